Source: an optimization exercise on an open RTL-to-GDS flow (aim: small area). Production flows keep margins and buffers that such runs may drop. RTL that was checked went through simulation tests only; none was proved equivalent to the original. Order is by start time. A run may have started before the one above it ended, and the first run may already hold edits. Some runs may be left out. An edit can pass the tests and still lose a function that they never use. For runs 1, 12 and 13, only the layout was checked, not whether the RTL still works.

==> flow/design.v <==
module BTN_IF (
    input       wire      Fg_CLK,
    input       wire      Ext_RESETn,
    input       wire      iExtBtn,
    output      wire[2:0] oIntBtn
);
    reg [24:0]          rCnt;  
    reg [2:0]           rIntBtn;
    localparam Delay_Time = 25'd2400;
    assign oIntBtn = (rIntBtn[2] & ~rIntBtn[1] & (rCnt == 25'd0)) ? 1'd1 : 1'd0;
    always @(posedge Fg_CLK or negedge Ext_RESETn) begin    : u_rCNT
    if (~Ext_RESETn) begin
        rCnt <= 25'd0;
    end
    else begin   
        if(rCnt == 25'd0) begin
            rCnt <= (oIntBtn == 1'd1) ? 25'd1 : 25'd0;  
        end
        else begin 
            rCnt <= (rCnt != Delay_Time) ? rCnt+25'd1 : 25'd0;
        end
    end
    end
    always @(posedge Fg_CLK or negedge Ext_RESETn) begin  : u_rIntBtn
    if (~Ext_RESETn) begin
        rIntBtn <= 3'b111;
    end
    else    begin
        rIntBtn <=  {rIntBtn[1],rIntBtn[0],iExtBtn};
    end
    end
endmodule
module SamplingCtrl (
    input   wire    Fg_CLK,
    input   wire    [2:0]oIntBtn,
    input   wire    Fg_RESETn,
    output  wire    DDSEnable,  
    output  wire    DDSReady,
    output  wire    [2:0]DDSMode
);
    reg [2:0] rDDSMode;
    reg [13:0]rValue;
    reg [13:0] rCnt;
    reg rDDSEnable;
    reg begin_ready;
    reg rDDSReady;
    reg [6:0] rCnt_Ready;
    reg rPulse_In;
    assign  DDSMode = rDDSMode;
    assign  DDSReady = rDDSReady;
    assign  DDSEnable = rDDSEnable;
    always @(posedge Fg_CLK or negedge  Fg_RESETn) begin  : u_rCnt
        if (~Fg_RESETn) begin
            rCnt <= 13'd0;
        end
        else    begin
        rCnt <= (rCnt < rValue) ? rCnt + 13'd1 : 13'd0;
    end
    end
    always @(posedge Fg_CLK or negedge Fg_RESETn) begin : u_rValue
    if(~Fg_RESETn) begin
            rValue <= 13'd0;
    end
    else begin
            case (rDDSMode)
                0: rValue   <=  0;
                1: rValue   <=  9;
                2: rValue   <=  99;
                3: rValue   <=  999;
                4:rValue    <=  9999;
                default: rValue <= 0;
            endcase
    end
    end
    always @(posedge Fg_CLK or negedge Fg_RESETn) begin : u_rDDSEnable
    if (~Fg_RESETn) begin
        rDDSEnable <= 1'd0;
    end
    else begin
        rDDSEnable <= (rCnt == rValue) ? 1 : 0;
    end
    end
    always @(posedge Fg_CLK or negedge  Fg_RESETn) begin : u_rDDSMode
    if(~Fg_RESETn) begin
        rDDSMode <= 3'd0;
    end
    else begin
    if((oIntBtn && rDDSMode == 0) || (rDDSEnable && rPulse_In)) begin
        rDDSMode <= (rDDSMode < 3'd4) ? rDDSMode + 3'd1 : 3'd0;
    end
    end 
    end
    always @(posedge Fg_CLK or negedge  Fg_RESETn) begin : u_rPulse_In
    if(~Fg_RESETn) begin
        rPulse_In <= 1'd0;
    end
    else begin
        if(oIntBtn) begin
            rPulse_In <= 1'd1;
        end
            else if (rDDSEnable == 1) begin
                rPulse_In <= 1'd0;
            end
            else
                rPulse_In = rPulse_In;
    end
    end
    always @(posedge Fg_CLK or negedge Fg_RESETn) begin : u_rbegin_ready
    if (!Fg_RESETn) begin
        begin_ready <= 1'd1;
    end else begin
        begin_ready <= (rCnt_Ready < 80 &&  begin_ready == 1) ? 1'd1 : 0;
    end
    end
    always @(posedge Fg_CLK or negedge Fg_RESETn) begin : u_rCnt_Ready
    if (~Fg_RESETn) begin
        rCnt_Ready <= 7'd0;
    end
    else begin
        if (begin_ready == 1'd1) begin
            rCnt_Ready <= (rCnt_Ready < 80) ? rCnt_Ready + 7'd1 :  7'd0;
        end
    end
    end
    always @(posedge Fg_CLK or negedge Fg_RESETn) begin : u_rDDSReady
    if (~Fg_RESETn) begin
        rDDSReady <= 1'd0;
    end
    else begin 
        if(rCnt_Ready < 80) begin
            rDDSReady <= 1'd0;
        end 
        else    begin
            rDDSReady <= 1'd1;
        end
    end
    end
endmodule
module Oscillator(
    input   wire        Fg_CLK,
    input   wire        Fg_RESETn,
    input   wire        DDSEnable,
    input   wire        DDSReady,
    input   wire[31:0]  init_1,
    input   wire[31:0]  init_2,
    output  wire[31:0]  out_1, 
    output  wire[31:0]  out_2
); 
reg [31:0] r_out_1;
reg [31:0] r_out_2;
reg [31:0] r_out1_a;
reg [31:0] r_out;
reg [31:0] a;
reg [63:0] c;
assign  out_1 = r_out_1;
assign  out_2 = r_out_2;
always @(posedge Fg_CLK or negedge Fg_RESETn) begin :u_r_out_1
    if (~Fg_RESETn) begin
        r_out_1 <= 0;
    end
    else if(DDSReady) begin
        r_out_1 <= init_1;  
    end
    else if(DDSEnable) begin
        r_out_1 <= r_out;
    end
end
always @(posedge Fg_CLK or negedge  Fg_RESETn) begin : u_r_out_2
    if (~Fg_RESETn) begin
        r_out_2 <= 0;
    end
    else if(DDSReady) begin
        r_out_2 <= 0;
    end
    else if(DDSEnable) begin
        r_out_2 <= r_out_1;
    end
end
always @(posedge Fg_CLK or negedge  Fg_RESETn) begin    
    if (~Fg_RESETn) begin
        a <= 0;
    end
    else if(DDSReady) begin
        a <= init_2; 
    end
end
always @(*) begin 
   c <= $signed(a)*$signed(r_out_1);
    r_out1_a <= c[60:29];
end
always @(*) begin 
    r_out <= r_out1_a - r_out_2;
end
endmodule
module Interpolator (
    input   wire        Fg_CLK,
    input   wire        Fg_RESETn,
    input   wire [31:0] out_1,   
    input   wire [31:0] out_2,  
    input   wire [2:0]  DDSMode,
    input   wire        DDSEnable,
    output  wire [11:0] InterpOut
);
    reg [31:0] N;
    reg [63:0] delta;
    reg [32:0] Out;
    reg [11:0] rInterpOut;
    reg Enable_delay;
    assign  InterpOut = rInterpOut;
    always @(posedge Fg_CLK or negedge Fg_RESETn) begin 
    if (~Fg_RESETn) begin
        N <= 0;
    end
        else    begin
            case (DDSMode)
                0: N <= 32'd1; 
                1: N <= 32'd53687091;    
                2: N <= 32'd5368709;
                3: N <= 32'd536870;
                4: N <= 32'd53687;
                default: N <= 32'd1;
            endcase
        end
    end
    always @(*) begin
         delta <= $signed(out_1-out_2) * $signed(N);
    end
    always @(posedge Fg_CLK or negedge Fg_RESETn) begin 
    if (~Fg_RESETn) begin
        Enable_delay <= 0;
    end
    else
        Enable_delay <= DDSEnable;
    end
    always @(posedge Fg_CLK or negedge Fg_RESETn) begin
    if(~Fg_RESETn) begin
        Out <= 0;
    end
    else begin 
        if (Enable_delay) begin    
            Out <= out_2;
        end
         else begin
            Out <= $signed(Out) + delta[60:29];
        end
    end
    end
    always @(posedge Fg_CLK or negedge Fg_RESETn) begin
    if (~Fg_RESETn) begin
        rInterpOut <= 0;
    end
    else    
        rInterpOut <= Out[29:18]; 
    end
endmodule
module dds_core (
    input   wire        clk,         
    input   wire        rst_n,       
    input   wire        btn,         
    output  wire [11:0] dac_out,     
    output  wire [2:0]  mode         
);
    wire    [2:0]oIntBtn;
    wire    wDDSEnable;
    wire    [2:0]wDDSMode;
    wire    wDDSReady;
    wire    [31:0]wout_1;
    wire    [31:0]wout_2;
    wire    [11:0]wOUT;
    assign dac_out = wOUT;
    assign mode    = wDDSMode;
    BTN_IF m_BtnIf (
        .iExtBtn(btn),
        .Fg_CLK(clk),
        .oIntBtn(oIntBtn),
        .Ext_RESETn(rst_n)
    );
    SamplingCtrl m_samp(
        .Fg_CLK(clk),
        .oIntBtn(oIntBtn),
        .Fg_RESETn(rst_n),
        .DDSEnable(wDDSEnable),
        .DDSReady(wDDSReady),
        .DDSMode(wDDSMode)
    );
    Oscillator m_osc(
        .Fg_CLK(clk),
        .Fg_RESETn(rst_n),
        .DDSEnable(wDDSEnable),
        .DDSReady(wDDSReady),
        .init_1(32'd96878045), 
        .init_2(32'd1054193702), 
        .out_1(wout_1),
        .out_2(wout_2)
    );
    Interpolator m_interp(
        .Fg_CLK(clk),
        .Fg_RESETn(rst_n),
        .out_1(wout_1),
        .out_2(wout_2),
        .DDSMode(wDDSMode),
        .DDSEnable(wDDSEnable),
        .InterpOut(wOUT)
    );
endmodule
==> flow/run.sh <==
#!/bin/bash
# synth_recipe.tcl (not shown) runs the flow's synth.tcl, then flattens the netlist and writes it again
# the make line also repeats each setting of config.mk as NAME=value (left out here)
make -C /OpenROAD-flow-scripts/flow DESIGN_CONFIG=/design/flow/config.mk WORK_HOME=/design/flow/orfs CLKGATE_MAP_FILE= SYNTH_SCRIPT=/design/flow/synth_recipe.tcl finish
==> flow/config.mk <==
export PLATFORM = sky130hd
export DESIGN_NAME = dds_core
export DESIGN_NICKNAME = dds_core
export VERILOG_FILES = /design/flow/design.v
export SDC_FILE = /design/flow/constraint.sdc
export NUM_CORES = 4
export LEC_CHECK = 0
export CAP_MARGIN = 20
export CORE_MARGIN = 2
export CORE_UTILIZATION = 40
export PLACE_DENSITY = 0.6
export SLEW_MARGIN = 20
==> flow/constraint.sdc <==
create_clock -name core_clock -period 15.0 [get_ports {clk}]
set_input_delay 3.0000 -clock core_clock [delete_from_list [all_inputs] [get_ports {clk}]]
set_output_delay 3.0000 -clock core_clock [all_outputs]
set_load 0.01 [all_outputs]
==> flow_summary.ini, run 1 <==
[outcome]
outcome = no timing/DRC/antenna violations

[clocking]
postCtsHoldBufs = 0
cts_setup_buffers = 0
cts_root_buffer = clkbuf_16
cts_resized = 0
path_clk_slew_ps = 90
cts_buffers = 17
cts_max_level = 4
clock_latency_ps = 480
cts_buffer_depth = 2
tritoncts = done
clkSinkCount = 178

[routing]
first_pass_iters = 5
drt-total-wl_microns = 147000
drc = 0
ant_nets = 0
wire_per_inst_microns = 20.3
vias_per_cell = 5.02
num_vias = 36300
dr.first_iter.drc_count = 2203

[grt]
grt_max_degree = 111
grt_pass1_wl_microns = 235000
track_usage_pct = 22.4
grt_overflow_total = 0
first_global_vias = 40000
antenna_found_initial = 1

[critical_path]
cp_data_arrival_time_ps = 12820
end_kind = register
startpoint = m_osc.r_out_2[1]
regToRegSetupSlack_ps = 2510
ff2ff_path_depth = 49
critical_path.max_stage_delay_ps = 600
crit_path_start_kind = register
crit_top_cell = fa_1
required_ps = 15330
critPathKind = register to register
path_max_fanout = 8
r2r-start = m_osc.r_out_2[1]
r2r_end = m_interp.Out[29]
cp_slowest_cell = fa_1

[timing]
tightestPinTransition_ps = 1070
tns_ps = 0
timing_hold_violations_final = 0
skew_ps = 18.5
rsz0062_at_grt = false
finalCritPeriodShare_pct = 83.3
min_period_ps = 12490
setup_viol = 0
clock.fmax_ghz = 0.0801
drv_slew = 0
maxSlewHeadroom_pct = 28.6
fin_ws_ps = 2510

[placed_design]
hpwl_microns = 128000
post-place-ws_ps = 2600
port_buffers = 17
gp_congestion = 0.946

[floorplan]
start_util_pct = 40.3
fp.dieW_microns = 371
core_region_area_sq_um = 133000
std_cell_rows = 134
io-pin-count = 18
die_h_microns = 371
dieArea_sq_um = 137000

[final_layout]
num-nets-final = 7361
synthToLayoutAreaGrowth_pct = 5.55
drive_gt1_share_pct = 2.53

[hold_path]
hp-class = register to register
hold_end = m_BtnIf.rIntBtn[1]
min_from = m_BtnIf.rIntBtn[0]
hold_path_depth = 0

[job]
drv_cap = 0

[logic_synthesis]
syn_inst = 5464
synthFlopType = dfrtp_1
synth_cell_types = 88
synth_area_sq_um = 53800
synth_edf_count = 0
syn_nets = 7379
synthArstFlopShare_pct = 100
syn_avg_cell_area_sq_um = 9.84
yosys_warnings = 4
yosysSeqAreaShare_pct = 8.29
ys_ff_latch = 178
==> cells in the mapped netlist, drive strengths merged, types with 8 or more instances <==
library cell,instances,area [sq um]
a211o,8,70.1
a211oi,20,155
a21boi,10,78.8
a21o,72,541
a21oi,140,712
a31oi,15,100
and2,185,1160
and3,15,93.8
buf,8,47.5
clkbuf,91,342
dfrtp,174,4350
fa,1170,23400
ha,742,9280
inv,1566,5880
mux2,8,90.1
mux2i,49,490
nand2,313,1170
nand2b,48,300
nand3,46,230
nand4,33,206
nor2,163,612
nor2b,41,257
nor3,31,155
nor4,8,50.1
o211ai,8,60.1
o21a,27,203
o21ai,142,714
o21bai,22,165
o31ai,9,72.6
or3,12,75.1
xnor2,135,1200
xor2,61,534
==> critical path, delay by kind of cell, from the launching register on <==
kind | cells | cell delay (ps)
AO/OA/AOI/OAI | 21 | 4400
XOR/XNOR | 4 | 530
adder cells (fa/ha/maj) | 10 | 4600
buffers and inverters | 5 | 540
flip-flops | 1 | 460
multiplexers | 1 | 400
AND/OR/NAND/NOR | 8 | 1390
==> final cells by class <==
class / instances / area (sq um)
fill: 13200 / 76700
timing repair buffer: 62 / 512
clock inverter: 14 / 161
multi-input combinational: 3620 / 43100
tap: 1768 / 2210
antenna: 1 / 2.50
inverter: 1567 / 5880
sequential: 178 / 4470
clock buffer: 17 / 425
==> cells by family after synthesis <==
kind of cell	synth area share (%)
buffers and inverters	11.7
AOI/OAI and AO/OA	6.47
DFF	8.29
xor gates and xnor gates	3.22
muxes	1.08
and+or+nand+nor	8.44
adders and majority gates	60.8
==> cell usage in the layout, fill, tap and decap left out, drive strengths merged, types with 46 or more instances in the layout <==
cell type	count
xnor2	135
xor2	61
nand2	313
a21oi	140
dfrtp	174
nand3	46
nor2	163
ha	742
inv	1574
and2	185
fa	1170
mux2i	49
nand2b	48
a21o	72
o21ai	142
==> flip-flops by register name, indices dropped and copies added (netlist names) <==
name,flops
m_osc.r_out_1,32
m_osc.r_out_2,32
m_interp.Out,30
m_BtnIf.rCnt,25
m_samp.rCnt,14
m_interp.rInterpOut,12
m_interp.N,11
m_samp.rCnt_Ready,7
m_BtnIf.rIntBtn,3
m_samp.rDDSMode,3
m_samp.rValue,3
m_interp.Enable_delay,1
m_osc.a,1
m_samp.begin_ready,1
m_samp.rDDSEnable,1
m_samp.rDDSReady,1
m_samp.rPulse_In,1
==> metrics by stage <==
| step | hold WS, ps | area (sq um) | instances | util (%) |
|---|---|---|---|---|
| 3_3_place_gp | 347 | 56100 | 7195 | 42.1 |
| 2_1_floorplan | 345 | 53800 | 5464 | - |
| 4_1_cts | 360 | 56700 | 7226 | 42.5 |
| 6_report | 358 | 56700 | 7227 | 42.5 |
| 5_1_grt | 364 | 56700 | 7226 | 42.5 |
| 3_5_place_dp | 349 | 56100 | 7195 | 42.1 |
==> layer usage <==
metal	global-route usage, %	vias to the layer above	part of all wire (%)
li1	-	16600	-
met1	30.9	18600	44
met2	37.0	962	47
met3	3.23	181	5.9
met4	6.03	0	3.1
met5	0	-	0
==> worst max path at each step <==
stage | slack, ps | to | cells past startpoint
after floorplan | 4170 | m_interp.Out[29] | 50
after global placement | 2690 | m_interp.Out[29] | 50
after detailed placement | 2600 | m_interp.Out[26] | 49
after CTS | 2490 | m_interp.Out[26] | 49
after global routing | 1710 | m_interp.Out[29] | 50
final | 2510 | m_interp.Out[29] | 49
Power of run 1 is not shown: default switching activity piles up to over one toggle a cycle in this logic, so the estimate is an artifact.
==> run 2: changes to the inputs <==
==> flow/design.v (replaced) <==
module BTN_IF (
    input       wire      Fg_CLK,
    input       wire      Ext_RESETn,
    input       wire      iExtBtn,
    output      wire[2:0] oIntBtn
);
    reg [11:0]          rCnt;
    reg [2:0]           rIntBtn;
    localparam Delay_Time = 12'd2400;
    wire press = rIntBtn[2] & ~rIntBtn[1] & (rCnt == 12'd0);
    assign oIntBtn = {2'b00, press};
    always @(posedge Fg_CLK or negedge Ext_RESETn) begin
        if (~Ext_RESETn)
            rCnt <= 12'd0;
        else if (rCnt == 12'd0)
            rCnt <= {11'd0, press};
        else
            rCnt <= (rCnt != Delay_Time) ? rCnt + 12'd1 : 12'd0;
    end
    always @(posedge Fg_CLK or negedge Ext_RESETn) begin
        if (~Ext_RESETn)
            rIntBtn <= 3'b111;
        else
            rIntBtn <= {rIntBtn[1], rIntBtn[0], iExtBtn};
    end
endmodule
module SamplingCtrl (
    input   wire        Fg_CLK,
    input   wire  [2:0] oIntBtn,
    input   wire        Fg_RESETn,
    output  wire        DDSEnable,
    output  wire        DDSReady,
    output  wire  [2:0] DDSMode,
    output  wire  [2:0] DDSModeD     
);
    reg [2:0]  rDDSMode;
    reg [2:0]  rModeD;       
    reg [13:0] rCnt;
    reg        rDDSEnable;
    reg        rPulse_In;
    reg        begin_ready;
    reg        rDDSReady;
    reg [6:0]  rCnt_Ready;
    wire btn_ev = |oIntBtn;
    reg [13:0] rValue;
    always @(*) begin
        case (rModeD)
            3'd1:    rValue = 14'd9;
            3'd2:    rValue = 14'd99;
            3'd3:    rValue = 14'd999;
            3'd4:    rValue = 14'd9999;
            default: rValue = 14'd0;
        endcase
    end
    assign DDSMode   = rDDSMode;
    assign DDSModeD  = rModeD;
    assign DDSReady  = rDDSReady;
    assign DDSEnable = rDDSEnable;
    always @(posedge Fg_CLK or negedge Fg_RESETn) begin
        if (~Fg_RESETn) begin
            rCnt       <= 14'd0;
            rModeD     <= 3'd0;
            rDDSEnable <= 1'b0;
            rDDSMode   <= 3'd0;
            rPulse_In  <= 1'b0;
        end else begin
            rCnt       <= (rCnt < rValue) ? rCnt + 14'd1 : 14'd0;
            rModeD     <= rDDSMode;
            rDDSEnable <= (rCnt == rValue);
            if ((btn_ev && rDDSMode == 3'd0) || (rDDSEnable && rPulse_In))
                rDDSMode <= (rDDSMode < 3'd4) ? rDDSMode + 3'd1 : 3'd0;
            if (btn_ev)
                rPulse_In <= 1'b1;
            else if (rDDSEnable)
                rPulse_In <= 1'b0;
        end
    end
    always @(posedge Fg_CLK or negedge Fg_RESETn) begin
        if (~Fg_RESETn) begin
            begin_ready <= 1'b1;
            rCnt_Ready  <= 7'd0;
            rDDSReady   <= 1'b0;
        end else begin
            begin_ready <= (rCnt_Ready < 7'd80) && begin_ready;
            if (begin_ready)
                rCnt_Ready <= (rCnt_Ready < 7'd80) ? rCnt_Ready + 7'd1 : 7'd0;
            rDDSReady <= !(rCnt_Ready < 7'd80);
        end
    end
endmodule
module Oscillator (
    input   wire        Fg_CLK,
    input   wire        Fg_RESETn,
    input   wire        DDSEnable,
    input   wire        DDSReady,
    input   wire [31:0] init_1,
    input   wire [31:0] init_2,
    output  wire [31:0] out_1,
    output  wire [31:0] out_2
);
    reg [31:0] r_out_1;
    reg [31:0] r_out_2;
    assign out_1 = r_out_1;
    assign out_2 = r_out_2;
    wire [31:0] yp = r_out_1 ^ 32'h80000000;
    wire [31:0] yn = r_out_1 ^ 32'h7fffffff;
    wire [31:0] zn = r_out_2 ^ 32'h7fffffff;
    wire [60:0] c = ({29'd0,yp} << 30) + ({29'd0,yn} << 24) + ({29'd0,yn} << 21)
                  + ({29'd0,yn} << 19) + ({29'd0,yn} << 17) + ({29'd0,yn} << 14)
                  + ({29'd0,yn} << 11) + ({29'd0,yp} << 5)  + ({29'd0,yp} << 3)
                  + ({29'd0,yn} << 1)  + ({29'd0,zn} << 29) + 61'h0f6adbeb212a4802;
    wire [31:0] r_out = c[60:29];
    always @(posedge Fg_CLK or negedge Fg_RESETn) begin
        if (~Fg_RESETn) begin
            r_out_1 <= 32'd0;
            r_out_2 <= 32'd0;
        end else if (DDSReady) begin
            r_out_1 <= init_1;
            r_out_2 <= 32'd0;
        end else if (DDSEnable) begin
            r_out_1 <= r_out;
            r_out_2 <= r_out_1;
        end
    end
endmodule
module Interpolator (
    input   wire        Fg_CLK,
    input   wire        Fg_RESETn,
    input   wire [31:0] out_1,       
    input   wire [31:0] out_2,       
    input   wire [2:0]  DDSModeD,    
    input   wire        DDSEnable,
    output  wire [11:0] InterpOut
);
    reg [29:0] Out;
    reg [11:0] rInterpOut;
    reg        Enable_delay;
    assign InterpOut = rInterpOut;
    wire signed [31:0] d = out_1 - out_2;
    wire [31:0] xm1 = d;
    wire [33:0] xm3 = ({{2{d[31]}},d} << 0) + ({{2{d[31]}},d} << 1);
    wire [34:0] xm5 = ({{3{d[31]}},d} << 0) + ({{3{d[31]}},d} << 2);
    reg [58:0] row0;
    always @(*) case (DDSModeD)
      3'd1: row0 = ({59'd0, (xm3 ^ {1'b1,33'd0})} << 0);
      3'd2: row0 = ({59'd0, (xm5 ^ {1'b1,34'd0})} << 0);
      3'd3: row0 = ({59'd0, (xm3 ^ {1'b1,33'd0})} << 1);
      3'd4: row0 = ({59'd0, (xm1 ^ {1'b1,31'd0})} << 0);
      default: row0 = ({59'd0, (xm1 ^ {1'b1,31'd0})} << 0);
    endcase
    reg [58:0] row1;
    always @(*) case (DDSModeD)
      3'd1: row1 = ({59'd0, (xm3 ^ {1'b1,33'd0})} << 4);
      3'd2: row1 = ({59'd0, (xm1 ^ {1'b0,{31{1'b1}}})} << 7);
      3'd3: row1 = ({59'd0, (xm1 ^ {1'b1,31'd0})} << 5);
      3'd4: row1 = ({59'd0, (xm5 ^ {1'b0,{34{1'b1}}})} << 1);
      default: row1 = 59'd0;
    endcase
    reg [58:0] row2;
    always @(*) case (DDSModeD)
      3'd1: row2 = ({59'd0, (xm3 ^ {1'b1,33'd0})} << 8);
      3'd2: row2 = ({59'd0, (xm5 ^ {1'b0,{34{1'b1}}})} << 10);
      3'd3: row2 = ({59'd0, (xm1 ^ {1'b1,31'd0})} << 8);
      3'd4: row2 = ({59'd0, (xm1 ^ {1'b0,{31{1'b1}}})} << 6);
      default: row2 = 59'd0;
    endcase
    reg [58:0] row3;
    always @(*) case (DDSModeD)
      3'd1: row3 = ({59'd0, (xm3 ^ {1'b1,33'd0})} << 12);
      3'd2: row3 = ({59'd0, (xm1 ^ {1'b1,31'd0})} << 17);
      3'd3: row3 = ({59'd0, (xm3 ^ {1'b1,33'd0})} << 12);
      3'd4: row3 = ({59'd0, (xm1 ^ {1'b1,31'd0})} << 9);
      default: row3 = 59'd0;
    endcase
    reg [58:0] row4;
    always @(*) case (DDSModeD)
      3'd1: row4 = ({59'd0, (xm3 ^ {1'b1,33'd0})} << 16);
      3'd2: row4 = ({59'd0, (xm5 ^ {1'b1,34'd0})} << 20);
      3'd3: row4 = ({59'd0, (xm1 ^ {1'b1,31'd0})} << 19);
      3'd4: row4 = ({59'd0, (xm5 ^ {1'b1,34'd0})} << 12);
      default: row4 = 59'd0;
    endcase
    reg [58:0] row5;
    always @(*) case (DDSModeD)
      3'd1: row5 = ({59'd0, (xm3 ^ {1'b1,33'd0})} << 20);
      3'd2: row5 = 59'd0;
      3'd3: row5 = 59'd0;
      3'd4: row5 = ({59'd0, (xm1 ^ {1'b1,31'd0})} << 15);
      default: row5 = 59'd0;
    endcase
    reg [58:0] row6;
    always @(*) case (DDSModeD)
      3'd1: row6 = ({59'd0, (xm3 ^ {1'b1,33'd0})} << 24);
      3'd2: row6 = 59'd0;
      3'd3: row6 = 59'd0;
      3'd4: row6 = 59'd0;
      default: row6 = 59'd0;
    endcase
    reg [58:0] kc;
    always @(*) case (DDSModeD)
      3'd1: kc = 59'h5ddddde00000000;
      3'd2: kc = 59'h7beefbc00000480;
      3'd3: kc = 59'h7fbdf6c00000000;
      3'd4: kc = 59'h7ff7ed780000042;
      default: kc = 59'h7ffffff80000000;
    endcase
    wire [58:0] p = row0 + row1 + row2 + row3 + row4 + row5 + row6 + kc;
    wire [29:0] delta = p[58:29];
    always @(posedge Fg_CLK or negedge Fg_RESETn) begin
        if (~Fg_RESETn) begin
            Enable_delay <= 1'b0;
            Out          <= 30'd0;
            rInterpOut   <= 12'd0;
        end else begin
            Enable_delay <= DDSEnable;
            Out          <= Enable_delay ? out_2[29:0] : Out + delta;
            rInterpOut   <= Out[29:18];
        end
    end
endmodule
module dds_core (
    input   wire        clk,         
    input   wire        rst_n,       
    input   wire        btn,         
    output  wire [11:0] dac_out,     
    output  wire [2:0]  mode         
);
    wire    [2:0]  oIntBtn;
    wire           wDDSEnable;
    wire    [2:0]  wDDSMode;
    wire    [2:0]  wDDSModeD;
    wire           wDDSReady;
    wire    [31:0] wout_1;
    wire    [31:0] wout_2;
    assign mode = wDDSMode;
    BTN_IF m_BtnIf (
        .Fg_CLK(clk), .Ext_RESETn(rst_n), .iExtBtn(btn), .oIntBtn(oIntBtn)
    );
    SamplingCtrl m_samp (
        .Fg_CLK(clk), .oIntBtn(oIntBtn), .Fg_RESETn(rst_n),
        .DDSEnable(wDDSEnable), .DDSReady(wDDSReady),
        .DDSMode(wDDSMode), .DDSModeD(wDDSModeD)
    );
    Oscillator m_osc (
        .Fg_CLK(clk), .Fg_RESETn(rst_n),
        .DDSEnable(wDDSEnable), .DDSReady(wDDSReady),
        .init_1(32'd96878045),       
        .init_2(32'd1054193702),     
        .out_1(wout_1), .out_2(wout_2)
    );
    Interpolator m_interp (
        .Fg_CLK(clk), .Fg_RESETn(rst_n),
        .out_1(wout_1), .out_2(wout_2),
        .DDSModeD(wDDSModeD), .DDSEnable(wDDSEnable),
        .InterpOut(dac_out)
    );
endmodule
==> run 2 against run 1 <==
  * Cell area fell by 37%
  * Critical path depth rose by 2
  * Final cell count fell by 33%
  * Maximum frequency fell by 13%
  * Routed wire length fell by 24%
  * Flip-flop and latch count fell by 25
  * Global-route usage rose by 3.9 points
  * Utilization rose by 0.37 points
  * Non-clock buffer count rose by 12
  * Clock skew barely moved
  * Sequential share of layout area rose by 2.9 points
  * Critical endpoint is now m_interp.Out[28]
  * Largest cell class unchanged
==> flow_summary.ini, run 2 <==
[outcome]
outcome = no timing/DRC/antenna violations

[floorplan]
fp.dieW_microns = 294
std_cell_rows = 106
die_h_microns = 294
core_region_area_sq_um = 83400
dieArea_sq_um = 86400
io-pin-count = 18
start_util_pct = 40.3

[logic_synthesis]
synthFlopType = dfrtp_1
synth_edf_count = 0
yosysTopAreaCell = fa_1
synth_cell_types = 109
netlist.area_leader.share_pct = 24.7
yosys-top-cells-area = fa_1 (25%), ha_1 (18%), dfrtp_1 (11%)
yosys_warnings = 4
syn_inst = 3792
synthArstFlopShare_pct = 100
ys_ff_latch = 153
synth.most_common_cell = inv_1
netlist_top_cells_count = inv_1 (515), ha_1 (481), fa_1 (415), nor2_1 (275), nand2_1 (252)
syn_nets = 4691
yosysSeqAreaShare_pct = 11.4
syn_avg_cell_area_sq_um = 8.86
synth_area_sq_um = 33600

[critical_path]
path_max_fanout = 16
regToRegSetupSlack_ps = 640
crit_top_cell = inv_1
crit_path_start_kind = register
cp_slowest_cell = ha_1
critical_path.max_stage_delay_ps = 610
cp_data_arrival_time_ps = 14710
r2r_end = m_interp.Out[28]
r2r-start = m_osc.r_out_1[0]
end_kind = register
required_ps = 15350
ff2ff_path_depth = 51
critPathKind = register to register

[timing]
min_period_ps = 14360
tns_ps = 0
timing_hold_violations_final = 0
finalCritPeriodShare_pct = 95.7
fin_ws_ps = 638
tightestPinTransition_ps = 1140
setup_viol = 0
maxSlewHeadroom_pct = 23.5
drv_slew = 0
clock.fmax_ghz = 0.0696
skew_ps = 18.4
rsz0062_at_grt = false

[placed_design]
port_buffers = 17
gp_congestion = 0.999
post-place-ws_ps = 866
hpwl_microns = 90600

[routing]
drt-total-wl_microns = 112000
first_pass_iters = 7
num_vias = 28700
ant_nets = 0
vias_per_cell = 5.90
drc = 0
wire_per_inst_microns = 23.1
dr.first_iter.drc_count = 2811

[clocking]
path_clk_slew_ps = 80
tritoncts = done
cts_setup_buffers = 0
cts_root_buffer = clkbuf_16
cts_max_level = 4
clock_latency_ps = 470
cts_buffers = 17
postCtsHoldBufs = 0
cts_buffer_depth = 2
clkSinkCount = 153
cts_resized = 0

[grt]
grt_overflow_total = 0
antenna_found_initial = 0
track_usage_pct = 26.3
first_global_vias = 28500
grt_max_degree = 71
grt_pass1_wl_microns = 174000

[final_layout]
reg.largest.list = m_osc.r_out_1 (32), m_osc.r_out_2 (32), m_interp.Out (30)
layout_common_cells = inv_1 (513), ha_1 (481), fa_1 (415), nor2_1 (275), nand2_1 (250)
drive_gt1_share_pct = 5.19
nFillCells = 8263
multiInputGateArea_sq_um = 27300
num-nets-final = 4666
synthToLayoutAreaGrowth_pct = 6.47
final_common_cell = inv_1
final-seq-area_sq_um = 3840

[hold_path]
min_from = m_BtnIf.rIntBtn[0]
hp-class = register to register
hold_path_depth = 0
hold_end = m_BtnIf.rIntBtn[1]

[job]
drv_cap = 0
==> run 2: cell count changes in the layout (fill, tap and decap cells not counted), moves of 34 or more <==
| cell | delta |
|---|---|
| nand2_1 | -63 |
| ha_1 | -261 |
| and2_1 | -151 |
| a21oi_1 | +107 |
| o211ai_1 | +34 |
| inv_1 | -1047 |
| o21ai_0 | +55 |
| nor2_1 | +113 |
| fa_1 | -755 |
| nand3_1 | +44 |
==> run 2: worst max path at each step <==
stage | start | end | slack, ps | cells after the start
detailed placement | m_osc.r_out_1[0] | m_interp.Out[28] | 870 | 51
finish | m_osc.r_out_1[0] | m_interp.Out[28] | 640 | 51
floorplan | m_osc.r_out_1[0] | m_interp.Out[28] | 3350 | 52
CTS | m_osc.r_out_1[0] | m_interp.Out[28] | 840 | 51
global placement | m_osc.r_out_1[0] | m_interp.Out[29] | 1010 | 50
global route | m_osc.r_out_1[0] | m_interp.Out[28] | 70 | 51
==> run 2: logic make-up (layout without fill, tap and decap cells) <==
group | count (synthesis) | in the layout | synth area share [%]
xor+xnor | 195 | 195 | 5.26
compound gates | 936 | 936 | 18.7
fa+ha+maj | 897 | 897 | 42.7
other cells | 0 | 1 | 0
simple gates | 899 | 899 | 12.7
flops | 153 | 153 | 11.4
mux | 60 | 60 | 1.81
buf+inv | 652 | 640 | 7.40
==> run 2: final cells by class <==
class                           count  area share, %
Multi-Input combinational cell   2987           76.4
Sequential cell                   153           10.7
Inverter                          534           5.63
Tap cell                         1080           3.78
Timing Repair Buffer               74           1.73
Clock buffer                       18           1.23
Clock inverter                     14          0.476
Antenna cell                        1        0.00699
==> run 2: critical path, delay by kind of cell, from the launching register on <==
kind / cells / cell delay (ps)
buffers and inverters: 7 / 1010
and+or+nand+nor: 14 / 2710
AOI/OAI and AO/OA: 19 / 5180
adders and majority gates: 9 / 3920
DFF: 1 / 500
xor gates and xnor gates: 2 / 900
==> run 2: layer usage <==
layer	routed length [microns]	GRT usage (%)	share of wire, %
met1	49400	37.3	44
met2	48800	40.2	44
met3	9390	4.32	8.4
met4	4490	9.88	4.0
met5	0	0	0
==> run 2: metrics by stage <==
step	area, sq um	hold slack, ps	util, %	std cells
final	35800	357	42.9	4861
after global routing	35800	360	42.9	4860
after CTS	35700	357	42.8	4859
after detailed placement	35100	347	42.1	4827
after global placement	35100	346	42.1	4827
after floorplan	33600	345	-	3792
Power of run 2 is left out for the same reason.
==> run 3: changes to the inputs <==
--- a/flow/design.v
+++ b/flow/design.v
@@ -95,5 +95,5 @@
     input   wire        DDSReady,
     input   wire [31:0] init_1,
-    input   wire [31:0] init_2,
+    input   wire [31:0] r_out,       
     output  wire [31:0] out_1,
     output  wire [31:0] out_2
@@ -103,12 +103,4 @@
     assign out_1 = r_out_1;
     assign out_2 = r_out_2;
-    wire [31:0] yp = r_out_1 ^ 32'h80000000;
-    wire [31:0] yn = r_out_1 ^ 32'h7fffffff;
-    wire [31:0] zn = r_out_2 ^ 32'h7fffffff;
-    wire [60:0] c = ({29'd0,yp} << 30) + ({29'd0,yn} << 24) + ({29'd0,yn} << 21)
-                  + ({29'd0,yn} << 19) + ({29'd0,yn} << 17) + ({29'd0,yn} << 14)
-                  + ({29'd0,yn} << 11) + ({29'd0,yp} << 5)  + ({29'd0,yp} << 3)
-                  + ({29'd0,yn} << 1)  + ({29'd0,zn} << 29) + 61'h0f6adbeb212a4802;
-    wire [31:0] r_out = c[60:29];
     always @(posedge Fg_CLK or negedge Fg_RESETn) begin
         if (~Fg_RESETn) begin
@@ -124,95 +116,138 @@
     end
 endmodule
+module SharedMul (
+    input   wire [31:0] y1,
+    input   wire [31:0] y2,
+    input   wire        osc,         
+    input   wire [2:0]  mode,
+    output  wire [31:0] r_out,       
+    output  wire [29:0] dprod        
+);
+    wire [31:0] d = y1 - y2;
+    wire [31:0] mx = osc ? y1 : d;
+    wire [2:0] msel = osc ? 3'd5 : mode;
+    wire [60:0] zrow = osc ? {(y2 ^ 32'h7fffffff), 29'd0} : 61'd0;
+    wire [31:0] xm1 = mx;
+    wire [33:0] xm3 = ({{2{mx[31]}},mx} << 0) + ({{2{mx[31]}},mx} << 1);
+    reg [60:0] row0;
+    always @(*) case (msel)
+      3'd5: row0 = ({61'd0, (xm3 ^ {1'b1,33'd0})} << 1);
+      3'd1: row0 = ({61'd0, (xm3 ^ {1'b1,33'd0})} << 0);
+      3'd2: row0 = ({61'd0, (xm1 ^ {1'b1,31'd0})} << 0);
+      3'd3: row0 = ({61'd0, (xm3 ^ {1'b1,33'd0})} << 1);
+      3'd4: row0 = ({61'd0, (xm1 ^ {1'b1,31'd0})} << 0);
+      default: row0 = ({61'd0, (xm1 ^ {1'b1,31'd0})} << 0);
+    endcase
+    reg [60:0] row1;
+    always @(*) case (msel)
+      3'd5: row1 = ({61'd0, (xm1 ^ {1'b1,31'd0})} << 5);
+      3'd1: row1 = ({61'd0, (xm3 ^ {1'b1,33'd0})} << 4);
+      3'd2: row1 = ({61'd0, (xm1 ^ {1'b1,31'd0})} << 2);
+      3'd3: row1 = ({61'd0, (xm1 ^ {1'b1,31'd0})} << 5);
+      3'd4: row1 = ({61'd0, (xm3 ^ {1'b1,33'd0})} << 1);
+      default: row1 = 61'd0;
+    endcase
+    reg [60:0] row2;
+    always @(*) case (msel)
+      3'd5: row2 = ({61'd0, (xm1 ^ {1'b0,{31{1'b1}}})} << 11);
+      3'd1: row2 = ({61'd0, (xm3 ^ {1'b1,33'd0})} << 8);
+      3'd2: row2 = ({61'd0, (xm1 ^ {1'b1,31'd0})} << 7);
+      3'd3: row2 = ({61'd0, (xm1 ^ {1'b1,31'd0})} << 8);
+      3'd4: row2 = ({61'd0, (xm3 ^ {1'b1,33'd0})} << 4);
+      default: row2 = 61'd0;
+    endcase
+    reg [60:0] row3;
+    always @(*) case (msel)
+      3'd5: row3 = ({61'd0, (xm1 ^ {1'b0,{31{1'b1}}})} << 14);
+      3'd1: row3 = ({61'd0, (xm3 ^ {1'b1,33'd0})} << 12);
+      3'd2: row3 = ({61'd0, (xm3 ^ {1'b1,33'd0})} << 8);
+      3'd3: row3 = ({61'd0, (xm3 ^ {1'b1,33'd0})} << 12);
+      3'd4: row3 = ({61'd0, (xm3 ^ {1'b1,33'd0})} << 7);
+      default: row3 = 61'd0;
+    endcase
+    reg [60:0] row4;
+    always @(*) case (msel)
+      3'd5: row4 = ({61'd0, (xm3 ^ {1'b1,33'd0})} << 17);
+      3'd1: row4 = ({61'd0, (xm3 ^ {1'b1,33'd0})} << 16);
+      3'd2: row4 = ({61'd0, (xm3 ^ {1'b0,{33{1'b1}}})} << 11);
+      3'd3: row4 = ({61'd0, (xm1 ^ {1'b1,31'd0})} << 19);
+      3'd4: row4 = ({61'd0, (xm1 ^ {1'b1,31'd0})} << 12);
+      default: row4 = 61'd0;
+    endcase
+    reg [60:0] row5;
+    always @(*) case (msel)
+      3'd5: row5 = ({61'd0, (xm3 ^ {1'b0,{33{1'b1}}})} << 20);
+      3'd1: row5 = ({61'd0, (xm3 ^ {1'b1,33'd0})} << 20);
+      3'd2: row5 = ({61'd0, (xm1 ^ {1'b1,31'd0})} << 17);
+      3'd3: row5 = 61'd0;
+      3'd4: row5 = ({61'd0, (xm3 ^ {1'b1,33'd0})} << 14);
+      default: row5 = 61'd0;
+    endcase
+    reg [60:0] row6;
+    always @(*) case (msel)
+      3'd5: row6 = ({61'd0, (xm1 ^ {1'b0,{31{1'b1}}})} << 24);
+      3'd1: row6 = ({61'd0, (xm3 ^ {1'b1,33'd0})} << 24);
+      3'd2: row6 = ({61'd0, (xm1 ^ {1'b1,31'd0})} << 20);
+      3'd3: row6 = 61'd0;
+      3'd4: row6 = 61'd0;
+      default: row6 = 61'd0;
+    endcase
+    reg [60:0] row7;
+    always @(*) case (msel)
+      3'd5: row7 = ({61'd0, (xm1 ^ {1'b1,31'd0})} << 30);
+      3'd1: row7 = 61'd0;
+      3'd2: row7 = ({61'd0, (xm1 ^ {1'b1,31'd0})} << 22);
+      3'd3: row7 = 61'd0;
+      3'd4: row7 = 61'd0;
+      default: row7 = 61'd0;
+    endcase
+    reg [60:0] kc;
+    always @(*) case (msel)
+      3'd5: kc = 61'hf5bdbec21104800;
+      3'd1: kc = 61'h1dddddde00000000;
+      3'd2: kc = 61'h1fd6edbd80000800;
+      3'd3: kc = 61'h1ffbdf6c00000000;
+      3'd4: kc = 61'h1fff76db80000000;
+      default: kc = 61'h1fffffff80000000;
+    endcase
+    wire [60:0] prod = row0 + row1 + row2 + row3 + row4 + row5 + row6 + row7 + kc + zrow;
+    assign r_out = prod[60:29];
+    assign dprod = prod[58:29];
+endmodule
 module Interpolator (
     input   wire        Fg_CLK,
     input   wire        Fg_RESETn,
-    input   wire [31:0] out_1,       
     input   wire [31:0] out_2,       
-    input   wire [2:0]  DDSModeD,    
+    input   wire [29:0] dprod,       
+    input   wire [2:0]  DDSMode,
     input   wire        DDSEnable,
+    input   wire        DDSReady,
     output  wire [11:0] InterpOut
 );
     reg [29:0] Out;
+    reg [29:0] dreg;
     reg [11:0] rInterpOut;
     reg        Enable_delay;
     assign InterpOut = rInterpOut;
-    wire signed [31:0] d = out_1 - out_2;
-    wire [31:0] xm1 = d;
-    wire [33:0] xm3 = ({{2{d[31]}},d} << 0) + ({{2{d[31]}},d} << 1);
-    wire [34:0] xm5 = ({{3{d[31]}},d} << 0) + ({{3{d[31]}},d} << 2);
-    reg [58:0] row0;
-    always @(*) case (DDSModeD)
-      3'd1: row0 = ({59'd0, (xm3 ^ {1'b1,33'd0})} << 0);
-      3'd2: row0 = ({59'd0, (xm5 ^ {1'b1,34'd0})} << 0);
-      3'd3: row0 = ({59'd0, (xm3 ^ {1'b1,33'd0})} << 1);
-      3'd4: row0 = ({59'd0, (xm1 ^ {1'b1,31'd0})} << 0);
-      default: row0 = ({59'd0, (xm1 ^ {1'b1,31'd0})} << 0);
-    endcase
-    reg [58:0] row1;
-    always @(*) case (DDSModeD)
-      3'd1: row1 = ({59'd0, (xm3 ^ {1'b1,33'd0})} << 4);
-      3'd2: row1 = ({59'd0, (xm1 ^ {1'b0,{31{1'b1}}})} << 7);
-      3'd3: row1 = ({59'd0, (xm1 ^ {1'b1,31'd0})} << 5);
-      3'd4: row1 = ({59'd0, (xm5 ^ {1'b0,{34{1'b1}}})} << 1);
-      default: row1 = 59'd0;
-    endcase
-    reg [58:0] row2;
-    always @(*) case (DDSModeD)
-      3'd1: row2 = ({59'd0, (xm3 ^ {1'b1,33'd0})} << 8);
-      3'd2: row2 = ({59'd0, (xm5 ^ {1'b0,{34{1'b1}}})} << 10);
-      3'd3: row2 = ({59'd0, (xm1 ^ {1'b1,31'd0})} << 8);
-      3'd4: row2 = ({59'd0, (xm1 ^ {1'b0,{31{1'b1}}})} << 6);
-      default: row2 = 59'd0;
-    endcase
-    reg [58:0] row3;
-    always @(*) case (DDSModeD)
-      3'd1: row3 = ({59'd0, (xm3 ^ {1'b1,33'd0})} << 12);
-      3'd2: row3 = ({59'd0, (xm1 ^ {1'b1,31'd0})} << 17);
-      3'd3: row3 = ({59'd0, (xm3 ^ {1'b1,33'd0})} << 12);
-      3'd4: row3 = ({59'd0, (xm1 ^ {1'b1,31'd0})} << 9);
-      default: row3 = 59'd0;
-    endcase
-    reg [58:0] row4;
-    always @(*) case (DDSModeD)
-      3'd1: row4 = ({59'd0, (xm3 ^ {1'b1,33'd0})} << 16);
-      3'd2: row4 = ({59'd0, (xm5 ^ {1'b1,34'd0})} << 20);
-      3'd3: row4 = ({59'd0, (xm1 ^ {1'b1,31'd0})} << 19);
-      3'd4: row4 = ({59'd0, (xm5 ^ {1'b1,34'd0})} << 12);
-      default: row4 = 59'd0;
-    endcase
-    reg [58:0] row5;
-    always @(*) case (DDSModeD)
-      3'd1: row5 = ({59'd0, (xm3 ^ {1'b1,33'd0})} << 20);
-      3'd2: row5 = 59'd0;
-      3'd3: row5 = 59'd0;
-      3'd4: row5 = ({59'd0, (xm1 ^ {1'b1,31'd0})} << 15);
-      default: row5 = 59'd0;
-    endcase
-    reg [58:0] row6;
-    always @(*) case (DDSModeD)
-      3'd1: row6 = ({59'd0, (xm3 ^ {1'b1,33'd0})} << 24);
-      3'd2: row6 = 59'd0;
-      3'd3: row6 = 59'd0;
-      3'd4: row6 = 59'd0;
-      default: row6 = 59'd0;
-    endcase
-    reg [58:0] kc;
-    always @(*) case (DDSModeD)
-      3'd1: kc = 59'h5ddddde00000000;
-      3'd2: kc = 59'h7beefbc00000480;
-      3'd3: kc = 59'h7fbdf6c00000000;
-      3'd4: kc = 59'h7ff7ed780000042;
-      default: kc = 59'h7ffffff80000000;
-    endcase
-    wire [58:0] p = row0 + row1 + row2 + row3 + row4 + row5 + row6 + kc;
-    wire [29:0] delta = p[58:29];
+    reg [29:0] dready;
+    always @(*) begin
+        case (DDSMode)
+            3'd1:    dready = 30'd9687804;
+            3'd2:    dready = 30'd968780;
+            3'd3:    dready = 30'd96877;
+            3'd4:    dready = 30'd9687;
+            default: dready = 30'd0;
+        endcase
+    end
     always @(posedge Fg_CLK or negedge Fg_RESETn) begin
         if (~Fg_RESETn) begin
             Enable_delay <= 1'b0;
+            dreg         <= 30'd0;
             Out          <= 30'd0;
             rInterpOut   <= 12'd0;
         end else begin
             Enable_delay <= DDSEnable;
-            Out          <= Enable_delay ? out_2[29:0] : Out + delta;
+            dreg         <= DDSReady ? dready : dprod;
+            Out          <= Enable_delay ? out_2[29:0] : Out + dreg;
             rInterpOut   <= Out[29:18];
         end
@@ -233,4 +268,6 @@
     wire    [31:0] wout_1;
     wire    [31:0] wout_2;
+    wire    [31:0] wr_out;
+    wire    [29:0] wdprod;
     assign mode = wDDSMode;
     BTN_IF m_BtnIf (
@@ -242,15 +279,19 @@
         .DDSMode(wDDSMode), .DDSModeD(wDDSModeD)
     );
+    SharedMul m_mul (
+        .y1(wout_1), .y2(wout_2), .osc(wDDSEnable), .mode(wDDSMode),
+        .r_out(wr_out), .dprod(wdprod)
+    );
     Oscillator m_osc (
         .Fg_CLK(clk), .Fg_RESETn(rst_n),
         .DDSEnable(wDDSEnable), .DDSReady(wDDSReady),
         .init_1(32'd96878045),       
-        .init_2(32'd1054193702),     
+        .r_out(wr_out),
         .out_1(wout_1), .out_2(wout_2)
     );
     Interpolator m_interp (
         .Fg_CLK(clk), .Fg_RESETn(rst_n),
-        .out_1(wout_1), .out_2(wout_2),
-        .DDSModeD(wDDSModeD), .DDSEnable(wDDSEnable),
+        .out_2(wout_2), .dprod(wdprod),
+        .DDSMode(wDDSMode), .DDSEnable(wDDSEnable), .DDSReady(wDDSReady),
         .InterpOut(dac_out)
     );
==> run 3 against run 2 <==
  * Still clean on timing, DRC and antenna
  * Clock skew shrank 2.3 ps
  * First-iteration DRC count rose by 0.60%
  * Flip-flop and latch count grew 30
  * Critical endpoint is now m_osc.r_out_1[31]
==> flow_summary.ini, run 3 <==
[outcome]
outcome = no timing/DRC/antenna violations

[floorplan]
dieArea_sq_um = 67800
core_region_area_sq_um = 65400
start_util_pct = 40.2
die_h_microns = 260
fp.dieW_microns = 260
io-pin-count = 18
std_cell_rows = 94

[placed_design]
placed_area_sq_um = 27400
port_buffers = 17
gp_congestion = 1.00
hpwl_microns = 67600

[final_layout]
reg.largest.list = m_osc.r_out_1 (32), m_osc.r_out_2 (32)
multiInputGateArea_sq_um = 19900
fin_area_sq_um = 28000
layout_common_cells = nand2_1 (355), inv_1 (331), ha_1 (289), fa_1 (248), nor2_1 (228)
final-seq-area_sq_um = 4590
drive_gt1_share_pct = 5.03
nFillCells = 6606
final_common_cell = nand2_1
num-nets-final = 3586
synthToLayoutAreaGrowth_pct = 6.41

[routing]
wire_per_inst_microns = 22.4
ant_nets = 0
drc = 0
num_vias = 23400
dr.first_iter.drc_count = 2828
drt-total-wl_microns = 87900
first_pass_iters = 7
vias_per_cell = 5.96

[clocking]
clkSinkCount = 183
clock_latency_ps = 460
tritoncts = done
cts_buffers = 17
cts_resized = 0
cts_buffer_depth = 2
cts_root_buffer = clkbuf_16
cts_max_level = 4
path_clk_slew_ps = 80
cts_setup_buffers = 0
postCtsHoldBufs = 0

[hold_path]
hp-class = register to register

[logic_synthesis]
yosys_warnings = 5
synth_area_sq_um = 26300
netlist.area_leader.share_pct = 18.9
syn_avg_cell_area_sq_um = 8.48
synth.most_common_cell = nand2_1
syn_inst = 3102
synthArstFlopShare_pct = 100
syn_nets = 3642
synth_edf_count = 0
netlist_top_cells_count = nand2_1 (355), inv_1 (335), ha_1 (289), fa_1 (248), nor2_1 (229)
yosysSeqAreaShare_pct = 17.4
yosysTopAreaCell = fa_1
synthFlopType = dfrtp_1
synth_cell_types = 103
yosys-top-cells-area = fa_1 (19%), dfrtp_1 (17%), ha_1 (14%)
ys_ff_latch = 183

[critical_path]
end_kind = register
cp_data_arrival_time_ps = 13530
critical_path.max_stage_delay_ps = 860
crit_path_start_kind = register
cp_slowest_cell = a2111oi_0
path_max_fanout = 9
required_ps = 15360
critPathKind = register to register
crit_top_cell = fa_1

[grt]
grt_overflow_total = 0
track_usage_pct = 26.2
grt_use_met3_pct = 4.55
grt_max_degree = 115
grt_pass1_wl_microns = 137000
grt-busiest-layer = met2
first_global_vias = 23100
antenna_found_initial = 2
grt_use_met2_pct = 39.9
use_met1_pct = 36.0

[timing]
finalCritPeriodShare_pct = 87.8
tightestPinTransition_ps = 1100
holdWs_ps = 359
setup_viol = 0
drv_slew = 0
tns_ps = 0
maxSlewHeadroom_pct = 24.8
timing_hold_violations_final = 0
skew_ps = 16.1
min_period_ps = 13160
rsz0062_at_grt = false
clock.fmax_ghz = 0.0760

[job]
drv_cap = 0
==> run 3: layout make-up <==
| class | instances | share of cell area (%) |
|---|---|---|
| well taps | 864 | 3.86 |
| clock buffers | 17 | 1.52 |
| clock inverters | 15 | 0.501 |
| diodes | 2 | 0.0179 |
| repair buffers | 68 | 1.99 |
| inverters | 339 | 4.55 |
| multi-input cells | 2437 | 71.2 |
| flip-flops and latches | 183 | 16.4 |
==> run 3: layer usage <==
metal / wire, microns / share of wire (%)
met1: 37500 / 43
met2: 38400 / 44
met3: 7130 / 8.1
met4: 4950 / 5.6
met5: 0 / 0
==> run 3: final timing paths <==
| kind | from | endpoint | slack [ps] | cells after the start |
|---|---|---|---|---|
| max | m_osc.r_out_1[0] | m_osc.r_out_1[31] | 1840 | 40 |
| min | m_BtnIf.rIntBtn[0] | m_BtnIf.rIntBtn[1] | 360 | 0 |
| max reg2reg | m_osc.r_out_1[0] | m_osc.r_out_1[31] | 1840 | 40 |
| min reg2reg | m_BtnIf.rIntBtn[0] | m_BtnIf.rIntBtn[1] | 360 | 0 |
| max in group asynchronous | rst_n | m_samp.rDDSEnable | 10680 | 2 |
| min in group asynchronous | rst_n | m_samp.rCnt_Ready[6] | 2640 | 1 |
==> run 3: critical path: cells and delay by family (launching register included) <==
| kind | cells | cell delay, ps |
|---|---|---|
| compound gates | 16 | 5870 |
| fa+ha+maj | 9 | 3510 |
| simple gates | 8 | 1550 |
| xor+xnor | 2 | 940 |
| buf+inv | 4 | 560 |
| flops | 1 | 410 |
| mux | 1 | 230 |
==> run 3: cell families (layout without fill, tap and decap cells) <==
group           count (synthesis)  count (layout)  share of synthesized area, %
other cells                     0               2                             0
compound gates                818             818                          21.1
buf+inv                       482             439                          6.96
flops                         183             183                          17.4
simple gates                  920             920                          16.3
mux                            25              25                         0.961
fa+ha+maj                     537             537                          32.6
xor+xnor                      137             137                          4.68
==> run 3: through the flow <==
| stage | cells | setup WS, ps | utilization (%) |
|---|---|---|---|
| finish | 3925 | 1840 | 42.8 |
| global route | 3923 | 1060 | 42.8 |
| CTS | 3923 | 2090 | 42.8 |
| detailed placement | 3891 | 2130 | 41.9 |
| global placement | 3891 | 2280 | 41.9 |
| floorplan | 3102 | 4110 | - |
Power of run 3 is left out for the same reason.
--- run 4: outline of the changes from run 3 ---
flow/design.v: 298 -> 2441 lines; modules unchanged: 4
  SharedMul: edited, 99 -> 2009 lines, shown in part
  Interpolator: edited, 39 -> 272 lines
==> module SharedMul, changes in run 4, first 49 of 2088 lines <==
@@ -7,92 +7,2002 @@
     output  wire [29:0] dprod        
 );
-    wire [31:0] d = y1 - y2;
+    wire dsub_g0 = y1[0] & ~y2[0];
+    wire dsub_p0 = y1[0] ^ ~y2[0];
+    wire dsub_g1 = y1[1] & ~y2[1];
+    wire dsub_p1 = y1[1] ^ ~y2[1];
+    wire dsub_g2 = y1[2] & ~y2[2];
+    wire dsub_p2 = y1[2] ^ ~y2[2];
+    wire dsub_g3 = y1[3] & ~y2[3];
+    wire dsub_p3 = y1[3] ^ ~y2[3];
+    wire dsub_g4 = y1[4] & ~y2[4];
+    wire dsub_p4 = y1[4] ^ ~y2[4];
+    wire dsub_g5 = y1[5] & ~y2[5];
+    wire dsub_p5 = y1[5] ^ ~y2[5];
+    wire dsub_g6 = y1[6] & ~y2[6];
+    wire dsub_p6 = y1[6] ^ ~y2[6];
+    wire dsub_g7 = y1[7] & ~y2[7];
+    wire dsub_p7 = y1[7] ^ ~y2[7];
+    wire dsub_g8 = y1[8] & ~y2[8];
+    wire dsub_p8 = y1[8] ^ ~y2[8];
+    wire dsub_g9 = y1[9] & ~y2[9];
+    wire dsub_p9 = y1[9] ^ ~y2[9];
+    wire dsub_g10 = y1[10] & ~y2[10];
+    wire dsub_p10 = y1[10] ^ ~y2[10];
+    wire dsub_g11 = y1[11] & ~y2[11];
+    wire dsub_p11 = y1[11] ^ ~y2[11];
+    wire dsub_g12 = y1[12] & ~y2[12];
+    wire dsub_p12 = y1[12] ^ ~y2[12];
+    wire dsub_g13 = y1[13] & ~y2[13];
+    wire dsub_p13 = y1[13] ^ ~y2[13];
+    wire dsub_g14 = y1[14] & ~y2[14];
+    wire dsub_p14 = y1[14] ^ ~y2[14];
+    wire dsub_g15 = y1[15] & ~y2[15];
+    wire dsub_p15 = y1[15] ^ ~y2[15];
+    wire dsub_g16 = y1[16] & ~y2[16];
+    wire dsub_p16 = y1[16] ^ ~y2[16];
+    wire dsub_g17 = y1[17] & ~y2[17];
+    wire dsub_p17 = y1[17] ^ ~y2[17];
+    wire dsub_g18 = y1[18] & ~y2[18];
+    wire dsub_p18 = y1[18] ^ ~y2[18];
+    wire dsub_g19 = y1[19] & ~y2[19];
+    wire dsub_p19 = y1[19] ^ ~y2[19];
+    wire dsub_g20 = y1[20] & ~y2[20];
+    wire dsub_p20 = y1[20] ^ ~y2[20];
+    wire dsub_g21 = y1[21] & ~y2[21];
+    wire dsub_p21 = y1[21] ^ ~y2[21];
+    wire dsub_g22 = y1[22] & ~y2[22];
==> module Interpolator as of run 4 <==
module Interpolator (
    input   wire        Fg_CLK,
    input   wire        Fg_RESETn,
    input   wire [31:0] out_2,       
    input   wire [29:0] dprod,       
    input   wire [2:0]  DDSMode,
    input   wire        DDSEnable,
    input   wire        DDSReady,
    output  wire [11:0] InterpOut
);
    reg [29:0] Out;
    reg [29:0] dreg;
    reg [11:0] rInterpOut;
    reg        Enable_delay;
    assign InterpOut = rInterpOut;
    reg [29:0] dready;
    always @(*) begin
        case (DDSMode)
            3'd1:    dready = 30'd9687804;
            3'd2:    dready = 30'd968780;
            3'd3:    dready = 30'd96877;
            3'd4:    dready = 30'd9687;
            default: dready = 30'd0;
        endcase
    end
    wire acc_g0 = Out[0] & dreg[0];
    wire acc_p0 = Out[0] ^ dreg[0];
    wire acc_g1 = Out[1] & dreg[1];
    wire acc_p1 = Out[1] ^ dreg[1];
    wire acc_g2 = Out[2] & dreg[2];
    wire acc_p2 = Out[2] ^ dreg[2];
    wire acc_g3 = Out[3] & dreg[3];
    wire acc_p3 = Out[3] ^ dreg[3];
    wire acc_g4 = Out[4] & dreg[4];
    wire acc_p4 = Out[4] ^ dreg[4];
    wire acc_g5 = Out[5] & dreg[5];
    wire acc_p5 = Out[5] ^ dreg[5];
    wire acc_g6 = Out[6] & dreg[6];
    wire acc_p6 = Out[6] ^ dreg[6];
    wire acc_g7 = Out[7] & dreg[7];
    wire acc_p7 = Out[7] ^ dreg[7];
    wire acc_g8 = Out[8] & dreg[8];
    wire acc_p8 = Out[8] ^ dreg[8];
    wire acc_g9 = Out[9] & dreg[9];
    wire acc_p9 = Out[9] ^ dreg[9];
    wire acc_g10 = Out[10] & dreg[10];
    wire acc_p10 = Out[10] ^ dreg[10];
    wire acc_g11 = Out[11] & dreg[11];
    wire acc_p11 = Out[11] ^ dreg[11];
    wire acc_g12 = Out[12] & dreg[12];
    wire acc_p12 = Out[12] ^ dreg[12];
    wire acc_g13 = Out[13] & dreg[13];
    wire acc_p13 = Out[13] ^ dreg[13];
    wire acc_g14 = Out[14] & dreg[14];
    wire acc_p14 = Out[14] ^ dreg[14];
    wire acc_g15 = Out[15] & dreg[15];
    wire acc_p15 = Out[15] ^ dreg[15];
    wire acc_g16 = Out[16] & dreg[16];
    wire acc_p16 = Out[16] ^ dreg[16];
    wire acc_g17 = Out[17] & dreg[17];
    wire acc_p17 = Out[17] ^ dreg[17];
    wire acc_g18 = Out[18] & dreg[18];
    wire acc_p18 = Out[18] ^ dreg[18];
    wire acc_g19 = Out[19] & dreg[19];
    wire acc_p19 = Out[19] ^ dreg[19];
    wire acc_g20 = Out[20] & dreg[20];
    wire acc_p20 = Out[20] ^ dreg[20];
    wire acc_g21 = Out[21] & dreg[21];
    wire acc_p21 = Out[21] ^ dreg[21];
    wire acc_g22 = Out[22] & dreg[22];
    wire acc_p22 = Out[22] ^ dreg[22];
    wire acc_g23 = Out[23] & dreg[23];
    wire acc_p23 = Out[23] ^ dreg[23];
    wire acc_g24 = Out[24] & dreg[24];
    wire acc_p24 = Out[24] ^ dreg[24];
    wire acc_g25 = Out[25] & dreg[25];
    wire acc_p25 = Out[25] ^ dreg[25];
    wire acc_g26 = Out[26] & dreg[26];
    wire acc_p26 = Out[26] ^ dreg[26];
    wire acc_g27 = Out[27] & dreg[27];
    wire acc_p27 = Out[27] ^ dreg[27];
    wire acc_g28 = Out[28] & dreg[28];
    wire acc_p28 = Out[28] ^ dreg[28];
    wire acc_g29 = Out[29] & dreg[29];
    wire acc_p29 = Out[29] ^ dreg[29];
    wire acc_G1 = acc_g1 | (acc_p1 & acc_g0);
    wire acc_P1 = acc_p1 & acc_p0;
    wire acc_G2 = acc_g3 | (acc_p3 & acc_g2);
    wire acc_P2 = acc_p3 & acc_p2;
    wire acc_G3 = acc_g5 | (acc_p5 & acc_g4);
    wire acc_P3 = acc_p5 & acc_p4;
    wire acc_G4 = acc_g7 | (acc_p7 & acc_g6);
    wire acc_P4 = acc_p7 & acc_p6;
    wire acc_G5 = acc_g9 | (acc_p9 & acc_g8);
    wire acc_P5 = acc_p9 & acc_p8;
    wire acc_G6 = acc_g11 | (acc_p11 & acc_g10);
    wire acc_P6 = acc_p11 & acc_p10;
    wire acc_G7 = acc_g13 | (acc_p13 & acc_g12);
    wire acc_P7 = acc_p13 & acc_p12;
    wire acc_G8 = acc_g15 | (acc_p15 & acc_g14);
    wire acc_P8 = acc_p15 & acc_p14;
    wire acc_G9 = acc_g17 | (acc_p17 & acc_g16);
    wire acc_P9 = acc_p17 & acc_p16;
    wire acc_G10 = acc_g19 | (acc_p19 & acc_g18);
    wire acc_P10 = acc_p19 & acc_p18;
    wire acc_G11 = acc_g21 | (acc_p21 & acc_g20);
    wire acc_P11 = acc_p21 & acc_p20;
    wire acc_G12 = acc_g23 | (acc_p23 & acc_g22);
    wire acc_P12 = acc_p23 & acc_p22;
    wire acc_G13 = acc_g25 | (acc_p25 & acc_g24);
    wire acc_P13 = acc_p25 & acc_p24;
    wire acc_G14 = acc_g27 | (acc_p27 & acc_g26);
    wire acc_P14 = acc_p27 & acc_p26;
    wire acc_G15 = acc_g29 | (acc_p29 & acc_g28);
    wire acc_P15 = acc_p29 & acc_p28;
    wire acc_G16 = acc_g2 | (acc_p2 & acc_G1);
    wire acc_P16 = acc_p2 & acc_P1;
    wire acc_G17 = acc_G2 | (acc_P2 & acc_G1);
    wire acc_P17 = acc_P2 & acc_P1;
    wire acc_G18 = acc_g6 | (acc_p6 & acc_G3);
    wire acc_P18 = acc_p6 & acc_P3;
    wire acc_G19 = acc_G4 | (acc_P4 & acc_G3);
    wire acc_P19 = acc_P4 & acc_P3;
    wire acc_G20 = acc_g10 | (acc_p10 & acc_G5);
    wire acc_P20 = acc_p10 & acc_P5;
    wire acc_G21 = acc_G6 | (acc_P6 & acc_G5);
    wire acc_P21 = acc_P6 & acc_P5;
    wire acc_G22 = acc_g14 | (acc_p14 & acc_G7);
    wire acc_P22 = acc_p14 & acc_P7;
    wire acc_G23 = acc_G8 | (acc_P8 & acc_G7);
    wire acc_P23 = acc_P8 & acc_P7;
    wire acc_G24 = acc_g18 | (acc_p18 & acc_G9);
    wire acc_P24 = acc_p18 & acc_P9;
    wire acc_G25 = acc_G10 | (acc_P10 & acc_G9);
    wire acc_P25 = acc_P10 & acc_P9;
    wire acc_G26 = acc_g22 | (acc_p22 & acc_G11);
    wire acc_P26 = acc_p22 & acc_P11;
    wire acc_G27 = acc_G12 | (acc_P12 & acc_G11);
    wire acc_P27 = acc_P12 & acc_P11;
    wire acc_G28 = acc_g26 | (acc_p26 & acc_G13);
    wire acc_P28 = acc_p26 & acc_P13;
    wire acc_G29 = acc_G14 | (acc_P14 & acc_G13);
    wire acc_P29 = acc_P14 & acc_P13;
    wire acc_G30 = acc_g4 | (acc_p4 & acc_G17);
    wire acc_P30 = acc_p4 & acc_P17;
    wire acc_G31 = acc_G3 | (acc_P3 & acc_G17);
    wire acc_P31 = acc_P3 & acc_P17;
    wire acc_G32 = acc_G18 | (acc_P18 & acc_G17);
    wire acc_P32 = acc_P18 & acc_P17;
    wire acc_G33 = acc_G19 | (acc_P19 & acc_G17);
    wire acc_P33 = acc_P19 & acc_P17;
    wire acc_G34 = acc_g12 | (acc_p12 & acc_G21);
    wire acc_P34 = acc_p12 & acc_P21;
    wire acc_G35 = acc_G7 | (acc_P7 & acc_G21);
    wire acc_P35 = acc_P7 & acc_P21;
    wire acc_G36 = acc_G22 | (acc_P22 & acc_G21);
    wire acc_P36 = acc_P22 & acc_P21;
    wire acc_G37 = acc_G23 | (acc_P23 & acc_G21);
    wire acc_P37 = acc_P23 & acc_P21;
    wire acc_G38 = acc_g20 | (acc_p20 & acc_G25);
    wire acc_P38 = acc_p20 & acc_P25;
    wire acc_G39 = acc_G11 | (acc_P11 & acc_G25);
    wire acc_P39 = acc_P11 & acc_P25;
    wire acc_G40 = acc_G26 | (acc_P26 & acc_G25);
    wire acc_P40 = acc_P26 & acc_P25;
    wire acc_G41 = acc_G27 | (acc_P27 & acc_G25);
    wire acc_P41 = acc_P27 & acc_P25;
    wire acc_G42 = acc_g28 | (acc_p28 & acc_G29);
    wire acc_P42 = acc_p28 & acc_P29;
    wire acc_G43 = acc_G15 | (acc_P15 & acc_G29);
    wire acc_P43 = acc_P15 & acc_P29;
    wire acc_G44 = acc_g8 | (acc_p8 & acc_G33);
    wire acc_P44 = acc_p8 & acc_P33;
    wire acc_G45 = acc_G5 | (acc_P5 & acc_G33);
    wire acc_P45 = acc_P5 & acc_P33;
    wire acc_G46 = acc_G20 | (acc_P20 & acc_G33);
    wire acc_P46 = acc_P20 & acc_P33;
    wire acc_G47 = acc_G21 | (acc_P21 & acc_G33);
    wire acc_P47 = acc_P21 & acc_P33;
    wire acc_G48 = acc_G34 | (acc_P34 & acc_G33);
    wire acc_P48 = acc_P34 & acc_P33;
    wire acc_G49 = acc_G35 | (acc_P35 & acc_G33);
    wire acc_P49 = acc_P35 & acc_P33;
    wire acc_G50 = acc_G36 | (acc_P36 & acc_G33);
    wire acc_P50 = acc_P36 & acc_P33;
    wire acc_G51 = acc_G37 | (acc_P37 & acc_G33);
    wire acc_P51 = acc_P37 & acc_P33;
    wire acc_G52 = acc_g24 | (acc_p24 & acc_G41);
    wire acc_P52 = acc_p24 & acc_P41;
    wire acc_G53 = acc_G13 | (acc_P13 & acc_G41);
    wire acc_P53 = acc_P13 & acc_P41;
    wire acc_G54 = acc_G28 | (acc_P28 & acc_G41);
    wire acc_P54 = acc_P28 & acc_P41;
    wire acc_G55 = acc_G29 | (acc_P29 & acc_G41);
    wire acc_P55 = acc_P29 & acc_P41;
    wire acc_G56 = acc_G42 | (acc_P42 & acc_G41);
    wire acc_P56 = acc_P42 & acc_P41;
    wire acc_G57 = acc_G43 | (acc_P43 & acc_G41);
    wire acc_P57 = acc_P43 & acc_P41;
    wire acc_G58 = acc_g16 | (acc_p16 & acc_G51);
    wire acc_P58 = acc_p16 & acc_P51;
    wire acc_G59 = acc_G9 | (acc_P9 & acc_G51);
    wire acc_P59 = acc_P9 & acc_P51;
    wire acc_G60 = acc_G24 | (acc_P24 & acc_G51);
    wire acc_P60 = acc_P24 & acc_P51;
    wire acc_G61 = acc_G25 | (acc_P25 & acc_G51);
    wire acc_P61 = acc_P25 & acc_P51;
    wire acc_G62 = acc_G38 | (acc_P38 & acc_G51);
    wire acc_P62 = acc_P38 & acc_P51;
    wire acc_G63 = acc_G39 | (acc_P39 & acc_G51);
    wire acc_P63 = acc_P39 & acc_P51;
    wire acc_G64 = acc_G40 | (acc_P40 & acc_G51);
    wire acc_P64 = acc_P40 & acc_P51;
    wire acc_G65 = acc_G41 | (acc_P41 & acc_G51);
    wire acc_P65 = acc_P41 & acc_P51;
    wire acc_G66 = acc_G52 | (acc_P52 & acc_G51);
    wire acc_P66 = acc_P52 & acc_P51;
    wire acc_G67 = acc_G53 | (acc_P53 & acc_G51);
    wire acc_P67 = acc_P53 & acc_P51;
    wire acc_G68 = acc_G54 | (acc_P54 & acc_G51);
    wire acc_P68 = acc_P54 & acc_P51;
    wire acc_G69 = acc_G55 | (acc_P55 & acc_G51);
    wire acc_P69 = acc_P55 & acc_P51;
    wire acc_G70 = acc_G56 | (acc_P56 & acc_G51);
    wire acc_P70 = acc_P56 & acc_P51;
    wire acc_G71 = acc_G57 | (acc_P57 & acc_G51);
    wire acc_P71 = acc_P57 & acc_P51;
    wire acc_s0 = acc_p0;
    wire acc_s1 = acc_p1 ^ acc_g0;
    wire acc_s2 = acc_p2 ^ acc_G1;
    wire acc_s3 = acc_p3 ^ acc_G16;
    wire acc_s4 = acc_p4 ^ acc_G17;
    wire acc_s5 = acc_p5 ^ acc_G30;
    wire acc_s6 = acc_p6 ^ acc_G31;
    wire acc_s7 = acc_p7 ^ acc_G32;
    wire acc_s8 = acc_p8 ^ acc_G33;
    wire acc_s9 = acc_p9 ^ acc_G44;
    wire acc_s10 = acc_p10 ^ acc_G45;
    wire acc_s11 = acc_p11 ^ acc_G46;
    wire acc_s12 = acc_p12 ^ acc_G47;
    wire acc_s13 = acc_p13 ^ acc_G48;
    wire acc_s14 = acc_p14 ^ acc_G49;
    wire acc_s15 = acc_p15 ^ acc_G50;
    wire acc_s16 = acc_p16 ^ acc_G51;
    wire acc_s17 = acc_p17 ^ acc_G58;
    wire acc_s18 = acc_p18 ^ acc_G59;
    wire acc_s19 = acc_p19 ^ acc_G60;
    wire acc_s20 = acc_p20 ^ acc_G61;
    wire acc_s21 = acc_p21 ^ acc_G62;
    wire acc_s22 = acc_p22 ^ acc_G63;
    wire acc_s23 = acc_p23 ^ acc_G64;
    wire acc_s24 = acc_p24 ^ acc_G65;
    wire acc_s25 = acc_p25 ^ acc_G66;
    wire acc_s26 = acc_p26 ^ acc_G67;
    wire acc_s27 = acc_p27 ^ acc_G68;
    wire acc_s28 = acc_p28 ^ acc_G69;
    wire acc_s29 = acc_p29 ^ acc_G70;
    wire [29:0] Out_next = {acc_s29, acc_s28, acc_s27, acc_s26, acc_s25, acc_s24, acc_s23, acc_s22, acc_s21, acc_s20, acc_s19, acc_s18, acc_s17, acc_s16, acc_s15, acc_s14, acc_s13, acc_s12, acc_s11, acc_s10, acc_s9, acc_s8, acc_s7, acc_s6, acc_s5, acc_s4, acc_s3, acc_s2, acc_s1, acc_s0};
    always @(posedge Fg_CLK or negedge Fg_RESETn) begin
        if (~Fg_RESETn) begin
            Enable_delay <= 1'b0;
            dreg         <= 30'd0;
            Out          <= 30'd0;
            rInterpOut   <= 12'd0;
        end else begin
            Enable_delay <= DDSEnable;
            dreg         <= DDSReady ? dready : dprod;
            Out          <= Enable_delay ? out_2[29:0] : Out_next;
            rInterpOut   <= Out[29:18];
        end
    end
endmodule
==> run 4 against run 3 <==
  * Still clean on timing, DRC and antenna
  * Final cell count shrank 13%
  * Count of clock-buffer cells in the layout up 2
  * Hold slack better by 3.2 ps
  * Routed wire length decreased by 1.3%
  * Global-route usage is 2.7 points higher
  * Setup slack improved by 200 ps
  * Via count is 11% lower
  * Highest routed layer unchanged
==> flow_summary.ini, run 4 <==
[outcome]
outcome = no timing/DRC/antenna violations

[routing]
wl_met2_microns = 37900
wirelength_met1_microns = 38300
dr.first_iter.drc_count = 2619
drt-total-wl_microns = 86800
ant_nets = 0
wl_met3_microns = 7900
first_pass_iters = 6
maxUsedRoutingLayer = met4
drc = 0
vias_per_cell = 6.12
num_vias = 20900
wire_per_inst_microns = 25.4

[final_layout]
drive_gt1_share_pct = 6.16
insertedDiodeCount = 0
nFillCells = 5719
layout_common_cells = inv_1 (291), fa_1 (259), nor2_1 (244), nand2_1 (238), ha_1 (200)
final_common_cell = inv_1
num-nets-final = 3097
reg.largest.list = m_osc.r_out_1 (32), m_osc.r_out_2 (32)
synthToLayoutAreaGrowth_pct = 7.88
final_cells = 3413

[floorplan]
dieArea_sq_um = 60600
core_region_area_sq_um = 57800
std_cell_rows = 88
start_util_pct = 40.6
die_h_microns = 246
io-pin-count = 18
fp.dieW_microns = 246

[placed_design]
gp_congestion = 0.987
hpwl_microns = 67200
port_buffers = 17
post-place-ws_ps = 2290
dp_cells = 3381

[grt]
track_usage_pct = 28.9
grt_overflow_total = 0
grt_pass1_wl_microns = 132000
grt_max_degree = 113
first_global_vias = 21000
antenna_found_initial = 1

[clocking]
cts_buffer_depth = 2
postCtsHoldBufs = 0
clock_latency_ps = 460
cts_setup_buffers = 0
cts_root_buffer = clkbuf_16
clkSinkCount = 183
tritoncts = done
cts_resized = 0
cts_buffers = 17
path_clk_slew_ps = 80
cts_max_level = 4

[timing]
clock.fmax_ghz = 0.0771
setup_viol = 0
drv_slew = 0
tns_ps = 0
min_period_ps = 12970
fin_ws_ps = 2030
holdWs_ps = 362
timing_hold_violations_final = 0
skew_ps = 16.9
finalCritPeriodShare_pct = 86.5
rsz0062_at_grt = false
tightestPinTransition_ps = 1100
maxSlewHeadroom_pct = 26.5

[logic_synthesis]
synth-xor-area-share_pct = 4.74
synth.area.mux_share_pct = 1.36
synth_edf_count = 0
syn_avg_cell_area_sq_um = 8.84
synth_area_sq_um = 23400
syn_nets = 3114
ys_ff_latch = 183
synth_top_family_by_area = adder cells
synthAdderAreaFrac_pct = 32.8
netlist_top_cells_count = inv_1 (293), fa_1 (259), nor2_1 (244), nand2_1 (239), ha_1 (200)
yosysTopAreaCell = fa_1
yosys-top-cells-area = fa_1 (22%), dfrtp_1 (19%), ha_1 (11%)
synth-simple-area-share_pct = 14.5
yosys_warnings = 4
synthFlopType = dfrtp_1
synthArstFlopShare_pct = 100
yosysSeqAreaShare_pct = 19.6
synth_cell_types = 86
synth-compound-area-share_pct = 20.2
syn_inst = 2652
netlist.area_leader.share_pct = 22.1
synth.most_common_cell = inv_1

[critical_path]
cp_data_arrival_time_ps = 13300
startpoint = m_osc.r_out_1[0]
critical_path.max_stage_delay_ps = 640
r2r-start = m_osc.r_out_1[0]
crit_top_cell = fa_1
required_ps = 15330
r2r_end = m_osc.r_out_1[25]
ff2ff_path_depth = 40
crit_path_start_kind = register
cp_slowest_cell = a21boi_0
regToRegSetupSlack_ps = 2030
end_kind = register
path_max_fanout = 8
critPathKind = register to register
worstSetupEndpoint = m_osc.r_out_1[25]

[hold_path]
hp-class = register to register

[job]
drv_cap = 0
[run 4: through the flow]
stage                     cell area (sq um)  util (%)
after floorplan                       23400         -
after global placement                24600      42.6
after detailed placement              24700      42.7
after CTS                             25300      43.7
after global routing                  25300      43.8
final                                 25300      43.8
[run 4: kinds of logic after synthesis]
family	count (synthesis)
simple gates	746
compound gates	690
fa+ha+maj	460
buf+inv	415
flops	183
xor+xnor	127
mux	31
[run 4: cell type report]
class	count	area [sq um]	share of cell area, %
multi-input combinational	2054	17300	68.6
sequential	183	4590	18.2
inverter	297	1120	4.43
tap	765	957	3.78
timing repair buffer	82	662	2.62
clock buffer	19	453	1.79
clock inverter	13	163	0.643
[run 4: metal layers]
layer	vias up	track usage [%]
met5	-	0
met4	0	8.06
met3	218	5.37
met2	1133	44.2
met1	10300	41.5
li1	9201	-
[run 4: how the worst min path moves through the flow]
| stage | from | end | slack [ps] | depth (start not counted) |
|---|---|---|---|---|
| after floorplan | m_BtnIf.rIntBtn[0] | m_BtnIf.rIntBtn[1] | 350 | 0 |
| after global placement | m_BtnIf.rIntBtn[0] | m_BtnIf.rIntBtn[1] | 350 | 0 |
| after detailed placement | m_BtnIf.rIntBtn[0] | m_BtnIf.rIntBtn[1] | 350 | 0 |
| after CTS | m_BtnIf.rIntBtn[0] | m_BtnIf.rIntBtn[1] | 360 | 0 |
| after global routing | m_BtnIf.rIntBtn[0] | m_BtnIf.rIntBtn[1] | 360 | 0 |
| final | m_BtnIf.rIntBtn[0] | m_BtnIf.rIntBtn[1] | 360 | 0 |
[run 4: worst max-delay path: cells and delay by family (launching register included)]
kind            cells  cell delay [ps]
simple gates        6              880
compound gates     18             5960
buf+inv             4              540
flops               1              400
fa+ha+maj          11             4870
xor+xnor            1              160
Power of run 4 is left out for the same reason.
==> run 5: changes to the inputs <==
--- a/flow/config.mk
+++ b/flow/config.mk
@@ -8,5 +8,5 @@
 export CAP_MARGIN = 20
 export CORE_MARGIN = 2
-export CORE_UTILIZATION = 40
-export PLACE_DENSITY = 0.6
+export CORE_UTILIZATION = 65
+export PLACE_DENSITY = 0.8
 export SLEW_MARGIN = 20
==> run 5 against run 4 <==
  * Non-clock buffer count decreased by 1
  * Maximum frequency increased by 1.3%
  * Register-to-register slack improved by 170 ps
  * Final cell count decreased by 8.9%
  * Hold slack improved by 1.0 ps
  * First-iteration DRC count increased by 36%
  * Routed wire length decreased by 5.6%
  * Area after synthesis unchanged
  * Global-route usage increased by 15 points
  * Count of clock-buffer cells in the layout increased by 2
  * Flip-flop and latch count unchanged
  * Critical path type unchanged
  * Critical endpoint unchanged
==> flow_summary.ini, run 5 <==
[outcome]
outcome = no timing/DRC/antenna violations

[routing]
drt-total-wl_microns = 82000
wire_per_inst_microns = 26.4
ant_nets = 0
first_pass_iters = 8
num_vias = 21700
vias_per_cell = 6.98
drc = 0
dr.first_iter.drc_count = 3569

[logic_synthesis]
syn_inst = 2652
ys_ff_latch = 183
netlist_top_cells_count = inv_1 (293), fa_1 (259), nor2_1 (244), nand2_1 (239), ha_1 (200)
syn_avg_cell_area_sq_um = 8.84
synthArstFlopShare_pct = 100
synth_cell_types = 86
synthFlopType = dfrtp_1
yosys_warnings = 4
synth_edf_count = 0
synth.most_common_cell = inv_1
yosysTopAreaCell = fa_1
synth_area_sq_um = 23400
syn_nets = 3114
yosys-top-cells-area = fa_1 (22%), dfrtp_1 (19%), ha_1 (11%)
netlist.area_leader.share_pct = 22.1
yosysSeqAreaShare_pct = 19.6

[critical_path]
cpLargestDelayFamily = compound AO/OA/AOI/OAI gates
cp_slowest_cell = fa_1
critical_path.max_stage_delay_ps = 660
crit_path_start_kind = register
path_buf_inv = 4
required_ps = 15330
path_max_fanout = 8
critPathKind = register to register
crit_top_cell = fa_1
end_kind = register
cp_data_arrival_time_ps = 13130

[clocking]
path_clk_slew_ps = 70
clock_latency_ps = 440
cts_resized = 0
cts_setup_buffers = 0
cts_root_buffer = clkbuf_16
tritoncts = done
cts_buffer_depth = 2
postCtsHoldBufs = 0
clkSinkCount = 183
cts_buffers = 17
cts_max_level = 4

[timing]
maxSlewHeadroom_pct = 18.3
setup_viol = 0
drv_slew = 0
finalCritPeriodShare_pct = 85.3
rsz0062_at_grt = false
timing_hold_violations_final = 0
clock.fmax_ghz = 0.0781
skew_ps = 15.4
tightestPinTransition_ps = 1220
tns_ps = 0
min_period_ps = 12800

[final_layout]
num-nets-final = 3096
nFillCells = 2761
reg.largest.list = m_osc.r_out_1 (32), m_osc.r_out_2 (32)
synthToLayoutAreaGrowth_pct = 6.21
drive_gt1_share_pct = 5.82
layout_common_cells = inv_1 (291), fa_1 (259), nor2_1 (244), nand2_1 (238), ha_1 (200)
final_util_pct = 70.0
insertedDiodeCount = 0
final_common_cell = inv_1

[job]
drv_cap = 0

[floorplan]
die_h_microns = 194
fp.dieW_microns = 194
start_util_pct = 65.9
io-pin-count = 18
std_cell_rows = 69
core_region_area_sq_um = 35600
dieArea_sq_um = 37600

[hold_path]
hp-class = register to register

[grt]
grt_overflow_total = 0
antenna_found_initial = 0
track_usage_pct = 43.7
grt_pass1_wl_microns = 126000
first_global_vias = 21600
grt_max_degree = 106

[placed_design]
hpwl_microns = 62600
port_buffers = 17
gp_congestion = 1.06
## run 5: cell count changes in the layout (fill, tap and decap cells not counted), sizes merged
cell	change
buf	-1
bufinv	+1
inv	-1
clkinvlp	-2
clkbuf	+2
## run 5: routing by layer
metal / routed length, microns / GRT usage (%)
met5: 0 / 0
met4: 4410 / 19.2
met3: 10700 / 11.1
met2: 35000 / 65.3
met1: 31900 / 60.6
## run 5: area by class of cell
| cell class | count | area, sq um | share of cell area (%) |
|---|---|---|---|
| multi-input cells | 2054 | 17300 | 69.6 |
| flip-flops and latches | 183 | 4590 | 18.4 |
| inverters | 297 | 1120 | 4.50 |
| repair buffers | 81 | 672 | 2.70 |
| well taps | 461 | 577 | 2.32 |
| clock buffers | 21 | 460 | 1.85 |
| clock inverters | 11 | 159 | 0.638 |
## run 5: worst paths after layout
kind	startpoint	end	slack (ps)	cells after the start
max	m_osc.r_out_1[0]	m_osc.r_out_1[25]	2200	40
min	m_BtnIf.rIntBtn[0]	m_BtnIf.rIntBtn[1]	360	0
max reg2reg	m_osc.r_out_1[0]	m_osc.r_out_1[25]	2200	40
min reg2reg	m_BtnIf.rIntBtn[0]	m_BtnIf.rIntBtn[1]	360	0
max in group asynchronous	rst_n	m_BtnIf.rIntBtn[1]	11030	3
min in group asynchronous	rst_n	m_interp.rInterpOut[11]	2630	1
## run 5: cells by family (layout without fill, tap and decap cells)
logic type / count (synthesis) / in the layout / share of synthesized area (%)
adder cells (fa/ha/maj): 460 / 460 / 32.8
AND/OR/NAND/NOR: 746 / 746 / 14.5
XOR/XNOR: 127 / 127 / 4.74
AO/OA/AOI/OAI: 690 / 690 / 20.2
flip-flops: 183 / 183 / 19.6
multiplexers: 31 / 31 / 1.36
buffers and inverters: 415 / 410 / 6.76
## run 5: per-stage QoR
| stage | hold WS (ps) | cells | worst slack, ps | cell area (sq um) |
|---|---|---|---|---|
| 2_1_floorplan | 345 | 2652 | 4440 | 23400 |
| 3_3_place_gp | 349 | 3074 | 2820 | 24200 |
| 3_5_place_dp | 358 | 3074 | 2470 | 24200 |
| 4_1_cts | 366 | 3106 | 2380 | 24900 |
| 5_1_grt | 370 | 3108 | 1540 | 24900 |
| 6_report | 363 | 3108 | 2200 | 24900 |
Power of run 5 is left out for the same reason.
==> run 6: changes to the inputs <==
--- a/flow/design.v
+++ b/flow/design.v
@@ -221,164 +221,118 @@
     wire dsub_G16 = dsub_g31 | (dsub_p31 & dsub_g30);
     wire dsub_P16 = dsub_p31 & dsub_p30;
-    wire dsub_G17 = dsub_g2 | (dsub_p2 & dsub_G1);
-    wire dsub_P17 = dsub_p2 & dsub_P1;
-    wire dsub_G18 = dsub_G2 | (dsub_P2 & dsub_G1);
-    wire dsub_P18 = dsub_P2 & dsub_P1;
-    wire dsub_G19 = dsub_g6 | (dsub_p6 & dsub_G3);
-    wire dsub_P19 = dsub_p6 & dsub_P3;
-    wire dsub_G20 = dsub_G4 | (dsub_P4 & dsub_G3);
-    wire dsub_P20 = dsub_P4 & dsub_P3;
-    wire dsub_G21 = dsub_g10 | (dsub_p10 & dsub_G5);
-    wire dsub_P21 = dsub_p10 & dsub_P5;
-    wire dsub_G22 = dsub_G6 | (dsub_P6 & dsub_G5);
-    wire dsub_P22 = dsub_P6 & dsub_P5;
-    wire dsub_G23 = dsub_g14 | (dsub_p14 & dsub_G7);
-    wire dsub_P23 = dsub_p14 & dsub_P7;
-    wire dsub_G24 = dsub_G8 | (dsub_P8 & dsub_G7);
-    wire dsub_P24 = dsub_P8 & dsub_P7;
-    wire dsub_G25 = dsub_g18 | (dsub_p18 & dsub_G9);
-    wire dsub_P25 = dsub_p18 & dsub_P9;
-    wire dsub_G26 = dsub_G10 | (dsub_P10 & dsub_G9);
-    wire dsub_P26 = dsub_P10 & dsub_P9;
-    wire dsub_G27 = dsub_g22 | (dsub_p22 & dsub_G11);
-    wire dsub_P27 = dsub_p22 & dsub_P11;
-    wire dsub_G28 = dsub_G12 | (dsub_P12 & dsub_G11);
-    wire dsub_P28 = dsub_P12 & dsub_P11;
-    wire dsub_G29 = dsub_g26 | (dsub_p26 & dsub_G13);
-    wire dsub_P29 = dsub_p26 & dsub_P13;
-    wire dsub_G30 = dsub_G14 | (dsub_P14 & dsub_G13);
-    wire dsub_P30 = dsub_P14 & dsub_P13;
-    wire dsub_G31 = dsub_g30 | (dsub_p30 & dsub_G15);
-    wire dsub_P31 = dsub_p30 & dsub_P15;
-    wire dsub_G32 = dsub_G16 | (dsub_P16 & dsub_G15);
-    wire dsub_P32 = dsub_P16 & dsub_P15;
-    wire dsub_G33 = dsub_g4 | (dsub_p4 & dsub_G18);
-    wire dsub_P33 = dsub_p4 & dsub_P18;
-    wire dsub_G34 = dsub_G3 | (dsub_P3 & dsub_G18);
-    wire dsub_P34 = dsub_P3 & dsub_P18;
-    wire dsub_G35 = dsub_G19 | (dsub_P19 & dsub_G18);
-    wire dsub_P35 = dsub_P19 & dsub_P18;
-    wire dsub_G36 = dsub_G20 | (dsub_P20 & dsub_G18);
-    wire dsub_P36 = dsub_P20 & dsub_P18;
-    wire dsub_G37 = dsub_g12 | (dsub_p12 & dsub_G22);
-    wire dsub_P37 = dsub_p12 & dsub_P22;
-    wire dsub_G38 = dsub_G7 | (dsub_P7 & dsub_G22);
-    wire dsub_P38 = dsub_P7 & dsub_P22;
-    wire dsub_G39 = dsub_G23 | (dsub_P23 & dsub_G22);
-    wire dsub_P39 = dsub_P23 & dsub_P22;
-    wire dsub_G40 = dsub_G24 | (dsub_P24 & dsub_G22);
-    wire dsub_P40 = dsub_P24 & dsub_P22;
-    wire dsub_G41 = dsub_g20 | (dsub_p20 & dsub_G26);
-    wire dsub_P41 = dsub_p20 & dsub_P26;
-    wire dsub_G42 = dsub_G11 | (dsub_P11 & dsub_G26);
-    wire dsub_P42 = dsub_P11 & dsub_P26;
-    wire dsub_G43 = dsub_G27 | (dsub_P27 & dsub_G26);
-    wire dsub_P43 = dsub_P27 & dsub_P26;
-    wire dsub_G44 = dsub_G28 | (dsub_P28 & dsub_G26);
-    wire dsub_P44 = dsub_P28 & dsub_P26;
-    wire dsub_G45 = dsub_g28 | (dsub_p28 & dsub_G30);
-    wire dsub_P45 = dsub_p28 & dsub_P30;
-    wire dsub_G46 = dsub_G15 | (dsub_P15 & dsub_G30);
-    wire dsub_P46 = dsub_P15 & dsub_P30;
-    wire dsub_G47 = dsub_G31 | (dsub_P31 & dsub_G30);
-    wire dsub_P47 = dsub_P31 & dsub_P30;
-    wire dsub_G48 = dsub_G32 | (dsub_P32 & dsub_G30);
-    wire dsub_P48 = dsub_P32 & dsub_P30;
-    wire dsub_G49 = dsub_g8 | (dsub_p8 & dsub_G36);
-    wire dsub_P49 = dsub_p8 & dsub_P36;
-    wire dsub_G50 = dsub_G5 | (dsub_P5 & dsub_G36);
-    wire dsub_P50 = dsub_P5 & dsub_P36;
-    wire dsub_G51 = dsub_G21 | (dsub_P21 & dsub_G36);
-    wire dsub_P51 = dsub_P21 & dsub_P36;
-    wire dsub_G52 = dsub_G22 | (dsub_P22 & dsub_G36);
-    wire dsub_P52 = dsub_P22 & dsub_P36;
-    wire dsub_G53 = dsub_G37 | (dsub_P37 & dsub_G36);
-    wire dsub_P53 = dsub_P37 & dsub_P36;
-    wire dsub_G54 = dsub_G38 | (dsub_P38 & dsub_G36);
-    wire dsub_P54 = dsub_P38 & dsub_P36;
-    wire dsub_G55 = dsub_G39 | (dsub_P39 & dsub_G36);
-    wire dsub_P55 = dsub_P39 & dsub_P36;
-    wire dsub_G56 = dsub_G40 | (dsub_P40 & dsub_G36);
-    wire dsub_P56 = dsub_P40 & dsub_P36;
-    wire dsub_G57 = dsub_g24 | (dsub_p24 & dsub_G44);
-    wire dsub_P57 = dsub_p24 & dsub_P44;
-    wire dsub_G58 = dsub_G13 | (dsub_P13 & dsub_G44);
-    wire dsub_P58 = dsub_P13 & dsub_P44;
-    wire dsub_G59 = dsub_G29 | (dsub_P29 & dsub_G44);
-    wire dsub_P59 = dsub_P29 & dsub_P44;
-    wire dsub_G60 = dsub_G30 | (dsub_P30 & dsub_G44);
-    wire dsub_P60 = dsub_P30 & dsub_P44;
-    wire dsub_G61 = dsub_G45 | (dsub_P45 & dsub_G44);
-    wire dsub_P61 = dsub_P45 & dsub_P44;
-    wire dsub_G62 = dsub_G46 | (dsub_P46 & dsub_G44);
-    wire dsub_P62 = dsub_P46 & dsub_P44;
-    wire dsub_G63 = dsub_G47 | (dsub_P47 & dsub_G44);
-    wire dsub_P63 = dsub_P47 & dsub_P44;
-    wire dsub_G64 = dsub_G48 | (dsub_P48 & dsub_G44);
-    wire dsub_P64 = dsub_P48 & dsub_P44;
-    wire dsub_G65 = dsub_g16 | (dsub_p16 & dsub_G56);
-    wire dsub_P65 = dsub_p16 & dsub_P56;
-    wire dsub_G66 = dsub_G9 | (dsub_P9 & dsub_G56);
-    wire dsub_P66 = dsub_P9 & dsub_P56;
-    wire dsub_G67 = dsub_G25 | (dsub_P25 & dsub_G56);
-    wire dsub_P67 = dsub_P25 & dsub_P56;
-    wire dsub_G68 = dsub_G26 | (dsub_P26 & dsub_G56);
-    wire dsub_P68 = dsub_P26 & dsub_P56;
-    wire dsub_G69 = dsub_G41 | (dsub_P41 & dsub_G56);
-    wire dsub_P69 = dsub_P41 & dsub_P56;
-    wire dsub_G70 = dsub_G42 | (dsub_P42 & dsub_G56);
-    wire dsub_P70 = dsub_P42 & dsub_P56;
-    wire dsub_G71 = dsub_G43 | (dsub_P43 & dsub_G56);
-    wire dsub_P71 = dsub_P43 & dsub_P56;
-    wire dsub_G72 = dsub_G44 | (dsub_P44 & dsub_G56);
-    wire dsub_P72 = dsub_P44 & dsub_P56;
-    wire dsub_G73 = dsub_G57 | (dsub_P57 & dsub_G56);
-    wire dsub_P73 = dsub_P57 & dsub_P56;
-    wire dsub_G74 = dsub_G58 | (dsub_P58 & dsub_G56);
-    wire dsub_P74 = dsub_P58 & dsub_P56;
-    wire dsub_G75 = dsub_G59 | (dsub_P59 & dsub_G56);
-    wire dsub_P75 = dsub_P59 & dsub_P56;
-    wire dsub_G76 = dsub_G60 | (dsub_P60 & dsub_G56);
-    wire dsub_P76 = dsub_P60 & dsub_P56;
-    wire dsub_G77 = dsub_G61 | (dsub_P61 & dsub_G56);
-    wire dsub_P77 = dsub_P61 & dsub_P56;
-    wire dsub_G78 = dsub_G62 | (dsub_P62 & dsub_G56);
-    wire dsub_P78 = dsub_P62 & dsub_P56;
-    wire dsub_G79 = dsub_G63 | (dsub_P63 & dsub_G56);
-    wire dsub_P79 = dsub_P63 & dsub_P56;
-    wire dsub_G80 = dsub_G64 | (dsub_P64 & dsub_G56);
-    wire dsub_P80 = dsub_P64 & dsub_P56;
+    wire dsub_G17 = dsub_G2 | (dsub_P2 & dsub_G1);
+    wire dsub_P17 = dsub_P2 & dsub_P1;
+    wire dsub_G18 = dsub_G4 | (dsub_P4 & dsub_G3);
+    wire dsub_P18 = dsub_P4 & dsub_P3;
+    wire dsub_G19 = dsub_G6 | (dsub_P6 & dsub_G5);
+    wire dsub_P19 = dsub_P6 & dsub_P5;
+    wire dsub_G20 = dsub_G8 | (dsub_P8 & dsub_G7);
+    wire dsub_P20 = dsub_P8 & dsub_P7;
+    wire dsub_G21 = dsub_G10 | (dsub_P10 & dsub_G9);
+    wire dsub_P21 = dsub_P10 & dsub_P9;
+    wire dsub_G22 = dsub_G12 | (dsub_P12 & dsub_G11);
+    wire dsub_P22 = dsub_P12 & dsub_P11;
+    wire dsub_G23 = dsub_G14 | (dsub_P14 & dsub_G13);
+    wire dsub_P23 = dsub_P14 & dsub_P13;
+    wire dsub_G24 = dsub_G16 | (dsub_P16 & dsub_G15);
+    wire dsub_P24 = dsub_P16 & dsub_P15;
+    wire dsub_G25 = dsub_G18 | (dsub_P18 & dsub_G17);
+    wire dsub_P25 = dsub_P18 & dsub_P17;
+    wire dsub_G26 = dsub_G20 | (dsub_P20 & dsub_G19);
+    wire dsub_P26 = dsub_P20 & dsub_P19;
+    wire dsub_G27 = dsub_G22 | (dsub_P22 & dsub_G21);
+    wire dsub_P27 = dsub_P22 & dsub_P21;
+    wire dsub_G28 = dsub_G24 | (dsub_P24 & dsub_G23);
+    wire dsub_P28 = dsub_P24 & dsub_P23;
+    wire dsub_G29 = dsub_G26 | (dsub_P26 & dsub_G25);
+    wire dsub_P29 = dsub_P26 & dsub_P25;
+    wire dsub_G30 = dsub_G28 | (dsub_P28 & dsub_G27);
+    wire dsub_P30 = dsub_P28 & dsub_P27;
+    wire dsub_G31 = dsub_G30 | (dsub_P30 & dsub_G29);
+    wire dsub_P31 = dsub_P30 & dsub_P29;
+    wire dsub_G32 = dsub_G27 | (dsub_P27 & dsub_G29);
+    wire dsub_P32 = dsub_P27 & dsub_P29;
+    wire dsub_G33 = dsub_G19 | (dsub_P19 & dsub_G25);
+    wire dsub_P33 = dsub_P19 & dsub_P25;
+    wire dsub_G34 = dsub_G21 | (dsub_P21 & dsub_G29);
+    wire dsub_P34 = dsub_P21 & dsub_P29;
+    wire dsub_G35 = dsub_G23 | (dsub_P23 & dsub_G32);
+    wire dsub_P35 = dsub_P23 & dsub_P32;
+    wire dsub_G36 = dsub_G3 | (dsub_P3 & dsub_G17);
+    wire dsub_P36 = dsub_P3 & dsub_P17;
+    wire dsub_G37 = dsub_G5 | (dsub_P5 & dsub_G25);
+    wire dsub_P37 = dsub_P5 & dsub_P25;
+    wire dsub_G38 = dsub_G7 | (dsub_P7 & dsub_G33);
+    wire dsub_P38 = dsub_P7 & dsub_P33;
+    wire dsub_G39 = dsub_G9 | (dsub_P9 & dsub_G29);
+    wire dsub_P39 = dsub_P9 & dsub_P29;
+    wire dsub_G40 = dsub_G11 | (dsub_P11 & dsub_G34);
+    wire dsub_P40 = dsub_P11 & dsub_P34;
+    wire dsub_G41 = dsub_G13 | (dsub_P13 & dsub_G32);
+    wire dsub_P41 = dsub_P13 & dsub_P32;
+    wire dsub_G42 = dsub_G15 | (dsub_P15 & dsub_G35);
+    wire dsub_P42 = dsub_P15 & dsub_P35;
+    wire dsub_G43 = dsub_g2 | (dsub_p2 & dsub_G1);
+    wire dsub_P43 = dsub_p2 & dsub_P1;
+    wire dsub_G44 = dsub_g4 | (dsub_p4 & dsub_G17);
+    wire dsub_P44 = dsub_p4 & dsub_P17;
+    wire dsub_G45 = dsub_g6 | (dsub_p6 & dsub_G36);
+    wire dsub_P45 = dsub_p6 & dsub_P36;
+    wire dsub_G46 = dsub_g8 | (dsub_p8 & dsub_G25);
+    wire dsub_P46 = dsub_p8 & dsub_P25;
+    wire dsub_G47 = dsub_g10 | (dsub_p10 & dsub_G37);
+    wire dsub_P47 = dsub_p10 & dsub_P37;
+    wire dsub_G48 = dsub_g12 | (dsub_p12 & dsub_G33);
+    wire dsub_P48 = dsub_p12 & dsub_P33;
+    wire dsub_G49 = dsub_g14 | (dsub_p14 & dsub_G38);
+    wire dsub_P49 = dsub_p14 & dsub_P38;
+    wire dsub_G50 = dsub_g16 | (dsub_p16 & dsub_G29);
+    wire dsub_P50 = dsub_p16 & dsub_P29;
+    wire dsub_G51 = dsub_g18 | (dsub_p18 & dsub_G39);
+    wire dsub_P51 = dsub_p18 & dsub_P39;
+    wire dsub_G52 = dsub_g20 | (dsub_p20 & dsub_G34);
+    wire dsub_P52 = dsub_p20 & dsub_P34;
+    wire dsub_G53 = dsub_g22 | (dsub_p22 & dsub_G40);
+    wire dsub_P53 = dsub_p22 & dsub_P40;
+    wire dsub_G54 = dsub_g24 | (dsub_p24 & dsub_G32);
+    wire dsub_P54 = dsub_p24 & dsub_P32;
+    wire dsub_G55 = dsub_g26 | (dsub_p26 & dsub_G41);
+    wire dsub_P55 = dsub_p26 & dsub_P41;
+    wire dsub_G56 = dsub_g28 | (dsub_p28 & dsub_G35);
+    wire dsub_P56 = dsub_p28 & dsub_P35;
+    wire dsub_G57 = dsub_g30 | (dsub_p30 & dsub_G42);
+    wire dsub_P57 = dsub_p30 & dsub_P42;
     wire dsub_s0 = dsub_p0 ^ 1'b1;
     wire dsub_s1 = dsub_p1 ^ dsub_g0c;
     wire dsub_s2 = dsub_p2 ^ dsub_G1;
-    wire dsub_s3 = dsub_p3 ^ dsub_G17;
-    wire dsub_s4 = dsub_p4 ^ dsub_G18;
-    wire dsub_s5 = dsub_p5 ^ dsub_G33;
-    wire dsub_s6 = dsub_p6 ^ dsub_G34;
-    wire dsub_s7 = dsub_p7 ^ dsub_G35;
-    wire dsub_s8 = dsub_p8 ^ dsub_G36;
-    wire dsub_s9 = dsub_p9 ^ dsub_G49;
-    wire dsub_s10 = dsub_p10 ^ dsub_G50;
-    wire dsub_s11 = dsub_p11 ^ dsub_G51;
-    wire dsub_s12 = dsub_p12 ^ dsub_G52;
-    wire dsub_s13 = dsub_p13 ^ dsub_G53;
-    wire dsub_s14 = dsub_p14 ^ dsub_G54;
-    wire dsub_s15 = dsub_p15 ^ dsub_G55;
-    wire dsub_s16 = dsub_p16 ^ dsub_G56;
-    wire dsub_s17 = dsub_p17 ^ dsub_G65;
-    wire dsub_s18 = dsub_p18 ^ dsub_G66;
-    wire dsub_s19 = dsub_p19 ^ dsub_G67;
-    wire dsub_s20 = dsub_p20 ^ dsub_G68;
-    wire dsub_s21 = dsub_p21 ^ dsub_G69;
-    wire dsub_s22 = dsub_p22 ^ dsub_G70;
-    wire dsub_s23 = dsub_p23 ^ dsub_G71;
-    wire dsub_s24 = dsub_p24 ^ dsub_G72;
-    wire dsub_s25 = dsub_p25 ^ dsub_G73;
-    wire dsub_s26 = dsub_p26 ^ dsub_G74;
-    wire dsub_s27 = dsub_p27 ^ dsub_G75;
-    wire dsub_s28 = dsub_p28 ^ dsub_G76;
-    wire dsub_s29 = dsub_p29 ^ dsub_G77;
-    wire dsub_s30 = dsub_p30 ^ dsub_G78;
-    wire dsub_s31 = dsub_p31 ^ dsub_G79;
+    wire dsub_s3 = dsub_p3 ^ dsub_G43;
+    wire dsub_s4 = dsub_p4 ^ dsub_G17;
+    wire dsub_s5 = dsub_p5 ^ dsub_G44;
+    wire dsub_s6 = dsub_p6 ^ dsub_G36;
+    wire dsub_s7 = dsub_p7 ^ dsub_G45;
+    wire dsub_s8 = dsub_p8 ^ dsub_G25;
+    wire dsub_s9 = dsub_p9 ^ dsub_G46;
+    wire dsub_s10 = dsub_p10 ^ dsub_G37;
+    wire dsub_s11 = dsub_p11 ^ dsub_G47;
+    wire dsub_s12 = dsub_p12 ^ dsub_G33;
+    wire dsub_s13 = dsub_p13 ^ dsub_G48;
+    wire dsub_s14 = dsub_p14 ^ dsub_G38;
+    wire dsub_s15 = dsub_p15 ^ dsub_G49;
+    wire dsub_s16 = dsub_p16 ^ dsub_G29;
+    wire dsub_s17 = dsub_p17 ^ dsub_G50;
+    wire dsub_s18 = dsub_p18 ^ dsub_G39;
+    wire dsub_s19 = dsub_p19 ^ dsub_G51;
+    wire dsub_s20 = dsub_p20 ^ dsub_G34;
+    wire dsub_s21 = dsub_p21 ^ dsub_G52;
+    wire dsub_s22 = dsub_p22 ^ dsub_G40;
+    wire dsub_s23 = dsub_p23 ^ dsub_G53;
+    wire dsub_s24 = dsub_p24 ^ dsub_G32;
+    wire dsub_s25 = dsub_p25 ^ dsub_G54;
+    wire dsub_s26 = dsub_p26 ^ dsub_G41;
+    wire dsub_s27 = dsub_p27 ^ dsub_G55;
+    wire dsub_s28 = dsub_p28 ^ dsub_G35;
+    wire dsub_s29 = dsub_p29 ^ dsub_G56;
+    wire dsub_s30 = dsub_p30 ^ dsub_G42;
+    wire dsub_s31 = dsub_p31 ^ dsub_G57;
     wire [31:0] d = {dsub_s31, dsub_s30, dsub_s29, dsub_s28, dsub_s27, dsub_s26, dsub_s25, dsub_s24, dsub_s23, dsub_s22, dsub_s21, dsub_s20, dsub_s19, dsub_s18, dsub_s17, dsub_s16, dsub_s15, dsub_s14, dsub_s13, dsub_s12, dsub_s11, dsub_s10, dsub_s9, dsub_s8, dsub_s7, dsub_s6, dsub_s5, dsub_s4, dsub_s3, dsub_s2, dsub_s1, dsub_s0};
     wire [31:0] mx = osc ? y1 : d;
@@ -483,167 +437,121 @@
     wire x3_G16 = x3_g31 | (x3_p31 & x3_g30);
     wire x3_P16 = x3_p31 & x3_p30;
-    wire x3_G17 = x3_g2 | (x3_p2 & x3_G1);
-    wire x3_P17 = x3_p2 & x3_P1;
-    wire x3_G18 = x3_G2 | (x3_P2 & x3_G1);
-    wire x3_P18 = x3_P2 & x3_P1;
-    wire x3_G19 = x3_g6 | (x3_p6 & x3_G3);
-    wire x3_P19 = x3_p6 & x3_P3;
-    wire x3_G20 = x3_G4 | (x3_P4 & x3_G3);
-    wire x3_P20 = x3_P4 & x3_P3;
-    wire x3_G21 = x3_g10 | (x3_p10 & x3_G5);
-    wire x3_P21 = x3_p10 & x3_P5;
-    wire x3_G22 = x3_G6 | (x3_P6 & x3_G5);
-    wire x3_P22 = x3_P6 & x3_P5;
-    wire x3_G23 = x3_g14 | (x3_p14 & x3_G7);
-    wire x3_P23 = x3_p14 & x3_P7;
-    wire x3_G24 = x3_G8 | (x3_P8 & x3_G7);
-    wire x3_P24 = x3_P8 & x3_P7;
-    wire x3_G25 = x3_g18 | (x3_p18 & x3_G9);
-    wire x3_P25 = x3_p18 & x3_P9;
-    wire x3_G26 = x3_G10 | (x3_P10 & x3_G9);
-    wire x3_P26 = x3_P10 & x3_P9;
-    wire x3_G27 = x3_g22 | (x3_p22 & x3_G11);
-    wire x3_P27 = x3_p22 & x3_P11;
-    wire x3_G28 = x3_G12 | (x3_P12 & x3_G11);
-    wire x3_P28 = x3_P12 & x3_P11;
-    wire x3_G29 = x3_g26 | (x3_p26 & x3_G13);
-    wire x3_P29 = x3_p26 & x3_P13;
-    wire x3_G30 = x3_G14 | (x3_P14 & x3_G13);
-    wire x3_P30 = x3_P14 & x3_P13;
-    wire x3_G31 = x3_g30 | (x3_p30 & x3_G15);
-    wire x3_P31 = x3_p30 & x3_P15;
-    wire x3_G32 = x3_G16 | (x3_P16 & x3_G15);
-    wire x3_P32 = x3_P16 & x3_P15;
-    wire x3_G33 = x3_g4 | (x3_p4 & x3_G18);
-    wire x3_P33 = x3_p4 & x3_P18;
-    wire x3_G34 = x3_G3 | (x3_P3 & x3_G18);
-    wire x3_P34 = x3_P3 & x3_P18;
-    wire x3_G35 = x3_G19 | (x3_P19 & x3_G18);
-    wire x3_P35 = x3_P19 & x3_P18;
-    wire x3_G36 = x3_G20 | (x3_P20 & x3_G18);
-    wire x3_P36 = x3_P20 & x3_P18;
-    wire x3_G37 = x3_g12 | (x3_p12 & x3_G22);
-    wire x3_P37 = x3_p12 & x3_P22;
-    wire x3_G38 = x3_G7 | (x3_P7 & x3_G22);
-    wire x3_P38 = x3_P7 & x3_P22;
-    wire x3_G39 = x3_G23 | (x3_P23 & x3_G22);
-    wire x3_P39 = x3_P23 & x3_P22;
-    wire x3_G40 = x3_G24 | (x3_P24 & x3_G22);
-    wire x3_P40 = x3_P24 & x3_P22;
-    wire x3_G41 = x3_g20 | (x3_p20 & x3_G26);
-    wire x3_P41 = x3_p20 & x3_P26;
-    wire x3_G42 = x3_G11 | (x3_P11 & x3_G26);
-    wire x3_P42 = x3_P11 & x3_P26;
-    wire x3_G43 = x3_G27 | (x3_P27 & x3_G26);
-    wire x3_P43 = x3_P27 & x3_P26;
-    wire x3_G44 = x3_G28 | (x3_P28 & x3_G26);
-    wire x3_P44 = x3_P28 & x3_P26;
-    wire x3_G45 = x3_g28 | (x3_p28 & x3_G30);
-    wire x3_P45 = x3_p28 & x3_P30;
-    wire x3_G46 = x3_G15 | (x3_P15 & x3_G30);
-    wire x3_P46 = x3_P15 & x3_P30;
-    wire x3_G47 = x3_G31 | (x3_P31 & x3_G30);
-    wire x3_P47 = x3_P31 & x3_P30;
-    wire x3_G48 = x3_G32 | (x3_P32 & x3_G30);
-    wire x3_P48 = x3_P32 & x3_P30;
-    wire x3_G49 = x3_g8 | (x3_p8 & x3_G36);
-    wire x3_P49 = x3_p8 & x3_P36;
-    wire x3_G50 = x3_G5 | (x3_P5 & x3_G36);
-    wire x3_P50 = x3_P5 & x3_P36;
-    wire x3_G51 = x3_G21 | (x3_P21 & x3_G36);
-    wire x3_P51 = x3_P21 & x3_P36;
-    wire x3_G52 = x3_G22 | (x3_P22 & x3_G36);
-    wire x3_P52 = x3_P22 & x3_P36;
-    wire x3_G53 = x3_G37 | (x3_P37 & x3_G36);
-    wire x3_P53 = x3_P37 & x3_P36;
-    wire x3_G54 = x3_G38 | (x3_P38 & x3_G36);
-    wire x3_P54 = x3_P38 & x3_P36;
-    wire x3_G55 = x3_G39 | (x3_P39 & x3_G36);
-    wire x3_P55 = x3_P39 & x3_P36;
-    wire x3_G56 = x3_G40 | (x3_P40 & x3_G36);
-    wire x3_P56 = x3_P40 & x3_P36;
-    wire x3_G57 = x3_g24 | (x3_p24 & x3_G44);
-    wire x3_P57 = x3_p24 & x3_P44;
-    wire x3_G58 = x3_G13 | (x3_P13 & x3_G44);
-    wire x3_P58 = x3_P13 & x3_P44;
-    wire x3_G59 = x3_G29 | (x3_P29 & x3_G44);
-    wire x3_P59 = x3_P29 & x3_P44;
-    wire x3_G60 = x3_G30 | (x3_P30 & x3_G44);
-    wire x3_P60 = x3_P30 & x3_P44;
-    wire x3_G61 = x3_G45 | (x3_P45 & x3_G44);
-    wire x3_P61 = x3_P45 & x3_P44;
-    wire x3_G62 = x3_G46 | (x3_P46 & x3_G44);
-    wire x3_P62 = x3_P46 & x3_P44;
-    wire x3_G63 = x3_G47 | (x3_P47 & x3_G44);
-    wire x3_P63 = x3_P47 & x3_P44;
-    wire x3_G64 = x3_G48 | (x3_P48 & x3_G44);
-    wire x3_P64 = x3_P48 & x3_P44;
-    wire x3_G65 = x3_g16 | (x3_p16 & x3_G56);
-    wire x3_P65 = x3_p16 & x3_P56;
-    wire x3_G66 = x3_G9 | (x3_P9 & x3_G56);
-    wire x3_P66 = x3_P9 & x3_P56;
-    wire x3_G67 = x3_G25 | (x3_P25 & x3_G56);
-    wire x3_P67 = x3_P25 & x3_P56;
-    wire x3_G68 = x3_G26 | (x3_P26 & x3_G56);
-    wire x3_P68 = x3_P26 & x3_P56;
-    wire x3_G69 = x3_G41 | (x3_P41 & x3_G56);
-    wire x3_P69 = x3_P41 & x3_P56;
-    wire x3_G70 = x3_G42 | (x3_P42 & x3_G56);
-    wire x3_P70 = x3_P42 & x3_P56;
-    wire x3_G71 = x3_G43 | (x3_P43 & x3_G56);
-    wire x3_P71 = x3_P43 & x3_P56;
-    wire x3_G72 = x3_G44 | (x3_P44 & x3_G56);
-    wire x3_P72 = x3_P44 & x3_P56;
-    wire x3_G73 = x3_G57 | (x3_P57 & x3_G56);
-    wire x3_P73 = x3_P57 & x3_P56;
-    wire x3_G74 = x3_G58 | (x3_P58 & x3_G56);
-    wire x3_P74 = x3_P58 & x3_P56;
-    wire x3_G75 = x3_G59 | (x3_P59 & x3_G56);
-    wire x3_P75 = x3_P59 & x3_P56;
-    wire x3_G76 = x3_G60 | (x3_P60 & x3_G56);
-    wire x3_P76 = x3_P60 & x3_P56;
-    wire x3_G77 = x3_G61 | (x3_P61 & x3_G56);
-    wire x3_P77 = x3_P61 & x3_P56;
-    wire x3_G78 = x3_G62 | (x3_P62 & x3_G56);
-    wire x3_P78 = x3_P62 & x3_P56;
-    wire x3_G79 = x3_G63 | (x3_P63 & x3_G56);
-    wire x3_P79 = x3_P63 & x3_P56;
-    wire x3_G80 = x3_G64 | (x3_P64 & x3_G56);
-    wire x3_P80 = x3_P64 & x3_P56;
-    wire x3_G81 = x3_g32 | (x3_p32 & x3_G80);
-    wire x3_P81 = x3_p32 & x3_P80;
+    wire x3_G17 = x3_G2 | (x3_P2 & x3_G1);
+    wire x3_P17 = x3_P2 & x3_P1;
+    wire x3_G18 = x3_G4 | (x3_P4 & x3_G3);
+    wire x3_P18 = x3_P4 & x3_P3;
+    wire x3_G19 = x3_G6 | (x3_P6 & x3_G5);
+    wire x3_P19 = x3_P6 & x3_P5;
+    wire x3_G20 = x3_G8 | (x3_P8 & x3_G7);
+    wire x3_P20 = x3_P8 & x3_P7;
+    wire x3_G21 = x3_G10 | (x3_P10 & x3_G9);
+    wire x3_P21 = x3_P10 & x3_P9;
+    wire x3_G22 = x3_G12 | (x3_P12 & x3_G11);
+    wire x3_P22 = x3_P12 & x3_P11;
+    wire x3_G23 = x3_G14 | (x3_P14 & x3_G13);
+    wire x3_P23 = x3_P14 & x3_P13;
+    wire x3_G24 = x3_G16 | (x3_P16 & x3_G15);
+    wire x3_P24 = x3_P16 & x3_P15;
+    wire x3_G25 = x3_G18 | (x3_P18 & x3_G17);
+    wire x3_P25 = x3_P18 & x3_P17;
+    wire x3_G26 = x3_G20 | (x3_P20 & x3_G19);
+    wire x3_P26 = x3_P20 & x3_P19;
+    wire x3_G27 = x3_G22 | (x3_P22 & x3_G21);
+    wire x3_P27 = x3_P22 & x3_P21;
+    wire x3_G28 = x3_G24 | (x3_P24 & x3_G23);
+    wire x3_P28 = x3_P24 & x3_P23;
+    wire x3_G29 = x3_G26 | (x3_P26 & x3_G25);
+    wire x3_P29 = x3_P26 & x3_P25;
+    wire x3_G30 = x3_G28 | (x3_P28 & x3_G27);
+    wire x3_P30 = x3_P28 & x3_P27;
+    wire x3_G31 = x3_G30 | (x3_P30 & x3_G29);
+    wire x3_P31 = x3_P30 & x3_P29;
+    wire x3_G32 = x3_G27 | (x3_P27 & x3_G29);
+    wire x3_P32 = x3_P27 & x3_P29;
+    wire x3_G33 = x3_G19 | (x3_P19 & x3_G25);
+    wire x3_P33 = x3_P19 & x3_P25;
+    wire x3_G34 = x3_G21 | (x3_P21 & x3_G29);
+    wire x3_P34 = x3_P21 & x3_P29;
+    wire x3_G35 = x3_G23 | (x3_P23 & x3_G32);
+    wire x3_P35 = x3_P23 & x3_P32;
+    wire x3_G36 = x3_G3 | (x3_P3 & x3_G17);
+    wire x3_P36 = x3_P3 & x3_P17;
+    wire x3_G37 = x3_G5 | (x3_P5 & x3_G25);
+    wire x3_P37 = x3_P5 & x3_P25;
+    wire x3_G38 = x3_G7 | (x3_P7 & x3_G33);
+    wire x3_P38 = x3_P7 & x3_P33;
+    wire x3_G39 = x3_G9 | (x3_P9 & x3_G29);
+    wire x3_P39 = x3_P9 & x3_P29;
+    wire x3_G40 = x3_G11 | (x3_P11 & x3_G34);
+    wire x3_P40 = x3_P11 & x3_P34;
+    wire x3_G41 = x3_G13 | (x3_P13 & x3_G32);
+    wire x3_P41 = x3_P13 & x3_P32;
+    wire x3_G42 = x3_G15 | (x3_P15 & x3_G35);
+    wire x3_P42 = x3_P15 & x3_P35;
+    wire x3_G43 = x3_g2 | (x3_p2 & x3_G1);
+    wire x3_P43 = x3_p2 & x3_P1;
+    wire x3_G44 = x3_g4 | (x3_p4 & x3_G17);
+    wire x3_P44 = x3_p4 & x3_P17;
+    wire x3_G45 = x3_g6 | (x3_p6 & x3_G36);
+    wire x3_P45 = x3_p6 & x3_P36;
+    wire x3_G46 = x3_g8 | (x3_p8 & x3_G25);
+    wire x3_P46 = x3_p8 & x3_P25;
+    wire x3_G47 = x3_g10 | (x3_p10 & x3_G37);
+    wire x3_P47 = x3_p10 & x3_P37;
+    wire x3_G48 = x3_g12 | (x3_p12 & x3_G33);
+    wire x3_P48 = x3_p12 & x3_P33;
+    wire x3_G49 = x3_g14 | (x3_p14 & x3_G38);
+    wire x3_P49 = x3_p14 & x3_P38;
+    wire x3_G50 = x3_g16 | (x3_p16 & x3_G29);
+    wire x3_P50 = x3_p16 & x3_P29;
+    wire x3_G51 = x3_g18 | (x3_p18 & x3_G39);
+    wire x3_P51 = x3_p18 & x3_P39;
+    wire x3_G52 = x3_g20 | (x3_p20 & x3_G34);
+    wire x3_P52 = x3_p20 & x3_P34;
+    wire x3_G53 = x3_g22 | (x3_p22 & x3_G40);
+    wire x3_P53 = x3_p22 & x3_P40;
+    wire x3_G54 = x3_g24 | (x3_p24 & x3_G32);
+    wire x3_P54 = x3_p24 & x3_P32;
+    wire x3_G55 = x3_g26 | (x3_p26 & x3_G41);
+    wire x3_P55 = x3_p26 & x3_P41;
+    wire x3_G56 = x3_g28 | (x3_p28 & x3_G35);
+    wire x3_P56 = x3_p28 & x3_P35;
+    wire x3_G57 = x3_g30 | (x3_p30 & x3_G42);
+    wire x3_P57 = x3_p30 & x3_P42;
+    wire x3_G58 = x3_g32 | (x3_p32 & x3_G31);
+    wire x3_P58 = x3_p32 & x3_P31;
     wire x3_s0 = x3_p0;
     wire x3_s1 = x3_p1 ^ x3_g0;
     wire x3_s2 = x3_p2 ^ x3_G1;
-    wire x3_s3 = x3_p3 ^ x3_G17;
-    wire x3_s4 = x3_p4 ^ x3_G18;
-    wire x3_s5 = x3_p5 ^ x3_G33;
-    wire x3_s6 = x3_p6 ^ x3_G34;
-    wire x3_s7 = x3_p7 ^ x3_G35;
-    wire x3_s8 = x3_p8 ^ x3_G36;
-    wire x3_s9 = x3_p9 ^ x3_G49;
-    wire x3_s10 = x3_p10 ^ x3_G50;
-    wire x3_s11 = x3_p11 ^ x3_G51;
-    wire x3_s12 = x3_p12 ^ x3_G52;
-    wire x3_s13 = x3_p13 ^ x3_G53;
-    wire x3_s14 = x3_p14 ^ x3_G54;
-    wire x3_s15 = x3_p15 ^ x3_G55;
-    wire x3_s16 = x3_p16 ^ x3_G56;
-    wire x3_s17 = x3_p17 ^ x3_G65;
-    wire x3_s18 = x3_p18 ^ x3_G66;
-    wire x3_s19 = x3_p19 ^ x3_G67;
-    wire x3_s20 = x3_p20 ^ x3_G68;
-    wire x3_s21 = x3_p21 ^ x3_G69;
-    wire x3_s22 = x3_p22 ^ x3_G70;
-    wire x3_s23 = x3_p23 ^ x3_G71;
-    wire x3_s24 = x3_p24 ^ x3_G72;
-    wire x3_s25 = x3_p25 ^ x3_G73;
-    wire x3_s26 = x3_p26 ^ x3_G74;
-    wire x3_s27 = x3_p27 ^ x3_G75;
-    wire x3_s28 = x3_p28 ^ x3_G76;
-    wire x3_s29 = x3_p29 ^ x3_G77;
-    wire x3_s30 = x3_p30 ^ x3_G78;
-    wire x3_s31 = x3_p31 ^ x3_G79;
-    wire x3_s32 = x3_p32 ^ x3_G80;
+    wire x3_s3 = x3_p3 ^ x3_G43;
+    wire x3_s4 = x3_p4 ^ x3_G17;
+    wire x3_s5 = x3_p5 ^ x3_G44;
+    wire x3_s6 = x3_p6 ^ x3_G36;
+    wire x3_s7 = x3_p7 ^ x3_G45;
+    wire x3_s8 = x3_p8 ^ x3_G25;
+    wire x3_s9 = x3_p9 ^ x3_G46;
+    wire x3_s10 = x3_p10 ^ x3_G37;
+    wire x3_s11 = x3_p11 ^ x3_G47;
+    wire x3_s12 = x3_p12 ^ x3_G33;
+    wire x3_s13 = x3_p13 ^ x3_G48;
+    wire x3_s14 = x3_p14 ^ x3_G38;
+    wire x3_s15 = x3_p15 ^ x3_G49;
+    wire x3_s16 = x3_p16 ^ x3_G29;
+    wire x3_s17 = x3_p17 ^ x3_G50;
+    wire x3_s18 = x3_p18 ^ x3_G39;
+    wire x3_s19 = x3_p19 ^ x3_G51;
+    wire x3_s20 = x3_p20 ^ x3_G34;
+    wire x3_s21 = x3_p21 ^ x3_G52;
+    wire x3_s22 = x3_p22 ^ x3_G40;
+    wire x3_s23 = x3_p23 ^ x3_G53;
+    wire x3_s24 = x3_p24 ^ x3_G32;
+    wire x3_s25 = x3_p25 ^ x3_G54;
+    wire x3_s26 = x3_p26 ^ x3_G41;
+    wire x3_s27 = x3_p27 ^ x3_G55;
+    wire x3_s28 = x3_p28 ^ x3_G35;
+    wire x3_s29 = x3_p29 ^ x3_G56;
+    wire x3_s30 = x3_p30 ^ x3_G42;
+    wire x3_s31 = x3_p31 ^ x3_G57;
+    wire x3_s32 = x3_p32 ^ x3_G31;
     wire [33:0] xm3 = {x3_s32, x3_s31, x3_s30, x3_s29, x3_s28, x3_s27, x3_s26, x3_s25, x3_s24, x3_s23, x3_s22, x3_s21, x3_s20, x3_s19, x3_s18, x3_s17, x3_s16, x3_s15, x3_s14, x3_s13, x3_s12, x3_s11, x3_s10, x3_s9, x3_s8, x3_s7, x3_s6, x3_s5, x3_s4, x3_s3, x3_s2, x3_s1, x3_s0, mx[0]};
     wire s0 = (msel == 3'd0) | (msel == 3'd6) | (msel == 3'd7);
@@ -2240,156 +2148,116 @@
     wire acc_G15 = acc_g29 | (acc_p29 & acc_g28);
     wire acc_P15 = acc_p29 & acc_p28;
-    wire acc_G16 = acc_g2 | (acc_p2 & acc_G1);
-    wire acc_P16 = acc_p2 & acc_P1;
-    wire acc_G17 = acc_G2 | (acc_P2 & acc_G1);
-    wire acc_P17 = acc_P2 & acc_P1;
-    wire acc_G18 = acc_g6 | (acc_p6 & acc_G3);
-    wire acc_P18 = acc_p6 & acc_P3;
-    wire acc_G19 = acc_G4 | (acc_P4 & acc_G3);
-    wire acc_P19 = acc_P4 & acc_P3;
-    wire acc_G20 = acc_g10 | (acc_p10 & acc_G5);
-    wire acc_P20 = acc_p10 & acc_P5;
-    wire acc_G21 = acc_G6 | (acc_P6 & acc_G5);
-    wire acc_P21 = acc_P6 & acc_P5;
-    wire acc_G22 = acc_g14 | (acc_p14 & acc_G7);
-    wire acc_P22 = acc_p14 & acc_P7;
-    wire acc_G23 = acc_G8 | (acc_P8 & acc_G7);
-    wire acc_P23 = acc_P8 & acc_P7;
-    wire acc_G24 = acc_g18 | (acc_p18 & acc_G9);
-    wire acc_P24 = acc_p18 & acc_P9;
-    wire acc_G25 = acc_G10 | (acc_P10 & acc_G9);
-    wire acc_P25 = acc_P10 & acc_P9;
-    wire acc_G26 = acc_g22 | (acc_p22 & acc_G11);
-    wire acc_P26 = acc_p22 & acc_P11;
-    wire acc_G27 = acc_G12 | (acc_P12 & acc_G11);
-    wire acc_P27 = acc_P12 & acc_P11;
-    wire acc_G28 = acc_g26 | (acc_p26 & acc_G13);
-    wire acc_P28 = acc_p26 & acc_P13;
-    wire acc_G29 = acc_G14 | (acc_P14 & acc_G13);
-    wire acc_P29 = acc_P14 & acc_P13;
-    wire acc_G30 = acc_g4 | (acc_p4 & acc_G17);
-    wire acc_P30 = acc_p4 & acc_P17;
-    wire acc_G31 = acc_G3 | (acc_P3 & acc_G17);
-    wire acc_P31 = acc_P3 & acc_P17;
-    wire acc_G32 = acc_G18 | (acc_P18 & acc_G17);
-    wire acc_P32 = acc_P18 & acc_P17;
-    wire acc_G33 = acc_G19 | (acc_P19 & acc_G17);
-    wire acc_P33 = acc_P19 & acc_P17;
-    wire acc_G34 = acc_g12 | (acc_p12 & acc_G21);
-    wire acc_P34 = acc_p12 & acc_P21;
-    wire acc_G35 = acc_G7 | (acc_P7 & acc_G21);
-    wire acc_P35 = acc_P7 & acc_P21;
-    wire acc_G36 = acc_G22 | (acc_P22 & acc_G21);
-    wire acc_P36 = acc_P22 & acc_P21;
-    wire acc_G37 = acc_G23 | (acc_P23 & acc_G21);
-    wire acc_P37 = acc_P23 & acc_P21;
-    wire acc_G38 = acc_g20 | (acc_p20 & acc_G25);
-    wire acc_P38 = acc_p20 & acc_P25;
-    wire acc_G39 = acc_G11 | (acc_P11 & acc_G25);
-    wire acc_P39 = acc_P11 & acc_P25;
-    wire acc_G40 = acc_G26 | (acc_P26 & acc_G25);
-    wire acc_P40 = acc_P26 & acc_P25;
-    wire acc_G41 = acc_G27 | (acc_P27 & acc_G25);
-    wire acc_P41 = acc_P27 & acc_P25;
-    wire acc_G42 = acc_g28 | (acc_p28 & acc_G29);
-    wire acc_P42 = acc_p28 & acc_P29;
-    wire acc_G43 = acc_G15 | (acc_P15 & acc_G29);
-    wire acc_P43 = acc_P15 & acc_P29;
-    wire acc_G44 = acc_g8 | (acc_p8 & acc_G33);
-    wire acc_P44 = acc_p8 & acc_P33;
-    wire acc_G45 = acc_G5 | (acc_P5 & acc_G33);
-    wire acc_P45 = acc_P5 & acc_P33;
-    wire acc_G46 = acc_G20 | (acc_P20 & acc_G33);
-    wire acc_P46 = acc_P20 & acc_P33;
-    wire acc_G47 = acc_G21 | (acc_P21 & acc_G33);
-    wire acc_P47 = acc_P21 & acc_P33;
-    wire acc_G48 = acc_G34 | (acc_P34 & acc_G33);
-    wire acc_P48 = acc_P34 & acc_P33;
-    wire acc_G49 = acc_G35 | (acc_P35 & acc_G33);
-    wire acc_P49 = acc_P35 & acc_P33;
-    wire acc_G50 = acc_G36 | (acc_P36 & acc_G33);
-    wire acc_P50 = acc_P36 & acc_P33;
-    wire acc_G51 = acc_G37 | (acc_P37 & acc_G33);
-    wire acc_P51 = acc_P37 & acc_P33;
-    wire acc_G52 = acc_g24 | (acc_p24 & acc_G41);
-    wire acc_P52 = acc_p24 & acc_P41;
-    wire acc_G53 = acc_G13 | (acc_P13 & acc_G41);
-    wire acc_P53 = acc_P13 & acc_P41;
-    wire acc_G54 = acc_G28 | (acc_P28 & acc_G41);
-    wire acc_P54 = acc_P28 & acc_P41;
-    wire acc_G55 = acc_G29 | (acc_P29 & acc_G41);
-    wire acc_P55 = acc_P29 & acc_P41;
-    wire acc_G56 = acc_G42 | (acc_P42 & acc_G41);
-    wire acc_P56 = acc_P42 & acc_P41;
-    wire acc_G57 = acc_G43 | (acc_P43 & acc_G41);
-    wire acc_P57 = acc_P43 & acc_P41;
-    wire acc_G58 = acc_g16 | (acc_p16 & acc_G51);
-    wire acc_P58 = acc_p16 & acc_P51;
-    wire acc_G59 = acc_G9 | (acc_P9 & acc_G51);
-    wire acc_P59 = acc_P9 & acc_P51;
-    wire acc_G60 = acc_G24 | (acc_P24 & acc_G51);
-    wire acc_P60 = acc_P24 & acc_P51;
-    wire acc_G61 = acc_G25 | (acc_P25 & acc_G51);
-    wire acc_P61 = acc_P25 & acc_P51;
-    wire acc_G62 = acc_G38 | (acc_P38 & acc_G51);
-    wire acc_P62 = acc_P38 & acc_P51;
-    wire acc_G63 = acc_G39 | (acc_P39 & acc_G51);
-    wire acc_P63 = acc_P39 & acc_P51;
-    wire acc_G64 = acc_G40 | (acc_P40 & acc_G51);
-    wire acc_P64 = acc_P40 & acc_P51;
-    wire acc_G65 = acc_G41 | (acc_P41 & acc_G51);
-    wire acc_P65 = acc_P41 & acc_P51;
-    wire acc_G66 = acc_G52 | (acc_P52 & acc_G51);
-    wire acc_P66 = acc_P52 & acc_P51;
-    wire acc_G67 = acc_G53 | (acc_P53 & acc_G51);
-    wire acc_P67 = acc_P53 & acc_P51;
-    wire acc_G68 = acc_G54 | (acc_P54 & acc_G51);
-    wire acc_P68 = acc_P54 & acc_P51;
-    wire acc_G69 = acc_G55 | (acc_P55 & acc_G51);
-    wire acc_P69 = acc_P55 & acc_P51;
-    wire acc_G70 = acc_G56 | (acc_P56 & acc_G51);
-    wire acc_P70 = acc_P56 & acc_P51;
-    wire acc_G71 = acc_G57 | (acc_P57 & acc_G51);
-    wire acc_P71 = acc_P57 & acc_P51;
+    wire acc_G16 = acc_G2 | (acc_P2 & acc_G1);
+    wire acc_P16 = acc_P2 & acc_P1;
+    wire acc_G17 = acc_G4 | (acc_P4 & acc_G3);
+    wire acc_P17 = acc_P4 & acc_P3;
+    wire acc_G18 = acc_G6 | (acc_P6 & acc_G5);
+    wire acc_P18 = acc_P6 & acc_P5;
+    wire acc_G19 = acc_G8 | (acc_P8 & acc_G7);
+    wire acc_P19 = acc_P8 & acc_P7;
+    wire acc_G20 = acc_G10 | (acc_P10 & acc_G9);
+    wire acc_P20 = acc_P10 & acc_P9;
+    wire acc_G21 = acc_G12 | (acc_P12 & acc_G11);
+    wire acc_P21 = acc_P12 & acc_P11;
+    wire acc_G22 = acc_G14 | (acc_P14 & acc_G13);
+    wire acc_P22 = acc_P14 & acc_P13;
+    wire acc_G23 = acc_G17 | (acc_P17 & acc_G16);
+    wire acc_P23 = acc_P17 & acc_P16;
+    wire acc_G24 = acc_G19 | (acc_P19 & acc_G18);
+    wire acc_P24 = acc_P19 & acc_P18;
+    wire acc_G25 = acc_G21 | (acc_P21 & acc_G20);
+    wire acc_P25 = acc_P21 & acc_P20;
+    wire acc_G26 = acc_G24 | (acc_P24 & acc_G23);
+    wire acc_P26 = acc_P24 & acc_P23;
+    wire acc_G27 = acc_G25 | (acc_P25 & acc_G26);
+    wire acc_P27 = acc_P25 & acc_P26;
+    wire acc_G28 = acc_G18 | (acc_P18 & acc_G23);
+    wire acc_P28 = acc_P18 & acc_P23;
+    wire acc_G29 = acc_G20 | (acc_P20 & acc_G26);
+    wire acc_P29 = acc_P20 & acc_P26;
+    wire acc_G30 = acc_G22 | (acc_P22 & acc_G27);
+    wire acc_P30 = acc_P22 & acc_P27;
+    wire acc_G31 = acc_G3 | (acc_P3 & acc_G16);
+    wire acc_P31 = acc_P3 & acc_P16;
+    wire acc_G32 = acc_G5 | (acc_P5 & acc_G23);
+    wire acc_P32 = acc_P5 & acc_P23;
+    wire acc_G33 = acc_G7 | (acc_P7 & acc_G28);
+    wire acc_P33 = acc_P7 & acc_P28;
+    wire acc_G34 = acc_G9 | (acc_P9 & acc_G26);
+    wire acc_P34 = acc_P9 & acc_P26;
+    wire acc_G35 = acc_G11 | (acc_P11 & acc_G29);
+    wire acc_P35 = acc_P11 & acc_P29;
+    wire acc_G36 = acc_G13 | (acc_P13 & acc_G27);
+    wire acc_P36 = acc_P13 & acc_P27;
+    wire acc_G37 = acc_G15 | (acc_P15 & acc_G30);
+    wire acc_P37 = acc_P15 & acc_P30;
+    wire acc_G38 = acc_g2 | (acc_p2 & acc_G1);
+    wire acc_P38 = acc_p2 & acc_P1;
+    wire acc_G39 = acc_g4 | (acc_p4 & acc_G16);
+    wire acc_P39 = acc_p4 & acc_P16;
+    wire acc_G40 = acc_g6 | (acc_p6 & acc_G31);
+    wire acc_P40 = acc_p6 & acc_P31;
+    wire acc_G41 = acc_g8 | (acc_p8 & acc_G23);
+    wire acc_P41 = acc_p8 & acc_P23;
+    wire acc_G42 = acc_g10 | (acc_p10 & acc_G32);
+    wire acc_P42 = acc_p10 & acc_P32;
+    wire acc_G43 = acc_g12 | (acc_p12 & acc_G28);
+    wire acc_P43 = acc_p12 & acc_P28;
+    wire acc_G44 = acc_g14 | (acc_p14 & acc_G33);
+    wire acc_P44 = acc_p14 & acc_P33;
+    wire acc_G45 = acc_g16 | (acc_p16 & acc_G26);
+    wire acc_P45 = acc_p16 & acc_P26;
+    wire acc_G46 = acc_g18 | (acc_p18 & acc_G34);
+    wire acc_P46 = acc_p18 & acc_P34;
+    wire acc_G47 = acc_g20 | (acc_p20 & acc_G29);
+    wire acc_P47 = acc_p20 & acc_P29;
+    wire acc_G48 = acc_g22 | (acc_p22 & acc_G35);
+    wire acc_P48 = acc_p22 & acc_P35;
+    wire acc_G49 = acc_g24 | (acc_p24 & acc_G27);
+    wire acc_P49 = acc_p24 & acc_P27;
+    wire acc_G50 = acc_g26 | (acc_p26 & acc_G36);
+    wire acc_P50 = acc_p26 & acc_P36;
+    wire acc_G51 = acc_g28 | (acc_p28 & acc_G30);
+    wire acc_P51 = acc_p28 & acc_P30;
     wire acc_s0 = acc_p0;
     wire acc_s1 = acc_p1 ^ acc_g0;
     wire acc_s2 = acc_p2 ^ acc_G1;
-    wire acc_s3 = acc_p3 ^ acc_G16;
-    wire acc_s4 = acc_p4 ^ acc_G17;
-    wire acc_s5 = acc_p5 ^ acc_G30;
+    wire acc_s3 = acc_p3 ^ acc_G38;
+    wire acc_s4 = acc_p4 ^ acc_G16;
+    wire acc_s5 = acc_p5 ^ acc_G39;
     wire acc_s6 = acc_p6 ^ acc_G31;
-    wire acc_s7 = acc_p7 ^ acc_G32;
-    wire acc_s8 = acc_p8 ^ acc_G33;
-    wire acc_s9 = acc_p9 ^ acc_G44;
-    wire acc_s10 = acc_p10 ^ acc_G45;
-    wire acc_s11 = acc_p11 ^ acc_G46;
-    wire acc_s12 = acc_p12 ^ acc_G47;
-    wire acc_s13 = acc_p13 ^ acc_G48;
-    wire acc_s14 = acc_p14 ^ acc_G49;
-    wire acc_s15 = acc_p15 ^ acc_G50;
-    wire acc_s16 = acc_p16 ^ acc_G51;
-    wire acc_s17 = acc_p17 ^ acc_G58;
-    wire acc_s18 = acc_p18 ^ acc_G59;
-    wire acc_s19 = acc_p19 ^ acc_G60;
-    wire acc_s20 = acc_p20 ^ acc_G61;
-    wire acc_s21 = acc_p21 ^ acc_G62;
-    wire acc_s22 = acc_p22 ^ acc_G63;
-    wire acc_s23 = acc_p23 ^ acc_G64;
-    wire acc_s24 = acc_p24 ^ acc_G65;
-    wire acc_s25 = acc_p25 ^ acc_G66;
-    wire acc_s26 = acc_p26 ^ acc_G67;
-    wire acc_s27 = acc_p27 ^ acc_G68;
-    wire acc_s28 = acc_p28 ^ acc_G69;
-    wire acc_s29 = acc_p29 ^ acc_G70;
+    wire acc_s7 = acc_p7 ^ acc_G40;
+    wire acc_s8 = acc_p8 ^ acc_G23;
+    wire acc_s9 = acc_p9 ^ acc_G41;
+    wire acc_s10 = acc_p10 ^ acc_G32;
+    wire acc_s11 = acc_p11 ^ acc_G42;
+    wire acc_s12 = acc_p12 ^ acc_G28;
+    wire acc_s13 = acc_p13 ^ acc_G43;
+    wire acc_s14 = acc_p14 ^ acc_G33;
+    wire acc_s15 = acc_p15 ^ acc_G44;
+    wire acc_s16 = acc_p16 ^ acc_G26;
+    wire acc_s17 = acc_p17 ^ acc_G45;
+    wire acc_s18 = acc_p18 ^ acc_G34;
+    wire acc_s19 = acc_p19 ^ acc_G46;
+    wire acc_s20 = acc_p20 ^ acc_G29;
+    wire acc_s21 = acc_p21 ^ acc_G47;
+    wire acc_s22 = acc_p22 ^ acc_G35;
+    wire acc_s23 = acc_p23 ^ acc_G48;
+    wire acc_s24 = acc_p24 ^ acc_G27;
+    wire acc_s25 = acc_p25 ^ acc_G49;
+    wire acc_s26 = acc_p26 ^ acc_G36;
+    wire acc_s27 = acc_p27 ^ acc_G50;
+    wire acc_s28 = acc_p28 ^ acc_G30;
+    wire acc_s29 = acc_p29 ^ acc_G51;
     wire [29:0] Out_next = {acc_s29, acc_s28, acc_s27, acc_s26, acc_s25, acc_s24, acc_s23, acc_s22, acc_s21, acc_s20, acc_s19, acc_s18, acc_s17, acc_s16, acc_s15, acc_s14, acc_s13, acc_s12, acc_s11, acc_s10, acc_s9, acc_s8, acc_s7, acc_s6, acc_s5, acc_s4, acc_s3, acc_s2, acc_s1, acc_s0};
+    always @(posedge Fg_CLK)
+        dreg <= dprod | ({30{DDSReady}} & dready);
     always @(posedge Fg_CLK or negedge Fg_RESETn) begin
         if (~Fg_RESETn) begin
-            Enable_delay <= 1'b0;
-            dreg         <= 30'd0;
+            Enable_delay <= 1'b1;
             Out          <= 30'd0;
             rInterpOut   <= 12'd0;
         end else begin
             Enable_delay <= DDSEnable;
-            dreg         <= DDSReady ? dready : dprod;
             Out          <= Enable_delay ? out_2[29:0] : Out_next;
             rInterpOut   <= Out[29:18];
--- a/flow/config.mk
+++ b/flow/config.mk
@@ -8,5 +8,5 @@
 export CAP_MARGIN = 20
 export CORE_MARGIN = 2
-export CORE_UTILIZATION = 65
-export PLACE_DENSITY = 0.8
+export CORE_UTILIZATION = 40
+export PLACE_DENSITY = 0.6
 export SLEW_MARGIN = 20
==> run 6 against run 5 <==
  * Flip-flop and latch count unchanged
  * Setup slack got worse by 1400 ps
  * Global-route usage decreased by 15 points
  * Die area increased by 57%
  * Via count decreased by 6.0%
  * Routed wire length increased by 3.5%
  * Hold slack got worse by 4.1 ps
  * Sequential share of layout area decreased by 0.44 points
  * Final cell count increased by 7.3%
  * Highest routed layer unchanged
==> flow_summary.ini, run 6 <==
[final_layout]
num-nets-final = 3056
reg.largest.list = m_osc.r_out_1 (32), m_osc.r_out_2 (32)
final_cells = 3336
final_util_pct = 43.7
insertedDiodeCount = 0
final_common_cell = fa_1
synthToLayoutAreaGrowth_pct = 7.69
drive_gt1_share_pct = 5.43
layout_common_cells = fa_1 (288), inv_1 (287), nor2_1 (275), nand2_1 (240), ha_1 (198)

[critical_path]
crit_top_cell = fa_1
r2r-start = m_osc.r_out_1[0]
cp_data_arrival_time_ps = 14500
critical_path.max_stage_delay_ps = 790
crit_path_start_kind = register
end_kind = register
required_ps = 15300
startpoint = m_osc.r_out_1[0]
path_max_fanout = 9
cp_slowest_cell = a21boi_1
ff2ff_path_depth = 48
critPathKind = register to register

[timing]
skew_ps = 16.7
drv_slew = 0
min_period_ps = 14200
tightestPinTransition_ps = 1200
rsz0062_at_grt = false
clock.fmax_ghz = 0.0704
timing_hold_violations_final = 0
maxSlewHeadroom_pct = 17.6
tns_ps = 0
setup_viol = 0
finalCritPeriodShare_pct = 94.6

[clocking]
postCtsHoldBufs = 0
cts_max_level = 4
cts_buffers = 17
cts_buffer_depth = 2
tritoncts = done
clkSinkCount = 183
clock_latency_ps = 450
cts_root_buffer = clkbuf_16
cts_setup_buffers = 0
path_clk_slew_ps = 70
cts_resized = 0

[logic_synthesis]
synth-xor-area-share_pct = 4.24
syn_inst = 2589
yosys-top-cells-area = fa_1 (25%), dfrtp_1 (16%), ha_1 (11%)
synth_area_sq_um = 22900
yosysTopAreaCell = fa_1
synth-compound-area-share_pct = 17.3
synth.area.mux_share_pct = 1.48
netlist.area_leader.share_pct = 25.2
syn_nets = 3078
ys_ff_latch = 183
synthAdderAreaFrac_pct = 36.0
synthArstFlopShare_pct = 83.6
synth-simple-area-share_pct = 14.8
yosysSeqAreaShare_pct = 19.4
synthFlopType = dfrtp_1
synth_edf_count = 0
netlist_top_cells_count = fa_1 (288), inv_1 (288), nor2_1 (276), nand2_1 (242), ha_1 (198)
syn_avg_cell_area_sq_um = 8.85
synth_top_family_by_area = adder cells
yosys_warnings = 4
synth_cell_types = 80

[grt]
grt_pass1_wl_microns = 131000
first_global_vias = 21100
use_met1_pct = 38.6
grt-busiest-layer = met2
grt_use_met3_pct = 5.86
grt_overflow_total = 0
track_usage_pct = 29.1
grt_use_met2_pct = 45.6
antenna_found_initial = 0
grt_max_degree = 95

[placed_design]
gp_congestion = 1.02
hpwl_microns = 66200
dp_cells = 3303
port_buffers = 17

[outcome]
outcome = no timing/DRC/antenna violations

[routing]
wire_per_inst_microns = 25.4
drc = 0
first_pass_iters = 8
ant_nets = 0
drt-total-wl_microns = 84800
vias_per_cell = 6.11
num_vias = 20400
dr.first_iter.drc_count = 2344

[hold_path]
min_from = m_BtnIf.rIntBtn[0]
hp-class = register to register
hold_path_depth = 0

[floorplan]
start_util_pct = 40.5
dieArea_sq_um = 59200
die_h_microns = 243
std_cell_rows = 87
core_region_area_sq_um = 56500
io-pin-count = 18
fp.dieW_microns = 243

[job]
drv_cap = 0
[run 6: cell types whose count changed after synthesis, moves of 8 or more]
cell	before	now
mux2_2	6	15
dfrtp_1	179	148
nor2_1	244	276
xnor2_1	80	70
a211o_1	19	4
nor3_1	51	67
a21o_1	61	36
a221oi_1	42	27
fa_1	259	288
o21ai_1	16	24
dfxtp_1	0	30
o22ai_1	33	41
o21bai_1	20	4
o21ai_0	128	110
[run 6: per-stage QoR]
step / setup WS (ps) / hold slack (ps) / instance area [sq um]
floorplan: 3850 / 345 / 22900
global placement: 1540 / 350 / 24000
detailed placement: 1220 / 348 / 24000
CTS: 1160 / 359 / 24600
global route: 64.2 / 365 / 24700
finish: 804 / 359 / 24700
[run 6: metal layers]
layer / up-vias / share of wire [%]
met4: 0 / 5.5
met3: 273 / 8.8
met1: 10200 / 41
met5: - / 0
met2: 1069 / 45
li1: 8849 / -
[run 6: worst paths after layout]
path | to | slack (ps)
worst min register to register | m_BtnIf.rIntBtn[1] | 360
worst max-delay path | m_osc.r_out_1[17] | 800
worst max register to register | m_osc.r_out_1[17] | 800
max in group asynchronous | m_interp.Out[9] | 10950
worst min-delay path | m_BtnIf.rIntBtn[1] | 360
min in group asynchronous | m_samp.rCnt[7] | 2650
[run 6: kinds of logic after synthesis]
| family | count (synthesis) |
|---|---|
| muxes | 32 |
| AOI/OAI and AO/OA | 604 |
| xor gates and xnor gates | 111 |
| buffers and inverters | 410 |
| DFF | 183 |
| adders and majority gates | 487 |
| and+or+nand+nor | 762 |
[run 6: cell type report]
cell class              count  area [sq um]
fillers                  5560         31800
multi-input cells        1996         17000
flip-flops and latches    183          4440
inverters                 295          1110
well taps                 756           946
repair buffers             74           604
clock buffers              21           470
clock inverters            11           135
[run 6: worst max-delay path: cells and delay by family, from the launching register on]
kind,cells,cell delay (ps)
AND/OR/NAND/NOR,6,1500
buffers and inverters,5,530
AO/OA/AOI/OAI,24,6300
XOR/XNOR,2,880
adder cells (fa/ha/maj),11,4450
flip-flops,1,390
Power of run 6 is left out for the same reason.
## Run 7: large edit since run 6, in outline
flow/design.v: 2309 -> 2445 lines; modules unchanged: 3
  SharedMul: edited, 1917 -> 2010 lines, shown in part
  Interpolator: edited, 232 -> 274 lines
  dds_core: edited, 43 -> 44 lines
==> module SharedMul, changes in run 7, first 41 of 690 lines <==
@@ -5,5 +5,6 @@
     input   wire [2:0]  mode,
     output  wire [31:0] r_out,       
-    output  wire [29:0] dprod        
+    output  wire [29:0] dprod,       
+    output  wire [2:0]  dtop         
 );
     wire dsub_g0 = y1[0] & ~y2[0];
@@ -104,119 +105,166 @@
     wire dsub_G16 = dsub_g31 | (dsub_p31 & dsub_g30);
     wire dsub_P16 = dsub_p31 & dsub_p30;
-    wire dsub_G17 = dsub_G2 | (dsub_P2 & dsub_G1);
-    wire dsub_P17 = dsub_P2 & dsub_P1;
-    wire dsub_G18 = dsub_G4 | (dsub_P4 & dsub_G3);
-    wire dsub_P18 = dsub_P4 & dsub_P3;
-    wire dsub_G19 = dsub_G6 | (dsub_P6 & dsub_G5);
-    wire dsub_P19 = dsub_P6 & dsub_P5;
-    wire dsub_G20 = dsub_G8 | (dsub_P8 & dsub_G7);
-    wire dsub_P20 = dsub_P8 & dsub_P7;
-    wire dsub_G21 = dsub_G10 | (dsub_P10 & dsub_G9);
-    wire dsub_P21 = dsub_P10 & dsub_P9;
-    wire dsub_G22 = dsub_G12 | (dsub_P12 & dsub_G11);
-    wire dsub_P22 = dsub_P12 & dsub_P11;
-    wire dsub_G23 = dsub_G14 | (dsub_P14 & dsub_G13);
-    wire dsub_P23 = dsub_P14 & dsub_P13;
-    wire dsub_G24 = dsub_G16 | (dsub_P16 & dsub_G15);
-    wire dsub_P24 = dsub_P16 & dsub_P15;
-    wire dsub_G25 = dsub_G18 | (dsub_P18 & dsub_G17);
-    wire dsub_P25 = dsub_P18 & dsub_P17;
-    wire dsub_G26 = dsub_G20 | (dsub_P20 & dsub_G19);
-    wire dsub_P26 = dsub_P20 & dsub_P19;
-    wire dsub_G27 = dsub_G22 | (dsub_P22 & dsub_G21);
-    wire dsub_P27 = dsub_P22 & dsub_P21;
-    wire dsub_G28 = dsub_G24 | (dsub_P24 & dsub_G23);
-    wire dsub_P28 = dsub_P24 & dsub_P23;
-    wire dsub_G29 = dsub_G26 | (dsub_P26 & dsub_G25);
-    wire dsub_P29 = dsub_P26 & dsub_P25;
-    wire dsub_G30 = dsub_G28 | (dsub_P28 & dsub_G27);
-    wire dsub_P30 = dsub_P28 & dsub_P27;
-    wire dsub_G31 = dsub_G30 | (dsub_P30 & dsub_G29);
-    wire dsub_P31 = dsub_P30 & dsub_P29;
==> module Interpolator as of run 7 <==
module Interpolator (
    input   wire        Fg_CLK,
    input   wire        Fg_RESETn,
    input   wire [31:0] out_2,       
    input   wire [29:0] dprod,       
    input   wire [2:0]  dtop,        
    input   wire [2:0]  DDSMode,
    input   wire        DDSEnable,
    input   wire        DDSReady,
    output  wire [11:0] InterpOut
);
    reg [29:0] Out;
    reg [29:0] dreg;
    reg [11:0] rInterpOut;
    reg        Enable_delay;
    assign InterpOut = rInterpOut;
    reg [29:0] dready;
    always @(*) begin
        case (DDSMode)
            3'd1:    dready = 30'd9687804;
            3'd2:    dready = 30'd968780;
            3'd3:    dready = 30'd96877;
            3'd4:    dready = 30'd9687;
            default: dready = 30'd0;
        endcase
    end
    wire acc_g0 = Out[0] & dreg[0];
    wire acc_p0 = Out[0] ^ dreg[0];
    wire acc_g1 = Out[1] & dreg[1];
    wire acc_p1 = Out[1] ^ dreg[1];
    wire acc_g2 = Out[2] & dreg[2];
    wire acc_p2 = Out[2] ^ dreg[2];
    wire acc_g3 = Out[3] & dreg[3];
    wire acc_p3 = Out[3] ^ dreg[3];
    wire acc_g4 = Out[4] & dreg[4];
    wire acc_p4 = Out[4] ^ dreg[4];
    wire acc_g5 = Out[5] & dreg[5];
    wire acc_p5 = Out[5] ^ dreg[5];
    wire acc_g6 = Out[6] & dreg[6];
    wire acc_p6 = Out[6] ^ dreg[6];
    wire acc_g7 = Out[7] & dreg[7];
    wire acc_p7 = Out[7] ^ dreg[7];
    wire acc_g8 = Out[8] & dreg[8];
    wire acc_p8 = Out[8] ^ dreg[8];
    wire acc_g9 = Out[9] & dreg[9];
    wire acc_p9 = Out[9] ^ dreg[9];
    wire acc_g10 = Out[10] & dreg[10];
    wire acc_p10 = Out[10] ^ dreg[10];
    wire acc_g11 = Out[11] & dreg[11];
    wire acc_p11 = Out[11] ^ dreg[11];
    wire acc_g12 = Out[12] & dreg[12];
    wire acc_p12 = Out[12] ^ dreg[12];
    wire acc_g13 = Out[13] & dreg[13];
    wire acc_p13 = Out[13] ^ dreg[13];
    wire acc_g14 = Out[14] & dreg[14];
    wire acc_p14 = Out[14] ^ dreg[14];
    wire acc_g15 = Out[15] & dreg[15];
    wire acc_p15 = Out[15] ^ dreg[15];
    wire acc_g16 = Out[16] & dreg[16];
    wire acc_p16 = Out[16] ^ dreg[16];
    wire acc_g17 = Out[17] & dreg[17];
    wire acc_p17 = Out[17] ^ dreg[17];
    wire acc_g18 = Out[18] & dreg[18];
    wire acc_p18 = Out[18] ^ dreg[18];
    wire acc_g19 = Out[19] & dreg[19];
    wire acc_p19 = Out[19] ^ dreg[19];
    wire acc_g20 = Out[20] & dreg[20];
    wire acc_p20 = Out[20] ^ dreg[20];
    wire acc_g21 = Out[21] & dreg[21];
    wire acc_p21 = Out[21] ^ dreg[21];
    wire acc_g22 = Out[22] & dreg[22];
    wire acc_p22 = Out[22] ^ dreg[22];
    wire acc_g23 = Out[23] & dreg[23];
    wire acc_p23 = Out[23] ^ dreg[23];
    wire acc_g24 = Out[24] & dreg[24];
    wire acc_p24 = Out[24] ^ dreg[24];
    wire acc_g25 = Out[25] & dreg[25];
    wire acc_p25 = Out[25] ^ dreg[25];
    wire acc_g26 = Out[26] & dreg[26];
    wire acc_p26 = Out[26] ^ dreg[26];
    wire acc_g27 = Out[27] & dreg[27];
    wire acc_p27 = Out[27] ^ dreg[27];
    wire acc_g28 = Out[28] & dreg[28];
    wire acc_p28 = Out[28] ^ dreg[28];
    wire acc_g29 = Out[29] & dreg[29];
    wire acc_p29 = Out[29] ^ dreg[29];
    wire acc_G1 = acc_g1 | (acc_p1 & acc_g0);
    wire acc_P1 = acc_p1 & acc_p0;
    wire acc_G2 = acc_g3 | (acc_p3 & acc_g2);
    wire acc_P2 = acc_p3 & acc_p2;
    wire acc_G3 = acc_g5 | (acc_p5 & acc_g4);
    wire acc_P3 = acc_p5 & acc_p4;
    wire acc_G4 = acc_g7 | (acc_p7 & acc_g6);
    wire acc_P4 = acc_p7 & acc_p6;
    wire acc_G5 = acc_g9 | (acc_p9 & acc_g8);
    wire acc_P5 = acc_p9 & acc_p8;
    wire acc_G6 = acc_g11 | (acc_p11 & acc_g10);
    wire acc_P6 = acc_p11 & acc_p10;
    wire acc_G7 = acc_g13 | (acc_p13 & acc_g12);
    wire acc_P7 = acc_p13 & acc_p12;
    wire acc_G8 = acc_g15 | (acc_p15 & acc_g14);
    wire acc_P8 = acc_p15 & acc_p14;
    wire acc_G9 = acc_g17 | (acc_p17 & acc_g16);
    wire acc_P9 = acc_p17 & acc_p16;
    wire acc_G10 = acc_g19 | (acc_p19 & acc_g18);
    wire acc_P10 = acc_p19 & acc_p18;
    wire acc_G11 = acc_g21 | (acc_p21 & acc_g20);
    wire acc_P11 = acc_p21 & acc_p20;
    wire acc_G12 = acc_g23 | (acc_p23 & acc_g22);
    wire acc_P12 = acc_p23 & acc_p22;
    wire acc_G13 = acc_g25 | (acc_p25 & acc_g24);
    wire acc_P13 = acc_p25 & acc_p24;
    wire acc_G14 = acc_g27 | (acc_p27 & acc_g26);
    wire acc_P14 = acc_p27 & acc_p26;
    wire acc_G15 = acc_g29 | (acc_p29 & acc_g28);
    wire acc_P15 = acc_p29 & acc_p28;
    wire acc_G16 = acc_g2 | (acc_p2 & acc_G1);
    wire acc_P16 = acc_p2 & acc_P1;
    wire acc_G17 = acc_G2 | (acc_P2 & acc_G1);
    wire acc_P17 = acc_P2 & acc_P1;
    wire acc_G18 = acc_g6 | (acc_p6 & acc_G3);
    wire acc_P18 = acc_p6 & acc_P3;
    wire acc_G19 = acc_G4 | (acc_P4 & acc_G3);
    wire acc_P19 = acc_P4 & acc_P3;
    wire acc_G20 = acc_g10 | (acc_p10 & acc_G5);
    wire acc_P20 = acc_p10 & acc_P5;
    wire acc_G21 = acc_G6 | (acc_P6 & acc_G5);
    wire acc_P21 = acc_P6 & acc_P5;
    wire acc_G22 = acc_g14 | (acc_p14 & acc_G7);
    wire acc_P22 = acc_p14 & acc_P7;
    wire acc_G23 = acc_G8 | (acc_P8 & acc_G7);
    wire acc_P23 = acc_P8 & acc_P7;
    wire acc_G24 = acc_g18 | (acc_p18 & acc_G9);
    wire acc_P24 = acc_p18 & acc_P9;
    wire acc_G25 = acc_G10 | (acc_P10 & acc_G9);
    wire acc_P25 = acc_P10 & acc_P9;
    wire acc_G26 = acc_g22 | (acc_p22 & acc_G11);
    wire acc_P26 = acc_p22 & acc_P11;
    wire acc_G27 = acc_G12 | (acc_P12 & acc_G11);
    wire acc_P27 = acc_P12 & acc_P11;
    wire acc_G28 = acc_g26 | (acc_p26 & acc_G13);
    wire acc_P28 = acc_p26 & acc_P13;
    wire acc_G29 = acc_G14 | (acc_P14 & acc_G13);
    wire acc_P29 = acc_P14 & acc_P13;
    wire acc_G30 = acc_g4 | (acc_p4 & acc_G17);
    wire acc_P30 = acc_p4 & acc_P17;
    wire acc_G31 = acc_G3 | (acc_P3 & acc_G17);
    wire acc_P31 = acc_P3 & acc_P17;
    wire acc_G32 = acc_G18 | (acc_P18 & acc_G17);
    wire acc_P32 = acc_P18 & acc_P17;
    wire acc_G33 = acc_G19 | (acc_P19 & acc_G17);
    wire acc_P33 = acc_P19 & acc_P17;
    wire acc_G34 = acc_g12 | (acc_p12 & acc_G21);
    wire acc_P34 = acc_p12 & acc_P21;
    wire acc_G35 = acc_G7 | (acc_P7 & acc_G21);
    wire acc_P35 = acc_P7 & acc_P21;
    wire acc_G36 = acc_G22 | (acc_P22 & acc_G21);
    wire acc_P36 = acc_P22 & acc_P21;
    wire acc_G37 = acc_G23 | (acc_P23 & acc_G21);
    wire acc_P37 = acc_P23 & acc_P21;
    wire acc_G38 = acc_g20 | (acc_p20 & acc_G25);
    wire acc_P38 = acc_p20 & acc_P25;
    wire acc_G39 = acc_G11 | (acc_P11 & acc_G25);
    wire acc_P39 = acc_P11 & acc_P25;
    wire acc_G40 = acc_G26 | (acc_P26 & acc_G25);
    wire acc_P40 = acc_P26 & acc_P25;
    wire acc_G41 = acc_G27 | (acc_P27 & acc_G25);
    wire acc_P41 = acc_P27 & acc_P25;
    wire acc_G42 = acc_g28 | (acc_p28 & acc_G29);
    wire acc_P42 = acc_p28 & acc_P29;
    wire acc_G43 = acc_G15 | (acc_P15 & acc_G29);
    wire acc_P43 = acc_P15 & acc_P29;
    wire acc_G44 = acc_g8 | (acc_p8 & acc_G33);
    wire acc_P44 = acc_p8 & acc_P33;
    wire acc_G45 = acc_G5 | (acc_P5 & acc_G33);
    wire acc_P45 = acc_P5 & acc_P33;
    wire acc_G46 = acc_G20 | (acc_P20 & acc_G33);
    wire acc_P46 = acc_P20 & acc_P33;
    wire acc_G47 = acc_G21 | (acc_P21 & acc_G33);
    wire acc_P47 = acc_P21 & acc_P33;
    wire acc_G48 = acc_G34 | (acc_P34 & acc_G33);
    wire acc_P48 = acc_P34 & acc_P33;
    wire acc_G49 = acc_G35 | (acc_P35 & acc_G33);
    wire acc_P49 = acc_P35 & acc_P33;
    wire acc_G50 = acc_G36 | (acc_P36 & acc_G33);
    wire acc_P50 = acc_P36 & acc_P33;
    wire acc_G51 = acc_G37 | (acc_P37 & acc_G33);
    wire acc_P51 = acc_P37 & acc_P33;
    wire acc_G52 = acc_g24 | (acc_p24 & acc_G41);
    wire acc_P52 = acc_p24 & acc_P41;
    wire acc_G53 = acc_G13 | (acc_P13 & acc_G41);
    wire acc_P53 = acc_P13 & acc_P41;
    wire acc_G54 = acc_G28 | (acc_P28 & acc_G41);
    wire acc_P54 = acc_P28 & acc_P41;
    wire acc_G55 = acc_G29 | (acc_P29 & acc_G41);
    wire acc_P55 = acc_P29 & acc_P41;
    wire acc_G56 = acc_G42 | (acc_P42 & acc_G41);
    wire acc_P56 = acc_P42 & acc_P41;
    wire acc_G57 = acc_G43 | (acc_P43 & acc_G41);
    wire acc_P57 = acc_P43 & acc_P41;
    wire acc_G58 = acc_g16 | (acc_p16 & acc_G51);
    wire acc_P58 = acc_p16 & acc_P51;
    wire acc_G59 = acc_G9 | (acc_P9 & acc_G51);
    wire acc_P59 = acc_P9 & acc_P51;
    wire acc_G60 = acc_G24 | (acc_P24 & acc_G51);
    wire acc_P60 = acc_P24 & acc_P51;
    wire acc_G61 = acc_G25 | (acc_P25 & acc_G51);
    wire acc_P61 = acc_P25 & acc_P51;
    wire acc_G62 = acc_G38 | (acc_P38 & acc_G51);
    wire acc_P62 = acc_P38 & acc_P51;
    wire acc_G63 = acc_G39 | (acc_P39 & acc_G51);
    wire acc_P63 = acc_P39 & acc_P51;
    wire acc_G64 = acc_G40 | (acc_P40 & acc_G51);
    wire acc_P64 = acc_P40 & acc_P51;
    wire acc_G65 = acc_G41 | (acc_P41 & acc_G51);
    wire acc_P65 = acc_P41 & acc_P51;
    wire acc_G66 = acc_G52 | (acc_P52 & acc_G51);
    wire acc_P66 = acc_P52 & acc_P51;
    wire acc_G67 = acc_G53 | (acc_P53 & acc_G51);
    wire acc_P67 = acc_P53 & acc_P51;
    wire acc_G68 = acc_G54 | (acc_P54 & acc_G51);
    wire acc_P68 = acc_P54 & acc_P51;
    wire acc_G69 = acc_G55 | (acc_P55 & acc_G51);
    wire acc_P69 = acc_P55 & acc_P51;
    wire acc_G70 = acc_G56 | (acc_P56 & acc_G51);
    wire acc_P70 = acc_P56 & acc_P51;
    wire acc_G71 = acc_G57 | (acc_P57 & acc_G51);
    wire acc_P71 = acc_P57 & acc_P51;
    wire acc_s0 = acc_p0;
    wire acc_s1 = acc_p1 ^ acc_g0;
    wire acc_s2 = acc_p2 ^ acc_G1;
    wire acc_s3 = acc_p3 ^ acc_G16;
    wire acc_s4 = acc_p4 ^ acc_G17;
    wire acc_s5 = acc_p5 ^ acc_G30;
    wire acc_s6 = acc_p6 ^ acc_G31;
    wire acc_s7 = acc_p7 ^ acc_G32;
    wire acc_s8 = acc_p8 ^ acc_G33;
    wire acc_s9 = acc_p9 ^ acc_G44;
    wire acc_s10 = acc_p10 ^ acc_G45;
    wire acc_s11 = acc_p11 ^ acc_G46;
    wire acc_s12 = acc_p12 ^ acc_G47;
    wire acc_s13 = acc_p13 ^ acc_G48;
    wire acc_s14 = acc_p14 ^ acc_G49;
    wire acc_s15 = acc_p15 ^ acc_G50;
    wire acc_s16 = acc_p16 ^ acc_G51;
    wire acc_s17 = acc_p17 ^ acc_G58;
    wire acc_s18 = acc_p18 ^ acc_G59;
    wire acc_s19 = acc_p19 ^ acc_G60;
    wire acc_s20 = acc_p20 ^ acc_G61;
    wire acc_s21 = acc_p21 ^ acc_G62;
    wire acc_s22 = acc_p22 ^ acc_G63;
    wire acc_s23 = acc_p23 ^ acc_G64;
    wire acc_s24 = acc_p24 ^ acc_G65;
    wire acc_s25 = acc_p25 ^ acc_G66;
    wire acc_s26 = acc_p26 ^ acc_G67;
    wire acc_s27 = acc_p27 ^ acc_G68;
    wire acc_s28 = acc_p28 ^ acc_G69;
    wire acc_s29 = acc_p29 ^ acc_G70;
    wire [29:0] Out_next = {acc_s29, acc_s28, acc_s27, acc_s26, acc_s25, acc_s24, acc_s23, acc_s22, acc_s21, acc_s20, acc_s19, acc_s18, acc_s17, acc_s16, acc_s15, acc_s14, acc_s13, acc_s12, acc_s11, acc_s10, acc_s9, acc_s8, acc_s7, acc_s6, acc_s5, acc_s4, acc_s3, acc_s2, acc_s1, acc_s0};
    always @(posedge Fg_CLK)
        dreg <= (DDSMode == 3'd0 || DDSMode > 3'd4) ? {{27{dtop[2]}}, dtop}    
                                                    : (dprod | ({30{DDSReady}} & dready));
    always @(posedge Fg_CLK or negedge Fg_RESETn) begin
        if (~Fg_RESETn) begin
            Enable_delay <= 1'b1;
            Out          <= 30'd0;
            rInterpOut   <= 12'd0;
        end else begin
            Enable_delay <= DDSEnable;
            Out          <= Enable_delay ? out_2[29:0] : Out_next;
            rInterpOut   <= Out[29:18];
        end
    end
endmodule
==> module dds_core, changes in run 7 <==
@@ -15,4 +15,5 @@
     wire    [31:0] wr_out;
     wire    [29:0] wdprod;
+    wire    [2:0]  wdtop;
     assign mode = wDDSMode;
     BTN_IF m_BtnIf (
@@ -26,5 +27,5 @@
     SharedMul m_mul (
         .y1(wout_1), .y2(wout_2), .osc(wDDSEnable), .mode(wDDSMode),
-        .r_out(wr_out), .dprod(wdprod)
+        .r_out(wr_out), .dprod(wdprod), .dtop(wdtop)
     );
     Oscillator m_osc (
@@ -37,5 +38,5 @@
     Interpolator m_interp (
         .Fg_CLK(clk), .Fg_RESETn(rst_n),
-        .out_2(wout_2), .dprod(wdprod),
+        .out_2(wout_2), .dprod(wdprod), .dtop(wdtop),
         .DDSMode(wDDSMode), .DDSEnable(wDDSEnable), .DDSReady(wDDSReady),
         .InterpOut(dac_out)
==> run 7 against run 6 <==
  * Still clean
  * Register-to-register slack better by 1000 ps
  * First-iteration DRC count up 4.4%
  * Maximum frequency up 7.9%
  * Final cell count up 3.9%
  * Area after synthesis up 2.2%
  * Count of clock-buffer cells in the layout down 4
  * Critical path depth down 2
  * Utilization up 0.058 points
  * Clock skew down 3.3 ps
  * Critical path type unchanged
  * Critical endpoint is now m_osc.r_out_1[23]
  * Largest cell class unchanged
==> flow_summary.ini, run 7 <==
[grt]
grt_pass1_wl_microns = 134000
grt_overflow_total = 0
antenna_found_initial = 0
first_global_vias = 21500
grt_max_degree = 86
track_usage_pct = 29.1

[routing]
wirelength_met1_microns = 37900
wire_per_inst_microns = 25.2
vias_per_cell = 6.19
drc = 0
num_vias = 21500
ant_nets = 0
first_pass_iters = 7
dr.first_iter.drc_count = 2448
maxUsedRoutingLayer = met4
wl_met2_microns = 37600
drt-total-wl_microns = 87300
wl_met3_microns = 8180

[clocking]
clock_latency_ps = 450
path_clk_slew_ps = 80
cts_resized = 0
cts_max_level = 4
postCtsHoldBufs = 0
cts_buffer_depth = 2
tritoncts = done
cts_buffers = 17
cts_setup_buffers = 0
cts_root_buffer = clkbuf_16
clkSinkCount = 183

[critical_path]
crit_top_cell = inv_1
path_max_fanout = 14
critical_path.max_stage_delay_ps = 890
required_ps = 15340
cp_data_arrival_time_ps = 13500
end_kind = register
crit_path_start_kind = register
critPathKind = register to register
cp_slowest_cell = a2111oi_0

[placed_design]
gp_congestion = 1.02
port_buffers = 17
hpwl_microns = 67700

[timing]
timing_hold_violations_final = 0
clock.fmax_ghz = 0.0760
tns_ps = 0
min_period_ps = 13160
maxSlewHeadroom_pct = 22.1
rsz0062_at_grt = false
skew_ps = 13.4
finalCritPeriodShare_pct = 87.7
setup_viol = 0
tightestPinTransition_ps = 1140
drv_slew = 0

[floorplan]
dieArea_sq_um = 60500
io-pin-count = 18
fp.dieW_microns = 246
core_region_area_sq_um = 57800
std_cell_rows = 88
start_util_pct = 40.5
die_h_microns = 246

[logic_synthesis]
synthArstFlopShare_pct = 83.6
synth_cell_types = 87
yosys-top-cells-area = fa_1 (22%), dfrtp_1 (16%), ha_1 (11%)
yosysSeqAreaShare_pct = 19.0
syn_avg_cell_area_sq_um = 8.66
synth_area_sq_um = 23400
yosysTopAreaCell = fa_1
synth.most_common_cell = inv_1
ys_ff_latch = 183
netlist.area_leader.share_pct = 22.2
netlist_top_cells_count = inv_1 (303), fa_1 (259), nor2_1 (251), nand2_1 (238), ha_1 (202)
synth_edf_count = 0
yosys_warnings = 4
syn_inst = 2702
synthFlopType = dfrtp_1
syn_nets = 3166

[final_layout]
multiInputGateArea_sq_um = 17400
insertedDiodeCount = 0
nFillCells = 5696
final-seq-area_sq_um = 4440
layout_common_cells = inv_1 (302), fa_1 (259), nor2_1 (249), nand2_1 (238), ha_1 (202)
reg.largest.list = m_osc.r_out_1 (32), m_osc.r_out_2 (32)
num-nets-final = 3153
drive_gt1_share_pct = 6.00
synthToLayoutAreaGrowth_pct = 8.00
final_common_cell = inv_1

[job]
drv_cap = 0

[hold_path]
hp-class = register to register

[outcome]
outcome = no timing/DRC/antenna violations
run 7: layer usage:
metal  vias to the layer above  GRT usage, %
met1                     10600          41.2
li1                       9441             -
met2                      1171          43.8
met3                       238          5.70
met5                         -             0
met4                         0          11.1
run 7: logic make-up after synthesis:
| group | synth area share (%) |
|---|---|
| flip-flops | 19.0 |
| AO/OA/AOI/OAI | 21.0 |
| AND/OR/NAND/NOR | 14.8 |
| buffers and inverters | 6.91 |
| adder cells (fa/ha/maj) | 33.0 |
| multiplexers | 1.06 |
| XOR/XNOR | 4.29 |
run 7: stage by stage:
stage               setup WS (ps)  instances  hold slack (ps)  util, %  instance area (sq um)
floorplan                    4390       2702              345        -                  23400
global placement             2530       3435              358     42.6                  24700
detailed placement           2090       3435              360     42.7                  24700
CTS                          2060       3467              368     43.7                  25300
global route                 1260       3467              369     43.7                  25300
finish                       1840       3467              363     43.7                  25300
run 7: final cells by class:
| class | count | area share [%] |
|---|---|---|
| Clock buffer | 17 | 1.68 |
| Clock inverter | 15 | 0.658 |
| Inverter | 307 | 4.56 |
| Multi-Input combinational cell | 2091 | 68.9 |
| Sequential cell | 183 | 17.6 |
| Tap cell | 765 | 3.79 |
| Timing Repair Buffer | 89 | 2.82 |
run 7: critical path: cells and delay by family, from the launching register on:
kind            cells  cell delay (ps)
simple gates        5             1530
compound gates     24             6540
xor+xnor            1              330
buf+inv             7              750
fa+ha+maj           9             3490
flops               1              390
run 7: path summary, 6_finish.rpt:
check | startpoint | to | slack, ps | cells past startpoint
worst max-delay path | m_osc.r_out_1[0] | m_osc.r_out_1[23] | 1840 | 46
worst min-delay path | m_BtnIf.rIntBtn[0] | m_BtnIf.rIntBtn[1] | 360 | 0
worst max register to register | m_osc.r_out_1[0] | m_osc.r_out_1[23] | 1840 | 46
worst min register to register | m_BtnIf.rIntBtn[0] | m_BtnIf.rIntBtn[1] | 360 | 0
max in group asynchronous | rst_n | m_samp.rDDSReady | 10880 | 2
min in group asynchronous | rst_n | m_samp.rCnt[11] | 2630 | 1
Power of run 7 is left out for the same reason.
==> run 8: changes to the inputs <==
--- a/flow/design.v
+++ b/flow/design.v
@@ -222,164 +222,118 @@
     wire dsub_G16 = dsub_g31 | (dsub_p31 & dsub_g30);
     wire dsub_P16 = dsub_p31 & dsub_p30;
-    wire dsub_G17 = dsub_g2 | (dsub_p2 & dsub_G1);
-    wire dsub_P17 = dsub_p2 & dsub_P1;
-    wire dsub_G18 = dsub_G2 | (dsub_P2 & dsub_G1);
-    wire dsub_P18 = dsub_P2 & dsub_P1;
-    wire dsub_G19 = dsub_g6 | (dsub_p6 & dsub_G3);
-    wire dsub_P19 = dsub_p6 & dsub_P3;
-    wire dsub_G20 = dsub_G4 | (dsub_P4 & dsub_G3);
-    wire dsub_P20 = dsub_P4 & dsub_P3;
-    wire dsub_G21 = dsub_g10 | (dsub_p10 & dsub_G5);
-    wire dsub_P21 = dsub_p10 & dsub_P5;
-    wire dsub_G22 = dsub_G6 | (dsub_P6 & dsub_G5);
-    wire dsub_P22 = dsub_P6 & dsub_P5;
-    wire dsub_G23 = dsub_g14 | (dsub_p14 & dsub_G7);
-    wire dsub_P23 = dsub_p14 & dsub_P7;
-    wire dsub_G24 = dsub_G8 | (dsub_P8 & dsub_G7);
-    wire dsub_P24 = dsub_P8 & dsub_P7;
-    wire dsub_G25 = dsub_g18 | (dsub_p18 & dsub_G9);
-    wire dsub_P25 = dsub_p18 & dsub_P9;
-    wire dsub_G26 = dsub_G10 | (dsub_P10 & dsub_G9);
-    wire dsub_P26 = dsub_P10 & dsub_P9;
-    wire dsub_G27 = dsub_g22 | (dsub_p22 & dsub_G11);
-    wire dsub_P27 = dsub_p22 & dsub_P11;
-    wire dsub_G28 = dsub_G12 | (dsub_P12 & dsub_G11);
-    wire dsub_P28 = dsub_P12 & dsub_P11;
-    wire dsub_G29 = dsub_g26 | (dsub_p26 & dsub_G13);
-    wire dsub_P29 = dsub_p26 & dsub_P13;
-    wire dsub_G30 = dsub_G14 | (dsub_P14 & dsub_G13);
-    wire dsub_P30 = dsub_P14 & dsub_P13;
-    wire dsub_G31 = dsub_g30 | (dsub_p30 & dsub_G15);
-    wire dsub_P31 = dsub_p30 & dsub_P15;
-    wire dsub_G32 = dsub_G16 | (dsub_P16 & dsub_G15);
-    wire dsub_P32 = dsub_P16 & dsub_P15;
-    wire dsub_G33 = dsub_g4 | (dsub_p4 & dsub_G18);
-    wire dsub_P33 = dsub_p4 & dsub_P18;
-    wire dsub_G34 = dsub_G3 | (dsub_P3 & dsub_G18);
-    wire dsub_P34 = dsub_P3 & dsub_P18;
-    wire dsub_G35 = dsub_G19 | (dsub_P19 & dsub_G18);
-    wire dsub_P35 = dsub_P19 & dsub_P18;
-    wire dsub_G36 = dsub_G20 | (dsub_P20 & dsub_G18);
-    wire dsub_P36 = dsub_P20 & dsub_P18;
-    wire dsub_G37 = dsub_g12 | (dsub_p12 & dsub_G22);
-    wire dsub_P37 = dsub_p12 & dsub_P22;
-    wire dsub_G38 = dsub_G7 | (dsub_P7 & dsub_G22);
-    wire dsub_P38 = dsub_P7 & dsub_P22;
-    wire dsub_G39 = dsub_G23 | (dsub_P23 & dsub_G22);
-    wire dsub_P39 = dsub_P23 & dsub_P22;
-    wire dsub_G40 = dsub_G24 | (dsub_P24 & dsub_G22);
-    wire dsub_P40 = dsub_P24 & dsub_P22;
-    wire dsub_G41 = dsub_g20 | (dsub_p20 & dsub_G26);
-    wire dsub_P41 = dsub_p20 & dsub_P26;
-    wire dsub_G42 = dsub_G11 | (dsub_P11 & dsub_G26);
-    wire dsub_P42 = dsub_P11 & dsub_P26;
-    wire dsub_G43 = dsub_G27 | (dsub_P27 & dsub_G26);
-    wire dsub_P43 = dsub_P27 & dsub_P26;
-    wire dsub_G44 = dsub_G28 | (dsub_P28 & dsub_G26);
-    wire dsub_P44 = dsub_P28 & dsub_P26;
-    wire dsub_G45 = dsub_g28 | (dsub_p28 & dsub_G30);
-    wire dsub_P45 = dsub_p28 & dsub_P30;
-    wire dsub_G46 = dsub_G15 | (dsub_P15 & dsub_G30);
-    wire dsub_P46 = dsub_P15 & dsub_P30;
-    wire dsub_G47 = dsub_G31 | (dsub_P31 & dsub_G30);
-    wire dsub_P47 = dsub_P31 & dsub_P30;
-    wire dsub_G48 = dsub_G32 | (dsub_P32 & dsub_G30);
-    wire dsub_P48 = dsub_P32 & dsub_P30;
-    wire dsub_G49 = dsub_g8 | (dsub_p8 & dsub_G36);
-    wire dsub_P49 = dsub_p8 & dsub_P36;
-    wire dsub_G50 = dsub_G5 | (dsub_P5 & dsub_G36);
-    wire dsub_P50 = dsub_P5 & dsub_P36;
-    wire dsub_G51 = dsub_G21 | (dsub_P21 & dsub_G36);
-    wire dsub_P51 = dsub_P21 & dsub_P36;
-    wire dsub_G52 = dsub_G22 | (dsub_P22 & dsub_G36);
-    wire dsub_P52 = dsub_P22 & dsub_P36;
-    wire dsub_G53 = dsub_G37 | (dsub_P37 & dsub_G36);
-    wire dsub_P53 = dsub_P37 & dsub_P36;
-    wire dsub_G54 = dsub_G38 | (dsub_P38 & dsub_G36);
-    wire dsub_P54 = dsub_P38 & dsub_P36;
-    wire dsub_G55 = dsub_G39 | (dsub_P39 & dsub_G36);
-    wire dsub_P55 = dsub_P39 & dsub_P36;
-    wire dsub_G56 = dsub_G40 | (dsub_P40 & dsub_G36);
-    wire dsub_P56 = dsub_P40 & dsub_P36;
-    wire dsub_G57 = dsub_g24 | (dsub_p24 & dsub_G44);
-    wire dsub_P57 = dsub_p24 & dsub_P44;
-    wire dsub_G58 = dsub_G13 | (dsub_P13 & dsub_G44);
-    wire dsub_P58 = dsub_P13 & dsub_P44;
-    wire dsub_G59 = dsub_G29 | (dsub_P29 & dsub_G44);
-    wire dsub_P59 = dsub_P29 & dsub_P44;
-    wire dsub_G60 = dsub_G30 | (dsub_P30 & dsub_G44);
-    wire dsub_P60 = dsub_P30 & dsub_P44;
-    wire dsub_G61 = dsub_G45 | (dsub_P45 & dsub_G44);
-    wire dsub_P61 = dsub_P45 & dsub_P44;
-    wire dsub_G62 = dsub_G46 | (dsub_P46 & dsub_G44);
-    wire dsub_P62 = dsub_P46 & dsub_P44;
-    wire dsub_G63 = dsub_G47 | (dsub_P47 & dsub_G44);
-    wire dsub_P63 = dsub_P47 & dsub_P44;
-    wire dsub_G64 = dsub_G48 | (dsub_P48 & dsub_G44);
-    wire dsub_P64 = dsub_P48 & dsub_P44;
-    wire dsub_G65 = dsub_g16 | (dsub_p16 & dsub_G56);
-    wire dsub_P65 = dsub_p16 & dsub_P56;
-    wire dsub_G66 = dsub_G9 | (dsub_P9 & dsub_G56);
-    wire dsub_P66 = dsub_P9 & dsub_P56;
-    wire dsub_G67 = dsub_G25 | (dsub_P25 & dsub_G56);
-    wire dsub_P67 = dsub_P25 & dsub_P56;
-    wire dsub_G68 = dsub_G26 | (dsub_P26 & dsub_G56);
-    wire dsub_P68 = dsub_P26 & dsub_P56;
-    wire dsub_G69 = dsub_G41 | (dsub_P41 & dsub_G56);
-    wire dsub_P69 = dsub_P41 & dsub_P56;
-    wire dsub_G70 = dsub_G42 | (dsub_P42 & dsub_G56);
-    wire dsub_P70 = dsub_P42 & dsub_P56;
-    wire dsub_G71 = dsub_G43 | (dsub_P43 & dsub_G56);
-    wire dsub_P71 = dsub_P43 & dsub_P56;
-    wire dsub_G72 = dsub_G44 | (dsub_P44 & dsub_G56);
-    wire dsub_P72 = dsub_P44 & dsub_P56;
-    wire dsub_G73 = dsub_G57 | (dsub_P57 & dsub_G56);
-    wire dsub_P73 = dsub_P57 & dsub_P56;
-    wire dsub_G74 = dsub_G58 | (dsub_P58 & dsub_G56);
-    wire dsub_P74 = dsub_P58 & dsub_P56;
-    wire dsub_G75 = dsub_G59 | (dsub_P59 & dsub_G56);
-    wire dsub_P75 = dsub_P59 & dsub_P56;
-    wire dsub_G76 = dsub_G60 | (dsub_P60 & dsub_G56);
-    wire dsub_P76 = dsub_P60 & dsub_P56;
-    wire dsub_G77 = dsub_G61 | (dsub_P61 & dsub_G56);
-    wire dsub_P77 = dsub_P61 & dsub_P56;
-    wire dsub_G78 = dsub_G62 | (dsub_P62 & dsub_G56);
-    wire dsub_P78 = dsub_P62 & dsub_P56;
-    wire dsub_G79 = dsub_G63 | (dsub_P63 & dsub_G56);
-    wire dsub_P79 = dsub_P63 & dsub_P56;
-    wire dsub_G80 = dsub_G64 | (dsub_P64 & dsub_G56);
-    wire dsub_P80 = dsub_P64 & dsub_P56;
+    wire dsub_G17 = dsub_G2 | (dsub_P2 & dsub_G1);
+    wire dsub_P17 = dsub_P2 & dsub_P1;
+    wire dsub_G18 = dsub_G4 | (dsub_P4 & dsub_G3);
+    wire dsub_P18 = dsub_P4 & dsub_P3;
+    wire dsub_G19 = dsub_G6 | (dsub_P6 & dsub_G5);
+    wire dsub_P19 = dsub_P6 & dsub_P5;
+    wire dsub_G20 = dsub_G8 | (dsub_P8 & dsub_G7);
+    wire dsub_P20 = dsub_P8 & dsub_P7;
+    wire dsub_G21 = dsub_G10 | (dsub_P10 & dsub_G9);
+    wire dsub_P21 = dsub_P10 & dsub_P9;
+    wire dsub_G22 = dsub_G12 | (dsub_P12 & dsub_G11);
+    wire dsub_P22 = dsub_P12 & dsub_P11;
+    wire dsub_G23 = dsub_G14 | (dsub_P14 & dsub_G13);
+    wire dsub_P23 = dsub_P14 & dsub_P13;
+    wire dsub_G24 = dsub_G16 | (dsub_P16 & dsub_G15);
+    wire dsub_P24 = dsub_P16 & dsub_P15;
+    wire dsub_G25 = dsub_G18 | (dsub_P18 & dsub_G17);
+    wire dsub_P25 = dsub_P18 & dsub_P17;
+    wire dsub_G26 = dsub_G20 | (dsub_P20 & dsub_G19);
+    wire dsub_P26 = dsub_P20 & dsub_P19;
+    wire dsub_G27 = dsub_G22 | (dsub_P22 & dsub_G21);
+    wire dsub_P27 = dsub_P22 & dsub_P21;
+    wire dsub_G28 = dsub_G24 | (dsub_P24 & dsub_G23);
+    wire dsub_P28 = dsub_P24 & dsub_P23;
+    wire dsub_G29 = dsub_G26 | (dsub_P26 & dsub_G25);
+    wire dsub_P29 = dsub_P26 & dsub_P25;
+    wire dsub_G30 = dsub_G28 | (dsub_P28 & dsub_G27);
+    wire dsub_P30 = dsub_P28 & dsub_P27;
+    wire dsub_G31 = dsub_G30 | (dsub_P30 & dsub_G29);
+    wire dsub_P31 = dsub_P30 & dsub_P29;
+    wire dsub_G32 = dsub_G27 | (dsub_P27 & dsub_G29);
+    wire dsub_P32 = dsub_P27 & dsub_P29;
+    wire dsub_G33 = dsub_G19 | (dsub_P19 & dsub_G25);
+    wire dsub_P33 = dsub_P19 & dsub_P25;
+    wire dsub_G34 = dsub_G21 | (dsub_P21 & dsub_G29);
+    wire dsub_P34 = dsub_P21 & dsub_P29;
+    wire dsub_G35 = dsub_G23 | (dsub_P23 & dsub_G32);
+    wire dsub_P35 = dsub_P23 & dsub_P32;
+    wire dsub_G36 = dsub_G3 | (dsub_P3 & dsub_G17);
+    wire dsub_P36 = dsub_P3 & dsub_P17;
+    wire dsub_G37 = dsub_G5 | (dsub_P5 & dsub_G25);
+    wire dsub_P37 = dsub_P5 & dsub_P25;
+    wire dsub_G38 = dsub_G7 | (dsub_P7 & dsub_G33);
+    wire dsub_P38 = dsub_P7 & dsub_P33;
+    wire dsub_G39 = dsub_G9 | (dsub_P9 & dsub_G29);
+    wire dsub_P39 = dsub_P9 & dsub_P29;
+    wire dsub_G40 = dsub_G11 | (dsub_P11 & dsub_G34);
+    wire dsub_P40 = dsub_P11 & dsub_P34;
+    wire dsub_G41 = dsub_G13 | (dsub_P13 & dsub_G32);
+    wire dsub_P41 = dsub_P13 & dsub_P32;
+    wire dsub_G42 = dsub_G15 | (dsub_P15 & dsub_G35);
+    wire dsub_P42 = dsub_P15 & dsub_P35;
+    wire dsub_G43 = dsub_g2 | (dsub_p2 & dsub_G1);
+    wire dsub_P43 = dsub_p2 & dsub_P1;
+    wire dsub_G44 = dsub_g4 | (dsub_p4 & dsub_G17);
+    wire dsub_P44 = dsub_p4 & dsub_P17;
+    wire dsub_G45 = dsub_g6 | (dsub_p6 & dsub_G36);
+    wire dsub_P45 = dsub_p6 & dsub_P36;
+    wire dsub_G46 = dsub_g8 | (dsub_p8 & dsub_G25);
+    wire dsub_P46 = dsub_p8 & dsub_P25;
+    wire dsub_G47 = dsub_g10 | (dsub_p10 & dsub_G37);
+    wire dsub_P47 = dsub_p10 & dsub_P37;
+    wire dsub_G48 = dsub_g12 | (dsub_p12 & dsub_G33);
+    wire dsub_P48 = dsub_p12 & dsub_P33;
+    wire dsub_G49 = dsub_g14 | (dsub_p14 & dsub_G38);
+    wire dsub_P49 = dsub_p14 & dsub_P38;
+    wire dsub_G50 = dsub_g16 | (dsub_p16 & dsub_G29);
+    wire dsub_P50 = dsub_p16 & dsub_P29;
+    wire dsub_G51 = dsub_g18 | (dsub_p18 & dsub_G39);
+    wire dsub_P51 = dsub_p18 & dsub_P39;
+    wire dsub_G52 = dsub_g20 | (dsub_p20 & dsub_G34);
+    wire dsub_P52 = dsub_p20 & dsub_P34;
+    wire dsub_G53 = dsub_g22 | (dsub_p22 & dsub_G40);
+    wire dsub_P53 = dsub_p22 & dsub_P40;
+    wire dsub_G54 = dsub_g24 | (dsub_p24 & dsub_G32);
+    wire dsub_P54 = dsub_p24 & dsub_P32;
+    wire dsub_G55 = dsub_g26 | (dsub_p26 & dsub_G41);
+    wire dsub_P55 = dsub_p26 & dsub_P41;
+    wire dsub_G56 = dsub_g28 | (dsub_p28 & dsub_G35);
+    wire dsub_P56 = dsub_p28 & dsub_P35;
+    wire dsub_G57 = dsub_g30 | (dsub_p30 & dsub_G42);
+    wire dsub_P57 = dsub_p30 & dsub_P42;
     wire dsub_s0 = dsub_p0 ^ 1'b1;
     wire dsub_s1 = dsub_p1 ^ dsub_g0c;
     wire dsub_s2 = dsub_p2 ^ dsub_G1;
-    wire dsub_s3 = dsub_p3 ^ dsub_G17;
-    wire dsub_s4 = dsub_p4 ^ dsub_G18;
-    wire dsub_s5 = dsub_p5 ^ dsub_G33;
-    wire dsub_s6 = dsub_p6 ^ dsub_G34;
-    wire dsub_s7 = dsub_p7 ^ dsub_G35;
-    wire dsub_s8 = dsub_p8 ^ dsub_G36;
-    wire dsub_s9 = dsub_p9 ^ dsub_G49;
-    wire dsub_s10 = dsub_p10 ^ dsub_G50;
-    wire dsub_s11 = dsub_p11 ^ dsub_G51;
-    wire dsub_s12 = dsub_p12 ^ dsub_G52;
-    wire dsub_s13 = dsub_p13 ^ dsub_G53;
-    wire dsub_s14 = dsub_p14 ^ dsub_G54;
-    wire dsub_s15 = dsub_p15 ^ dsub_G55;
-    wire dsub_s16 = dsub_p16 ^ dsub_G56;
-    wire dsub_s17 = dsub_p17 ^ dsub_G65;
-    wire dsub_s18 = dsub_p18 ^ dsub_G66;
-    wire dsub_s19 = dsub_p19 ^ dsub_G67;
-    wire dsub_s20 = dsub_p20 ^ dsub_G68;
-    wire dsub_s21 = dsub_p21 ^ dsub_G69;
-    wire dsub_s22 = dsub_p22 ^ dsub_G70;
-    wire dsub_s23 = dsub_p23 ^ dsub_G71;
-    wire dsub_s24 = dsub_p24 ^ dsub_G72;
-    wire dsub_s25 = dsub_p25 ^ dsub_G73;
-    wire dsub_s26 = dsub_p26 ^ dsub_G74;
-    wire dsub_s27 = dsub_p27 ^ dsub_G75;
-    wire dsub_s28 = dsub_p28 ^ dsub_G76;
-    wire dsub_s29 = dsub_p29 ^ dsub_G77;
-    wire dsub_s30 = dsub_p30 ^ dsub_G78;
-    wire dsub_s31 = dsub_p31 ^ dsub_G79;
+    wire dsub_s3 = dsub_p3 ^ dsub_G43;
+    wire dsub_s4 = dsub_p4 ^ dsub_G17;
+    wire dsub_s5 = dsub_p5 ^ dsub_G44;
+    wire dsub_s6 = dsub_p6 ^ dsub_G36;
+    wire dsub_s7 = dsub_p7 ^ dsub_G45;
+    wire dsub_s8 = dsub_p8 ^ dsub_G25;
+    wire dsub_s9 = dsub_p9 ^ dsub_G46;
+    wire dsub_s10 = dsub_p10 ^ dsub_G37;
+    wire dsub_s11 = dsub_p11 ^ dsub_G47;
+    wire dsub_s12 = dsub_p12 ^ dsub_G33;
+    wire dsub_s13 = dsub_p13 ^ dsub_G48;
+    wire dsub_s14 = dsub_p14 ^ dsub_G38;
+    wire dsub_s15 = dsub_p15 ^ dsub_G49;
+    wire dsub_s16 = dsub_p16 ^ dsub_G29;
+    wire dsub_s17 = dsub_p17 ^ dsub_G50;
+    wire dsub_s18 = dsub_p18 ^ dsub_G39;
+    wire dsub_s19 = dsub_p19 ^ dsub_G51;
+    wire dsub_s20 = dsub_p20 ^ dsub_G34;
+    wire dsub_s21 = dsub_p21 ^ dsub_G52;
+    wire dsub_s22 = dsub_p22 ^ dsub_G40;
+    wire dsub_s23 = dsub_p23 ^ dsub_G53;
+    wire dsub_s24 = dsub_p24 ^ dsub_G32;
+    wire dsub_s25 = dsub_p25 ^ dsub_G54;
+    wire dsub_s26 = dsub_p26 ^ dsub_G41;
+    wire dsub_s27 = dsub_p27 ^ dsub_G55;
+    wire dsub_s28 = dsub_p28 ^ dsub_G35;
+    wire dsub_s29 = dsub_p29 ^ dsub_G56;
+    wire dsub_s30 = dsub_p30 ^ dsub_G42;
+    wire dsub_s31 = dsub_p31 ^ dsub_G57;
     wire [31:0] d = {dsub_s31, dsub_s30, dsub_s29, dsub_s28, dsub_s27, dsub_s26, dsub_s25, dsub_s24, dsub_s23, dsub_s22, dsub_s21, dsub_s20, dsub_s19, dsub_s18, dsub_s17, dsub_s16, dsub_s15, dsub_s14, dsub_s13, dsub_s12, dsub_s11, dsub_s10, dsub_s9, dsub_s8, dsub_s7, dsub_s6, dsub_s5, dsub_s4, dsub_s3, dsub_s2, dsub_s1, dsub_s0};
     assign dtop = d[31:29];
@@ -485,167 +439,121 @@
     wire x3_G16 = x3_g31 | (x3_p31 & x3_g30);
     wire x3_P16 = x3_p31 & x3_p30;
-    wire x3_G17 = x3_g2 | (x3_p2 & x3_G1);
-    wire x3_P17 = x3_p2 & x3_P1;
-    wire x3_G18 = x3_G2 | (x3_P2 & x3_G1);
-    wire x3_P18 = x3_P2 & x3_P1;
-    wire x3_G19 = x3_g6 | (x3_p6 & x3_G3);
-    wire x3_P19 = x3_p6 & x3_P3;
-    wire x3_G20 = x3_G4 | (x3_P4 & x3_G3);
-    wire x3_P20 = x3_P4 & x3_P3;
-    wire x3_G21 = x3_g10 | (x3_p10 & x3_G5);
-    wire x3_P21 = x3_p10 & x3_P5;
-    wire x3_G22 = x3_G6 | (x3_P6 & x3_G5);
-    wire x3_P22 = x3_P6 & x3_P5;
-    wire x3_G23 = x3_g14 | (x3_p14 & x3_G7);
-    wire x3_P23 = x3_p14 & x3_P7;
-    wire x3_G24 = x3_G8 | (x3_P8 & x3_G7);
-    wire x3_P24 = x3_P8 & x3_P7;
-    wire x3_G25 = x3_g18 | (x3_p18 & x3_G9);
-    wire x3_P25 = x3_p18 & x3_P9;
-    wire x3_G26 = x3_G10 | (x3_P10 & x3_G9);
-    wire x3_P26 = x3_P10 & x3_P9;
-    wire x3_G27 = x3_g22 | (x3_p22 & x3_G11);
-    wire x3_P27 = x3_p22 & x3_P11;
-    wire x3_G28 = x3_G12 | (x3_P12 & x3_G11);
-    wire x3_P28 = x3_P12 & x3_P11;
-    wire x3_G29 = x3_g26 | (x3_p26 & x3_G13);
-    wire x3_P29 = x3_p26 & x3_P13;
-    wire x3_G30 = x3_G14 | (x3_P14 & x3_G13);
-    wire x3_P30 = x3_P14 & x3_P13;
-    wire x3_G31 = x3_g30 | (x3_p30 & x3_G15);
-    wire x3_P31 = x3_p30 & x3_P15;
-    wire x3_G32 = x3_G16 | (x3_P16 & x3_G15);
-    wire x3_P32 = x3_P16 & x3_P15;
-    wire x3_G33 = x3_g4 | (x3_p4 & x3_G18);
-    wire x3_P33 = x3_p4 & x3_P18;
-    wire x3_G34 = x3_G3 | (x3_P3 & x3_G18);
-    wire x3_P34 = x3_P3 & x3_P18;
-    wire x3_G35 = x3_G19 | (x3_P19 & x3_G18);
-    wire x3_P35 = x3_P19 & x3_P18;
-    wire x3_G36 = x3_G20 | (x3_P20 & x3_G18);
-    wire x3_P36 = x3_P20 & x3_P18;
-    wire x3_G37 = x3_g12 | (x3_p12 & x3_G22);
-    wire x3_P37 = x3_p12 & x3_P22;
-    wire x3_G38 = x3_G7 | (x3_P7 & x3_G22);
-    wire x3_P38 = x3_P7 & x3_P22;
-    wire x3_G39 = x3_G23 | (x3_P23 & x3_G22);
-    wire x3_P39 = x3_P23 & x3_P22;
-    wire x3_G40 = x3_G24 | (x3_P24 & x3_G22);
-    wire x3_P40 = x3_P24 & x3_P22;
-    wire x3_G41 = x3_g20 | (x3_p20 & x3_G26);
-    wire x3_P41 = x3_p20 & x3_P26;
-    wire x3_G42 = x3_G11 | (x3_P11 & x3_G26);
-    wire x3_P42 = x3_P11 & x3_P26;
-    wire x3_G43 = x3_G27 | (x3_P27 & x3_G26);
-    wire x3_P43 = x3_P27 & x3_P26;
-    wire x3_G44 = x3_G28 | (x3_P28 & x3_G26);
-    wire x3_P44 = x3_P28 & x3_P26;
-    wire x3_G45 = x3_g28 | (x3_p28 & x3_G30);
-    wire x3_P45 = x3_p28 & x3_P30;
-    wire x3_G46 = x3_G15 | (x3_P15 & x3_G30);
-    wire x3_P46 = x3_P15 & x3_P30;
-    wire x3_G47 = x3_G31 | (x3_P31 & x3_G30);
-    wire x3_P47 = x3_P31 & x3_P30;
-    wire x3_G48 = x3_G32 | (x3_P32 & x3_G30);
-    wire x3_P48 = x3_P32 & x3_P30;
-    wire x3_G49 = x3_g8 | (x3_p8 & x3_G36);
-    wire x3_P49 = x3_p8 & x3_P36;
-    wire x3_G50 = x3_G5 | (x3_P5 & x3_G36);
-    wire x3_P50 = x3_P5 & x3_P36;
-    wire x3_G51 = x3_G21 | (x3_P21 & x3_G36);
-    wire x3_P51 = x3_P21 & x3_P36;
-    wire x3_G52 = x3_G22 | (x3_P22 & x3_G36);
-    wire x3_P52 = x3_P22 & x3_P36;
-    wire x3_G53 = x3_G37 | (x3_P37 & x3_G36);
-    wire x3_P53 = x3_P37 & x3_P36;
-    wire x3_G54 = x3_G38 | (x3_P38 & x3_G36);
-    wire x3_P54 = x3_P38 & x3_P36;
-    wire x3_G55 = x3_G39 | (x3_P39 & x3_G36);
-    wire x3_P55 = x3_P39 & x3_P36;
-    wire x3_G56 = x3_G40 | (x3_P40 & x3_G36);
-    wire x3_P56 = x3_P40 & x3_P36;
-    wire x3_G57 = x3_g24 | (x3_p24 & x3_G44);
-    wire x3_P57 = x3_p24 & x3_P44;
-    wire x3_G58 = x3_G13 | (x3_P13 & x3_G44);
-    wire x3_P58 = x3_P13 & x3_P44;
-    wire x3_G59 = x3_G29 | (x3_P29 & x3_G44);
-    wire x3_P59 = x3_P29 & x3_P44;
-    wire x3_G60 = x3_G30 | (x3_P30 & x3_G44);
-    wire x3_P60 = x3_P30 & x3_P44;
-    wire x3_G61 = x3_G45 | (x3_P45 & x3_G44);
-    wire x3_P61 = x3_P45 & x3_P44;
-    wire x3_G62 = x3_G46 | (x3_P46 & x3_G44);
-    wire x3_P62 = x3_P46 & x3_P44;
-    wire x3_G63 = x3_G47 | (x3_P47 & x3_G44);
-    wire x3_P63 = x3_P47 & x3_P44;
-    wire x3_G64 = x3_G48 | (x3_P48 & x3_G44);
-    wire x3_P64 = x3_P48 & x3_P44;
-    wire x3_G65 = x3_g16 | (x3_p16 & x3_G56);
-    wire x3_P65 = x3_p16 & x3_P56;
-    wire x3_G66 = x3_G9 | (x3_P9 & x3_G56);
-    wire x3_P66 = x3_P9 & x3_P56;
-    wire x3_G67 = x3_G25 | (x3_P25 & x3_G56);
-    wire x3_P67 = x3_P25 & x3_P56;
-    wire x3_G68 = x3_G26 | (x3_P26 & x3_G56);
-    wire x3_P68 = x3_P26 & x3_P56;
-    wire x3_G69 = x3_G41 | (x3_P41 & x3_G56);
-    wire x3_P69 = x3_P41 & x3_P56;
-    wire x3_G70 = x3_G42 | (x3_P42 & x3_G56);
-    wire x3_P70 = x3_P42 & x3_P56;
-    wire x3_G71 = x3_G43 | (x3_P43 & x3_G56);
-    wire x3_P71 = x3_P43 & x3_P56;
-    wire x3_G72 = x3_G44 | (x3_P44 & x3_G56);
-    wire x3_P72 = x3_P44 & x3_P56;
-    wire x3_G73 = x3_G57 | (x3_P57 & x3_G56);
-    wire x3_P73 = x3_P57 & x3_P56;
-    wire x3_G74 = x3_G58 | (x3_P58 & x3_G56);
-    wire x3_P74 = x3_P58 & x3_P56;
-    wire x3_G75 = x3_G59 | (x3_P59 & x3_G56);
-    wire x3_P75 = x3_P59 & x3_P56;
-    wire x3_G76 = x3_G60 | (x3_P60 & x3_G56);
-    wire x3_P76 = x3_P60 & x3_P56;
-    wire x3_G77 = x3_G61 | (x3_P61 & x3_G56);
-    wire x3_P77 = x3_P61 & x3_P56;
-    wire x3_G78 = x3_G62 | (x3_P62 & x3_G56);
-    wire x3_P78 = x3_P62 & x3_P56;
-    wire x3_G79 = x3_G63 | (x3_P63 & x3_G56);
-    wire x3_P79 = x3_P63 & x3_P56;
-    wire x3_G80 = x3_G64 | (x3_P64 & x3_G56);
-    wire x3_P80 = x3_P64 & x3_P56;
-    wire x3_G81 = x3_g32 | (x3_p32 & x3_G80);
-    wire x3_P81 = x3_p32 & x3_P80;
+    wire x3_G17 = x3_G2 | (x3_P2 & x3_G1);
+    wire x3_P17 = x3_P2 & x3_P1;
+    wire x3_G18 = x3_G4 | (x3_P4 & x3_G3);
+    wire x3_P18 = x3_P4 & x3_P3;
+    wire x3_G19 = x3_G6 | (x3_P6 & x3_G5);
+    wire x3_P19 = x3_P6 & x3_P5;
+    wire x3_G20 = x3_G8 | (x3_P8 & x3_G7);
+    wire x3_P20 = x3_P8 & x3_P7;
+    wire x3_G21 = x3_G10 | (x3_P10 & x3_G9);
+    wire x3_P21 = x3_P10 & x3_P9;
+    wire x3_G22 = x3_G12 | (x3_P12 & x3_G11);
+    wire x3_P22 = x3_P12 & x3_P11;
+    wire x3_G23 = x3_G14 | (x3_P14 & x3_G13);
+    wire x3_P23 = x3_P14 & x3_P13;
+    wire x3_G24 = x3_G16 | (x3_P16 & x3_G15);
+    wire x3_P24 = x3_P16 & x3_P15;
+    wire x3_G25 = x3_G18 | (x3_P18 & x3_G17);
+    wire x3_P25 = x3_P18 & x3_P17;
+    wire x3_G26 = x3_G20 | (x3_P20 & x3_G19);
+    wire x3_P26 = x3_P20 & x3_P19;
+    wire x3_G27 = x3_G22 | (x3_P22 & x3_G21);
+    wire x3_P27 = x3_P22 & x3_P21;
+    wire x3_G28 = x3_G24 | (x3_P24 & x3_G23);
+    wire x3_P28 = x3_P24 & x3_P23;
+    wire x3_G29 = x3_G26 | (x3_P26 & x3_G25);
+    wire x3_P29 = x3_P26 & x3_P25;
+    wire x3_G30 = x3_G28 | (x3_P28 & x3_G27);
+    wire x3_P30 = x3_P28 & x3_P27;
+    wire x3_G31 = x3_G30 | (x3_P30 & x3_G29);
+    wire x3_P31 = x3_P30 & x3_P29;
+    wire x3_G32 = x3_G27 | (x3_P27 & x3_G29);
+    wire x3_P32 = x3_P27 & x3_P29;
+    wire x3_G33 = x3_G19 | (x3_P19 & x3_G25);
+    wire x3_P33 = x3_P19 & x3_P25;
+    wire x3_G34 = x3_G21 | (x3_P21 & x3_G29);
+    wire x3_P34 = x3_P21 & x3_P29;
+    wire x3_G35 = x3_G23 | (x3_P23 & x3_G32);
+    wire x3_P35 = x3_P23 & x3_P32;
+    wire x3_G36 = x3_G3 | (x3_P3 & x3_G17);
+    wire x3_P36 = x3_P3 & x3_P17;
+    wire x3_G37 = x3_G5 | (x3_P5 & x3_G25);
+    wire x3_P37 = x3_P5 & x3_P25;
+    wire x3_G38 = x3_G7 | (x3_P7 & x3_G33);
+    wire x3_P38 = x3_P7 & x3_P33;
+    wire x3_G39 = x3_G9 | (x3_P9 & x3_G29);
+    wire x3_P39 = x3_P9 & x3_P29;
+    wire x3_G40 = x3_G11 | (x3_P11 & x3_G34);
+    wire x3_P40 = x3_P11 & x3_P34;
+    wire x3_G41 = x3_G13 | (x3_P13 & x3_G32);
+    wire x3_P41 = x3_P13 & x3_P32;
+    wire x3_G42 = x3_G15 | (x3_P15 & x3_G35);
+    wire x3_P42 = x3_P15 & x3_P35;
+    wire x3_G43 = x3_g2 | (x3_p2 & x3_G1);
+    wire x3_P43 = x3_p2 & x3_P1;
+    wire x3_G44 = x3_g4 | (x3_p4 & x3_G17);
+    wire x3_P44 = x3_p4 & x3_P17;
+    wire x3_G45 = x3_g6 | (x3_p6 & x3_G36);
+    wire x3_P45 = x3_p6 & x3_P36;
+    wire x3_G46 = x3_g8 | (x3_p8 & x3_G25);
+    wire x3_P46 = x3_p8 & x3_P25;
+    wire x3_G47 = x3_g10 | (x3_p10 & x3_G37);
+    wire x3_P47 = x3_p10 & x3_P37;
+    wire x3_G48 = x3_g12 | (x3_p12 & x3_G33);
+    wire x3_P48 = x3_p12 & x3_P33;
+    wire x3_G49 = x3_g14 | (x3_p14 & x3_G38);
+    wire x3_P49 = x3_p14 & x3_P38;
+    wire x3_G50 = x3_g16 | (x3_p16 & x3_G29);
+    wire x3_P50 = x3_p16 & x3_P29;
+    wire x3_G51 = x3_g18 | (x3_p18 & x3_G39);
+    wire x3_P51 = x3_p18 & x3_P39;
+    wire x3_G52 = x3_g20 | (x3_p20 & x3_G34);
+    wire x3_P52 = x3_p20 & x3_P34;
+    wire x3_G53 = x3_g22 | (x3_p22 & x3_G40);
+    wire x3_P53 = x3_p22 & x3_P40;
+    wire x3_G54 = x3_g24 | (x3_p24 & x3_G32);
+    wire x3_P54 = x3_p24 & x3_P32;
+    wire x3_G55 = x3_g26 | (x3_p26 & x3_G41);
+    wire x3_P55 = x3_p26 & x3_P41;
+    wire x3_G56 = x3_g28 | (x3_p28 & x3_G35);
+    wire x3_P56 = x3_p28 & x3_P35;
+    wire x3_G57 = x3_g30 | (x3_p30 & x3_G42);
+    wire x3_P57 = x3_p30 & x3_P42;
+    wire x3_G58 = x3_g32 | (x3_p32 & x3_G31);
+    wire x3_P58 = x3_p32 & x3_P31;
     wire x3_s0 = x3_p0;
     wire x3_s1 = x3_p1 ^ x3_g0;
     wire x3_s2 = x3_p2 ^ x3_G1;
-    wire x3_s3 = x3_p3 ^ x3_G17;
-    wire x3_s4 = x3_p4 ^ x3_G18;
-    wire x3_s5 = x3_p5 ^ x3_G33;
-    wire x3_s6 = x3_p6 ^ x3_G34;
-    wire x3_s7 = x3_p7 ^ x3_G35;
-    wire x3_s8 = x3_p8 ^ x3_G36;
-    wire x3_s9 = x3_p9 ^ x3_G49;
-    wire x3_s10 = x3_p10 ^ x3_G50;
-    wire x3_s11 = x3_p11 ^ x3_G51;
-    wire x3_s12 = x3_p12 ^ x3_G52;
-    wire x3_s13 = x3_p13 ^ x3_G53;
-    wire x3_s14 = x3_p14 ^ x3_G54;
-    wire x3_s15 = x3_p15 ^ x3_G55;
-    wire x3_s16 = x3_p16 ^ x3_G56;
-    wire x3_s17 = x3_p17 ^ x3_G65;
-    wire x3_s18 = x3_p18 ^ x3_G66;
-    wire x3_s19 = x3_p19 ^ x3_G67;
-    wire x3_s20 = x3_p20 ^ x3_G68;
-    wire x3_s21 = x3_p21 ^ x3_G69;
-    wire x3_s22 = x3_p22 ^ x3_G70;
-    wire x3_s23 = x3_p23 ^ x3_G71;
-    wire x3_s24 = x3_p24 ^ x3_G72;
-    wire x3_s25 = x3_p25 ^ x3_G73;
-    wire x3_s26 = x3_p26 ^ x3_G74;
-    wire x3_s27 = x3_p27 ^ x3_G75;
-    wire x3_s28 = x3_p28 ^ x3_G76;
-    wire x3_s29 = x3_p29 ^ x3_G77;
-    wire x3_s30 = x3_p30 ^ x3_G78;
-    wire x3_s31 = x3_p31 ^ x3_G79;
-    wire x3_s32 = x3_p32 ^ x3_G80;
+    wire x3_s3 = x3_p3 ^ x3_G43;
+    wire x3_s4 = x3_p4 ^ x3_G17;
+    wire x3_s5 = x3_p5 ^ x3_G44;
+    wire x3_s6 = x3_p6 ^ x3_G36;
+    wire x3_s7 = x3_p7 ^ x3_G45;
+    wire x3_s8 = x3_p8 ^ x3_G25;
+    wire x3_s9 = x3_p9 ^ x3_G46;
+    wire x3_s10 = x3_p10 ^ x3_G37;
+    wire x3_s11 = x3_p11 ^ x3_G47;
+    wire x3_s12 = x3_p12 ^ x3_G33;
+    wire x3_s13 = x3_p13 ^ x3_G48;
+    wire x3_s14 = x3_p14 ^ x3_G38;
+    wire x3_s15 = x3_p15 ^ x3_G49;
+    wire x3_s16 = x3_p16 ^ x3_G29;
+    wire x3_s17 = x3_p17 ^ x3_G50;
+    wire x3_s18 = x3_p18 ^ x3_G39;
+    wire x3_s19 = x3_p19 ^ x3_G51;
+    wire x3_s20 = x3_p20 ^ x3_G34;
+    wire x3_s21 = x3_p21 ^ x3_G52;
+    wire x3_s22 = x3_p22 ^ x3_G40;
+    wire x3_s23 = x3_p23 ^ x3_G53;
+    wire x3_s24 = x3_p24 ^ x3_G32;
+    wire x3_s25 = x3_p25 ^ x3_G54;
+    wire x3_s26 = x3_p26 ^ x3_G41;
+    wire x3_s27 = x3_p27 ^ x3_G55;
+    wire x3_s28 = x3_p28 ^ x3_G35;
+    wire x3_s29 = x3_p29 ^ x3_G56;
+    wire x3_s30 = x3_p30 ^ x3_G42;
+    wire x3_s31 = x3_p31 ^ x3_G57;
+    wire x3_s32 = x3_p32 ^ x3_G31;
     wire [33:0] xm3 = {x3_s32, x3_s31, x3_s30, x3_s29, x3_s28, x3_s27, x3_s26, x3_s25, x3_s24, x3_s23, x3_s22, x3_s21, x3_s20, x3_s19, x3_s18, x3_s17, x3_s16, x3_s15, x3_s14, x3_s13, x3_s12, x3_s11, x3_s10, x3_s9, x3_s8, x3_s7, x3_s6, x3_s5, x3_s4, x3_s3, x3_s2, x3_s1, x3_s0, mx[0]};
     wire s1 = (msel == 3'd1);
@@ -2242,146 +2150,106 @@
     wire acc_G15 = acc_g29 | (acc_p29 & acc_g28);
     wire acc_P15 = acc_p29 & acc_p28;
-    wire acc_G16 = acc_g2 | (acc_p2 & acc_G1);
-    wire acc_P16 = acc_p2 & acc_P1;
-    wire acc_G17 = acc_G2 | (acc_P2 & acc_G1);
-    wire acc_P17 = acc_P2 & acc_P1;
-    wire acc_G18 = acc_g6 | (acc_p6 & acc_G3);
-    wire acc_P18 = acc_p6 & acc_P3;
-    wire acc_G19 = acc_G4 | (acc_P4 & acc_G3);
-    wire acc_P19 = acc_P4 & acc_P3;
-    wire acc_G20 = acc_g10 | (acc_p10 & acc_G5);
-    wire acc_P20 = acc_p10 & acc_P5;
-    wire acc_G21 = acc_G6 | (acc_P6 & acc_G5);
-    wire acc_P21 = acc_P6 & acc_P5;
-    wire acc_G22 = acc_g14 | (acc_p14 & acc_G7);
-    wire acc_P22 = acc_p14 & acc_P7;
-    wire acc_G23 = acc_G8 | (acc_P8 & acc_G7);
-    wire acc_P23 = acc_P8 & acc_P7;
-    wire acc_G24 = acc_g18 | (acc_p18 & acc_G9);
-    wire acc_P24 = acc_p18 & acc_P9;
-    wire acc_G25 = acc_G10 | (acc_P10 & acc_G9);
-    wire acc_P25 = acc_P10 & acc_P9;
-    wire acc_G26 = acc_g22 | (acc_p22 & acc_G11);
-    wire acc_P26 = acc_p22 & acc_P11;
-    wire acc_G27 = acc_G12 | (acc_P12 & acc_G11);
-    wire acc_P27 = acc_P12 & acc_P11;
-    wire acc_G28 = acc_g26 | (acc_p26 & acc_G13);
-    wire acc_P28 = acc_p26 & acc_P13;
-    wire acc_G29 = acc_G14 | (acc_P14 & acc_G13);
-    wire acc_P29 = acc_P14 & acc_P13;
-    wire acc_G30 = acc_g4 | (acc_p4 & acc_G17);
-    wire acc_P30 = acc_p4 & acc_P17;
-    wire acc_G31 = acc_G3 | (acc_P3 & acc_G17);
-    wire acc_P31 = acc_P3 & acc_P17;
-    wire acc_G32 = acc_G18 | (acc_P18 & acc_G17);
-    wire acc_P32 = acc_P18 & acc_P17;
-    wire acc_G33 = acc_G19 | (acc_P19 & acc_G17);
-    wire acc_P33 = acc_P19 & acc_P17;
-    wire acc_G34 = acc_g12 | (acc_p12 & acc_G21);
-    wire acc_P34 = acc_p12 & acc_P21;
-    wire acc_G35 = acc_G7 | (acc_P7 & acc_G21);
-    wire acc_P35 = acc_P7 & acc_P21;
-    wire acc_G36 = acc_G22 | (acc_P22 & acc_G21);
-    wire acc_P36 = acc_P22 & acc_P21;
-    wire acc_G37 = acc_G23 | (acc_P23 & acc_G21);
-    wire acc_P37 = acc_P23 & acc_P21;
-    wire acc_G38 = acc_g20 | (acc_p20 & acc_G25);
-    wire acc_P38 = acc_p20 & acc_P25;
-    wire acc_G39 = acc_G11 | (acc_P11 & acc_G25);
-    wire acc_P39 = acc_P11 & acc_P25;
-    wire acc_G40 = acc_G26 | (acc_P26 & acc_G25);
-    wire acc_P40 = acc_P26 & acc_P25;
-    wire acc_G41 = acc_G27 | (acc_P27 & acc_G25);
-    wire acc_P41 = acc_P27 & acc_P25;
-    wire acc_G42 = acc_g28 | (acc_p28 & acc_G29);
-    wire acc_P42 = acc_p28 & acc_P29;
-    wire acc_G43 = acc_G15 | (acc_P15 & acc_G29);
-    wire acc_P43 = acc_P15 & acc_P29;
-    wire acc_G44 = acc_g8 | (acc_p8 & acc_G33);
-    wire acc_P44 = acc_p8 & acc_P33;
-    wire acc_G45 = acc_G5 | (acc_P5 & acc_G33);
-    wire acc_P45 = acc_P5 & acc_P33;
-    wire acc_G46 = acc_G20 | (acc_P20 & acc_G33);
-    wire acc_P46 = acc_P20 & acc_P33;
-    wire acc_G47 = acc_G21 | (acc_P21 & acc_G33);
-    wire acc_P47 = acc_P21 & acc_P33;
-    wire acc_G48 = acc_G34 | (acc_P34 & acc_G33);
-    wire acc_P48 = acc_P34 & acc_P33;
-    wire acc_G49 = acc_G35 | (acc_P35 & acc_G33);
-    wire acc_P49 = acc_P35 & acc_P33;
-    wire acc_G50 = acc_G36 | (acc_P36 & acc_G33);
-    wire acc_P50 = acc_P36 & acc_P33;
-    wire acc_G51 = acc_G37 | (acc_P37 & acc_G33);
-    wire acc_P51 = acc_P37 & acc_P33;
-    wire acc_G52 = acc_g24 | (acc_p24 & acc_G41);
-    wire acc_P52 = acc_p24 & acc_P41;
-    wire acc_G53 = acc_G13 | (acc_P13 & acc_G41);
-    wire acc_P53 = acc_P13 & acc_P41;
-    wire acc_G54 = acc_G28 | (acc_P28 & acc_G41);
-    wire acc_P54 = acc_P28 & acc_P41;
-    wire acc_G55 = acc_G29 | (acc_P29 & acc_G41);
-    wire acc_P55 = acc_P29 & acc_P41;
-    wire acc_G56 = acc_G42 | (acc_P42 & acc_G41);
-    wire acc_P56 = acc_P42 & acc_P41;
-    wire acc_G57 = acc_G43 | (acc_P43 & acc_G41);
-    wire acc_P57 = acc_P43 & acc_P41;
-    wire acc_G58 = acc_g16 | (acc_p16 & acc_G51);
-    wire acc_P58 = acc_p16 & acc_P51;
-    wire acc_G59 = acc_G9 | (acc_P9 & acc_G51);
-    wire acc_P59 = acc_P9 & acc_P51;
-    wire acc_G60 = acc_G24 | (acc_P24 & acc_G51);
-    wire acc_P60 = acc_P24 & acc_P51;
-    wire acc_G61 = acc_G25 | (acc_P25 & acc_G51);
-    wire acc_P61 = acc_P25 & acc_P51;
-    wire acc_G62 = acc_G38 | (acc_P38 & acc_G51);
-    wire acc_P62 = acc_P38 & acc_P51;
-    wire acc_G63 = acc_G39 | (acc_P39 & acc_G51);
-    wire acc_P63 = acc_P39 & acc_P51;
-    wire acc_G64 = acc_G40 | (acc_P40 & acc_G51);
-    wire acc_P64 = acc_P40 & acc_P51;
-    wire acc_G65 = acc_G41 | (acc_P41 & acc_G51);
-    wire acc_P65 = acc_P41 & acc_P51;
-    wire acc_G66 = acc_G52 | (acc_P52 & acc_G51);
-    wire acc_P66 = acc_P52 & acc_P51;
-    wire acc_G67 = acc_G53 | (acc_P53 & acc_G51);
-    wire acc_P67 = acc_P53 & acc_P51;
-    wire acc_G68 = acc_G54 | (acc_P54 & acc_G51);
-    wire acc_P68 = acc_P54 & acc_P51;
-    wire acc_G69 = acc_G55 | (acc_P55 & acc_G51);
-    wire acc_P69 = acc_P55 & acc_P51;
-    wire acc_G70 = acc_G56 | (acc_P56 & acc_G51);
-    wire acc_P70 = acc_P56 & acc_P51;
-    wire acc_G71 = acc_G57 | (acc_P57 & acc_G51);
-    wire acc_P71 = acc_P57 & acc_P51;
+    wire acc_G16 = acc_G2 | (acc_P2 & acc_G1);
+    wire acc_P16 = acc_P2 & acc_P1;
+    wire acc_G17 = acc_G4 | (acc_P4 & acc_G3);
+    wire acc_P17 = acc_P4 & acc_P3;
+    wire acc_G18 = acc_G6 | (acc_P6 & acc_G5);
+    wire acc_P18 = acc_P6 & acc_P5;
+    wire acc_G19 = acc_G8 | (acc_P8 & acc_G7);
+    wire acc_P19 = acc_P8 & acc_P7;
+    wire acc_G20 = acc_G10 | (acc_P10 & acc_G9);
+    wire acc_P20 = acc_P10 & acc_P9;
+    wire acc_G21 = acc_G12 | (acc_P12 & acc_G11);
+    wire acc_P21 = acc_P12 & acc_P11;
+    wire acc_G22 = acc_G14 | (acc_P14 & acc_G13);
+    wire acc_P22 = acc_P14 & acc_P13;
+    wire acc_G23 = acc_G17 | (acc_P17 & acc_G16);
+    wire acc_P23 = acc_P17 & acc_P16;
+    wire acc_G24 = acc_G19 | (acc_P19 & acc_G18);
+    wire acc_P24 = acc_P19 & acc_P18;
+    wire acc_G25 = acc_G21 | (acc_P21 & acc_G20);
+    wire acc_P25 = acc_P21 & acc_P20;
+    wire acc_G26 = acc_G24 | (acc_P24 & acc_G23);
+    wire acc_P26 = acc_P24 & acc_P23;
+    wire acc_G27 = acc_G25 | (acc_P25 & acc_G26);
+    wire acc_P27 = acc_P25 & acc_P26;
+    wire acc_G28 = acc_G18 | (acc_P18 & acc_G23);
+    wire acc_P28 = acc_P18 & acc_P23;
+    wire acc_G29 = acc_G20 | (acc_P20 & acc_G26);
+    wire acc_P29 = acc_P20 & acc_P26;
+    wire acc_G30 = acc_G22 | (acc_P22 & acc_G27);
+    wire acc_P30 = acc_P22 & acc_P27;
+    wire acc_G31 = acc_G3 | (acc_P3 & acc_G16);
+    wire acc_P31 = acc_P3 & acc_P16;
+    wire acc_G32 = acc_G5 | (acc_P5 & acc_G23);
+    wire acc_P32 = acc_P5 & acc_P23;
+    wire acc_G33 = acc_G7 | (acc_P7 & acc_G28);
+    wire acc_P33 = acc_P7 & acc_P28;
+    wire acc_G34 = acc_G9 | (acc_P9 & acc_G26);
+    wire acc_P34 = acc_P9 & acc_P26;
+    wire acc_G35 = acc_G11 | (acc_P11 & acc_G29);
+    wire acc_P35 = acc_P11 & acc_P29;
+    wire acc_G36 = acc_G13 | (acc_P13 & acc_G27);
+    wire acc_P36 = acc_P13 & acc_P27;
+    wire acc_G37 = acc_G15 | (acc_P15 & acc_G30);
+    wire acc_P37 = acc_P15 & acc_P30;
+    wire acc_G38 = acc_g2 | (acc_p2 & acc_G1);
+    wire acc_P38 = acc_p2 & acc_P1;
+    wire acc_G39 = acc_g4 | (acc_p4 & acc_G16);
+    wire acc_P39 = acc_p4 & acc_P16;
+    wire acc_G40 = acc_g6 | (acc_p6 & acc_G31);
+    wire acc_P40 = acc_p6 & acc_P31;
+    wire acc_G41 = acc_g8 | (acc_p8 & acc_G23);
+    wire acc_P41 = acc_p8 & acc_P23;
+    wire acc_G42 = acc_g10 | (acc_p10 & acc_G32);
+    wire acc_P42 = acc_p10 & acc_P32;
+    wire acc_G43 = acc_g12 | (acc_p12 & acc_G28);
+    wire acc_P43 = acc_p12 & acc_P28;
+    wire acc_G44 = acc_g14 | (acc_p14 & acc_G33);
+    wire acc_P44 = acc_p14 & acc_P33;
+    wire acc_G45 = acc_g16 | (acc_p16 & acc_G26);
+    wire acc_P45 = acc_p16 & acc_P26;
+    wire acc_G46 = acc_g18 | (acc_p18 & acc_G34);
+    wire acc_P46 = acc_p18 & acc_P34;
+    wire acc_G47 = acc_g20 | (acc_p20 & acc_G29);
+    wire acc_P47 = acc_p20 & acc_P29;
+    wire acc_G48 = acc_g22 | (acc_p22 & acc_G35);
+    wire acc_P48 = acc_p22 & acc_P35;
+    wire acc_G49 = acc_g24 | (acc_p24 & acc_G27);
+    wire acc_P49 = acc_p24 & acc_P27;
+    wire acc_G50 = acc_g26 | (acc_p26 & acc_G36);
+    wire acc_P50 = acc_p26 & acc_P36;
+    wire acc_G51 = acc_g28 | (acc_p28 & acc_G30);
+    wire acc_P51 = acc_p28 & acc_P30;
     wire acc_s0 = acc_p0;
     wire acc_s1 = acc_p1 ^ acc_g0;
     wire acc_s2 = acc_p2 ^ acc_G1;
-    wire acc_s3 = acc_p3 ^ acc_G16;
-    wire acc_s4 = acc_p4 ^ acc_G17;
-    wire acc_s5 = acc_p5 ^ acc_G30;
+    wire acc_s3 = acc_p3 ^ acc_G38;
+    wire acc_s4 = acc_p4 ^ acc_G16;
+    wire acc_s5 = acc_p5 ^ acc_G39;
     wire acc_s6 = acc_p6 ^ acc_G31;
-    wire acc_s7 = acc_p7 ^ acc_G32;
-    wire acc_s8 = acc_p8 ^ acc_G33;
-    wire acc_s9 = acc_p9 ^ acc_G44;
-    wire acc_s10 = acc_p10 ^ acc_G45;
-    wire acc_s11 = acc_p11 ^ acc_G46;
-    wire acc_s12 = acc_p12 ^ acc_G47;
-    wire acc_s13 = acc_p13 ^ acc_G48;
-    wire acc_s14 = acc_p14 ^ acc_G49;
-    wire acc_s15 = acc_p15 ^ acc_G50;
-    wire acc_s16 = acc_p16 ^ acc_G51;
-    wire acc_s17 = acc_p17 ^ acc_G58;
-    wire acc_s18 = acc_p18 ^ acc_G59;
-    wire acc_s19 = acc_p19 ^ acc_G60;
-    wire acc_s20 = acc_p20 ^ acc_G61;
-    wire acc_s21 = acc_p21 ^ acc_G62;
-    wire acc_s22 = acc_p22 ^ acc_G63;
-    wire acc_s23 = acc_p23 ^ acc_G64;
-    wire acc_s24 = acc_p24 ^ acc_G65;
-    wire acc_s25 = acc_p25 ^ acc_G66;
-    wire acc_s26 = acc_p26 ^ acc_G67;
-    wire acc_s27 = acc_p27 ^ acc_G68;
-    wire acc_s28 = acc_p28 ^ acc_G69;
-    wire acc_s29 = acc_p29 ^ acc_G70;
+    wire acc_s7 = acc_p7 ^ acc_G40;
+    wire acc_s8 = acc_p8 ^ acc_G23;
+    wire acc_s9 = acc_p9 ^ acc_G41;
+    wire acc_s10 = acc_p10 ^ acc_G32;
+    wire acc_s11 = acc_p11 ^ acc_G42;
+    wire acc_s12 = acc_p12 ^ acc_G28;
+    wire acc_s13 = acc_p13 ^ acc_G43;
+    wire acc_s14 = acc_p14 ^ acc_G33;
+    wire acc_s15 = acc_p15 ^ acc_G44;
+    wire acc_s16 = acc_p16 ^ acc_G26;
+    wire acc_s17 = acc_p17 ^ acc_G45;
+    wire acc_s18 = acc_p18 ^ acc_G34;
+    wire acc_s19 = acc_p19 ^ acc_G46;
+    wire acc_s20 = acc_p20 ^ acc_G29;
+    wire acc_s21 = acc_p21 ^ acc_G47;
+    wire acc_s22 = acc_p22 ^ acc_G35;
+    wire acc_s23 = acc_p23 ^ acc_G48;
+    wire acc_s24 = acc_p24 ^ acc_G27;
+    wire acc_s25 = acc_p25 ^ acc_G49;
+    wire acc_s26 = acc_p26 ^ acc_G36;
+    wire acc_s27 = acc_p27 ^ acc_G50;
+    wire acc_s28 = acc_p28 ^ acc_G30;
+    wire acc_s29 = acc_p29 ^ acc_G51;
     wire [29:0] Out_next = {acc_s29, acc_s28, acc_s27, acc_s26, acc_s25, acc_s24, acc_s23, acc_s22, acc_s21, acc_s20, acc_s19, acc_s18, acc_s17, acc_s16, acc_s15, acc_s14, acc_s13, acc_s12, acc_s11, acc_s10, acc_s9, acc_s8, acc_s7, acc_s6, acc_s5, acc_s4, acc_s3, acc_s2, acc_s1, acc_s0};
     always @(posedge Fg_CLK)
==> run 8 against run 7 <==
  * Still clean
  * Hold slack worse by 5.9 ps
  * Synthesized cell count is 2.7% lower
  * Setup slack worse by 1200 ps
  * Sequential share of layout area is 0.27 points higher
  * Flip-flop and latch count stayed put
  * Final cell count is 2.9% lower
  * Routed wire length is 1.9% lower
  * Non-clock buffer count is 21 lower
  * Clock skew is 4.6 ps lower
==> flow_summary.ini, run 8 <==
[hold_path]
min_from = m_BtnIf.rIntBtn[0]
hold_path_depth = 0
hp-class = register to register
hold_end = m_BtnIf.rIntBtn[1]

[timing]
tightestPinTransition_ps = 1180
fin_ws_ps = 604
setup_viol = 0
finalCritPeriodShare_pct = 96.0
min_period_ps = 14400
skew_ps = 8.74
clock.fmax_ghz = 0.0695
drv_slew = 0
timing_hold_violations_final = 0
maxSlewHeadroom_pct = 19.6
rsz0062_at_grt = false
tns_ps = 0

[grt]
grt_max_degree = 92
first_global_vias = 21200
track_usage_pct = 29.1
grt_pass1_wl_microns = 132000
antenna_found_initial = 0
grt_overflow_total = 0

[logic_synthesis]
synth.most_common_cell = inv_1
syn_inst = 2630
synth_area_sq_um = 23300
synthFlopType = dfrtp_1
yosys_warnings = 4
yosysTopAreaCell = fa_1
synth_edf_count = 0
syn_nets = 3120
ys_ff_latch = 183
netlist_top_cells_count = inv_1 (300), fa_1 (287), nor2_1 (265), nand2_1 (229), ha_1 (200)
yosys-top-cells-area = fa_1 (25%), dfrtp_1 (16%), ha_1 (11%)
netlist.area_leader.share_pct = 24.7
yosysSeqAreaShare_pct = 19.1
synthArstFlopShare_pct = 83.6
syn_avg_cell_area_sq_um = 8.85
synth_cell_types = 85

[critical_path]
cp_slowest_cell = a2111oi_0
cp_data_arrival_time_ps = 14750
required_ps = 15350
end_kind = register
crit_top_cell = fa_1
r2r_end = m_osc.r_out_1[30]
r2r-start = m_osc.r_out_1[0]
ff2ff_path_depth = 44
critPathKind = register to register
crit_path_start_kind = register
regToRegSetupSlack_ps = 600
critical_path.max_stage_delay_ps = 800
path_max_fanout = 9

[final_layout]
insertedDiodeCount = 0
num-nets-final = 3077
synthToLayoutAreaGrowth_pct = 7.00
drive_gt1_share_pct = 5.92
layout_common_cells = inv_1 (298), fa_1 (287), nor2_1 (263), nand2_1 (227), ha_1 (200)
final_common_cell = inv_1
reg.largest.list = m_osc.r_out_1 (32), m_osc.r_out_2 (32)

[clocking]
clock_latency_ps = 460
tritoncts = done
cts_max_level = 4
cts_root_buffer = clkbuf_16
cts_resized = 0
cts_buffers = 17
path_clk_slew_ps = 70
clkSinkCount = 183
cts_buffer_depth = 2
postCtsHoldBufs = 0
cts_setup_buffers = 0

[floorplan]
die_h_microns = 245
std_cell_rows = 88
start_util_pct = 40.4
dieArea_sq_um = 60100
core_region_area_sq_um = 57600
io-pin-count = 18
fp.dieW_microns = 245

[routing]
drc = 0
vias_per_cell = 6.14
num_vias = 20700
drt-total-wl_microns = 85700
ant_nets = 0
dr.first_iter.drc_count = 2384
wire_per_inst_microns = 25.5
first_pass_iters = 6

[outcome]
outcome = no timing/DRC/antenna violations

[placed_design]
port_buffers = 17
post-place-ws_ps = 974
gp_congestion = 1.01
hpwl_microns = 67700

[job]
drv_cap = 0
## run 8: cell count changes after synthesis, moves of 13 or more
cell / previous run / this run
a2111oi_0: 60 / 46
a21oi_1: 188 / 167
fa_1: 259 / 287
nand3_1: 44 / 27
nor2_1: 251 / 265
o21ai_0: 121 / 108
or3_1: 21 / 8
## run 8: worst max-delay path by stage
stage	from	to	slack, ps
floorplan	m_osc.r_out_1[0]	m_osc.r_out_1[30]	2890
global placement	m_osc.r_out_1[0]	m_osc.r_out_1[30]	1450
detailed placement	m_osc.r_out_1[0]	m_osc.r_out_1[30]	970
CTS	m_osc.r_out_1[0]	m_osc.r_out_1[30]	930
global route	m_osc.r_out_1[0]	m_osc.r_out_1[30]	150
finish	m_osc.r_out_1[0]	m_osc.r_out_1[30]	600
## run 8: per-layer routing
layer  global-route usage [%]  share of wire, %
met1                     38.5                40
met2                     47.0                46
met3                     5.29               8.4
met4                     12.1               4.9
met5                        0                 0
## run 8: cells by family (layout without fill, tap and decap cells)
| family | after synthesis | after routing | synth area share (%) |
|---|---|---|---|
| AO/OA/AOI/OAI | 646 | 646 | 18.6 |
| multiplexers | 31 | 31 | 1.41 |
| adder cells (fa/ha/maj) | 489 | 489 | 35.5 |
| XOR/XNOR | 103 | 103 | 3.88 |
| flip-flops | 183 | 183 | 19.1 |
| buffers and inverters | 433 | 403 | 7.04 |
| AND/OR/NAND/NOR | 745 | 745 | 14.5 |
## run 8: area by class of cell
cell class / instances / area (sq um)
timing repair buffer: 68 / 554
fill: 5668 / 32700
sequential: 183 / 4440
clock inverter: 15 / 141
multi-input combinational: 2014 / 17200
clock buffer: 17 / 425
inverter: 303 / 1140
tap: 765 / 957
## run 8: critical path: cells and delay by family (launching register included)
family,cells,cell delay (ps)
AOI/OAI and AO/OA,23,6380
and+or+nand+nor,4,730
adders and majority gates,11,4810
buffers and inverters,4,690
muxes,1,570
DFF,1,400
xor gates and xnor gates,1,690
## run 8: through the flow
stage / hold slack (ps) / instance area (sq um) / util (%) / cells
finish: 357 / 24900 / 43.2 / 3365
global route: 366 / 24900 / 43.2 / 3365
CTS: 359 / 24900 / 43.2 / 3365
detailed placement: 349 / 24300 / 42.2 / 3333
global placement: 345 / 24300 / 42.2 / 3333
floorplan: 345 / 23300 / - / 2630
Power of run 8 is left out for the same reason.
==> run 9: changes to the inputs <==
--- a/flow/design.v
+++ b/flow/design.v
@@ -65,5 +65,5 @@
             rPulse_In  <= 1'b0;
         end else begin
-            rCnt       <= (rCnt < rValue) ? rCnt + 14'd1 : 14'd0;
+            rCnt       <= (rValue == 14'd0 || rCnt == rValue) ? 14'd0 : rCnt + 14'd1;
             rModeD     <= rDDSMode;
             rDDSEnable <= (rCnt == rValue);
@@ -121,7 +121,7 @@
     input   wire        osc,         
     input   wire [2:0]  mode,
+    input   wire [29:0] acc,         
     output  wire [31:0] r_out,       
-    output  wire [29:0] dprod,       
-    output  wire [2:0]  dtop         
+    output  wire [29:0] dprod        
 );
     wire dsub_g0 = y1[0] & ~y2[0];
@@ -337,5 +337,4 @@
     wire dsub_s31 = dsub_p31 ^ dsub_G57;
     wire [31:0] d = {dsub_s31, dsub_s30, dsub_s29, dsub_s28, dsub_s27, dsub_s26, dsub_s25, dsub_s24, dsub_s23, dsub_s22, dsub_s21, dsub_s20, dsub_s19, dsub_s18, dsub_s17, dsub_s16, dsub_s15, dsub_s14, dsub_s13, dsub_s12, dsub_s11, dsub_s10, dsub_s9, dsub_s8, dsub_s7, dsub_s6, dsub_s5, dsub_s4, dsub_s3, dsub_s2, dsub_s1, dsub_s0};
-    assign dtop = d[31:29];
     wire [31:0] mx = osc ? y1 : d;
     wire [2:0] msel = osc ? 3'd5 : mode;
@@ -557,4 +556,5 @@
     wire x3_s32 = x3_p32 ^ x3_G31;
     wire [33:0] xm3 = {x3_s32, x3_s31, x3_s30, x3_s29, x3_s28, x3_s27, x3_s26, x3_s25, x3_s24, x3_s23, x3_s22, x3_s21, x3_s20, x3_s19, x3_s18, x3_s17, x3_s16, x3_s15, x3_s14, x3_s13, x3_s12, x3_s11, x3_s10, x3_s9, x3_s8, x3_s7, x3_s6, x3_s5, x3_s4, x3_s3, x3_s2, x3_s1, x3_s0, mx[0]};
+    wire s0 = (msel == 3'd0) | (msel == 3'd6) | (msel == 3'd7);
     wire s1 = (msel == 3'd1);
     wire s2 = (msel == 3'd2);
@@ -562,36 +562,36 @@
     wire s4 = (msel == 3'd4);
     wire s5 = (msel == 3'd5);
-    wire r0_0 = (s1 & xm3[0]) | (s2 & xm1[0]) | (s4 & xm1[0]);
-    wire r0_1 = (s1 & xm3[1]) | (s2 & xm1[1]) | (s3 & xm3[0]) | (s4 & xm1[1]) | (s5 & xm3[0]);
-    wire r0_2 = (s1 & xm3[2]) | (s2 & xm1[2]) | (s3 & xm3[1]) | (s4 & xm1[2]) | (s5 & xm3[1]);
-    wire r0_3 = (s1 & xm3[3]) | (s2 & xm1[3]) | (s3 & xm3[2]) | (s4 & xm1[3]) | (s5 & xm3[2]);
-    wire r0_4 = (s1 & xm3[4]) | (s2 & xm1[4]) | (s3 & xm3[3]) | (s4 & xm1[4]) | (s5 & xm3[3]);
-    wire r0_5 = (s1 & xm3[5]) | (s2 & xm1[5]) | (s3 & xm3[4]) | (s4 & xm1[5]) | (s5 & xm3[4]);
-    wire r0_6 = (s1 & xm3[6]) | (s2 & xm1[6]) | (s3 & xm3[5]) | (s4 & xm1[6]) | (s5 & xm3[5]);
-    wire r0_7 = (s1 & xm3[7]) | (s2 & xm1[7]) | (s3 & xm3[6]) | (s4 & xm1[7]) | (s5 & xm3[6]);
-    wire r0_8 = (s1 & xm3[8]) | (s2 & xm1[8]) | (s3 & xm3[7]) | (s4 & xm1[8]) | (s5 & xm3[7]);
-    wire r0_9 = (s1 & xm3[9]) | (s2 & xm1[9]) | (s3 & xm3[8]) | (s4 & xm1[9]) | (s5 & xm3[8]);
-    wire r0_10 = (s1 & xm3[10]) | (s2 & xm1[10]) | (s3 & xm3[9]) | (s4 & xm1[10]) | (s5 & xm3[9]);
-    wire r0_11 = (s1 & xm3[11]) | (s2 & xm1[11]) | (s3 & xm3[10]) | (s4 & xm1[11]) | (s5 & xm3[10]);
-    wire r0_12 = (s1 & xm3[12]) | (s2 & xm1[12]) | (s3 & xm3[11]) | (s4 & xm1[12]) | (s5 & xm3[11]);
-    wire r0_13 = (s1 & xm3[13]) | (s2 & xm1[13]) | (s3 & xm3[12]) | (s4 & xm1[13]) | (s5 & xm3[12]);
-    wire r0_14 = (s1 & xm3[14]) | (s2 & xm1[14]) | (s3 & xm3[13]) | (s4 & xm1[14]) | (s5 & xm3[13]);
-    wire r0_15 = (s1 & xm3[15]) | (s2 & xm1[15]) | (s3 & xm3[14]) | (s4 & xm1[15]) | (s5 & xm3[14]);
-    wire r0_16 = (s1 & xm3[16]) | (s2 & xm1[16]) | (s3 & xm3[15]) | (s4 & xm1[16]) | (s5 & xm3[15]);
-    wire r0_17 = (s1 & xm3[17]) | (s2 & xm1[17]) | (s3 & xm3[16]) | (s4 & xm1[17]) | (s5 & xm3[16]);
-    wire r0_18 = (s1 & xm3[18]) | (s2 & xm1[18]) | (s3 & xm3[17]) | (s4 & xm1[18]) | (s5 & xm3[17]);
-    wire r0_19 = (s1 & xm3[19]) | (s2 & xm1[19]) | (s3 & xm3[18]) | (s4 & xm1[19]) | (s5 & xm3[18]);
-    wire r0_20 = (s1 & xm3[20]) | (s2 & xm1[20]) | (s3 & xm3[19]) | (s4 & xm1[20]) | (s5 & xm3[19]);
-    wire r0_21 = (s1 & xm3[21]) | (s2 & xm1[21]) | (s3 & xm3[20]) | (s4 & xm1[21]) | (s5 & xm3[20]);
-    wire r0_22 = (s1 & xm3[22]) | (s2 & xm1[22]) | (s3 & xm3[21]) | (s4 & xm1[22]) | (s5 & xm3[21]);
-    wire r0_23 = (s1 & xm3[23]) | (s2 & xm1[23]) | (s3 & xm3[22]) | (s4 & xm1[23]) | (s5 & xm3[22]);
-    wire r0_24 = (s1 & xm3[24]) | (s2 & xm1[24]) | (s3 & xm3[23]) | (s4 & xm1[24]) | (s5 & xm3[23]);
-    wire r0_25 = (s1 & xm3[25]) | (s2 & xm1[25]) | (s3 & xm3[24]) | (s4 & xm1[25]) | (s5 & xm3[24]);
-    wire r0_26 = (s1 & xm3[26]) | (s2 & xm1[26]) | (s3 & xm3[25]) | (s4 & xm1[26]) | (s5 & xm3[25]);
-    wire r0_27 = (s1 & xm3[27]) | (s2 & xm1[27]) | (s3 & xm3[26]) | (s4 & xm1[27]) | (s5 & xm3[26]);
-    wire r0_28 = (s1 & xm3[28]) | (s2 & xm1[28]) | (s3 & xm3[27]) | (s4 & xm1[28]) | (s5 & xm3[27]);
-    wire r0_29 = (s1 & xm3[29]) | (s2 & xm1[29]) | (s3 & xm3[28]) | (s4 & xm1[29]) | (s5 & xm3[28]);
-    wire r0_30 = (s1 & xm3[30]) | (s2 & xm1[30]) | (s3 & xm3[29]) | (s4 & xm1[30]) | (s5 & xm3[29]);
-    wire r0_31 = (s1 & xm3[31]) | (s2 & ~xm1[31]) | (s3 & xm3[30]) | (s4 & ~xm1[31]) | (s5 & xm3[30]);
+    wire r0_0 = (s0 & xm1[0]) | (s1 & xm3[0]) | (s2 & xm1[0]) | (s4 & xm1[0]);
+    wire r0_1 = (s0 & xm1[1]) | (s1 & xm3[1]) | (s2 & xm1[1]) | (s3 & xm3[0]) | (s4 & xm1[1]) | (s5 & xm3[0]);
+    wire r0_2 = (s0 & xm1[2]) | (s1 & xm3[2]) | (s2 & xm1[2]) | (s3 & xm3[1]) | (s4 & xm1[2]) | (s5 & xm3[1]);
+    wire r0_3 = (s0 & xm1[3]) | (s1 & xm3[3]) | (s2 & xm1[3]) | (s3 & xm3[2]) | (s4 & xm1[3]) | (s5 & xm3[2]);
+    wire r0_4 = (s0 & xm1[4]) | (s1 & xm3[4]) | (s2 & xm1[4]) | (s3 & xm3[3]) | (s4 & xm1[4]) | (s5 & xm3[3]);
+    wire r0_5 = (s0 & xm1[5]) | (s1 & xm3[5]) | (s2 & xm1[5]) | (s3 & xm3[4]) | (s4 & xm1[5]) | (s5 & xm3[4]);
+    wire r0_6 = (s0 & xm1[6]) | (s1 & xm3[6]) | (s2 & xm1[6]) | (s3 & xm3[5]) | (s4 & xm1[6]) | (s5 & xm3[5]);
+    wire r0_7 = (s0 & xm1[7]) | (s1 & xm3[7]) | (s2 & xm1[7]) | (s3 & xm3[6]) | (s4 & xm1[7]) | (s5 & xm3[6]);
+    wire r0_8 = (s0 & xm1[8]) | (s1 & xm3[8]) | (s2 & xm1[8]) | (s3 & xm3[7]) | (s4 & xm1[8]) | (s5 & xm3[7]);
+    wire r0_9 = (s0 & xm1[9]) | (s1 & xm3[9]) | (s2 & xm1[9]) | (s3 & xm3[8]) | (s4 & xm1[9]) | (s5 & xm3[8]);
+    wire r0_10 = (s0 & xm1[10]) | (s1 & xm3[10]) | (s2 & xm1[10]) | (s3 & xm3[9]) | (s4 & xm1[10]) | (s5 & xm3[9]);
+    wire r0_11 = (s0 & xm1[11]) | (s1 & xm3[11]) | (s2 & xm1[11]) | (s3 & xm3[10]) | (s4 & xm1[11]) | (s5 & xm3[10]);
+    wire r0_12 = (s0 & xm1[12]) | (s1 & xm3[12]) | (s2 & xm1[12]) | (s3 & xm3[11]) | (s4 & xm1[12]) | (s5 & xm3[11]);
+    wire r0_13 = (s0 & xm1[13]) | (s1 & xm3[13]) | (s2 & xm1[13]) | (s3 & xm3[12]) | (s4 & xm1[13]) | (s5 & xm3[12]);
+    wire r0_14 = (s0 & xm1[14]) | (s1 & xm3[14]) | (s2 & xm1[14]) | (s3 & xm3[13]) | (s4 & xm1[14]) | (s5 & xm3[13]);
+    wire r0_15 = (s0 & xm1[15]) | (s1 & xm3[15]) | (s2 & xm1[15]) | (s3 & xm3[14]) | (s4 & xm1[15]) | (s5 & xm3[14]);
+    wire r0_16 = (s0 & xm1[16]) | (s1 & xm3[16]) | (s2 & xm1[16]) | (s3 & xm3[15]) | (s4 & xm1[16]) | (s5 & xm3[15]);
+    wire r0_17 = (s0 & xm1[17]) | (s1 & xm3[17]) | (s2 & xm1[17]) | (s3 & xm3[16]) | (s4 & xm1[17]) | (s5 & xm3[16]);
+    wire r0_18 = (s0 & xm1[18]) | (s1 & xm3[18]) | (s2 & xm1[18]) | (s3 & xm3[17]) | (s4 & xm1[18]) | (s5 & xm3[17]);
+    wire r0_19 = (s0 & xm1[19]) | (s1 & xm3[19]) | (s2 & xm1[19]) | (s3 & xm3[18]) | (s4 & xm1[19]) | (s5 & xm3[18]);
+    wire r0_20 = (s0 & xm1[20]) | (s1 & xm3[20]) | (s2 & xm1[20]) | (s3 & xm3[19]) | (s4 & xm1[20]) | (s5 & xm3[19]);
+    wire r0_21 = (s0 & xm1[21]) | (s1 & xm3[21]) | (s2 & xm1[21]) | (s3 & xm3[20]) | (s4 & xm1[21]) | (s5 & xm3[20]);
+    wire r0_22 = (s0 & xm1[22]) | (s1 & xm3[22]) | (s2 & xm1[22]) | (s3 & xm3[21]) | (s4 & xm1[22]) | (s5 & xm3[21]);
+    wire r0_23 = (s0 & xm1[23]) | (s1 & xm3[23]) | (s2 & xm1[23]) | (s3 & xm3[22]) | (s4 & xm1[23]) | (s5 & xm3[22]);
+    wire r0_24 = (s0 & xm1[24]) | (s1 & xm3[24]) | (s2 & xm1[24]) | (s3 & xm3[23]) | (s4 & xm1[24]) | (s5 & xm3[23]);
+    wire r0_25 = (s0 & xm1[25]) | (s1 & xm3[25]) | (s2 & xm1[25]) | (s3 & xm3[24]) | (s4 & xm1[25]) | (s5 & xm3[24]);
+    wire r0_26 = (s0 & xm1[26]) | (s1 & xm3[26]) | (s2 & xm1[26]) | (s3 & xm3[25]) | (s4 & xm1[26]) | (s5 & xm3[25]);
+    wire r0_27 = (s0 & xm1[27]) | (s1 & xm3[27]) | (s2 & xm1[27]) | (s3 & xm3[26]) | (s4 & xm1[27]) | (s5 & xm3[26]);
+    wire r0_28 = (s0 & xm1[28]) | (s1 & xm3[28]) | (s2 & xm1[28]) | (s3 & xm3[27]) | (s4 & xm1[28]) | (s5 & xm3[27]);
+    wire r0_29 = (s0 & xm1[29]) | (s1 & xm3[29]) | (s2 & xm1[29]) | (s3 & xm3[28]) | (s4 & xm1[29]) | (s5 & xm3[28]);
+    wire r0_30 = (s0 & xm1[30]) | (s1 & xm3[30]) | (s2 & xm1[30]) | (s3 & xm3[29]) | (s4 & xm1[30]) | (s5 & xm3[29]);
+    wire r0_31 = (s0 & ~xm1[31]) | (s1 & xm3[31]) | (s2 & ~xm1[31]) | (s3 & xm3[30]) | (s4 & ~xm1[31]) | (s5 & xm3[30]);
     wire r0_32 = (s1 & xm3[32]) | (s3 & xm3[31]) | (s5 & xm3[31]);
     wire r0_33 = (s1 & ~xm3[33]) | (s3 & xm3[32]) | (s5 & xm3[32]);
@@ -869,34 +869,34 @@
     wire r7_59 = (s5 & xm1[29]);
     wire r7_60 = (s5 & xm1[30]);
-    wire z_29 = s5 & ~y2[0];
-    wire z_30 = s5 & ~y2[1];
-    wire z_31 = s5 & ~y2[2];
-    wire z_32 = s5 & ~y2[3];
-    wire z_33 = s5 & ~y2[4];
-    wire z_34 = s5 & ~y2[5];
-    wire z_35 = s5 & ~y2[6];
-    wire z_36 = s5 & ~y2[7];
-    wire z_37 = s5 & ~y2[8];
-    wire z_38 = s5 & ~y2[9];
-    wire z_39 = s5 & ~y2[10];
-    wire z_40 = s5 & ~y2[11];
-    wire z_41 = s5 & ~y2[12];
-    wire z_42 = s5 & ~y2[13];
-    wire z_43 = s5 & ~y2[14];
-    wire z_44 = s5 & ~y2[15];
-    wire z_45 = s5 & ~y2[16];
-    wire z_46 = s5 & ~y2[17];
-    wire z_47 = s5 & ~y2[18];
-    wire z_48 = s5 & ~y2[19];
-    wire z_49 = s5 & ~y2[20];
-    wire z_50 = s5 & ~y2[21];
-    wire z_51 = s5 & ~y2[22];
-    wire z_52 = s5 & ~y2[23];
-    wire z_53 = s5 & ~y2[24];
-    wire z_54 = s5 & ~y2[25];
-    wire z_55 = s5 & ~y2[26];
-    wire z_56 = s5 & ~y2[27];
-    wire z_57 = s5 & ~y2[28];
-    wire z_58 = s5 & ~y2[29];
+    wire z_29 = osc ? ~y2[0] : acc[0];
+    wire z_30 = osc ? ~y2[1] : acc[1];
+    wire z_31 = osc ? ~y2[2] : acc[2];
+    wire z_32 = osc ? ~y2[3] : acc[3];
+    wire z_33 = osc ? ~y2[4] : acc[4];
+    wire z_34 = osc ? ~y2[5] : acc[5];
+    wire z_35 = osc ? ~y2[6] : acc[6];
+    wire z_36 = osc ? ~y2[7] : acc[7];
+    wire z_37 = osc ? ~y2[8] : acc[8];
+    wire z_38 = osc ? ~y2[9] : acc[9];
+    wire z_39 = osc ? ~y2[10] : acc[10];
+    wire z_40 = osc ? ~y2[11] : acc[11];
+    wire z_41 = osc ? ~y2[12] : acc[12];
+    wire z_42 = osc ? ~y2[13] : acc[13];
+    wire z_43 = osc ? ~y2[14] : acc[14];
+    wire z_44 = osc ? ~y2[15] : acc[15];
+    wire z_45 = osc ? ~y2[16] : acc[16];
+    wire z_46 = osc ? ~y2[17] : acc[17];
+    wire z_47 = osc ? ~y2[18] : acc[18];
+    wire z_48 = osc ? ~y2[19] : acc[19];
+    wire z_49 = osc ? ~y2[20] : acc[20];
+    wire z_50 = osc ? ~y2[21] : acc[21];
+    wire z_51 = osc ? ~y2[22] : acc[22];
+    wire z_52 = osc ? ~y2[23] : acc[23];
+    wire z_53 = osc ? ~y2[24] : acc[24];
+    wire z_54 = osc ? ~y2[25] : acc[25];
+    wire z_55 = osc ? ~y2[26] : acc[26];
+    wire z_56 = osc ? ~y2[27] : acc[27];
+    wire z_57 = osc ? ~y2[28] : acc[28];
+    wire z_58 = osc ? ~y2[29] : acc[29];
     wire z_59 = s5 & ~y2[30];
     wire z_60 = s5 & y2[31];
@@ -906,27 +906,27 @@
     wire kc_24 = s5;
     wire kc_29 = s5;
-    wire kc_31 = s2 | s4;
-    wire kc_32 = s2 | s4;
-    wire kc_33 = s1 | s4;
-    wire kc_34 = s1 | s2 | s3 | s5;
-    wire kc_36 = s1 | s2 | s4;
-    wire kc_37 = s2 | s3 | s5;
-    wire kc_38 = s1 | s3 | s4 | s5;
-    wire kc_39 = s1 | s2 | s4 | s5;
-    wire kc_40 = s1 | s2 | s3 | s5;
-    wire kc_41 = s3 | s4 | s5;
-    wire kc_42 = s1 | s2 | s3 | s4;
-    wire kc_43 = s1 | s2 | s3 | s5;
-    wire kc_44 = s1 | s3 | s4 | s5;
-    wire kc_45 = s2 | s4;
-    wire kc_47 = s1 | s2 | s3 | s5;
-    wire kc_48 = s1 | s3 | s4 | s5;
-    wire kc_49 = s2 | s3 | s4 | s5;
-    wire kc_50 = s1 | s2 | s4;
-    wire kc_51 = s1 | s3 | s4 | s5;
-    wire kc_53 = s3 | s4;
-    wire kc_55 = s1 | s2 | s3 | s4;
-    wire kc_57 = s2 | s3 | s4 | s5;
-    wire kc_60 = s1 | s2 | s3 | s4;
+    wire kc_31 = s0 | s2 | s4;
+    wire kc_32 = s0 | s2 | s4;
+    wire kc_33 = s0 | s1 | s4;
+    wire kc_34 = s0 | s1 | s2 | s3 | s5;
+    wire kc_36 = s0 | s1 | s2 | s4;
+    wire kc_37 = s0 | s2 | s3 | s5;
+    wire kc_38 = s0 | s1 | s3 | s4 | s5;
+    wire kc_39 = s0 | s1 | s2 | s4 | s5;
+    wire kc_40 = s0 | s1 | s2 | s3 | s5;
+    wire kc_41 = s0 | s3 | s4 | s5;
+    wire kc_42 = s0 | s1 | s2 | s3 | s4;
+    wire kc_43 = s0 | s1 | s2 | s3 | s5;
+    wire kc_44 = s0 | s1 | s3 | s4 | s5;
+    wire kc_45 = s0 | s2 | s4;
+    wire kc_47 = s0 | s1 | s2 | s3 | s5;
+    wire kc_48 = s0 | s1 | s3 | s4 | s5;
+    wire kc_49 = s0 | s2 | s3 | s4 | s5;
+    wire kc_50 = s0 | s1 | s2 | s4;
+    wire kc_51 = s0 | s1 | s3 | s4 | s5;
+    wire kc_53 = s0 | s3 | s4;
+    wire kc_55 = s0 | s1 | s2 | s3 | s4;
+    wire kc_57 = s0 | s2 | s3 | s4 | s5;
+    wire kc_60 = s0 | s1 | s2 | s3 | s4;
     wire t1, t2;
     assign {t2, t1} = {1'b0,r0_4} + {1'b0,r1_4};
@@ -2037,16 +2037,16 @@
     input   wire        Fg_CLK,
     input   wire        Fg_RESETn,
-    input   wire [31:0] out_2,       
+    input   wire [31:0] out_1,       
     input   wire [29:0] dprod,       
-    input   wire [2:0]  dtop,        
     input   wire [2:0]  DDSMode,
     input   wire        DDSEnable,
     input   wire        DDSReady,
+    output  wire [29:0] acc,
     output  wire [11:0] InterpOut
 );
-    reg [29:0] Out;
-    reg [29:0] dreg;
+    reg [29:0] racc;         
+    reg [11:0] out_hi;       
     reg [11:0] rInterpOut;
-    reg        Enable_delay;
+    assign acc = racc;
     assign InterpOut = rInterpOut;
     reg [29:0] dready;
@@ -2060,209 +2060,13 @@
         endcase
     end
-    wire acc_g0 = Out[0] & dreg[0];
-    wire acc_p0 = Out[0] ^ dreg[0];
-    wire acc_g1 = Out[1] & dreg[1];
-    wire acc_p1 = Out[1] ^ dreg[1];
-    wire acc_g2 = Out[2] & dreg[2];
-    wire acc_p2 = Out[2] ^ dreg[2];
-    wire acc_g3 = Out[3] & dreg[3];
-    wire acc_p3 = Out[3] ^ dreg[3];
-    wire acc_g4 = Out[4] & dreg[4];
-    wire acc_p4 = Out[4] ^ dreg[4];
-    wire acc_g5 = Out[5] & dreg[5];
-    wire acc_p5 = Out[5] ^ dreg[5];
-    wire acc_g6 = Out[6] & dreg[6];
-    wire acc_p6 = Out[6] ^ dreg[6];
-    wire acc_g7 = Out[7] & dreg[7];
-    wire acc_p7 = Out[7] ^ dreg[7];
-    wire acc_g8 = Out[8] & dreg[8];
-    wire acc_p8 = Out[8] ^ dreg[8];
-    wire acc_g9 = Out[9] & dreg[9];
-    wire acc_p9 = Out[9] ^ dreg[9];
-    wire acc_g10 = Out[10] & dreg[10];
-    wire acc_p10 = Out[10] ^ dreg[10];
-    wire acc_g11 = Out[11] & dreg[11];
-    wire acc_p11 = Out[11] ^ dreg[11];
-    wire acc_g12 = Out[12] & dreg[12];
-    wire acc_p12 = Out[12] ^ dreg[12];
-    wire acc_g13 = Out[13] & dreg[13];
-    wire acc_p13 = Out[13] ^ dreg[13];
-    wire acc_g14 = Out[14] & dreg[14];
-    wire acc_p14 = Out[14] ^ dreg[14];
-    wire acc_g15 = Out[15] & dreg[15];
-    wire acc_p15 = Out[15] ^ dreg[15];
-    wire acc_g16 = Out[16] & dreg[16];
-    wire acc_p16 = Out[16] ^ dreg[16];
-    wire acc_g17 = Out[17] & dreg[17];
-    wire acc_p17 = Out[17] ^ dreg[17];
-    wire acc_g18 = Out[18] & dreg[18];
-    wire acc_p18 = Out[18] ^ dreg[18];
-    wire acc_g19 = Out[19] & dreg[19];
-    wire acc_p19 = Out[19] ^ dreg[19];
-    wire acc_g20 = Out[20] & dreg[20];
-    wire acc_p20 = Out[20] ^ dreg[20];
-    wire acc_g21 = Out[21] & dreg[21];
-    wire acc_p21 = Out[21] ^ dreg[21];
-    wire acc_g22 = Out[22] & dreg[22];
-    wire acc_p22 = Out[22] ^ dreg[22];
-    wire acc_g23 = Out[23] & dreg[23];
-    wire acc_p23 = Out[23] ^ dreg[23];
-    wire acc_g24 = Out[24] & dreg[24];
-    wire acc_p24 = Out[24] ^ dreg[24];
-    wire acc_g25 = Out[25] & dreg[25];
-    wire acc_p25 = Out[25] ^ dreg[25];
-    wire acc_g26 = Out[26] & dreg[26];
-    wire acc_p26 = Out[26] ^ dreg[26];
-    wire acc_g27 = Out[27] & dreg[27];
-    wire acc_p27 = Out[27] ^ dreg[27];
-    wire acc_g28 = Out[28] & dreg[28];
-    wire acc_p28 = Out[28] ^ dreg[28];
-    wire acc_g29 = Out[29] & dreg[29];
-    wire acc_p29 = Out[29] ^ dreg[29];
-    wire acc_G1 = acc_g1 | (acc_p1 & acc_g0);
-    wire acc_P1 = acc_p1 & acc_p0;
-    wire acc_G2 = acc_g3 | (acc_p3 & acc_g2);
-    wire acc_P2 = acc_p3 & acc_p2;
-    wire acc_G3 = acc_g5 | (acc_p5 & acc_g4);
-    wire acc_P3 = acc_p5 & acc_p4;
-    wire acc_G4 = acc_g7 | (acc_p7 & acc_g6);
-    wire acc_P4 = acc_p7 & acc_p6;
-    wire acc_G5 = acc_g9 | (acc_p9 & acc_g8);
-    wire acc_P5 = acc_p9 & acc_p8;
-    wire acc_G6 = acc_g11 | (acc_p11 & acc_g10);
-    wire acc_P6 = acc_p11 & acc_p10;
-    wire acc_G7 = acc_g13 | (acc_p13 & acc_g12);
-    wire acc_P7 = acc_p13 & acc_p12;
-    wire acc_G8 = acc_g15 | (acc_p15 & acc_g14);
-    wire acc_P8 = acc_p15 & acc_p14;
-    wire acc_G9 = acc_g17 | (acc_p17 & acc_g16);
-    wire acc_P9 = acc_p17 & acc_p16;
-    wire acc_G10 = acc_g19 | (acc_p19 & acc_g18);
-    wire acc_P10 = acc_p19 & acc_p18;
-    wire acc_G11 = acc_g21 | (acc_p21 & acc_g20);
-    wire acc_P11 = acc_p21 & acc_p20;
-    wire acc_G12 = acc_g23 | (acc_p23 & acc_g22);
-    wire acc_P12 = acc_p23 & acc_p22;
-    wire acc_G13 = acc_g25 | (acc_p25 & acc_g24);
-    wire acc_P13 = acc_p25 & acc_p24;
-    wire acc_G14 = acc_g27 | (acc_p27 & acc_g26);
-    wire acc_P14 = acc_p27 & acc_p26;
-    wire acc_G15 = acc_g29 | (acc_p29 & acc_g28);
-    wire acc_P15 = acc_p29 & acc_p28;
-    wire acc_G16 = acc_G2 | (acc_P2 & acc_G1);
-    wire acc_P16 = acc_P2 & acc_P1;
-    wire acc_G17 = acc_G4 | (acc_P4 & acc_G3);
-    wire acc_P17 = acc_P4 & acc_P3;
-    wire acc_G18 = acc_G6 | (acc_P6 & acc_G5);
-    wire acc_P18 = acc_P6 & acc_P5;
-    wire acc_G19 = acc_G8 | (acc_P8 & acc_G7);
-    wire acc_P19 = acc_P8 & acc_P7;
-    wire acc_G20 = acc_G10 | (acc_P10 & acc_G9);
-    wire acc_P20 = acc_P10 & acc_P9;
-    wire acc_G21 = acc_G12 | (acc_P12 & acc_G11);
-    wire acc_P21 = acc_P12 & acc_P11;
-    wire acc_G22 = acc_G14 | (acc_P14 & acc_G13);
-    wire acc_P22 = acc_P14 & acc_P13;
-    wire acc_G23 = acc_G17 | (acc_P17 & acc_G16);
-    wire acc_P23 = acc_P17 & acc_P16;
-    wire acc_G24 = acc_G19 | (acc_P19 & acc_G18);
-    wire acc_P24 = acc_P19 & acc_P18;
-    wire acc_G25 = acc_G21 | (acc_P21 & acc_G20);
-    wire acc_P25 = acc_P21 & acc_P20;
-    wire acc_G26 = acc_G24 | (acc_P24 & acc_G23);
-    wire acc_P26 = acc_P24 & acc_P23;
-    wire acc_G27 = acc_G25 | (acc_P25 & acc_G26);
-    wire acc_P27 = acc_P25 & acc_P26;
-    wire acc_G28 = acc_G18 | (acc_P18 & acc_G23);
-    wire acc_P28 = acc_P18 & acc_P23;
-    wire acc_G29 = acc_G20 | (acc_P20 & acc_G26);
-    wire acc_P29 = acc_P20 & acc_P26;
-    wire acc_G30 = acc_G22 | (acc_P22 & acc_G27);
-    wire acc_P30 = acc_P22 & acc_P27;
-    wire acc_G31 = acc_G3 | (acc_P3 & acc_G16);
-    wire acc_P31 = acc_P3 & acc_P16;
-    wire acc_G32 = acc_G5 | (acc_P5 & acc_G23);
-    wire acc_P32 = acc_P5 & acc_P23;
-    wire acc_G33 = acc_G7 | (acc_P7 & acc_G28);
-    wire acc_P33 = acc_P7 & acc_P28;
-    wire acc_G34 = acc_G9 | (acc_P9 & acc_G26);
-    wire acc_P34 = acc_P9 & acc_P26;
-    wire acc_G35 = acc_G11 | (acc_P11 & acc_G29);
-    wire acc_P35 = acc_P11 & acc_P29;
-    wire acc_G36 = acc_G13 | (acc_P13 & acc_G27);
-    wire acc_P36 = acc_P13 & acc_P27;
-    wire acc_G37 = acc_G15 | (acc_P15 & acc_G30);
-    wire acc_P37 = acc_P15 & acc_P30;
-    wire acc_G38 = acc_g2 | (acc_p2 & acc_G1);
-    wire acc_P38 = acc_p2 & acc_P1;
-    wire acc_G39 = acc_g4 | (acc_p4 & acc_G16);
-    wire acc_P39 = acc_p4 & acc_P16;
-    wire acc_G40 = acc_g6 | (acc_p6 & acc_G31);
-    wire acc_P40 = acc_p6 & acc_P31;
-    wire acc_G41 = acc_g8 | (acc_p8 & acc_G23);
-    wire acc_P41 = acc_p8 & acc_P23;
-    wire acc_G42 = acc_g10 | (acc_p10 & acc_G32);
-    wire acc_P42 = acc_p10 & acc_P32;
-    wire acc_G43 = acc_g12 | (acc_p12 & acc_G28);
-    wire acc_P43 = acc_p12 & acc_P28;
-    wire acc_G44 = acc_g14 | (acc_p14 & acc_G33);
-    wire acc_P44 = acc_p14 & acc_P33;
-    wire acc_G45 = acc_g16 | (acc_p16 & acc_G26);
-    wire acc_P45 = acc_p16 & acc_P26;
-    wire acc_G46 = acc_g18 | (acc_p18 & acc_G34);
-    wire acc_P46 = acc_p18 & acc_P34;
-    wire acc_G47 = acc_g20 | (acc_p20 & acc_G29);
-    wire acc_P47 = acc_p20 & acc_P29;
-    wire acc_G48 = acc_g22 | (acc_p22 & acc_G35);
-    wire acc_P48 = acc_p22 & acc_P35;
-    wire acc_G49 = acc_g24 | (acc_p24 & acc_G27);
-    wire acc_P49 = acc_p24 & acc_P27;
-    wire acc_G50 = acc_g26 | (acc_p26 & acc_G36);
-    wire acc_P50 = acc_p26 & acc_P36;
-    wire acc_G51 = acc_g28 | (acc_p28 & acc_G30);
-    wire acc_P51 = acc_p28 & acc_P30;
-    wire acc_s0 = acc_p0;
-    wire acc_s1 = acc_p1 ^ acc_g0;
-    wire acc_s2 = acc_p2 ^ acc_G1;
-    wire acc_s3 = acc_p3 ^ acc_G38;
-    wire acc_s4 = acc_p4 ^ acc_G16;
-    wire acc_s5 = acc_p5 ^ acc_G39;
-    wire acc_s6 = acc_p6 ^ acc_G31;
-    wire acc_s7 = acc_p7 ^ acc_G40;
-    wire acc_s8 = acc_p8 ^ acc_G23;
-    wire acc_s9 = acc_p9 ^ acc_G41;
-    wire acc_s10 = acc_p10 ^ acc_G32;
-    wire acc_s11 = acc_p11 ^ acc_G42;
-    wire acc_s12 = acc_p12 ^ acc_G28;
-    wire acc_s13 = acc_p13 ^ acc_G43;
-    wire acc_s14 = acc_p14 ^ acc_G33;
-    wire acc_s15 = acc_p15 ^ acc_G44;
-    wire acc_s16 = acc_p16 ^ acc_G26;
-    wire acc_s17 = acc_p17 ^ acc_G45;
-    wire acc_s18 = acc_p18 ^ acc_G34;
-    wire acc_s19 = acc_p19 ^ acc_G46;
-    wire acc_s20 = acc_p20 ^ acc_G29;
-    wire acc_s21 = acc_p21 ^ acc_G47;
-    wire acc_s22 = acc_p22 ^ acc_G35;
-    wire acc_s23 = acc_p23 ^ acc_G48;
-    wire acc_s24 = acc_p24 ^ acc_G27;
-    wire acc_s25 = acc_p25 ^ acc_G49;
-    wire acc_s26 = acc_p26 ^ acc_G36;
-    wire acc_s27 = acc_p27 ^ acc_G50;
-    wire acc_s28 = acc_p28 ^ acc_G30;
-    wire acc_s29 = acc_p29 ^ acc_G51;
-    wire [29:0] Out_next = {acc_s29, acc_s28, acc_s27, acc_s26, acc_s25, acc_s24, acc_s23, acc_s22, acc_s21, acc_s20, acc_s19, acc_s18, acc_s17, acc_s16, acc_s15, acc_s14, acc_s13, acc_s12, acc_s11, acc_s10, acc_s9, acc_s8, acc_s7, acc_s6, acc_s5, acc_s4, acc_s3, acc_s2, acc_s1, acc_s0};
-    always @(posedge Fg_CLK)
-        dreg <= (DDSMode == 3'd0 || DDSMode > 3'd4) ? {{27{dtop[2]}}, dtop}    
-                                                    : (dprod | ({30{DDSReady}} & dready));
     always @(posedge Fg_CLK or negedge Fg_RESETn) begin
         if (~Fg_RESETn) begin
-            Enable_delay <= 1'b1;
-            Out          <= 30'd0;
-            rInterpOut   <= 12'd0;
+            racc       <= 30'd0;
+            out_hi     <= 12'd0;
+            rInterpOut <= 12'd0;
         end else begin
-            Enable_delay <= DDSEnable;
-            Out          <= Enable_delay ? out_2[29:0] : Out_next;
-            rInterpOut   <= Out[29:18];
+            racc       <= DDSEnable ? out_1[29:0] : (dprod | ({30{DDSReady}} & dready));
+            out_hi     <= racc[29:18];
+            rInterpOut <= out_hi;
         end
     end
@@ -2284,5 +2088,5 @@
     wire    [31:0] wr_out;
     wire    [29:0] wdprod;
-    wire    [2:0]  wdtop;
+    wire    [29:0] wacc;
     assign mode = wDDSMode;
     BTN_IF m_BtnIf (
@@ -2295,6 +2099,6 @@
     );
     SharedMul m_mul (
-        .y1(wout_1), .y2(wout_2), .osc(wDDSEnable), .mode(wDDSMode),
-        .r_out(wr_out), .dprod(wdprod), .dtop(wdtop)
+        .y1(wout_1), .y2(wout_2), .osc(wDDSEnable), .mode(wDDSMode), .acc(wacc),
+        .r_out(wr_out), .dprod(wdprod)
     );
     Oscillator m_osc (
@@ -2307,5 +2111,5 @@
     Interpolator m_interp (
         .Fg_CLK(clk), .Fg_RESETn(rst_n),
-        .out_2(wout_2), .dprod(wdprod), .dtop(wdtop),
+        .out_1(wout_1), .dprod(wdprod), .acc(wacc),
         .DDSMode(wDDSMode), .DDSEnable(wDDSEnable), .DDSReady(wDDSReady),
         .InterpOut(dac_out)
==> run 9 against run 8 <==
  * Still clean on timing, DRC and antenna
  * Hold slack lost 13 ps
  * Area after synthesis shrank 7.9%
  * Die area shrank 7.8%
  * Global-route usage grew 0.76 points
  * Maximum frequency grew 7.7%
  * Setup slack gained 1000 ps
  * Clock skew grew 1.3 ps
  * Utilization grew 0.27 points
  * Cell area shrank 7.8%
==> flow_summary.ini, run 9 <==
[outcome]
outcome = no timing/DRC/antenna violations

[timing]
clock.fmax_ghz = 0.0748
setup_viol = 0
skew_ps = 10.0
maxSlewHeadroom_pct = 18.6
drv_slew = 0
finalCritPeriodShare_pct = 89.1
timing_hold_violations_final = 0
tns_ps = 0
tightestPinTransition_ps = 1210
rsz0062_at_grt = false
min_period_ps = 13370

[final_layout]
layout_common_cells = nor2_1 (300), fa_1 (272), inv_1 (268), nand2_1 (177), a21oi_1 (165)
multiInputGateArea_sq_um = 15800
final_util_pct = 43.5
reg.largest.list = m_osc.r_out_1 (32), m_osc.r_out_2 (32), m_interp.racc (30)
synthToLayoutAreaGrowth_pct = 7.13
insertedDiodeCount = 0
final_common_cell = nor2_1
num-nets-final = 2850
final-seq-area_sq_um = 4120
drive_gt1_share_pct = 5.27
nFillCells = 5325

[placed_design]
hpwl_microns = 63200
port_buffers = 17
gp_congestion = 1.01

[floorplan]
fp.dieW_microns = 235
dieArea_sq_um = 55400
core_region_area_sq_um = 52800
io-pin-count = 18
std_cell_rows = 84
start_util_pct = 40.6
die_h_microns = 235

[critical_path]
crit_top_cell = fa_1
path_max_fanout = 8
r2r_end = m_osc.r_out_1[31]
end_kind = register
required_ps = 15310
cp_slowest_cell = a2111oi_0
critical_path.max_stage_delay_ps = 870
r2r-start = m_osc.r_out_1[0]
ff2ff_path_depth = 43
regToRegSetupSlack_ps = 1630
startpoint = m_osc.r_out_1[0]
crit_path_start_kind = register
critPathKind = register to register
cp_data_arrival_time_ps = 13680
worstSetupEndpoint = m_osc.r_out_1[31]

[grt]
grt_pass1_wl_microns = 125000
grt_overflow_total = 0
track_usage_pct = 29.9
antenna_found_initial = 0
first_global_vias = 19300
grt_use_met2_pct = 44.4
grt_use_met3_pct = 5.08
grt-busiest-layer = met2
grt_max_degree = 73
use_met1_pct = 43.7

[logic_synthesis]
synth.most_common_cell = nor2_1
netlist_top_cells_count = nor2_1 (300), fa_1 (272), inv_1 (269), nand2_1 (179), a21oi_1 (167)
yosysSeqAreaShare_pct = 19.2
synthArstFlopShare_pct = 100
ys_ff_latch = 164
synth_edf_count = 0
synth_area_sq_um = 21400
syn_inst = 2456
yosysTopAreaCell = fa_1
netlist.area_leader.share_pct = 25.4
yosys-top-cells-area = fa_1 (25%), dfrtp_1 (19%), ha_1 (9.3%)
synth_cell_types = 82
syn_avg_cell_area_sq_um = 8.72
yosys_warnings = 4
synthFlopType = dfrtp_1
syn_nets = 2891

[clocking]
cts_root_buffer = clkbuf_16
clkSinkCount = 164
tritoncts = done
cts_buffer_depth = 2
cts_buffers = 17
postCtsHoldBufs = 0
cts_max_level = 4
cts_resized = 0
clock_latency_ps = 450
path_clk_slew_ps = 60
cts_setup_buffers = 0

[routing]
ant_nets = 0
num_vias = 19300
drc = 0
dr.first_iter.drc_count = 2419
drt-total-wl_microns = 82000
first_pass_iters = 6
vias_per_cell = 6.19
wire_per_inst_microns = 26.3

[job]
drv_cap = 0

[hold_path]
hp-class = register to register
[run 9: cell count changes after synthesis, moves of 13 or more]
cell,change
nand2_1,-50
ha_1,-40
nor2_1,+35
inv_1,-31
a21o_1,-30
dfxtp_1,-30
o22ai_1,+28
o21ai_0,+23
xnor2_1,-16
fa_1,-15
a2111oi_0,-13
[run 9: worst max-delay path, delay by kind of cell, from the launching register on]
kind	cells	cell delay, ps
buffers and inverters	4	360
DFF	1	400
xor gates and xnor gates	2	640
AOI/OAI and AO/OA	17	5040
adders and majority gates	13	5250
muxes	1	460
and+or+nand+nor	6	1080
[run 9: final cells by class]
type	instances	share of cell area [%]
Multi-Input combinational cell	1886	68.8
Sequential cell	164	17.9
Inverter	279	4.57
Tap cell	688	3.75
Timing Repair Buffer	67	2.38
Clock buffer	20	1.99
Clock inverter	12	0.556
[run 9: kinds of logic (layout without fill, tap and decap cells)]
logic type,after synthesis,after routing,share of synthesized area (%)
muxes,27,27,1.40
xor gates and xnor gates,95,95,3.88
and+or+nand+nor,717,717,15.0
AOI/OAI and AO/OA,612,612,18.4
buffers and inverters,406,378,7.21
adders and majority gates,435,435,34.9
DFF,164,164,19.2
[run 9: worst min-delay path by stage]
| stage | cells past startpoint | startpoint | slack (ps) | end |
|---|---|---|---|---|
| after global routing | 0 | m_interp.out_hi[6] | 360 | m_interp.rInterpOut[6] |
| final | 0 | m_interp.out_hi[6] | 340 | m_interp.rInterpOut[6] |
| after CTS | 0 | m_interp.out_hi[6] | 350 | m_interp.rInterpOut[6] |
| after global placement | 0 | m_interp.out_hi[8] | 330 | m_interp.rInterpOut[8] |
| after floorplan | 0 | m_interp.out_hi[0] | 330 | m_interp.rInterpOut[0] |
| after detailed placement | 0 | m_interp.out_hi[10] | 330 | m_interp.rInterpOut[10] |
[run 9: routing by layer]
| metal | wire [microns] | up-vias |
|---|---|---|
| met5 | 70 | - |
| met4 | 3030 | 2 |
| met3 | 7850 | 195 |
| met2 | 35300 | 1131 |
| met1 | 35800 | 9591 |
| li1 | - | 8362 |
[run 9: stage by stage]
step / setup WS [ps] / cells / cell area [sq um] / hold slack, ps
after detailed placement: 1860 / 3084 / 22400 / 335
after global routing: 974 / 3116 / 23000 / 358
after global placement: 1920 / 3084 / 22400 / 332
after CTS: 1810 / 3116 / 22900 / 349
final: 1630 / 3116 / 23000 / 344
after floorplan: 3650 / 2456 / 21400 / 331
Power of run 9 is left out for the same reason.
==> run 10: changes to the inputs <==
--- a/flow/design.v
+++ b/flow/design.v
@@ -35,12 +35,12 @@
 );
     reg [2:0]  rDDSMode;
-    reg [2:0]  rModeD;       
+    reg        rModeChg;     
     reg [13:0] rCnt;
     reg        rDDSEnable;
     reg        rPulse_In;
-    reg        begin_ready;
-    reg        rDDSReady;
     reg [6:0]  rCnt_Ready;
     wire btn_ev = |oIntBtn;
+    wire mode_step = (btn_ev && rDDSMode == 3'd0) || (rDDSEnable && rPulse_In);
+    wire [2:0] rModeD = !rModeChg ? rDDSMode : (rDDSMode == 3'd0) ? 3'd4 : rDDSMode - 3'd1;
     reg [13:0] rValue;
     always @(*) begin
@@ -55,10 +55,9 @@
     assign DDSMode   = rDDSMode;
     assign DDSModeD  = rModeD;
-    assign DDSReady  = rDDSReady;
     assign DDSEnable = rDDSEnable;
     always @(posedge Fg_CLK or negedge Fg_RESETn) begin
         if (~Fg_RESETn) begin
             rCnt       <= 14'd0;
-            rModeD     <= 3'd0;
+            rModeChg   <= 1'b0;
             rDDSEnable <= 1'b0;
             rDDSMode   <= 3'd0;
@@ -66,7 +65,7 @@
         end else begin
             rCnt       <= (rValue == 14'd0 || rCnt == rValue) ? 14'd0 : rCnt + 14'd1;
-            rModeD     <= rDDSMode;
+            rModeChg   <= mode_step;
             rDDSEnable <= (rCnt == rValue);
-            if ((btn_ev && rDDSMode == 3'd0) || (rDDSEnable && rPulse_In))
+            if (mode_step)
                 rDDSMode <= (rDDSMode < 3'd4) ? rDDSMode + 3'd1 : 3'd0;
             if (btn_ev)
@@ -76,15 +75,10 @@
         end
     end
+    assign DDSReady = (rCnt_Ready == 7'd81);
     always @(posedge Fg_CLK or negedge Fg_RESETn) begin
-        if (~Fg_RESETn) begin
-            begin_ready <= 1'b1;
-            rCnt_Ready  <= 7'd0;
-            rDDSReady   <= 1'b0;
-        end else begin
-            begin_ready <= (rCnt_Ready < 7'd80) && begin_ready;
-            if (begin_ready)
-                rCnt_Ready <= (rCnt_Ready < 7'd80) ? rCnt_Ready + 7'd1 : 7'd0;
-            rDDSReady <= !(rCnt_Ready < 7'd80);
-        end
+        if (~Fg_RESETn)
+            rCnt_Ready <= 7'd0;
+        else if (rCnt_Ready != 7'd82)
+            rCnt_Ready <= rCnt_Ready + 7'd1;
     end
 endmodule
@@ -107,10 +101,11 @@
             r_out_1 <= 32'd0;
             r_out_2 <= 32'd0;
-        end else if (DDSReady) begin
-            r_out_1 <= init_1;
-            r_out_2 <= 32'd0;
-        end else if (DDSEnable) begin
-            r_out_1 <= r_out;
-            r_out_2 <= r_out_1;
+        end else begin
+            if (DDSReady)
+                r_out_1 <= init_1;
+            else if (DDSEnable)
+                r_out_1 <= r_out;
+            if (DDSReady | DDSEnable)
+                r_out_2 <= r_out_1;
         end
     end
==> run 10 against run 9 <==
  * Utilization down 0.18 points
  * First-iteration DRC count up 4.4%
  * Routed wire length down 5.3%
  * Maximum frequency down 5.0%
  * Non-clock buffer count down 6
  * Critical path depth up 3
  * Via count down 4.5%
  * Final cell count down 2.6%
  * Clock skew down 1.1 ps
  * Flip-flop and latch count down 4
  * Hold slack better by 1.7 ps
  * Die area down 1.4%
  * Still clean
==> flow_summary.ini, run 10 <==
[floorplan]
dieArea_sq_um = 54700
die_h_microns = 234
std_cell_rows = 84
start_util_pct = 40.4
io-pin-count = 18
fp.dieW_microns = 234
core_region_area_sq_um = 52300

[clocking]
clock_latency_ps = 440
tritoncts = done
cts_setup_buffers = 0
cts_buffers = 17
path_clk_slew_ps = 60
cts_buffer_depth = 2
postCtsHoldBufs = 0
cts_resized = 0
cts_root_buffer = clkbuf_16
clkSinkCount = 160
cts_max_level = 4

[critical_path]
cp_data_arrival_time_ps = 14350
ff2ff_path_depth = 46
regToRegSetupSlack_ps = 930
r2r-start = m_osc.r_out_1[0]
cp_slowest_cell = a2111oi_0
r2r_end = m_interp.racc[21]
worstSetupEndpoint = m_interp.racc[21]
startpoint = m_osc.r_out_1[0]
crit_top_cell = fa_1
critical_path.max_stage_delay_ps = 1000
critPathKind = register to register
required_ps = 15280
end_kind = register
crit_path_start_kind = register
path_max_fanout = 7

[logic_synthesis]
yosys_warnings = 4
yosysTopAreaCell = fa_1
synth_edf_count = 0
synth_area_sq_um = 21100
synthFlopType = dfrtp_1
syn_nets = 2804
netlist.area_leader.share_pct = 25.8
synthArstFlopShare_pct = 100
syn_avg_cell_area_sq_um = 8.93
yosys-top-cells-area = fa_1 (26%), dfrtp_1 (19%), ha_1 (9.7%)
synth_cell_types = 81
yosysSeqAreaShare_pct = 19.0
netlist_top_cells_count = nor2_1 (315), fa_1 (272), inv_1 (262), ha_1 (164), dfrtp_1 (157)
ys_ff_latch = 160
synth.most_common_cell = nor2_1
syn_inst = 2365

[routing]
drc = 0
vias_per_cell = 6.07
num_vias = 18400
first_pass_iters = 8
dr.first_iter.drc_count = 2526
drt-total-wl_microns = 77700
wire_per_inst_microns = 25.6
ant_nets = 0

[timing]
maxSlewHeadroom_pct = 22.2
finalCritPeriodShare_pct = 93.8
tightestPinTransition_ps = 1160
drv_slew = 0
timing_hold_violations_final = 0
rsz0062_at_grt = false
setup_viol = 0
skew_ps = 8.87
clock.fmax_ghz = 0.0711
min_period_ps = 14070
tns_ps = 0
holdWs_ps = 346

[grt]
track_usage_pct = 29.3
grt_pass1_wl_microns = 120000
grt-busiest-layer = met2
antenna_found_initial = 0
grt_use_met2_pct = 43.8
grt_overflow_total = 0
grt_use_met3_pct = 4.94
grt_max_degree = 89
first_global_vias = 18800
use_met1_pct = 42.6

[outcome]
outcome = no timing/DRC/antenna violations

[final_layout]
multiInputGateArea_sq_um = 15700
final-seq-area_sq_um = 4010
final_common_cell = nor2_1
layout_common_cells = nor2_1 (313), fa_1 (272), inv_1 (262), ha_1 (164), dfrtp_1 (156)
drive_gt1_share_pct = 6.39
num-nets-final = 2775
synthToLayoutAreaGrowth_pct = 7.34
nFillCells = 5196
insertedDiodeCount = 0
reg.largest.list = m_osc.r_out_1 (32), m_osc.r_out_2 (32), m_interp.racc (30)
final_util_pct = 43.3
fin_area_sq_um = 22700

[hold_path]
hp-class = register to register

[placed_design]
hpwl_microns = 60700
gp_congestion = 1.03
placed_area_sq_um = 22100
port_buffers = 17

[job]
drv_cap = 0
[run 10: critical path, delay by kind of cell, from the launching register on]
| family | cells | cell delay [ps] |
|---|---|---|
| mux | 1 | 550 |
| buf+inv | 4 | 410 |
| compound gates | 19 | 5590 |
| flops | 1 | 410 |
| fa+ha+maj | 12 | 4690 |
| simple gates | 8 | 1450 |
| xor+xnor | 2 | 800 |
[run 10: layer usage]
metal  vias to the layer above  routed length [microns]  part of all wire (%)
met5                         -                        0                     0
met1                      9043                    34100                    44
met3                       230                     7170                   9.2
li1                       8084                        -                     -
met4                         0                     3370                   4.3
met2                      1060                    33100                    43
[run 10: how the worst min path moves through the flow]
stage | end | from | depth (start not counted)
floorplan | m_interp.rInterpOut[0] | m_interp.out_hi[0] | 0
global placement | m_interp.rInterpOut[9] | m_interp.out_hi[9] | 0
global route | m_interp.rInterpOut[11] | m_interp.out_hi[11] | 0
detailed placement | m_interp.rInterpOut[4] | m_interp.out_hi[4] | 0
CTS | m_interp.rInterpOut[11] | m_interp.out_hi[11] | 0
finish | m_interp.rInterpOut[11] | m_interp.out_hi[11] | 0
[run 10: layout make-up]
type | count | share of cell area (%)
flip-flops and latches | 160 | 17.7
repair buffers | 61 | 2.21
clock buffers | 21 | 2.03
inverters | 268 | 4.44
multi-input cells | 1828 | 69.3
clock inverters | 9 | 0.491
well taps | 688 | 3.80
[run 10: kinds of logic after synthesis]
| group | after synthesis | synth area share (%) |
|---|---|---|
| AO/OA/AOI/OAI | 538 | 17.0 |
| XOR/XNOR | 96 | 3.98 |
| adder cells (fa/ha/maj) | 437 | 35.5 |
| buffers and inverters | 377 | 6.73 |
| flip-flops | 160 | 19.0 |
| multiplexers | 46 | 2.39 |
| AND/OR/NAND/NOR | 711 | 15.3 |
[run 10: through the flow]
step                worst slack [ps]  cells
floorplan                       3370   2365
global placement                1420   3005
detailed placement              1130   3005
CTS                             1090   3035
global route                     286   3035
finish                           929   3035
Power of run 10 is left out for the same reason.
==> run 11: changes to the inputs <==
--- a/flow/design.v
+++ b/flow/design.v
@@ -102,8 +102,6 @@
             r_out_2 <= 32'd0;
         end else begin
-            if (DDSReady)
-                r_out_1 <= init_1;
-            else if (DDSEnable)
-                r_out_1 <= r_out;
+            if (DDSReady | DDSEnable)
+                r_out_1 <= r_out | ({32{DDSReady}} & init_1);
             if (DDSReady | DDSEnable)
                 r_out_2 <= r_out_1;
--- a/flow/config.mk
+++ b/flow/config.mk
@@ -9,4 +9,5 @@
 export CORE_MARGIN = 2
 export CORE_UTILIZATION = 40
+export CTS_BUF_LIST = sky130_fd_sc_hd__clkbuf_4 sky130_fd_sc_hd__clkbuf_8
 export PLACE_DENSITY = 0.6
 export SLEW_MARGIN = 20
==> run 11 against run 10 <==
  * Still clean on timing, DRC and antenna
  * Sequential share of layout area grew 0.29 points
  * Register-to-register slack worse by 140 ps
  * Clock skew is 10 ps higher
  * Via count increased by 1.0%
  * Routed wire length rose by 0.60%
  * Global-route usage increased by 0.053 points
  * Maximum frequency decreased by 0.98%
  * Cell area down 1.6%
  * Hold slack improved by 5.2 ps
  * Critical path type unchanged
==> flow_summary.ini, run 11 <==
[critical_path]
cp_data_arrival_time_ps = 14550
path_max_fanout = 9
required_ps = 15330
cp_slowest_cell = xor2_1
critPathKind = register to register
end_kind = register
crit_path_start_kind = register
crit_top_cell = fa_1
critical_path.max_stage_delay_ps = 870

[timing]
skew_ps = 19.1
tightestPinTransition_ps = 1180
tns_ps = 0
timing_hold_violations_final = 0
clock.fmax_ghz = 0.0704
finalCritPeriodShare_pct = 94.7
drv_slew = 0
min_period_ps = 14210
rsz0062_at_grt = false
setup_viol = 0
maxSlewHeadroom_pct = 19.5

[logic_synthesis]
yosys-top-cells-area = fa_1 (26%), dfrtp_1 (19%), ha_1 (9.8%)
netlist_top_cells_count = nor2_1 (289), fa_1 (272), inv_1 (253), ha_1 (164), dfrtp_1 (157)
yosysSeqAreaShare_pct = 19.1
yosysTopAreaCell = fa_1
synth_edf_count = 0
ys_ff_latch = 160
syn_avg_cell_area_sq_um = 9.00
syn_inst = 2335
synth_area_sq_um = 21000
yosys_warnings = 4
syn_nets = 2774
netlist.area_leader.share_pct = 25.9
synth.most_common_cell = nor2_1
synth_cell_types = 76
synthArstFlopShare_pct = 100
synthFlopType = dfrtp_1

[floorplan]
fp.dieW_microns = 233
std_cell_rows = 84
core_region_area_sq_um = 52200
dieArea_sq_um = 54400
start_util_pct = 40.2
die_h_microns = 233
io-pin-count = 18

[job]
drv_cap = 0

[clocking]
tritoncts = done
cts_buffer_depth = 2
cts_buffers = 17
clock_latency_ps = 490
path_clk_slew_ps = 100
cts_max_level = 4
postCtsHoldBufs = 0
clkSinkCount = 160
cts_resized = 0
cts_setup_buffers = 0
cts_root_buffer = clkbuf_8

[grt]
grt_max_degree = 90
track_usage_pct = 29.4
antenna_found_initial = 0
first_global_vias = 18700
grt_overflow_total = 0
grt_pass1_wl_microns = 120000

[routing]
dr.first_iter.drc_count = 2299
ant_nets = 0
wire_per_inst_microns = 26.0
drt-total-wl_microns = 78200
vias_per_cell = 6.19
first_pass_iters = 8
drc = 0
num_vias = 18600

[final_layout]
num-nets-final = 2742
final_common_cell = nor2_1
nFillCells = 5079
insertedDiodeCount = 0
layout_common_cells = nor2_1 (287), fa_1 (272), inv_1 (252), ha_1 (164), dfrtp_1 (156)
reg.largest.list = m_osc.r_out_1 (32), m_osc.r_out_2 (32), m_interp.racc (30)
synthToLayoutAreaGrowth_pct = 6.18
drive_gt1_share_pct = 6.56

[placed_design]
hpwl_microns = 61400
gp_congestion = 1.00
port_buffers = 17

[hold_path]
hp-class = register to register

[outcome]
outcome = no timing/DRC/antenna violations
-- run 11: area by class of cell --
cell class,count,area (sq um),area share (%)
timing repair buffer,57,468,2.10
sequential,160,4010,18.0
clock buffer,19,255,1.14
tap,688,861,3.86
inverter,265,995,4.46
clock inverter,13,105,0.471
multi-input combinational,1802,15600,70.0
-- run 11: cells by family after synthesis --
logic type	after synthesis	synth area share (%)
AND/OR/NAND/NOR	650	13.9
AO/OA/AOI/OAI	551	17.1
adder cells (fa/ha/maj)	437	35.7
buffers and inverters	373	6.76
flip-flops	160	19.1
XOR/XNOR	107	4.46
multiplexers	57	2.98
-- run 11: worst max-delay path, delay by kind of cell, from the launching register on --
family / cells / cell delay [ps]
flip-flops: 1 / 390
buffers and inverters: 6 / 860
AO/OA/AOI/OAI: 21 / 5650
multiplexers: 1 / 280
XOR/XNOR: 2 / 1080
AND/OR/NAND/NOR: 6 / 1190
adder cells (fa/ha/maj): 11 / 4610
-- run 11: per-stage QoR --
step	hold slack [ps]	area, sq um	instances	utilization (%)	worst slack [ps]
finish	351	22300	3004	42.7	790
global route	343	22300	3004	42.7	176
CTS	351	22300	3004	42.7	1160
detailed placement	336	22000	2972	42.0	1220
global placement	333	21900	2971	42.0	1380
floorplan	331	21000	2335	-	3700
-- run 11: layer usage --
metal	routed length (microns)	GRT usage, %	vias to the layer above
li1	-	-	8010
met1	33100	41.1	9251
met2	34200	44.5	1103
met3	7510	6.59	244
met4	3350	10.8	0
met5	0	0	-
-- run 11: worst paths after layout --
| path | cells after the start | start | endpoint | slack (ps) |
|---|---|---|---|---|
| min in group asynchronous | 1 | rst_n | m_interp.out_hi[10] | 2550 |
| hold reg to reg | 0 | m_BtnIf.rIntBtn[0] | m_BtnIf.rIntBtn[1] | 350 |
| setup reg to reg | 47 | m_osc.r_out_1[0] | m_osc.r_out_1[25] | 790 |
| setup / recovery | 47 | m_osc.r_out_1[0] | m_osc.r_out_1[25] | 790 |
| max in group asynchronous | 2 | rst_n | m_samp.rDDSEnable | 10890 |
| hold / removal | 0 | m_BtnIf.rIntBtn[0] | m_BtnIf.rIntBtn[1] | 350 |
Power of run 11 is left out for the same reason.
==> run 12: changes to the inputs <==
--- a/flow/design.v
+++ b/flow/design.v
@@ -215,118 +215,164 @@
     wire dsub_G16 = dsub_g31 | (dsub_p31 & dsub_g30);
     wire dsub_P16 = dsub_p31 & dsub_p30;
-    wire dsub_G17 = dsub_G2 | (dsub_P2 & dsub_G1);
-    wire dsub_P17 = dsub_P2 & dsub_P1;
-    wire dsub_G18 = dsub_G4 | (dsub_P4 & dsub_G3);
-    wire dsub_P18 = dsub_P4 & dsub_P3;
-    wire dsub_G19 = dsub_G6 | (dsub_P6 & dsub_G5);
-    wire dsub_P19 = dsub_P6 & dsub_P5;
-    wire dsub_G20 = dsub_G8 | (dsub_P8 & dsub_G7);
-    wire dsub_P20 = dsub_P8 & dsub_P7;
-    wire dsub_G21 = dsub_G10 | (dsub_P10 & dsub_G9);
-    wire dsub_P21 = dsub_P10 & dsub_P9;
-    wire dsub_G22 = dsub_G12 | (dsub_P12 & dsub_G11);
-    wire dsub_P22 = dsub_P12 & dsub_P11;
-    wire dsub_G23 = dsub_G14 | (dsub_P14 & dsub_G13);
-    wire dsub_P23 = dsub_P14 & dsub_P13;
-    wire dsub_G24 = dsub_G16 | (dsub_P16 & dsub_G15);
-    wire dsub_P24 = dsub_P16 & dsub_P15;
-    wire dsub_G25 = dsub_G18 | (dsub_P18 & dsub_G17);
-    wire dsub_P25 = dsub_P18 & dsub_P17;
-    wire dsub_G26 = dsub_G20 | (dsub_P20 & dsub_G19);
-    wire dsub_P26 = dsub_P20 & dsub_P19;
-    wire dsub_G27 = dsub_G22 | (dsub_P22 & dsub_G21);
-    wire dsub_P27 = dsub_P22 & dsub_P21;
-    wire dsub_G28 = dsub_G24 | (dsub_P24 & dsub_G23);
-    wire dsub_P28 = dsub_P24 & dsub_P23;
-    wire dsub_G29 = dsub_G26 | (dsub_P26 & dsub_G25);
-    wire dsub_P29 = dsub_P26 & dsub_P25;
-    wire dsub_G30 = dsub_G28 | (dsub_P28 & dsub_G27);
-    wire dsub_P30 = dsub_P28 & dsub_P27;
-    wire dsub_G31 = dsub_G30 | (dsub_P30 & dsub_G29);
-    wire dsub_P31 = dsub_P30 & dsub_P29;
-    wire dsub_G32 = dsub_G27 | (dsub_P27 & dsub_G29);
-    wire dsub_P32 = dsub_P27 & dsub_P29;
-    wire dsub_G33 = dsub_G19 | (dsub_P19 & dsub_G25);
-    wire dsub_P33 = dsub_P19 & dsub_P25;
-    wire dsub_G34 = dsub_G21 | (dsub_P21 & dsub_G29);
-    wire dsub_P34 = dsub_P21 & dsub_P29;
-    wire dsub_G35 = dsub_G23 | (dsub_P23 & dsub_G32);
-    wire dsub_P35 = dsub_P23 & dsub_P32;
-    wire dsub_G36 = dsub_G3 | (dsub_P3 & dsub_G17);
-    wire dsub_P36 = dsub_P3 & dsub_P17;
-    wire dsub_G37 = dsub_G5 | (dsub_P5 & dsub_G25);
-    wire dsub_P37 = dsub_P5 & dsub_P25;
-    wire dsub_G38 = dsub_G7 | (dsub_P7 & dsub_G33);
-    wire dsub_P38 = dsub_P7 & dsub_P33;
-    wire dsub_G39 = dsub_G9 | (dsub_P9 & dsub_G29);
-    wire dsub_P39 = dsub_P9 & dsub_P29;
-    wire dsub_G40 = dsub_G11 | (dsub_P11 & dsub_G34);
-    wire dsub_P40 = dsub_P11 & dsub_P34;
-    wire dsub_G41 = dsub_G13 | (dsub_P13 & dsub_G32);
-    wire dsub_P41 = dsub_P13 & dsub_P32;
-    wire dsub_G42 = dsub_G15 | (dsub_P15 & dsub_G35);
-    wire dsub_P42 = dsub_P15 & dsub_P35;
-    wire dsub_G43 = dsub_g2 | (dsub_p2 & dsub_G1);
-    wire dsub_P43 = dsub_p2 & dsub_P1;
-    wire dsub_G44 = dsub_g4 | (dsub_p4 & dsub_G17);
-    wire dsub_P44 = dsub_p4 & dsub_P17;
-    wire dsub_G45 = dsub_g6 | (dsub_p6 & dsub_G36);
-    wire dsub_P45 = dsub_p6 & dsub_P36;
-    wire dsub_G46 = dsub_g8 | (dsub_p8 & dsub_G25);
-    wire dsub_P46 = dsub_p8 & dsub_P25;
-    wire dsub_G47 = dsub_g10 | (dsub_p10 & dsub_G37);
-    wire dsub_P47 = dsub_p10 & dsub_P37;
-    wire dsub_G48 = dsub_g12 | (dsub_p12 & dsub_G33);
-    wire dsub_P48 = dsub_p12 & dsub_P33;
-    wire dsub_G49 = dsub_g14 | (dsub_p14 & dsub_G38);
-    wire dsub_P49 = dsub_p14 & dsub_P38;
-    wire dsub_G50 = dsub_g16 | (dsub_p16 & dsub_G29);
-    wire dsub_P50 = dsub_p16 & dsub_P29;
-    wire dsub_G51 = dsub_g18 | (dsub_p18 & dsub_G39);
-    wire dsub_P51 = dsub_p18 & dsub_P39;
-    wire dsub_G52 = dsub_g20 | (dsub_p20 & dsub_G34);
-    wire dsub_P52 = dsub_p20 & dsub_P34;
-    wire dsub_G53 = dsub_g22 | (dsub_p22 & dsub_G40);
-    wire dsub_P53 = dsub_p22 & dsub_P40;
-    wire dsub_G54 = dsub_g24 | (dsub_p24 & dsub_G32);
-    wire dsub_P54 = dsub_p24 & dsub_P32;
-    wire dsub_G55 = dsub_g26 | (dsub_p26 & dsub_G41);
-    wire dsub_P55 = dsub_p26 & dsub_P41;
-    wire dsub_G56 = dsub_g28 | (dsub_p28 & dsub_G35);
-    wire dsub_P56 = dsub_p28 & dsub_P35;
-    wire dsub_G57 = dsub_g30 | (dsub_p30 & dsub_G42);
-    wire dsub_P57 = dsub_p30 & dsub_P42;
+    wire dsub_G17 = dsub_g2 | (dsub_p2 & dsub_G1);
+    wire dsub_P17 = dsub_p2 & dsub_P1;
+    wire dsub_G18 = dsub_G2 | (dsub_P2 & dsub_G1);
+    wire dsub_P18 = dsub_P2 & dsub_P1;
+    wire dsub_G19 = dsub_g6 | (dsub_p6 & dsub_G3);
+    wire dsub_P19 = dsub_p6 & dsub_P3;
+    wire dsub_G20 = dsub_G4 | (dsub_P4 & dsub_G3);
+    wire dsub_P20 = dsub_P4 & dsub_P3;
+    wire dsub_G21 = dsub_g10 | (dsub_p10 & dsub_G5);
+    wire dsub_P21 = dsub_p10 & dsub_P5;
+    wire dsub_G22 = dsub_G6 | (dsub_P6 & dsub_G5);
+    wire dsub_P22 = dsub_P6 & dsub_P5;
+    wire dsub_G23 = dsub_g14 | (dsub_p14 & dsub_G7);
+    wire dsub_P23 = dsub_p14 & dsub_P7;
+    wire dsub_G24 = dsub_G8 | (dsub_P8 & dsub_G7);
+    wire dsub_P24 = dsub_P8 & dsub_P7;
+    wire dsub_G25 = dsub_g18 | (dsub_p18 & dsub_G9);
+    wire dsub_P25 = dsub_p18 & dsub_P9;
+    wire dsub_G26 = dsub_G10 | (dsub_P10 & dsub_G9);
+    wire dsub_P26 = dsub_P10 & dsub_P9;
+    wire dsub_G27 = dsub_g22 | (dsub_p22 & dsub_G11);
+    wire dsub_P27 = dsub_p22 & dsub_P11;
+    wire dsub_G28 = dsub_G12 | (dsub_P12 & dsub_G11);
+    wire dsub_P28 = dsub_P12 & dsub_P11;
+    wire dsub_G29 = dsub_g26 | (dsub_p26 & dsub_G13);
+    wire dsub_P29 = dsub_p26 & dsub_P13;
+    wire dsub_G30 = dsub_G14 | (dsub_P14 & dsub_G13);
+    wire dsub_P30 = dsub_P14 & dsub_P13;
+    wire dsub_G31 = dsub_g30 | (dsub_p30 & dsub_G15);
+    wire dsub_P31 = dsub_p30 & dsub_P15;
+    wire dsub_G32 = dsub_G16 | (dsub_P16 & dsub_G15);
+    wire dsub_P32 = dsub_P16 & dsub_P15;
+    wire dsub_G33 = dsub_g4 | (dsub_p4 & dsub_G18);
+    wire dsub_P33 = dsub_p4 & dsub_P18;
+    wire dsub_G34 = dsub_G3 | (dsub_P3 & dsub_G18);
+    wire dsub_P34 = dsub_P3 & dsub_P18;
+    wire dsub_G35 = dsub_G19 | (dsub_P19 & dsub_G18);
+    wire dsub_P35 = dsub_P19 & dsub_P18;
+    wire dsub_G36 = dsub_G20 | (dsub_P20 & dsub_G18);
+    wire dsub_P36 = dsub_P20 & dsub_P18;
+    wire dsub_G37 = dsub_g12 | (dsub_p12 & dsub_G22);
+    wire dsub_P37 = dsub_p12 & dsub_P22;
+    wire dsub_G38 = dsub_G7 | (dsub_P7 & dsub_G22);
+    wire dsub_P38 = dsub_P7 & dsub_P22;
+    wire dsub_G39 = dsub_G23 | (dsub_P23 & dsub_G22);
+    wire dsub_P39 = dsub_P23 & dsub_P22;
+    wire dsub_G40 = dsub_G24 | (dsub_P24 & dsub_G22);
+    wire dsub_P40 = dsub_P24 & dsub_P22;
+    wire dsub_G41 = dsub_g20 | (dsub_p20 & dsub_G26);
+    wire dsub_P41 = dsub_p20 & dsub_P26;
+    wire dsub_G42 = dsub_G11 | (dsub_P11 & dsub_G26);
+    wire dsub_P42 = dsub_P11 & dsub_P26;
+    wire dsub_G43 = dsub_G27 | (dsub_P27 & dsub_G26);
+    wire dsub_P43 = dsub_P27 & dsub_P26;
+    wire dsub_G44 = dsub_G28 | (dsub_P28 & dsub_G26);
+    wire dsub_P44 = dsub_P28 & dsub_P26;
+    wire dsub_G45 = dsub_g28 | (dsub_p28 & dsub_G30);
+    wire dsub_P45 = dsub_p28 & dsub_P30;
+    wire dsub_G46 = dsub_G15 | (dsub_P15 & dsub_G30);
+    wire dsub_P46 = dsub_P15 & dsub_P30;
+    wire dsub_G47 = dsub_G31 | (dsub_P31 & dsub_G30);
+    wire dsub_P47 = dsub_P31 & dsub_P30;
+    wire dsub_G48 = dsub_G32 | (dsub_P32 & dsub_G30);
+    wire dsub_P48 = dsub_P32 & dsub_P30;
+    wire dsub_G49 = dsub_g8 | (dsub_p8 & dsub_G36);
+    wire dsub_P49 = dsub_p8 & dsub_P36;
+    wire dsub_G50 = dsub_G5 | (dsub_P5 & dsub_G36);
+    wire dsub_P50 = dsub_P5 & dsub_P36;
+    wire dsub_G51 = dsub_G21 | (dsub_P21 & dsub_G36);
+    wire dsub_P51 = dsub_P21 & dsub_P36;
+    wire dsub_G52 = dsub_G22 | (dsub_P22 & dsub_G36);
+    wire dsub_P52 = dsub_P22 & dsub_P36;
+    wire dsub_G53 = dsub_G37 | (dsub_P37 & dsub_G36);
+    wire dsub_P53 = dsub_P37 & dsub_P36;
+    wire dsub_G54 = dsub_G38 | (dsub_P38 & dsub_G36);
+    wire dsub_P54 = dsub_P38 & dsub_P36;
+    wire dsub_G55 = dsub_G39 | (dsub_P39 & dsub_G36);
+    wire dsub_P55 = dsub_P39 & dsub_P36;
+    wire dsub_G56 = dsub_G40 | (dsub_P40 & dsub_G36);
+    wire dsub_P56 = dsub_P40 & dsub_P36;
+    wire dsub_G57 = dsub_g24 | (dsub_p24 & dsub_G44);
+    wire dsub_P57 = dsub_p24 & dsub_P44;
+    wire dsub_G58 = dsub_G13 | (dsub_P13 & dsub_G44);
+    wire dsub_P58 = dsub_P13 & dsub_P44;
+    wire dsub_G59 = dsub_G29 | (dsub_P29 & dsub_G44);
+    wire dsub_P59 = dsub_P29 & dsub_P44;
+    wire dsub_G60 = dsub_G30 | (dsub_P30 & dsub_G44);
+    wire dsub_P60 = dsub_P30 & dsub_P44;
+    wire dsub_G61 = dsub_G45 | (dsub_P45 & dsub_G44);
+    wire dsub_P61 = dsub_P45 & dsub_P44;
+    wire dsub_G62 = dsub_G46 | (dsub_P46 & dsub_G44);
+    wire dsub_P62 = dsub_P46 & dsub_P44;
+    wire dsub_G63 = dsub_G47 | (dsub_P47 & dsub_G44);
+    wire dsub_P63 = dsub_P47 & dsub_P44;
+    wire dsub_G64 = dsub_G48 | (dsub_P48 & dsub_G44);
+    wire dsub_P64 = dsub_P48 & dsub_P44;
+    wire dsub_G65 = dsub_g16 | (dsub_p16 & dsub_G56);
+    wire dsub_P65 = dsub_p16 & dsub_P56;
+    wire dsub_G66 = dsub_G9 | (dsub_P9 & dsub_G56);
+    wire dsub_P66 = dsub_P9 & dsub_P56;
+    wire dsub_G67 = dsub_G25 | (dsub_P25 & dsub_G56);
+    wire dsub_P67 = dsub_P25 & dsub_P56;
+    wire dsub_G68 = dsub_G26 | (dsub_P26 & dsub_G56);
+    wire dsub_P68 = dsub_P26 & dsub_P56;
+    wire dsub_G69 = dsub_G41 | (dsub_P41 & dsub_G56);
+    wire dsub_P69 = dsub_P41 & dsub_P56;
+    wire dsub_G70 = dsub_G42 | (dsub_P42 & dsub_G56);
+    wire dsub_P70 = dsub_P42 & dsub_P56;
+    wire dsub_G71 = dsub_G43 | (dsub_P43 & dsub_G56);
+    wire dsub_P71 = dsub_P43 & dsub_P56;
+    wire dsub_G72 = dsub_G44 | (dsub_P44 & dsub_G56);
+    wire dsub_P72 = dsub_P44 & dsub_P56;
+    wire dsub_G73 = dsub_G57 | (dsub_P57 & dsub_G56);
+    wire dsub_P73 = dsub_P57 & dsub_P56;
+    wire dsub_G74 = dsub_G58 | (dsub_P58 & dsub_G56);
+    wire dsub_P74 = dsub_P58 & dsub_P56;
+    wire dsub_G75 = dsub_G59 | (dsub_P59 & dsub_G56);
+    wire dsub_P75 = dsub_P59 & dsub_P56;
+    wire dsub_G76 = dsub_G60 | (dsub_P60 & dsub_G56);
+    wire dsub_P76 = dsub_P60 & dsub_P56;
+    wire dsub_G77 = dsub_G61 | (dsub_P61 & dsub_G56);
+    wire dsub_P77 = dsub_P61 & dsub_P56;
+    wire dsub_G78 = dsub_G62 | (dsub_P62 & dsub_G56);
+    wire dsub_P78 = dsub_P62 & dsub_P56;
+    wire dsub_G79 = dsub_G63 | (dsub_P63 & dsub_G56);
+    wire dsub_P79 = dsub_P63 & dsub_P56;
+    wire dsub_G80 = dsub_G64 | (dsub_P64 & dsub_G56);
+    wire dsub_P80 = dsub_P64 & dsub_P56;
     wire dsub_s0 = dsub_p0 ^ 1'b1;
     wire dsub_s1 = dsub_p1 ^ dsub_g0c;
     wire dsub_s2 = dsub_p2 ^ dsub_G1;
-    wire dsub_s3 = dsub_p3 ^ dsub_G43;
-    wire dsub_s4 = dsub_p4 ^ dsub_G17;
-    wire dsub_s5 = dsub_p5 ^ dsub_G44;
-    wire dsub_s6 = dsub_p6 ^ dsub_G36;
-    wire dsub_s7 = dsub_p7 ^ dsub_G45;
-    wire dsub_s8 = dsub_p8 ^ dsub_G25;
-    wire dsub_s9 = dsub_p9 ^ dsub_G46;
-    wire dsub_s10 = dsub_p10 ^ dsub_G37;
-    wire dsub_s11 = dsub_p11 ^ dsub_G47;
-    wire dsub_s12 = dsub_p12 ^ dsub_G33;
-    wire dsub_s13 = dsub_p13 ^ dsub_G48;
-    wire dsub_s14 = dsub_p14 ^ dsub_G38;
-    wire dsub_s15 = dsub_p15 ^ dsub_G49;
-    wire dsub_s16 = dsub_p16 ^ dsub_G29;
-    wire dsub_s17 = dsub_p17 ^ dsub_G50;
-    wire dsub_s18 = dsub_p18 ^ dsub_G39;
-    wire dsub_s19 = dsub_p19 ^ dsub_G51;
-    wire dsub_s20 = dsub_p20 ^ dsub_G34;
-    wire dsub_s21 = dsub_p21 ^ dsub_G52;
-    wire dsub_s22 = dsub_p22 ^ dsub_G40;
-    wire dsub_s23 = dsub_p23 ^ dsub_G53;
-    wire dsub_s24 = dsub_p24 ^ dsub_G32;
-    wire dsub_s25 = dsub_p25 ^ dsub_G54;
-    wire dsub_s26 = dsub_p26 ^ dsub_G41;
-    wire dsub_s27 = dsub_p27 ^ dsub_G55;
-    wire dsub_s28 = dsub_p28 ^ dsub_G35;
-    wire dsub_s29 = dsub_p29 ^ dsub_G56;
-    wire dsub_s30 = dsub_p30 ^ dsub_G42;
-    wire dsub_s31 = dsub_p31 ^ dsub_G57;
+    wire dsub_s3 = dsub_p3 ^ dsub_G17;
+    wire dsub_s4 = dsub_p4 ^ dsub_G18;
+    wire dsub_s5 = dsub_p5 ^ dsub_G33;
+    wire dsub_s6 = dsub_p6 ^ dsub_G34;
+    wire dsub_s7 = dsub_p7 ^ dsub_G35;
+    wire dsub_s8 = dsub_p8 ^ dsub_G36;
+    wire dsub_s9 = dsub_p9 ^ dsub_G49;
+    wire dsub_s10 = dsub_p10 ^ dsub_G50;
+    wire dsub_s11 = dsub_p11 ^ dsub_G51;
+    wire dsub_s12 = dsub_p12 ^ dsub_G52;
+    wire dsub_s13 = dsub_p13 ^ dsub_G53;
+    wire dsub_s14 = dsub_p14 ^ dsub_G54;
+    wire dsub_s15 = dsub_p15 ^ dsub_G55;
+    wire dsub_s16 = dsub_p16 ^ dsub_G56;
+    wire dsub_s17 = dsub_p17 ^ dsub_G65;
+    wire dsub_s18 = dsub_p18 ^ dsub_G66;
+    wire dsub_s19 = dsub_p19 ^ dsub_G67;
+    wire dsub_s20 = dsub_p20 ^ dsub_G68;
+    wire dsub_s21 = dsub_p21 ^ dsub_G69;
+    wire dsub_s22 = dsub_p22 ^ dsub_G70;
+    wire dsub_s23 = dsub_p23 ^ dsub_G71;
+    wire dsub_s24 = dsub_p24 ^ dsub_G72;
+    wire dsub_s25 = dsub_p25 ^ dsub_G73;
+    wire dsub_s26 = dsub_p26 ^ dsub_G74;
+    wire dsub_s27 = dsub_p27 ^ dsub_G75;
+    wire dsub_s28 = dsub_p28 ^ dsub_G76;
+    wire dsub_s29 = dsub_p29 ^ dsub_G77;
+    wire dsub_s30 = dsub_p30 ^ dsub_G78;
+    wire dsub_s31 = dsub_p31 ^ dsub_G79;
     wire [31:0] d = {dsub_s31, dsub_s30, dsub_s29, dsub_s28, dsub_s27, dsub_s26, dsub_s25, dsub_s24, dsub_s23, dsub_s22, dsub_s21, dsub_s20, dsub_s19, dsub_s18, dsub_s17, dsub_s16, dsub_s15, dsub_s14, dsub_s13, dsub_s12, dsub_s11, dsub_s10, dsub_s9, dsub_s8, dsub_s7, dsub_s6, dsub_s5, dsub_s4, dsub_s3, dsub_s2, dsub_s1, dsub_s0};
     wire [31:0] mx = osc ? y1 : d;
==> run 12 against run 11 <==
  * Global-route usage down 0.25 points
  * Largest cell class unchanged
  * Critical endpoint is now m_osc.r_out_1[31]
  * Die area grew 3.1%
  * Synthesized cell count grew 2.0%
  * Area after synthesis increased by 3.2%
==> flow_summary.ini, run 12 <==
[timing]
setup_viol = 0
rsz0062_at_grt = false
tns_ps = 0
min_period_ps = 13270
maxSlewHeadroom_pct = 20.7
skew_ps = 10.3
tightestPinTransition_ps = 1160
clock.fmax_ghz = 0.0754
drv_slew = 0
finalCritPeriodShare_pct = 88.4
timing_hold_violations_final = 0

[critical_path]
cp_slowest_cell = a2111oi_0
ff2ff_path_depth = 46
critPathKind = register to register
startpoint = m_osc.r_out_1[0]
end_kind = register
crit_top_cell = fa_1
required_ps = 15350
critical_path.max_stage_delay_ps = 910
worstSetupEndpoint = m_osc.r_out_1[31]
r2r_end = m_osc.r_out_1[31]
crit_path_start_kind = register
path_max_fanout = 11
regToRegSetupSlack_ps = 1730
cp_data_arrival_time_ps = 13620
r2r-start = m_osc.r_out_1[0]

[clocking]
tritoncts = done
clock_latency_ps = 490
postCtsHoldBufs = 0
cts_buffer_depth = 2
path_clk_slew_ps = 90
cts_setup_buffers = 0
cts_max_level = 4
cts_resized = 0
cts_buffers = 17
cts_root_buffer = clkbuf_8
clkSinkCount = 160

[routing]
num_vias = 18900
ant_nets = 0
drc = 0
vias_per_cell = 6.18
wire_per_inst_microns = 26.1
drt-total-wl_microns = 79700
first_pass_iters = 6
dr.first_iter.drc_count = 2333

[final_layout]
layout_common_cells = fa_1 (263), inv_1 (257), nor2_1 (236), ha_1 (164), dfrtp_1 (156)
final_common_cell = fa_1
drive_gt1_share_pct = 8.67
synthToLayoutAreaGrowth_pct = 6.43
final-seq-area_sq_um = 4010
nFillCells = 5255
num-nets-final = 2771
multiInputGateArea_sq_um = 16200
reg.largest.list = m_osc.r_out_1 (32), m_osc.r_out_2 (32), m_interp.racc (30)

[logic_synthesis]
ys_ff_latch = 160
synthArstFlopShare_pct = 100
netlist_top_cells_count = fa_1 (263), inv_1 (257), nor2_1 (238), ha_1 (164), dfrtp_1 (157)
yosys-top-cells-area = fa_1 (24%), dfrtp_1 (18%), ha_1 (9.5%)
synth_cell_types = 103
synthFlopType = dfrtp_1
syn_avg_cell_area_sq_um = 9.10
yosysTopAreaCell = fa_1
synth_area_sq_um = 21700
netlist.area_leader.share_pct = 24.3
syn_inst = 2382
synth_edf_count = 0
syn_nets = 2812
yosysSeqAreaShare_pct = 18.5
yosys_warnings = 4
synth.most_common_cell = fa_1

[grt]
grt_pass1_wl_microns = 123000
grt_max_degree = 79
grt_overflow_total = 0
track_usage_pct = 29.2
antenna_found_initial = 1
first_global_vias = 19600

[floorplan]
fp.dieW_microns = 237
std_cell_rows = 85
start_util_pct = 40.4
io-pin-count = 18
dieArea_sq_um = 56100
core_region_area_sq_um = 53700
die_h_microns = 237

[hold_path]
hp-class = register to register
hold_path_depth = 0

[job]
drv_cap = 0

[placed_design]
hpwl_microns = 61800
gp_congestion = 1.03
port_buffers = 17

[outcome]
outcome = no timing/DRC/antenna violations
-- run 12: cell types whose count changed in the layout (fill, tap and decap cells not counted), sizes merged, moves of 9 or more --
cell / change
o21ai: +29
a22oi: +9
nor2: -49
a211oi: +11
fa: -9
o22ai: -10
nor4: -11
and2: +13
nor2b: +10
nand2: +13
xnor2: +11
a221oi: +12
nor3: -12
a2111oi: +19
-- run 12: worst min path at each step --
stage	from	to	slack, ps
5_1_grt	m_interp.out_hi[6]	m_interp.rInterpOut[6]	360
3_3_place_gp	m_interp.out_hi[9]	m_interp.rInterpOut[9]	330
4_1_cts	m_interp.out_hi[7]	m_interp.rInterpOut[7]	350
3_5_place_dp	m_interp.out_hi[7]	m_interp.rInterpOut[7]	340
6_report	m_interp.out_hi[8]	m_interp.rInterpOut[8]	350
2_1_floorplan	m_interp.out_hi[0]	m_interp.rInterpOut[0]	330
-- run 12: layout make-up --
cell class	count	share of cell area (%)
well taps	696	3.77
repair buffers	61	2.17
multi-input cells	1834	70.3
clock buffers	20	1.19
flip-flops and latches	160	17.4
diodes	2	0.0217
inverters	267	4.37
clock inverters	12	0.775
-- run 12: per-stage QoR --
stage | utilization, % | std cells | area [sq um] | hold slack [ps] | setup slack, ps
2_1_floorplan | - | 2382 | 21700 | 331 | 4290
3_3_place_gp | 42.1 | 3018 | 22600 | 332 | 2380
3_5_place_dp | 42.1 | 3018 | 22600 | 336 | 2100
4_1_cts | 43.0 | 3050 | 23100 | 355 | 2040
5_1_grt | 43.0 | 3051 | 23100 | 362 | 1220
6_report | 43.0 | 3052 | 23100 | 350 | 1730
-- run 12: cell families after synthesis --
family / synth area share (%)
compound gates: 20.2
xor+xnor: 4.76
fa+ha+maj: 33.9
buf+inv: 6.85
flops: 18.5
mux: 2.68
simple gates: 13.2
-- run 12: worst max-delay path, delay by kind of cell (launching register included) --
family | cells | cell delay, ps
simple gates | 9 | 1110
xor+xnor | 3 | 520
buf+inv | 3 | 230
flops | 1 | 410
compound gates | 19 | 6360
fa+ha+maj | 12 | 4460
-- run 12: metal layers --
layer | global-route usage [%] | wire length [microns] | up-vias
met5 | 0 | 0 | -
met4 | 13.2 | 4030 | 0
met3 | 5.74 | 7320 | 258
met2 | 45.4 | 35300 | 1048
met1 | 39.3 | 33000 | 9337
li1 | - | - | 8232
Power of run 12 is left out for the same reason.
==> run 13: changes to the inputs <==
--- a/flow/design.v
+++ b/flow/design.v
@@ -215,164 +215,118 @@
     wire dsub_G16 = dsub_g31 | (dsub_p31 & dsub_g30);
     wire dsub_P16 = dsub_p31 & dsub_p30;
-    wire dsub_G17 = dsub_g2 | (dsub_p2 & dsub_G1);
-    wire dsub_P17 = dsub_p2 & dsub_P1;
-    wire dsub_G18 = dsub_G2 | (dsub_P2 & dsub_G1);
-    wire dsub_P18 = dsub_P2 & dsub_P1;
-    wire dsub_G19 = dsub_g6 | (dsub_p6 & dsub_G3);
-    wire dsub_P19 = dsub_p6 & dsub_P3;
-    wire dsub_G20 = dsub_G4 | (dsub_P4 & dsub_G3);
-    wire dsub_P20 = dsub_P4 & dsub_P3;
-    wire dsub_G21 = dsub_g10 | (dsub_p10 & dsub_G5);
-    wire dsub_P21 = dsub_p10 & dsub_P5;
-    wire dsub_G22 = dsub_G6 | (dsub_P6 & dsub_G5);
-    wire dsub_P22 = dsub_P6 & dsub_P5;
-    wire dsub_G23 = dsub_g14 | (dsub_p14 & dsub_G7);
-    wire dsub_P23 = dsub_p14 & dsub_P7;
-    wire dsub_G24 = dsub_G8 | (dsub_P8 & dsub_G7);
-    wire dsub_P24 = dsub_P8 & dsub_P7;
-    wire dsub_G25 = dsub_g18 | (dsub_p18 & dsub_G9);
-    wire dsub_P25 = dsub_p18 & dsub_P9;
-    wire dsub_G26 = dsub_G10 | (dsub_P10 & dsub_G9);
-    wire dsub_P26 = dsub_P10 & dsub_P9;
-    wire dsub_G27 = dsub_g22 | (dsub_p22 & dsub_G11);
-    wire dsub_P27 = dsub_p22 & dsub_P11;
-    wire dsub_G28 = dsub_G12 | (dsub_P12 & dsub_G11);
-    wire dsub_P28 = dsub_P12 & dsub_P11;
-    wire dsub_G29 = dsub_g26 | (dsub_p26 & dsub_G13);
-    wire dsub_P29 = dsub_p26 & dsub_P13;
-    wire dsub_G30 = dsub_G14 | (dsub_P14 & dsub_G13);
-    wire dsub_P30 = dsub_P14 & dsub_P13;
-    wire dsub_G31 = dsub_g30 | (dsub_p30 & dsub_G15);
-    wire dsub_P31 = dsub_p30 & dsub_P15;
-    wire dsub_G32 = dsub_G16 | (dsub_P16 & dsub_G15);
-    wire dsub_P32 = dsub_P16 & dsub_P15;
-    wire dsub_G33 = dsub_g4 | (dsub_p4 & dsub_G18);
-    wire dsub_P33 = dsub_p4 & dsub_P18;
-    wire dsub_G34 = dsub_G3 | (dsub_P3 & dsub_G18);
-    wire dsub_P34 = dsub_P3 & dsub_P18;
-    wire dsub_G35 = dsub_G19 | (dsub_P19 & dsub_G18);
-    wire dsub_P35 = dsub_P19 & dsub_P18;
-    wire dsub_G36 = dsub_G20 | (dsub_P20 & dsub_G18);
-    wire dsub_P36 = dsub_P20 & dsub_P18;
-    wire dsub_G37 = dsub_g12 | (dsub_p12 & dsub_G22);
-    wire dsub_P37 = dsub_p12 & dsub_P22;
-    wire dsub_G38 = dsub_G7 | (dsub_P7 & dsub_G22);
-    wire dsub_P38 = dsub_P7 & dsub_P22;
-    wire dsub_G39 = dsub_G23 | (dsub_P23 & dsub_G22);
-    wire dsub_P39 = dsub_P23 & dsub_P22;
-    wire dsub_G40 = dsub_G24 | (dsub_P24 & dsub_G22);
-    wire dsub_P40 = dsub_P24 & dsub_P22;
-    wire dsub_G41 = dsub_g20 | (dsub_p20 & dsub_G26);
-    wire dsub_P41 = dsub_p20 & dsub_P26;
-    wire dsub_G42 = dsub_G11 | (dsub_P11 & dsub_G26);
-    wire dsub_P42 = dsub_P11 & dsub_P26;
-    wire dsub_G43 = dsub_G27 | (dsub_P27 & dsub_G26);
-    wire dsub_P43 = dsub_P27 & dsub_P26;
-    wire dsub_G44 = dsub_G28 | (dsub_P28 & dsub_G26);
-    wire dsub_P44 = dsub_P28 & dsub_P26;
-    wire dsub_G45 = dsub_g28 | (dsub_p28 & dsub_G30);
-    wire dsub_P45 = dsub_p28 & dsub_P30;
-    wire dsub_G46 = dsub_G15 | (dsub_P15 & dsub_G30);
-    wire dsub_P46 = dsub_P15 & dsub_P30;
-    wire dsub_G47 = dsub_G31 | (dsub_P31 & dsub_G30);
-    wire dsub_P47 = dsub_P31 & dsub_P30;
-    wire dsub_G48 = dsub_G32 | (dsub_P32 & dsub_G30);
-    wire dsub_P48 = dsub_P32 & dsub_P30;
-    wire dsub_G49 = dsub_g8 | (dsub_p8 & dsub_G36);
-    wire dsub_P49 = dsub_p8 & dsub_P36;
-    wire dsub_G50 = dsub_G5 | (dsub_P5 & dsub_G36);
-    wire dsub_P50 = dsub_P5 & dsub_P36;
-    wire dsub_G51 = dsub_G21 | (dsub_P21 & dsub_G36);
-    wire dsub_P51 = dsub_P21 & dsub_P36;
-    wire dsub_G52 = dsub_G22 | (dsub_P22 & dsub_G36);
-    wire dsub_P52 = dsub_P22 & dsub_P36;
-    wire dsub_G53 = dsub_G37 | (dsub_P37 & dsub_G36);
-    wire dsub_P53 = dsub_P37 & dsub_P36;
-    wire dsub_G54 = dsub_G38 | (dsub_P38 & dsub_G36);
-    wire dsub_P54 = dsub_P38 & dsub_P36;
-    wire dsub_G55 = dsub_G39 | (dsub_P39 & dsub_G36);
-    wire dsub_P55 = dsub_P39 & dsub_P36;
-    wire dsub_G56 = dsub_G40 | (dsub_P40 & dsub_G36);
-    wire dsub_P56 = dsub_P40 & dsub_P36;
-    wire dsub_G57 = dsub_g24 | (dsub_p24 & dsub_G44);
-    wire dsub_P57 = dsub_p24 & dsub_P44;
-    wire dsub_G58 = dsub_G13 | (dsub_P13 & dsub_G44);
-    wire dsub_P58 = dsub_P13 & dsub_P44;
-    wire dsub_G59 = dsub_G29 | (dsub_P29 & dsub_G44);
-    wire dsub_P59 = dsub_P29 & dsub_P44;
-    wire dsub_G60 = dsub_G30 | (dsub_P30 & dsub_G44);
-    wire dsub_P60 = dsub_P30 & dsub_P44;
-    wire dsub_G61 = dsub_G45 | (dsub_P45 & dsub_G44);
-    wire dsub_P61 = dsub_P45 & dsub_P44;
-    wire dsub_G62 = dsub_G46 | (dsub_P46 & dsub_G44);
-    wire dsub_P62 = dsub_P46 & dsub_P44;
-    wire dsub_G63 = dsub_G47 | (dsub_P47 & dsub_G44);
-    wire dsub_P63 = dsub_P47 & dsub_P44;
-    wire dsub_G64 = dsub_G48 | (dsub_P48 & dsub_G44);
-    wire dsub_P64 = dsub_P48 & dsub_P44;
-    wire dsub_G65 = dsub_g16 | (dsub_p16 & dsub_G56);
-    wire dsub_P65 = dsub_p16 & dsub_P56;
-    wire dsub_G66 = dsub_G9 | (dsub_P9 & dsub_G56);
-    wire dsub_P66 = dsub_P9 & dsub_P56;
-    wire dsub_G67 = dsub_G25 | (dsub_P25 & dsub_G56);
-    wire dsub_P67 = dsub_P25 & dsub_P56;
-    wire dsub_G68 = dsub_G26 | (dsub_P26 & dsub_G56);
-    wire dsub_P68 = dsub_P26 & dsub_P56;
-    wire dsub_G69 = dsub_G41 | (dsub_P41 & dsub_G56);
-    wire dsub_P69 = dsub_P41 & dsub_P56;
-    wire dsub_G70 = dsub_G42 | (dsub_P42 & dsub_G56);
-    wire dsub_P70 = dsub_P42 & dsub_P56;
-    wire dsub_G71 = dsub_G43 | (dsub_P43 & dsub_G56);
-    wire dsub_P71 = dsub_P43 & dsub_P56;
-    wire dsub_G72 = dsub_G44 | (dsub_P44 & dsub_G56);
-    wire dsub_P72 = dsub_P44 & dsub_P56;
-    wire dsub_G73 = dsub_G57 | (dsub_P57 & dsub_G56);
-    wire dsub_P73 = dsub_P57 & dsub_P56;
-    wire dsub_G74 = dsub_G58 | (dsub_P58 & dsub_G56);
-    wire dsub_P74 = dsub_P58 & dsub_P56;
-    wire dsub_G75 = dsub_G59 | (dsub_P59 & dsub_G56);
-    wire dsub_P75 = dsub_P59 & dsub_P56;
-    wire dsub_G76 = dsub_G60 | (dsub_P60 & dsub_G56);
-    wire dsub_P76 = dsub_P60 & dsub_P56;
-    wire dsub_G77 = dsub_G61 | (dsub_P61 & dsub_G56);
-    wire dsub_P77 = dsub_P61 & dsub_P56;
-    wire dsub_G78 = dsub_G62 | (dsub_P62 & dsub_G56);
-    wire dsub_P78 = dsub_P62 & dsub_P56;
-    wire dsub_G79 = dsub_G63 | (dsub_P63 & dsub_G56);
-    wire dsub_P79 = dsub_P63 & dsub_P56;
-    wire dsub_G80 = dsub_G64 | (dsub_P64 & dsub_G56);
-    wire dsub_P80 = dsub_P64 & dsub_P56;
+    wire dsub_G17 = dsub_G2 | (dsub_P2 & dsub_G1);
+    wire dsub_P17 = dsub_P2 & dsub_P1;
+    wire dsub_G18 = dsub_G4 | (dsub_P4 & dsub_G3);
+    wire dsub_P18 = dsub_P4 & dsub_P3;
+    wire dsub_G19 = dsub_G6 | (dsub_P6 & dsub_G5);
+    wire dsub_P19 = dsub_P6 & dsub_P5;
+    wire dsub_G20 = dsub_G8 | (dsub_P8 & dsub_G7);
+    wire dsub_P20 = dsub_P8 & dsub_P7;
+    wire dsub_G21 = dsub_G10 | (dsub_P10 & dsub_G9);
+    wire dsub_P21 = dsub_P10 & dsub_P9;
+    wire dsub_G22 = dsub_G12 | (dsub_P12 & dsub_G11);
+    wire dsub_P22 = dsub_P12 & dsub_P11;
+    wire dsub_G23 = dsub_G14 | (dsub_P14 & dsub_G13);
+    wire dsub_P23 = dsub_P14 & dsub_P13;
+    wire dsub_G24 = dsub_G16 | (dsub_P16 & dsub_G15);
+    wire dsub_P24 = dsub_P16 & dsub_P15;
+    wire dsub_G25 = dsub_G18 | (dsub_P18 & dsub_G17);
+    wire dsub_P25 = dsub_P18 & dsub_P17;
+    wire dsub_G26 = dsub_G20 | (dsub_P20 & dsub_G19);
+    wire dsub_P26 = dsub_P20 & dsub_P19;
+    wire dsub_G27 = dsub_G22 | (dsub_P22 & dsub_G21);
+    wire dsub_P27 = dsub_P22 & dsub_P21;
+    wire dsub_G28 = dsub_G24 | (dsub_P24 & dsub_G23);
+    wire dsub_P28 = dsub_P24 & dsub_P23;
+    wire dsub_G29 = dsub_G26 | (dsub_P26 & dsub_G25);
+    wire dsub_P29 = dsub_P26 & dsub_P25;
+    wire dsub_G30 = dsub_G28 | (dsub_P28 & dsub_G27);
+    wire dsub_P30 = dsub_P28 & dsub_P27;
+    wire dsub_G31 = dsub_G30 | (dsub_P30 & dsub_G29);
+    wire dsub_P31 = dsub_P30 & dsub_P29;
+    wire dsub_G32 = dsub_G27 | (dsub_P27 & dsub_G29);
+    wire dsub_P32 = dsub_P27 & dsub_P29;
+    wire dsub_G33 = dsub_G19 | (dsub_P19 & dsub_G25);
+    wire dsub_P33 = dsub_P19 & dsub_P25;
+    wire dsub_G34 = dsub_G21 | (dsub_P21 & dsub_G29);
+    wire dsub_P34 = dsub_P21 & dsub_P29;
+    wire dsub_G35 = dsub_G23 | (dsub_P23 & dsub_G32);
+    wire dsub_P35 = dsub_P23 & dsub_P32;
+    wire dsub_G36 = dsub_G3 | (dsub_P3 & dsub_G17);
+    wire dsub_P36 = dsub_P3 & dsub_P17;
+    wire dsub_G37 = dsub_G5 | (dsub_P5 & dsub_G25);
+    wire dsub_P37 = dsub_P5 & dsub_P25;
+    wire dsub_G38 = dsub_G7 | (dsub_P7 & dsub_G33);
+    wire dsub_P38 = dsub_P7 & dsub_P33;
+    wire dsub_G39 = dsub_G9 | (dsub_P9 & dsub_G29);
+    wire dsub_P39 = dsub_P9 & dsub_P29;
+    wire dsub_G40 = dsub_G11 | (dsub_P11 & dsub_G34);
+    wire dsub_P40 = dsub_P11 & dsub_P34;
+    wire dsub_G41 = dsub_G13 | (dsub_P13 & dsub_G32);
+    wire dsub_P41 = dsub_P13 & dsub_P32;
+    wire dsub_G42 = dsub_G15 | (dsub_P15 & dsub_G35);
+    wire dsub_P42 = dsub_P15 & dsub_P35;
+    wire dsub_G43 = dsub_g2 | (dsub_p2 & dsub_G1);
+    wire dsub_P43 = dsub_p2 & dsub_P1;
+    wire dsub_G44 = dsub_g4 | (dsub_p4 & dsub_G17);
+    wire dsub_P44 = dsub_p4 & dsub_P17;
+    wire dsub_G45 = dsub_g6 | (dsub_p6 & dsub_G36);
+    wire dsub_P45 = dsub_p6 & dsub_P36;
+    wire dsub_G46 = dsub_g8 | (dsub_p8 & dsub_G25);
+    wire dsub_P46 = dsub_p8 & dsub_P25;
+    wire dsub_G47 = dsub_g10 | (dsub_p10 & dsub_G37);
+    wire dsub_P47 = dsub_p10 & dsub_P37;
+    wire dsub_G48 = dsub_g12 | (dsub_p12 & dsub_G33);
+    wire dsub_P48 = dsub_p12 & dsub_P33;
+    wire dsub_G49 = dsub_g14 | (dsub_p14 & dsub_G38);
+    wire dsub_P49 = dsub_p14 & dsub_P38;
+    wire dsub_G50 = dsub_g16 | (dsub_p16 & dsub_G29);
+    wire dsub_P50 = dsub_p16 & dsub_P29;
+    wire dsub_G51 = dsub_g18 | (dsub_p18 & dsub_G39);
+    wire dsub_P51 = dsub_p18 & dsub_P39;
+    wire dsub_G52 = dsub_g20 | (dsub_p20 & dsub_G34);
+    wire dsub_P52 = dsub_p20 & dsub_P34;
+    wire dsub_G53 = dsub_g22 | (dsub_p22 & dsub_G40);
+    wire dsub_P53 = dsub_p22 & dsub_P40;
+    wire dsub_G54 = dsub_g24 | (dsub_p24 & dsub_G32);
+    wire dsub_P54 = dsub_p24 & dsub_P32;
+    wire dsub_G55 = dsub_g26 | (dsub_p26 & dsub_G41);
+    wire dsub_P55 = dsub_p26 & dsub_P41;
+    wire dsub_G56 = dsub_g28 | (dsub_p28 & dsub_G35);
+    wire dsub_P56 = dsub_p28 & dsub_P35;
+    wire dsub_G57 = dsub_g30 | (dsub_p30 & dsub_G42);
+    wire dsub_P57 = dsub_p30 & dsub_P42;
     wire dsub_s0 = dsub_p0 ^ 1'b1;
     wire dsub_s1 = dsub_p1 ^ dsub_g0c;
     wire dsub_s2 = dsub_p2 ^ dsub_G1;
-    wire dsub_s3 = dsub_p3 ^ dsub_G17;
-    wire dsub_s4 = dsub_p4 ^ dsub_G18;
-    wire dsub_s5 = dsub_p5 ^ dsub_G33;
-    wire dsub_s6 = dsub_p6 ^ dsub_G34;
-    wire dsub_s7 = dsub_p7 ^ dsub_G35;
-    wire dsub_s8 = dsub_p8 ^ dsub_G36;
-    wire dsub_s9 = dsub_p9 ^ dsub_G49;
-    wire dsub_s10 = dsub_p10 ^ dsub_G50;
-    wire dsub_s11 = dsub_p11 ^ dsub_G51;
-    wire dsub_s12 = dsub_p12 ^ dsub_G52;
-    wire dsub_s13 = dsub_p13 ^ dsub_G53;
-    wire dsub_s14 = dsub_p14 ^ dsub_G54;
-    wire dsub_s15 = dsub_p15 ^ dsub_G55;
-    wire dsub_s16 = dsub_p16 ^ dsub_G56;
-    wire dsub_s17 = dsub_p17 ^ dsub_G65;
-    wire dsub_s18 = dsub_p18 ^ dsub_G66;
-    wire dsub_s19 = dsub_p19 ^ dsub_G67;
-    wire dsub_s20 = dsub_p20 ^ dsub_G68;
-    wire dsub_s21 = dsub_p21 ^ dsub_G69;
-    wire dsub_s22 = dsub_p22 ^ dsub_G70;
-    wire dsub_s23 = dsub_p23 ^ dsub_G71;
-    wire dsub_s24 = dsub_p24 ^ dsub_G72;
-    wire dsub_s25 = dsub_p25 ^ dsub_G73;
-    wire dsub_s26 = dsub_p26 ^ dsub_G74;
-    wire dsub_s27 = dsub_p27 ^ dsub_G75;
-    wire dsub_s28 = dsub_p28 ^ dsub_G76;
-    wire dsub_s29 = dsub_p29 ^ dsub_G77;
-    wire dsub_s30 = dsub_p30 ^ dsub_G78;
-    wire dsub_s31 = dsub_p31 ^ dsub_G79;
+    wire dsub_s3 = dsub_p3 ^ dsub_G43;
+    wire dsub_s4 = dsub_p4 ^ dsub_G17;
+    wire dsub_s5 = dsub_p5 ^ dsub_G44;
+    wire dsub_s6 = dsub_p6 ^ dsub_G36;
+    wire dsub_s7 = dsub_p7 ^ dsub_G45;
+    wire dsub_s8 = dsub_p8 ^ dsub_G25;
+    wire dsub_s9 = dsub_p9 ^ dsub_G46;
+    wire dsub_s10 = dsub_p10 ^ dsub_G37;
+    wire dsub_s11 = dsub_p11 ^ dsub_G47;
+    wire dsub_s12 = dsub_p12 ^ dsub_G33;
+    wire dsub_s13 = dsub_p13 ^ dsub_G48;
+    wire dsub_s14 = dsub_p14 ^ dsub_G38;
+    wire dsub_s15 = dsub_p15 ^ dsub_G49;
+    wire dsub_s16 = dsub_p16 ^ dsub_G29;
+    wire dsub_s17 = dsub_p17 ^ dsub_G50;
+    wire dsub_s18 = dsub_p18 ^ dsub_G39;
+    wire dsub_s19 = dsub_p19 ^ dsub_G51;
+    wire dsub_s20 = dsub_p20 ^ dsub_G34;
+    wire dsub_s21 = dsub_p21 ^ dsub_G52;
+    wire dsub_s22 = dsub_p22 ^ dsub_G40;
+    wire dsub_s23 = dsub_p23 ^ dsub_G53;
+    wire dsub_s24 = dsub_p24 ^ dsub_G32;
+    wire dsub_s25 = dsub_p25 ^ dsub_G54;
+    wire dsub_s26 = dsub_p26 ^ dsub_G41;
+    wire dsub_s27 = dsub_p27 ^ dsub_G55;
+    wire dsub_s28 = dsub_p28 ^ dsub_G35;
+    wire dsub_s29 = dsub_p29 ^ dsub_G56;
+    wire dsub_s30 = dsub_p30 ^ dsub_G42;
+    wire dsub_s31 = dsub_p31 ^ dsub_G57;
     wire [31:0] d = {dsub_s31, dsub_s30, dsub_s29, dsub_s28, dsub_s27, dsub_s26, dsub_s25, dsub_s24, dsub_s23, dsub_s22, dsub_s21, dsub_s20, dsub_s19, dsub_s18, dsub_s17, dsub_s16, dsub_s15, dsub_s14, dsub_s13, dsub_s12, dsub_s11, dsub_s10, dsub_s9, dsub_s8, dsub_s7, dsub_s6, dsub_s5, dsub_s4, dsub_s3, dsub_s2, dsub_s1, dsub_s0};
     wire [31:0] mx = osc ? y1 : d;
@@ -991,7 +945,7 @@
     assign {t22, t21} = {1'b0,r3_10} + {1'b0,t16} + {1'b0,t19};
     wire t23, t24;
-    assign {t24, t23} = {1'b0,r0_11} + {1'b0,r1_11} + {1'b0,r2_11};
+    assign {t24, t23} = {1'b0,kc_11} + {1'b0,r0_11} + {1'b0,r1_11};
     wire t25, t26;
-    assign {t26, t25} = {1'b0,r3_11} + {1'b0,r4_11} + {1'b0,kc_11};
+    assign {t26, t25} = {1'b0,r2_11} + {1'b0,r3_11} + {1'b0,r4_11};
     wire t27, t28;
     assign {t28, t27} = {1'b0,t20} + {1'b0,t23} + {1'b0,t25};
@@ -1009,9 +963,9 @@
     assign {t40, t39} = {1'b0,t35} + {1'b0,t32} + {1'b0,t37};
     wire t41, t42;
-    assign {t42, t41} = {1'b0,r0_14} + {1'b0,r1_14} + {1'b0,r2_14};
+    assign {t42, t41} = {1'b0,kc_14} + {1'b0,r0_14} + {1'b0,r1_14};
     wire t43, t44;
-    assign {t44, t43} = {1'b0,r3_14} + {1'b0,r4_14} + {1'b0,r5_14};
+    assign {t44, t43} = {1'b0,r2_14} + {1'b0,r3_14} + {1'b0,r4_14};
     wire t45, t46;
-    assign {t46, t45} = {1'b0,kc_14} + {1'b0,t36} + {1'b0,t41};
+    assign {t46, t45} = {1'b0,r5_14} + {1'b0,t36} + {1'b0,t41};
     wire t47, t48;
     assign {t48, t47} = {1'b0,t43} + {1'b0,t38} + {1'b0,t45};
@@ -1057,9 +1011,9 @@
     assign {t88, t87} = {1'b0,t83} + {1'b0,t78} + {1'b0,t85};
     wire t89, t90;
-    assign {t90, t89} = {1'b0,r0_20} + {1'b0,r1_20} + {1'b0,r2_20};
+    assign {t90, t89} = {1'b0,kc_20} + {1'b0,r6_20} + {1'b0,r0_20};
     wire t91, t92;
-    assign {t92, t91} = {1'b0,r3_20} + {1'b0,r4_20} + {1'b0,r5_20};
+    assign {t92, t91} = {1'b0,r1_20} + {1'b0,r2_20} + {1'b0,r3_20};
     wire t93, t94;
-    assign {t94, t93} = {1'b0,r6_20} + {1'b0,kc_20} + {1'b0,t82};
+    assign {t94, t93} = {1'b0,r4_20} + {1'b0,r5_20} + {1'b0,t82};
     wire t95, t96;
     assign {t96, t95} = {1'b0,t84} + {1'b0,t89} + {1'b0,t91};
@@ -1067,9 +1021,9 @@
     assign {t98, t97} = {1'b0,t86} + {1'b0,t93} + {1'b0,t95};
     wire t99, t100;
-    assign {t100, t99} = {1'b0,r0_21} + {1'b0,r1_21} + {1'b0,r2_21};
+    assign {t100, t99} = {1'b0,r6_21} + {1'b0,r0_21} + {1'b0,r1_21};
     wire t101, t102;
-    assign {t102, t101} = {1'b0,r3_21} + {1'b0,r4_21} + {1'b0,r5_21};
+    assign {t102, t101} = {1'b0,r2_21} + {1'b0,r3_21} + {1'b0,r4_21};
     wire t103, t104;
-    assign {t104, t103} = {1'b0,r6_21} + {1'b0,t90} + {1'b0,t92};
+    assign {t104, t103} = {1'b0,r5_21} + {1'b0,t90} + {1'b0,t92};
     wire t105, t106;
     assign {t106, t105} = {1'b0,t99} + {1'b0,t101} + {1'b0,t94};
@@ -1077,9 +1031,9 @@
     assign {t108, t107} = {1'b0,t96} + {1'b0,t103} + {1'b0,t98};
     wire t109, t110;
-    assign {t110, t109} = {1'b0,r0_22} + {1'b0,r1_22} + {1'b0,r2_22};
+    assign {t110, t109} = {1'b0,r6_22} + {1'b0,r7_22} + {1'b0,r0_22};
     wire t111, t112;
-    assign {t112, t111} = {1'b0,r3_22} + {1'b0,r4_22} + {1'b0,r5_22};
+    assign {t112, t111} = {1'b0,r1_22} + {1'b0,r2_22} + {1'b0,r3_22};
     wire t113, t114;
-    assign {t114, t113} = {1'b0,r6_22} + {1'b0,r7_22} + {1'b0,t100};
+    assign {t114, t113} = {1'b0,r4_22} + {1'b0,r5_22} + {1'b0,t100};
     wire t115, t116;
     assign {t116, t115} = {1'b0,t102} + {1'b0,t109} + {1'b0,t111};
@@ -1089,9 +1043,9 @@
     assign {t120, t119} = {1'b0,t106} + {1'b0,t117};
     wire t121, t122;
-    assign {t122, t121} = {1'b0,r0_23} + {1'b0,r1_23} + {1'b0,r2_23};
+    assign {t122, t121} = {1'b0,r6_23} + {1'b0,r7_23} + {1'b0,r0_23};
     wire t123, t124;
-    assign {t124, t123} = {1'b0,r3_23} + {1'b0,r4_23} + {1'b0,r5_23};
+    assign {t124, t123} = {1'b0,r1_23} + {1'b0,r2_23} + {1'b0,r3_23};
     wire t125, t126;
-    assign {t126, t125} = {1'b0,r6_23} + {1'b0,r7_23} + {1'b0,t110};
+    assign {t126, t125} = {1'b0,r4_23} + {1'b0,r5_23} + {1'b0,t110};
     wire t127, t128;
     assign {t128, t127} = {1'b0,t112} + {1'b0,t121} + {1'b0,t123};
@@ -1101,9 +1055,9 @@
     assign {t132, t131} = {1'b0,t127} + {1'b0,t118} + {1'b0,t129};
     wire t133, t134;
-    assign {t134, t133} = {1'b0,r0_24} + {1'b0,r1_24} + {1'b0,r2_24};
+    assign {t134, t133} = {1'b0,kc_24} + {1'b0,r7_24} + {1'b0,r0_24};
     wire t135, t136;
-    assign {t136, t135} = {1'b0,r3_24} + {1'b0,r4_24} + {1'b0,r5_24};
+    assign {t136, t135} = {1'b0,r1_24} + {1'b0,r2_24} + {1'b0,r3_24};
     wire t137, t138;
-    assign {t138, t137} = {1'b0,r6_24} + {1'b0,r7_24} + {1'b0,kc_24};
+    assign {t138, t137} = {1'b0,r4_24} + {1'b0,r5_24} + {1'b0,r6_24};
     wire t139, t140;
     assign {t140, t139} = {1'b0,t122} + {1'b0,t124} + {1'b0,t133};
@@ -1115,9 +1069,9 @@
     assign {t146, t145} = {1'b0,t141} + {1'b0,t132};
     wire t147, t148;
-    assign {t148, t147} = {1'b0,r0_25} + {1'b0,r1_25} + {1'b0,r2_25};
+    assign {t148, t147} = {1'b0,r7_25} + {1'b0,r0_25} + {1'b0,r1_25};
     wire t149, t150;
-    assign {t150, t149} = {1'b0,r3_25} + {1'b0,r4_25} + {1'b0,r5_25};
+    assign {t150, t149} = {1'b0,r2_25} + {1'b0,r3_25} + {1'b0,r4_25};
     wire t151, t152;
-    assign {t152, t151} = {1'b0,r6_25} + {1'b0,r7_25} + {1'b0,t134};
+    assign {t152, t151} = {1'b0,r5_25} + {1'b0,r6_25} + {1'b0,t134};
     wire t153, t154;
     assign {t154, t153} = {1'b0,t136} + {1'b0,t138} + {1'b0,t147};
@@ -1129,9 +1083,9 @@
     assign {t160, t159} = {1'b0,t144} + {1'b0,t157};
     wire t161, t162;
-    assign {t162, t161} = {1'b0,r0_26} + {1'b0,r1_26} + {1'b0,r2_26};
+    assign {t162, t161} = {1'b0,r7_26} + {1'b0,r0_26} + {1'b0,r1_26};
     wire t163, t164;
-    assign {t164, t163} = {1'b0,r3_26} + {1'b0,r4_26} + {1'b0,r5_26};
+    assign {t164, t163} = {1'b0,r2_26} + {1'b0,r3_26} + {1'b0,r4_26};
     wire t165, t166;
-    assign {t166, t165} = {1'b0,r6_26} + {1'b0,r7_26} + {1'b0,t148};
+    assign {t166, t165} = {1'b0,r5_26} + {1'b0,r6_26} + {1'b0,t148};
     wire t167, t168;
     assign {t168, t167} = {1'b0,t150} + {1'b0,t161} + {1'b0,t163};
@@ -1143,9 +1097,9 @@
     assign {t174, t173} = {1'b0,t158} + {1'b0,t171};
     wire t175, t176;
-    assign {t176, t175} = {1'b0,r0_27} + {1'b0,r1_27} + {1'b0,r2_27};
+    assign {t176, t175} = {1'b0,r7_27} + {1'b0,r0_27} + {1'b0,r1_27};
     wire t177, t178;
-    assign {t178, t177} = {1'b0,r3_27} + {1'b0,r4_27} + {1'b0,r5_27};
+    assign {t178, t177} = {1'b0,r2_27} + {1'b0,r3_27} + {1'b0,r4_27};
     wire t179, t180;
-    assign {t180, t179} = {1'b0,r6_27} + {1'b0,r7_27} + {1'b0,t162};
+    assign {t180, t179} = {1'b0,r5_27} + {1'b0,r6_27} + {1'b0,t162};
     wire t181, t182;
     assign {t182, t181} = {1'b0,t164} + {1'b0,t175} + {1'b0,t177};
@@ -1157,9 +1111,9 @@
     assign {t188, t187} = {1'b0,t172} + {1'b0,t185};
     wire t189, t190;
-    assign {t190, t189} = {1'b0,r0_28} + {1'b0,r1_28} + {1'b0,r2_28};
+    assign {t190, t189} = {1'b0,r7_28} + {1'b0,r0_28} + {1'b0,r1_28};
     wire t191, t192;
-    assign {t192, t191} = {1'b0,r3_28} + {1'b0,r4_28} + {1'b0,r5_28};
+    assign {t192, t191} = {1'b0,r2_28} + {1'b0,r3_28} + {1'b0,r4_28};
     wire t193, t194;
-    assign {t194, t193} = {1'b0,r6_28} + {1'b0,r7_28} + {1'b0,t176};
+    assign {t194, t193} = {1'b0,r5_28} + {1'b0,r6_28} + {1'b0,t176};
     wire t195, t196;
     assign {t196, t195} = {1'b0,t178} + {1'b0,t189} + {1'b0,t191};
@@ -1171,13 +1125,13 @@
     assign {t202, t201} = {1'b0,t186} + {1'b0,t199};
     wire t203, t204;
-    assign {t204, t203} = {1'b0,r0_29} + {1'b0,r1_29} + {1'b0,r2_29};
+    assign {t204, t203} = {1'b0,z_29} + {1'b0,kc_29} + {1'b0,r7_29};
     wire t205, t206;
-    assign {t206, t205} = {1'b0,r3_29} + {1'b0,r4_29} + {1'b0,r5_29};
+    assign {t206, t205} = {1'b0,t203} + {1'b0,r0_29} + {1'b0,r1_29};
     wire t207, t208;
-    assign {t208, t207} = {1'b0,r6_29} + {1'b0,r7_29} + {1'b0,z_29};
+    assign {t208, t207} = {1'b0,r2_29} + {1'b0,r3_29} + {1'b0,r4_29};
     wire t209, t210;
-    assign {t210, t209} = {1'b0,kc_29} + {1'b0,t190} + {1'b0,t192};
+    assign {t210, t209} = {1'b0,r5_29} + {1'b0,r6_29} + {1'b0,t190};
     wire t211, t212;
-    assign {t212, t211} = {1'b0,t203} + {1'b0,t205} + {1'b0,t207};
+    assign {t212, t211} = {1'b0,t192} + {1'b0,t205} + {1'b0,t207};
     wire t213, t214;
     assign {t214, t213} = {1'b0,t194} + {1'b0,t196} + {1'b0,t209};
@@ -1187,13 +1141,13 @@
     assign {t218, t217} = {1'b0,t200} + {1'b0,t215};
     wire t219, t220;
-    assign {t220, t219} = {1'b0,r0_30} + {1'b0,r1_30} + {1'b0,r2_30};
+    assign {t220, t219} = {1'b0,z_30} + {1'b0,r7_30} + {1'b0,t204};
     wire t221, t222;
-    assign {t222, t221} = {1'b0,r3_30} + {1'b0,r4_30} + {1'b0,r5_30};
+    assign {t222, t221} = {1'b0,t219} + {1'b0,r0_30} + {1'b0,r1_30};
     wire t223, t224;
-    assign {t224, t223} = {1'b0,r6_30} + {1'b0,r7_30} + {1'b0,z_30};
+    assign {t224, t223} = {1'b0,r2_30} + {1'b0,r3_30} + {1'b0,r4_30};
     wire t225, t226;
-    assign {t226, t225} = {1'b0,t204} + {1'b0,t206} + {1'b0,t208};
+    assign {t226, t225} = {1'b0,r5_30} + {1'b0,r6_30} + {1'b0,t206};
     wire t227, t228;
-    assign {t228, t227} = {1'b0,t219} + {1'b0,t221} + {1'b0,t223};
+    assign {t228, t227} = {1'b0,t208} + {1'b0,t221} + {1'b0,t223};
     wire t229, t230;
     assign {t230, t229} = {1'b0,t210} + {1'b0,t212} + {1'b0,t225};
@@ -1203,93 +1157,93 @@
     assign {t234, t233} = {1'b0,t216} + {1'b0,t231};
     wire t235, t236;
-    assign {t236, t235} = {1'b0,r0_31} + {1'b0,r1_31} + {1'b0,r2_31};
+    assign {t236, t235} = {1'b0,z_31} + {1'b0,kc_31} + {1'b0,r7_31};
     wire t237, t238;
-    assign {t238, t237} = {1'b0,r3_31} + {1'b0,r4_31} + {1'b0,r5_31};
+    assign {t238, t237} = {1'b0,t235} + {1'b0,t220} + {1'b0,r0_31};
     wire t239, t240;
-    assign {t240, t239} = {1'b0,r6_31} + {1'b0,r7_31} + {1'b0,z_31};
+    assign {t240, t239} = {1'b0,r1_31} + {1'b0,r2_31} + {1'b0,r3_31};
     wire t241, t242;
-    assign {t242, t241} = {1'b0,kc_31} + {1'b0,t220} + {1'b0,t222};
+    assign {t242, t241} = {1'b0,r4_31} + {1'b0,r5_31} + {1'b0,r6_31};
     wire t243, t244;
-    assign {t244, t243} = {1'b0,t224} + {1'b0,t235} + {1'b0,t237};
+    assign {t244, t243} = {1'b0,t222} + {1'b0,t224} + {1'b0,t237};
     wire t245, t246;
-    assign {t246, t245} = {1'b0,t239} + {1'b0,t226} + {1'b0,t228};
+    assign {t246, t245} = {1'b0,t239} + {1'b0,t241} + {1'b0,t226};
     wire t247, t248;
-    assign {t248, t247} = {1'b0,t241} + {1'b0,t243} + {1'b0,t230};
+    assign {t248, t247} = {1'b0,t228} + {1'b0,t243} + {1'b0,t230};
     wire t249, t250;
     assign {t250, t249} = {1'b0,t245} + {1'b0,t232} + {1'b0,t247};
     wire t251, t252;
-    assign {t252, t251} = {1'b0,r0_32} + {1'b0,r1_32} + {1'b0,r2_32};
+    assign {t252, t251} = {1'b0,z_32} + {1'b0,kc_32} + {1'b0,r7_32};
     wire t253, t254;
-    assign {t254, t253} = {1'b0,r3_32} + {1'b0,r4_32} + {1'b0,r5_32};
+    assign {t254, t253} = {1'b0,t236} + {1'b0,t251} + {1'b0,r0_32};
     wire t255, t256;
-    assign {t256, t255} = {1'b0,r6_32} + {1'b0,r7_32} + {1'b0,z_32};
+    assign {t256, t255} = {1'b0,r1_32} + {1'b0,r2_32} + {1'b0,r3_32};
     wire t257, t258;
-    assign {t258, t257} = {1'b0,kc_32} + {1'b0,t236} + {1'b0,t238};
+    assign {t258, t257} = {1'b0,r4_32} + {1'b0,r5_32} + {1'b0,r6_32};
     wire t259, t260;
-    assign {t260, t259} = {1'b0,t240} + {1'b0,t251} + {1'b0,t253};
+    assign {t260, t259} = {1'b0,t238} + {1'b0,t240} + {1'b0,t242};
     wire t261, t262;
-    assign {t262, t261} = {1'b0,t255} + {1'b0,t242} + {1'b0,t244};
+    assign {t262, t261} = {1'b0,t253} + {1'b0,t255} + {1'b0,t257};
     wire t263, t264;
-    assign {t264, t263} = {1'b0,t257} + {1'b0,t259} + {1'b0,t246};
+    assign {t264, t263} = {1'b0,t244} + {1'b0,t259} + {1'b0,t261};
     wire t265, t266;
-    assign {t266, t265} = {1'b0,t261} + {1'b0,t248} + {1'b0,t263};
+    assign {t266, t265} = {1'b0,t246} + {1'b0,t263} + {1'b0,t248};
     wire t267, t268;
-    assign {t268, t267} = {1'b0,r0_33} + {1'b0,r1_33} + {1'b0,r2_33};
+    assign {t268, t267} = {1'b0,z_33} + {1'b0,kc_33} + {1'b0,r7_33};
     wire t269, t270;
-    assign {t270, t269} = {1'b0,r3_33} + {1'b0,r4_33} + {1'b0,r5_33};
+    assign {t270, t269} = {1'b0,t252} + {1'b0,t267} + {1'b0,r0_33};
     wire t271, t272;
-    assign {t272, t271} = {1'b0,r6_33} + {1'b0,r7_33} + {1'b0,z_33};
+    assign {t272, t271} = {1'b0,r1_33} + {1'b0,r2_33} + {1'b0,r3_33};
     wire t273, t274;
-    assign {t274, t273} = {1'b0,kc_33} + {1'b0,t252} + {1'b0,t254};
+    assign {t274, t273} = {1'b0,r4_33} + {1'b0,r5_33} + {1'b0,r6_33};
     wire t275, t276;
-    assign {t276, t275} = {1'b0,t256} + {1'b0,t267} + {1'b0,t269};
+    assign {t276, t275} = {1'b0,t254} + {1'b0,t256} + {1'b0,t258};
     wire t277, t278;
-    assign {t278, t277} = {1'b0,t271} + {1'b0,t258} + {1'b0,t260};
+    assign {t278, t277} = {1'b0,t269} + {1'b0,t271} + {1'b0,t273};
     wire t279, t280;
-    assign {t280, t279} = {1'b0,t273} + {1'b0,t275} + {1'b0,t262};
+    assign {t280, t279} = {1'b0,t260} + {1'b0,t262} + {1'b0,t275};
     wire t281, t282;
     assign {t282, t281} = {1'b0,t277} + {1'b0,t264} + {1'b0,t279};
     wire t283, t284;
-    assign {t284, t283} = {1'b0,r0_34} + {1'b0,r1_34} + {1'b0,r2_34};
+    assign {t284, t283} = {1'b0,z_34} + {1'b0,kc_34} + {1'b0,r7_34};
     wire t285, t286;
-    assign {t286, t285} = {1'b0,r3_34} + {1'b0,r4_34} + {1'b0,r5_34};
+    assign {t286, t285} = {1'b0,t268} + {1'b0,t283} + {1'b0,r0_34};
     wire t287, t288;
-    assign {t288, t287} = {1'b0,r6_34} + {1'b0,r7_34} + {1'b0,z_34};
+    assign {t288, t287} = {1'b0,r1_34} + {1'b0,r2_34} + {1'b0,r3_34};
     wire t289, t290;
-    assign {t290, t289} = {1'b0,kc_34} + {1'b0,t268} + {1'b0,t270};
+    assign {t290, t289} = {1'b0,r4_34} + {1'b0,r5_34} + {1'b0,r6_34};
     wire t291, t292;
-    assign {t292, t291} = {1'b0,t272} + {1'b0,t283} + {1'b0,t285};
+    assign {t292, t291} = {1'b0,t270} + {1'b0,t272} + {1'b0,t274};
     wire t293, t294;
-    assign {t294, t293} = {1'b0,t287} + {1'b0,t274} + {1'b0,t276};
+    assign {t294, t293} = {1'b0,t285} + {1'b0,t287} + {1'b0,t289};
     wire t295, t296;
-    assign {t296, t295} = {1'b0,t289} + {1'b0,t291} + {1'b0,t278};
+    assign {t296, t295} = {1'b0,t276} + {1'b0,t278} + {1'b0,t291};
     wire t297, t298;
     assign {t298, t297} = {1'b0,t293} + {1'b0,t280} + {1'b0,t295};
     wire t299, t300;
-    assign {t300, t299} = {1'b0,r1_35} + {1'b0,r2_35} + {1'b0,r3_35};
+    assign {t300, t299} = {1'b0,z_35} + {1'b0,1'b1} + {1'b0,r7_35};
     wire t301, t302;
-    assign {t302, t301} = {1'b0,r4_35} + {1'b0,r5_35} + {1'b0,r6_35};
+    assign {t302, t301} = {1'b0,t284} + {1'b0,t299} + {1'b0,r1_35};
     wire t303, t304;
-    assign {t304, t303} = {1'b0,r7_35} + {1'b0,z_35} + {1'b0,1'b1};
+    assign {t304, t303} = {1'b0,r2_35} + {1'b0,r3_35} + {1'b0,r4_35};
     wire t305, t306;
-    assign {t306, t305} = {1'b0,t284} + {1'b0,t286} + {1'b0,t288};
+    assign {t306, t305} = {1'b0,r5_35} + {1'b0,r6_35} + {1'b0,t286};
     wire t307, t308;
-    assign {t308, t307} = {1'b0,t299} + {1'b0,t301} + {1'b0,t303};
+    assign {t308, t307} = {1'b0,t288} + {1'b0,t290} + {1'b0,t301};
     wire t309, t310;
-    assign {t310, t309} = {1'b0,t290} + {1'b0,t292} + {1'b0,t305};
+    assign {t310, t309} = {1'b0,t303} + {1'b0,t292} + {1'b0,t294};
     wire t311, t312;
-    assign {t312, t311} = {1'b0,t307} + {1'b0,t294} + {1'b0,t309};
+    assign {t312, t311} = {1'b0,t305} + {1'b0,t307} + {1'b0,t296};
     wire t313, t314;
-    assign {t314, t313} = {1'b0,t296} + {1'b0,t311};
+    assign {t314, t313} = {1'b0,t309} + {1'b0,t298};
     wire t315, t316;
-    assign {t316, t315} = {1'b0,r1_36} + {1'b0,r2_36} + {1'b0,r3_36};
+    assign {t316, t315} = {1'b0,z_36} + {1'b0,kc_36} + {1'b0,r7_36};
     wire t317, t318;
-    assign {t318, t317} = {1'b0,r4_36} + {1'b0,r5_36} + {1'b0,r6_36};
+    assign {t318, t317} = {1'b0,t300} + {1'b0,t315} + {1'b0,r1_36};
     wire t319, t320;
-    assign {t320, t319} = {1'b0,r7_36} + {1'b0,z_36} + {1'b0,kc_36};
+    assign {t320, t319} = {1'b0,r2_36} + {1'b0,r3_36} + {1'b0,r4_36};
     wire t321, t322;
-    assign {t322, t321} = {1'b0,t300} + {1'b0,t302} + {1'b0,t304};
+    assign {t322, t321} = {1'b0,r5_36} + {1'b0,r6_36} + {1'b0,t302};
     wire t323, t324;
-    assign {t324, t323} = {1'b0,t315} + {1'b0,t317} + {1'b0,t319};
+    assign {t324, t323} = {1'b0,t304} + {1'b0,t317} + {1'b0,t319};
     wire t325, t326;
     assign {t326, t325} = {1'b0,t306} + {1'b0,t308} + {1'b0,t321};
@@ -1299,13 +1253,13 @@
     assign {t330, t329} = {1'b0,t312} + {1'b0,t327};
     wire t331, t332;
-    assign {t332, t331} = {1'b0,r1_37} + {1'b0,r2_37} + {1'b0,r3_37};
+    assign {t332, t331} = {1'b0,z_37} + {1'b0,kc_37} + {1'b0,r7_37};
     wire t333, t334;
-    assign {t334, t333} = {1'b0,r4_37} + {1'b0,r5_37} + {1'b0,r6_37};
+    assign {t334, t333} = {1'b0,t316} + {1'b0,t331} + {1'b0,r1_37};
     wire t335, t336;
-    assign {t336, t335} = {1'b0,r7_37} + {1'b0,z_37} + {1'b0,kc_37};
+    assign {t336, t335} = {1'b0,r2_37} + {1'b0,r3_37} + {1'b0,r4_37};
     wire t337, t338;
-    assign {t338, t337} = {1'b0,t316} + {1'b0,t318} + {1'b0,t320};
+    assign {t338, t337} = {1'b0,r5_37} + {1'b0,r6_37} + {1'b0,t318};
     wire t339, t340;
-    assign {t340, t339} = {1'b0,t331} + {1'b0,t333} + {1'b0,t335};
+    assign {t340, t339} = {1'b0,t320} + {1'b0,t333} + {1'b0,t335};
     wire t341, t342;
     assign {t342, t341} = {1'b0,t322} + {1'b0,t324} + {1'b0,t337};
@@ -1315,27 +1269,27 @@
     assign {t346, t345} = {1'b0,t328} + {1'b0,t343};
     wire t347, t348;
-    assign {t348, t347} = {1'b0,r2_38} + {1'b0,r3_38} + {1'b0,r4_38};
+    assign {t348, t347} = {1'b0,z_38} + {1'b0,kc_38} + {1'b0,r7_38};
     wire t349, t350;
-    assign {t350, t349} = {1'b0,r5_38} + {1'b0,r6_38} + {1'b0,r7_38};
+    assign {t350, t349} = {1'b0,t332} + {1'b0,t347} + {1'b0,r2_38};
     wire t351, t352;
-    assign {t352, t351} = {1'b0,z_38} + {1'b0,kc_38} + {1'b0,t332};
+    assign {t352, t351} = {1'b0,r3_38} + {1'b0,r4_38} + {1'b0,r5_38};
     wire t353, t354;
-    assign {t354, t353} = {1'b0,t334} + {1'b0,t336} + {1'b0,t347};
+    assign {t354, t353} = {1'b0,r6_38} + {1'b0,t334} + {1'b0,t336};
     wire t355, t356;
-    assign {t356, t355} = {1'b0,t349} + {1'b0,t338} + {1'b0,t340};
+    assign {t356, t355} = {1'b0,t349} + {1'b0,t351} + {1'b0,t338};
     wire t357, t358;
-    assign {t358, t357} = {1'b0,t351} + {1'b0,t353} + {1'b0,t342};
+    assign {t358, t357} = {1'b0,t340} + {1'b0,t353} + {1'b0,t342};
     wire t359, t360;
     assign {t360, t359} = {1'b0,t355} + {1'b0,t344} + {1'b0,t357};
     wire t361, t362;
-    assign {t362, t361} = {1'b0,r2_39} + {1'b0,r3_39} + {1'b0,r4_39};
+    assign {t362, t361} = {1'b0,z_39} + {1'b0,kc_39} + {1'b0,r7_39};
     wire t363, t364;
-    assign {t364, t363} = {1'b0,r5_39} + {1'b0,r6_39} + {1'b0,r7_39};
+    assign {t364, t363} = {1'b0,t348} + {1'b0,t361} + {1'b0,r2_39};
     wire t365, t366;
-    assign {t366, t365} = {1'b0,z_39} + {1'b0,kc_39} + {1'b0,t348};
+    assign {t366, t365} = {1'b0,r3_39} + {1'b0,r4_39} + {1'b0,r5_39};
     wire t367, t368;
-    assign {t368, t367} = {1'b0,t350} + {1'b0,t361} + {1'b0,t363};
+    assign {t368, t367} = {1'b0,r6_39} + {1'b0,t350} + {1'b0,t352};
     wire t369, t370;
-    assign {t370, t369} = {1'b0,t352} + {1'b0,t354} + {1'b0,t365};
+    assign {t370, t369} = {1'b0,t363} + {1'b0,t365} + {1'b0,t354};
     wire t371, t372;
     assign {t372, t371} = {1'b0,t367} + {1'b0,t356} + {1'b0,t369};
@@ -1343,13 +1297,13 @@
     assign {t374, t373} = {1'b0,t358} + {1'b0,t371};
     wire t375, t376;
-    assign {t376, t375} = {1'b0,r2_40} + {1'b0,r3_40} + {1'b0,r4_40};
+    assign {t376, t375} = {1'b0,z_40} + {1'b0,kc_40} + {1'b0,r7_40};
     wire t377, t378;
-    assign {t378, t377} = {1'b0,r5_40} + {1'b0,r6_40} + {1'b0,r7_40};
+    assign {t378, t377} = {1'b0,t362} + {1'b0,t375} + {1'b0,r2_40};
     wire t379, t380;
-    assign {t380, t379} = {1'b0,z_40} + {1'b0,kc_40} + {1'b0,t362};
+    assign {t380, t379} = {1'b0,r3_40} + {1'b0,r4_40} + {1'b0,r5_40};
     wire t381, t382;
-    assign {t382, t381} = {1'b0,t364} + {1'b0,t375} + {1'b0,t377};
+    assign {t382, t381} = {1'b0,r6_40} + {1'b0,t364} + {1'b0,t366};
     wire t383, t384;
-    assign {t384, t383} = {1'b0,t366} + {1'b0,t368} + {1'b0,t379};
+    assign {t384, t383} = {1'b0,t377} + {1'b0,t379} + {1'b0,t368};
     wire t385, t386;
     assign {t386, t385} = {1'b0,t381} + {1'b0,t370} + {1'b0,t383};
@@ -1357,13 +1311,13 @@
     assign {t388, t387} = {1'b0,t372} + {1'b0,t385};
     wire t389, t390;
-    assign {t390, t389} = {1'b0,r2_41} + {1'b0,r3_41} + {1'b0,r4_41};
+    assign {t390, t389} = {1'b0,z_41} + {1'b0,kc_41} + {1'b0,r7_41};
     wire t391, t392;
-    assign {t392, t391} = {1'b0,r5_41} + {1'b0,r6_41} + {1'b0,r7_41};
+    assign {t392, t391} = {1'b0,t376} + {1'b0,t389} + {1'b0,r2_41};
     wire t393, t394;
-    assign {t394, t393} = {1'b0,z_41} + {1'b0,kc_41} + {1'b0,t376};
+    assign {t394, t393} = {1'b0,r3_41} + {1'b0,r4_41} + {1'b0,r5_41};
     wire t395, t396;
-    assign {t396, t395} = {1'b0,t378} + {1'b0,t389} + {1'b0,t391};
+    assign {t396, t395} = {1'b0,r6_41} + {1'b0,t378} + {1'b0,t380};
     wire t397, t398;
-    assign {t398, t397} = {1'b0,t380} + {1'b0,t382} + {1'b0,t393};
+    assign {t398, t397} = {1'b0,t391} + {1'b0,t393} + {1'b0,t382};
     wire t399, t400;
     assign {t400, t399} = {1'b0,t395} + {1'b0,t384} + {1'b0,t397};
@@ -1371,13 +1325,13 @@
     assign {t402, t401} = {1'b0,t386} + {1'b0,t399};
     wire t403, t404;
-    assign {t404, t403} = {1'b0,r2_42} + {1'b0,r3_42} + {1'b0,r4_42};
+    assign {t404, t403} = {1'b0,z_42} + {1'b0,kc_42} + {1'b0,r2_42};
     wire t405, t406;
-    assign {t406, t405} = {1'b0,r5_42} + {1'b0,r6_42} + {1'b0,r7_42};
+    assign {t406, t405} = {1'b0,r7_42} + {1'b0,t390} + {1'b0,t403};
     wire t407, t408;
-    assign {t408, t407} = {1'b0,z_42} + {1'b0,kc_42} + {1'b0,t390};
+    assign {t408, t407} = {1'b0,t405} + {1'b0,r3_42} + {1'b0,r4_42};
     wire t409, t410;
-    assign {t410, t409} = {1'b0,t392} + {1'b0,t403} + {1'b0,t405};
+    assign {t410, t409} = {1'b0,r5_42} + {1'b0,r6_42} + {1'b0,t392};
     wire t411, t412;
-    assign {t412, t411} = {1'b0,t394} + {1'b0,t396} + {1'b0,t407};
+    assign {t412, t411} = {1'b0,t394} + {1'b0,t407} + {1'b0,t396};
     wire t413, t414;
     assign {t414, t413} = {1'b0,t409} + {1'b0,t398} + {1'b0,t411};
@@ -1385,23 +1339,23 @@
     assign {t416, t415} = {1'b0,t400} + {1'b0,t413};
     wire t417, t418;
-    assign {t418, t417} = {1'b0,r3_43} + {1'b0,r4_43} + {1'b0,r5_43};
+    assign {t418, t417} = {1'b0,z_43} + {1'b0,kc_43} + {1'b0,r7_43};
     wire t419, t420;
-    assign {t420, t419} = {1'b0,r6_43} + {1'b0,r7_43} + {1'b0,z_43};
+    assign {t420, t419} = {1'b0,t404} + {1'b0,t417} + {1'b0,t406};
     wire t421, t422;
-    assign {t422, t421} = {1'b0,kc_43} + {1'b0,t404} + {1'b0,t406};
+    assign {t422, t421} = {1'b0,r3_43} + {1'b0,r4_43} + {1'b0,r5_43};
     wire t423, t424;
-    assign {t424, t423} = {1'b0,t417} + {1'b0,t419} + {1'b0,t408};
+    assign {t424, t423} = {1'b0,r6_43} + {1'b0,t419} + {1'b0,t408};
     wire t425, t426;
-    assign {t426, t425} = {1'b0,t410} + {1'b0,t421} + {1'b0,t412};
+    assign {t426, t425} = {1'b0,t421} + {1'b0,t410} + {1'b0,t423};
     wire t427, t428;
-    assign {t428, t427} = {1'b0,t423} + {1'b0,t414} + {1'b0,t425};
+    assign {t428, t427} = {1'b0,t412} + {1'b0,t425} + {1'b0,t414};
     wire t429, t430;
-    assign {t430, t429} = {1'b0,r3_44} + {1'b0,r4_44} + {1'b0,r5_44};
+    assign {t430, t429} = {1'b0,z_44} + {1'b0,kc_44} + {1'b0,r7_44};
     wire t431, t432;
-    assign {t432, t431} = {1'b0,r6_44} + {1'b0,r7_44} + {1'b0,z_44};
+    assign {t432, t431} = {1'b0,t418} + {1'b0,t429} + {1'b0,r3_44};
     wire t433, t434;
-    assign {t434, t433} = {1'b0,kc_44} + {1'b0,t418} + {1'b0,t420};
+    assign {t434, t433} = {1'b0,r4_44} + {1'b0,r5_44} + {1'b0,r6_44};
     wire t435, t436;
-    assign {t436, t435} = {1'b0,t429} + {1'b0,t431} + {1'b0,t422};
+    assign {t436, t435} = {1'b0,t420} + {1'b0,t422} + {1'b0,t431};
     wire t437, t438;
     assign {t438, t437} = {1'b0,t433} + {1'b0,t424} + {1'b0,t435};
@@ -1409,11 +1363,11 @@
     assign {t440, t439} = {1'b0,t426} + {1'b0,t437};
     wire t441, t442;
-    assign {t442, t441} = {1'b0,r3_45} + {1'b0,r4_45} + {1'b0,r5_45};
+    assign {t442, t441} = {1'b0,z_45} + {1'b0,kc_45} + {1'b0,r7_45};
     wire t443, t444;
-    assign {t444, t443} = {1'b0,r6_45} + {1'b0,r7_45} + {1'b0,z_45};
+    assign {t444, t443} = {1'b0,t430} + {1'b0,t441} + {1'b0,r3_45};
     wire t445, t446;
-    assign {t446, t445} = {1'b0,kc_45} + {1'b0,t430} + {1'b0,t432};
+    assign {t446, t445} = {1'b0,r4_45} + {1'b0,r5_45} + {1'b0,r6_45};
     wire t447, t448;
-    assign {t448, t447} = {1'b0,t441} + {1'b0,t443} + {1'b0,t434};
+    assign {t448, t447} = {1'b0,t432} + {1'b0,t434} + {1'b0,t443};
     wire t449, t450;
     assign {t450, t449} = {1'b0,t445} + {1'b0,t436} + {1'b0,t447};
@@ -1421,19 +1375,19 @@
     assign {t452, t451} = {1'b0,t438} + {1'b0,t449};
     wire t453, t454;
-    assign {t454, t453} = {1'b0,r4_46} + {1'b0,r5_46} + {1'b0,r6_46};
+    assign {t454, t453} = {1'b0,z_46} + {1'b0,1'b1} + {1'b0,r7_46};
     wire t455, t456;
-    assign {t456, t455} = {1'b0,r7_46} + {1'b0,z_46} + {1'b0,1'b1};
+    assign {t456, t455} = {1'b0,t442} + {1'b0,t453} + {1'b0,r4_46};
     wire t457, t458;
-    assign {t458, t457} = {1'b0,t442} + {1'b0,t444} + {1'b0,t453};
+    assign {t458, t457} = {1'b0,r5_46} + {1'b0,r6_46} + {1'b0,t444};
     wire t459, t460;
-    assign {t460, t459} = {1'b0,t455} + {1'b0,t446} + {1'b0,t457};
+    assign {t460, t459} = {1'b0,t446} + {1'b0,t455} + {1'b0,t448};
     wire t461, t462;
-    assign {t462, t461} = {1'b0,t448} + {1'b0,t459} + {1'b0,t450};
+    assign {t462, t461} = {1'b0,t457} + {1'b0,t450} + {1'b0,t459};
     wire t463, t464;
-    assign {t464, t463} = {1'b0,r4_47} + {1'b0,r5_47} + {1'b0,r6_47};
+    assign {t464, t463} = {1'b0,z_47} + {1'b0,kc_47} + {1'b0,r7_47};
     wire t465, t466;
-    assign {t466, t465} = {1'b0,r7_47} + {1'b0,z_47} + {1'b0,kc_47};
+    assign {t466, t465} = {1'b0,t454} + {1'b0,t463} + {1'b0,r4_47};
     wire t467, t468;
-    assign {t468, t467} = {1'b0,t454} + {1'b0,t456} + {1'b0,t463};
+    assign {t468, t467} = {1'b0,r5_47} + {1'b0,r6_47} + {1'b0,t456};
     wire t469, t470;
     assign {t470, t469} = {1'b0,t465} + {1'b0,t458} + {1'b0,t467};
@@ -1441,9 +1395,9 @@
     assign {t472, t471} = {1'b0,t460} + {1'b0,t469};
     wire t473, t474;
-    assign {t474, t473} = {1'b0,r4_48} + {1'b0,r5_48} + {1'b0,r6_48};
+    assign {t474, t473} = {1'b0,z_48} + {1'b0,kc_48} + {1'b0,r7_48};
     wire t475, t476;
-    assign {t476, t475} = {1'b0,r7_48} + {1'b0,z_48} + {1'b0,kc_48};
+    assign {t476, t475} = {1'b0,t464} + {1'b0,t473} + {1'b0,r4_48};
     wire t477, t478;
-    assign {t478, t477} = {1'b0,t464} + {1'b0,t466} + {1'b0,t473};
+    assign {t478, t477} = {1'b0,r5_48} + {1'b0,r6_48} + {1'b0,t466};
     wire t479, t480;
     assign {t480, t479} = {1'b0,t475} + {1'b0,t468} + {1'b0,t477};
@@ -1451,9 +1405,9 @@
     assign {t482, t481} = {1'b0,t470} + {1'b0,t479};
     wire t483, t484;
-    assign {t484, t483} = {1'b0,r4_49} + {1'b0,r5_49} + {1'b0,r6_49};
+    assign {t484, t483} = {1'b0,z_49} + {1'b0,kc_49} + {1'b0,r7_49};
     wire t485, t486;
-    assign {t486, t485} = {1'b0,r7_49} + {1'b0,z_49} + {1'b0,kc_49};
+    assign {t486, t485} = {1'b0,t474} + {1'b0,t483} + {1'b0,r4_49};
     wire t487, t488;
-    assign {t488, t487} = {1'b0,t474} + {1'b0,t476} + {1'b0,t483};
+    assign {t488, t487} = {1'b0,r5_49} + {1'b0,r6_49} + {1'b0,t476};
     wire t489, t490;
     assign {t490, t489} = {1'b0,t485} + {1'b0,t478} + {1'b0,t487};
@@ -1461,9 +1415,9 @@
     assign {t492, t491} = {1'b0,t480} + {1'b0,t489};
     wire t493, t494;
-    assign {t494, t493} = {1'b0,r4_50} + {1'b0,r5_50} + {1'b0,r6_50};
+    assign {t494, t493} = {1'b0,z_50} + {1'b0,kc_50} + {1'b0,r7_50};
     wire t495, t496;
-    assign {t496, t495} = {1'b0,r7_50} + {1'b0,z_50} + {1'b0,kc_50};
+    assign {t496, t495} = {1'b0,t484} + {1'b0,t493} + {1'b0,r4_50};
     wire t497, t498;
-    assign {t498, t497} = {1'b0,t484} + {1'b0,t486} + {1'b0,t493};
+    assign {t498, t497} = {1'b0,r5_50} + {1'b0,r6_50} + {1'b0,t486};
     wire t499, t500;
     assign {t500, t499} = {1'b0,t495} + {1'b0,t488} + {1'b0,t497};
@@ -1471,61 +1425,61 @@
     assign {t502, t501} = {1'b0,t490} + {1'b0,t499};
     wire t503, t504;
-    assign {t504, t503} = {1'b0,r5_51} + {1'b0,r6_51} + {1'b0,r7_51};
+    assign {t504, t503} = {1'b0,z_51} + {1'b0,kc_51} + {1'b0,r7_51};
     wire t505, t506;
-    assign {t506, t505} = {1'b0,z_51} + {1'b0,kc_51} + {1'b0,t494};
+    assign {t506, t505} = {1'b0,t494} + {1'b0,t503} + {1'b0,r5_51};
     wire t507, t508;
-    assign {t508, t507} = {1'b0,t496} + {1'b0,t503} + {1'b0,t498};
+    assign {t508, t507} = {1'b0,r6_51} + {1'b0,t496} + {1'b0,t505};
     wire t509, t510;
-    assign {t510, t509} = {1'b0,t505} + {1'b0,t500} + {1'b0,t507};
+    assign {t510, t509} = {1'b0,t498} + {1'b0,t507} + {1'b0,t500};
     wire t511, t512;
-    assign {t512, t511} = {1'b0,r5_52} + {1'b0,r6_52} + {1'b0,r7_52};
+    assign {t512, t511} = {1'b0,z_52} + {1'b0,1'b1} + {1'b0,r7_52};
     wire t513, t514;
-    assign {t514, t513} = {1'b0,z_52} + {1'b0,1'b1} + {1'b0,t504};
+    assign {t514, t513} = {1'b0,t504} + {1'b0,t511} + {1'b0,r5_52};
     wire t515, t516;
-    assign {t516, t515} = {1'b0,t511} + {1'b0,t506} + {1'b0,t513};
+    assign {t516, t515} = {1'b0,r6_52} + {1'b0,t506} + {1'b0,t513};
     wire t517, t518;
     assign {t518, t517} = {1'b0,t508} + {1'b0,t515};
     wire t519, t520;
-    assign {t520, t519} = {1'b0,r5_53} + {1'b0,r6_53} + {1'b0,r7_53};
+    assign {t520, t519} = {1'b0,z_53} + {1'b0,kc_53} + {1'b0,r7_53};
     wire t521, t522;
-    assign {t522, t521} = {1'b0,z_53} + {1'b0,kc_53} + {1'b0,t512};
+    assign {t522, t521} = {1'b0,t512} + {1'b0,t519} + {1'b0,r5_53};
     wire t523, t524;
-    assign {t524, t523} = {1'b0,t519} + {1'b0,t514} + {1'b0,t521};
+    assign {t524, t523} = {1'b0,r6_53} + {1'b0,t514} + {1'b0,t521};
     wire t525, t526;
     assign {t526, t525} = {1'b0,t516} + {1'b0,t523};
     wire t527, t528;
-    assign {t528, t527} = {1'b0,r6_54} + {1'b0,r7_54} + {1'b0,z_54};
+    assign {t528, t527} = {1'b0,z_54} + {1'b0,1'b1} + {1'b0,r7_54};
     wire t529, t530;
-    assign {t530, t529} = {1'b0,1'b1} + {1'b0,t520} + {1'b0,t527};
+    assign {t530, t529} = {1'b0,t520} + {1'b0,t527} + {1'b0,r6_54};
     wire t531, t532;
     assign {t532, t531} = {1'b0,t522} + {1'b0,t529} + {1'b0,t524};
     wire t533, t534;
-    assign {t534, t533} = {1'b0,r6_55} + {1'b0,r7_55} + {1'b0,z_55};
+    assign {t534, t533} = {1'b0,z_55} + {1'b0,kc_55} + {1'b0,r7_55};
     wire t535, t536;
-    assign {t536, t535} = {1'b0,kc_55} + {1'b0,t528} + {1'b0,t533};
+    assign {t536, t535} = {1'b0,t528} + {1'b0,t533} + {1'b0,r6_55};
     wire t537, t538;
     assign {t538, t537} = {1'b0,t530} + {1'b0,t535};
     wire t539, t540;
-    assign {t540, t539} = {1'b0,r6_56} + {1'b0,r7_56} + {1'b0,z_56};
+    assign {t540, t539} = {1'b0,z_56} + {1'b0,1'b1} + {1'b0,r7_56};
     wire t541, t542;
-    assign {t542, t541} = {1'b0,1'b1} + {1'b0,t534} + {1'b0,t539};
+    assign {t542, t541} = {1'b0,t534} + {1'b0,t539} + {1'b0,r6_56};
     wire t543, t544;
     assign {t544, t543} = {1'b0,t536} + {1'b0,t541};
     wire t545, t546;
-    assign {t546, t545} = {1'b0,r6_57} + {1'b0,r7_57} + {1'b0,z_57};
+    assign {t546, t545} = {1'b0,z_57} + {1'b0,kc_57} + {1'b0,r7_57};
     wire t547, t548;
-    assign {t548, t547} = {1'b0,kc_57} + {1'b0,t540} + {1'b0,t545};
+    assign {t548, t547} = {1'b0,t540} + {1'b0,t545} + {1'b0,r6_57};
     wire t549, t550;
     assign {t550, t549} = {1'b0,t542} + {1'b0,t547};
     wire t551, t552;
-    assign {t552, t551} = {1'b0,r7_58} + {1'b0,z_58} + {1'b0,1'b1};
+    assign {t552, t551} = {1'b0,z_58} + {1'b0,1'b1} + {1'b0,r7_58};
     wire t553, t554;
     assign {t554, t553} = {1'b0,t546} + {1'b0,t551} + {1'b0,t548};
     wire t555, t556;
-    assign {t556, t555} = {1'b0,r7_59} + {1'b0,z_59} + {1'b0,1'b1};
+    assign {t556, t555} = {1'b0,z_59} + {1'b0,1'b1} + {1'b0,r7_59};
     wire t557, t558;
     assign {t558, t557} = {1'b0,t552} + {1'b0,t555};
     wire t559, t560;
-    assign {t560, t559} = {1'b0,r7_60} + {1'b0,z_60} + {1'b0,kc_60};
+    assign {t560, t559} = {1'b0,z_60} + {1'b0,kc_60} + {1'b0,r7_60};
     wire t561, t562;
     assign {t562, t561} = {1'b0,t556} + {1'b0,t559};
@@ -1596,10 +1550,10 @@
     wire fin_g32 = t250 & t265;
     wire fin_p32 = t250 ^ t265;
-    wire fin_g33 = t266 & t281;
-    wire fin_p33 = t266 ^ t281;
+    wire fin_g33 = t281 & t266;
+    wire fin_p33 = t281 ^ t266;
     wire fin_g34 = t282 & t297;
     wire fin_p34 = t282 ^ t297;
-    wire fin_g35 = t298 & t313;
-    wire fin_p35 = t298 ^ t313;
+    wire fin_g35 = t311 & t313;
+    wire fin_p35 = t311 ^ t313;
     wire fin_g36 = t314 & t329;
     wire fin_p36 = t314 ^ t329;
@@ -1618,12 +1572,12 @@
     wire fin_g43 = t416 & t427;
     wire fin_p43 = t416 ^ t427;
-    wire fin_g44 = t428 & t439;
-    wire fin_p44 = t428 ^ t439;
+    wire fin_g44 = t439 & t428;
+    wire fin_p44 = t439 ^ t428;
     wire fin_g45 = t440 & t451;
     wire fin_p45 = t440 ^ t451;
     wire fin_g46 = t452 & t461;
     wire fin_p46 = t452 ^ t461;
-    wire fin_g47 = t471 & t462;
-    wire fin_p47 = t471 ^ t462;
+    wire fin_g47 = t462 & t471;
+    wire fin_p47 = t462 ^ t471;
     wire fin_g48 = t472 & t481;
     wire fin_p48 = t472 ^ t481;
@@ -1634,6 +1588,6 @@
     wire fin_g51 = t502 & t509;
     wire fin_p51 = t502 ^ t509;
-    wire fin_g52 = t510 & t517;
-    wire fin_p52 = t510 ^ t517;
+    wire fin_g52 = t517 & t510;
+    wire fin_p52 = t517 ^ t510;
     wire fin_g53 = t518 & t525;
     wire fin_p53 = t518 ^ t525;
==> run 13 against run 12 <==
  * Routed wire length increased by 4.1%
  * Register-to-register slack got worse by 690 ps
  * First-iteration DRC count unchanged
  * Critical endpoint is now m_osc.r_out_1[12]
  * Via count increased by 0.37%
  * Utilization increased by 0.24 points
  * Non-clock buffer count increased by 1
  * Clock skew increased by 15 ps
  * Largest cell class unchanged
  * Flip-flop and latch count unchanged
  * Die area decreased by 1.5%
  * Global-route usage increased by 1.2 points
  * Hold slack got worse by 1.4 ps
==> flow_summary.ini, run 13 <==
[logic_synthesis]
ys_ff_latch = 160
syn_avg_cell_area_sq_um = 8.92
syn_inst = 2395
yosysTopAreaCell = fa_1
synthFlopType = dfrtp_1
yosys_warnings = 4
yosys-top-cells-area = fa_1 (25%), dfrtp_1 (18%), ha_1 (9.6%)
synth_cell_types = 86
syn_nets = 2834
netlist.area_leader.share_pct = 25.5
synth_area_sq_um = 21400
netlist_top_cells_count = nor2_1 (287), fa_1 (272), inv_1 (264), ha_1 (164), dfrtp_1 (157)
synthArstFlopShare_pct = 100
yosysSeqAreaShare_pct = 18.8
synth.most_common_cell = nor2_1
synth_edf_count = 0

[floorplan]
fp.dieW_microns = 235
io-pin-count = 18
die_h_microns = 235
std_cell_rows = 84
core_region_area_sq_um = 52700
dieArea_sq_um = 55300
start_util_pct = 40.6

[final_layout]
drive_gt1_share_pct = 6.92
nFillCells = 5143
multiInputGateArea_sq_um = 15900
num-nets-final = 2797
insertedDiodeCount = 0
final-seq-area_sq_um = 4010
reg.largest.list = m_osc.r_out_1 (32), m_osc.r_out_2 (32), m_interp.racc (30)
layout_common_cells = nor2_1 (286), fa_1 (272), inv_1 (263), ha_1 (164), dfrtp_1 (156)
final_util_pct = 43.2
final_cells = 3059
final_common_cell = nor2_1
synthToLayoutAreaGrowth_pct = 6.51

[job]
drv_cap = 0

[grt]
first_global_vias = 19200
track_usage_pct = 30.3
antenna_found_initial = 1
grt_overflow_total = 0
grt_pass1_wl_microns = 126000
grt_max_degree = 98

[hold_path]
hold_path_depth = 0
min_from = m_interp.out_hi[11]
hp-class = register to register
hold_end = m_interp.rInterpOut[11]

[timing]
tns_ps = 0
tightestPinTransition_ps = 1180
holdWs_ps = 349
clock.fmax_ghz = 0.0717
rsz0062_at_grt = false
finalCritPeriodShare_pct = 93.0
maxSlewHeadroom_pct = 19.3
skew_ps = 24.8
setup_viol = 0
timing_hold_violations_final = 0
min_period_ps = 13950
drv_slew = 0

[routing]
num_vias = 18900
first_pass_iters = 8
wire_per_inst_microns = 27.1
dr.first_iter.drc_count = 2333
vias_per_cell = 6.19
drc = 0
ant_nets = 0
drt-total-wl_microns = 82900

[critical_path]
cp_slowest_cell = fa_1
crit_path_start_kind = register
ff2ff_path_depth = 50
end_kind = register
r2r-start = m_osc.r_out_1[0]
required_ps = 15370
critPathKind = register to register
cp_data_arrival_time_ps = 14330
r2r_end = m_osc.r_out_1[12]
crit_top_cell = a21o_1
critical_path.max_stage_delay_ps = 790
regToRegSetupSlack_ps = 1050
path_max_fanout = 9

[clocking]
cts_setup_buffers = 0
clkSinkCount = 160
cts_max_level = 4
cts_root_buffer = clkbuf_8
clock_latency_ps = 510
postCtsHoldBufs = 0
path_clk_slew_ps = 110
cts_buffer_depth = 2
cts_resized = 0
cts_buffers = 17
tritoncts = done

[placed_design]
port_buffers = 17
dp_cells = 3027
gp_congestion = 1.02
hpwl_microns = 65400

[outcome]
outcome = no timing/DRC/antenna violations
==> run 13: changes by cell type after synthesis, sizes merged, moves of 10 or more <==
cell / change
a2111oi: -27
nor2: +49
a21o: +16
a221oi: -21
nor4: +12
nor3: +10
xnor2: -11
a21oi: -19
==> run 13: cell families after synthesis <==
kind of cell / count (synthesis) / synth area share, %
compound gates: 579 / 17.7
xor+xnor: 105 / 4.30
fa+ha+maj: 439 / 35.2
buf+inv: 390 / 6.92
flops: 160 / 18.8
mux: 56 / 2.92
simple gates: 666 / 14.1
==> run 13: area by class of cell <==
| class | instances | area share [%] |
|---|---|---|
| Clock inverter | 15 | 0.869 |
| Tap cell | 688 | 3.78 |
| Timing Repair Buffer | 62 | 2.22 |
| Sequential cell | 160 | 17.6 |
| Clock buffer | 17 | 1.03 |
| Multi-Input combinational cell | 1845 | 70.0 |
| Inverter | 272 | 4.49 |
==> run 13: worst max path at each step <==
stage,slack (ps),endpoint,start,depth (start not counted)
after CTS,1030,m_osc.r_out_1[15],m_osc.r_out_1[0],50
after global placement,1350,m_osc.r_out_1[15],m_osc.r_out_1[0],50
after detailed placement,1080,m_osc.r_out_1[15],m_osc.r_out_1[0],50
after global routing,220,m_osc.r_out_1[15],m_osc.r_out_1[0],50
after floorplan,3280,m_osc.r_out_1[30],m_osc.r_out_1[0],52
final,1050,m_osc.r_out_1[12],m_osc.r_out_1[0],50
==> run 13: per-layer routing <==
| metal | part of all wire (%) | up-vias | global-route usage [%] | routed length [microns] |
|---|---|---|---|---|
| li1 | - | 8190 | - | - |
| met1 | 44 | 9484 | 44.4 | 36500 |
| met2 | 41 | 1074 | 43.1 | 34400 |
| met3 | 11 | 197 | 8.15 | 9060 |
| met4 | 3.6 | 0 | 10.1 | 2950 |
| met5 | 0 | - | 0 | 0 |
==> run 13: worst max-delay path: cells and delay by family, from the launching register on <==
kind	cells	cell delay [ps]
AND/OR/NAND/NOR	7	920
AO/OA/AOI/OAI	24	5780
adder cells (fa/ha/maj)	12	5210
buffers and inverters	5	720
XOR/XNOR	1	260
multiplexers	1	530
flip-flops	1	410
==> run 13: metrics by stage <==
stage,setup slack (ps),cell area (sq um)
floorplan,3280,21400
global placement,1350,22300
detailed placement,1080,22300
CTS,1030,22700
global route,218,22800
finish,1050,22800
Power of run 13 is left out for the same reason.
==> run 14: changes to the inputs <==
==> flow/design.v: back to that of run 11 <==
--- a/flow/config.mk
+++ b/flow/config.mk
@@ -10,4 +10,6 @@
 export CORE_UTILIZATION = 40
 export CTS_BUF_LIST = sky130_fd_sc_hd__clkbuf_4 sky130_fd_sc_hd__clkbuf_8
+export CTS_CLUSTER_DIAMETER = 80
+export CTS_CLUSTER_SIZE = 40
 export PLACE_DENSITY = 0.6
 export SLEW_MARGIN = 20
==> run 14 against run 13 <==
  * Routed wire length is 5.7% lower
  * Largest cell class unchanged
  * Via count is 1.8% lower
  * Flip-flop and latch count stayed put
  * Count of clock-buffer cells in the layout is 2 higher
  * Highest routed layer unchanged
  * Cell area is 1.9% lower
  * Die area is 1.6% lower
  * Final cell count is 1.8% lower
  * Critical path depth is 3 lower
  * Register-to-register slack worse by 260 ps
  * Synthesized cell count is 2.5% lower
  * Maximum frequency is 1.8% lower
  * Critical endpoint is now m_osc.r_out_1[25]
==> flow_summary.ini, run 14 <==
[routing]
drt-total-wl_microns = 78200
ant_nets = 0
num_vias = 18600
vias_per_cell = 6.19
first_pass_iters = 8
drc = 0
dr.first_iter.drc_count = 2299
wire_per_inst_microns = 26.0

[critical_path]
end_kind = register
path_buf_inv = 6
required_ps = 15330
cp_data_arrival_time_ps = 14550
crit_top_cell = fa_1
cpLargestDelayFamily = compound AO/OA/AOI/OAI gates
critPathKind = register to register
critical_path.max_stage_delay_ps = 870
cp_slowest_cell = xor2_1
crit_path_start_kind = register
path_max_fanout = 9

[hold_path]
hp-class = register to register

[job]
drv_cap = 0

[grt]
grt_max_degree = 90
antenna_found_initial = 0
first_global_vias = 18700
track_usage_pct = 29.4
grt_overflow_total = 0
grt_pass1_wl_microns = 120000

[final_layout]
insertedDiodeCount = 0
reg.largest.list = m_osc.r_out_1 (32), m_osc.r_out_2 (32), m_interp.racc (30)
nFillCells = 5079
num-nets-final = 2742
layout_common_cells = nor2_1 (287), fa_1 (272), inv_1 (252), ha_1 (164), dfrtp_1 (156)
drive_gt1_share_pct = 6.56
final_common_cell = nor2_1
synthToLayoutAreaGrowth_pct = 6.18

[clocking]
clkSinkCount = 160
tritoncts = done
cts_max_level = 4
cts_root_buffer = clkbuf_8
postCtsHoldBufs = 0
cts_buffers = 17
cts_setup_buffers = 0
cts_buffer_depth = 2
clock_latency_ps = 490
path_clk_slew_ps = 100
cts_resized = 0

[logic_synthesis]
netlist_top_cells_count = nor2_1 (289), fa_1 (272), inv_1 (253), ha_1 (164), dfrtp_1 (157)
synthArstFlopShare_pct = 100
syn_nets = 2774
yosys_warnings = 4
yosys-top-cells-area = fa_1 (26%), dfrtp_1 (19%), ha_1 (9.8%)
synth_area_sq_um = 21000
synth.most_common_cell = nor2_1
synth_cell_types = 76
syn_avg_cell_area_sq_um = 9.00
synthFlopType = dfrtp_1
syn_inst = 2335
netlist.area_leader.share_pct = 25.9
yosysSeqAreaShare_pct = 19.1
ys_ff_latch = 160
synth_edf_count = 0
yosysTopAreaCell = fa_1

[placed_design]
gp_congestion = 1.00
port_buffers = 17
hpwl_microns = 61400

[timing]
timing_hold_violations_final = 0
maxSlewHeadroom_pct = 19.5
rsz0062_at_grt = false
skew_ps = 19.1
min_period_ps = 14210
clock.fmax_ghz = 0.0704
tns_ps = 0
setup_viol = 0
finalCritPeriodShare_pct = 94.7
tightestPinTransition_ps = 1180
drv_slew = 0

[floorplan]
core_region_area_sq_um = 52200
fp.dieW_microns = 233
dieArea_sq_um = 54400
std_cell_rows = 84
io-pin-count = 18
start_util_pct = 40.2
die_h_microns = 233

[outcome]
outcome = no timing/DRC/antenna violations
## run 14: final timing paths
kind	start	endpoint	slack, ps	cells after the start
min reg2reg	m_BtnIf.rIntBtn[0]	m_BtnIf.rIntBtn[1]	350	0
max in group asynchronous	rst_n	m_samp.rDDSEnable	10890	2
min	m_BtnIf.rIntBtn[0]	m_BtnIf.rIntBtn[1]	350	0
max reg2reg	m_osc.r_out_1[0]	m_osc.r_out_1[25]	790	47
max	m_osc.r_out_1[0]	m_osc.r_out_1[25]	790	47
min in group asynchronous	rst_n	m_interp.out_hi[10]	2550	1
## run 14: per-layer routing
metal  GRT usage, %  vias up  routed length [microns]
met2           44.5     1103                    34200
met1           41.1     9251                    33100
met3           6.59      244                     7510
met4           10.8        0                     3350
li1               -     8010                        -
met5              0        -                        0
## run 14: kinds of logic after synthesis
kind of cell	share of synthesized area (%)
AOI/OAI and AO/OA	17.1
buffers and inverters	6.76
DFF	19.1
muxes	2.98
xor gates and xnor gates	4.46
adders and majority gates	35.7
and+or+nand+nor	13.9
## run 14: layout make-up
| type | instances | area, sq um | area share (%) |
|---|---|---|---|
| clock buffers | 19 | 255 | 1.14 |
| clock inverters | 13 | 105 | 0.471 |
| inverters | 265 | 995 | 4.46 |
| multi-input cells | 1802 | 15600 | 70.0 |
| flip-flops and latches | 160 | 4010 | 18.0 |
| well taps | 688 | 861 | 3.86 |
| repair buffers | 57 | 468 | 2.10 |
## run 14: per-stage QoR
step / utilization (%) / std cells / instance area [sq um] / hold slack [ps] / worst slack (ps)
final: 42.7 / 3004 / 22300 / 351 / 790
after global routing: 42.7 / 3004 / 22300 / 343 / 176
after CTS: 42.7 / 3004 / 22300 / 351 / 1160
after detailed placement: 42.0 / 2972 / 22000 / 336 / 1220
after global placement: 42.0 / 2971 / 21900 / 333 / 1380
after floorplan: - / 2335 / 21000 / 331 / 3700
Power of run 14 is left out for the same reason.

## port drivers added, routing unchanged
No port has a modelled driver above. Below, the same layouts with a new extraction and two added sets of constraints. Step 1 assumes that a clkbuf_16 drives the clock port and a buf_2 every other input. Step 2 also shifts input and output timing later by t, the mid clock arrival at the registers, as if the neighbouring blocks saw the same clock. Three values: ideal, step 1, step 2; two values: the first two.
run | t (ns) | slack for setup (ns) | hold WS [ns] | worst slew at a driven data input, ns
run 1 | 0.534 | 2.512 / 2.512 / 2.512 | 0.358 / 0.358 / 0.358 | 0.06
run 2 | 0.518 | 0.638 / 0.638 / 0.638 | 0.357 / 0.357 / 0.357 | 0.04
run 3 | 0.496 | 1.835 / 1.835 / 1.835 | 0.359 / 0.359 / 0.359 | 0.04
run 4 | 0.491 | 2.032 / 2.032 / 2.032 | 0.362 / 0.362 / 0.362 | 0.04
run 5 | 0.488 | 2.198 / 2.198 / 2.198 | 0.363 / 0.363 / 0.363 | 0.05
run 6 | 0.494 | 0.804 / 0.804 / 0.804 | 0.359 / 0.359 / 0.359 | 0.04
run 7 | 0.492 | 1.839 / 1.839 / 1.839 | 0.363 / 0.363 / 0.363 | 0.04
run 8 | 0.506 | 0.604 / 0.604 / 0.604 | 0.357 / 0.357 / 0.357 | 0.08
run 9 | 0.493 | 1.628 / 1.628 / 1.628 | 0.344 / 0.344 / 0.344 | 0.04
run 10 | 0.483 | 0.929 / 0.929 / 0.929 | 0.346 / 0.346 / 0.346 | 0.04
run 11 | 0.528 | 0.790 / 0.790 / 0.790 | 0.351 / 0.351 / 0.351 | 0.04
run 12 | 0.530 | 1.733 / 1.733 / 1.733 | 0.350 / 0.350 / 0.350 | 0.04
run 13 | 0.547 | 1.046 / 1.046 / 1.046 | 0.349 / 0.349 / 0.349 | 0.04
run 14 | 0.528 | 0.790 / 0.790 / 0.790 | 0.351 / 0.351 / 0.351 | 0.04
After both steps setup and hold are still met in every run listed.
